Source: an optimization exercise on an open RTL-to-GDS flow (aim: small area and a short achievable clock period). Production flows keep margins and buffers that such runs may drop.
At most, simulation tests tie the RTL to the original design; equivalence was not proved.
The runs stand in the order in which they began. Some may have run side by side, so a run need not build on the results above it, and the first need not be the original design.
Some runs may be left out. An edit can pass the tests and still lose a function that they never use.
Function not checked in runs 2 to 9: the RTL went through the layout flow alone.
The clock input has no modelled driver; a real chip could not lean on it and would need a root buffer or a full tree.
Power is estimated from default activity; no workload was simulated.

$ cat flow/design.v
`timescale 1ns / 1ps
module conv( input clk, input data_in, input [1:0]row_in, input [1:0]col_in,
input signed [7:0]data, output reg signed [7:0]out );
reg [71:0] x_flat;
localparam [35:0] KERNEL = {4'hF, 4'hE, 4'hF,    
                            4'h0, 4'h0, 4'h0,    
                            4'h1, 4'h2, 4'h1};   
integer m,n,sum;
reg signed [3:0] k;
reg [7:0] px;
always @(posedge clk) begin
if (data_in == 1) begin
  if (row_in <= 2 && col_in <= 2)
    x_flat[(row_in*3+col_in)*8 +: 8] <= data;
end
else begin
  sum = 0;
  for (m = 0 ; m <= 2 ; m = m + 1) begin
    for (n = 0 ; n <= 2 ; n = n + 1) begin
      k  = KERNEL[((2-m)*3+(2-n))*4 +: 4];
      px = x_flat[(m*3+n)*8 +: 8];
      sum = sum + $signed({1'b0, px}) * k;
    end
  end
  if (sum > 255)
    out <= 255;
  else if (sum < 0)
    out <= 0;
  else
    out <= sum[7:0];
end
end
endmodule
$ cat flow/run.sh
#!/bin/bash
# synth_recipe.tcl (not shown) runs the flow's synth.tcl, then flattens the netlist and writes it again
# the make line also repeats each setting of config.mk as NAME=value (left out here)
make -C /OpenROAD-flow-scripts/flow DESIGN_CONFIG=/design/flow/config.mk WORK_HOME=/design/flow/orfs CLKGATE_MAP_FILE= SYNTH_SCRIPT=/design/flow/synth_recipe.tcl finish
$ cat flow/config.mk
export PLATFORM = sky130hd
export DESIGN_NAME = conv
export DESIGN_NICKNAME = conv
export VERILOG_FILES = /design/flow/design.v
export SDC_FILE = /design/flow/constraint.sdc
export NUM_CORES = 4
export LEC_CHECK = 0
export CAP_MARGIN = 20
export CORE_MARGIN = 2
export CORE_UTILIZATION = 40
export SLEW_MARGIN = 20
$ cat flow/constraint.sdc
create_clock -name core_clock -period 6.0 [get_ports {clk}]
set_input_delay 1.2000 -clock core_clock [delete_from_list [all_inputs] [get_ports {clk}]]
set_output_delay 1.2000 -clock core_clock [all_outputs]
set_load 0.01 [all_outputs]
==> results of run 1 <==
[cells in the mapped netlist, types with 2 or more instances]
| cell type | instances |
|---|---|
| sky130_fd_sc_hd__a211oi_2 | 3 |
| sky130_fd_sc_hd__xor2_1 | 7 |
| sky130_fd_sc_hd__nor4_1 | 2 |
| sky130_fd_sc_hd__inv_1 | 87 |
| sky130_fd_sc_hd__o211ai_1 | 2 |
| sky130_fd_sc_hd__nand2_1 | 41 |
| sky130_fd_sc_hd__ha_1 | 38 |
| sky130_fd_sc_hd__a2111oi_4 | 2 |
| sky130_fd_sc_hd__a311o_1 | 2 |
| sky130_fd_sc_hd__o31ai_1 | 2 |
| sky130_fd_sc_hd__nand4_1 | 3 |
| sky130_fd_sc_hd__or3_1 | 2 |
| sky130_fd_sc_hd__fa_1 | 33 |
| sky130_fd_sc_hd__a21o_1 | 2 |
| sky130_fd_sc_hd__clkbuf_1 | 5 |
| sky130_fd_sc_hd__buf_2 | 2 |
| sky130_fd_sc_hd__a211o_1 | 2 |
| sky130_fd_sc_hd__o21ai_0 | 32 |
| sky130_fd_sc_hd__o21a_1 | 3 |
| sky130_fd_sc_hd__mux2_2 | 32 |
| sky130_fd_sc_hd__mux2_1 | 3 |
| sky130_fd_sc_hd__xnor2_1 | 9 |
| sky130_fd_sc_hd__a211oi_1 | 2 |
| sky130_fd_sc_hd__nor3_1 | 6 |
| sky130_fd_sc_hd__nor2_1 | 24 |
| sky130_fd_sc_hd__a21oi_2 | 4 |
| sky130_fd_sc_hd__a21oi_1 | 31 |
| sky130_fd_sc_hd__and3_1 | 2 |
| sky130_fd_sc_hd__nand3_1 | 3 |
| sky130_fd_sc_hd__and4_1 | 2 |
| sky130_fd_sc_hd__o21ai_1 | 4 |
| sky130_fd_sc_hd__nand2b_1 | 6 |
| sky130_fd_sc_hd__edfxtp_1 | 56 |
| sky130_fd_sc_hd__a41oi_1 | 2 |
| sky130_fd_sc_hd__buf_6 | 6 |
[cells by family after synthesis]
group	Yosys count	share of synthesized area, %
flops	56	33.5
mux	36	8.06
simple gates	101	9.91
buf+inv	101	8.58
compound gates	106	14.4
fa+ha+maj	71	22.7
xor+xnor	16	2.80
[sequential cells by signal, summed over array words and instances (netlist names)]
register and cells:
out 8, x_flat 48
[layout make-up]
class	instances	area, µm²
Clock buffer	5	125
Clock inverter	3	47.5
Fill cell	1154	6550
Inverter	87	327
Multi-Input combinational cell	330	2920
Sequential cell	56	1680
Tap cell	168	210
Timing Repair Buffer	26	248
[critical path, stage by stage (launching register included)]
cell,delay (ps)
sky130_fd_sc_hd__edfxtp_1,480
sky130_fd_sc_hd__nor2_1,280
sky130_fd_sc_hd__nand2_1,130
sky130_fd_sc_hd__nor2_1,160
sky130_fd_sc_hd__xnor2_1,150
sky130_fd_sc_hd__fa_1,440
sky130_fd_sc_hd__inv_1,80
sky130_fd_sc_hd__fa_1,440
sky130_fd_sc_hd__fa_1,550
sky130_fd_sc_hd__inv_1,40
sky130_fd_sc_hd__ha_1,360
sky130_fd_sc_hd__a21oi_1,300
sky130_fd_sc_hd__and2_1,210
sky130_fd_sc_hd__a21oi_2,100
sky130_fd_sc_hd__o21ai_0,250
sky130_fd_sc_hd__a21oi_1,130
sky130_fd_sc_hd__a2111oi_2,390
sky130_fd_sc_hd__and4_1,390
sky130_fd_sc_hd__a21oi_1,130
[worst paths after layout]
check	to	slack, ps	depth (start not counted)
worst max-delay path	out[6]	700	18
worst min-delay path	x_flat[16]	580	1
worst max register to register	out[6]	700	18
worst min register to register	x_flat[16]	580	1
[where the power goes]
| part | internal, mW | switching [mW] |
|---|---|---|
| sequential | 0.508 | 0.0213 |
| clock | 0.199 | 0.145 |
| combinational | 0.515 | 0.685 |
| total | 1.22 | 0.851 |
[layer usage]
metal,up-vias,GRT usage (%)
met3,9,2.82
met5,-,0
met1,1741,22.2
li1,1722,-
met4,0,4.29
met2,56,27.1
==> summary.md, run 1 <==
| Metric | Value |
|---|---|
| Max-slew violation count | `0` |
| DRC violation count after routing | `0` |
| Average size of a mapped cell | `10.3 µm²` |
| Fin. Hold Viols | `0` |
| Maximum level of the CTS H-tree | `2` |
| Clock root buffer | `sky130_fd_sc_hd__clkbuf_16` |
| Worst-path fanout max | `8` |
| Leading cell types by total area after synthesis | `sky130_fd_sc_hd__edfxtp_1, sky130_fd_sc_hd__fa_1, sky130_fd_sc_hd__ha_1, sky130_fd_sc_hd__mux2_2, sky130_fd_sc_hd__inv_1` |
| Number of inserted diodes | `0` |
| Vias in the first global route | `3532` |
| Area added between synthesis and finish | `10.9%` |
| Count of clock tree sinks | `56` |
| Worst setup path startpoint | `x_flat[8]` |
| #FFs+latches synth | `56` |
| Die outline width | `116 µm` |
| Share of synthesized area occupied by flip-flops and latches | `33.5%` |
| LEAKAGE | `around 2.3 nW` |
| Met3 wire length | `365 µm` |
| Fraction of layout instances using a drive strength above 1 | `12.8%` |
| Power Total | `2.07 mW` |
| Setup fix buffers added after clock tree synthesis | `0` |
| Global-route wire length before repair | `17100 µm` |
| Post-route non-filler standard cell count | `675` |
| Count of input and output buffers | `21` |
| Global route total overflow | `0` |
| Library cells used by synthesis | `60` |
| Status | `finished clean` |
| Pin count of the biggest net entering global routing | `49` |
| Worst slack, placed | `745 ps` |
| Worst-path clk slew | `70 ps` |
| Post-synthesis cell type with the largest combined area | `sky130_fd_sc_hd__edfxtp_1` |
| Die height | `116 µm` |
| Global-route usage over all layers | `16.3%` |
| Warnings from Yosys | `1` |
| Worst setup SP type | `flip-flop` |
| Async set or reset register ratio after synthesis | `0%` |
| Data arrival time at the worst-slack endpoint | `5330 ps` |
| Dominant register cell in the synthesized netlist | `sky130_fd_sc_hd__edfxtp_1` |
| Residual antenna-violating net count after detailed routing | `0` |
| Num ports | `22` |
| Hold slack final | `about 580 ps` |
| Nets@finish | `591` |
| Count of mapped cells out of synthesis | `487` |
| CTS hold repair buffers | `0` |
| Crit end category | `flip-flop` |
| Fin crit period | `5300 ps` |
| Per-cell routed wire length | `15.4 µm` |
| Total setup violations reported at the end of the flow | `0` |
| Number of standard-cell rows in the floorplan | `40` |
| Setup TNS after final layout | `0 ps` |
| Most frequent standard cell in the layout excluding fill and tap cells | `sky130_fd_sc_hd__inv_1` |
| Peak Freq | `189 MHz` |
| Detailed Routing Iterations Pass 1 | `4` |
| Dpl hpwl | `about 8100 µm` |
| Setup repair after global routing missed its margin | `no` |
| CORE AREA | `0.0121 mm²` |
| Routed vias | `3528` |
| Part of the cycle the worst path needs | `88.4%` |
| Starting Density | `41.4%` |
| Metal1 wirelength | `between 5000 and 6000 µm` |
| Area share of the largest cell type after synthesis | `33.5%` |
| Antenna violations before repair | `0` |
| Actual transition at the worst max-transition pin | `about 650 ps` |
| Total CTS buffers | `5` |
| Hold Path Class | `flip-flop to flip-flop` |
| Routability congestion estimate from global placement | `between 0.8 and 0.9` |
| Die ar. | `0.0134 mm²` |
| Uppermost layer routed | `met4` |
| Launch point of the worst hold path | `x_flat[16]` |
| Most frequent cells in the layout | `sky130_fd_sc_hd__inv_1, sky130_fd_sc_hd__edfxtp_1, sky130_fd_sc_hd__nand2_1, sky130_fd_sc_hd__ha_1, sky130_fd_sc_hd__fa_1` |
| Max IR drop VDD | `0.161 mV` |
| Clock tree from TritonCTS | `done` |
| Tightest slew margin relative to the limit | `a little under three fifths` |
| Placed insts | `667` |
| Clock network latency to the later pin of the worst-skew pair | `310 ps` |
| Critical path class | `flip-flop to flip-flop` |
| Final core utilization | `45.9%` |
| Routed vias/inst | `5.23` |
| Pwr Density | `between 300 and 400 mW/mm²` |
| Post-detailed-routing wire length | `10400 µm` |
| CTS resizes | `0` |
| Bufs on Longest Clock Path | `2` |
| Largest clock skew in the final design | `5.48 ps` |
| Non-Filler Cell Area, Final | `0.00556 mm²` |
| Total of max-cap violations | `0` |
| Met2 routed WL | `4910 µm` |
| Critical path required time | `6030 ps` |
| Post-synth EDFFs | `56` |
| Worst setup margin | `698 ps` |
| Critical register-to-register path startpoint | `x_flat[8]` |
| Post-placement cell area | `0.00539 mm²` |
| Post-synthesis instance area | `0.00501 mm²` |
| Iteration-0 DRC Markers | `172` |
==> inputs of run 2 (changes only) <==
==> flow/design.v (replaced) <==
`timescale 1ns / 1ps
module conv( input clk, input data_in, input [1:0]row_in, input [1:0]col_in,
input signed [7:0]data, output reg signed [7:0]out );
reg [7:0] x00, x01, x02, x20, x21, x22;
wire w0 = data_in & (row_in == 2'd0);
wire w2 = data_in & (row_in == 2'd2);
always @(posedge clk) begin
  if (w0 & (col_in == 2'd0)) x00 <= data;
  if (w0 & (col_in == 2'd1)) x01 <= data;
  if (w0 & (col_in == 2'd2)) x02 <= data;
  if (w2 & (col_in == 2'd0)) x20 <= data;
  if (w2 & (col_in == 2'd1)) x21 <= data;
  if (w2 & (col_in == 2'd2)) x22 <= data;
end
wire [9:0] p = x20 + {x21, 1'b0} + x22;
wire [9:0] n = x00 + {x01, 1'b0} + x02;
wire [10:0] s = {1'b0, p} - {1'b0, n};
always @(posedge clk)
  if (!data_in)
    out <= s[10] ? 8'd0 : (|s[9:8]) ? 8'd255 : s[7:0];
endmodule
==> run 2 against run 1 <==
  * Combinational power decreased by about 80%
  * Area after synthesis shrank 38%
  * Cell count shrank 48%
  * Maximum frequency is 35% higher
  * Routed wire length fell by 52%
  * Core utilization grew 0.71 points
  * First-iteration DRC count decreased by 69%
  * Largest cell class is now registers
  * Largest power group is now registers
==> summary.md, run 2 <==
| Metric | Value |
|---|---|
| Critical path required time | `6070 ps` |
| Average size of a mapped cell | `~14 µm²` |
| Dpl hpwl | `3810 µm` |
| Per-cell routed wire length | `14.0 µm` |
| Starting Density | `40.8%` |
| Status | `finished clean` |
| Most frequently used cell type in the post-synthesis netlist | `sky130_fd_sc_hd__inv_1` |
| Bufs on Longest Clock Path | `2` |
| List of most frequent post-synthesis cells | `sky130_fd_sc_hd__inv_1, sky130_fd_sc_hd__edfxtp_1, sky130_fd_sc_hd__fa_1, sky130_fd_sc_hd__ha_1` |
| Critical register-to-register path startpoint | `x02[2]` |
| Actual transition at the worst max-transition pin | `976 ps` |
| Area share of the largest cell type after synthesis | `53.9%` |
| Worst-path fanout max | `8` |
| Total of max-cap violations | `0` |
| Number of inserted diodes | `0` |
| Global-route wire length before repair | `8350 µm` |
| Vias in the first global route | `1743` |
| #FFs+latches synth | `56` |
| Worst setup SP type | `flip-flop` |
| DRC violation count after routing | `0` |
| Warnings from Yosys | `1` |
| Pwr Density | `256 mW/mm²` |
| Num ports | `22` |
| Library cells used by synthesis | `27` |
| Setup TNS after final layout | `0 ps` |
| Nets@finish | `~310` |
| Total CTS buffers | `5` |
| Routed vias/inst | `4.56` |
| LEAKAGE | `between 1 and 1.5 nW` |
| Power Total | `0.913 mW` |
| Fraction of layout instances using a drive strength above 1 | `under 10%` |
| Largest clock skew in the final design | `around 7.7 ps` |
| Most frequent standard cell in the layout excluding fill and tap cells | `sky130_fd_sc_hd__inv_1` |
| Dominant register cell in the synthesized netlist | `sky130_fd_sc_hd__edfxtp_1` |
| CTS resizes | `0` |
| Routability congestion estimate from global placement | `0.779` |
| Setup repair after global routing missed its margin | `no` |
| Die outline width | `92.3 µm` |
| Global route total overflow | `0` |
| Leading cell types by total area after synthesis | `sky130_fd_sc_hd__edfxtp_1, sky130_fd_sc_hd__fa_1, sky130_fd_sc_hd__inv_1, sky130_fd_sc_hd__ha_1, sky130_fd_sc_hd__o21a_1` |
| Count of input and output buffers | `21` |
| Die ar. | `0.00853 mm²` |
| Part of the cycle the worst path needs | `roughly 65%` |
| Clock root buffer | `sky130_fd_sc_hd__clkbuf_8` |
| Maximum level of the CTS H-tree | `2` |
| Setup fix buffers added after clock tree synthesis | `0` |
| Peak Freq | `255 MHz` |
| Iteration-0 DRC Markers | `53` |
| Hold Path Class | `flip-flop to flip-flop` |
| Fin crit period | `3920 ps` |
| Detailed Routing Iterations Pass 1 | `4` |
| Max IR drop VDD | `0.120 mV` |
| Critical path class | `flip-flop to flip-flop` |
| Total setup violations reported at the end of the flow | `0` |
| Routed vias | `1608` |
| Residual antenna-violating net count after detailed routing | `0` |
| Data arrival time at the worst-slack endpoint | `between 3000 and 4000 ps` |
| Worst setup path startpoint | `x02[2]` |
| Global-route usage over all layers | `12.8%` |
| Antenna violations before repair | `0` |
| Post-synthesis instance area | `0.00312 mm²` |
| Clock network latency to the later pin of the worst-skew pair | `310 ps` |
| Post-synthesis cell type with the largest combined area | `sky130_fd_sc_hd__edfxtp_1` |
| CORE AREA | `around 0.0076 mm²` |
| Async set or reset register ratio after synthesis | `0%` |
| Tightest slew margin relative to the limit | `approximately a third` |
| Post-detailed-routing wire length | `approximately 4900 µm` |
| Fin. Hold Viols | `0` |
| Launch point of the worst hold path | `x00[1]` |
| Number of standard-cell rows in the floorplan | `32` |
| Crit end category | `flip-flop` |
| Clock tree from TritonCTS | `done` |
| Post-synth EDFFs | `56` |
| Hold slack final | `835 ps` |
| Area added between synthesis and finish | `14.2%` |
| Worst-path clk slew | `100 ps` |
| Count of clock tree sinks | `56` |
| Share of synthesized area occupied by flip-flops and latches | `53.9%` |
| CTS hold repair buffers | `0` |
| Most frequent cells in the layout | `sky130_fd_sc_hd__inv_1, sky130_fd_sc_hd__edfxtp_1, sky130_fd_sc_hd__fa_1, sky130_fd_sc_hd__clkdlybuf4s50_1, sky130_fd_sc_hd__ha_1` |
| Die height | `92.3 µm` |
| Count of mapped cells out of synthesis | `between 200 and 250` |
| Max-slew violation count | `0` |
| Pin count of the biggest net entering global routing | `19` |
==> run 2: cells by family (layout without fill, tap and decap cells) <==
kind of cell / count (synthesis) / count (layout) / synth area share, %
buffers and inverters: 69 / 98 / 8.30
flip-flops: 56 / 56 / 53.9
AO/OA/AOI/OAI: 30 / 30 / 7.62
AND/OR/NAND/NOR: 19 / 19 / 4.13
adder cells (fa/ha/maj): 43 / 43 / 24.7
XOR/XNOR: 5 / 5 / 1.40
==> run 2: metrics by stage <==
step	cell area [µm²]	utilization [%]	setup WS [ps]	std cells
after floorplan	3120	-	2320	222
after global placement	3470	45.4	2100	345
after detailed placement	3470	45.4	2090	345
after CTS	3560	46.6	2060	353
after global routing	3560	46.6	1850	353
final	3560	46.6	2080	353
==> run 2: final cells by class <==
type	count	area [µm²]
repair buffers	21	210
inverters	69	259
clock inverters	3	21.3
clock buffers	5	68.8
flip-flops and latches	56	1680
well taps	102	128
fillers	691	4080
multi-input cells	97	1200
==> run 2: report_power, final <==
| part | leakage, nW | internal, mW | total, mW | switching (mW) |
|---|---|---|---|---|
| logic | 0.907 | 0.117 | 0.246 | 0.129 |
| clock network | 0.0445 | 0.0831 | 0.208 | 0.125 |
| registers | 0.515 | 0.454 | 0.458 | 0.00460 |
| total | 1.47 | 0.654 | 0.913 | 0.259 |
==> run 2: path summary, 6_finish.rpt <==
kind / slack, ps / cells past startpoint / endpoint
setup / recovery: 2080 / 12 / out[6]
hold / removal: 830 / 3 / out[0]
setup reg to reg: 2080 / 12 / out[6]
hold reg to reg: 830 / 3 / out[0]
==> run 2: layer usage <==
layer  vias up  global-route usage [%]  part of all wire (%)
li1        776                       -                     -
met5         -                       0                     0
met3         5                    2.69                   2.8
met4         0                    3.36                  0.91
met2        18                    22.1                    53
met1       809                    16.5                    43
==> run 2: worst max-delay path, stage by stage (launching register included) <==
cell	delay, ps
sky130_fd_sc_hd__edfxtp_1	380
sky130_fd_sc_hd__inv_1	80
sky130_fd_sc_hd__fa_1	430
sky130_fd_sc_hd__fa_1	540
sky130_fd_sc_hd__inv_1	50
sky130_fd_sc_hd__fa_1	620
sky130_fd_sc_hd__inv_1	60
sky130_fd_sc_hd__ha_1	320
sky130_fd_sc_hd__a211oi_2	310
sky130_fd_sc_hd__nor4b_2	120
sky130_fd_sc_hd__nor4_2	350
sky130_fd_sc_hd__o32ai_4	190
sky130_fd_sc_hd__o21a_1	220
==> inputs of run 3 (changes only) <==
--- a/flow/config.mk
+++ b/flow/config.mk
@@ -7,5 +7,6 @@
 export LEC_CHECK = 0
 export CAP_MARGIN = 20
 export CORE_MARGIN = 2
-export CORE_UTILIZATION = 40
+export CORE_UTILIZATION = 60
+export SETUP_SLACK_MARGIN = 3.8
 export SLEW_MARGIN = 20
==> run 3 against run 2 <==
  * Still clean
  * Combinational power grew 32%
  * Cell count shrank 5.1%
  * Flip-flop and latch count is the same
  * Global-route usage grew 8.3 points
  * Hold slack lost 0.51 ps
  * Routed wire length grew 8.6%
  * Sequential power is essentially flat
  * Critical path depth is the same
  * Non-clock buffer count grew 14
  * Largest cell class unchanged
  * Largest power group unchanged
==> summary.md, run 3 <==
| Metric | Value |
|---|---|
| Starting Density | `61.5%` |
| CTS hold repair buffers | `0` |
| Top Family by Delay on Critical Path | `adder cells` |
| Bufs on Longest Clock Path | `2` |
| Dominant register cell in the synthesized netlist | `sky130_fd_sc_hd__edfxtp_1` |
| Area added between synthesis and finish | `22.7%` |
| DRC violation count after routing | `0` |
| Max IR drop VDD | `0.196 mV` |
| CORE AREA | `just over 0.005 mm²` |
| Critical path, cell by cell | `fa_1 -> fa_1 -> inv_1 -> fa_2 -> inv_2 -> ha_4 -> a211oi_4 -> nor4b_4 -> buf_4 -> nor4_4 -> o32ai_4 -> o21a_1` |
| Max-slew violation count | `0` |
| Clock tree from TritonCTS | `done` |
| Largest stage delay on the critical path | `560 ps` |
| Dpl hpwl | `3910 µm` |
| Routed vias | `1739` |
| Die ar. | `0.00580 mm²` |
| Routability congestion estimate from global placement | `between 0.8 and 0.9` |
| Global-route wire length before repair | `9250 µm` |
| Library cells used by synthesis | `27` |
| Number of buffers and inverters on the critical path | `3` |
| Fraction of layout instances using a drive strength above 1 | `24.5%` |
| Area share of the largest cell type after synthesis | `53.9%` |
| Iteration-0 DRC Markers | `73` |
| Actual transition at the worst max-transition pin | `524 ps` |
| Antenna violations before repair | `0` |
| Critical path class | `flip-flop to flip-flop` |
| Die outline width | `76.1 µm` |
| Worst-path clk slew | `around 100 ps` |
| Clock network latency to the later pin of the worst-skew pair | `300 ps` |
| Pin count of the biggest net entering global routing | `18` |
| Most frequent cells in the layout | `sky130_fd_sc_hd__inv_1, sky130_fd_sc_hd__edfxtp_1, sky130_fd_sc_hd__fa_1, sky130_fd_sc_hd__inv_2, sky130_fd_sc_hd__buf_4` |
| #FFs+latches synth | `56` |
| Number of standard-cell rows in the floorplan | `26` |
| Global route total overflow | `0` |
| Fin. Hold Viols | `0` |
| Share of synthesized area occupied by flip-flops and latches | `a little over half` |
| Post-route non-filler standard cell count | `roughly 340` |
| LEAKAGE | `1.58 nW` |
| Power Total | `about 0.98 mW` |
| Hold Path Class | `flip-flop to flip-flop` |
| Count of input and output buffers | `21` |
| List of most frequent post-synthesis cells | `sky130_fd_sc_hd__inv_1, sky130_fd_sc_hd__edfxtp_1, sky130_fd_sc_hd__fa_1, sky130_fd_sc_hd__ha_1` |
| Final core utilization | `75.5%` |
| Warnings from Yosys | `1` |
| Data arrival time at the worst-slack endpoint | `3710 ps` |
| Hold slack final | `834 ps` |
| Maximum level of the CTS H-tree | `2` |
| Per-cell routed wire length | `16.0 µm` |
| Count of clock tree sinks | `56` |
| Crit end category | `flip-flop` |
| Fin crit period | `3650 ps` |
| Largest clock skew in the final design | `between 4 and 5 ps` |
| Average size of a mapped cell | `~14 µm²` |
| Pwr Density | `257 mW/mm²` |
| Leading cell types by total area after synthesis | `sky130_fd_sc_hd__edfxtp_1, sky130_fd_sc_hd__fa_1, sky130_fd_sc_hd__inv_1, sky130_fd_sc_hd__ha_1, sky130_fd_sc_hd__o21a_1` |
| Tightest slew margin relative to the limit | `64.9%` |
| Status | `finished clean` |
| Number of inserted diodes | `0` |
| Detailed Routing Iterations Pass 1 | `4` |
| Part of the cycle the worst path needs | `60.8%` |
| Setup repair after global routing missed its margin | `yes` |
| Vias in the first global route | `1916` |
| Slowest cell on the critical path | `sky130_fd_sc_hd__fa_2` |
| Async set or reset register ratio after synthesis | `0%` |
| Global-route usage over all layers | `about a fifth` |
| Peak Freq | `274 MHz` |
| Post-synthesis cell type with the largest combined area | `sky130_fd_sc_hd__edfxtp_1` |
| Residual antenna-violating net count after detailed routing | `0` |
| Post-synth EDFFs | `56` |
| Clock root buffer | `sky130_fd_sc_hd__clkbuf_8` |
| Worst-path fanout max | `8` |
| Dominant cell type by count on the critical path | `sky130_fd_sc_hd__fa_1` |
| Num ports | `22` |
| Total CTS buffers | `5` |
| Placed insts | `313` |
| Post-detailed-routing wire length | `between 5000 and 6000 µm` |
| Count of mapped cells out of synthesis | `between 200 and 250` |
| Routed vias/inst | `5.19` |
| Post-synthesis instance area | `0.00312 mm²` |
| Total setup violations reported at the end of the flow | `0` |
| Most frequently used cell type in the post-synthesis netlist | `sky130_fd_sc_hd__inv_1` |
| Critical path required time | `approximately 6000 ps` |
| Worst setup SP type | `flip-flop` |
| Die height | `around 76 µm` |
| Nets@finish | `321` |
| Total of max-cap violations | `0` |
| Setup TNS after final layout | `0 ps` |
[run 3: worst register-to-register path, stage by stage (launching register included)]
cell and delay, ps:
sky130_fd_sc_hd__edfxtp_1 420, sky130_fd_sc_hd__fa_1 520, sky130_fd_sc_hd__fa_1 500, sky130_fd_sc_hd__inv_1 50
sky130_fd_sc_hd__fa_2 560, sky130_fd_sc_hd__inv_2 50, sky130_fd_sc_hd__ha_4 220, sky130_fd_sc_hd__a211oi_4 260
sky130_fd_sc_hd__nor4b_4 90, sky130_fd_sc_hd__buf_4 150, sky130_fd_sc_hd__nor4_4 180, sky130_fd_sc_hd__o32ai_4 190
sky130_fd_sc_hd__o21a_1 220
[run 3: per-layer routing]
layer  up-vias  routed length [µm]  track usage, %
li1        805                   -               -
met3        12                 225            4.98
met2        43                2620            34.5
met4         0                  91            6.73
met5         -                   0               0
met1       879                2440            28.7
[run 3: worst paths after layout]
| check | startpoint | end | slack [ps] | depth (start not counted) |
|---|---|---|---|---|
| setup reg to reg | x20[2] | out[3] | 2350 | 12 |
| hold reg to reg | x00[1] | out[0] | 830 | 3 |
| setup / recovery | x20[2] | out[3] | 2350 | 12 |
| hold / removal | x00[1] | out[0] | 830 | 3 |
[run 3: what timing repair did]
action | 4_1_cts | 5_1_grt
buffers inserted | 10 | 4
resized for setup | 28 | 21
pin swaps | 8 | 14
setup endpoints to repair | 64 | 43
[run 3: layout make-up]
class,count,area (µm²)
Clock inverter,2,13.8
Sequential cell,56,1680
Fill cell,341,1240
Multi-Input combinational cell,97,1400
Inverter,69,263
Clock buffer,6,72.6
Timing Repair Buffer,35,315
Tap cell,70,87.6
[run 3: logic make-up after synthesis]
family / count (synthesis) / synth area share [%]
AO/OA/AOI/OAI: 30 / 7.62
XOR/XNOR: 5 / 1.40
adder cells (fa/ha/maj): 43 / 24.7
buffers and inverters: 69 / 8.30
flip-flops: 56 / 53.9
AND/OR/NAND/NOR: 19 / 4.13
[run 3: power breakdown]
group          total, mW  switching [mW]  internal [mW]  leakage (nW)
Sequential         0.459         0.00493          0.454         0.515
Clock              0.202           0.119         0.0835        0.0456
Combinational      0.324           0.166          0.157          1.02
[run 3: through the flow]
stage / setup WS (ps) / area, µm²
2_1_floorplan: 2560 / 3280
3_3_place_gp: 2440 / 3580
3_5_place_dp: 2320 / 3580
4_1_cts: 2360 / 3780
5_1_grt: 2210 / 3830
6_report: 2350 / 3830
==> inputs of run 4 (changes only) <==
--- a/flow/config.mk
+++ b/flow/config.mk
@@ -8,5 +8,5 @@
 export CAP_MARGIN = 20
 export CORE_MARGIN = 2
 export CORE_UTILIZATION = 60
-export SETUP_SLACK_MARGIN = 3.8
+export SETUP_SLACK_MARGIN = 3.0
 export SLEW_MARGIN = 20
==> run 4 against run 3 <==
  * Hold slack better by 50 ps
  * Sequential share of layout area up 1.0 points
  * Worst setup slack worse by 7.7 ps
  * Via count fell by 4.5%
  * Total power is 1.1% lower
  * Routed wire length is 1.2% lower
  * Sequential power hardly changed
  * Area after synthesis is the same
  * Die area did not move
  * Largest cell class unchanged
==> summary.md, run 4 <==
| Metric | Value |
|---|---|
| Area added between synthesis and finish | `19.9%` |
| Crit end category | `flip-flop` |
| Worst-path clk slew | `90 ps` |
| Net switching share of the total power | `28.4%` |
| Number of inserted diodes | `0` |
| Portion of total power attributed to sequential cells | `roughly 47%` |
| Critical path class | `flip-flop to flip-flop` |
| Clock tree from TritonCTS | `done` |
| Post-synthesis cell type with the largest combined area | `sky130_fd_sc_hd__edfxtp_1` |
| Reported clock group power | `0.189 mW` |
| Number of standard-cell rows in the floorplan | `26` |
| Non-Filler Cell Area, Final | `roughly 0.0037 mm²` |
| Library cells used by synthesis | `27` |
| Switching pwr | `0.276 mW` |
| Worst slack, placed | `between 2000 and 2500 ps` |
| Hold Path Class | `flip-flop to flip-flop` |
| Power consumed by sequential cells | `0.459 mW` |
| Post-synth EDFFs | `56` |
| Total CTS buffers | `5` |
| Routed vias | `1660` |
| List of most frequent post-synthesis cells | `sky130_fd_sc_hd__inv_1, sky130_fd_sc_hd__edfxtp_1, sky130_fd_sc_hd__fa_1, sky130_fd_sc_hd__ha_1` |
| Post-placement cell area | `0.00357 mm²` |
| Count of clock tree sinks | `56` |
| Worst-path fanout max | `8` |
| Vias in the first global route | `1824` |
| Reported combinational group power | `0.326 mW` |
| Max IR drop VDD | `0.177 mV` |
| Portion of total power attributed to the clock network | `19.4%` |
| Max-slew violation count | `0` |
| Per-cell routed wire length | `16.1 µm` |
| Final core utilization | `about three quarters` |
| Peak Freq | `274 MHz` |
| Clock network latency to the later pin of the worst-skew pair | `300 ps` |
| Part of the cycle the worst path needs | `60.9%` |
| Detailed Routing Iterations Pass 1 | `4` |
| Share of synthesized area occupied by flip-flops and latches | `53.9%` |
| Dpl hpwl | `between 3000 and 4000 µm` |
| #FFs+latches synth | `56` |
| Fin crit period | `3650 ps` |
| Post-route non-filler standard cell count | `329` |
| Most frequent standard cell in the layout excluding fill and tap cells | `sky130_fd_sc_hd__inv_1` |
| Average size of a mapped cell | `14.1 µm²` |
| Total of max-cap violations | `0` |
| Total setup violations reported at the end of the flow | `0` |
| Leading cell types by total area after synthesis | `sky130_fd_sc_hd__edfxtp_1, sky130_fd_sc_hd__fa_1, sky130_fd_sc_hd__inv_1, sky130_fd_sc_hd__ha_1, sky130_fd_sc_hd__o21a_1` |
| Post-synthesis instance area | `around 0.0031 mm²` |
| Biggest power consumer among the groups | `registers` |
| Die height | `76.1 µm` |
| Pwr Density | `260 mW/mm²` |
| Worst setup SP type | `flip-flop` |
| Largest clock skew in the final design | `around 8.2 ps` |
| Iteration-0 DRC Markers | `44` |
| Status | `finished clean` |
| Die ar. | `0.00580 mm²` |
| Global-route wire length before repair | `8780 µm` |
| Routed vias/inst | `5.05` |
| Starting Density | `approximately 62%` |
| Critical path required time | `6060 ps` |
| Power Total | `slightly below 1 mW` |
| Routability congestion estimate from global placement | `just over 0.8` |
| Antenna violations before repair | `0` |
| Bufs on Longest Clock Path | `2` |
| Warnings from Yosys | `1` |
| Global-route usage over all layers | `slightly above 20%` |
| Count of mapped cells out of synthesis | `222` |
| Async set or reset register ratio after synthesis | `0%` |
| Nets@finish | `about 320` |
| Actual transition at the worst max-transition pin | `1020 ps` |
| Internal power consumption | `roughly 0.7 mW` |
| Most frequently used cell type in the post-synthesis netlist | `sky130_fd_sc_hd__inv_1` |
| Dominant register cell in the synthesized netlist | `sky130_fd_sc_hd__edfxtp_1` |
| Num ports | `22` |
| Residual antenna-violating net count after detailed routing | `0` |
| Fraction of layout instances using a drive strength above 1 | `18.1%` |
| Pin count of the biggest net entering global routing | `17` |
| CTS hold repair buffers | `0` |
| Data arrival time at the worst-slack endpoint | `approximately 3700 ps` |
| Worst setup margin | `2350 ps` |
| Area share of the largest cell type after synthesis | `around 54%` |
| Combinational group share of total power | `33.4%` |
| Tightest slew margin relative to the limit | `31.8%` |
| Hold slack final | `884 ps` |
| Count of input and output buffers | `21` |
| Setup TNS after final layout | `0 ps` |
| Most frequent cells in the layout | `sky130_fd_sc_hd__inv_1, sky130_fd_sc_hd__edfxtp_1, sky130_fd_sc_hd__fa_1, sky130_fd_sc_hd__clkdlybuf4s50_1, sky130_fd_sc_hd__buf_4` |
| Post-detailed-routing wire length | `5310 µm` |
| Clock root buffer | `sky130_fd_sc_hd__clkbuf_8` |
| Setup repair after global routing missed its margin | `yes` |
| CORE AREA | `between 0.005 and 0.006 mm²` |
| LEAKAGE | `1.53 nW` |
| Maximum level of the CTS H-tree | `2` |
| Global route total overflow | `0` |
| Placed insts | `313` |
| Die outline width | `~76 µm` |
| Fin. Hold Viols | `0` |
| DRC violation count after routing | `0` |
==> run 4: cell types whose count changed in the layout (fill, tap and decap cells not counted), moves of 2 or more <==
cell	change
sky130_fd_sc_hd__clkdlybuf4s50_1	+13
sky130_fd_sc_hd__clkdlybuf4s15_1	-4
sky130_fd_sc_hd__buf_6	-2
sky130_fd_sc_hd__inv_2	-4
sky130_fd_sc_hd__dlygate4sd2_1	-6
sky130_fd_sc_hd__inv_1	+5
sky130_fd_sc_hd__nor3_4	-2
sky130_fd_sc_hd__buf_4	-3
==> run 4: path summary, 6_finish.rpt <==
| kind | startpoint | depth (start not counted) | slack, ps | endpoint |
|---|---|---|---|---|
| worst max-delay path | x00[0] | 14 | 2350 | out[2] |
| worst min-delay path | x00[1] | 3 | 880 | out[0] |
| worst max register to register | x00[0] | 14 | 2350 | out[2] |
| worst min register to register | x00[1] | 3 | 880 | out[0] |
==> run 4: cells by family (layout without fill, tap and decap cells) <==
| family | Yosys count | after routing | synth area share (%) |
|---|---|---|---|
| adders and majority gates | 43 | 43 | 24.7 |
| buffers and inverters | 69 | 106 | 8.30 |
| xor gates and xnor gates | 5 | 5 | 1.40 |
| and+or+nand+nor | 19 | 19 | 4.13 |
| AOI/OAI and AO/OA | 30 | 30 | 7.62 |
| DFF | 56 | 56 | 53.9 |
==> run 4: cell type report <==
class / count / area, µm²
clock inverters: 2 / 12.5
flip-flops and latches: 56 / 1680
fillers: 349 / 1330
inverters: 69 / 259
well taps: 70 / 87.6
repair buffers: 30 / 278
clock buffers: 5 / 68.8
multi-input cells: 97 / 1360
==> run 4: critical path, stage by stage, from the launching register on <==
cell	delay, ps
sky130_fd_sc_hd__edfxtp_1	400
sky130_fd_sc_hd__fa_1	550
sky130_fd_sc_hd__inv_1	50
sky130_fd_sc_hd__fa_2	330
sky130_fd_sc_hd__inv_2	60
sky130_fd_sc_hd__fa_1	420
sky130_fd_sc_hd__inv_2	80
sky130_fd_sc_hd__ha_4	130
sky130_fd_sc_hd__inv_2	40
sky130_fd_sc_hd__fa_2	380
sky130_fd_sc_hd__nand2b_4	160
sky130_fd_sc_hd__a21oi_4	190
sky130_fd_sc_hd__o2111a_1	270
sky130_fd_sc_hd__o32ai_4	150
sky130_fd_sc_hd__o21a_1	220
==> run 4: routing by layer <==
metal | vias to the layer above | wire (µm) | GRT usage (%)
met4 | 0 | 107 | 8.00
met5 | - | 0 | 0
met2 | 27 | 2850 | 36.6
met3 | 9 | 157 | 4.15
li1 | 794 | - | -
met1 | 830 | 2200 | 24.9
==> run 4: timing repair <==
action | CTS | global route
gates resized for setup | 6 | 3
pin swaps | 17 | 10
setup buffers | 4 | 5
endpoints found under the setup margin | 24 | 16
cloned | 0 | 0
==> inputs of run 5 (changes only) <==
==> flow/flow/run.sh (new file) <==
#!/bin/bash
# Standard ORFS flow with chosen overrides; full tool output goes to standard.log.
bash standard.sh BUFFER_PORTS_ARGS='-buffer_cell sky130_fd_sc_hd__buf_2' CORE_UTILIZATION=60 ABC_AREA=1 finish > standard.log 2>&1
==> flow/standard.sh (new file) <==
#!/bin/bash
# synth_recipe.tcl (not shown) runs the flow's synth.tcl, then flattens the netlist and writes it again
# the make line also repeats each setting of config.mk as NAME=value (left out here)
make -C /OpenROAD-flow-scripts/flow DESIGN_CONFIG=/design/flow/config.mk WORK_HOME=/design/flow/orfs CLKGATE_MAP_FILE= SYNTH_SCRIPT=/design/flow/synth_recipe.tcl "${@:-finish}"
--- a/flow/config.mk
+++ b/flow/config.mk
@@ -7,6 +7,5 @@
 export LEC_CHECK = 0
 export CAP_MARGIN = 20
 export CORE_MARGIN = 2
-export CORE_UTILIZATION = 60
-export SETUP_SLACK_MARGIN = 3.0
+export CORE_UTILIZATION = 40
 export SLEW_MARGIN = 20
removed: flow/run.sh
==> run 5 against run 4 <==
  * Still clean on timing, DRC and antenna
  * First-iteration DRC count rose by 120%
  * Sequential share of layout area rose by 3.6 points
  * Count of clock-buffer cells in the layout grew 1
  * Cell count rose by 7.3%
  * Worst setup slack better by 76 ps
  * Clock power hardly changed
  * Critical path type unchanged
  * Largest cell class unchanged
==> summary.md, run 5 <==
| Metric | Value |
|---|---|
| Switching pwr | `0.260 mW` |
| Clock tree from TritonCTS | `done` |
| Critical path required time | `6050 ps` |
| Async set or reset register ratio after synthesis | `0%` |
| Warnings from Yosys | `1` |
| Adder and majority cell fraction of the synthesized area | `~24%` |
| Area share of the largest cell type after synthesis | `53.2%` |
| List of most frequent post-synthesis cells | `sky130_fd_sc_hd__inv_1, sky130_fd_sc_hd__edfxtp_1, sky130_fd_sc_hd__fa_1, sky130_fd_sc_hd__nand2_1, sky130_fd_sc_hd__ha_1` |
| CTS hold repair buffers | `0` |
| Worst-path clk slew | `~90 ps` |
| Post-synthesis instance area | `0.00316 mm²` |
| CORE AREA | `0.00511 mm²` |
| Synth Area in Compound Gates | `2.73%` |
| Fin. Hold Viols | `0` |
| Total CTS buffers | `5` |
| Global-route usage over all layers | `18.7%` |
| Worst setup SP type | `flip-flop` |
| Post-detailed-routing wire length | `around 4700 µm` |
| Setup fix buffers added after clock tree synthesis | `0` |
| Antenna violations before repair | `0` |
| Hold slack final | `a little over 900 ps` |
| Dominant register cell in the synthesized netlist | `sky130_fd_sc_hd__edfxtp_1` |
| Setup TNS after final layout | `0 ps` |
| Share of the synthesized netlist area taken by xor and xnor gates | `0.831%` |
| Iteration-0 DRC Markers | `between 90 and 100` |
| Number of standard-cell rows in the floorplan | `26` |
| Routed vias | `around 1.7k` |
| Worst-path fanout max | `8` |
| Area added between synthesis and finish | `9.66%` |
| Data arrival time at the worst-slack endpoint | `3630 ps` |
| Routability congestion estimate from global placement | `between 0.8 and 0.9` |
| Worst slack, placed | `2430 ps` |
| Pwr Density | `255 mW/mm²` |
| Net switching share of the total power | `29.4%` |
| Hold Path Class | `flip-flop to flip-flop` |
| Largest stage delay on the critical path | `550 ps` |
| Critical path, cell by cell | `fa_1 -> inv_1 -> fa_1 -> inv_1 -> fa_1 -> inv_1 -> ha_1 -> inv_1 -> fa_1 -> inv_1 -> nand2_1 -> nand2_2 -> nand3_2 -> nand3_2 -> nand2_2 -> nor2_4 -> a21oi_1` |
| LEAKAGE | `1.57 nW` |
| Status | `finished clean` |
| Portion of total power attributed to the clock network | `a little over a fifth` |
| Nets@finish | `340` |
| Final core utilization | `roughly 68%` |
| Setup repair after global routing missed its margin | `no` |
| Average size of a mapped cell | `12.5 µm²` |
| CTS resizes | `0` |
| Crit end category | `flip-flop` |
| Max IR drop VDD | `0.134 mV` |
| Vias in the first global route | `between 1.5k and 2k` |
| Combinational group share of total power | `between 20% and 30%` |
| Total of max-cap violations | `0` |
| Post-synthesis cell type with the largest combined area | `sky130_fd_sc_hd__edfxtp_1` |
| Critical path class | `flip-flop to flip-flop` |
| Die ar. | `0.00587 mm²` |
| Most frequent standard cell in the layout excluding fill and tap cells | `sky130_fd_sc_hd__inv_1` |
| Most frequently used cell type in the post-synthesis netlist | `sky130_fd_sc_hd__inv_1` |
| Clock network latency to the later pin of the worst-skew pair | `~300 ps` |
| Dominant cell type by count on the critical path | `sky130_fd_sc_hd__inv_1` |
| Part of the cycle the worst path needs | `59.6%` |
| Actual transition at the worst max-transition pin | `977 ps` |
| Post-synth EDFFs | `56` |
| Max-slew violation count | `0` |
| Num ports | `22` |
| Fin crit period | `approximately 3600 ps` |
| Routed vias/inst | `just under 5` |
| Largest clock skew in the final design | `4.97 ps` |
| #FFs+latches synth | `between 50 and 60` |
| Tightest slew margin relative to the limit | `between 30 and 40%` |
| Slowest cell on the critical path | `sky130_fd_sc_hd__fa_1` |
| Number of inserted diodes | `0` |
| Count of input and output buffers | `21` |
| Portion of total power attributed to sequential cells | `51.7%` |
| Per-cell routed wire length | `between 10 and 15 µm` |
| Most frequent cells in the layout | `sky130_fd_sc_hd__inv_1, sky130_fd_sc_hd__edfxtp_1, sky130_fd_sc_hd__fa_1, sky130_fd_sc_hd__nand2_1, sky130_fd_sc_hd__buf_2` |
| Starting Density | `61.9%` |
| Proportion of synthesized area in mux cells | `0%` |
| Pin count of the biggest net entering global routing | `16` |
| DRC violation count after routing | `0` |
| Library cells used by synthesis | `19` |
| Residual antenna-violating net count after detailed routing | `0` |
| Share of synthesized area occupied by flip-flops and latches | `53.2%` |
| Global route total overflow | `0` |
| Fraction of layout instances using a drive strength above 1 | `17.3%` |
| Clock root buffer | `sky130_fd_sc_hd__clkbuf_8` |
| Maximum level of the CTS H-tree | `2` |
| Die height | `76.6 µm` |
| Worst setup margin | `2420 ps` |
| Global-route wire length before repair | `slightly above 8000 µm` |
| Count of mapped cells out of synthesis | `253` |
| Simple-gate area share of the yosys netlist | `about 9%` |
| Internal power consumption | `0.625 mW` |
| Dpl hpwl | `3600 µm` |
| Detailed Routing Iterations Pass 1 | `4` |
| Die outline width | `76.6 µm` |
| Leading cell types by total area after synthesis | `sky130_fd_sc_hd__edfxtp_1, sky130_fd_sc_hd__fa_1, sky130_fd_sc_hd__inv_1, sky130_fd_sc_hd__ha_1, sky130_fd_sc_hd__nand2_1` |
| Bufs on Longest Clock Path | `2` |
| Total setup violations reported at the end of the flow | `0` |
| Combinational family with the most area after synthesis | `adder cells` |
| Count of clock tree sinks | `between 50 and 60` |
| Peak Freq | `about 280 MHz` |
[run 5: layout make-up]
cell class	instances	area [µm²]
Sequential cell	56	1680
Multi-Input combinational cell	115	1190
Tap cell	70	87.6
Fill cell	411	1640
Clock buffer	6	72.6
Timing Repair Buffer	23	120
Clock inverter	1	5.00
Inverter	82	308
[run 5: metrics by stage]
stage	cell area, µm²	instances	power, mW
after floorplan	3160	253	0.649
after global placement	3390	346	0.700
after detailed placement	3390	346	0.704
after CTS	3470	353	0.891
after global routing	3470	353	0.944
final	3470	353	0.885
[run 5: cells by family after synthesis]
logic type	count (synthesis)
buffers and inverters	82
AOI/OAI and AO/OA	13
adders and majority gates	43
DFF	56
xor gates and xnor gates	3
and+or+nand+nor	56
[run 5: final timing paths]
check	startpoint	end	slack [ps]	cells after the start
setup / recovery	x00[0]	out[6]	2420	17
hold / removal	x00[1]	out[0]	910	4
setup reg to reg	x00[0]	out[6]	2420	17
hold reg to reg	x00[1]	out[0]	910	4
[run 5: power groups by stage]
| stage | combinational, mW | sequential [mW] | clock (mW) |
|---|---|---|---|
| floorplan | 0.175 | 0.473 | 0 |
| global placement | 0.234 | 0.466 | 0 |
| detailed placement | 0.238 | 0.467 | 0 |
| CTS | 0.239 | 0.458 | 0.194 |
| global route | 0.271 | 0.459 | 0.214 |
| finish | 0.238 | 0.457 | 0.189 |
[run 5: layer usage]
metal	share of wire [%]	vias to the layer above	track usage [%]
met4	1.2	0	6.55
met1	51	849	29.5
met5	0	-	0
met3	3.4	6	3.67
li1	-	840	-
met2	44	27	26.3
[run 5: critical path: cells and delay by family, from the launching register on]
| family | cells | cell delay [ps] |
|---|---|---|
| and+or+nand+nor | 6 | 550 |
| buffers and inverters | 5 | 340 |
| DFF | 1 | 400 |
| AOI/OAI and AO/OA | 1 | 100 |
| adders and majority gates | 5 | 1930 |
==> inputs of run 6 (changes only) <==
==> flow/design.v (replaced) <==
`timescale 1ns / 1ps
module conv( input clk, input data_in, input [1:0]row_in, input [1:0]col_in,
input signed [7:0]data, output reg signed [7:0]out );
reg [7:0] n00, n01, n02, x20, x21, x22;
wire w0 = data_in & (row_in == 2'd0);
wire w2 = data_in & (row_in == 2'd2);
always @(posedge clk) begin
  if (w0 & (col_in == 2'd0)) n00 <= ~data;
  if (w0 & (col_in == 2'd1)) n01 <= ~data;
  if (w0 & (col_in == 2'd2)) n02 <= ~data;
  if (w2 & (col_in == 2'd0)) x20 <= data;
  if (w2 & (col_in == 2'd1)) x21 <= data;
  if (w2 & (col_in == 2'd2)) x22 <= data;
end
wire [10:0] a = {3'b0, x20}, b = {3'b0, x22}, c = {3'b0, n00};
wire [10:0] d = {3'b0, n02}, e = {2'b0, x21, 1'b0}, f = {2'b0, n01, 1'b0};
wire [10:0] s1 = a ^ b ^ c, c1 = {(a & b | a & c | b & c), 1'b0};
wire [10:0] s2 = d ^ e ^ f, c2 = {(d & e | d & f | e & f), 1'b0};
wire [10:0] s3 = s1 ^ c1 ^ s2, c3 = {(s1 & c1 | s1 & s2 | c1 & s2), 1'b0};
wire [10:0] s4 = s3 ^ c3 ^ c2, c4 = {(s3 & c3 | s3 & c2 | c3 & c2), 1'b0};
wire [10:0] t = s4 + c4 + 11'd4;
always @(posedge clk)
  if (!data_in)
    out <= t[10] ? ((t[9] | t[8]) ? 8'd255 : t[7:0]) : 8'd0;
endmodule
==> run 6 against run 5 <==
  * Critical path depth rose by 2
  * Global-route usage rose by 0.051 points
  * Die area barely moved
  * Area after synthesis barely moved
  * Still clean on timing, DRC and antenna
  * Register-to-register slack got worse by 350 ps
  * Count of clock-buffer cells in the layout fell by 1
==> summary.md, run 6 <==
| Metric | Value |
|---|---|
| Clock network latency to the later pin of the worst-skew pair | `310 ps` |
| Average size of a mapped cell | `12.9 µm²` |
| Fill cell count | `398` |
| Critical path required time | `~6000 ps` |
| Net switching share of the total power | `roughly a third` |
| Die outline width | `76.6 µm` |
| Post-synthesis instance area | `0.00316 mm²` |
| Internal power consumption | `roughly 0.65 mW` |
| Residual antenna-violating net count after detailed routing | `0` |
| Portion of total power attributed to the clock network | `21.1%` |
| Dpl hpwl | `around 3500 µm` |
| Biggest power consumer among the groups | `registers` |
| Number of standard-cell rows in the floorplan | `26` |
| Hold-critical path endpoint | `out[0]` |
| Die height | `76.6 µm` |
| Total of max-cap violations | `0` |
| Count of clock tree sinks | `56` |
| Nets@finish | `338` |
| Launch point of the worst hold path | `n02[0]` |
| Die ar. | `0.00587 mm²` |
| Switching pwr | `0.298 mW` |
| Dominant register cell in the synthesized netlist | `sky130_fd_sc_hd__edfxtp_1` |
| Starting Density | `62.0%` |
| Setup repair after global routing missed its margin | `no` |
| CTS hold repair buffers | `0` |
| Critical path class | `flip-flop to flip-flop` |
| Global-route usage over all layers | `18.8%` |
| CORE AREA | `0.00511 mm²` |
| Actual transition at the worst max-transition pin | `915 ps` |
| DRC violation count after routing | `0` |
| Global-route wire length before repair | `8130 µm` |
| Part of the cycle the worst path needs | `65.4%` |
| Fin. Hold Viols | `0` |
| Hold Path Cell Cnt | `5` |
| Post-synthesis cell type with the largest combined area | `sky130_fd_sc_hd__edfxtp_1` |
| Crit end category | `flip-flop` |
| Flip-flop and latch area | `0.00168 mm²` |
| Combinational group share of total power | `30.1%` |
| Post-detailed-routing wire length | `4730 µm` |
| Maximum level of the CTS H-tree | `2` |
| Detailed Routing Iterations Pass 1 | `4` |
| Reported combinational group power | `between 0.2 and 0.3 mW` |
| Max IR drop VDD | `0.177 mV` |
| Status | `finished clean` |
| Hold Path Class | `flip-flop to flip-flop` |
| Number of inserted diodes | `0` |
| Pin count of the biggest net entering global routing | `18` |
| Cell depth of the worst flop-to-flop path | `19` |
| LEAKAGE | `~1.6 nW` |
| Post-placement cell area | `0.00339 mm²` |
| Power consumed by sequential cells | `between 0.4 and 0.5 mW` |
| Count of mapped cells out of synthesis | `246` |
| Most frequent standard cell in the layout excluding fill and tap cells | `sky130_fd_sc_hd__inv_1` |
| Post-synth EDFFs | `between 50 and 60` |
| Clock tree from TritonCTS | `done` |
| Worst-path fanout max | `8` |
| Num ports | `22` |
| Area added between synthesis and finish | `9.81%` |
| Iteration-0 DRC Markers | `64` |
| Leading cell types by total area after synthesis | `sky130_fd_sc_hd__edfxtp_1, sky130_fd_sc_hd__fa_1, sky130_fd_sc_hd__inv_1, sky130_fd_sc_hd__ha_1, sky130_fd_sc_hd__nand2_1` |
| Power Total | `0.947 mW` |
| Setup TNS after final layout | `0 ps` |
| Most frequently used cell type in the post-synthesis netlist | `sky130_fd_sc_hd__inv_1` |
| Pwr Density | `approximately 270 mW/mm²` |
| Fin crit period | `a little under 4000 ps` |
| Critical register-to-register path startpoint | `x20[3]` |
| Portion of total power attributed to sequential cells | `48.8%` |
| Bufs on Longest Clock Path | `2` |
| Most frequent cells in the layout | `sky130_fd_sc_hd__inv_1, sky130_fd_sc_hd__edfxtp_1, sky130_fd_sc_hd__fa_1, sky130_fd_sc_hd__nand2_1, sky130_fd_sc_hd__buf_2` |
| Worst-path clk slew | `90 ps` |
| Routed vias/inst | `~4.8` |
| Warnings from Yosys | `1` |
| Area share of the largest cell type after synthesis | `between 50% and 60%` |
| Non-Filler Cell Area, Final | `0.00347 mm²` |
| #FFs+latches synth | `56` |
| Reported clock group power | `0.200 mW` |
| Tightest slew margin relative to the limit | `38.6%` |
| Max-slew violation count | `0` |
| Global route total overflow | `0` |
| Total CTS buffers | `5` |
| Data arrival time at the worst-slack endpoint | `4000 ps` |
| Library cells used by synthesis | `19` |
| List of most frequent post-synthesis cells | `sky130_fd_sc_hd__inv_1, sky130_fd_sc_hd__edfxtp_1, sky130_fd_sc_hd__fa_1, sky130_fd_sc_hd__nand2_1, sky130_fd_sc_hd__ha_1` |
| Routability congestion estimate from global placement | `0.745` |
| CTS resizes | `0` |
| Clock root buffer | `sky130_fd_sc_hd__clkbuf_8` |
| Share of synthesized area occupied by flip-flops and latches | `between 50% and 60%` |
| Peak Freq | `255 MHz` |
| Fraction of layout instances using a drive strength above 1 | `15.3%` |
| Count of input and output buffers | `21` |
| Area of combinational cells with multiple inputs | `between 0.001 and 0.0015 mm²` |
| Worst setup SP type | `flip-flop` |
| Per-cell routed wire length | `13.7 µm` |
| Post-route non-filler standard cell count | `around 350` |
| Async set or reset register ratio after synthesis | `0%` |
| Routed vias | `1656` |
| Largest clock skew in the final design | `5.61 ps` |
| Vias in the first global route | `1714` |
| Placed insts | `approximately 340` |
| Setup fix buffers added after clock tree synthesis | `0` |
| Antenna violations before repair | `0` |
| Worst reg2reg endpoint | `out[3]` |
| Worst-case register-to-register setup slack | `2070 ps` |
| Total setup violations reported at the end of the flow | `0` |
## run 6: cell count changes after synthesis, sizes merged, moves of 2 or more
cell | before | now
nand4 | 2 | 0
inv | 82 | 74
a21oi | 12 | 3
nor2 | 7 | 5
ha | 12 | 18
xor2 | 3 | 1
nand3 | 4 | 14
## run 6: how the worst max path moves through the flow
stage | from | to | slack, ps | depth (start not counted)
after floorplan | x20[3] | out[0] | 2270 | 19
after global placement | x20[3] | out[2] | 2160 | 19
after detailed placement | x20[3] | out[1] | 2090 | 19
after CTS | x20[3] | out[1] | 2060 | 19
after global routing | x20[3] | out[1] | 1750 | 19
final | x20[3] | out[3] | 2070 | 19
## run 6: metrics by stage
step                      hold slack [ps]  setup WS [ps]  util, %
after global placement                741           2160     66.3
after global routing                  824           1750     68.0
final                                 765           2070     68.0
after detailed placement              738           2090     66.3
after floorplan                       695           2270        -
after CTS                             761           2060     68.0
## run 6: cell type report
type | instances | area share [%]
inverter | 75 | 8.10
tap | 70 | 2.52
sequential | 56 | 48.4
clock buffer | 5 | 1.98
clock inverter | 3 | 0.540
timing repair buffer | 21 | 3.02
multi-input combinational | 115 | 35.4
## run 6: routing by layer
layer,part of all wire [%],track usage (%),vias to the layer above
li1,-,-,822
met1,47,26.2,796
met2,48,30.0,31
met3,3.3,3.55,7
met4,2.0,6.55,0
met5,0,0,-
## run 6: cell families (layout without fill, tap and decap cells)
group	Yosys count	count (layout)	synth area share, %
buffers and inverters	75	104	8.90
DFF	56	56	53.1
xor gates and xnor gates	2	2	0.554
and+or+nand+nor	59	59	9.21
adders and majority gates	50	50	27.4
AOI/OAI and AO/OA	4	4	0.831
## run 6: critical path, cell delays in order, from the launching register on
cell and delay, ps:
sky130_fd_sc_hd__edfxtp_1 400, sky130_fd_sc_hd__fa_1 540, sky130_fd_sc_hd__inv_1 50, sky130_fd_sc_hd__fa_1 520
sky130_fd_sc_hd__inv_1 60, sky130_fd_sc_hd__fa_1 480, sky130_fd_sc_hd__ha_1 300, sky130_fd_sc_hd__ha_1 190
sky130_fd_sc_hd__inv_1 60, sky130_fd_sc_hd__fa_1 380, sky130_fd_sc_hd__inv_1 60, sky130_fd_sc_hd__nand2_1 60
sky130_fd_sc_hd__nand2_1 90, sky130_fd_sc_hd__nand3_2 80, sky130_fd_sc_hd__nand2_1 80, sky130_fd_sc_hd__nand2_2 60
sky130_fd_sc_hd__nand2_4 90, sky130_fd_sc_hd__nand3_1 80, sky130_fd_sc_hd__nand2_1 60, sky130_fd_sc_hd__inv_1 40
==> inputs of run 7 (changes only) <==
--- a/flow/design.v
+++ b/flow/design.v
@@ -14,12 +14,35 @@
 end
 wire [10:0] a = {3'b0, x20}, b = {3'b0, x22}, c = {3'b0, n00};
 wire [10:0] d = {3'b0, n02}, e = {2'b0, x21, 1'b0}, f = {2'b0, n01, 1'b0};
-wire [10:0] s1 = a ^ b ^ c, c1 = {(a & b | a & c | b & c), 1'b0};
-wire [10:0] s2 = d ^ e ^ f, c2 = {(d & e | d & f | e & f), 1'b0};
-wire [10:0] s3 = s1 ^ c1 ^ s2, c3 = {(s1 & c1 | s1 & s2 | c1 & s2), 1'b0};
-wire [10:0] s4 = s3 ^ c3 ^ c2, c4 = {(s3 & c3 | s3 & c2 | c3 & c2), 1'b0};
-wire [10:0] t = s4 + c4 + 11'd4;
+wire [10:0] s1 = a ^ b ^ c;
+wire [10:0] c1 = {(a & b | a & c | b & c), 1'b1};
+wire [10:0] s2 = d ^ e ^ f;
+wire [10:0] maj2 = d & e | d & f | e & f;    
+wire [10:0] c2 = {maj2[9:1], 1'b1, 1'b0};
+wire [10:0] s3 = s1 ^ c1 ^ s2;
+wire [10:0] c3 = {(s1 & c1 | s1 & s2 | c1 & s2), 1'b1};
+wire [10:0] s4 = s3 ^ c3 ^ c2;
+wire [10:0] c4 = {(s3 & c3 | s3 & c2 | c3 & c2), 1'b0};
+wire [9:0] g = s4[9:0] & c4[9:0];
+wire [9:0] p = s4[9:0] ^ c4[9:0];
+wire [7:0] g1, p1, g2, p2, g3;
+genvar i;
+generate for (i = 0; i < 8; i = i + 1) begin : ks
+  assign g1[i] = (i >= 1) ? g[i] | p[i] & g[i-1] : g[i];
+  assign p1[i] = (i >= 1) ? p[i] & p[i-1] : p[i];
+  assign g2[i] = (i >= 2) ? g1[i] | p1[i] & g1[i-2] : g1[i];
+  assign p2[i] = (i >= 2) ? p1[i] & p1[i-2] : p1[i];
+  assign g3[i] = (i >= 4) ? g2[i] | p2[i] & g2[i-4] : g2[i];
+end endgenerate
+wire [8:0] cy = {g3, 1'b0};           
+wire [7:0] lo = p[7:0] ^ cy[7:0];
+wire t8_0 = p[8],  t9_0 = p[9] ^ g[8],          t10_0 = c4[10] | g[9] | p[9] & g[8];
+wire t8_1 = ~p[8], t9_1 = p[9] ^ (g[8] | p[8]), t10_1 = c4[10] | g[9] | p[9] & (g[8] | p[8]);
+wire sat_0 = t10_0 & (t9_0 | t8_0), pass_0 = t10_0;
+wire sat_1 = t10_1 & (t9_1 | t8_1), pass_1 = t10_1;
+wire sat  = cy[8] ? sat_1 : sat_0;
+wire pass = cy[8] ? pass_1 : pass_0;
 always @(posedge clk)
   if (!data_in)
-    out <= t[10] ? ((t[9] | t[8]) ? 8'd255 : t[7:0]) : 8'd0;
+    out <= {8{sat}} | (lo & {8{pass}});
 endmodule
==> flow/flow/run.sh (replaced) <==
#!/bin/bash
# Standard ORFS flow with chosen overrides; full tool output goes to standard.log.
bash standard.sh SYNTH_ARGS=-noabc ABC_AREA=1 BUFFER_PORTS_ARGS='-buffer_cell sky130_fd_sc_hd__buf_2' CORE_UTILIZATION=60 finish > standard.log 2>&1
==> run 7 against run 6 <==
  * Combinational power down 15%
  * Final area down 4.4%
  * Die area down 5.2%
  * Sequential share of layout area up 2.2 points
  * Sequential power up 2%
  * Critical path type unchanged
  * Largest power group unchanged
  * Highest routed layer unchanged
==> summary.md, run 7 <==
| Metric | Value |
|---|---|
| Post-synthesis instance area | `0.00299 mm²` |
| Total setup violations reported at the end of the flow | `0` |
| Largest clock skew in the final design | `approximately 8.4 ps` |
| Area of combinational cells with multiple inputs | `0.00122 mm²` |
| #FFs+latches synth | `56` |
| Iteration-0 DRC Markers | `66` |
| Fin. Hold Viols | `0` |
| Total of max-cap violations | `0` |
| Count of mapped cells out of synthesis | `slightly above 200` |
| Clock network latency to the later pin of the worst-skew pair | `310 ps` |
| Global-route wire length before repair | `between 7000 and 8000 µm` |
| Async set or reset register ratio after synthesis | `0%` |
| Dominant register cell in the synthesized netlist | `sky130_fd_sc_hd__edfxtp_1` |
| Area share of the largest cell type after synthesis | `56.2%` |
| Clock root buffer | `sky130_fd_sc_hd__clkbuf_8` |
| Num ports | `22` |
| Critical path class | `flip-flop to flip-flop` |
| Combinational group share of total power | `about a quarter` |
| Data arrival time at the worst-slack endpoint | `3460 ps` |
| Setup TNS after final layout | `0 ps` |
| Per-cell routed wire length | `between 10 and 15 µm` |
| Die ar. | `0.00556 mm²` |
| Peak Freq | `294 MHz` |
| Count of clock tree sinks | `56` |
| Fill cell count | `347` |
| Cell depth of the worst flop-to-flop path | `11` |
| Residual antenna-violating net count after detailed routing | `0` |
| Setup fix buffers added after clock tree synthesis | `0` |
| Max IR drop VDD | `0.170 mV` |
| Count of input and output buffers | `21` |
| Crit end category | `flip-flop` |
| Pin count of the biggest net entering global routing | `18` |
| Post-synthesis cell type with the largest combined area | `sky130_fd_sc_hd__edfxtp_1` |
| Die height | `about 75 µm` |
| Worst-path fanout max | `8` |
| Most frequently used cell type in the post-synthesis netlist | `sky130_fd_sc_hd__edfxtp_1` |
| LEAKAGE | `1.36 nW` |
| Critical path required time | `6060 ps` |
| Global-route usage over all layers | `about 18%` |
| Leading cell types by total area after synthesis | `sky130_fd_sc_hd__edfxtp_1, sky130_fd_sc_hd__fa_1, sky130_fd_sc_hd__ha_1, sky130_fd_sc_hd__nand2_1, sky130_fd_sc_hd__inv_1` |
| Most frequent cells in the layout | `sky130_fd_sc_hd__edfxtp_1, sky130_fd_sc_hd__nand2_1, sky130_fd_sc_hd__fa_1, sky130_fd_sc_hd__inv_1, sky130_fd_sc_hd__buf_2` |
| Area added between synthesis and finish | `11.0%` |
| Die outline width | `74.6 µm` |
| Worst-path clk slew | `around 90 ps` |
| Bufs on Longest Clock Path | `2` |
| Global route total overflow | `0` |
| Worst slack, placed | `2590 ps` |
| Hold-critical path endpoint | `out[0]` |
| Worst reg2reg endpoint | `out[4]` |
| Max-slew violation count | `0` |
| Clock tree from TritonCTS | `done` |
| CORE AREA | `0.00475 mm²` |
| Internal power consumption | `0.689 mW` |
| Library cells used by synthesis | `21` |
| Number of inserted diodes | `0` |
| Launch point of the worst hold path | `n02[0]` |
| Status | `finished clean` |
| Fin crit period | `between 3000 and 4000 ps` |
| Hold Path Class | `flip-flop to flip-flop` |
| Actual transition at the worst max-transition pin | `about 940 ps` |
| Worst-case register-to-register setup slack | `2600 ps` |
| CTS hold repair buffers | `0` |
| Post-synth EDFFs | `56` |
| Flip-flop and latch area | `0.00168 mm²` |
| Pwr Density | `287 mW/mm²` |
| Routed vias | `1525` |
| Setup repair after global routing missed its margin | `no` |
| Worst setup margin | `roughly 2600 ps` |
| Starting Density | `62.9%` |
| Number of standard-cell rows in the floorplan | `25` |
| Portion of total power attributed to the clock network | `25.1%` |
| Warnings from Yosys | `1` |
| Average size of a mapped cell | `14.4 µm²` |
| Dpl hpwl | `3410 µm` |
| Worst setup SP type | `flip-flop` |
| Detailed Routing Iterations Pass 1 | `4` |
| Switching pwr | `0.264 mW` |
| Net switching share of the total power | `27.7%` |
| Fraction of layout instances using a drive strength above 1 | `19.9%` |
| Post-detailed-routing wire length | `between 4000 and 5000 µm` |
| Total CTS buffers | `5` |
| Tightest slew margin relative to the limit | `a little under two fifths` |
| DRC violation count after routing | `0` |
| Vias in the first global route | `1620` |
| Critical register-to-register path startpoint | `x20[7]` |
| Portion of total power attributed to sequential cells | `49.5%` |
| Routed vias/inst | `5.03` |
| Hold Path Cell Cnt | `4` |
| List of most frequent post-synthesis cells | `sky130_fd_sc_hd__edfxtp_1, sky130_fd_sc_hd__nand2_1, sky130_fd_sc_hd__fa_1, sky130_fd_sc_hd__inv_1, sky130_fd_sc_hd__ha_1` |
| Share of synthesized area occupied by flip-flops and latches | `~56%` |
| Most frequent standard cell in the layout excluding fill and tap cells | `sky130_fd_sc_hd__edfxtp_1` |
| Nets@finish | `296` |
| CTS resizes | `0` |
| Antenna violations before repair | `0` |
| Part of the cycle the worst path needs | `56.7%` |
| Maximum level of the CTS H-tree | `2` |
| Routability congestion estimate from global placement | `0.836` |
## run 7: changes by cell type in the layout (fill, tap and decap cells not counted), moves of 3 or more
cell                      change
sky130_fd_sc_hd__ha_1         -3
sky130_fd_sc_hd__inv_1       -45
sky130_fd_sc_hd__nand2_1     +11
sky130_fd_sc_hd__nand2_2      +3
sky130_fd_sc_hd__nand3_1      -8
## run 7: per-stage QoR
step           util, %  hold WS [ps]  instances  power [mW]  area, µm²
3_5_place_dp      67.5           761        295       0.726       3210
3_3_place_gp      67.5           755        295       0.719       3210
4_1_cts           69.8           784        303       0.962       3320
5_1_grt           69.8           827        303        1.01       3320
2_1_floorplan        -           716        207       0.663       2990
6_report          69.8           779        303       0.954       3320
## run 7: cell families after synthesis
kind of cell / Yosys count / share of synthesized area (%)
simple gates: 66 / 10.2
compound gates: 4 / 1.13
xor+xnor: 3 / 0.879
buf+inv: 31 / 3.89
fa+ha+maj: 47 / 27.7
flops: 56 / 56.2
## run 7: worst max-delay path, cell delays in order (launching register included)
cell	delay [ps]
sky130_fd_sc_hd__edfxtp_1	410
sky130_fd_sc_hd__fa_1	470
sky130_fd_sc_hd__fa_1	470
sky130_fd_sc_hd__fa_1	440
sky130_fd_sc_hd__fa_1	480
sky130_fd_sc_hd__ha_1	190
sky130_fd_sc_hd__or2_2	290
sky130_fd_sc_hd__o21a_1	110
sky130_fd_sc_hd__nand3_1	60
sky130_fd_sc_hd__nand2_1	70
sky130_fd_sc_hd__inv_2	110
sky130_fd_sc_hd__nand2_1	70
## run 7: power groups by stage
stage                     combinational [mW]  clock (mW)  sequential (mW)
after CTS                              0.246       0.243            0.472
final                                  0.242       0.240            0.472
after global routing                   0.280       0.258            0.475
after floorplan                        0.171           0            0.492
after detailed placement               0.245           0            0.481
after global placement                 0.238           0            0.481
## run 7: metal layers
metal  routed length [µm]  track usage, %  part of all wire, %  vias up
met5                    0               0                    0        -
met4                   77            8.33                  1.8        0
met3                  225            5.42                  5.2        5
met2                 2360            31.1                   54       35
met1                 1710            20.6                   39      750
li1                     -               -                    -      735
## run 7: cell type report
cell class,count,area share [%]
Clock buffer,6,2.19
Clock inverter,2,1.17
Inverter,31,3.50
Multi-Input combinational cell,120,36.8
Sequential cell,56,50.6
Tap cell,67,2.52
Timing Repair Buffer,21,3.17
## run 7: how the worst max path moves through the flow
stage | start | endpoint | slack (ps)
after floorplan | x20[7] | out[0] | 2760
after global placement | x20[7] | out[4] | 2700
after detailed placement | x20[7] | out[4] | 2590
after CTS | x20[7] | out[4] | 2590
after global routing | x20[7] | out[6] | 2440
final | x20[7] | out[4] | 2600
--- run 8: outline of the changes from run 7 ---
flow/design.v: 48 -> 51 lines; modules unchanged: 0
  conv: edited, 47 -> 50 lines, not shown
new, not shown: flow/flow/skew.tcl
==> flow/flow/run.sh (replaced) <==
#!/bin/bash
# Standard ORFS flow with chosen overrides, plus flow/skew.tcl after clock tree
# synthesis, which delays the clock of the out register (useful skew for the
# paths from the window registers into it). Full tool output goes to standard.log.
export SKEW_DLY_COUNT=1
export SKEW_DRV_CELL=sky130_fd_sc_hd__clkbuf_4
bash standard.sh SYNTH_ARGS=-noabc ABC_AREA=1 BUFFER_PORTS_ARGS='-buffer_cell sky130_fd_sc_hd__buf_2' CORE_UTILIZATION=60 HOLD_SLACK_MARGIN=0.1 POST_CTS_TCL=$PWD/flow/skew.tcl finish > standard.log 2>&1
==> run 8 against run 7 <==
  * Register-to-register slack improved by 930 ps
  * First-iteration DRC count increased by 30%
  * Critical path depth decreased by 10
  * Critical endpoint is now out[0]
  * Highest routed layer unchanged
==> summary.md, run 8 <==
| Metric | Value |
|---|---|
| Post-synthesis cell type with the largest combined area | `sky130_fd_sc_hd__dfxtp_1` |
| Num ports | `22` |
| Nets@finish | `404` |
| Dpl hpwl | `4030 µm` |
| Average size of a mapped cell | `9.57 µm²` |
| Dominant register cell in the synthesized netlist | `sky130_fd_sc_hd__dfxtp_1` |
| Most frequent cells in the layout | `sky130_fd_sc_hd__nand2_1, sky130_fd_sc_hd__dfxtp_1, sky130_fd_sc_hd__inv_1, sky130_fd_sc_hd__fa_1` |
| Total of max-cap violations | `0` |
| Number of buffers and inverters on the critical path | `1` |
| Residual antenna-violating net count after detailed routing | `0` |
| Global-route wire length before repair | `8850 µm` |
| Antenna violations before repair | `0` |
| Routed vias/inst | `4.91` |
| Levels on crit path | `1` |
| Count of clock tree sinks | `56` |
| Critical path, cell by cell | `buf_2` |
| Fraction of layout instances using a drive strength above 1 | `between 20% and 30%` |
| Part of the cycle the worst path needs | `43.4%` |
| Number of standard-cell rows in the floorplan | `26` |
| Most frequent standard cell in the layout excluding fill and tap cells | `sky130_fd_sc_hd__nand2_1` |
| Setup TNS after final layout | `0 ps` |
| Crit end category | `output pin` |
| Worst-path clk slew | `90 ps` |
| Die outline width | `75.8 µm` |
| Area share of the largest cell type after synthesis | `36.3%` |
| Vias in the first global route | `~2k` |
| Worst setup SP type | `flip-flop` |
| Worst reg2reg endpoint | `out[7]` |
| Worst-path fanout max | `2` |
| Top Family by Delay on Critical Path | `flip-flops` |
| Pin count of the biggest net entering global routing | `18` |
| Die height | `roughly 76 µm` |
| DRC violation count after routing | `0` |
| Status | `finished clean` |
| Warnings from Yosys | `1` |
| Routed vias | `2052` |
| Share of synthesized area occupied by flip-flops and latches | `36.3%` |
| Most frequently used cell type in the post-synthesis netlist | `sky130_fd_sc_hd__nand2_1` |
| Die ar. | `0.00574 mm²` |
| Starting Density | `approximately three fifths` |
| Setup repair after global routing missed its margin | `no` |
| Count of mapped cells out of synthesis | `323` |
| Number of inserted diodes | `0` |
| Clock network latency to the later pin of the worst-skew pair | `930 ps` |
| Slowest cell on the critical path | `sky130_fd_sc_hd__dfxtp_1` |
| List of most frequent post-synthesis cells | `sky130_fd_sc_hd__nand2_1, sky130_fd_sc_hd__dfxtp_1, sky130_fd_sc_hd__fa_1, sky130_fd_sc_hd__inv_1` |
| Fin. Hold Viols | `0` |
| Total setup violations reported at the end of the flow | `0` |
| Count of input and output buffers | `21` |
| Area added between synthesis and finish | `7.37%` |
| Per-cell routed wire length | `12.5 µm` |
| Data arrival time at the worst-slack endpoint | `1400 ps` |
| Fin crit period | `2600 ps` |
| CORE AREA | `0.00504 mm²` |
| Hold Path Class | `flip-flop to flip-flop` |
| Critical path capture point | `out[0]` |
| Largest clock skew in the final design | `about 650 ps` |
| Leading cell types by total area after synthesis | `sky130_fd_sc_hd__dfxtp_1, sky130_fd_sc_hd__fa_1, sky130_fd_sc_hd__nand2_1, sky130_fd_sc_hd__o21ai_2, sky130_fd_sc_hd__ha_1` |
| Worst-case register-to-register setup slack | `3530 ps` |
| Actual transition at the worst max-transition pin | `approximately 450 ps` |
| Iteration-0 DRC Markers | `86` |
| Tightest slew margin relative to the limit | `70.1%` |
| Post-detailed-routing wire length | `5240 µm` |
| Library cells used by synthesis | `24` |
| Cell depth of the worst flop-to-flop path | `11` |
| Critical register-to-register path startpoint | `x20[5]` |
| Max-slew violation count | `0` |
| Largest stage delay on the critical path | `about 340 ps` |
| Critical path class | `flip-flop to output pin` |
| Peak Freq | `384 MHz` |
| Async set or reset register ratio after synthesis | `0%` |
| Post-synth EDFFs | `0` |
| Global-route usage over all layers | `20.8%` |
| Critical path required time | `4800 ps` |
| Routability congestion estimate from global placement | `0.839` |
| Post-synthesis instance area | `~0.003 mm²` |
| Clock tree from TritonCTS | `done` |
| #FFs+latches synth | `56` |
| Detailed Routing Iterations Pass 1 | `4` |
| Worst setup path startpoint | `out[0]` |
| Global route total overflow | `0` |
run 8: logic make-up after synthesis:
logic type | after synthesis | synth area share (%)
buffers and inverters | 40 | 6.64
flip-flops | 56 | 36.3
AND/OR/NAND/NOR | 127 | 19.3
adder cells (fa/ha/maj) | 43 | 24.9
XOR/XNOR | 3 | 0.850
AO/OA/AOI/OAI | 54 | 12.0
run 8: layout make-up, without the clock buffers:
| class | count | area, µm² |
|---|---|---|
| flip-flops and latches | 56 | 1120 |
| repair buffers | 22 | 115 |
| inverters | 33 | 126 |
| multi-input cells | 227 | 1760 |
| clock inverters | 2 | 13.8 |
| well taps | 70 | 87.6 |
| fillers | 460 | 1720 |
run 8: routing by layer:
layer / global-route usage (%) / share of wire, %
met5: 0 / 0
met2: 36.3 / 50
met1: 26.0 / 47
met4: 6.04 / 1.1
met3: 4.37 / 1.7
run 8: worst register-to-register path, stage by stage (launching register included):
cell	delay [ps]
sky130_fd_sc_hd__dfxtp_1	340
sky130_fd_sc_hd__fa_1	520
sky130_fd_sc_hd__fa_1	570
sky130_fd_sc_hd__fa_1	420
sky130_fd_sc_hd__ha_1	370
sky130_fd_sc_hd__nand2_1	80
sky130_fd_sc_hd__nand2_1	100
sky130_fd_sc_hd__a21oi_4	190
sky130_fd_sc_hd__nand2_2	90
sky130_fd_sc_hd__nand2_2	60
sky130_fd_sc_hd__nand3_2	160
sky130_fd_sc_hd__nand3_1	130
run 8: worst min-delay path by stage:
stage	start	to	slack, ps	cells past startpoint
global route	x22[0]	out[0]	440	5
finish	x22[0]	out[0]	380	5
global placement	out[2]	out[2]	450	2
detailed placement	out[4]	out[4]	450	2
floorplan	n02[0]	n02[0]	430	2
run 8: through the flow:
stage / hold slack [ps] / worst slack, ps / std cells / instance area, µm² / utilization (%)
after floorplan: 434 / 3100 / 323 / 3090 / -
after global placement: 451 / 2950 / 407 / 3200 / 63.5
after detailed placement: 453 / 2920 / 407 / 3200 / 63.5
after global routing: 436 / 3330 / 418 / 3320 / 65.8
final: 376 / 3400 / 418 / 3320 / 65.8
Power of run 8 is not shown: default switching activity piles up to over one toggle a cycle in this logic, so the estimate is an artifact.
==> inputs of run 9 (changes only) <==
==> flow/flow/run.sh (replaced) <==
#!/bin/bash
# Standard ORFS flow with chosen overrides, plus flow/skew.tcl after clock tree
# synthesis, which delays the clock of the out register (useful skew for the
# paths from the window registers into it). Full tool output goes to standard.log.
export SKEW_DLY_COUNT=1
export SKEW_DRV_CELL=sky130_fd_sc_hd__clkbuf_4
bash standard.sh SYNTH_ARGS=-noabc ABC_AREA=1 BUFFER_PORTS_ARGS='-buffer_cell sky130_fd_sc_hd__buf_2' CORE_UTILIZATION=60 HOLD_SLACK_MARGIN=0.1 SETUP_SLACK_MARGIN=3.5 POST_CTS_TCL=$PWD/flow/skew.tcl finish > standard.log 2>&1
==> run 9 against run 8 <==
  * Still clean on timing, DRC and antenna
  * Worst setup slack improved by 27 ps
  * Via count rose by 3.7%
  * Routed wire length rose by 8.2%
  * Area after synthesis did not move
  * First-iteration DRC count fell by 9.3%
  * Final area rose by 5.0%
  * Synthesized cell count did not move
  * Maximum frequency rose by 1.1%
  * Die area did not move
  * Core utilization rose by 3.3 points
  * Sequential share of layout area fell by 1.2 points
  * Cell count rose by 0.24%
  * Largest cell class unchanged
==> summary.md, run 9 <==
| Metric | Value |
|---|---|
| Status | `finished clean` |
| Largest clock skew in the final design | `636 ps` |
| Global-route wire length before repair | `9310 µm` |
| Part of the cycle the worst path needs | `~43%` |
| Total of max-cap violations | `0` |
| Fin crit period | `2580 ps` |
| Clock network latency to the later pin of the worst-skew pair | `910 ps` |
| Die ar. | `0.00574 mm²` |
| Actual transition at the worst max-transition pin | `484 ps` |
| Slowest cell on the critical path | `sky130_fd_sc_hd__dfxtp_2` |
| Setup repair after global routing missed its margin | `yes` |
| Count of input and output buffers | `21` |
| Post-synthesis instance area | `0.00309 mm²` |
| Routability congestion estimate from global placement | `0.855` |
| Count of mapped cells out of synthesis | `323` |
| Dpl hpwl | `4130 µm` |
| Warnings from Yosys | `1` |
| Number of inserted diodes | `0` |
| Critical path required time | `about 4800 ps` |
| Per-cell routed wire length | `about 14 µm` |
| Global route total overflow | `0` |
| Post-synthesis cell type with the largest combined area | `sky130_fd_sc_hd__dfxtp_1` |
| Post-detailed-routing wire length | `5670 µm` |
| Async set or reset register ratio after synthesis | `0%` |
| Worst-path clk slew | `100 ps` |
| Average size of a mapped cell | `around 9.6 µm²` |
| Leading cell types by total area after synthesis | `sky130_fd_sc_hd__dfxtp_1, sky130_fd_sc_hd__fa_1, sky130_fd_sc_hd__nand2_1, sky130_fd_sc_hd__o21ai_2, sky130_fd_sc_hd__ha_1` |
| Num ports | `22` |
| Hold slack final | `89.6 ps` |
| Vias in the first global route | `~2.1k` |
| Number of buffers and inverters on the critical path | `1` |
| Nets@finish | `405` |
| Share of synthesized area occupied by flip-flops and latches | `36.3%` |
| List of most frequent post-synthesis cells | `sky130_fd_sc_hd__nand2_1, sky130_fd_sc_hd__dfxtp_1, sky130_fd_sc_hd__fa_1, sky130_fd_sc_hd__inv_1` |
| Die height | `75.8 µm` |
| Dominant register cell in the synthesized netlist | `sky130_fd_sc_hd__dfxtp_1` |
| Final core utilization | `69.1%` |
| Post-synth EDFFs | `0` |
| #FFs+latches synth | `56` |
| Crit end category | `output pin` |
| Iteration-0 DRC Markers | `78` |
| Antenna violations before repair | `0` |
| DRC violation count after routing | `0` |
| Critical path, cell by cell | `buf_6` |
| Data arrival time at the worst-slack endpoint | `1380 ps` |
| Most frequent cells in the layout | `sky130_fd_sc_hd__nand2_1, sky130_fd_sc_hd__dfxtp_1, sky130_fd_sc_hd__inv_1, sky130_fd_sc_hd__fa_1` |
| Fin. Hold Viols | `0` |
| Global-route usage over all layers | `22.0%` |
| Die outline width | `roughly 76 µm` |
| Residual antenna-violating net count after detailed routing | `0` |
| Pin count of the biggest net entering global routing | `18` |
| Worst setup SP type | `flip-flop` |
| Top Family by Delay on Critical Path | `flip-flops` |
| Fill cell count | `421` |
| Detailed Routing Iterations Pass 1 | `5` |
| Worst-path fanout max | `2` |
| Most frequently used cell type in the post-synthesis netlist | `sky130_fd_sc_hd__nand2_1` |
| Peak Freq | `388 MHz` |
| Total setup violations reported at the end of the flow | `0` |
| Tightest slew margin relative to the limit | `67.6%` |
| Area added between synthesis and finish | `12.7%` |
| Routed vias | `~2.1k` |
| Max-slew violation count | `0` |
| Critical path class | `flip-flop to output pin` |
| Hold Path Class | `flip-flop to flip-flop` |
| Most frequent standard cell in the layout excluding fill and tap cells | `sky130_fd_sc_hd__nand2_1` |
| Starting Density | `between 60% and 70%` |
| Setup TNS after final layout | `0 ps` |
| Clock tree from TritonCTS | `done` |
| Fraction of layout instances using a drive strength above 1 | `~28%` |
| Area share of the largest cell type after synthesis | `about 36%` |
| Count of clock tree sinks | `56` |
| Number of standard-cell rows in the floorplan | `26` |
| Largest stage delay on the critical path | `360 ps` |
| Library cells used by synthesis | `24` |
| CORE AREA | `0.00504 mm²` |
| Routed vias/inst | `5.08` |
==> run 9: cell type report, without the clock buffers <==
cell class | instances | area, µm² | area share (%)
Clock inverter | 2 | 13.8 | 0.395
Tap cell | 70 | 87.6 | 2.51
Inverter | 33 | 126 | 3.63
Multi-Input combinational cell | 227 | 1860 | 53.4
Sequential cell | 56 | 1140 | 32.6
Timing Repair Buffer | 23 | 170 | 4.89
==> run 9: worst paths after layout <==
kind / start / cells past startpoint / endpoint / slack, ps
worst max-delay path: out[1] / 1 / out[1] / 3420
worst min-delay path: n02[0] / 4 / out[0] / 90
worst max register to register: n00[5] / 12 / out[7] / 3650
worst min register to register: n02[0] / 4 / out[0] / 90
==> run 9: logic make-up after synthesis <==
| kind of cell | Yosys count | synth area share (%) |
|---|---|---|
| XOR/XNOR | 3 | 0.850 |
| flip-flops | 56 | 36.3 |
| buffers and inverters | 40 | 6.64 |
| adder cells (fa/ha/maj) | 43 | 24.9 |
| AO/OA/AOI/OAI | 54 | 12.0 |
| AND/OR/NAND/NOR | 127 | 19.3 |
==> run 9: metrics by stage <==
step / cells / worst slack, ps / area, µm²
3_3_place_gp: 407 / 3060 / 3270
6_report: 419 / 3420 / 3480
5_1_grt: 419 / 3380 / 3480
3_5_place_dp: 407 / 3010 / 3270
2_1_floorplan: 323 / 3190 / 3150
==> run 9: layer usage <==
layer	wire length (µm)	track usage, %	vias to the layer above
met1	2720	29.2	1003
met5	0	0	-
met3	154	4.23	8
met2	2700	36.8	29
met4	87	5.85	0
li1	-	-	1087
Power of run 9 is left out for the same reason.
==> inputs of run 10 (changes only) <==
--- a/flow/design.v
+++ b/flow/design.v
@@ -4,17 +4,13 @@
 reg [7:0] n00, n01, n02, x20, x21, x22;
 wire w0 = data_in & (row_in == 2'd0);
 wire w2 = data_in & (row_in == 2'd2);
-wire [5:0] we = {w2 & (col_in == 2'd2), w2 & (col_in == 2'd1), w2 & (col_in == 2'd0),
-                 w0 & (col_in == 2'd2), w0 & (col_in == 2'd1), w0 & (col_in == 2'd0)};
-wire [5:0] we_n = ~we;
-wire [7:0] dn = ~data;
 always @(posedge clk) begin
-  n00 <= {8{we[0]}} & dn   | {8{we_n[0]}} & n00;
-  n01 <= {8{we[1]}} & dn   | {8{we_n[1]}} & n01;
-  n02 <= {8{we[2]}} & dn   | {8{we_n[2]}} & n02;
-  x20 <= {8{we[3]}} & data | {8{we_n[3]}} & x20;
-  x21 <= {8{we[4]}} & data | {8{we_n[4]}} & x21;
-  x22 <= {8{we[5]}} & data | {8{we_n[5]}} & x22;
+  if (w0 & (col_in == 2'd0)) n00 <= ~data;
+  if (w0 & (col_in == 2'd1)) n01 <= ~data;
+  if (w0 & (col_in == 2'd2)) n02 <= ~data;
+  if (w2 & (col_in == 2'd0)) x20 <= data;
+  if (w2 & (col_in == 2'd1)) x21 <= data;
+  if (w2 & (col_in == 2'd2)) x22 <= data;
 end
 wire [10:0] a = {3'b0, x20}, b = {3'b0, x22}, c = {3'b0, n00};
 wire [10:0] d = {3'b0, n02}, e = {2'b0, x21, 1'b0}, f = {2'b0, n01, 1'b0};
==> flow/flow/run.sh (replaced) <==
#!/bin/bash
# Standard ORFS flow with chosen overrides, plus flow/skew.tcl after clock tree
# synthesis, which delays the clock of the out register (useful skew for the
# paths from the window registers into it). Full tool output goes to standard.log.
export SKEW_DLY_COUNT=1
export SKEW_DRV_CELL=sky130_fd_sc_hd__clkbuf_4
bash standard.sh SYNTH_ARGS=-noabc ABC_AREA=1 BUFFER_PORTS_ARGS='-buffer_cell sky130_fd_sc_hd__buf_2' CORE_UTILIZATION=60 HOLD_SLACK_MARGIN=0.1 POST_CTS_TCL=$PWD/flow/skew.tcl finish > standard.log 2>&1
==> run 10 against run 9 <==
  * Sequential share of layout area increased by 17 points
  * Via count decreased by 20%
  * First-iteration DRC count stayed put
  * Highest routed layer unchanged
  * Core utilization down 0.29 points
  * Critical path type is now input port to flip-flop
  * Routed wire length decreased by 12%
  * Clock skew rose by 18 ps
  * Register-to-register slack got worse by 210 ps
==> summary.md, run 10 <==
| Metric | Value |
|---|---|
| LEAKAGE | `1.32 nW` |
| Area of combinational cells with multiple inputs | `0.00123 mm²` |
| Global-route wire length before repair | `7900 µm` |
| Number of inserted diodes | `0` |
| Nets@finish | `305` |
| Clock tree from TritonCTS | `done` |
| Global route total overflow | `0` |
| Async set or reset register ratio after synthesis | `0%` |
| Post-detailed-routing wire length | `roughly 5000 µm` |
| Post-synthesis instance area | `about 0.0029 mm²` |
| Vias in the first global route | `1761` |
| Non-Filler Cell Area, Final | `0.00325 mm²` |
| Fin. Hold Viols | `0` |
| Flip-flop and latch area | `0.00160 mm²` |
| Setup TNS after final layout | `0 ps` |
| Fill cell count | `351` |
| Max IR drop VDD | `0.189 mV` |
| Clock network latency to the later pin of the worst-skew pair | `930 ps` |
| Starting Density | `about 62%` |
| Critical path required time | `5900 ps` |
| DRC violation count after routing | `0` |
| Post-route non-filler standard cell count | `approximately 320` |
| Total setup violations reported at the end of the flow | `0` |
| Most frequent cells in the layout | `sky130_fd_sc_hd__edfxtp_1, sky130_fd_sc_hd__nand2_1, sky130_fd_sc_hd__inv_1, sky130_fd_sc_hd__fa_1, sky130_fd_sc_hd__nand3_1` |
| Routed vias/inst | `5.37` |
| Number of standard-cell rows in the floorplan | `25` |
| Max-slew violation count | `0` |
| Post-placement cell area | `0.00314 mm²` |
| CORE AREA | `0.00472 mm²` |
| Share of synthesized area occupied by flip-flops and latches | `54.7%` |
| Actual transition at the worst max-transition pin | `973 ps` |
| Dominant register cell in the synthesized netlist | `sky130_fd_sc_hd__edfxtp_1` |
| Library cells used by synthesis | `22` |
| Critical register-to-register path startpoint | `x20[5]` |
| Power Total | `0.954 mW` |
| Worst-path fanout max | `10` |
| Worst-path clk slew | `90 ps` |
| Launch point of the worst hold path | `n02[0]` |
| Global-route usage over all layers | `20.7%` |
| Antenna violations before repair | `0` |
| Fin crit period | `about 2600 ps` |
| Tightest slew margin relative to the limit | `a little over a third` |
| Peak Freq | `approximately 380 MHz` |
| Average size of a mapped cell | `between 10 and 15 µm²` |
| Pwr Density | `between 200 and 300 mW/mm²` |
| Critical path class | `input port to flip-flop` |
| List of most frequent post-synthesis cells | `sky130_fd_sc_hd__edfxtp_1, sky130_fd_sc_hd__nand2_1, sky130_fd_sc_hd__fa_1, sky130_fd_sc_hd__inv_1, sky130_fd_sc_hd__nand3_1` |
| Dpl hpwl | `around 3800 µm` |
| Most frequent standard cell in the layout excluding fill and tap cells | `sky130_fd_sc_hd__edfxtp_1` |
| Detailed Routing Iterations Pass 1 | `4` |
| Warnings from Yosys | `1` |
| Die ar. | `~0.0055 mm²` |
| Part of the cycle the worst path needs | `43.8%` |
| Data arrival time at the worst-slack endpoint | `2530 ps` |
| Worst setup path startpoint | `data_in` |
| Post-synth EDFFs | `48` |
| Area share of the largest cell type after synthesis | `49.2%` |
| Leading cell types by total area after synthesis | `sky130_fd_sc_hd__edfxtp_1, sky130_fd_sc_hd__fa_1, sky130_fd_sc_hd__dfxtp_1, sky130_fd_sc_hd__ha_1, sky130_fd_sc_hd__nand2_1` |
| Die height | `around 74 µm` |
| Crit end category | `flip-flop` |
| Iteration-0 DRC Markers | `78` |
| Count of input and output buffers | `21` |
| Routability congestion estimate from global placement | `0.903` |
| Count of clock tree sinks | `56` |
| Count of mapped cells out of synthesis | `219` |
| Largest clock skew in the final design | `~650 ps` |
| Most frequently used cell type in the post-synthesis netlist | `sky130_fd_sc_hd__edfxtp_1` |
| Area added between synthesis and finish | `10.9%` |
| Routed vias | `1696` |
| Fraction of layout instances using a drive strength above 1 | `between 15 and 20%` |
| Num ports | `22` |
| Residual antenna-violating net count after detailed routing | `0` |
| Per-cell routed wire length | `15.7 µm` |
| #FFs+latches synth | `56` |
| Worst setup SP type | `input port` |
| Placed insts | `306` |
| Setup repair after global routing missed its margin | `no` |
| Status | `finished clean` |
| Pin count of the biggest net entering global routing | `18` |
| Die outline width | `73.9 µm` |
| Total of max-cap violations | `0` |
| Hold Path Class | `flip-flop to flip-flop` |
| Post-synthesis cell type with the largest combined area | `sky130_fd_sc_hd__edfxtp_1` |
==> run 10: cell count changes after synthesis, moves of 3 or more <==
cell	before	now
sky130_fd_sc_hd__nand2_2	9	4
sky130_fd_sc_hd__nor3_1	0	6
sky130_fd_sc_hd__o21ai_1	24	1
sky130_fd_sc_hd__edfxtp_1	0	48
sky130_fd_sc_hd__dfxtp_1	56	8
sky130_fd_sc_hd__buf_6	7	0
sky130_fd_sc_hd__o21ai_2	24	0
sky130_fd_sc_hd__nand3_2	5	2
sky130_fd_sc_hd__nand2_1	79	34
==> run 10: critical path, stage by stage <==
cell,delay [ps]
sky130_fd_sc_hd__buf_2,190
sky130_fd_sc_hd__inv_2,130
sky130_fd_sc_hd__nor2_1,120
sky130_fd_sc_hd__nand2_1,130
sky130_fd_sc_hd__nor3_2,760
==> run 10: stage by stage <==
step | util [%] | hold slack, ps | setup WS (ps)
finish | 68.8 | 79.6 | 3370
global route | 68.8 | 125 | 3280
detailed placement | 66.6 | 456 | 2830
global placement | 66.6 | 454 | 2910
floorplan | - | 500 | 3040
==> run 10: layout make-up, without the clock buffers <==
| type | instances | area share [%] |
|---|---|---|
| Multi-Input combinational cell | 129 | 37.9 |
| Inverter | 33 | 3.81 |
| Clock inverter | 3 | 0.578 |
| Sequential cell | 56 | 49.3 |
| Timing Repair Buffer | 21 | 3.23 |
| Tap cell | 67 | 2.58 |
==> run 10: cells by family (layout without fill, tap and decap cells) <==
logic type / Yosys count / count (layout) / share of synthesized area, %
AO/OA/AOI/OAI: 6 / 6 / 1.41
AND/OR/NAND/NOR: 77 / 77 / 12.3
buffers and inverters: 34 / 64 / 4.40
adder cells (fa/ha/maj): 43 / 43 / 26.3
flip-flops: 56 / 56 / 54.7
XOR/XNOR: 3 / 3 / 0.897
==> run 10: per-layer routing <==
layer | part of all wire, % | global-route usage, % | routed length, µm
met1 | 39 | 25.1 | 1930
met2 | 53 | 35.0 | 2650
met5 | 0 | 0 | 0
met4 | 3.4 | 9.70 | 167
met3 | 4.4 | 4.80 | 219
==> run 10: power breakdown <==
| group | total (mW) | leakage, nW | switching (mW) | internal (mW) |
|---|---|---|---|---|
| Sequential | 0.472 | 0.501 | 0.0159 | 0.456 |
| Combinational | 0.260 | 0.772 | 0.156 | 0.104 |
| Clock | 0.222 | 0.0463 | 0.122 | 0.0995 |
==> run 10: path summary, 6_finish.rpt <==
path             to  slack (ps)  cells past startpoint
min reg2reg  out[0]          80                      4
max          x20[0]        3370                      5
max reg2reg  out[3]        3440                     11
min          out[0]          80                      4
==> inputs of run 11 (changes only) <==
==> flow/flow/run.sh (replaced) <==
#!/bin/bash
# Standard ORFS flow with chosen overrides, plus flow/skew.tcl after clock tree
# synthesis, which delays the clock of the out register (useful skew for the
# paths from the window registers into it). Full tool output goes to standard.log.

export SKEW_DRV_CELL=sky130_fd_sc_hd__clkbuf_4
bash standard.sh SYNTH_ARGS=-noabc ABC_AREA=1 BUFFER_PORTS_ARGS='-buffer_cell sky130_fd_sc_hd__buf_2' CORE_UTILIZATION=60 HOLD_SLACK_MARGIN=0.1 POST_CTS_TCL=$PWD/flow/skew.tcl finish > standard.log 2>&1
==> flow/flow/skew.tcl (replaced) <==
# Useful skew for the paths from the window registers into the out register:
# after clock tree synthesis, delay the clock of the out flip-flops with a
# buffer (SKEW_DRV_CELL) and a chain of delay cells in front of it. Each cell
# of the chain is chosen from a list by the worst setup slack it gives, and the
# chain stops when no cell improves that slack.
proc skew_env {name default} {
  if {[info exists ::env($name)] && $::env($name) ne ""} { return $::env($name) }
  return $default
}
set drv_cell [skew_env SKEW_DRV_CELL sky130_fd_sc_hd__clkbuf_4]
set cands [skew_env SKEW_CANDS {sky130_fd_sc_hd__clkdlybuf4s50_1 sky130_fd_sc_hd__clkdlybuf4s25_1 sky130_fd_sc_hd__clkdlybuf4s18_1 sky130_fd_sc_hd__clkdlybuf4s15_1 sky130_fd_sc_hd__clkbuf_1}]
set max_cells [skew_env SKEW_MAX_CELLS 6]

proc skew_ws {} {
  estimate_parasitics -placement
  return [worst_slack -max]
}
proc skew_input_pin {inst} {
  return [get_pins -of_objects [get_cells $inst] -filter "direction == input"]
}

set pins {}
foreach pin [all_registers -clock_pins] {
  if {[string match {out\[*} [get_full_name $pin]]} { lappend pins $pin }
}
puts "skew: [llength $pins] out clock pins"
set ws0 [skew_ws]
puts "skew: worst setup slack without skew $ws0"
set head [insert_buffer -buffer_cell $drv_cell -load_pins $pins -load_pins_on_diff_nets -buffer_name skew_drv -net_name skew_net]
set ws [skew_ws]
puts "skew: driver $head ($drv_cell): worst setup slack $ws"
if {$ws <= $ws0} {
  remove_buffers $head
  estimate_parasitics -placement
  puts "skew: no gain, driver removed"
} else {
  for {set i 0} {$i < $max_cells} {incr i} {
    set x [insert_buffer -buffer_cell [lindex $cands 0] -load_pins [skew_input_pin $head] -buffer_name skew_dly$i -net_name skew_net]
    set best ""
    set best_ws $ws
    foreach c $cands {
      replace_cell $x $c
      set w [skew_ws]
      puts "skew:   $c: $w"
      if {$w > $best_ws + 0.002} { set best $c; set best_ws $w }
    }
    if {$best eq ""} {
      remove_buffers $x
      estimate_parasitics -placement
      puts "skew: no cell improves the slack; chain done"
      break
    }
    replace_cell $x $best
    set head $x
    set ws [skew_ws]
    puts "skew: added $x ($best): worst setup slack $ws"
  }
}
foreach n [[ord::get_db_block] getNets] {
  if {[string match skew_net* [$n getName]]} { $n setSigType CLOCK }
}
detailed_placement
check_placement -verbose
estimate_parasitics -placement
puts "skew: final worst setup slack [worst_slack -max]"
==> run 11 against run 10 <==
  * Via count down 0.71%
  * Sequential share of layout area unchanged
  * Core utilization stayed put
  * Worst setup slack lost 16 ps
  * Routed wire length grew 0.38%
  * Clock skew is 5.3 ps higher
  * Critical path type is now flip-flop to output pin
  * Largest cell class unchanged
==> summary.md, run 11 <==
| Metric | Value |
|---|---|
| Warnings from Yosys | `1` |
| Number of buffers and inverters on the critical path | `1` |
| Pin count of the biggest net entering global routing | `18` |
| Total of max-cap violations | `0` |
| Routed vias/inst | `5.33` |
| Average size of a mapped cell | `roughly 13 µm²` |
| Switching pwr | `0.296 mW` |
| Leading cell types by total area after synthesis | `sky130_fd_sc_hd__edfxtp_1, sky130_fd_sc_hd__fa_1, sky130_fd_sc_hd__dfxtp_1, sky130_fd_sc_hd__ha_1, sky130_fd_sc_hd__nand2_1` |
| Internal power consumption | `0.660 mW` |
| Post-synth EDFFs | `48` |
| Global-route usage over all layers | `20.7%` |
| Clock tree from TritonCTS | `done` |
| Setup repair after global routing missed its margin | `no` |
| Async set or reset register ratio after synthesis | `0%` |
| Antenna violations before repair | `0` |
| Global route total overflow | `0` |
| #FFs+latches synth | `56` |
| Area added between synthesis and finish | `10.9%` |
| Critical register-to-register path startpoint | `x20[5]` |
| DRC violation count after routing | `0` |
| Total setup violations reported at the end of the flow | `0` |
| Critical path, cell by cell | `buf_2` |
| Max IR drop VDD | `0.189 mV` |
| Worst setup SP type | `flip-flop` |
| Most frequent standard cell in the layout excluding fill and tap cells | `sky130_fd_sc_hd__edfxtp_1` |
| Post-synthesis instance area | `0.00293 mm²` |
| Routability congestion estimate from global placement | `0.903` |
| Number of inserted diodes | `0` |
| Starting Density | `62.0%` |
| Area share of the largest cell type after synthesis | `49.2%` |
| Die outline width | `73.9 µm` |
| Largest clock skew in the final design | `660 ps` |
| Data arrival time at the worst-slack endpoint | `1450 ps` |
| Most frequently used cell type in the post-synthesis netlist | `sky130_fd_sc_hd__edfxtp_1` |
| Num ports | `22` |
| Worst setup path startpoint | `out[5]` |
| Most frequent cells in the layout | `sky130_fd_sc_hd__edfxtp_1, sky130_fd_sc_hd__nand2_1, sky130_fd_sc_hd__inv_1, sky130_fd_sc_hd__fa_1, sky130_fd_sc_hd__nand3_1` |
| Critical path capture point | `out[5]` |
| Vias in the first global route | `roughly 1.8k` |
| Peak Freq | `378 MHz` |
| Per-cell routed wire length | `15.8 µm` |
| Clock network latency to the later pin of the worst-skew pair | `930 ps` |
| Hold slack final | `74.7 ps` |
| List of most frequent post-synthesis cells | `sky130_fd_sc_hd__edfxtp_1, sky130_fd_sc_hd__nand2_1, sky130_fd_sc_hd__fa_1, sky130_fd_sc_hd__inv_1, sky130_fd_sc_hd__nand3_1` |
| Max-slew violation count | `0` |
| Worst-case register-to-register setup slack | `3450 ps` |
| Global-route wire length before repair | `7900 µm` |
| Count of input and output buffers | `21` |
| Iteration-0 DRC Markers | `76` |
| Hold Path Cell Cnt | `4` |
| Worst-path clk slew | `90 ps` |
| Dpl hpwl | `approximately 3800 µm` |
| Setup TNS after final layout | `0 ps` |
| Die height | `between 70 and 80 µm` |
| Pwr Density | `294 mW/mm²` |
| Top Family by Delay on Critical Path | `flip-flops` |
| Largest stage delay on the critical path | `360 ps` |
| Count of clock tree sinks | `56` |
| Dominant register cell in the synthesized netlist | `sky130_fd_sc_hd__edfxtp_1` |
| Net switching share of the total power | `31.0%` |
| Levels on crit path | `1` |
| Portion of total power attributed to sequential cells | `49.5%` |
| Portion of total power attributed to the clock network | `roughly a quarter` |
| Fraction of layout instances using a drive strength above 1 | `18.5%` |
| Cell depth of the worst flop-to-flop path | `11` |
| Detailed Routing Iterations Pass 1 | `4` |
| Actual transition at the worst max-transition pin | `slightly below 1000 ps` |
| Slowest cell on the critical path | `sky130_fd_sc_hd__dfxtp_1` |
| Combinational group share of total power | `a little over a quarter` |
| Fin. Hold Viols | `0` |
| Share of synthesized area occupied by flip-flops and latches | `54.7%` |
| Part of the cycle the worst path needs | `44.1%` |
| Worst reg2reg endpoint | `out[3]` |
| Fin crit period | `2650 ps` |
| Critical path class | `flip-flop to output pin` |
| LEAKAGE | `1.32 nW` |
| Tightest slew margin relative to the limit | `approximately a third` |
| Die ar. | `0.00546 mm²` |
| Residual antenna-violating net count after detailed routing | `0` |
| CORE AREA | `~0.0047 mm²` |
| Number of standard-cell rows in the floorplan | `25` |
| Count of mapped cells out of synthesis | `219` |
| Post-synthesis cell type with the largest combined area | `sky130_fd_sc_hd__edfxtp_1` |
| Post-detailed-routing wire length | `4990 µm` |
| Status | `finished clean` |
| Library cells used by synthesis | `22` |
| Crit end category | `output pin` |
| Nets@finish | `305` |
| Fill cell count | `351` |
| Worst-path fanout max | `2` |
| Hold Path Class | `flip-flop to flip-flop` |
| Critical path required time | `4800 ps` |
| Routed vias | `between 1.5k and 2k` |
run 11: through the flow:
step	utilization (%)	cells	worst slack, ps	power (mW)	area (µm²)
after floorplan	-	219	3040	0.664	2930
after global placement	66.6	306	2910	0.730	3140
final	68.8	316	3350	0.956	3250
after detailed placement	66.6	306	2830	0.741	3140
after global routing	68.8	316	3280	1.01	3250
run 11: metal layers:
metal  global-route usage, %  vias to the layer above  part of all wire, %
met1                    25.1                      851                   40
met3                    4.80                       13                  3.0
met2                    35.0                       36                   53
met5                       0                        -                    0
li1                        -                      784                    -
met4                    9.70                        0                  3.3
run 11: power by group through the flow:
stage	combinational [mW]	clock, mW	sequential [mW]
global route	0.293	0.238	0.476
finish	0.260	0.222	0.473
detailed placement	0.260	0	0.481
global placement	0.251	0	0.479
floorplan	0.170	0	0.494
run 11: logic make-up after synthesis:
group	after synthesis	synth area share, %
buffers and inverters	34	4.40
and+or+nand+nor	77	12.3
AOI/OAI and AO/OA	6	1.41
xor gates and xnor gates	3	0.897
DFF	56	54.7
adders and majority gates	43	26.3
run 11: final cells by class, without the clock buffers:
type                            instances  area, µm²  share of cell area, %
Clock inverter                          3       18.8                  0.578
Inverter                               33        124                   3.81
Multi-Input combinational cell        129       1230                   37.9
Sequential cell                        56       1600                   49.3
Tap cell                               67       83.8                   2.58
Timing Repair Buffer                   21        105                   3.23
run 11: worst min path at each step:
stage          startpoint  endpoint  slack (ps)
6_report           n02[0]    out[0]          70
5_1_grt            n02[0]    out[0]         130
3_5_place_dp       out[4]    out[4]         460
3_3_place_gp       out[6]    out[6]         450
2_1_floorplan      out[6]    out[6]         500
==> inputs of run 12 (changes only) <==
==> flow/flow/run.sh (replaced) <==
#!/bin/bash
# The standard ORFS flow (standard.sh) with these changes:
#  - synthesis without Yosys's early ABC pass (SYNTH_ARGS=-noabc), ABC area script;
#  - extra don't-use cells: sky130_fd_sc_hd__ha_1 sky130_fd_sc_hd__ha_2 sky130_fd_sc_hd__ha_4
#  - port buffers of a chosen cell;
#  - flow/skew.tcl after clock tree synthesis, which delays the clock of the out
#    register (useful skew for the paths from the window registers into it).
# The full output of the tools goes to standard.log here (ORFS's own logs are under orfs/logs).
export SKEW_DRV_CELL=sky130_fd_sc_hd__clkbuf_4
export DONT_USE_CELLS="sky130_fd_sc_hd__ha_1 sky130_fd_sc_hd__ha_2 sky130_fd_sc_hd__ha_4"
bash standard.sh SYNTH_ARGS=-noabc ABC_AREA=1 BUFFER_PORTS_ARGS='-buffer_cell sky130_fd_sc_hd__buf_2' CORE_UTILIZATION=60 HOLD_SLACK_MARGIN=0.1  POST_CTS_TCL=$PWD/flow/skew.tcl finish > standard.log 2>&1
==> run 12 against run 11 <==
  * Via count did not move
  * Critical endpoint unchanged
  * Global-route usage is the same
  * Routed wire length unchanged
  * Largest power group unchanged
  * Sequential share of layout area is the same
  * Maximum frequency is the same
  * Register-to-register slack about the same
  * First-iteration DRC count is the same
==> summary.md, run 12 <==
| Metric | Value |
|---|---|
| Peak Freq | `378 MHz` |
| Iteration-0 DRC Markers | `76` |
| Max IR drop VDD | `0.189 mV` |
| Worst-path clk slew | `90 ps` |
| Worst setup SP type | `flip-flop` |
| Post-route non-filler standard cell count | `316` |
| Routed vias/inst | `between 5 and 6` |
| Total setup violations reported at the end of the flow | `0` |
| Most frequent standard cell in the layout excluding fill and tap cells | `sky130_fd_sc_hd__edfxtp_1` |
| Placed insts | `306` |
| Num ports | `22` |
| Clock tree from TritonCTS | `done` |
| Area added between synthesis and finish | `10.9%` |
| Most frequently used cell type in the post-synthesis netlist | `sky130_fd_sc_hd__edfxtp_1` |
| Post-synthesis instance area | `between 0.002 and 0.003 mm²` |
| Detailed Routing Iterations Pass 1 | `4` |
| DRC violation count after routing | `0` |
| Cell depth of the worst flop-to-flop path | `11` |
| Most frequent cells in the layout | `sky130_fd_sc_hd__edfxtp_1, sky130_fd_sc_hd__nand2_1, sky130_fd_sc_hd__inv_1, sky130_fd_sc_hd__fa_1, sky130_fd_sc_hd__nand3_1` |
| Hold-critical path endpoint | `out[0]` |
| Routability congestion estimate from global placement | `about 0.90` |
| Largest clock skew in the final design | `660 ps` |
| Critical register-to-register path startpoint | `x20[5]` |
| Actual transition at the worst max-transition pin | `991 ps` |
| Critical path required time | `4800 ps` |
| Starting Density | `62.0%` |
| Global route total overflow | `0` |
| Critical path, cell by cell | `buf_2` |
| Total of max-cap violations | `0` |
| Fin crit period | `~2600 ps` |
| CORE AREA | `0.00472 mm²` |
| Fin. Hold Viols | `0` |
| Routed vias | `1684` |
| Pwr Density | `294 mW/mm²` |
| Global-route usage over all layers | `between 20% and 30%` |
| Worst-case register-to-register setup slack | `3450 ps` |
| Worst reg2reg endpoint | `out[3]` |
| Clock network latency to the later pin of the worst-skew pair | `930 ps` |
| Number of inserted diodes | `0` |
| Pin count of the biggest net entering global routing | `18` |
| Number of buffers and inverters on the critical path | `1` |
| Number of standard-cell rows in the floorplan | `25` |
| Status | `finished clean` |
| Hold Path Cell Cnt | `4` |
| Nets@finish | `305` |
| Data arrival time at the worst-slack endpoint | `1450 ps` |
| Largest stage delay on the critical path | `360 ps` |
| Die outline width | `around 74 µm` |
| Count of mapped cells out of synthesis | `219` |
| Final core utilization | `between 60% and 70%` |
| Die height | `73.9 µm` |
| #FFs+latches synth | `56` |
| Global-route wire length before repair | `7900 µm` |
| Per-cell routed wire length | `15.8 µm` |
| Average size of a mapped cell | `13.4 µm²` |
| Non-Filler Cell Area, Final | `0.00325 mm²` |
| Fraction of layout instances using a drive strength above 1 | `18.5%` |
| Slowest cell on the critical path | `sky130_fd_sc_hd__dfxtp_1` |
| Share of synthesized area occupied by flip-flops and latches | `54.7%` |
| Hold Path Class | `flip-flop to flip-flop` |
| Antenna violations before repair | `0` |
| Max-slew violation count | `0` |
| List of most frequent post-synthesis cells | `sky130_fd_sc_hd__edfxtp_1, sky130_fd_sc_hd__nand2_1, sky130_fd_sc_hd__fa_1, sky130_fd_sc_hd__inv_1, sky130_fd_sc_hd__nand3_1` |
| Tightest slew margin relative to the limit | `33.6%` |
| Top Family by Delay on Critical Path | `flip-flops` |
| Count of clock tree sinks | `56` |
| Residual antenna-violating net count after detailed routing | `0` |
| Count of input and output buffers | `21` |
| Async set or reset register ratio after synthesis | `0%` |
| Dpl hpwl | `3770 µm` |
| Worst-path fanout max | `2` |
| Vias in the first global route | `roughly 1.8k` |
| Warnings from Yosys | `1` |
| Critical path class | `flip-flop to output pin` |
| Library cells used by synthesis | `22` |
| Setup repair after global routing missed its margin | `no` |
| Launch point of the worst hold path | `n02[0]` |
| Post-synth EDFFs | `48` |
| Crit end category | `output pin` |
| Hold slack final | `74.7 ps` |
| Post-synthesis cell type with the largest combined area | `sky130_fd_sc_hd__edfxtp_1` |
| Part of the cycle the worst path needs | `44.1%` |
| Dominant register cell in the synthesized netlist | `sky130_fd_sc_hd__edfxtp_1` |
| LEAKAGE | `about 1.3 nW` |
| Die ar. | `0.00546 mm²` |
| Post-detailed-routing wire length | `4990 µm` |
| Leading cell types by total area after synthesis | `sky130_fd_sc_hd__edfxtp_1, sky130_fd_sc_hd__fa_1, sky130_fd_sc_hd__dfxtp_1, sky130_fd_sc_hd__ha_1, sky130_fd_sc_hd__nand2_1` |
| Post-placement cell area | `0.00314 mm²` |
| Setup TNS after final layout | `0 ps` |
| Area share of the largest cell type after synthesis | `49.2%` |
## run 12: power by group
part	internal (mW)	switching [mW]	leakage, nW
clock network	0.0995	0.123	0.0463
logic	0.104	0.156	0.772
registers	0.456	0.0163	0.501
## run 12: per-stage QoR
step / power (mW) / setup WS [ps]
floorplan: 0.664 / 3040
global placement: 0.730 / 2910
detailed placement: 0.741 / 2830
global route: 1.01 / 3280
finish: 0.956 / 3350
## run 12: area by class of cell, without the clock buffers
| class | count | area [µm²] |
|---|---|---|
| timing repair buffer | 21 | 105 |
| clock inverter | 3 | 18.8 |
| fill | 351 | 1470 |
| inverter | 33 | 124 |
| multi-input combinational | 129 | 1230 |
| tap | 67 | 83.8 |
| sequential | 56 | 1600 |
## run 12: how the worst max path moves through the flow
| stage | cells past startpoint | end | slack (ps) | from |
|---|---|---|---|---|
| 2_1_floorplan | 12 | out[0] | 3040 | x20[5] |
| 3_3_place_gp | 11 | out[5] | 2910 | x20[5] |
| 3_5_place_dp | 11 | out[3] | 2830 | x20[5] |
| 5_1_grt | 11 | out[3] | 3280 | x20[5] |
| 6_report | 1 | out[5] | 3350 | out[5] |
## run 12: cell families after synthesis
family | after synthesis | share of synthesized area (%)
simple gates | 77 | 12.3
flops | 56 | 54.7
fa+ha+maj | 43 | 26.3
buf+inv | 34 | 4.40
compound gates | 6 | 1.41
xor+xnor | 3 | 0.897
## run 12: layer usage
layer | up-vias | routed length (µm) | GRT usage, %
met3 | 13 | 148 | 4.80
met5 | - | 0 | 0
li1 | 784 | - | -
met2 | 36 | 2650 | 35.0
met1 | 851 | 2020 | 25.1
met4 | 0 | 167 | 9.70
==> inputs of run 13 (changes only) <==
--- a/flow/flow/run.sh
+++ b/flow/flow/run.sh
@@ -8,4 +8,4 @@
 # The full output of the tools goes to standard.log here (ORFS's own logs are under orfs/logs).
 export SKEW_DRV_CELL=sky130_fd_sc_hd__clkbuf_4
 export DONT_USE_CELLS="sky130_fd_sc_hd__ha_1 sky130_fd_sc_hd__ha_2 sky130_fd_sc_hd__ha_4"
-bash standard.sh SYNTH_ARGS=-noabc ABC_AREA=1 BUFFER_PORTS_ARGS='-buffer_cell sky130_fd_sc_hd__buf_2' CORE_UTILIZATION=60 HOLD_SLACK_MARGIN=0.1  POST_CTS_TCL=$PWD/flow/skew.tcl finish > standard.log 2>&1
+bash standard.sh SYNTH_ARGS=-noabc ABC_AREA=1 BUFFER_PORTS_ARGS='-buffer_cell sky130_fd_sc_hd__buf_2' CORE_UTILIZATION=60 HOLD_SLACK_MARGIN=0.1 SETUP_SLACK_MARGIN=3.7 SETUP_MOVE_SEQUENCE=swap POST_CTS_TCL=$PWD/flow/skew.tcl finish > standard.log 2>&1
==> run 13 against run 12 <==
  * Total power rose by 2.6%
  * Clock power barely moved
  * Via count fell by 1.2%
  * Largest cell class unchanged
==> summary.md, run 13 <==
| Metric | Value |
|---|---|
| Status | `finished clean` |
| Clock tree from TritonCTS | `done` |
| Die ar. | `0.00546 mm²` |
| Metal1 wirelength | `1960 µm` |
| Number of standard-cell rows in the floorplan | `25` |
| Met3 wire length | `130 µm` |
| Residual antenna-violating net count after detailed routing | `0` |
| LEAKAGE | `approximately 1.3 nW` |
| Total setup violations reported at the end of the flow | `0` |
| Count of mapped cells out of synthesis | `219` |
| Largest clock skew in the final design | `651 ps` |
| Nets@finish | `305` |
| Post-synth EDFFs | `48` |
| Critical path required time | `4800 ps` |
| Pwr Density | `approximately 290 mW/mm²` |
| Area of combinational cells with multiple inputs | `0.00132 mm²` |
| Vias in the first global route | `1816` |
| Top Family by Delay on Critical Path | `flip-flops` |
| Max-slew violation count | `0` |
| DRC violation count after routing | `0` |
| Starting Density | `62.0%` |
| Worst-path clk slew | `90 ps` |
| Most frequent cells in the layout | `sky130_fd_sc_hd__edfxtp_1, sky130_fd_sc_hd__nand2_1, sky130_fd_sc_hd__inv_1, sky130_fd_sc_hd__fa_1, sky130_fd_sc_hd__nand3_1` |
| Peak Freq | `382 MHz` |
| Dpl hpwl | `~3700 µm` |
| Critical path class | `flip-flop to output pin` |
| Detailed Routing Iterations Pass 1 | `4` |
| Hold Path Class | `flip-flop to flip-flop` |
| Flip-flop and latch area | `0.00160 mm²` |
| Met2 routed WL | `about 2700 µm` |
| Leading cell types by total area after synthesis | `sky130_fd_sc_hd__edfxtp_1, sky130_fd_sc_hd__fa_1, sky130_fd_sc_hd__dfxtp_1, sky130_fd_sc_hd__ha_1, sky130_fd_sc_hd__nand2_1` |
| Area added between synthesis and finish | `14.0%` |
| Pin count of the biggest net entering global routing | `18` |
| Max IR drop VDD | `0.205 mV` |
| Per-cell routed wire length | `between 15 and 20 µm` |
| Die outline width | `73.9 µm` |
| Warnings from Yosys | `1` |
| Routed vias | `1663` |
| Total of max-cap violations | `0` |
| Setup TNS after final layout | `0 ps` |
| Area share of the largest cell type after synthesis | `about half` |
| Part of the cycle the worst path needs | `about 44%` |
| Fin crit period | `about 2600 ps` |
| Most frequent standard cell in the layout excluding fill and tap cells | `sky130_fd_sc_hd__edfxtp_1` |
| Post-synthesis instance area | `0.00293 mm²` |
| Global-route usage over all layers | `21.5%` |
| Largest stage delay on the critical path | `350 ps` |
| Global-route wire length before repair | `8280 µm` |
| Global route total overflow | `0` |
| Worst-path fanout max | `2` |
| Count of clock tree sinks | `56` |
| Worst setup SP type | `flip-flop` |
| Data arrival time at the worst-slack endpoint | `1420 ps` |
| Actual transition at the worst max-transition pin | `931 ps` |
| Iteration-0 DRC Markers | `106` |
| Fin. Hold Viols | `0` |
| List of most frequent post-synthesis cells | `sky130_fd_sc_hd__edfxtp_1, sky130_fd_sc_hd__nand2_1, sky130_fd_sc_hd__fa_1, sky130_fd_sc_hd__inv_1, sky130_fd_sc_hd__nand3_1` |
| Average size of a mapped cell | `13.4 µm²` |
| Post-detailed-routing wire length | `about 4900 µm` |
| Number of buffers and inverters on the critical path | `1` |
| Power Total | `0.981 mW` |
| CORE AREA | `0.00472 mm²` |
| Uppermost layer routed | `met4` |
| Fraction of layout instances using a drive strength above 1 | `21.7%` |
| Worst-case register-to-register setup slack | `3520 ps` |
| Num ports | `22` |
| Number of inserted diodes | `0` |
| Slowest cell on the critical path | `sky130_fd_sc_hd__dfxtp_1` |
| Antenna violations before repair | `0` |
| Clock network latency to the later pin of the worst-skew pair | `940 ps` |
| Routability congestion estimate from global placement | `about 0.96` |
| #FFs+latches synth | `56` |
| Tightest slew margin relative to the limit | `37.6%` |
| Routed vias/inst | `5.26` |
| Fill cell count | `between 300 and 400` |
| Setup repair after global routing missed its margin | `yes` |
| Library cells used by synthesis | `22` |
| Crit end category | `output pin` |
| Share of synthesized area occupied by flip-flops and latches | `54.7%` |
| Die height | `73.9 µm` |
| Critical path, cell by cell | `buf_2` |
| Async set or reset register ratio after synthesis | `0%` |
| Count of input and output buffers | `21` |
| Post-synthesis cell type with the largest combined area | `sky130_fd_sc_hd__edfxtp_1` |
| Most frequently used cell type in the post-synthesis netlist | `sky130_fd_sc_hd__edfxtp_1` |
| Dominant register cell in the synthesized netlist | `sky130_fd_sc_hd__edfxtp_1` |
-- run 13: cell counts after synthesis --
No cell type changed its count.
-- run 13: layer usage --
metal	vias up	global-route usage (%)
met1	847	25.7
met3	6	4.25
met2	22	39.3
met4	0	6.26
met5	-	0
li1	788	-
-- run 13: final timing paths --
kind                            startpoint     end  cells past startpoint
worst min-delay path                n02[0]  out[0]                      4
worst min register to register      n02[0]  out[0]                      4
worst max register to register      n00[2]  out[0]                     12
worst max-delay path                out[2]  out[2]                      1
-- run 13: where the power goes --
group	total, mW	internal (mW)	switching (mW)
clock network	0.225	0.102	0.123
logic	0.284	0.123	0.161
registers	0.472	0.456	0.0158
-- run 13: final cells by class, without the clock buffers --
type / count / share of cell area, %
inverters: 33 / 3.71
well taps: 67 / 2.51
repair buffers: 21 / 3.15
flip-flops and latches: 56 / 48.0
multi-input cells: 129 / 39.5
clock inverters: 2 / 0.487
-- run 13: cells by family (layout without fill, tap and decap cells) --
kind of cell	Yosys count	in the layout	synth area share, %
AO/OA/AOI/OAI	6	6	1.41
flip-flops	56	56	54.7
buffers and inverters	34	64	4.40
AND/OR/NAND/NOR	77	77	12.3
XOR/XNOR	3	3	0.897
adder cells (fa/ha/maj)	43	43	26.3
-- run 13: through the flow --
step                      utilization, %  area, µm²  worst slack [ps]  instances  hold slack [ps]
after floorplan                        -       3050              3120        219              499
after global placement              68.5       3230              2950        306              452
after detailed placement            68.5       3230              2900        306              450
after global routing                70.7       3340              3300        316              170
final                               70.7       3340              3380        316              155
==> inputs of run 14 (changes only) <==
==> flow/flow/run.sh (replaced) <==
#!/bin/bash
# The standard ORFS flow (standard.sh) with these changes:
#  - synthesis without Yosys's early ABC pass (SYNTH_ARGS=-noabc), ABC area script;
#  - extra don't-use cells: sky130_fd_sc_hd__ha_1 sky130_fd_sc_hd__ha_2 sky130_fd_sc_hd__ha_4
#  - port buffers of a chosen cell;
#  - flow/skew.tcl after clock tree synthesis, which delays the clock of the out
#    register (useful skew for the paths from the window registers into it).
# The full output of the tools goes to standard.log here (ORFS's own logs are under orfs/logs).
export SKEW_DRV_CELL=sky130_fd_sc_hd__clkbuf_4
# The platform's don't-use list, then the extra cells.
DU="sky130_fd_sc_hd__lpflow_bleeder_1 sky130_fd_sc_hd__lpflow_clkbufkapwr_1 sky130_fd_sc_hd__lpflow_clkbufkapwr_16 sky130_fd_sc_hd__lpflow_clkbufkapwr_2 sky130_fd_sc_hd__lpflow_clkbufkapwr_4 sky130_fd_sc_hd__lpflow_clkbufkapwr_8 sky130_fd_sc_hd__lpflow_clkinvkapwr_1 sky130_fd_sc_hd__lpflow_clkinvkapwr_16 sky130_fd_sc_hd__lpflow_clkinvkapwr_2 sky130_fd_sc_hd__lpflow_clkinvkapwr_4 sky130_fd_sc_hd__lpflow_clkinvkapwr_8 sky130_fd_sc_hd__lpflow_decapkapwr_12 sky130_fd_sc_hd__lpflow_decapkapwr_3 sky130_fd_sc_hd__lpflow_decapkapwr_4 sky130_fd_sc_hd__lpflow_decapkapwr_6 sky130_fd_sc_hd__lpflow_decapkapwr_8 sky130_fd_sc_hd__lpflow_inputiso0n_1 sky130_fd_sc_hd__lpflow_inputiso0p_1 sky130_fd_sc_hd__lpflow_inputiso1n_1 sky130_fd_sc_hd__lpflow_inputiso1p_1 sky130_fd_sc_hd__lpflow_inputisolatch_1 sky130_fd_sc_hd__lpflow_isobufsrc_1 sky130_fd_sc_hd__lpflow_isobufsrc_16 sky130_fd_sc_hd__lpflow_isobufsrc_2 sky130_fd_sc_hd__lpflow_isobufsrc_4 sky130_fd_sc_hd__lpflow_isobufsrc_8 sky130_fd_sc_hd__lpflow_isobufsrckapwr_16 sky130_fd_sc_hd__lpflow_lsbuf_lh_hl_isowell_tap_1 sky130_fd_sc_hd__lpflow_lsbuf_lh_hl_isowell_tap_2 sky130_fd_sc_hd__lpflow_lsbuf_lh_hl_isowell_tap_4 sky130_fd_sc_hd__lpflow_lsbuf_lh_isowell_4 sky130_fd_sc_hd__lpflow_lsbuf_lh_isowell_tap_1 sky130_fd_sc_hd__lpflow_lsbuf_lh_isowell_tap_2 sky130_fd_sc_hd__lpflow_lsbuf_lh_isowell_tap_4 sky130_fd_sc_hd__probe_p_8 sky130_fd_sc_hd__probec_p_8  sky130_fd_sc_hd__ha_1 sky130_fd_sc_hd__ha_2 sky130_fd_sc_hd__ha_4"
bash standard.sh DONT_USE_CELLS="$DU" SYNTH_ARGS=-noabc ABC_AREA=1 BUFFER_PORTS_ARGS='-buffer_cell sky130_fd_sc_hd__buf_2' CORE_UTILIZATION=60 HOLD_SLACK_MARGIN=0.1  POST_CTS_TCL=$PWD/flow/skew.tcl finish > standard.log 2>&1
==> run 14 against run 13 <==
  * Still clean on timing, DRC and antenna
  * Routed wire length down 2.5%
  * Area after synthesis down 1.0%
  * Sequential power down 2%
  * Critical endpoint is now x22[0]
  * Largest cell class unchanged
==> summary.md, run 14 <==
| Metric | Value |
|---|---|
| Status | `finished clean` |
| Area added between synthesis and finish | `10.5%` |
| Worst setup path startpoint | `data_in` |
| Critical path class | `input port to flip-flop` |
| Worst-path clk slew | `100 ps` |
| List of most frequent post-synthesis cells | `sky130_fd_sc_hd__edfxtp_1, sky130_fd_sc_hd__nand2_1, sky130_fd_sc_hd__fa_1, sky130_fd_sc_hd__inv_1, sky130_fd_sc_hd__nand3_1` |
| #FFs+latches synth | `56` |
| Max-slew violation count | `0` |
| Average size of a mapped cell | `12.6 µm²` |
| Cell depth of the worst flop-to-flop path | `10` |
| Total of max-cap violations | `0` |
| Worst-case register-to-register setup slack | `3530 ps` |
| Share of synthesized area occupied by flip-flops and latches | `approximately 55%` |
| Most frequent cells in the layout | `sky130_fd_sc_hd__edfxtp_1, sky130_fd_sc_hd__nand2_1, sky130_fd_sc_hd__fa_1, sky130_fd_sc_hd__inv_1, sky130_fd_sc_hd__nand3_1` |
| Tightest slew margin relative to the limit | `36.2%` |
| Switching pwr | `between 0.2 and 0.3 mW` |
| Worst reg2reg endpoint | `out[7]` |
| Pwr Density | `roughly 280 mW/mm²` |
| Global-route usage over all layers | `21.0%` |
| Peak Freq | `between 300 and 400 MHz` |
| Part of the cycle the worst path needs | `44.5%` |
| DRC violation count after routing | `0` |
| Max IR drop VDD | `0.175 mV` |
| Starting Density | `61.8%` |
| Fraction of layout instances using a drive strength above 1 | `21.8%` |
| Die ar. | `0.00541 mm²` |
| Final core utilization | `68.3%` |
| Warnings from Yosys | `1` |
| Post-synth EDFFs | `48` |
| Internal power consumption | `0.643 mW` |
| Area share of the largest cell type after synthesis | `49.7%` |
| Critical path capture point | `x22[0]` |
| Critical register-to-register path startpoint | `x20[2]` |
| Placed insts | `306` |
| Die height | `about 74 µm` |
| Non-Filler Cell Area, Final | `0.00320 mm²` |
| Number of standard-cell rows in the floorplan | `25` |
| Routed vias/inst | `5.25` |
| Per-cell routed wire length | `15.0 µm` |
| Global-route wire length before repair | `8170 µm` |
| Portion of total power attributed to sequential cells | `50.9%` |
| Setup TNS after final layout | `0 ps` |
| Total setup violations reported at the end of the flow | `0` |
| Largest clock skew in the final design | `653 ps` |
| Most frequent standard cell in the layout excluding fill and tap cells | `sky130_fd_sc_hd__edfxtp_1` |
| Dpl hpwl | `approximately 3600 µm` |
| Number of inserted diodes | `0` |
| Global route total overflow | `0` |
| Count of mapped cells out of synthesis | `231` |
| Die outline width | `73.5 µm` |
| CORE AREA | `0.00469 mm²` |
| LEAKAGE | `1.33 nW` |
| Hold Path Class | `flip-flop to flip-flop` |
| Library cells used by synthesis | `22` |
| Crit end category | `flip-flop` |
| Pin count of the biggest net entering global routing | `18` |
| Async set or reset register ratio after synthesis | `0%` |
| Antenna violations before repair | `0` |
| Worst setup SP type | `input port` |
| Data arrival time at the worst-slack endpoint | `2580 ps` |
| Worst-path fanout max | `10` |
| Iteration-0 DRC Markers | `slightly above 100` |
| Actual transition at the worst max-transition pin | `951 ps` |
| Count of clock tree sinks | `56` |
| Clock network latency to the later pin of the worst-skew pair | `930 ps` |
| Num ports | `22` |
| Post-detailed-routing wire length | `roughly 4800 µm` |
| Post-synthesis cell type with the largest combined area | `sky130_fd_sc_hd__edfxtp_1` |
| Post-placement cell area | `0.00310 mm²` |
| Portion of total power attributed to the clock network | `24.4%` |
| Setup repair after global routing missed its margin | `no` |
| Post-synthesis instance area | `0.00290 mm²` |
| Clock tree from TritonCTS | `done` |
| Leading cell types by total area after synthesis | `sky130_fd_sc_hd__edfxtp_1, sky130_fd_sc_hd__fa_1, sky130_fd_sc_hd__nand2_1, sky130_fd_sc_hd__dfxtp_1, sky130_fd_sc_hd__nand3_1` |
| Residual antenna-violating net count after detailed routing | `0` |
| Critical path required time | `5910 ps` |
| Dominant register cell in the synthesized netlist | `sky130_fd_sc_hd__edfxtp_1` |
| Nets@finish | `306` |
| Fin crit period | `2670 ps` |
| Detailed Routing Iterations Pass 1 | `4` |
| Post-route non-filler standard cell count | `316` |
| Fin. Hold Viols | `0` |
| Routed vias | `1658` |
| Net switching share of the total power | `29.5%` |
| Most frequently used cell type in the post-synthesis netlist | `sky130_fd_sc_hd__edfxtp_1` |
| Combinational group share of total power | `24.7%` |
| Count of input and output buffers | `21` |
| Vias in the first global route | `1767` |
| Routability congestion estimate from global placement | `around 0.84` |
-- run 14: changes by cell type after synthesis, moves of 3 or more --
cell,delta
sky130_fd_sc_hd__ha_1,-12
sky130_fd_sc_hd__inv_1,-4
sky130_fd_sc_hd__nand2_1,+13
sky130_fd_sc_hd__nand2_2,+4
sky130_fd_sc_hd__nor2_1,+4
sky130_fd_sc_hd__nor2_2,+3
-- run 14: area by class of cell, without the clock buffers --
type,instances,area [µm²]
multi-input combinational,144,1210
clock inverter,2,13.8
fill,361,1490
inverter,30,113
sequential,56,1600
timing repair buffer,22,113
tap,54,67.6
-- run 14: routing by layer --
layer	vias to the layer above	global-route usage, %	part of all wire, %
met3	11	4.80	2.6
met1	812	26.2	44
met2	24	35.0	51
met5	-	0	0
met4	0	9.29	2.7
li1	811	-	-
-- run 14: power groups by stage --
| stage | clock network (mW) | registers (mW) | logic [mW] |
|---|---|---|---|
| after floorplan | 0 | 0.482 | 0.155 |
| after global placement | 0 | 0.472 | 0.222 |
| after detailed placement | 0 | 0.472 | 0.228 |
| after global routing | 0.241 | 0.468 | 0.260 |
| final | 0.223 | 0.464 | 0.225 |
-- run 14: worst min path at each step --
stage | start | end | slack [ps] | cells after the start
6_report | n02[0] | out[0] | 130 | 4
5_1_grt | n02[0] | out[0] | 200 | 4
3_5_place_dp | out[0] | out[0] | 460 | 2
3_3_place_gp | out[0] | out[0] | 460 | 2
2_1_floorplan | out[1] | out[1] | 500 | 2
-- run 14: worst max-delay path, stage by stage --
cell and delay (ps):
sky130_fd_sc_hd__buf_2 180, sky130_fd_sc_hd__clkinv_1 290, sky130_fd_sc_hd__nor2_1 170, sky130_fd_sc_hd__nand2_1 130
sky130_fd_sc_hd__nor3_2 610
-- run 14: through the flow --
step	hold WS (ps)	worst slack, ps	total power [mW]
after detailed placement	457	2920	0.700
after floorplan	500	3070	0.637
after global placement	458	2710	0.694
after global routing	198	3150	0.968
final	129	3330	0.912
-- run 14: cells by family (layout without fill, tap and decap cells) --
kind of cell | count (synthesis) | in the layout | share of synthesized area [%]
xor gates and xnor gates | 3 | 3 | 0.906
and+or+nand+nor | 105 | 105 | 17.6
AOI/OAI and AO/OA | 5 | 5 | 0.863
DFF | 56 | 56 | 55.2
adders and majority gates | 31 | 31 | 21.4
buffers and inverters | 31 | 62 | 4.06
==> inputs of run 15 (changes only) <==
--- a/flow/flow/run.sh
+++ b/flow/flow/run.sh
@@ -9,4 +9,4 @@
 export SKEW_DRV_CELL=sky130_fd_sc_hd__clkbuf_4
 # The platform's don't-use list, then the extra cells.
 DU="sky130_fd_sc_hd__lpflow_bleeder_1 sky130_fd_sc_hd__lpflow_clkbufkapwr_1 sky130_fd_sc_hd__lpflow_clkbufkapwr_16 sky130_fd_sc_hd__lpflow_clkbufkapwr_2 sky130_fd_sc_hd__lpflow_clkbufkapwr_4 sky130_fd_sc_hd__lpflow_clkbufkapwr_8 sky130_fd_sc_hd__lpflow_clkinvkapwr_1 sky130_fd_sc_hd__lpflow_clkinvkapwr_16 sky130_fd_sc_hd__lpflow_clkinvkapwr_2 sky130_fd_sc_hd__lpflow_clkinvkapwr_4 sky130_fd_sc_hd__lpflow_clkinvkapwr_8 sky130_fd_sc_hd__lpflow_decapkapwr_12 sky130_fd_sc_hd__lpflow_decapkapwr_3 sky130_fd_sc_hd__lpflow_decapkapwr_4 sky130_fd_sc_hd__lpflow_decapkapwr_6 sky130_fd_sc_hd__lpflow_decapkapwr_8 sky130_fd_sc_hd__lpflow_inputiso0n_1 sky130_fd_sc_hd__lpflow_inputiso0p_1 sky130_fd_sc_hd__lpflow_inputiso1n_1 sky130_fd_sc_hd__lpflow_inputiso1p_1 sky130_fd_sc_hd__lpflow_inputisolatch_1 sky130_fd_sc_hd__lpflow_isobufsrc_1 sky130_fd_sc_hd__lpflow_isobufsrc_16 sky130_fd_sc_hd__lpflow_isobufsrc_2 sky130_fd_sc_hd__lpflow_isobufsrc_4 sky130_fd_sc_hd__lpflow_isobufsrc_8 sky130_fd_sc_hd__lpflow_isobufsrckapwr_16 sky130_fd_sc_hd__lpflow_lsbuf_lh_hl_isowell_tap_1 sky130_fd_sc_hd__lpflow_lsbuf_lh_hl_isowell_tap_2 sky130_fd_sc_hd__lpflow_lsbuf_lh_hl_isowell_tap_4 sky130_fd_sc_hd__lpflow_lsbuf_lh_isowell_4 sky130_fd_sc_hd__lpflow_lsbuf_lh_isowell_tap_1 sky130_fd_sc_hd__lpflow_lsbuf_lh_isowell_tap_2 sky130_fd_sc_hd__lpflow_lsbuf_lh_isowell_tap_4 sky130_fd_sc_hd__probe_p_8 sky130_fd_sc_hd__probec_p_8  sky130_fd_sc_hd__ha_1 sky130_fd_sc_hd__ha_2 sky130_fd_sc_hd__ha_4"
-bash standard.sh DONT_USE_CELLS="$DU" SYNTH_ARGS=-noabc ABC_AREA=1 BUFFER_PORTS_ARGS='-buffer_cell sky130_fd_sc_hd__buf_2' CORE_UTILIZATION=60 HOLD_SLACK_MARGIN=0.1  POST_CTS_TCL=$PWD/flow/skew.tcl finish > standard.log 2>&1
+bash standard.sh DONT_USE_CELLS="$DU" SYNTH_ARGS=-noabc ABC_AREA=1 BUFFER_PORTS_ARGS='-buffer_cell sky130_fd_sc_hd__buf_2' CORE_UTILIZATION=60 HOLD_SLACK_MARGIN=0.1 SLEW_MARGIN=60 POST_CTS_TCL=$PWD/flow/skew.tcl finish > standard.log 2>&1
==> run 15 against run 14 <==
  * Global-route usage rose by 0.37 points
  * Sequential share of layout area fell by 0.79 points
  * Still clean
  * Area after synthesis did not move
  * Clock skew rose by 2.1 ps
  * Highest routed layer unchanged
  * Final area rose by 1.6%
  * Clock power barely moved
  * Total power rose by 0.19%
==> summary.md, run 15 <==
| Metric | Value |
|---|---|
| Actual transition at the worst max-transition pin | `377 ps` |
| Part of the cycle the worst path needs | `between 40% and 50%` |
| Number of inserted diodes | `0` |
| #FFs+latches synth | `56` |
| Clock tree from TritonCTS | `done` |
| Fraction of layout instances using a drive strength above 1 | `23.2%` |
| Status | `finished clean` |
| Warnings from Yosys | `1` |
| Fin. Hold Viols | `0` |
| Dominant register cell in the synthesized netlist | `sky130_fd_sc_hd__edfxtp_1` |
| Die ar. | `0.00541 mm²` |
| Tightest slew margin relative to the limit | `74.7%` |
| Antenna violations before repair | `0` |
| Critical path required time | `4800 ps` |
| Largest clock skew in the final design | `between 600 and 700 ps` |
| Average size of a mapped cell | `12.6 µm²` |
| Global-route wire length before repair | `8340 µm` |
| Async set or reset register ratio after synthesis | `0%` |
| Routed vias | `1696` |
| Residual antenna-violating net count after detailed routing | `0` |
| Worst-case register-to-register setup slack | `approximately 3600 ps` |
| Iteration-0 DRC Markers | `133` |
| Most frequent standard cell in the layout excluding fill and tap cells | `sky130_fd_sc_hd__edfxtp_1` |
| Post-route non-filler standard cell count | `321` |
| Per-cell routed wire length | `14.8 µm` |
| Most frequent cells in the layout | `sky130_fd_sc_hd__edfxtp_1, sky130_fd_sc_hd__nand2_1, sky130_fd_sc_hd__fa_1, sky130_fd_sc_hd__inv_1` |
| Detailed Routing Iterations Pass 1 | `4` |
| Critical register-to-register path startpoint | `x20[2]` |
| Pin count of the biggest net entering global routing | `18` |
| Critical path class | `flip-flop to output pin` |
| Number of standard-cell rows in the floorplan | `25` |
| Nets@finish | `311` |
| DRC violation count after routing | `0` |
| Post-synth EDFFs | `48` |
| Share of synthesized area occupied by flip-flops and latches | `55.2%` |
| LEAKAGE | `1.36 nW` |
| Routability congestion estimate from global placement | `0.845` |
| Fin crit period | `2630 ps` |
| Post-synthesis cell type with the largest combined area | `sky130_fd_sc_hd__edfxtp_1` |
| Placed insts | `311` |
| Post-detailed-routing wire length | `4740 µm` |
| CORE AREA | `0.00469 mm²` |
| Die height | `around 74 µm` |
| Num ports | `22` |
| List of most frequent post-synthesis cells | `sky130_fd_sc_hd__edfxtp_1, sky130_fd_sc_hd__nand2_1, sky130_fd_sc_hd__fa_1, sky130_fd_sc_hd__inv_1, sky130_fd_sc_hd__nand3_1` |
| Number of buffers and inverters on the critical path | `1` |
| Clock network latency to the later pin of the worst-skew pair | `930 ps` |
| Most frequently used cell type in the post-synthesis netlist | `sky130_fd_sc_hd__edfxtp_1` |
| Peak Freq | `around 380 MHz` |
| Critical path, cell by cell | `buf_2` |
| Total of max-cap violations | `0` |
| Global-route usage over all layers | `21.3%` |
| Post-synthesis instance area | `0.00290 mm²` |
| Count of clock tree sinks | `56` |
| Max-slew violation count | `0` |
| Hold Path Class | `flip-flop to flip-flop` |
| Routed vias/inst | `5.28` |
| Count of input and output buffers | `21` |
| Die outline width | `73.5 µm` |
| Levels on crit path | `1` |
| Largest stage delay on the critical path | `360 ps` |
| Pwr Density | `281 mW/mm²` |
| Worst reg2reg endpoint | `out[7]` |
| Area share of the largest cell type after synthesis | `49.7%` |
| Max IR drop VDD | `0.195 mV` |
| Area added between synthesis and finish | `12.3%` |
| Setup repair after global routing missed its margin | `no` |
| Worst-path fanout max | `2` |
| Global route total overflow | `0` |
| Launch point of the worst hold path | `n02[0]` |
| Data arrival time at the worst-slack endpoint | `1430 ps` |
| Slowest cell on the critical path | `sky130_fd_sc_hd__dfxtp_1` |
| Leading cell types by total area after synthesis | `sky130_fd_sc_hd__edfxtp_1, sky130_fd_sc_hd__fa_1, sky130_fd_sc_hd__nand2_1, sky130_fd_sc_hd__dfxtp_1, sky130_fd_sc_hd__nand3_1` |
| Vias in the first global route | `1836` |
| Top Family by Delay on Critical Path | `flip-flops` |
| Total setup violations reported at the end of the flow | `0` |
| Critical path capture point | `out[7]` |
| Starting Density | `61.8%` |
| Count of mapped cells out of synthesis | `231` |
| Hold Path Cell Cnt | `5` |
| Worst-path clk slew | `100 ps` |
| Worst setup SP type | `flip-flop` |
| Library cells used by synthesis | `22` |
| Setup TNS after final layout | `0 ps` |
| Crit end category | `output pin` |
| Cell depth of the worst flop-to-flop path | `10` |
| Dpl hpwl | `slightly below 4000 µm` |
| Worst setup path startpoint | `out[7]` |
==> run 15: cell counts after synthesis <==
Identical to the previous run, type by type.
==> run 15: layer usage <==
layer	part of all wire (%)	wire [µm]	up-vias	GRT usage (%)
li1	-	-	827	-
met1	42	1980	842	26.2
met5	0	0	-	0
met2	54	2580	22	37.5
met3	2.8	132	5	4.25
met4	1.0	49	0	7.47
==> run 15: layout make-up, without the clock buffers <==
cell class,count,area [µm²]
Clock inverter,2,13.8
Fill cell,347,1440
Inverter,30,113
Multi-Input combinational cell,144,1220
Sequential cell,56,1600
Tap cell,54,67.6
Timing Repair Buffer,27,145
==> run 15: kinds of logic after synthesis <==
logic type      share of synthesized area, %
compound gates                         0.863
flops                                   55.2
buf+inv                                 4.06
xor+xnor                               0.906
fa+ha+maj                               21.4
simple gates                            17.6
==> run 15: worst min-delay path by stage <==
stage | to | slack [ps]
after floorplan | out[1] | 500
after global placement | out[0] | 460
final | out[0] | 110
after global routing | out[0] | 200
after detailed placement | out[0] | 460
==> run 15: where the power goes <==
part	total (mW)	switching [mW]	internal (mW)
Combinational	0.228	0.137	0.0908
Sequential	0.465	0.0149	0.450
Clock	0.221	0.119	0.102
==> run 15: stage by stage <==
| stage | util (%) | area (µm²) | power [mW] | worst slack, ps | hold WS (ps) |
|---|---|---|---|---|---|
| 2_1_floorplan | - | 2900 | 0.637 | 3070 | 500 |
| 3_3_place_gp | 65.9 | 3090 | 0.694 | 2710 | 458 |
| 3_5_place_dp | 67.2 | 3150 | 0.703 | 2940 | 457 |
| 5_1_grt | 69.4 | 3260 | 0.974 | 3250 | 200 |
| 6_report | 69.4 | 3260 | 0.914 | 3370 | 109 |
--- run 16: outline of the changes from run 15 ---
changed, not shown: flow/flow/run.sh
--- a/flow/flow/skew.tcl
+++ b/flow/flow/skew.tcl
@@ -56,6 +56,13 @@
     puts "skew: added $x ($best): worst setup slack $ws"
   }
 }
+# Optionally, size up cells on the worst paths once the skew is in place.
+set gain [skew_env SKEW_REPAIR_GAIN 0]
+if {$gain > 0} {
+  set ws [skew_ws]
+  repair_timing -setup -setup_margin [expr {$ws + $gain}] -sequence [skew_env SKEW_REPAIR_SEQ "sizeup,swap"] -verbose
+  puts "skew: after repair, worst setup slack [skew_ws]"
+}
 foreach n [[ord::get_db_block] getNets] {
   if {[string match skew_net* [$n getName]]} { $n setSigType CLOCK }
 }
==> run 16 against run 15 <==
  * Still clean
  * Core utilization unchanged
  * Critical path type unchanged
  * Final area unchanged
  * First-iteration DRC count unchanged
  * Hold slack unchanged
  * Clock power about the same
  * Register-to-register slack about the same
  * Flip-flop and latch count unchanged
  * Sequential share of layout area unchanged
  * Combinational power about the same
  * Total power unchanged
  * Critical endpoint unchanged
==> summary.md, run 16 <==
| Metric | Value |
|---|---|
| Status | `finished clean` |
| Worst-path fanout max | `2` |
| Non-Filler Cell Area, Final | `0.00326 mm²` |
| Most frequent cells in the layout | `sky130_fd_sc_hd__edfxtp_1, sky130_fd_sc_hd__nand2_1, sky130_fd_sc_hd__fa_1, sky130_fd_sc_hd__inv_1` |
| Total setup violations reported at the end of the flow | `0` |
| Library cells used by synthesis | `22` |
| Slowest cell on the critical path | `sky130_fd_sc_hd__dfxtp_1` |
| Number of inserted diodes | `0` |
| Post-route non-filler standard cell count | `321` |
| Post-synth EDFFs | `48` |
| Max IR drop VDD | `0.195 mV` |
| Vias in the first global route | `1836` |
| Die outline width | `between 70 and 80 µm` |
| Critical path required time | `4800 ps` |
| Global route total overflow | `0` |
| Num ports | `22` |
| Starting Density | `61.8%` |
| Dpl hpwl | `3960 µm` |
| Placed insts | `311` |
| DRC violation count after routing | `0` |
| #FFs+latches synth | `56` |
| Fin crit period | `roughly 2600 ps` |
| Post-synthesis cell type with the largest combined area | `sky130_fd_sc_hd__edfxtp_1` |
| Post-synthesis instance area | `0.00290 mm²` |
| Routability congestion estimate from global placement | `0.845` |
| Setup repair after global routing missed its margin | `no` |
| Nets@finish | `311` |
| Pin count of the biggest net entering global routing | `18` |
| Area share of the largest cell type after synthesis | `49.7%` |
| Area added between synthesis and finish | `12.3%` |
| LEAKAGE | `1.36 nW` |
| Critical path, cell by cell | `buf_2` |
| Fin. Hold Viols | `0` |
| Peak Freq | `381 MHz` |
| Routed vias/inst | `around 5.3` |
| Setup TNS after final layout | `0 ps` |
| Data arrival time at the worst-slack endpoint | `1430 ps` |
| Largest stage delay on the critical path | `between 300 and 400 ps` |
| Die height | `about 74 µm` |
| Fraction of layout instances using a drive strength above 1 | `between 20% and 30%` |
| Count of clock tree sinks | `56` |
| Leading cell types by total area after synthesis | `sky130_fd_sc_hd__edfxtp_1, sky130_fd_sc_hd__fa_1, sky130_fd_sc_hd__nand2_1, sky130_fd_sc_hd__dfxtp_1, sky130_fd_sc_hd__nand3_1` |
| Top Family by Delay on Critical Path | `flip-flops` |
| Count of input and output buffers | `21` |
| Max-slew violation count | `0` |
| Async set or reset register ratio after synthesis | `0%` |
| Iteration-0 DRC Markers | `between 100 and 150` |
| Clock tree from TritonCTS | `done` |
| Pwr Density | `281 mW/mm²` |
| Global-route usage over all layers | `21.3%` |
| Detailed Routing Iterations Pass 1 | `4` |
| Most frequent standard cell in the layout excluding fill and tap cells | `sky130_fd_sc_hd__edfxtp_1` |
| Per-cell routed wire length | `around 15 µm` |
| Dominant register cell in the synthesized netlist | `sky130_fd_sc_hd__edfxtp_1` |
| Warnings from Yosys | `1` |
| Worst-path clk slew | `100 ps` |
| Count of mapped cells out of synthesis | `approximately 230` |
| Largest clock skew in the final design | `655 ps` |
| Actual transition at the worst max-transition pin | `377 ps` |
| Number of standard-cell rows in the floorplan | `25` |
| Post-detailed-routing wire length | `around 4700 µm` |
| Average size of a mapped cell | `around 13 µm²` |
| Worst setup SP type | `flip-flop` |
| Crit end category | `output pin` |
| Hold Path Class | `flip-flop to flip-flop` |
| Power Total | `about 0.9 mW` |
| Clock network latency to the later pin of the worst-skew pair | `930 ps` |
| Part of the cycle the worst path needs | `43.8%` |
| Antenna violations before repair | `0` |
| Number of buffers and inverters on the critical path | `1` |
| Die ar. | `approximately 0.0054 mm²` |
| Most frequently used cell type in the post-synthesis netlist | `sky130_fd_sc_hd__edfxtp_1` |
| Total of max-cap violations | `0` |
| Tightest slew margin relative to the limit | `74.7%` |
| Routed vias | `1696` |
| Final core utilization | `between 60% and 70%` |
| Post-placement cell area | `between 0.003 and 0.004 mm²` |
| CORE AREA | `0.00469 mm²` |
| List of most frequent post-synthesis cells | `sky130_fd_sc_hd__edfxtp_1, sky130_fd_sc_hd__nand2_1, sky130_fd_sc_hd__fa_1, sky130_fd_sc_hd__inv_1, sky130_fd_sc_hd__nand3_1` |
| Global-route wire length before repair | `8340 µm` |
| Share of synthesized area occupied by flip-flops and latches | `55.2%` |
| Critical path class | `flip-flop to output pin` |
| Residual antenna-violating net count after detailed routing | `0` |
## run 16: area by class of cell, without the clock buffers
cell class,count,area (µm²)
flip-flops and latches,56,1600
fillers,347,1440
multi-input cells,144,1220
repair buffers,27,145
inverters,30,113
well taps,54,67.6
clock inverters,2,13.8
## run 16: routing by layer
| layer | vias up | share of wire (%) | track usage (%) | routed length (µm) |
|---|---|---|---|---|
| li1 | 827 | - | - | - |
| met5 | - | 0 | 0 | 0 |
| met4 | 0 | 1.0 | 7.47 | 49 |
| met2 | 22 | 54 | 37.5 | 2580 |
| met1 | 842 | 42 | 26.2 | 1980 |
| met3 | 5 | 2.8 | 4.25 | 132 |
## run 16: power by group
| part | switching (mW) | internal [mW] |
|---|---|---|
| clock | 0.119 | 0.102 |
| sequential | 0.0149 | 0.450 |
| combinational | 0.137 | 0.0908 |
| total | 0.270 | 0.643 |
## run 16: cells by family after synthesis
family          count (synthesis)  synth area share [%]
simple gates                  105                  17.6
xor+xnor                        3                 0.906
fa+ha+maj                      31                  21.4
compound gates                  5                 0.863
flops                          56                  55.2
buf+inv                        31                  4.06
## run 16: final timing paths
path	start	to	slack [ps]	cells past startpoint
worst max-delay path	out[7]	out[7]	3370	1
worst max register to register	x20[2]	out[7]	3570	10
worst min register to register	n02[0]	out[0]	110	5
worst min-delay path	n02[0]	out[0]	110	5
## run 16: per-stage QoR
stage                     hold slack, ps  worst slack (ps)
after floorplan                      500              3070
final                                109              3370
after global placement               458              2710
after global routing                 200              3250
after detailed placement             457              2940
--- run 17: outline of the changes from run 16 ---
changed, not shown: flow/flow/run.sh
==> run 17 against run 16 <==
  * Hold slack improved by 13 ps
  * Synthesized cell count unchanged
  * Routed wire length rose by 2.2%
  * Critical endpoint is now out[3]
  * Still clean
  * Total power is 3.6% higher
==> summary.md, run 17 <==
| Metric | Value |
|---|---|
| Setup repair after global routing missed its margin | `no` |
| Post-placement cell area | `0.00310 mm²` |
| Number of standard-cell rows in the floorplan | `25` |
| Fin crit period | `2580 ps` |
| Share of synthesized area occupied by flip-flops and latches | `55.2%` |
| Library cells used by synthesis | `22` |
| Dominant register cell in the synthesized netlist | `sky130_fd_sc_hd__edfxtp_1` |
| Most frequent cells in the layout | `sky130_fd_sc_hd__edfxtp_1, sky130_fd_sc_hd__nand2_1, sky130_fd_sc_hd__fa_1, sky130_fd_sc_hd__inv_1, sky130_fd_sc_hd__nand3_1` |
| Critical path class | `flip-flop to output pin` |
| Flip-flop and latch area | `0.00161 mm²` |
| Final core utilization | `69.8%` |
| LEAKAGE | `1.35 nW` |
| Area added between synthesis and finish | `13.0%` |
| Max-slew violation count | `0` |
| Status | `finished clean` |
| Total of max-cap violations | `0` |
| Routed vias/inst | `5.30` |
| Largest clock skew in the final design | `654 ps` |
| Fraction of layout instances using a drive strength above 1 | `24.8%` |
| Most frequently used cell type in the post-synthesis netlist | `sky130_fd_sc_hd__edfxtp_1` |
| Iteration-0 DRC Markers | `130` |
| Async set or reset register ratio after synthesis | `0%` |
| Antenna violations before repair | `0` |
| Worst setup path startpoint | `out[3]` |
| Pin count of the biggest net entering global routing | `18` |
| Critical register-to-register path startpoint | `x20[2]` |
| Worst-path fanout max | `2` |
| Global-route wire length before repair | `8260 µm` |
| #FFs+latches synth | `56` |
| Worst-path clk slew | `100 ps` |
| Worst slack, placed | `2920 ps` |
| Vias in the first global route | `1787` |
| Critical path, cell by cell | `buf_6` |
| Count of input and output buffers | `21` |
| Post-synthesis instance area | `between 0.002 and 0.003 mm²` |
| Worst setup SP type | `flip-flop` |
| Average size of a mapped cell | `12.6 µm²` |
| Launch point of the worst hold path | `n02[0]` |
| Post-synthesis cell type with the largest combined area | `sky130_fd_sc_hd__edfxtp_1` |
| Starting Density | `61.8%` |
| Top Family by Delay on Critical Path | `flip-flops` |
| List of most frequent post-synthesis cells | `sky130_fd_sc_hd__edfxtp_1, sky130_fd_sc_hd__nand2_1, sky130_fd_sc_hd__fa_1, sky130_fd_sc_hd__inv_1, sky130_fd_sc_hd__nand3_1` |
| Per-cell routed wire length | `15.3 µm` |
| Hold Path Class | `flip-flop to flip-flop` |
| Residual antenna-violating net count after detailed routing | `0` |
| Max IR drop VDD | `0.176 mV` |
| Post-detailed-routing wire length | `around 4800 µm` |
| Slowest cell on the critical path | `sky130_fd_sc_hd__dfxtp_2` |
| Most frequent standard cell in the layout excluding fill and tap cells | `sky130_fd_sc_hd__edfxtp_1` |
| Leading cell types by total area after synthesis | `sky130_fd_sc_hd__edfxtp_1, sky130_fd_sc_hd__fa_1, sky130_fd_sc_hd__nand2_1, sky130_fd_sc_hd__dfxtp_1, sky130_fd_sc_hd__nand3_1` |
| Worst setup margin | `between 3000 and 4000 ps` |
| Die height | `73.5 µm` |
| Num ports | `22` |
| Part of the cycle the worst path needs | `43.0%` |
| Post-synth EDFFs | `48` |
| Dpl hpwl | `3650 µm` |
| Non-Filler Cell Area, Final | `0.00328 mm²` |
| Routability congestion estimate from global placement | `0.845` |
| Count of clock tree sinks | `56` |
| Crit end category | `output pin` |
| Warnings from Yosys | `1` |
| Actual transition at the worst max-transition pin | `961 ps` |
| Total setup violations reported at the end of the flow | `0` |
| Routed vias | `1676` |
| Tightest slew margin relative to the limit | `~36%` |
| Data arrival time at the worst-slack endpoint | `1380 ps` |
| Largest stage delay on the critical path | `340 ps` |
| Clock network latency to the later pin of the worst-skew pair | `around 930 ps` |
| Area of combinational cells with multiple inputs | `0.00122 mm²` |
| Detailed Routing Iterations Pass 1 | `4` |
| Global route total overflow | `0` |
| DRC violation count after routing | `0` |
| Count of mapped cells out of synthesis | `231` |
| Global-route usage over all layers | `21.2%` |
| Die outline width | `73.5 µm` |
| Fin. Hold Viols | `0` |
| Fill cell count | `354` |
| Power Total | `0.946 mW` |
| Peak Freq | `387 MHz` |
| Pwr Density | `a little under 300 mW/mm²` |
| Setup TNS after final layout | `0 ps` |
| Die ar. | `around 0.0054 mm²` |
| Clock tree from TritonCTS | `done` |
| Area share of the largest cell type after synthesis | `49.7%` |
| Number of buffers and inverters on the critical path | `1` |
| CORE AREA | `approximately 0.0047 mm²` |
| Nets@finish | `306` |
| Number of inserted diodes | `0` |
| Critical path required time | `4800 ps` |
run 17: cell count changes in the layout (fill, tap and decap cells not counted):
cell / before / now
sky130_fd_sc_hd__buf_2: 23 / 13
sky130_fd_sc_hd__buf_4: 4 / 1
sky130_fd_sc_hd__buf_6: 0 / 8
sky130_fd_sc_hd__dfxtp_1: 8 / 0
sky130_fd_sc_hd__dfxtp_2: 0 / 8
sky130_fd_sc_hd__nor3_2: 2 / 3
sky130_fd_sc_hd__nor3_4: 3 / 2
run 17: kinds of logic after synthesis:
family	count (synthesis)	synth area share (%)
DFF	56	55.2
and+or+nand+nor	105	17.6
xor gates and xnor gates	3	0.906
buffers and inverters	31	4.06
AOI/OAI and AO/OA	5	0.863
adders and majority gates	31	21.4
run 17: worst paths after layout:
| kind | end | slack [ps] | depth (start not counted) |
|---|---|---|---|
| worst max-delay path | out[3] | 3420 | 1 |
| worst min-delay path | out[0] | 120 | 5 |
| worst max register to register | out[7] | 3530 | 10 |
| worst min register to register | out[0] | 120 | 5 |
run 17: metal layers:
metal | part of all wire [%] | track usage [%] | wire (µm)
met3 | 2.5 | 4.94 | 122
met2 | 51 | 35.4 | 2470
met5 | 0 | 0 | 0
met4 | 3.1 | 9.90 | 150
met1 | 43 | 26.2 | 2100
run 17: layout make-up, without the clock buffers:
| cell class | count | area share (%) |
|---|---|---|
| flip-flops and latches | 56 | 49.2 |
| inverters | 30 | 3.44 |
| clock inverters | 2 | 0.420 |
| multi-input cells | 144 | 37.2 |
| repair buffers | 22 | 4.96 |
| well taps | 54 | 2.06 |
run 17: metrics by stage:
step | instances | hold slack, ps
finish | 316 | 122
global placement | 306 | 458
floorplan | 231 | 500
global route | 316 | 194
detailed placement | 306 | 457
run 17: where the power goes:
| group | total (mW) | leakage [nW] | internal (mW) | switching (mW) |
|---|---|---|---|---|
| combinational | 0.249 | 0.790 | 0.114 | 0.136 |
| sequential | 0.474 | 0.502 | 0.455 | 0.0188 |
| clock | 0.223 | 0.0541 | 0.102 | 0.121 |
| total | 0.946 | 1.35 | 0.671 | 0.276 |
==> inputs of run 18 (changes only) <==
--- a/flow/design.v
+++ b/flow/design.v
@@ -35,7 +35,8 @@
   assign g3[i] = (i >= 4) ? g2[i] | p2[i] & g2[i-4] : g2[i];
 end endgenerate
 wire [8:0] cy = {g3, 1'b0};           
-wire [7:0] lo = p ^ cy[7:0];
+wire g1_copy = ~(~s4[1] | ~c4[1]);
+wire [7:0] lo = p ^ {cy[7:3], g1_copy, cy[1:0]};
 localparam [127:0] HTAB = 128'hfffffffffffffffbfffbb220b2200000;
 wire [4:0] hb = {c4[10], c4[9], s4[9], c4[8], s4[8]};
 wire [3:0] hf = HTAB[hb*4 +: 4];
==> run 18 against run 17 <==
  * Sequential power down 3%
  * Critical endpoint is now out[6]
  * Sequential share of layout area up 0.61 points
  * Routed wire length down 0.48%
  * Core utilization down 0.82 points
  * Hold slack better by 13 ps
  * Global-route usage down 0.92 points
  * Clock skew down 14 ps
  * First-iteration DRC count down 58%
  * Die area down 1.1%
  * Critical path depth unchanged
  * Still clean
  * Register-to-register slack better by 30 ps
==> summary.md, run 18 <==
| Metric | Value |
|---|---|
| Hold slack final | `135 ps` |
| Worst setup margin | `3400 ps` |
| Slowest cell on the critical path | `sky130_fd_sc_hd__dfxtp_1` |
| Share of synthesized area occupied by flip-flops and latches | `55.8%` |
| Fill cell count | `354` |
| Pwr Density | `293 mW/mm²` |
| Total setup violations reported at the end of the flow | `0` |
| Worst-path fanout max | `2` |
| Routed vias/inst | `5.27` |
| Iteration-0 DRC Markers | `54` |
| Worst slack, placed | `between 2000 and 3000 ps` |
| Global-route wire length before repair | `7780 µm` |
| Most frequent standard cell in the layout excluding fill and tap cells | `sky130_fd_sc_hd__nand2_1` |
| Max IR drop VDD | `0.173 mV` |
| Nets@finish | `310` |
| Critical path class | `flip-flop to output pin` |
| Peak Freq | `384 MHz` |
| List of most frequent post-synthesis cells | `sky130_fd_sc_hd__nand2_1, sky130_fd_sc_hd__edfxtp_1, sky130_fd_sc_hd__fa_1, sky130_fd_sc_hd__inv_1, sky130_fd_sc_hd__nand3_1` |
| Area share of the largest cell type after synthesis | `50.3%` |
| Post-synthesis cell type with the largest combined area | `sky130_fd_sc_hd__edfxtp_1` |
| Max-slew violation count | `0` |
| Post-placement cell area | `0.00307 mm²` |
| Dpl hpwl | `3550 µm` |
| Actual transition at the worst max-transition pin | `1010 ps` |
| Num ports | `22` |
| Post-synthesis instance area | `about 0.0029 mm²` |
| Setup TNS after final layout | `0 ps` |
| Async set or reset register ratio after synthesis | `0%` |
| Critical path required time | `about 4800 ps` |
| Power Total | `between 0.9 and 1 mW` |
| Clock tree from TritonCTS | `done` |
| Total of max-cap violations | `0` |
| Fraction of layout instances using a drive strength above 1 | `17.6%` |
| Dominant register cell in the synthesized netlist | `sky130_fd_sc_hd__edfxtp_1` |
| Area added between synthesis and finish | `12.2%` |
| Count of mapped cells out of synthesis | `233` |
| Residual antenna-violating net count after detailed routing | `0` |
| Average size of a mapped cell | `12.3 µm²` |
| Worst setup SP type | `flip-flop` |
| Crit end category | `output pin` |
| LEAKAGE | `between 1 and 1.5 nW` |
| Routability congestion estimate from global placement | `0.803` |
| Most frequent cells in the layout | `sky130_fd_sc_hd__nand2_1, sky130_fd_sc_hd__edfxtp_1, sky130_fd_sc_hd__fa_1, sky130_fd_sc_hd__inv_1, sky130_fd_sc_hd__nand3_1` |
| Worst-case register-to-register setup slack | `3560 ps` |
| Post-synth EDFFs | `48` |
| Vias in the first global route | `between 1.5k and 2k` |
| Number of standard-cell rows in the floorplan | `25` |
| Number of inserted diodes | `0` |
| Non-Filler Cell Area, Final | `0.00322 mm²` |
| Library cells used by synthesis | `21` |
| Part of the cycle the worst path needs | `43.4%` |
| Placed insts | `310` |
| Data arrival time at the worst-slack endpoint | `1400 ps` |
| Clock network latency to the later pin of the worst-skew pair | `910 ps` |
| Per-cell routed wire length | `15.0 µm` |
| Global route total overflow | `0` |
| Worst-path clk slew | `around 90 ps` |
| Final core utilization | `69.0%` |
| CORE AREA | `0.00466 mm²` |
| Die height | `about 73 µm` |
| Largest stage delay on the critical path | `between 300 and 400 ps` |
| Global-route usage over all layers | `20.3%` |
| Hold Path Class | `flip-flop to flip-flop` |
| Detailed Routing Iterations Pass 1 | `4` |
| Pin count of the biggest net entering global routing | `18` |
| Antenna violations before repair | `0` |
| Routed vias | `1691` |
| DRC violation count after routing | `0` |
| Tightest slew margin relative to the limit | `32.1%` |
| Number of buffers and inverters on the critical path | `1` |
| Post-detailed-routing wire length | `4820 µm` |
| Top Family by Delay on Critical Path | `flip-flops` |
| Post-route non-filler standard cell count | `roughly 320` |
| Count of input and output buffers | `21` |
| Die ar. | `approximately 0.0053 mm²` |
| #FFs+latches synth | `56` |
| Leading cell types by total area after synthesis | `sky130_fd_sc_hd__edfxtp_1, sky130_fd_sc_hd__fa_1, sky130_fd_sc_hd__nand2_1, sky130_fd_sc_hd__dfxtp_1, sky130_fd_sc_hd__nand3_1` |
| Die outline width | `73.1 µm` |
| Fin. Hold Viols | `0` |
| Count of clock tree sinks | `56` |
| Setup repair after global routing missed its margin | `no` |
| Starting Density | `61.5%` |
| Critical path, cell by cell | `buf_2` |
| Warnings from Yosys | `1` |
| Largest clock skew in the final design | `640 ps` |
| Fin crit period | `~2600 ps` |
| Most frequently used cell type in the post-synthesis netlist | `sky130_fd_sc_hd__nand2_1` |
| Status | `finished clean` |
## run 18: cell count changes after synthesis, sizes merged
cell,previous run,this run
clkinv,1,2
fa,31,30
or2,2,1
nand4,0,1
nand3,26,24
nand2b,0,1
xnor2,1,2
xor2,2,3
o21ai,2,4
a21oi,3,0
nand2,57,63
inv,29,25
## run 18: where the power goes
group / leakage [nW] / switching, mW / internal [mW] / total [mW]
clock: 0.0643 / 0.122 / 0.142 / 0.264
sequential: 0.501 / 0.0125 / 0.449 / 0.462
combinational: 0.762 / 0.132 / 0.0851 / 0.217
## run 18: routing by layer
metal / vias up / share of wire (%) / track usage [%]
met5: - / 0 / 0
met4: 0 / 1.2 / 6.17
met3: 7 / 4.0 / 4.83
met2: 28 / 50 / 34.0
met1: 828 / 44 / 26.4
li1: 828 / - / -
## run 18: path summary, 6_finish.rpt
check        startpoint  endpoint  depth (start not counted)
max              out[6]    out[6]                          1
min              n02[0]    out[1]                          5
max reg2reg      x20[6]    out[5]                         14
min reg2reg      n02[0]    out[1]                          5
## run 18: kinds of logic after synthesis
kind of cell    share of synthesized area [%]
compound gates                          0.698
xor+xnor                                 1.53
fa+ha+maj                                20.9
buf+inv                                  3.71
flops                                    55.8
simple gates                             17.3
## run 18: worst reg2reg max path: stages, from the launching register on
cell                       delay (ps)
sky130_fd_sc_hd__edfxtp_1         410
sky130_fd_sc_hd__fa_1             530
sky130_fd_sc_hd__fa_1             520
sky130_fd_sc_hd__fa_1             580
sky130_fd_sc_hd__inv_1             70
sky130_fd_sc_hd__nand2_1           70
sky130_fd_sc_hd__nand2_2           80
sky130_fd_sc_hd__nand2_2           90
sky130_fd_sc_hd__nor2_1            50
sky130_fd_sc_hd__nor2_2           100
sky130_fd_sc_hd__nand2_1           80
sky130_fd_sc_hd__nand2_1          100
sky130_fd_sc_hd__nand2_4           90
sky130_fd_sc_hd__nand3_1           90
sky130_fd_sc_hd__nand3_1           90
## run 18: layout make-up, without the clock buffers
type                            instances  area (µm²)  share of cell area (%)
Clock inverter                          3        42.5                    1.32
Multi-Input combinational cell        149        1180                    36.7
Timing Repair Buffer                   25         138                    4.28
Tap cell                               54        67.6                    2.10
Sequential cell                        56        1600                    49.8
Inverter                               27         101                    3.15
==> inputs of run 19 (changes only) <==
--- a/flow/flow/run.sh
+++ b/flow/flow/run.sh
@@ -7,7 +7,7 @@
 #    register (useful skew for the paths from the window registers into it).
 # The full output of the tools goes to standard.log here (ORFS's own logs are under orfs/logs).
 export SKEW_DRV_CELL=sky130_fd_sc_hd__clkbuf_4
-export SKEW_REPAIR_GAIN=0.15
+export SKEW_REPAIR_GAIN=0.3
 # The platform's don't-use list, then the extra cells.
 DU="sky130_fd_sc_hd__lpflow_bleeder_1 sky130_fd_sc_hd__lpflow_clkbufkapwr_1 sky130_fd_sc_hd__lpflow_clkbufkapwr_16 sky130_fd_sc_hd__lpflow_clkbufkapwr_2 sky130_fd_sc_hd__lpflow_clkbufkapwr_4 sky130_fd_sc_hd__lpflow_clkbufkapwr_8 sky130_fd_sc_hd__lpflow_clkinvkapwr_1 sky130_fd_sc_hd__lpflow_clkinvkapwr_16 sky130_fd_sc_hd__lpflow_clkinvkapwr_2 sky130_fd_sc_hd__lpflow_clkinvkapwr_4 sky130_fd_sc_hd__lpflow_clkinvkapwr_8 sky130_fd_sc_hd__lpflow_decapkapwr_12 sky130_fd_sc_hd__lpflow_decapkapwr_3 sky130_fd_sc_hd__lpflow_decapkapwr_4 sky130_fd_sc_hd__lpflow_decapkapwr_6 sky130_fd_sc_hd__lpflow_decapkapwr_8 sky130_fd_sc_hd__lpflow_inputiso0n_1 sky130_fd_sc_hd__lpflow_inputiso0p_1 sky130_fd_sc_hd__lpflow_inputiso1n_1 sky130_fd_sc_hd__lpflow_inputiso1p_1 sky130_fd_sc_hd__lpflow_inputisolatch_1 sky130_fd_sc_hd__lpflow_isobufsrc_1 sky130_fd_sc_hd__lpflow_isobufsrc_16 sky130_fd_sc_hd__lpflow_isobufsrc_2 sky130_fd_sc_hd__lpflow_isobufsrc_4 sky130_fd_sc_hd__lpflow_isobufsrc_8 sky130_fd_sc_hd__lpflow_isobufsrckapwr_16 sky130_fd_sc_hd__lpflow_lsbuf_lh_hl_isowell_tap_1 sky130_fd_sc_hd__lpflow_lsbuf_lh_hl_isowell_tap_2 sky130_fd_sc_hd__lpflow_lsbuf_lh_hl_isowell_tap_4 sky130_fd_sc_hd__lpflow_lsbuf_lh_isowell_4 sky130_fd_sc_hd__lpflow_lsbuf_lh_isowell_tap_1 sky130_fd_sc_hd__lpflow_lsbuf_lh_isowell_tap_2 sky130_fd_sc_hd__lpflow_lsbuf_lh_isowell_tap_4 sky130_fd_sc_hd__probe_p_8 sky130_fd_sc_hd__probec_p_8  sky130_fd_sc_hd__ha_1 sky130_fd_sc_hd__ha_2 sky130_fd_sc_hd__ha_4"
 bash standard.sh DONT_USE_CELLS="$DU" SYNTH_ARGS=-noabc ABC_AREA=1 BUFFER_PORTS_ARGS='-buffer_cell sky130_fd_sc_hd__buf_2' CORE_UTILIZATION=60 HOLD_SLACK_MARGIN=0.1  POST_CTS_TCL=$PWD/flow/skew.tcl finish > standard.log 2>&1
==> run 19 against run 18 <==
  * Clock power barely moved
  * Register-to-register slack barely moved
  * Worst setup slack improved by 31 ps
  * Synthesized cell count did not move
  * Still clean
  * Highest routed layer unchanged
  * Cell count did not move
==> summary.md, run 19 <==
| Metric | Value |
|---|---|
| Worst reg2reg endpoint | `out[5]` |
| Library cells used by synthesis | `21` |
| Clock network latency to the later pin of the worst-skew pair | `910 ps` |
| Num ports | `22` |
| Post-synthesis cell type with the largest combined area | `sky130_fd_sc_hd__edfxtp_1` |
| Pin count of the biggest net entering global routing | `18` |
| Most frequent cells in the layout | `sky130_fd_sc_hd__nand2_1, sky130_fd_sc_hd__edfxtp_1, sky130_fd_sc_hd__fa_1, sky130_fd_sc_hd__inv_1, sky130_fd_sc_hd__nand3_1` |
| CORE AREA | `0.00466 mm²` |
| LEAKAGE | `1.35 nW` |
| Starting Density | `approximately three fifths` |
| Top Family by Delay on Critical Path | `flip-flops` |
| Setup repair after global routing missed its margin | `no` |
| Number of inserted diodes | `0` |
| Routability congestion estimate from global placement | `0.803` |
| Part of the cycle the worst path needs | `between 40% and 50%` |
| Worst-path clk slew | `90 ps` |
| Count of input and output buffers | `21` |
| Worst-path fanout max | `2` |
| Critical path required time | `about 4800 ps` |
| Routed vias | `roughly 1.7k` |
| Area share of the largest cell type after synthesis | `about half` |
| Warnings from Yosys | `1` |
| Antenna violations before repair | `0` |
| Fin crit period | `between 2000 and 3000 ps` |
| Count of clock tree sinks | `56` |
| Peak Freq | `389 MHz` |
| Vias in the first global route | `1717` |
| Per-cell routed wire length | `15.1 µm` |
| Die outline width | `73.1 µm` |
| Cell depth of the worst flop-to-flop path | `14` |
| Power Total | `between 0.9 and 1 mW` |
| Leading cell types by total area after synthesis | `sky130_fd_sc_hd__edfxtp_1, sky130_fd_sc_hd__fa_1, sky130_fd_sc_hd__nand2_1, sky130_fd_sc_hd__dfxtp_1, sky130_fd_sc_hd__nand3_1` |
| Hold Path Class | `flip-flop to flip-flop` |
| Most frequent standard cell in the layout excluding fill and tap cells | `sky130_fd_sc_hd__nand2_1` |
| Hold Path Cell Cnt | `5` |
| Post-synth EDFFs | `48` |
| Global route total overflow | `0` |
| Clock tree from TritonCTS | `done` |
| Tightest slew margin relative to the limit | `34.8%` |
| Share of synthesized area occupied by flip-flops and latches | `55.8%` |
| Fraction of layout instances using a drive strength above 1 | `20.6%` |
| Pwr Density | `approximately 300 mW/mm²` |
| Nets@finish | `slightly above 300` |
| Launch point of the worst hold path | `n02[0]` |
| Largest clock skew in the final design | `~640 ps` |
| Average size of a mapped cell | `around 12 µm²` |
| Actual transition at the worst max-transition pin | `~970 ps` |
| Fill cell count | `345` |
| Slowest cell on the critical path | `sky130_fd_sc_hd__dfxtp_2` |
| Most frequently used cell type in the post-synthesis netlist | `sky130_fd_sc_hd__nand2_1` |
| Number of standard-cell rows in the floorplan | `25` |
| Hold-critical path endpoint | `out[1]` |
| Count of mapped cells out of synthesis | `about 230` |
| Data arrival time at the worst-slack endpoint | `about 1400 ps` |
| Max IR drop VDD | `around 0.17 mV` |
| Number of buffers and inverters on the critical path | `1` |
| Critical path, cell by cell | `buf_6` |
| Die ar. | `approximately 0.0053 mm²` |
| Crit end category | `output pin` |
| Residual antenna-violating net count after detailed routing | `0` |
| Dpl hpwl | `3550 µm` |
| Die height | `73.1 µm` |
| Fin. Hold Viols | `0` |
| Area added between synthesis and finish | `14.5%` |
| Post-detailed-routing wire length | `4850 µm` |
| Hold slack final | `130 ps` |
| Detailed Routing Iterations Pass 1 | `4` |
| Dominant register cell in the synthesized netlist | `sky130_fd_sc_hd__edfxtp_1` |
| Max-slew violation count | `0` |
| Critical path class | `flip-flop to output pin` |
| Global-route usage over all layers | `20.4%` |
| List of most frequent post-synthesis cells | `sky130_fd_sc_hd__nand2_1, sky130_fd_sc_hd__edfxtp_1, sky130_fd_sc_hd__fa_1, sky130_fd_sc_hd__inv_1, sky130_fd_sc_hd__nand3_1` |
| DRC violation count after routing | `0` |
| Routed vias/inst | `5.30` |
| Total of max-cap violations | `0` |
| Post-synthesis instance area | `0.00287 mm²` |
| Global-route wire length before repair | `7830 µm` |
| Critical register-to-register path startpoint | `x20[6]` |
| Status | `finished clean` |
| Worst setup SP type | `flip-flop` |
| Largest stage delay on the critical path | `about 340 ps` |
| Final core utilization | `between 70% and 80%` |
| Setup TNS after final layout | `0 ps` |
| Worst-case register-to-register setup slack | `3560 ps` |
| Total setup violations reported at the end of the flow | `0` |
| #FFs+latches synth | `56` |
| Iteration-0 DRC Markers | `61` |
| Async set or reset register ratio after synthesis | `0%` |
run 19: cells by family (layout without fill, tap and decap cells):
kind of cell	Yosys count	after routing	synth area share, %
xor gates and xnor gates	5	5	1.53
and+or+nand+nor	110	110	17.3
adders and majority gates	30	30	20.9
AOI/OAI and AO/OA	4	4	0.698
DFF	56	56	55.8
buffers and inverters	28	62	3.71
run 19: worst max path at each step:
stage                       start     end  slack, ps  cells past startpoint
after floorplan            x20[6]  out[1]       3200                     14
after global placement    data_in  x20[5]       2960                      6
after detailed placement  data_in  x20[4]       2900                      6
after global routing       x20[7]  out[5]       3350                     14
final                      out[4]  out[4]       3430                      1
run 19: where the power goes:
part	total [mW]	internal [mW]	switching, mW	leakage (nW)
Combinational	0.240	0.107	0.133	0.779
Sequential	0.471	0.453	0.0172	0.502
Clock	0.265	0.142	0.123	0.0643
Total	0.976	0.703	0.273	1.35
run 19: layout make-up, without the clock buffers:
class	instances	area (µm²)	share of cell area, %
timing repair buffer	25	188	5.72
inverter	27	101	3.09
sequential	56	1610	49.1
tap	54	67.6	2.06
multi-input combinational	149	1190	36.1
clock inverter	3	42.5	1.30
run 19: through the flow:
stage	setup slack [ps]	std cells	instance area, µm²
6_report	3430	321	3280
5_1_grt	3350	321	3280
3_5_place_dp	2900	310	3070
3_3_place_gp	2960	310	3070
2_1_floorplan	3200	233	2870
run 19: metal layers:
| layer | GRT usage, % | up-vias | wire length, µm |
|---|---|---|---|
| li1 | - | 832 | - |
| met1 | 27.3 | 842 | 2230 |
| met5 | 0 | - | 0 |
| met2 | 34.6 | 22 | 2470 |
| met4 | 5.14 | 0 | 40 |
| met3 | 3.87 | 5 | 107 |
--- run 20: outline of the changes from run 19 ---
changed, not shown: flow/flow/run.sh
==> run 20 against run 19 <==
  * Critical path depth is the same
  * Global-route usage down 0.35 points
  * Core utilization increased by 2.1 points
  * Largest cell class unchanged
  * Largest power group unchanged
  * Highest routed layer unchanged
==> summary.md, run 20 <==
| Metric | Value |
|---|---|
| Status | `finished clean` |
| Setup TNS after final layout | `0 ps` |
| Clock network latency to the later pin of the worst-skew pair | `1010 ps` |
| Part of the cycle the worst path needs | `between 40% and 50%` |
| Count of clock tree sinks | `56` |
| Routed vias | `1413` |
| Num ports | `22` |
| Launch point of the worst hold path | `x22[0]` |
| Critical register-to-register path startpoint | `x20[4]` |
| Critical path class | `flip-flop to output pin` |
| Max-slew violation count | `0` |
| Peak Freq | `around 370 MHz` |
| Largest clock skew in the final design | `726 ps` |
| Iteration-0 DRC Markers | `42` |
| Count of input and output buffers | `21` |
| Critical path, cell by cell | `buf_6` |
| Cell depth of the worst flop-to-flop path | `9` |
| Count of mapped cells out of synthesis | `164` |
| Most frequent cells in the layout | `sky130_fd_sc_hd__edfxtp_1, sky130_fd_sc_hd__fa_1, sky130_fd_sc_hd__buf_2` |
| Nets@finish | `between 200 and 250` |
| Dpl hpwl | `3350 µm` |
| Tightest slew margin relative to the limit | `between 30% and 40%` |
| Post-synthesis instance area | `0.00274 mm²` |
| Area of combinational cells with multiple inputs | `roughly 0.0011 mm²` |
| Post-synth EDFFs | `48` |
| Dominant register cell in the synthesized netlist | `sky130_fd_sc_hd__edfxtp_1` |
| Most frequent standard cell in the layout excluding fill and tap cells | `sky130_fd_sc_hd__edfxtp_1` |
| Most frequently used cell type in the post-synthesis netlist | `sky130_fd_sc_hd__edfxtp_1` |
| Fraction of layout instances using a drive strength above 1 | `~28%` |
| Number of inserted diodes | `0` |
| Average size of a mapped cell | `roughly 17 µm²` |
| Warnings from Yosys | `1` |
| Global route total overflow | `0` |
| Global-route usage over all layers | `20.0%` |
| Fin crit period | `approximately 2700 ps` |
| #FFs+latches synth | `56` |
| Die outline width | `71.5 µm` |
| Post-synthesis cell type with the largest combined area | `sky130_fd_sc_hd__edfxtp_1` |
| Worst-path fanout max | `2` |
| Crit end category | `output pin` |
| Library cells used by synthesis | `35` |
| Levels on crit path | `1` |
| Post-detailed-routing wire length | `between 4000 and 5000 µm` |
| Hold slack final | `129 ps` |
| LEAKAGE | `1.12 nW` |
| Critical path capture point | `out[2]` |
| Detailed Routing Iterations Pass 1 | `4` |
| Routability congestion estimate from global placement | `0.821` |
| Slowest cell on the critical path | `sky130_fd_sc_hd__dfxtp_2` |
| Pin count of the biggest net entering global routing | `18` |
| Setup repair after global routing missed its margin | `no` |
| Worst reg2reg endpoint | `out[1]` |
| Die height | `approximately 72 µm` |
| CORE AREA | `between 0.004 and 0.005 mm²` |
| Largest stage delay on the critical path | `360 ps` |
| Vias in the first global route | `~1.6k` |
| Total of max-cap violations | `0` |
| DRC violation count after routing | `0` |
| Area added between synthesis and finish | `16.3%` |
| Final core utilization | `between 70% and 80%` |
| Share of synthesized area occupied by flip-flops and latches | `58.6%` |
| Die ar. | `0.00511 mm²` |
| List of most frequent post-synthesis cells | `sky130_fd_sc_hd__edfxtp_1, sky130_fd_sc_hd__fa_1, sky130_fd_sc_hd__nor2_1` |
| Fin. Hold Viols | `0` |
| Data arrival time at the worst-slack endpoint | `around 1500 ps` |
| Area share of the largest cell type after synthesis | `52.7%` |
| Antenna violations before repair | `0` |
| Residual antenna-violating net count after detailed routing | `0` |
| Worst-path clk slew | `~90 ps` |
| Number of standard-cell rows in the floorplan | `24` |
| Number of buffers and inverters on the critical path | `1` |
| Leading cell types by total area after synthesis | `sky130_fd_sc_hd__edfxtp_1, sky130_fd_sc_hd__fa_1, sky130_fd_sc_hd__dfxtp_1, sky130_fd_sc_hd__xnor2_1, sky130_fd_sc_hd__nor2b_1` |
| Pwr Density | `300 mW/mm²` |
| Actual transition at the worst max-transition pin | `slightly above 900 ps` |
| Routed vias/inst | `5.61` |
| Per-cell routed wire length | `about 18 µm` |
| Global-route wire length before repair | `7450 µm` |
| Clock tree from TritonCTS | `done` |
| Async set or reset register ratio after synthesis | `0%` |
| Top Family by Delay on Critical Path | `flip-flops` |
| Worst setup path startpoint | `out[2]` |
| Starting Density | `62.4%` |
| Worst setup SP type | `flip-flop` |
| Critical path required time | `around 4800 ps` |
| Total setup violations reported at the end of the flow | `0` |
| Flip-flop and latch area | `0.00161 mm²` |
| Max IR drop VDD | `~0.17 mV` |
| Fill cell count | `about 290` |
| Hold Path Class | `flip-flop to flip-flop` |
| Worst-case register-to-register setup slack | `3440 ps` |
==> run 20: how the worst min path moves through the flow <==
stage / cells past startpoint / to
6_report: 3 / out[0]
5_1_grt: 3 / out[0]
3_5_place_dp: 2 / out[3]
3_3_place_gp: 2 / out[3]
2_1_floorplan: 2 / out[0]
==> run 20: cell type report, without the clock buffers <==
type                       count  share of cell area, %
sequential                    56                   50.7
multi-input combinational     99                   36.0
tap                           52                   2.05
clock inverter                 3                   1.34
inverter                       8                  0.944
timing repair buffer          26                   6.22
==> run 20: worst reg2reg max path: cells and delay by family, from the launching register on <==
| family | cells | cell delay, ps |
|---|---|---|
| AOI/OAI and AO/OA | 4 | 760 |
| and+or+nand+nor | 2 | 380 |
| DFF | 1 | 410 |
| adders and majority gates | 3 | 1580 |
==> run 20: kinds of logic (layout without fill, tap and decap cells) <==
kind of cell	after synthesis	count (layout)	share of synthesized area, %
AO/OA/AOI/OAI	21	21	5.86
XOR/XNOR	12	12	4.39
adder cells (fa/ha/maj)	31	31	22.3
buffers and inverters	9	45	1.24
flip-flops	56	56	58.6
AND/OR/NAND/NOR	35	35	7.64
==> run 20: metal layers <==
layer / share of wire [%] / track usage [%] / vias to the layer above
met5: 0 / 0 / -
met4: 1.9 / 8.18 / 0
met3: 1.9 / 3.09 / 7
met2: 55 / 34.9 / 18
met1: 42 / 25.4 / 726
li1: - / - / 662
==> run 20: stage by stage <==
step	std cells	worst slack, ps	total power, mW	instance area, µm²
final	252	3330	0.955	3180
after detailed placement	239	2600	0.664	2940
after global placement	239	2710	0.656	2940
after floorplan	164	2830	0.609	2740
after global routing	252	3220	1.00	3180
==> run 20: report_power, final <==
group | total (mW) | switching [mW] | leakage, nW | internal (mW)
Combinational | 0.222 | 0.112 | 0.550 | 0.111
Sequential | 0.464 | 0.0151 | 0.500 | 0.449
Clock | 0.269 | 0.124 | 0.0655 | 0.145
==> inputs of run 21 (changes only) <==
==> flow/flow/run.sh (replaced) <==
#!/bin/bash
# The standard ORFS flow (standard.sh) with these changes:
#  - synthesis without Yosys's early ABC pass (SYNTH_ARGS=-noabc), ABC area script;
#  - extra don't-use cells: 
#  - port buffers of a chosen cell;
#  - flow/skew.tcl after clock tree synthesis, which delays the clock of the out
#    register (useful skew for the paths from the window registers into it).
# The full output of the tools goes to standard.log here (ORFS's own logs are under orfs/logs).
export SKEW_DRV_CELL=sky130_fd_sc_hd__clkbuf_4
export SKEW_REPAIR_GAIN=0.3
# The platform's don't-use list, then the extra cells.
DU="sky130_fd_sc_hd__lpflow_bleeder_1 sky130_fd_sc_hd__lpflow_clkbufkapwr_1 sky130_fd_sc_hd__lpflow_clkbufkapwr_16 sky130_fd_sc_hd__lpflow_clkbufkapwr_2 sky130_fd_sc_hd__lpflow_clkbufkapwr_4 sky130_fd_sc_hd__lpflow_clkbufkapwr_8 sky130_fd_sc_hd__lpflow_clkinvkapwr_1 sky130_fd_sc_hd__lpflow_clkinvkapwr_16 sky130_fd_sc_hd__lpflow_clkinvkapwr_2 sky130_fd_sc_hd__lpflow_clkinvkapwr_4 sky130_fd_sc_hd__lpflow_clkinvkapwr_8 sky130_fd_sc_hd__lpflow_decapkapwr_12 sky130_fd_sc_hd__lpflow_decapkapwr_3 sky130_fd_sc_hd__lpflow_decapkapwr_4 sky130_fd_sc_hd__lpflow_decapkapwr_6 sky130_fd_sc_hd__lpflow_decapkapwr_8 sky130_fd_sc_hd__lpflow_inputiso0n_1 sky130_fd_sc_hd__lpflow_inputiso0p_1 sky130_fd_sc_hd__lpflow_inputiso1n_1 sky130_fd_sc_hd__lpflow_inputiso1p_1 sky130_fd_sc_hd__lpflow_inputisolatch_1 sky130_fd_sc_hd__lpflow_isobufsrc_1 sky130_fd_sc_hd__lpflow_isobufsrc_16 sky130_fd_sc_hd__lpflow_isobufsrc_2 sky130_fd_sc_hd__lpflow_isobufsrc_4 sky130_fd_sc_hd__lpflow_isobufsrc_8 sky130_fd_sc_hd__lpflow_isobufsrckapwr_16 sky130_fd_sc_hd__lpflow_lsbuf_lh_hl_isowell_tap_1 sky130_fd_sc_hd__lpflow_lsbuf_lh_hl_isowell_tap_2 sky130_fd_sc_hd__lpflow_lsbuf_lh_hl_isowell_tap_4 sky130_fd_sc_hd__lpflow_lsbuf_lh_isowell_4 sky130_fd_sc_hd__lpflow_lsbuf_lh_isowell_tap_1 sky130_fd_sc_hd__lpflow_lsbuf_lh_isowell_tap_2 sky130_fd_sc_hd__lpflow_lsbuf_lh_isowell_tap_4 sky130_fd_sc_hd__probe_p_8 sky130_fd_sc_hd__probec_p_8  "
bash standard.sh DONT_USE_CELLS="$DU" SYNTH_ARGS=-noabc ABC_AREA=1 BUFFER_PORTS_ARGS='-buffer_cell sky130_fd_sc_hd__buf_2' CORE_UTILIZATION=60 HOLD_SLACK_MARGIN=0.1 ADDER_MAP_FILE= POST_CTS_TCL=$PWD/flow/skew.tcl finish > standard.log 2>&1
==> run 21 against run 20 <==
  * Still clean on timing, DRC and antenna
  * Synthesized cell count increased to 3.4 times the previous value
  * Clock skew decreased by 710 ps
  * Sequential share of layout area decreased by 12 points
  * Combinational power decreased by 26%
  * Clock power decreased by about 20%
  * Final area increased by 31%
==> summary.md, run 21 <==
| Metric | Value |
|---|---|
| Per-cell routed wire length | `12.3 µm` |
| Antenna violations before repair | `0` |
| Number of inserted diodes | `0` |
| Clock network latency to the later pin of the worst-skew pair | `320 ps` |
| Crit end category | `flip-flop` |
| CORE AREA | `0.00624 mm²` |
| Hold Path Class | `flip-flop to flip-flop` |
| Fin crit period | `2540 ps` |
| Dominant register cell in the synthesized netlist | `sky130_fd_sc_hd__edfxtp_1` |
| Status | `finished clean` |
| Post-synthesis cell type with the largest combined area | `sky130_fd_sc_hd__edfxtp_1` |
| Max-slew violation count | `0` |
| Routability congestion estimate from global placement | `0.816` |
| Setup TNS after final layout | `0 ps` |
| Residual antenna-violating net count after detailed routing | `0` |
| DRC violation count after routing | `0` |
| #FFs+latches synth | `56` |
| Most frequent cells in the layout | `sky130_fd_sc_hd__nand2_1, sky130_fd_sc_hd__nand3_1, sky130_fd_sc_hd__inv_1, sky130_fd_sc_hd__edfxtp_1, sky130_fd_sc_hd__buf_2` |
| Worst setup SP type | `input port` |
| Fill cell count | `about 540` |
| Total setup violations reported at the end of the flow | `0` |
| Nets@finish | `600` |
| Async set or reset register ratio after synthesis | `0%` |
| Number of standard-cell rows in the floorplan | `29` |
| Die ar. | `0.00703 mm²` |
| Total of max-cap violations | `0` |
| Fraction of layout instances using a drive strength above 1 | `between 10% and 20%` |
| Detailed Routing Iterations Pass 1 | `5` |
| Average size of a mapped cell | `6.89 µm²` |
| Die outline width | `83.9 µm` |
| Pin count of the biggest net entering global routing | `20` |
| Actual transition at the worst max-transition pin | `494 ps` |
| Area added between synthesis and finish | `9.16%` |
| Num ports | `22` |
| Clock tree from TritonCTS | `done` |
| Die height | `83.9 µm` |
| Part of the cycle the worst path needs | `42.3%` |
| Library cells used by synthesis | `28` |
| Global-route wire length before repair | `approximately 14000 µm` |
| Iteration-0 DRC Markers | `roughly 170` |
| Routed vias/inst | `between 5 and 6` |
| Power Total | `0.834 mW` |
| Worst-path clk slew | `~110 ps` |
| Global-route usage over all layers | `between 20 and 25%` |
| Max IR drop VDD | `0.156 mV` |
| Worst-path fanout max | `11` |
| Global route total overflow | `0` |
| Starting Density | `61.3%` |
| Count of clock tree sinks | `56` |
| Count of mapped cells out of synthesis | `approximately 560` |
| Warnings from Yosys | `1` |
| LEAKAGE | `2.23 nW` |
| Post-detailed-routing wire length | `8170 µm` |
| Leading cell types by total area after synthesis | `sky130_fd_sc_hd__edfxtp_1, sky130_fd_sc_hd__nand2_1, sky130_fd_sc_hd__nand3_1, sky130_fd_sc_hd__inv_1, sky130_fd_sc_hd__dfxtp_1` |
| Peak Freq | `394 MHz` |
| Share of synthesized area occupied by flip-flops and latches | `41.9%` |
| Dpl hpwl | `between 6000 and 7000 µm` |
| Fin. Hold Viols | `0` |
| Critical path required time | `6040 ps` |
| Setup repair after global routing missed its margin | `no` |
| Area share of the largest cell type after synthesis | `a little under two fifths` |
| Most frequently used cell type in the post-synthesis netlist | `sky130_fd_sc_hd__nand2_1` |
| Tightest slew margin relative to the limit | `67.0%` |
| Largest clock skew in the final design | `11.3 ps` |
| Count of input and output buffers | `21` |
| Most frequent standard cell in the layout excluding fill and tap cells | `sky130_fd_sc_hd__nand2_1` |
| Pwr Density | `200 mW/mm²` |
| Critical path class | `input port to flip-flop` |
| Vias in the first global route | `around 3.2k` |
| List of most frequent post-synthesis cells | `sky130_fd_sc_hd__nand2_1, sky130_fd_sc_hd__nand3_1, sky130_fd_sc_hd__inv_1, sky130_fd_sc_hd__edfxtp_1, sky130_fd_sc_hd__nor2_1` |
| Routed vias | `3486` |
| Data arrival time at the worst-slack endpoint | `~2600 ps` |
| Post-synthesis instance area | `0.00383 mm²` |
| Post-synth EDFFs | `48` |
[run 21: worst paths after layout]
| path | startpoint | slack [ps] | end | depth (start not counted) |
|---|---|---|---|---|
| worst max-delay path | data_in | 3460 | x20[7] | 6 |
| worst min-delay path | out[2] | 580 | out[2] | 3 |
| worst max register to register | x20[2] | 3600 | out[2] | 18 |
| worst min register to register | out[2] | 580 | out[2] | 3 |
[run 21: layout make-up, without the clock buffers]
| cell class | instances | area, µm² | share of cell area [%] |
|---|---|---|---|
| Clock inverter | 3 | 26.3 | 0.629 |
| Inverter | 82 | 308 | 7.37 |
| Multi-Input combinational cell | 416 | 1940 | 46.5 |
| Sequential cell | 56 | 1600 | 38.3 |
| Tap cell | 77 | 96.3 | 2.31 |
| Timing Repair Buffer | 25 | 135 | 3.24 |
[run 21: per-layer routing]
layer	GRT usage [%]	wire length, µm
met1	31.6	3730
met2	44.7	4110
met3	3.46	249
met5	0	0
met4	6.01	80
[run 21: critical path: stages]
cell and delay [ps]:
sky130_fd_sc_hd__buf_2 190, sky130_fd_sc_hd__clkinv_1 250, sky130_fd_sc_hd__nor2_1 140, sky130_fd_sc_hd__nand2_1 170, sky130_fd_sc_hd__nor3_2 380, sky130_fd_sc_hd__buf_4 240
[run 21: cells by family (layout without fill, tap and decap cells)]
group	count (synthesis)	count (layout)	synth area share (%)
XOR/XNOR	7	7	1.60
AND/OR/NAND/NOR	383	383	43.8
AO/OA/AOI/OAI	26	26	4.64
buffers and inverters	83	115	8.14
flip-flops	56	56	41.9
[run 21: power by group]
group	total (mW)	leakage [nW]	internal, mW	switching (mW)
logic	0.165	1.69	0.0593	0.106
registers	0.453	0.500	0.441	0.0113
clock network	0.216	0.0423	0.0852	0.131
total	0.834	2.23	0.586	0.248
[run 21: metrics by stage]
stage / utilization (%) / hold slack, ps / cells / worst slack, ps / area, µm²
3_3_place_gp: 65.0 / 545 / 656 / 2710 / 4050
6_report: 66.9 / 579 / 664 / 3460 / 4180
5_1_grt: 66.9 / 607 / 664 / 3160 / 4180
3_5_place_dp: 65.1 / 558 / 656 / 2950 / 4060
2_1_floorplan: - / 587 / 555 / 3440 / 3830
--- run 22: outline of the changes from run 21 ---
changed, not shown: flow/flow/run.sh
changed, not shown: flow/flow/skew.tcl
==> run 22 against run 21 <==
  * The flow now stops in 4_1_cts
  * Area after synthesis is 25% lower
  * Synthesized cell count is 58% lower
==> summary.md, run 22 <==
| Metric | Value |
|---|---|
| Leading cell types by total area after synthesis | `sky130_fd_sc_hd__edfxtp_1, sky130_fd_sc_hd__fa_1, sky130_fd_sc_hd__nand2_1, sky130_fd_sc_hd__dfxtp_1, sky130_fd_sc_hd__nand3_1` |
| Most frequently used cell type in the post-synthesis netlist | `sky130_fd_sc_hd__nand2_1` |
| Die outline width | `73.1 µm` |
| Error message | `Error: cts.tcl, 90 can't read "::skew_out_regs": no such variable` |
| Status | `did not finish` |
| Die height | `~73 µm` |
| List of most frequent post-synthesis cells | `sky130_fd_sc_hd__nand2_1, sky130_fd_sc_hd__edfxtp_1, sky130_fd_sc_hd__fa_1, sky130_fd_sc_hd__inv_1, sky130_fd_sc_hd__nand3_1` |
| Warnings from Yosys | `1` |
| Count of clock tree sinks | `56` |
| Post-synthesis cell type with the largest combined area | `sky130_fd_sc_hd__edfxtp_1` |
| Post-synthesis instance area | `~0.0029 mm²` |
| Stage where the flow stopped | `4_1_cts` |
| Starting Density | `between 60 and 70%` |
| Number of standard-cell rows in the floorplan | `25` |
| Post-synth EDFFs | `48` |
| Routability congestion estimate from global placement | `0.803` |
| Async set or reset register ratio after synthesis | `0%` |
| Count of mapped cells out of synthesis | `233` |
| Dpl hpwl | `between 3000 and 4000 µm` |
| Count of input and output buffers | `21` |
| Worst slack, placed | `2900 ps` |
| Dominant register cell in the synthesized netlist | `sky130_fd_sc_hd__edfxtp_1` |
| Share of synthesized area occupied by flip-flops and latches | `55.8%` |
| Average size of a mapped cell | `12.3 µm²` |
| #FFs+latches synth | `56` |
| Num ports | `22` |
| Library cells used by synthesis | `21` |
| Area share of the largest cell type after synthesis | `between 50% and 60%` |
[run 22: stage by stage]
step / utilization (%) / hold WS (ps) / instances / instance area [µm²]
after floorplan: - / 500 / 233 / 2870
after global placement: 65.9 / 451 / 310 / 3070
after detailed placement: 65.9 / 454 / 310 / 3070
[run 22: how the worst min path moves through the flow]
stage / slack, ps / from / endpoint / depth (start not counted)
after detailed placement: 450 / out[0] / out[0] / 2
after global placement: 450 / out[1] / out[1] / 2
after floorplan: 500 / out[1] / out[1] / 2
[run 22: kinds of logic after synthesis]
| group | count (synthesis) | synth area share, % |
|---|---|---|
| flops | 56 | 55.8 |
| buf+inv | 28 | 3.71 |
| xor+xnor | 5 | 1.53 |
| simple gates | 110 | 17.3 |
| fa+ha+maj | 30 | 20.9 |
| compound gates | 4 | 0.698 |
==> inputs of run 23 (changes only) <==
--- a/flow/flow/run.sh
+++ b/flow/flow/run.sh
@@ -8,7 +8,7 @@
 # The full output of the tools goes to standard.log here (ORFS's own logs are under orfs/logs).
 export SKEW_DRV_CELL=sky130_fd_sc_hd__clkbuf_4
 export SKEW_REPAIR_GAIN=0.15
-export SKEW_OUT_MARGIN=0
+export SKEW_OUT_MARGIN=0.06
 # The platform's don't-use list, then the extra cells.
 DU="sky130_fd_sc_hd__lpflow_bleeder_1 sky130_fd_sc_hd__lpflow_clkbufkapwr_1 sky130_fd_sc_hd__lpflow_clkbufkapwr_16 sky130_fd_sc_hd__lpflow_clkbufkapwr_2 sky130_fd_sc_hd__lpflow_clkbufkapwr_4 sky130_fd_sc_hd__lpflow_clkbufkapwr_8 sky130_fd_sc_hd__lpflow_clkinvkapwr_1 sky130_fd_sc_hd__lpflow_clkinvkapwr_16 sky130_fd_sc_hd__lpflow_clkinvkapwr_2 sky130_fd_sc_hd__lpflow_clkinvkapwr_4 sky130_fd_sc_hd__lpflow_clkinvkapwr_8 sky130_fd_sc_hd__lpflow_decapkapwr_12 sky130_fd_sc_hd__lpflow_decapkapwr_3 sky130_fd_sc_hd__lpflow_decapkapwr_4 sky130_fd_sc_hd__lpflow_decapkapwr_6 sky130_fd_sc_hd__lpflow_decapkapwr_8 sky130_fd_sc_hd__lpflow_inputiso0n_1 sky130_fd_sc_hd__lpflow_inputiso0p_1 sky130_fd_sc_hd__lpflow_inputiso1n_1 sky130_fd_sc_hd__lpflow_inputiso1p_1 sky130_fd_sc_hd__lpflow_inputisolatch_1 sky130_fd_sc_hd__lpflow_isobufsrc_1 sky130_fd_sc_hd__lpflow_isobufsrc_16 sky130_fd_sc_hd__lpflow_isobufsrc_2 sky130_fd_sc_hd__lpflow_isobufsrc_4 sky130_fd_sc_hd__lpflow_isobufsrc_8 sky130_fd_sc_hd__lpflow_isobufsrckapwr_16 sky130_fd_sc_hd__lpflow_lsbuf_lh_hl_isowell_tap_1 sky130_fd_sc_hd__lpflow_lsbuf_lh_hl_isowell_tap_2 sky130_fd_sc_hd__lpflow_lsbuf_lh_hl_isowell_tap_4 sky130_fd_sc_hd__lpflow_lsbuf_lh_isowell_4 sky130_fd_sc_hd__lpflow_lsbuf_lh_isowell_tap_1 sky130_fd_sc_hd__lpflow_lsbuf_lh_isowell_tap_2 sky130_fd_sc_hd__lpflow_lsbuf_lh_isowell_tap_4 sky130_fd_sc_hd__probe_p_8 sky130_fd_sc_hd__probec_p_8  sky130_fd_sc_hd__ha_1 sky130_fd_sc_hd__ha_2 sky130_fd_sc_hd__ha_4"
 bash standard.sh DONT_USE_CELLS="$DU" SYNTH_ARGS=-noabc ABC_AREA=1 BUFFER_PORTS_ARGS='-buffer_cell sky130_fd_sc_hd__buf_2' CORE_UTILIZATION=60 HOLD_SLACK_MARGIN=0.1  POST_CTS_TCL=$PWD/flow/skew.tcl finish > standard.log 2>&1
==> run 23 against run 22 <==
  * The run again fails in 4_1_cts
  * Area after synthesis is the same
  * Synthesized cell count did not move
==> summary.md, run 23 <==
| Metric | Value |
|---|---|
| Area share of the largest cell type after synthesis | `50.3%` |
| Starting Density | `61.5%` |
| Post-synth EDFFs | `48` |
| Stage where the flow stopped | `4_1_cts` |
| Routability congestion estimate from global placement | `0.803` |
| Dpl hpwl | `~3500 µm` |
| #FFs+latches synth | `56` |
| Synth Area in Compound Gates | `0.698%` |
| Count of mapped cells out of synthesis | `233` |
| Share of synthesized area occupied by flip-flops and latches | `roughly 56%` |
| Post-synthesis instance area | `0.00287 mm²` |
| Warnings from Yosys | `1` |
| Library cells used by synthesis | `21` |
| Combinational family with the most area after synthesis | `adder cells` |
| Count of input and output buffers | `21` |
| Post-placement cell area | `about 0.003 mm²` |
| Dominant register cell in the synthesized netlist | `sky130_fd_sc_hd__edfxtp_1` |
| Leading cell types by total area after synthesis | `sky130_fd_sc_hd__edfxtp_1, sky130_fd_sc_hd__fa_1, sky130_fd_sc_hd__nand2_1, sky130_fd_sc_hd__dfxtp_1, sky130_fd_sc_hd__nand3_1` |
| Status | `did not finish` |
| Most frequently used cell type in the post-synthesis netlist | `sky130_fd_sc_hd__nand2_1` |
| Worst slack, placed | `roughly 2900 ps` |
| Async set or reset register ratio after synthesis | `0%` |
| Num ports | `22` |
| List of most frequent post-synthesis cells | `sky130_fd_sc_hd__nand2_1, sky130_fd_sc_hd__edfxtp_1, sky130_fd_sc_hd__fa_1, sky130_fd_sc_hd__inv_1, sky130_fd_sc_hd__nand3_1` |
| Post-synthesis cell type with the largest combined area | `sky130_fd_sc_hd__edfxtp_1` |
| Number of standard-cell rows in the floorplan | `25` |
| Count of clock tree sinks | `56` |
| Error message | `Error: cts.tcl, 90 can't read "::skew_out_regs": no such variable` |
| Simple-gate area share of the yosys netlist | `17.3%` |
| Proportion of synthesized area in mux cells | `0%` |
| Die outline width | `~73 µm` |
| Average size of a mapped cell | `12.3 µm²` |
| Adder and majority cell fraction of the synthesized area | `around a fifth` |
| Share of the synthesized netlist area taken by xor and xnor gates | `1.53%` |
| Die height | `73.1 µm` |
## run 23: worst max path at each step
stage	depth (start not counted)	slack, ps	endpoint	startpoint
global placement	6	2960	x20[5]	data_in
floorplan	14	3200	out[1]	x20[6]
detailed placement	6	2900	x20[4]	data_in
## run 23: metrics by stage
stage               hold slack (ps)  std cells
global placement                451        310
detailed placement              454        310
floorplan                       500        233
## run 23: cell families after synthesis
logic type | count (synthesis)
adders and majority gates | 30
buffers and inverters | 28
AOI/OAI and AO/OA | 4
and+or+nand+nor | 110
xor gates and xnor gates | 5
DFF | 56
==> inputs of run 24 (changes only) <==
--- a/flow/flow/skew.tcl
+++ b/flow/flow/skew.tcl
@@ -10,7 +10,7 @@
 set drv_cell [skew_env SKEW_DRV_CELL sky130_fd_sc_hd__clkbuf_4]
 set cands [skew_env SKEW_CANDS {sky130_fd_sc_hd__clkdlybuf4s50_1 sky130_fd_sc_hd__clkdlybuf4s25_1 sky130_fd_sc_hd__clkdlybuf4s18_1 sky130_fd_sc_hd__clkdlybuf4s15_1 sky130_fd_sc_hd__clkbuf_1}]
 set max_cells [skew_env SKEW_MAX_CELLS 6]
-set skew_out_margin [skew_env SKEW_OUT_MARGIN 0]
+set ::skew_out_margin [skew_env SKEW_OUT_MARGIN 0]
 
 # The slack the skew trades: the worst of the paths into the out flip-flops
 # and the paths from them to the output ports.
@@ -30,7 +30,7 @@
   if {[string match {out\[*} [get_full_name $pin]]} { lappend pins $pin }
 }
 puts "skew: [llength $pins] out clock pins"
-set skew_out_regs [get_cells -of_objects $pins]
+set ::skew_out_regs [get_cells -of_objects $pins]
 set ws0 [skew_ws]
 puts "skew: worst setup slack without skew $ws0"
 set head [insert_buffer -buffer_cell $drv_cell -load_pins $pins -load_pins_on_diff_nets -buffer_name skew_drv -net_name skew_net]
==> run 24 against run 23 <==
  * Now clean on timing, DRC and antenna
  * Area after synthesis did not move
  * Synthesized cell count did not move
==> summary.md, run 24 <==
| Metric | Value |
|---|---|
| Routed vias/inst | `around 5.2` |
| Pwr Density | `around 290 mW/mm²` |
| Simple-gate area share of the yosys netlist | `17.3%` |
| Global-route usage over all layers | `20.3%` |
| Hold Path Cell Cnt | `4` |
| Max-slew violation count | `0` |
| #FFs+latches synth | `56` |
| CORE AREA | `0.00466 mm²` |
| Crit end category | `flip-flop` |
| Dpl hpwl | `3550 µm` |
| Count of input and output buffers | `21` |
| Internal power consumption | `0.677 mW` |
| Clock tree from TritonCTS | `done` |
| Fill cell count | `355` |
| Data arrival time at the worst-slack endpoint | `3250 ps` |
| Leading cell types by total area after synthesis | `sky130_fd_sc_hd__edfxtp_1, sky130_fd_sc_hd__fa_1, sky130_fd_sc_hd__nand2_1, sky130_fd_sc_hd__dfxtp_1, sky130_fd_sc_hd__nand3_1` |
| Slowest cell on the critical path | `sky130_fd_sc_hd__fa_1` |
| Most frequent standard cell in the layout excluding fill and tap cells | `sky130_fd_sc_hd__nand2_1` |
| Tightest slew margin relative to the limit | `33.9%` |
| Proportion of synthesized area in mux cells | `0%` |
| Nets@finish | `a little over 300` |
| Hold Path Class | `flip-flop to flip-flop` |
| Post-synthesis instance area | `0.00287 mm²` |
| Antenna violations before repair | `0` |
| Most frequently used cell type in the post-synthesis netlist | `sky130_fd_sc_hd__nand2_1` |
| Post-route non-filler standard cell count | `about 320` |
| DRC violation count after routing | `0` |
| Status | `finished clean` |
| Post-detailed-routing wire length | `4830 µm` |
| Residual antenna-violating net count after detailed routing | `0` |
| Library cells used by synthesis | `21` |
| Part of the cycle the worst path needs | `between 40% and 50%` |
| Total setup violations reported at the end of the flow | `0` |
| Critical path, cell by cell | `fa_1 -> fa_1 -> fa_1 -> inv_1 -> nand2_1 -> nand2_2 -> nand2_2 -> nor2_1 -> nor2_2 -> nand2_1 -> nand2_1 -> nand2_4 -> nand3_1 -> nand3_1` |
| Critical path class | `flip-flop to flip-flop` |
| Detailed Routing Iterations Pass 1 | `4` |
| Placed insts | `310` |
| Fin. Hold Viols | `0` |
| Average size of a mapped cell | `12.3 µm²` |
| Routed vias | `1682` |
| List of most frequent post-synthesis cells | `sky130_fd_sc_hd__nand2_1, sky130_fd_sc_hd__edfxtp_1, sky130_fd_sc_hd__fa_1, sky130_fd_sc_hd__inv_1, sky130_fd_sc_hd__nand3_1` |
| Count of clock tree sinks | `56` |
| Synth Area in Compound Gates | `0.698%` |
| Vias in the first global route | `1728` |
| Most frequent cells in the layout | `sky130_fd_sc_hd__nand2_1, sky130_fd_sc_hd__edfxtp_1, sky130_fd_sc_hd__fa_1, sky130_fd_sc_hd__inv_1, sky130_fd_sc_hd__nand3_1` |
| Async set or reset register ratio after synthesis | `0%` |
| Worst-path clk slew | `about 90 ps` |
| Share of synthesized area occupied by flip-flops and latches | `55.8%` |
| Dominant register cell in the synthesized netlist | `sky130_fd_sc_hd__edfxtp_1` |
| Pin count of the biggest net entering global routing | `18` |
| Share of the synthesized netlist area taken by xor and xnor gates | `1.53%` |
| Critical path required time | `6660 ps` |
| Cell depth of the worst flop-to-flop path | `14` |
| Portion of total power attributed to the clock network | `28.2%` |
| Worst-path fanout max | `8` |
| Routability congestion estimate from global placement | `0.803` |
| Max IR drop VDD | `0.173 mV` |
| Die outline width | `around 73 µm` |
| Per-cell routed wire length | `15.1 µm` |
| Die ar. | `0.00535 mm²` |
| Power Total | `0.945 mW` |
| Combinational group share of total power | `23.0%` |
| Number of inserted diodes | `0` |
| Fraction of layout instances using a drive strength above 1 | `between 10% and 20%` |
| Count of mapped cells out of synthesis | `between 200 and 250` |
| Setup TNS after final layout | `0 ps` |
| LEAKAGE | `1.32 nW` |
| Post-synth EDFFs | `48` |
| Fin crit period | `2590 ps` |
| Area added between synthesis and finish | `12.0%` |
| Actual transition at the worst max-transition pin | `985 ps` |
| Largest stage delay on the critical path | `580 ps` |
| Iteration-0 DRC Markers | `57` |
| Worst setup margin | `3410 ps` |
| Global-route wire length before repair | `7780 µm` |
| Num ports | `22` |
| Combinational family with the most area after synthesis | `adder cells` |
| Total of max-cap violations | `0` |
| Setup repair after global routing missed its margin | `no` |
| Peak Freq | `386 MHz` |
| Post-synthesis cell type with the largest combined area | `sky130_fd_sc_hd__edfxtp_1` |
| Switching pwr | `0.268 mW` |
| Worst slack, placed | `2900 ps` |
| Largest clock skew in the final design | `between 400 and 500 ps` |
| Area share of the largest cell type after synthesis | `50.3%` |
| Global route total overflow | `0` |
| Adder and majority cell fraction of the synthesized area | `20.9%` |
| Starting Density | `61.5%` |
| Net switching share of the total power | `roughly 28%` |
| Number of standard-cell rows in the floorplan | `25` |
| Worst setup SP type | `flip-flop` |
| Portion of total power attributed to sequential cells | `48.8%` |
| Clock network latency to the later pin of the worst-skew pair | `770 ps` |
| Die height | `73.1 µm` |
| Warnings from Yosys | `1` |
-- run 24: cell counts after synthesis --
No cell type changed its count.
-- run 24: worst max-delay path, delay by kind of cell (launching register included) --
kind          cells  cell delay [ps]
buf+inv           1               70
simple gates     10              840
flops             1              410
fa+ha+maj         3             1630
-- run 24: through the flow --
step           hold WS [ps]  utilization [%]  area (µm²)
2_1_floorplan           500                -        2870
3_3_place_gp            451             65.9        3070
3_5_place_dp            454             65.9        3070
5_1_grt                 214             68.9        3210
6_report                190             68.9        3210
-- run 24: cell families (layout without fill, tap and decap cells) --
family,after synthesis,after routing
simple gates,110,110
flops,56,56
compound gates,4,4
buf+inv,28,62
fa+ha+maj,30,30
xor+xnor,5,5
-- run 24: power groups by stage --
stage	clock network [mW]	logic [mW]	registers [mW]
floorplan	0	0.149	0.480
global placement	0	0.213	0.470
detailed placement	0	0.217	0.470
global route	0.285	0.249	0.464
finish	0.267	0.217	0.462
-- run 24: path summary, 6_finish.rpt --
path	from	end	slack, ps
worst max-delay path	x20[6]	out[5]	3410
worst min register to register	n02[0]	out[0]	190
worst min-delay path	n02[0]	out[0]	190
worst max register to register	x20[6]	out[5]	3410
-- run 24: area by class of cell, without the clock buffers --
cell class | count | area [µm²] | share of cell area [%]
clock inverter | 3 | 42.5 | 1.33
inverter | 27 | 101 | 3.16
multi-input combinational | 149 | 1180 | 36.7
sequential | 56 | 1600 | 49.9
tap | 54 | 67.6 | 2.10
timing repair buffer | 24 | 128 | 3.98
-- run 24: layer usage --
metal | GRT usage (%) | share of wire, %
met3 | 4.83 | 3.0
met5 | 0 | 0
met1 | 26.4 | 46
met2 | 34.0 | 50
met4 | 6.17 | 1.4
==> inputs of run 25 (changes only) <==
--- a/flow/flow/run.sh
+++ b/flow/flow/run.sh
@@ -8,7 +8,7 @@
 # The full output of the tools goes to standard.log here (ORFS's own logs are under orfs/logs).
 export SKEW_DRV_CELL=sky130_fd_sc_hd__clkbuf_4
 export SKEW_REPAIR_GAIN=0.15
-export SKEW_OUT_MARGIN=0.06
+export SKEW_OUT_MARGIN=0
 # The platform's don't-use list, then the extra cells.
 DU="sky130_fd_sc_hd__lpflow_bleeder_1 sky130_fd_sc_hd__lpflow_clkbufkapwr_1 sky130_fd_sc_hd__lpflow_clkbufkapwr_16 sky130_fd_sc_hd__lpflow_clkbufkapwr_2 sky130_fd_sc_hd__lpflow_clkbufkapwr_4 sky130_fd_sc_hd__lpflow_clkbufkapwr_8 sky130_fd_sc_hd__lpflow_clkinvkapwr_1 sky130_fd_sc_hd__lpflow_clkinvkapwr_16 sky130_fd_sc_hd__lpflow_clkinvkapwr_2 sky130_fd_sc_hd__lpflow_clkinvkapwr_4 sky130_fd_sc_hd__lpflow_clkinvkapwr_8 sky130_fd_sc_hd__lpflow_decapkapwr_12 sky130_fd_sc_hd__lpflow_decapkapwr_3 sky130_fd_sc_hd__lpflow_decapkapwr_4 sky130_fd_sc_hd__lpflow_decapkapwr_6 sky130_fd_sc_hd__lpflow_decapkapwr_8 sky130_fd_sc_hd__lpflow_inputiso0n_1 sky130_fd_sc_hd__lpflow_inputiso0p_1 sky130_fd_sc_hd__lpflow_inputiso1n_1 sky130_fd_sc_hd__lpflow_inputiso1p_1 sky130_fd_sc_hd__lpflow_inputisolatch_1 sky130_fd_sc_hd__lpflow_isobufsrc_1 sky130_fd_sc_hd__lpflow_isobufsrc_16 sky130_fd_sc_hd__lpflow_isobufsrc_2 sky130_fd_sc_hd__lpflow_isobufsrc_4 sky130_fd_sc_hd__lpflow_isobufsrc_8 sky130_fd_sc_hd__lpflow_isobufsrckapwr_16 sky130_fd_sc_hd__lpflow_lsbuf_lh_hl_isowell_tap_1 sky130_fd_sc_hd__lpflow_lsbuf_lh_hl_isowell_tap_2 sky130_fd_sc_hd__lpflow_lsbuf_lh_hl_isowell_tap_4 sky130_fd_sc_hd__lpflow_lsbuf_lh_isowell_4 sky130_fd_sc_hd__lpflow_lsbuf_lh_isowell_tap_1 sky130_fd_sc_hd__lpflow_lsbuf_lh_isowell_tap_2 sky130_fd_sc_hd__lpflow_lsbuf_lh_isowell_tap_4 sky130_fd_sc_hd__probe_p_8 sky130_fd_sc_hd__probec_p_8  sky130_fd_sc_hd__ha_1 sky130_fd_sc_hd__ha_2 sky130_fd_sc_hd__ha_4"
 bash standard.sh DONT_USE_CELLS="$DU" SYNTH_ARGS=-noabc ABC_AREA=1 BUFFER_PORTS_ARGS='-buffer_cell sky130_fd_sc_hd__buf_2' CORE_UTILIZATION=60 HOLD_SLACK_MARGIN=0.1  POST_CTS_TCL=$PWD/flow/skew.tcl finish > standard.log 2>&1
==> run 25 against run 24 <==
  * Still clean
  * Sequential power is essentially flat
  * Flip-flop and latch count is the same
  * First-iteration DRC count shrank 5.3%
  * Worst setup slack lost 11 ps
  * Total power shrank 0.25%
==> summary.md, run 25 <==
| Metric | Value |
|---|---|
| Status | `finished clean` |
| Launch point of the worst hold path | `n02[0]` |
| Area of combinational cells with multiple inputs | `0.00118 mm²` |
| Post-synthesis instance area | `0.00287 mm²` |
| Power Total | `between 0.9 and 1 mW` |
| Dpl hpwl | `roughly 3500 µm` |
| Library cells used by synthesis | `21` |
| Most frequent standard cell in the layout excluding fill and tap cells | `sky130_fd_sc_hd__nand2_1` |
| Vias in the first global route | `1725` |
| Routed vias | `1691` |
| Fraction of met2 tracks used by global routing | `34.0%` |
| Most frequent cells in the layout | `sky130_fd_sc_hd__nand2_1, sky130_fd_sc_hd__edfxtp_1, sky130_fd_sc_hd__fa_1, sky130_fd_sc_hd__inv_1, sky130_fd_sc_hd__nand3_1` |
| Fin crit period | `2600 ps` |
| Count of clock tree sinks | `56` |
| Area share of the largest cell type after synthesis | `50.3%` |
| Met1 demand-to-capacity share in global routing | `26.4%` |
| Routed vias/inst | `5.27` |
| Worst slack, placed | `2900 ps` |
| Global route total overflow | `0` |
| Post-detailed-routing wire length | `4820 µm` |
| List of most frequent post-synthesis cells | `sky130_fd_sc_hd__nand2_1, sky130_fd_sc_hd__edfxtp_1, sky130_fd_sc_hd__fa_1, sky130_fd_sc_hd__inv_1, sky130_fd_sc_hd__nand3_1` |
| Antenna violations before repair | `0` |
| Total setup violations reported at the end of the flow | `0` |
| Per-cell routed wire length | `15.0 µm` |
| Detailed Routing Iterations Pass 1 | `4` |
| Worst setup path startpoint | `out[6]` |
| Routability congestion estimate from global placement | `around 0.8` |
| Data arrival time at the worst-slack endpoint | `1400 ps` |
| Nets@finish | `310` |
| Largest stage delay on the critical path | `around 350 ps` |
| Worst setup SP type | `flip-flop` |
| Area added between synthesis and finish | `12.2%` |
| Clock tree from TritonCTS | `done` |
| Post-route non-filler standard cell count | `321` |
| Total of max-cap violations | `0` |
| Tightest slew margin relative to the limit | `32.1%` |
| Share of synthesized area occupied by flip-flops and latches | `around 56%` |
| Global-route layer with the greatest usage | `met2` |
| Top Family by Delay on Critical Path | `flip-flops` |
| Actual transition at the worst max-transition pin | `about 1000 ps` |
| Max-slew violation count | `0` |
| Slowest cell on the critical path | `sky130_fd_sc_hd__dfxtp_1` |
| Fill cell count | `354` |
| Peak Freq | `~380 MHz` |
| Count of mapped cells out of synthesis | `233` |
| Leading cell types by total area after synthesis | `sky130_fd_sc_hd__edfxtp_1, sky130_fd_sc_hd__fa_1, sky130_fd_sc_hd__nand2_1, sky130_fd_sc_hd__dfxtp_1, sky130_fd_sc_hd__nand3_1` |
| Die ar. | `roughly 0.0053 mm²` |
| Worst-path fanout max | `2` |
| Clock network latency to the later pin of the worst-skew pair | `910 ps` |
| Critical register-to-register path startpoint | `x20[6]` |
| Fraction of layout instances using a drive strength above 1 | `17.6%` |
| Global-route wire length before repair | `between 7000 and 8000 µm` |
| Hold Path Class | `flip-flop to flip-flop` |
| Critical path, cell by cell | `buf_2` |
| Pwr Density | `between 200 and 300 mW/mm²` |
| Critical path required time | `4800 ps` |
| Iteration-0 DRC Markers | `54` |
| Fin. Hold Viols | `0` |
| Most frequently used cell type in the post-synthesis netlist | `sky130_fd_sc_hd__nand2_1` |
| LEAKAGE | `between 1 and 1.5 nW` |
| Met3 routing resource usage after global routing | `4.83%` |
| Die outline width | `73.1 µm` |
| Max IR drop VDD | `~0.17 mV` |
| Number of inserted diodes | `0` |
| Dominant register cell in the synthesized netlist | `sky130_fd_sc_hd__edfxtp_1` |
| Number of buffers and inverters on the critical path | `1` |
| Warnings from Yosys | `1` |
| Placed insts | `310` |
| Count of input and output buffers | `21` |
| Post-synthesis cell type with the largest combined area | `sky130_fd_sc_hd__edfxtp_1` |
| Setup repair after global routing missed its margin | `no` |
| Number of standard-cell rows in the floorplan | `25` |
| CORE AREA | `0.00466 mm²` |
| Post-synth EDFFs | `between 40 and 50` |
| Setup TNS after final layout | `0 ps` |
| DRC violation count after routing | `0` |
| Average size of a mapped cell | `12.3 µm²` |
| Starting Density | `61.5%` |
| Crit end category | `output pin` |
| Global-route usage over all layers | `20.3%` |
| Die height | `between 70 and 80 µm` |
| Worst setup margin | `roughly 3400 ps` |
| Pin count of the biggest net entering global routing | `18` |
| Flip-flop and latch area | `0.00160 mm²` |
| Largest clock skew in the final design | `640 ps` |
| Residual antenna-violating net count after detailed routing | `0` |
| Final core utilization | `69.0%` |
| Num ports | `22` |
| Worst-path clk slew | `90 ps` |
| Async set or reset register ratio after synthesis | `0%` |
| Critical path class | `flip-flop to output pin` |
| Part of the cycle the worst path needs | `between 40% and 50%` |
| #FFs+latches synth | `56` |
[run 25: kinds of logic (layout without fill, tap and decap cells)]
| group | count (synthesis) | after routing | share of synthesized area [%] |
|---|---|---|---|
| and+or+nand+nor | 110 | 110 | 17.3 |
| DFF | 56 | 56 | 55.8 |
| adders and majority gates | 30 | 30 | 20.9 |
| buffers and inverters | 28 | 62 | 3.71 |
| xor gates and xnor gates | 5 | 5 | 1.53 |
| AOI/OAI and AO/OA | 4 | 4 | 0.698 |
[run 25: final timing paths]
| path | to | slack, ps | cells after the start |
|---|---|---|---|
| max | out[6] | 3400 | 1 |
| min | out[1] | 140 | 5 |
| max reg2reg | out[5] | 3560 | 14 |
| min reg2reg | out[1] | 140 | 5 |
[run 25: worst reg2reg max path, delay by kind of cell (launching register included)]
| kind | cells | cell delay [ps] |
|---|---|---|
| simple gates | 10 | 840 |
| buf+inv | 1 | 70 |
| fa+ha+maj | 3 | 1630 |
| flops | 1 | 410 |
[run 25: through the flow]
step / instance area, µm² / hold WS (ps)
after floorplan: 2870 / 500
after global placement: 3070 / 451
after detailed placement: 3070 / 454
after global routing: 3220 / 154
final: 3220 / 135
[run 25: cell type report, without the clock buffers]
cell class                 count  share of cell area, %
multi-input combinational    149                   36.7
timing repair buffer          25                   4.28
inverter                      27                   3.15
sequential                    56                   49.8
clock inverter                 3                   1.32
tap                           54                   2.10
[run 25: where the power goes]
group / total (mW) / leakage (nW) / switching [mW] / internal (mW)
Clock: 0.264 / 0.0643 / 0.122 / 0.142
Combinational: 0.217 / 0.762 / 0.132 / 0.0851
Sequential: 0.462 / 0.501 / 0.0125 / 0.449
Total: 0.943 / 1.33 / 0.266 / 0.677
[run 25: layer usage]
layer	part of all wire [%]	routed length [µm]
met1	44	2140
met5	0	0
met4	1.2	60
met2	50	2430
met3	4.0	192
--- run 26: outline of the changes from run 25 ---
changed, not shown: flow/flow/run.sh
new, not shown: flow/flow/tree.tcl
--- a/flow/flow/skew.tcl
+++ b/flow/flow/skew.tcl
@@ -25,6 +25,11 @@
   return [get_pins -of_objects [get_cells $inst] -filter "direction == input"]
 }
 
+# Optionally replace the clock tree first (flow/tree.tcl).
+if {[skew_env TREE_N 0] > 0} {
+  source [file join [file dirname [info script]] tree.tcl]
+  estimate_parasitics -placement
+}
 set pins {}
 foreach pin [all_registers -clock_pins] {
   if {[string match {out\[*} [get_full_name $pin]]} { lappend pins $pin }
==> run 26 against run 25 <==
  * Total power decreased by 9.9%
  * Critical path depth increased by 5
  * Combinational power is essentially flat
  * Still clean on timing, DRC and antenna
  * Hold slack worse by 96 ps
  * Sequential power is essentially flat
  * Core utilization fell by 1.4 points
==> summary.md, run 26 <==
| Metric | Value |
|---|---|
| Status | `finished clean` |
| Global-route usage over all layers | `20.2%` |
| Post-synthesis instance area | `0.00287 mm²` |
| Area share of the largest cell type after synthesis | `between 50% and 60%` |
| Async set or reset register ratio after synthesis | `0%` |
| Critical register-to-register path startpoint | `x20[6]` |
| Total setup violations reported at the end of the flow | `0` |
| Fill cell count | `360` |
| Worst-path fanout max | `10` |
| LEAKAGE | `1.30 nW` |
| DRC violation count after routing | `0` |
| Peak Freq | `about 370 MHz` |
| Routed vias/inst | `5.33` |
| Nets@finish | `308` |
| Residual antenna-violating net count after detailed routing | `0` |
| Starting Density | `61.5%` |
| Die height | `about 73 µm` |
| Launch point of the worst hold path | `n02[0]` |
| Crit end category | `flip-flop` |
| Worst setup margin | `roughly 3300 ps` |
| Antenna violations before repair | `0` |
| List of most frequent post-synthesis cells | `sky130_fd_sc_hd__nand2_1, sky130_fd_sc_hd__edfxtp_1, sky130_fd_sc_hd__fa_1, sky130_fd_sc_hd__inv_1, sky130_fd_sc_hd__nand3_1` |
| Most frequently used cell type in the post-synthesis netlist | `sky130_fd_sc_hd__nand2_1` |
| Hold-critical path endpoint | `out[0]` |
| Worst-path clk slew | `90 ps` |
| Num ports | `22` |
| Actual transition at the worst max-transition pin | `943 ps` |
| Slowest cell on the critical path | `sky130_fd_sc_hd__nor3_2` |
| Area added between synthesis and finish | `9.86%` |
| Setup TNS after final layout | `0 ps` |
| Critical path, cell by cell | `buf_2 -> clkinv_1 -> nor2_1 -> nand2_1 -> nor3_2 -> buf_4` |
| Worst reg2reg endpoint | `out[5]` |
| Fin crit period | `2690 ps` |
| Count of input and output buffers | `21` |
| Most frequent cells in the layout | `sky130_fd_sc_hd__nand2_1, sky130_fd_sc_hd__edfxtp_1, sky130_fd_sc_hd__fa_1, sky130_fd_sc_hd__inv_1, sky130_fd_sc_hd__nand3_1` |
| Number of inserted diodes | `0` |
| Pin count of the biggest net entering global routing | `15` |
| Die outline width | `roughly 73 µm` |
| Largest stage delay on the critical path | `310 ps` |
| Flip-flop and latch area | `0.00160 mm²` |
| Worst setup path startpoint | `data_in` |
| Most frequent standard cell in the layout excluding fill and tap cells | `sky130_fd_sc_hd__nand2_1` |
| Top Family by Delay on Critical Path | `buffers and inverters` |
| Post-synth EDFFs | `48` |
| Average size of a mapped cell | `12.3 µm²` |
| Total of max-cap violations | `0` |
| Clock network latency to the later pin of the worst-skew pair | `just under 800 ps` |
| Critical path class | `input port to flip-flop` |
| Routability congestion estimate from global placement | `0.803` |
| Critical path required time | `5830 ps` |
| Count of mapped cells out of synthesis | `233` |
| Worst setup SP type | `input port` |
| Die ar. | `0.00535 mm²` |
| Leading cell types by total area after synthesis | `sky130_fd_sc_hd__edfxtp_1, sky130_fd_sc_hd__fa_1, sky130_fd_sc_hd__nand2_1, sky130_fd_sc_hd__dfxtp_1, sky130_fd_sc_hd__nand3_1` |
| Hold Path Cell Cnt | `4` |
| Number of standard-cell rows in the floorplan | `25` |
| Vias in the first global route | `1669` |
| Area of combinational cells with multiple inputs | `around 0.0012 mm²` |
| Routed vias | `about 1.7k` |
| Share of synthesized area occupied by flip-flops and latches | `55.8%` |
| Fraction of layout instances using a drive strength above 1 | `between 10% and 20%` |
| Post-synthesis cell type with the largest combined area | `sky130_fd_sc_hd__edfxtp_1` |
| Dominant register cell in the synthesized netlist | `sky130_fd_sc_hd__edfxtp_1` |
| Warnings from Yosys | `1` |
| Levels on crit path | `6` |
| Largest clock skew in the final design | `644 ps` |
| Global route total overflow | `0` |
| Data arrival time at the worst-slack endpoint | `2530 ps` |
| #FFs+latches synth | `56` |
| Iteration-0 DRC Markers | `67` |
| CORE AREA | `0.00466 mm²` |
| Worst-case register-to-register setup slack | `3570 ps` |
| Max-slew violation count | `0` |
| Dpl hpwl | `3550 µm` |
| Per-cell routed wire length | `14.9 µm` |
| Detailed Routing Iterations Pass 1 | `4` |
| Global-route wire length before repair | `7660 µm` |
| Part of the cycle the worst path needs | `between 40% and 50%` |
| Pwr Density | `270 mW/mm²` |
| Setup repair after global routing missed its margin | `no` |
| Post-detailed-routing wire length | `around 4700 µm` |
| Fin. Hold Viols | `0` |
| Power Total | `0.850 mW` |
| Library cells used by synthesis | `21` |
| Worst slack, placed | `2900 ps` |
| Max IR drop VDD | `0.186 mV` |
| Hold Path Class | `flip-flop to flip-flop` |
| Count of clock tree sinks | `56` |
| Tightest slew margin relative to the limit | `a little under two fifths` |
| Number of buffers and inverters on the critical path | `3` |
| Cell depth of the worst flop-to-flop path | `14` |
[run 26: cell counts after synthesis]
No cell type changed its count.
[run 26: per-layer routing]
| metal | GRT usage [%] | share of wire, % | vias to the layer above |
|---|---|---|---|
| met5 | 0 | 0 | - |
| met4 | 6.79 | 1.4 | 0 |
| met3 | 3.31 | 2.3 | 5 |
| met2 | 33.9 | 50 | 28 |
| met1 | 26.9 | 46 | 830 |
| li1 | - | - | 820 |
[run 26: cell families after synthesis]
group / Yosys count / synth area share (%)
AOI/OAI and AO/OA: 4 / 0.698
adders and majority gates: 30 / 20.9
buffers and inverters: 28 / 3.71
and+or+nand+nor: 110 / 17.3
DFF: 56 / 55.8
xor gates and xnor gates: 5 / 1.53
[run 26: final cells by class, without the clock buffers]
class | instances | share of cell area, %
multi-input combinational | 149 | 37.5
sequential | 56 | 50.8
inverter | 27 | 3.22
tap | 54 | 2.14
buffer | 4 | 1.75
timing repair buffer | 24 | 4.05
[run 26: stage by stage]
step / std cells / utilization, % / cell area (µm²) / hold slack [ps]
2_1_floorplan: 233 / - / 2870 / 500
3_3_place_gp: 310 / 65.9 / 3070 / 451
3_5_place_dp: 310 / 65.9 / 3070 / 454
5_1_grt: 316 / 67.6 / 3150 / 108
6_report: 316 / 67.6 / 3150 / 39.8
[run 26: how the worst max path moves through the flow]
stage                         to  slack, ps
after floorplan           out[1]       3200
after global placement    x20[5]       2960
after detailed placement  x20[4]       2900
after global routing      x20[3]       3160
final                     x20[3]       3310
[run 26: where the power goes]
part	internal (mW)	switching, mW	total (mW)
logic	0.0849	0.132	0.217
clock network	0.0798	0.0917	0.172
registers	0.449	0.0124	0.461
[run 26: tightest hold or removal path, delay by kind of cell (launching register included)]
family / cells / cell delay, ps
buf+inv: 1 / 50
flops: 1 / 390
xor+xnor: 1 / 90
simple gates: 2 / 130
--- run 27: outline of the changes from run 26 ---
changed, not shown: flow/flow/run.sh
--- a/flow/flow/skew.tcl
+++ b/flow/flow/skew.tcl
@@ -68,6 +68,22 @@
     puts "skew: added $x ($best): worst setup slack $ws"
   }
 }
+# Optionally, repair the paths from the input ports alone (the skew does not
+# change them) up to the slack the skew reached, plus SKEW_INPUT_EXTRA.
+set in_extra [skew_env SKEW_INPUT_EXTRA ""]
+if {$in_extra ne ""} {
+  set target [expr {[skew_ws] + $in_extra}]
+  set d [get_pins -of_objects $::skew_out_regs -filter "direction == input"]
+  set_false_path -setup -to $d
+  set_false_path -setup -to [all_outputs]
+  estimate_parasitics -placement
+  puts "skew: input paths: worst slack [worst_slack -max], target $target"
+  repair_timing -setup -setup_margin $target -verbose
+  unset_path_exceptions -setup -to $d
+  unset_path_exceptions -setup -to [all_outputs]
+  estimate_parasitics -placement
+  puts "skew: after input repair, worst setup slack [worst_slack -max]"
+}
 # Optionally, size up cells on the worst paths once the skew is in place.
 set gain [skew_env SKEW_REPAIR_GAIN 0]
 if {$gain > 0} {
==> run 27 against run 26 <==
  * Still clean
  * First-iteration DRC count down 30%
  * Area after synthesis unchanged
  * Clock power about the same
  * Maximum frequency up 4.5%
  * Register-to-register slack better by 30 ps
  * Clock skew up 0.53 ps
  * Hold slack about the same
  * Critical path depth down 3
  * Worst setup slack better by 120 ps
==> summary.md, run 27 <==
| Metric | Value |
|---|---|
| Share of synthesized area occupied by flip-flops and latches | `~56%` |
| Pwr Density | `268 mW/mm²` |
| Routed vias/inst | `5.27` |
| Count of clock tree sinks | `56` |
| Combinational group share of total power | `about a quarter` |
| List of most frequent post-synthesis cells | `sky130_fd_sc_hd__nand2_1, sky130_fd_sc_hd__edfxtp_1, sky130_fd_sc_hd__fa_1, sky130_fd_sc_hd__inv_1, sky130_fd_sc_hd__nand3_1` |
| Leading cell types by total area after synthesis | `sky130_fd_sc_hd__edfxtp_1, sky130_fd_sc_hd__fa_1, sky130_fd_sc_hd__nand2_1, sky130_fd_sc_hd__dfxtp_1, sky130_fd_sc_hd__nand3_1` |
| Die height | `73.1 µm` |
| Portion of total power attributed to sequential cells | `54.2%` |
| Peak Freq | `388 MHz` |
| Area share of the largest cell type after synthesis | `50.3%` |
| Dominant register cell in the synthesized netlist | `sky130_fd_sc_hd__edfxtp_1` |
| Routability congestion estimate from global placement | `around 0.8` |
| Worst-path fanout max | `10` |
| Internal power consumption | `0.615 mW` |
| Fill cell count | `357` |
| Average size of a mapped cell | `12.3 µm²` |
| Nets@finish | `310` |
| Worst slack, placed | `approximately 2900 ps` |
| Count of input and output buffers | `21` |
| Hold Path Cell Cnt | `4` |
| Fin crit period | `2580 ps` |
| Async set or reset register ratio after synthesis | `0%` |
| Setup repair after global routing missed its margin | `no` |
| Post-synth EDFFs | `48` |
| Status | `finished clean` |
| Post-route non-filler standard cell count | `318` |
| Residual antenna-violating net count after detailed routing | `0` |
| LEAKAGE | `roughly 1.3 nW` |
| Portion of total power attributed to the clock network | `20.2%` |
| Flip-flop and latch area | `roughly 0.0016 mm²` |
| Crit end category | `flip-flop` |
| Power Total | `0.851 mW` |
| Total setup violations reported at the end of the flow | `0` |
| Antenna violations before repair | `0` |
| Largest clock skew in the final design | `645 ps` |
| Most frequent cells in the layout | `sky130_fd_sc_hd__nand2_1, sky130_fd_sc_hd__edfxtp_1, sky130_fd_sc_hd__fa_1, sky130_fd_sc_hd__inv_1, sky130_fd_sc_hd__nand3_1` |
| Switching pwr | `0.236 mW` |
| Area of combinational cells with multiple inputs | `0.00119 mm²` |
| Fin. Hold Viols | `0` |
| Per-cell routed wire length | `14.9 µm` |
| Global-route wire length before repair | `7690 µm` |
| Hold Path Class | `flip-flop to flip-flop` |
| Critical path class | `input port to flip-flop` |
| Part of the cycle the worst path needs | `43.0%` |
| Starting Density | `61.5%` |
| Post-synthesis cell type with the largest combined area | `sky130_fd_sc_hd__edfxtp_1` |
| Detailed Routing Iterations Pass 1 | `4` |
| #FFs+latches synth | `56` |
| CORE AREA | `approximately 0.0047 mm²` |
| Total of max-cap violations | `0` |
| Cell depth of the worst flop-to-flop path | `14` |
| Number of standard-cell rows in the floorplan | `25` |
| Fraction of layout instances using a drive strength above 1 | `17.8%` |
| Post-detailed-routing wire length | `4740 µm` |
| Worst-path clk slew | `about 90 ps` |
| Pin count of the biggest net entering global routing | `15` |
| Actual transition at the worst max-transition pin | `962 ps` |
| Setup TNS after final layout | `0 ps` |
| Post-synthesis instance area | `between 0.002 and 0.003 mm²` |
| Data arrival time at the worst-slack endpoint | `2330 ps` |
| Worst setup SP type | `input port` |
| Die ar. | `roughly 0.0053 mm²` |
| Max IR drop VDD | `0.187 mV` |
| Tightest slew margin relative to the limit | `35.5%` |
| Iteration-0 DRC Markers | `47` |
| Max-slew violation count | `0` |
| Placed insts | `310` |
| Library cells used by synthesis | `21` |
| Critical path required time | `5750 ps` |
| Dpl hpwl | `3550 µm` |
| Global route total overflow | `0` |
| Area added between synthesis and finish | `10.7%` |
| Die outline width | `~73 µm` |
| Warnings from Yosys | `1` |
| Vias in the first global route | `1684` |
| Count of mapped cells out of synthesis | `roughly 230` |
| Most frequently used cell type in the post-synthesis netlist | `sky130_fd_sc_hd__nand2_1` |
| Number of inserted diodes | `0` |
| Net switching share of the total power | `~28%` |
| Routed vias | `1675` |
| Num ports | `22` |
| Worst setup margin | `3420 ps` |
| Clock network latency to the later pin of the worst-skew pair | `770 ps` |
| DRC violation count after routing | `0` |
| Most frequent standard cell in the layout excluding fill and tap cells | `sky130_fd_sc_hd__nand2_1` |
| Global-route usage over all layers | `20.3%` |
==> run 27: cell count changes in the layout (fill, tap and decap cells not counted), sizes merged <==
cell / previous run / this run
buf: 24 / 26
clkinv: 2 / 1
clkinvlp: 0 / 1
==> run 27: worst paths after layout <==
| kind | start | to | slack (ps) |
|---|---|---|---|
| worst max-delay path | data_in | n00[0] | 3420 |
| worst min-delay path | n02[0] | out[0] | 40 |
| worst max register to register | x20[6] | out[5] | 3600 |
| worst min register to register | n02[0] | out[0] | 40 |
==> run 27: routing by layer <==
layer	GRT usage [%]	up-vias	share of wire [%]
li1	-	822	-
met3	3.31	5	1.8
met5	0	-	0
met2	34.3	19	50
met1	26.8	829	47
met4	6.79	0	1.4
==> run 27: final cells by class, without the clock buffers <==
type,count,share of cell area [%]
repair buffers,26,4.49
plain buffers,4,1.73
multi-input cells,149,37.4
flip-flops and latches,56,50.4
well taps,54,2.13
inverters,27,3.31
==> run 27: worst max-delay path, cell delays in order <==
cell and delay [ps]:
sky130_fd_sc_hd__buf_2 210, sky130_fd_sc_hd__nand2_1 160, sky130_fd_sc_hd__nor3_2 750
==> run 27: power groups by stage <==
stage / Combinational, mW / Clock (mW) / Sequential, mW
detailed placement: 0.217 / 0 / 0.470
global placement: 0.213 / 0 / 0.470
finish: 0.218 / 0.172 / 0.461
global route: 0.251 / 0.187 / 0.464
floorplan: 0.149 / 0 / 0.480
==> run 27: cells by family (layout without fill, tap and decap cells) <==
logic type,count (synthesis),count (layout),synth area share [%]
adders and majority gates,30,30,20.9
buffers and inverters,28,59,3.71
AOI/OAI and AO/OA,4,4,0.698
and+or+nand+nor,110,110,17.3
DFF,56,56,55.8
xor gates and xnor gates,5,5,1.53
==> run 27: metrics by stage <==
step           hold slack [ps]  util (%)  cell area (µm²)
2_1_floorplan              500         -             2870
3_3_place_gp               451      65.9             3070
3_5_place_dp               454      65.9             3070
5_1_grt                    108      68.1             3180
6_report                  40.2      68.1             3180
==> inputs of run 28 (changes only) <==
--- a/flow/flow/run.sh
+++ b/flow/flow/run.sh
@@ -8,7 +8,7 @@
 #    register (useful skew for the paths from the window registers into it).
 # The full output of the tools goes to standard.log here (ORFS's own logs are under orfs/logs).
 export SKEW_DRV_CELL=sky130_fd_sc_hd__clkbuf_4
-export SKEW_REPAIR_GAIN=0
+export SKEW_REPAIR_GAIN=0.1
 export SKEW_OUT_MARGIN=0
 export TREE_N=4
 export SKEW_INPUT_EXTRA=0.05
==> run 28 against run 27 <==
  * Sequential share of layout area unchanged
  * Clock power about the same
  * Die area unchanged
  * Hold slack unchanged
  * Core utilization unchanged
  * Flip-flop and latch count unchanged
  * Final area unchanged
  * Synthesized cell count unchanged
  * Critical path type unchanged
  * Critical endpoint unchanged
==> summary.md, run 28 <==
| Metric | Value |
|---|---|
| Part of the cycle the worst path needs | `43.0%` |
| Global route total overflow | `0` |
| DRC violation count after routing | `0` |
| Post-synth EDFFs | `48` |
| List of most frequent post-synthesis cells | `sky130_fd_sc_hd__nand2_1, sky130_fd_sc_hd__edfxtp_1, sky130_fd_sc_hd__fa_1, sky130_fd_sc_hd__inv_1, sky130_fd_sc_hd__nand3_1` |
| CORE AREA | `0.00466 mm²` |
| Crit end category | `flip-flop` |
| Data arrival time at the worst-slack endpoint | `~2300 ps` |
| Fin. Hold Viols | `0` |
| Hold Path Class | `flip-flop to flip-flop` |
| Post-synthesis instance area | `0.00287 mm²` |
| Post-synthesis cell type with the largest combined area | `sky130_fd_sc_hd__edfxtp_1` |
| Peak Freq | `388 MHz` |
| Total setup violations reported at the end of the flow | `0` |
| Number of standard-cell rows in the floorplan | `25` |
| Worst-path clk slew | `90 ps` |
| Tightest slew margin relative to the limit | `35.5%` |
| Count of clock tree sinks | `56` |
| Routed vias | `1675` |
| Antenna violations before repair | `0` |
| Per-cell routed wire length | `14.9 µm` |
| Num ports | `22` |
| Routed vias/inst | `roughly 5.3` |
| Library cells used by synthesis | `21` |
| LEAKAGE | `about 1.3 nW` |
| Async set or reset register ratio after synthesis | `0%` |
| Share of synthesized area occupied by flip-flops and latches | `between 50 and 60%` |
| Setup repair after global routing missed its margin | `no` |
| Actual transition at the worst max-transition pin | `962 ps` |
| Post-detailed-routing wire length | `4740 µm` |
| Pin count of the biggest net entering global routing | `15` |
| Max-slew violation count | `0` |
| Routability congestion estimate from global placement | `0.803` |
| Status | `finished clean` |
| #FFs+latches synth | `56` |
| Critical path, cell by cell | `buf_2 -> nand2_1 -> nor3_2` |
| Die outline width | `73.1 µm` |
| Worst slack, placed | `between 2000 and 3000 ps` |
| Total of max-cap violations | `0` |
| Vias in the first global route | `1684` |
| Number of inserted diodes | `0` |
| Most frequent standard cell in the layout excluding fill and tap cells | `sky130_fd_sc_hd__nand2_1` |
| Count of input and output buffers | `21` |
| Count of mapped cells out of synthesis | `roughly 230` |
| Most frequent cells in the layout | `sky130_fd_sc_hd__nand2_1, sky130_fd_sc_hd__edfxtp_1, sky130_fd_sc_hd__fa_1, sky130_fd_sc_hd__inv_1, sky130_fd_sc_hd__nand3_1` |
| Global-route usage over all layers | `a little over 20%` |
| Most frequently used cell type in the post-synthesis netlist | `sky130_fd_sc_hd__nand2_1` |
| Critical path class | `input port to flip-flop` |
| Largest clock skew in the final design | `645 ps` |
| Max IR drop VDD | `0.187 mV` |
| Hold slack final | `40.2 ps` |
| Slowest cell on the critical path | `sky130_fd_sc_hd__nor3_2` |
| Iteration-0 DRC Markers | `47` |
| Die ar. | `about 0.0053 mm²` |
| Clock network latency to the later pin of the worst-skew pair | `about 770 ps` |
| Die height | `73.1 µm` |
| Fraction of layout instances using a drive strength above 1 | `17.8%` |
| Global-route wire length before repair | `7690 µm` |
| Worst setup SP type | `input port` |
| Dominant register cell in the synthesized netlist | `sky130_fd_sc_hd__edfxtp_1` |
| Largest stage delay on the critical path | `750 ps` |
| Critical path required time | `~5800 ps` |
| Dpl hpwl | `3550 µm` |
| Detailed Routing Iterations Pass 1 | `4` |
| Leading cell types by total area after synthesis | `sky130_fd_sc_hd__edfxtp_1, sky130_fd_sc_hd__fa_1, sky130_fd_sc_hd__nand2_1, sky130_fd_sc_hd__dfxtp_1, sky130_fd_sc_hd__nand3_1` |
| Area added between synthesis and finish | `10.7%` |
| Fin crit period | `2580 ps` |
| Area share of the largest cell type after synthesis | `50.3%` |
| Worst setup margin | `between 3000 and 4000 ps` |
| Worst-path fanout max | `10` |
| Average size of a mapped cell | `12.3 µm²` |
| Warnings from Yosys | `1` |
| Setup TNS after final layout | `0 ps` |
| Nets@finish | `310` |
| Starting Density | `61.5%` |
| Residual antenna-violating net count after detailed routing | `0` |
| Fill cell count | `357` |
| Pwr Density | `268 mW/mm²` |
run 28: kinds of logic after synthesis:
| kind of cell | count (synthesis) | share of synthesized area (%) |
|---|---|---|
| xor+xnor | 5 | 1.53 |
| simple gates | 110 | 17.3 |
| buf+inv | 28 | 3.71 |
| compound gates | 4 | 0.698 |
| fa+ha+maj | 30 | 20.9 |
| flops | 56 | 55.8 |
run 28: cell type report, without the clock buffers:
cell class              instances  area (µm²)  share of cell area [%]
well taps                      54        67.6                    2.13
repair buffers                 26         143                    4.49
multi-input cells             149        1190                    37.4
flip-flops and latches         56        1600                    50.4
plain buffers                   4        55.1                    1.73
inverters                      27         105                    3.31
run 28: worst max-delay path: cells and delay by family:
family	cells	cell delay, ps
buffers and inverters	1	210
and+or+nand+nor	2	910
run 28: report_power, final:
part / leakage (nW) / internal [mW] / total, mW / switching, mW
clock: 0.0373 / 0.0798 / 0.172 / 0.0919
sequential: 0.501 / 0.449 / 0.461 / 0.0122
combinational: 0.770 / 0.0856 / 0.218 / 0.132
total: 1.31 / 0.615 / 0.851 / 0.236
run 28: path summary, 6_finish.rpt:
| path | start | end | slack, ps | depth (start not counted) |
|---|---|---|---|---|
| max | data_in | n00[0] | 3420 | 3 |
| min | n02[0] | out[0] | 40 | 4 |
| max reg2reg | x20[6] | out[5] | 3600 | 14 |
| min reg2reg | n02[0] | out[0] | 40 | 4 |
run 28: per-stage QoR:
stage / cells / instance area [µm²] / util (%) / total power, mW
after global placement: 310 / 3070 / 65.9 / 0.683
final: 318 / 3180 / 68.1 / 0.851
after floorplan: 233 / 2870 / - / 0.629
after detailed placement: 310 / 3070 / 65.9 / 0.687
after global routing: 318 / 3180 / 68.1 / 0.901
run 28: routing by layer:
metal	part of all wire, %	GRT usage [%]
met5	0	0
met4	1.4	6.79
met3	1.8	3.31
met2	50	34.3
met1	47	26.8
--- run 29: outline of the changes from run 28 ---
changed, not shown: flow/flow/run.sh
--- a/flow/flow/skew.tcl
+++ b/flow/flow/skew.tcl
@@ -68,6 +68,31 @@
     puts "skew: added $x ($best): worst setup slack $ws"
   }
 }
+# Optionally, give the nets that drive the flip-flops' enable pins
+# (SKEW_DE_FANOUT or more of them) a stronger driver: the same cell at drive
+# strength 4 when the library has it.
+set de_fanout [skew_env SKEW_DE_FANOUT 0]
+if {$de_fanout > 0} {
+  set lib_cells {}
+  foreach n [[ord::get_db_block] getNets] {
+    set de 0
+    set drv ""
+    foreach it [$n getITerms] {
+      if {[$it getMTerm] ne "" && [[$it getMTerm] getName] eq "DE"} { incr de }
+      if {[$it isOutputSignal]} { set drv [$it getInst] }
+    }
+    if {$de >= $de_fanout && $drv ne ""} {
+      set m [[$drv getMaster] getName]
+      regsub {_[0-9]+$} $m {_4} m4
+      if {$m4 ne $m && [[ord::get_db] findMaster $m4] ne "NULL"} {
+        puts "skew: [$drv getName] $m -> $m4 (drives $de enable pins)"
+        replace_cell [$drv getName] $m4
+      }
+    }
+  }
+  estimate_parasitics -placement
+  puts "skew: after enable drivers, worst setup slack [worst_slack -max]"
+}
 # Optionally, repair the paths from the input ports alone (the skew does not
 # change them) up to the slack the skew reached, plus SKEW_INPUT_EXTRA.
 set in_extra [skew_env SKEW_INPUT_EXTRA ""]
==> run 29 against run 28 <==
  * Still clean on timing, DRC and antenna
  * Worst setup slack worse by 320 ps
  * Final area is 0.35% lower
  * Hold slack improved by 6.0 ps
  * Largest cell class unchanged
==> summary.md, run 29 <==
| Metric | Value |
|---|---|
| Setup TNS after final layout | `0 ps` |
| Hold Path Cell Cnt | `4` |
| Total of max-cap violations | `0` |
| Leading cell types by total area after synthesis | `sky130_fd_sc_hd__edfxtp_1, sky130_fd_sc_hd__fa_1, sky130_fd_sc_hd__nand2_1, sky130_fd_sc_hd__dfxtp_1, sky130_fd_sc_hd__nand3_1` |
| Setup repair after global routing missed its margin | `no` |
| Slowest cell on the critical path | `sky130_fd_sc_hd__nor3_1` |
| Critical path required time | `between 5000 and 6000 ps` |
| Library cells used by synthesis | `21` |
| Routed vias | `approximately 1.7k` |
| Actual transition at the worst max-transition pin | `617 ps` |
| Number of standard-cell rows in the floorplan | `25` |
| Area share of the largest cell type after synthesis | `50.3%` |
| Status | `finished clean` |
| List of most frequent post-synthesis cells | `sky130_fd_sc_hd__nand2_1, sky130_fd_sc_hd__edfxtp_1, sky130_fd_sc_hd__fa_1, sky130_fd_sc_hd__inv_1, sky130_fd_sc_hd__nand3_1` |
| CORE AREA | `0.00466 mm²` |
| Internal power consumption | `0.614 mW` |
| Area added between synthesis and finish | `10.3%` |
| Number of inserted diodes | `0` |
| Clock network latency to the later pin of the worst-skew pair | `770 ps` |
| Total setup violations reported at the end of the flow | `0` |
| Worst reg2reg endpoint | `out[5]` |
| Post-synth EDFFs | `48` |
| Pwr Density | `around 270 mW/mm²` |
| Global route total overflow | `0` |
| Count of clock tree sinks | `56` |
| Hold Path Class | `flip-flop to flip-flop` |
| Worst-path fanout max | `10` |
| Final core utilization | `67.9%` |
| Combinational group share of total power | `between 20% and 30%` |
| Residual antenna-violating net count after detailed routing | `0` |
| Global-route wire length before repair | `7660 µm` |
| Part of the cycle the worst path needs | `about half` |
| Fin. Hold Viols | `0` |
| Starting Density | `61.5%` |
| Dpl hpwl | `3550 µm` |
| Met3 routing resource usage after global routing | `3.31%` |
| Cell depth of the worst flop-to-flop path | `14` |
| LEAKAGE | `approximately 1.3 nW` |
| Worst setup SP type | `input port` |
| Most frequent standard cell in the layout excluding fill and tap cells | `sky130_fd_sc_hd__nand2_1` |
| Num ports | `22` |
| Critical register-to-register path startpoint | `x20[6]` |
| #FFs+latches synth | `56` |
| Crit end category | `flip-flop` |
| Net switching share of the total power | `approximately 28%` |
| Average size of a mapped cell | `roughly 12 µm²` |
| Top Family by Delay on Critical Path | `buffers and inverters` |
| Die ar. | `around 0.0053 mm²` |
| Pin count of the biggest net entering global routing | `15` |
| Number of buffers and inverters on the critical path | `3` |
| Most frequently used cell type in the post-synthesis netlist | `sky130_fd_sc_hd__nand2_1` |
| Warnings from Yosys | `1` |
| Power Total | `between 0.8 and 0.9 mW` |
| Launch point of the worst hold path | `n02[0]` |
| Worst-path clk slew | `about 90 ps` |
| Met1 demand-to-capacity share in global routing | `26.9%` |
| Post-detailed-routing wire length | `4700 µm` |
| Die outline width | `about 73 µm` |
| Die height | `73.1 µm` |
| Largest stage delay on the critical path | `480 ps` |
| Antenna violations before repair | `0` |
| Per-cell routed wire length | `14.9 µm` |
| Largest clock skew in the final design | `641 ps` |
| Global-route layer with the greatest usage | `met2` |
| Fraction of layout instances using a drive strength above 1 | `16.4%` |
| DRC violation count after routing | `0` |
| Post-synthesis cell type with the largest combined area | `sky130_fd_sc_hd__edfxtp_1` |
| Tightest slew margin relative to the limit | `58.7%` |
| Dominant register cell in the synthesized netlist | `sky130_fd_sc_hd__edfxtp_1` |
| Critical path class | `input port to flip-flop` |
| Levels on crit path | `6` |
| Count of input and output buffers | `21` |
| Async set or reset register ratio after synthesis | `0%` |
| Worst setup path startpoint | `data_in` |
| Fraction of met2 tracks used by global routing | `33.4%` |
| Hold-critical path endpoint | `out[0]` |
| Detailed Routing Iterations Pass 1 | `4` |
| Share of synthesized area occupied by flip-flops and latches | `55.8%` |
| Most frequent cells in the layout | `sky130_fd_sc_hd__nand2_1, sky130_fd_sc_hd__edfxtp_1, sky130_fd_sc_hd__fa_1, sky130_fd_sc_hd__inv_1, sky130_fd_sc_hd__nand3_1` |
| Nets@finish | `between 300 and 400` |
| Data arrival time at the worst-slack endpoint | `2730 ps` |
| Portion of total power attributed to the clock network | `between 20% and 30%` |
| Iteration-0 DRC Markers | `65` |
| Routability congestion estimate from global placement | `0.803` |
| Global-route usage over all layers | `between 20% and 30%` |
| Count of mapped cells out of synthesis | `233` |
| Switching pwr | `0.236 mW` |
| Fin crit period | `2890 ps` |
| Routed vias/inst | `approximately 5.3` |
| Worst-case register-to-register setup slack | `3590 ps` |
| Post-synthesis instance area | `about 0.0029 mm²` |
| Portion of total power attributed to sequential cells | `54.3%` |
| Peak Freq | `between 300 and 400 MHz` |
| Vias in the first global route | `1672` |
| Max-slew violation count | `0` |
| Max IR drop VDD | `between 0.15 and 0.2 mV` |
| Critical path, cell by cell | `buf_2 -> clkinv_1 -> nor2_1 -> nand2_1 -> nor3_1 -> buf_4` |
-- run 29: cell types whose count changed in the layout (fill, tap and decap cells not counted), sizes merged --
cell	delta
clkinv	+1
buf	-2
clkinvlp	-1
-- run 29: cell families (layout without fill, tap and decap cells) --
family,after synthesis,after routing,synth area share [%]
AND/OR/NAND/NOR,110,110,17.3
flip-flops,56,56,55.8
adder cells (fa/ha/maj),30,30,20.9
buffers and inverters,28,57,3.71
AO/OA/AOI/OAI,4,4,0.698
XOR/XNOR,5,5,1.53
-- run 29: worst max-delay path by stage --
| stage | end | slack, ps |
|---|---|---|
| floorplan | out[1] | 3200 |
| global placement | x20[5] | 2960 |
| detailed placement | x20[4] | 2900 |
| global route | x20[3] | 2930 |
| finish | x20[3] | 3110 |
-- run 29: layer usage --
metal / wire length (µm) / vias to the layer above / share of wire (%)
li1: - / 822 / -
met1: 2080 / 813 / 44
met2: 2330 / 25 / 50
met3: 173 / 7 / 3.7
met4: 104 / 0 / 2.2
met5: 0 / - / 0
-- run 29: through the flow --
step	hold slack [ps]	setup slack [ps]	cell area [µm²]	std cells
floorplan	500	3200	2870	233
global placement	451	2960	3070	310
global route	109	2930	3160	316
finish	46.2	3110	3160	316
detailed placement	454	2900	3070	310
-- run 29: area by class of cell, without the clock buffers --
cell class	count	area (µm²)
fillers	355	1500
well taps	54	67.6
repair buffers	24	128
plain buffers	4	55.1
inverters	27	101
flip-flops and latches	56	1600
multi-input cells	149	1190
-- run 29: tightest hold or removal path, cell delays in order (launching register included) --
cell	delay (ps)
sky130_fd_sc_hd__edfxtp_1	390
sky130_fd_sc_hd__xnor2_1	90
sky130_fd_sc_hd__inv_1	50
sky130_fd_sc_hd__nand3_1	70
sky130_fd_sc_hd__nand3_1	60
-- run 29: power groups by stage --
stage / Sequential (mW) / Combinational [mW] / Clock, mW
floorplan: 0.480 / 0.149 / 0
detailed placement: 0.470 / 0.217 / 0
global placement: 0.470 / 0.213 / 0
finish: 0.461 / 0.217 / 0.172
global route: 0.464 / 0.250 / 0.187
==> inputs of run 30 (changes only) <==
--- a/flow/flow/run.sh
+++ b/flow/flow/run.sh
@@ -11,7 +11,7 @@
 export SKEW_REPAIR_GAIN=0
 export SKEW_OUT_MARGIN=0
 export TREE_N=4
-export SKEW_INPUT_EXTRA=
+export SKEW_INPUT_EXTRA=0.1
 export SKEW_DE_FANOUT=4
 export TREE_CELL=sky130_fd_sc_hd__clkbuf_8
 # The platform's don't-use list, then the extra cells.
==> run 30 against run 29 <==
  * Via count is 4.4% higher
  * Cell count is 1.6% higher
  * Clock skew is 6.9 ps higher
  * Global-route usage is 0.69 points higher
  * Clock power hardly changed
  * Register-to-register slack hardly changed
  * Core utilization is 1.9 points higher
  * Synthesized cell count stayed put
  * Routed wire length is 5.9% higher
  * Area after synthesis stayed put
  * Largest cell class unchanged
==> summary.md, run 30 <==
| Metric | Value |
|---|---|
| Power Total | `0.857 mW` |
| Area share of the largest cell type after synthesis | `50.3%` |
| Share of synthesized area occupied by flip-flops and latches | `55.8%` |
| Peak Freq | `407 MHz` |
| Leading cell types by total area after synthesis | `sky130_fd_sc_hd__edfxtp_1, sky130_fd_sc_hd__fa_1, sky130_fd_sc_hd__nand2_1, sky130_fd_sc_hd__dfxtp_1, sky130_fd_sc_hd__nand3_1` |
| Total setup violations reported at the end of the flow | `0` |
| Fraction of layout instances using a drive strength above 1 | `a little under a fifth` |
| Count of input and output buffers | `21` |
| Proportion of synthesized area in mux cells | `0%` |
| Hold Path Cell Cnt | `4` |
| Async set or reset register ratio after synthesis | `0%` |
| Most frequent cells in the layout | `sky130_fd_sc_hd__nand2_1, sky130_fd_sc_hd__edfxtp_1, sky130_fd_sc_hd__fa_1, sky130_fd_sc_hd__inv_1, sky130_fd_sc_hd__nand3_1` |
| Crit end category | `flip-flop` |
| Clock network latency to the later pin of the worst-skew pair | `between 700 and 800 ps` |
| Total of max-cap violations | `0` |
| Critical register-to-register path startpoint | `x20[6]` |
| Max IR drop VDD | `0.185 mV` |
| List of most frequent post-synthesis cells | `sky130_fd_sc_hd__nand2_1, sky130_fd_sc_hd__edfxtp_1, sky130_fd_sc_hd__fa_1, sky130_fd_sc_hd__inv_1, sky130_fd_sc_hd__nand3_1` |
| Simple-gate area share of the yosys netlist | `between 10% and 20%` |
| Max-slew violation count | `0` |
| Fill cell count | `around 340` |
| Critical path required time | `between 5000 and 6000 ps` |
| Worst-case register-to-register setup slack | `3580 ps` |
| Num ports | `22` |
| DRC violation count after routing | `0` |
| Actual transition at the worst max-transition pin | `314 ps` |
| Number of inserted diodes | `0` |
| Synth Area in Compound Gates | `less than 1%` |
| Worst reg2reg endpoint | `out[2]` |
| Pwr Density | `263 mW/mm²` |
| Pin count of the biggest net entering global routing | `15` |
| Worst-path fanout max | `10` |
| Non-Filler Cell Area, Final | `0.00325 mm²` |
| Post-synthesis instance area | `0.00287 mm²` |
| Cell depth of the worst flop-to-flop path | `14` |
| Setup TNS after final layout | `0 ps` |
| Die ar. | `about 0.0053 mm²` |
| Routed vias | `1741` |
| Routability congestion estimate from global placement | `approximately 0.80` |
| Die height | `73.1 µm` |
| Average size of a mapped cell | `12.3 µm²` |
| Launch point of the worst hold path | `n02[0]` |
| Critical path capture point | `x22[0]` |
| Hold slack final | `between 30 and 40 ps` |
| Count of clock tree sinks | `56` |
| CORE AREA | `0.00466 mm²` |
| Hold Path Class | `flip-flop to flip-flop` |
| Die outline width | `73.1 µm` |
| Post-detailed-routing wire length | `4970 µm` |
| Antenna violations before repair | `0` |
| Status | `finished clean` |
| Post-placement cell area | `0.00307 mm²` |
| Global-route usage over all layers | `20.9%` |
| Global-route wire length before repair | `between 7000 and 8000 µm` |
| Most frequently used cell type in the post-synthesis netlist | `sky130_fd_sc_hd__nand2_1` |
| Library cells used by synthesis | `21` |
| Dpl hpwl | `3550 µm` |
| Area added between synthesis and finish | `13.5%` |
| Per-cell routed wire length | `15.5 µm` |
| Combinational family with the most area after synthesis | `adder cells` |
| Worst-path clk slew | `90 ps` |
| Global route total overflow | `0` |
| Starting Density | `around three fifths` |
| Number of standard-cell rows in the floorplan | `25` |
| Worst setup path startpoint | `data_in` |
| Routed vias/inst | `5.42` |
| Count of mapped cells out of synthesis | `233` |
| Critical path class | `input port to flip-flop` |
| Residual antenna-violating net count after detailed routing | `0` |
| Tightest slew margin relative to the limit | `78.9%` |
| Post-synthesis cell type with the largest combined area | `sky130_fd_sc_hd__edfxtp_1` |
| Share of the synthesized netlist area taken by xor and xnor gates | `1.53%` |
| Adder and majority cell fraction of the synthesized area | `20.9%` |
| Detailed Routing Iterations Pass 1 | `4` |
| Fin crit period | `2460 ps` |
| LEAKAGE | `1.34 nW` |
| Vias in the first global route | `approximately 1.8k` |
| Nets@finish | `~310` |
| Iteration-0 DRC Markers | `71` |
| #FFs+latches synth | `56` |
| Worst setup SP type | `input port` |
| Fin. Hold Viols | `0` |
| Warnings from Yosys | `1` |
| Part of the cycle the worst path needs | `40.9%` |
| Largest clock skew in the final design | `roughly 650 ps` |
| Setup repair after global routing missed its margin | `no` |
| Data arrival time at the worst-slack endpoint | `2290 ps` |
| Dominant register cell in the synthesized netlist | `sky130_fd_sc_hd__edfxtp_1` |
| Post-synth EDFFs | `48` |
| Most frequent standard cell in the layout excluding fill and tap cells | `sky130_fd_sc_hd__nand2_1` |
## run 30: cell types whose count changed in the layout (fill, tap and decap cells not counted)
cell                         delta
sky130_fd_sc_hd__clkinvlp_4     +1
sky130_fd_sc_hd__buf_12         +3
sky130_fd_sc_hd__clkinv_1       -1
sky130_fd_sc_hd__buf_4          +2
sky130_fd_sc_hd__nor3_4         +1
sky130_fd_sc_hd__nor3_1         -1
## run 30: metal layers
layer,track usage (%),vias to the layer above,share of wire [%]
met4,8.64,0,2.7
li1,-,827,-
met5,0,-,0
met3,3.31,13,3.9
met1,27.2,851,42
met2,35.1,50,51
## run 30: area by class of cell, without the clock buffers
cell class,count,area (µm²),area share [%]
buffer,4,55.1,1.69
inverter,27,105,3.23
multi-input combinational,149,1200,37.0
sequential,56,1600,49.2
tap,54,67.6,2.08
timing repair buffer,29,203,6.23
## run 30: critical path: stages
cell and delay, ps:
sky130_fd_sc_hd__buf_2 220, sky130_fd_sc_hd__clkinvlp_4 150, sky130_fd_sc_hd__nor2_1 120, sky130_fd_sc_hd__nand2_1 130, sky130_fd_sc_hd__nor3_1 210, sky130_fd_sc_hd__buf_4 250
## run 30: worst min path at each step
stage | slack [ps] | to
after detailed placement | 450 | out[0]
after global routing | 110 | out[0]
after global placement | 450 | out[1]
final | 40 | out[0]
after floorplan | 500 | out[1]
## run 30: cell families after synthesis
kind of cell,count (synthesis)
xor+xnor,5
flops,56
simple gates,110
fa+ha+maj,30
compound gates,4
buf+inv,28
## run 30: per-stage QoR
stage | std cells | setup WS [ps] | utilization, %
2_1_floorplan | 233 | 3200 | -
3_3_place_gp | 310 | 2960 | 65.9
3_5_place_dp | 310 | 2900 | 65.9
5_1_grt | 321 | 3340 | 69.8
6_report | 321 | 3540 | 69.8
## run 30: power breakdown
group          internal (mW)  switching (mW)
registers              0.449          0.0127
clock network         0.0799          0.0924
logic                 0.0871           0.136
total                  0.616           0.241
--- run 31: outline of the changes from run 30 ---
changed, not shown: flow/flow/run.sh
--- a/flow/flow/skew.tcl
+++ b/flow/flow/skew.tcl
@@ -81,7 +81,10 @@
       if {[$it getMTerm] ne "" && [[$it getMTerm] getName] eq "DE"} { incr de }
       if {[$it isOutputSignal]} { set drv [$it getInst] }
     }
-    if {$de >= $de_fanout && $drv ne ""} {
+    if {$de >= $de_fanout && $drv ne "" && [skew_env SKEW_DE_BUF ""] ne ""} {
+      set b [insert_buffer -buffer_cell [skew_env SKEW_DE_BUF ""] -net [$n getName]]
+      puts "skew: buffered [$n getName] ($de enable pins) with [skew_env SKEW_DE_BUF ""]"
+    } elseif {$de >= $de_fanout && $drv ne ""} {
       set m [[$drv getMaster] getName]
       regsub {_[0-9]+$} $m {_4} m4
       if {$m4 ne $m && [[ord::get_db] findMaster $m4] ne "NULL"} {
==> run 31 against run 30 <==
  * Combinational power hardly changed
  * Critical path depth down 5
  * Clock power barely moved
  * Maximum frequency is 0.27% higher
  * Highest routed layer unchanged
==> summary.md, run 31 <==
| Metric | Value |
|---|---|
| CORE AREA | `about 0.0047 mm²` |
| List of most frequent post-synthesis cells | `sky130_fd_sc_hd__nand2_1, sky130_fd_sc_hd__edfxtp_1, sky130_fd_sc_hd__fa_1, sky130_fd_sc_hd__inv_1, sky130_fd_sc_hd__nand3_1` |
| Max IR drop VDD | `between 0.15 and 0.2 mV` |
| Critical path class | `flip-flop to output pin` |
| Cell depth of the worst flop-to-flop path | `14` |
| Warnings from Yosys | `1` |
| Async set or reset register ratio after synthesis | `0%` |
| Most frequent cells in the layout | `sky130_fd_sc_hd__nand2_1, sky130_fd_sc_hd__edfxtp_1, sky130_fd_sc_hd__fa_1, sky130_fd_sc_hd__inv_1, sky130_fd_sc_hd__nand3_1` |
| Iteration-0 DRC Markers | `53` |
| Launch point of the worst hold path | `n02[0]` |
| Switching pwr | `between 0.2 and 0.25 mW` |
| Portion of total power attributed to the clock network | `about 20%` |
| Levels on crit path | `1` |
| Setup repair after global routing missed its margin | `no` |
| Global route total overflow | `0` |
| Most frequently used cell type in the post-synthesis netlist | `sky130_fd_sc_hd__nand2_1` |
| Worst-path clk slew | `90 ps` |
| Global-route wire length before repair | `7950 µm` |
| Worst setup SP type | `flip-flop` |
| Worst reg2reg endpoint | `out[5]` |
| Post-synthesis cell type with the largest combined area | `sky130_fd_sc_hd__edfxtp_1` |
| Routed vias | `1719` |
| Clock network latency to the later pin of the worst-skew pair | `between 700 and 800 ps` |
| Crit end category | `output pin` |
| Die ar. | `0.00535 mm²` |
| Num ports | `22` |
| Dpl hpwl | `3550 µm` |
| Count of clock tree sinks | `56` |
| Worst-case register-to-register setup slack | `3600 ps` |
| Fill cell count | `354` |
| Routability congestion estimate from global placement | `0.803` |
| Post-synth EDFFs | `48` |
| Fraction of layout instances using a drive strength above 1 | `20.0%` |
| Critical path capture point | `out[6]` |
| Number of inserted diodes | `0` |
| Routed vias/inst | `5.31` |
| Area share of the largest cell type after synthesis | `50.3%` |
| Number of standard-cell rows in the floorplan | `25` |
| Detailed Routing Iterations Pass 1 | `4` |
| Starting Density | `61.5%` |
| Share of synthesized area occupied by flip-flops and latches | `55.8%` |
| Global-route usage over all layers | `20.9%` |
| Antenna violations before repair | `0` |
| Die height | `73.1 µm` |
| DRC violation count after routing | `0` |
| Worst-path fanout max | `2` |
| Average size of a mapped cell | `around 12 µm²` |
| #FFs+latches synth | `56` |
| Flip-flop and latch area | `0.00160 mm²` |
| Hold slack final | `between 30 and 40 ps` |
| Pin count of the biggest net entering global routing | `15` |
| Actual transition at the worst max-transition pin | `about 320 ps` |
| Worst setup path startpoint | `out[6]` |
| Critical path required time | `4800 ps` |
| Number of buffers and inverters on the critical path | `1` |
| Max-slew violation count | `0` |
| Library cells used by synthesis | `21` |
| Hold Path Class | `flip-flop to flip-flop` |
| Fin. Hold Viols | `0` |
| Status | `finished clean` |
| Portion of total power attributed to sequential cells | `between 50% and 60%` |
| Internal power consumption | `0.616 mW` |
| Critical register-to-register path startpoint | `x20[6]` |
| Data arrival time at the worst-slack endpoint | `1250 ps` |
| Area added between synthesis and finish | `12.5%` |
| Combinational group share of total power | `25.8%` |
| Count of input and output buffers | `21` |
| Part of the cycle the worst path needs | `40.8%` |
| Post-detailed-routing wire length | `4890 µm` |
| Per-cell routed wire length | `15.1 µm` |
| Die outline width | `73.1 µm` |
| Peak Freq | `408 MHz` |
| LEAKAGE | `1.34 nW` |
| Total of max-cap violations | `0` |
| Slowest cell on the critical path | `sky130_fd_sc_hd__dfxtp_1` |
| Nets@finish | `316` |
| Total setup violations reported at the end of the flow | `0` |
| Most frequent standard cell in the layout excluding fill and tap cells | `sky130_fd_sc_hd__nand2_1` |
| Largest stage delay on the critical path | `350 ps` |
| Dominant register cell in the synthesized netlist | `sky130_fd_sc_hd__edfxtp_1` |
| Fin crit period | `2450 ps` |
| Leading cell types by total area after synthesis | `sky130_fd_sc_hd__edfxtp_1, sky130_fd_sc_hd__fa_1, sky130_fd_sc_hd__nand2_1, sky130_fd_sc_hd__dfxtp_1, sky130_fd_sc_hd__nand3_1` |
| Residual antenna-violating net count after detailed routing | `0` |
| Pwr Density | `264 mW/mm²` |
| Area of combinational cells with multiple inputs | `0.00119 mm²` |
| Vias in the first global route | `1736` |
| Tightest slew margin relative to the limit | `78.7%` |
| Post-synthesis instance area | `~0.0029 mm²` |
| Largest clock skew in the final design | `647 ps` |
| Top Family by Delay on Critical Path | `flip-flops` |
| Count of mapped cells out of synthesis | `233` |
| Net switching share of the total power | `around 28%` |
| Setup TNS after final layout | `0 ps` |
| Critical path, cell by cell | `buf_2` |
-- run 31: area by class of cell, without the clock buffers --
cell class / count / share of cell area, %
buffer: 4 / 1.71
inverter: 27 / 3.26
multi-input combinational: 149 / 36.9
sequential: 56 / 49.7
tap: 54 / 2.09
timing repair buffer: 32 / 5.90
-- run 31: routing by layer --
| layer | up-vias | track usage (%) | routed length [µm] |
|---|---|---|---|
| met4 | 0 | 8.64 | 121 |
| met1 | 845 | 27.5 | 2190 |
| met5 | - | 0 | 0 |
| met2 | 29 | 34.5 | 2440 |
| li1 | 836 | - | - |
| met3 | 9 | 4.01 | 137 |
-- run 31: per-stage QoR --
stage	setup WS [ps]	util, %	cells	total power [mW]	cell area [µm²]
detailed placement	2900	65.9	310	0.687	3070
finish	3550	69.2	324	0.853	3230
floorplan	3200	-	233	0.629	2870
global route	3350	69.2	324	0.904	3230
global placement	2960	65.9	310	0.683	3070
-- run 31: how the worst min path moves through the flow --
stage	slack, ps	endpoint	depth (start not counted)
after floorplan	500	out[1]	2
after global placement	450	out[1]	2
after detailed placement	450	out[0]	2
after global routing	110	out[0]	4
final	40	out[0]	4
-- run 31: cells by family after synthesis --
group,synth area share [%]
and+or+nand+nor,17.3
AOI/OAI and AO/OA,0.698
buffers and inverters,3.71
xor gates and xnor gates,1.53
adders and majority gates,20.9
DFF,55.8
-- run 31: power by group through the flow --
stage / combinational (mW) / clock, mW / sequential (mW)
floorplan: 0.149 / 0 / 0.480
global placement: 0.213 / 0 / 0.470
detailed placement: 0.217 / 0 / 0.470
global route: 0.252 / 0.187 / 0.464
finish: 0.220 / 0.171 / 0.461
==> inputs of run 32 (changes only) <==
--- a/flow/flow/run.sh
+++ b/flow/flow/run.sh
@@ -17,4 +17,4 @@
 export TREE_CELL=sky130_fd_sc_hd__clkbuf_8
 # The platform's don't-use list, then the extra cells.
 DU="sky130_fd_sc_hd__lpflow_bleeder_1 sky130_fd_sc_hd__lpflow_clkbufkapwr_1 sky130_fd_sc_hd__lpflow_clkbufkapwr_16 sky130_fd_sc_hd__lpflow_clkbufkapwr_2 sky130_fd_sc_hd__lpflow_clkbufkapwr_4 sky130_fd_sc_hd__lpflow_clkbufkapwr_8 sky130_fd_sc_hd__lpflow_clkinvkapwr_1 sky130_fd_sc_hd__lpflow_clkinvkapwr_16 sky130_fd_sc_hd__lpflow_clkinvkapwr_2 sky130_fd_sc_hd__lpflow_clkinvkapwr_4 sky130_fd_sc_hd__lpflow_clkinvkapwr_8 sky130_fd_sc_hd__lpflow_decapkapwr_12 sky130_fd_sc_hd__lpflow_decapkapwr_3 sky130_fd_sc_hd__lpflow_decapkapwr_4 sky130_fd_sc_hd__lpflow_decapkapwr_6 sky130_fd_sc_hd__lpflow_decapkapwr_8 sky130_fd_sc_hd__lpflow_inputiso0n_1 sky130_fd_sc_hd__lpflow_inputiso0p_1 sky130_fd_sc_hd__lpflow_inputiso1n_1 sky130_fd_sc_hd__lpflow_inputiso1p_1 sky130_fd_sc_hd__lpflow_inputisolatch_1 sky130_fd_sc_hd__lpflow_isobufsrc_1 sky130_fd_sc_hd__lpflow_isobufsrc_16 sky130_fd_sc_hd__lpflow_isobufsrc_2 sky130_fd_sc_hd__lpflow_isobufsrc_4 sky130_fd_sc_hd__lpflow_isobufsrc_8 sky130_fd_sc_hd__lpflow_isobufsrckapwr_16 sky130_fd_sc_hd__lpflow_lsbuf_lh_hl_isowell_tap_1 sky130_fd_sc_hd__lpflow_lsbuf_lh_hl_isowell_tap_2 sky130_fd_sc_hd__lpflow_lsbuf_lh_hl_isowell_tap_4 sky130_fd_sc_hd__lpflow_lsbuf_lh_isowell_4 sky130_fd_sc_hd__lpflow_lsbuf_lh_isowell_tap_1 sky130_fd_sc_hd__lpflow_lsbuf_lh_isowell_tap_2 sky130_fd_sc_hd__lpflow_lsbuf_lh_isowell_tap_4 sky130_fd_sc_hd__probe_p_8 sky130_fd_sc_hd__probec_p_8  sky130_fd_sc_hd__ha_1 sky130_fd_sc_hd__ha_2 sky130_fd_sc_hd__ha_4"
-bash standard.sh DONT_USE_CELLS="$DU" SYNTH_ARGS=-noabc ABC_AREA=1 BUFFER_PORTS_ARGS='-buffer_cell sky130_fd_sc_hd__buf_2' CORE_UTILIZATION=60 HOLD_SLACK_MARGIN=0.1  POST_CTS_TCL=$PWD/flow/skew.tcl finish > standard.log 2>&1
+bash standard.sh DONT_USE_CELLS="$DU" SYNTH_ARGS=-noabc ABC_AREA=1 BUFFER_PORTS_ARGS='-buffer_cell sky130_fd_sc_hd__buf_1' CORE_UTILIZATION=60 HOLD_SLACK_MARGIN=0.1 HOLD_SLACK_MARGIN=0.2 POST_CTS_TCL=$PWD/flow/skew.tcl finish > standard.log 2>&1
==> run 32 against run 31 <==
  * Combinational power decreased by 2%
  * Clock power hardly changed
  * Core utilization increased by 0.54 points
  * Global-route usage is 0.40 points higher
  * Critical path type unchanged
  * Highest routed layer unchanged
==> summary.md, run 32 <==
| Metric | Value |
|---|---|
| Status | `finished clean` |
| DRC violation count after routing | `0` |
| Setup TNS after final layout | `0 ps` |
| Critical path required time | `4800 ps` |
| Async set or reset register ratio after synthesis | `0%` |
| Post-route non-filler standard cell count | `327` |
| Routed vias/inst | `5.25` |
| Worst slack, placed | `between 2000 and 3000 ps` |
| Routed vias | `roughly 1.7k` |
| Fill cell count | `334` |
| LEAKAGE | `1.31 nW` |
| Die ar. | `about 0.0053 mm²` |
| Critical path class | `flip-flop to output pin` |
| Critical path, cell by cell | `buf_1` |
| Tightest slew margin relative to the limit | `a little over two thirds` |
| Warnings from Yosys | `1` |
| Area added between synthesis and finish | `13.4%` |
| Count of clock tree sinks | `56` |
| Share of synthesized area occupied by flip-flops and latches | `55.8%` |
| Slowest cell on the critical path | `sky130_fd_sc_hd__dfxtp_1` |
| Die height | `73.1 µm` |
| Vias in the first global route | `1787` |
| Number of inserted diodes | `0` |
| Post-synthesis instance area | `between 0.002 and 0.003 mm²` |
| Most frequent cells in the layout | `sky130_fd_sc_hd__nand2_1, sky130_fd_sc_hd__edfxtp_1, sky130_fd_sc_hd__fa_1, sky130_fd_sc_hd__inv_1, sky130_fd_sc_hd__nand3_1` |
| CORE AREA | `0.00466 mm²` |
| Setup repair after global routing missed its margin | `no` |
| Most frequent standard cell in the layout excluding fill and tap cells | `sky130_fd_sc_hd__nand2_1` |
| Most frequently used cell type in the post-synthesis netlist | `sky130_fd_sc_hd__nand2_1` |
| Post-synthesis cell type with the largest combined area | `sky130_fd_sc_hd__edfxtp_1` |
| Worst-path fanout max | `2` |
| Top Family by Delay on Critical Path | `flip-flops` |
| Pin count of the biggest net entering global routing | `15` |
| Fin crit period | `approximately 2500 ps` |
| Total setup violations reported at the end of the flow | `0` |
| Residual antenna-violating net count after detailed routing | `0` |
| Starting Density | `61.5%` |
| Peak Freq | `402 MHz` |
| Largest stage delay on the critical path | `approximately 360 ps` |
| Post-detailed-routing wire length | `4970 µm` |
| Num ports | `22` |
| Worst-case register-to-register setup slack | `around 3600 ps` |
| Number of buffers and inverters on the critical path | `1` |
| Nets@finish | `319` |
| Average size of a mapped cell | `12.3 µm²` |
| Global-route usage over all layers | `about a fifth` |
| Per-cell routed wire length | `15.2 µm` |
| Iteration-0 DRC Markers | `103` |
| Worst setup SP type | `flip-flop` |
| Actual transition at the worst max-transition pin | `454 ps` |
| Pwr Density | `262 mW/mm²` |
| Total of max-cap violations | `0` |
| Global-route wire length before repair | `8140 µm` |
| #FFs+latches synth | `56` |
| Count of input and output buffers | `21` |
| Dpl hpwl | `3730 µm` |
| List of most frequent post-synthesis cells | `sky130_fd_sc_hd__nand2_1, sky130_fd_sc_hd__edfxtp_1, sky130_fd_sc_hd__fa_1, sky130_fd_sc_hd__inv_1, sky130_fd_sc_hd__nand3_1` |
| Part of the cycle the worst path needs | `between 40 and 50%` |
| Routability congestion estimate from global placement | `0.798` |
| Dominant register cell in the synthesized netlist | `sky130_fd_sc_hd__edfxtp_1` |
| Count of mapped cells out of synthesis | `233` |
| Non-Filler Cell Area, Final | `0.00325 mm²` |
| Max IR drop VDD | `0.196 mV` |
| Leading cell types by total area after synthesis | `sky130_fd_sc_hd__edfxtp_1, sky130_fd_sc_hd__fa_1, sky130_fd_sc_hd__nand2_1, sky130_fd_sc_hd__dfxtp_1, sky130_fd_sc_hd__nand3_1` |
| Number of standard-cell rows in the floorplan | `25` |
| Global route total overflow | `0` |
| Placed insts | `310` |
| Largest clock skew in the final design | `653 ps` |
| Area share of the largest cell type after synthesis | `50.3%` |
| Final core utilization | `69.7%` |
| Post-synth EDFFs | `48` |
| Worst setup margin | `3510 ps` |
| Hold Path Class | `flip-flop to flip-flop` |
| Crit end category | `output pin` |
| Hold slack final | `206 ps` |
| Antenna violations before repair | `0` |
| Max-slew violation count | `0` |
| Detailed Routing Iterations Pass 1 | `4` |
| Die outline width | `~73 µm` |
| Data arrival time at the worst-slack endpoint | `between 1000 and 1500 ps` |
| Worst-path clk slew | `90 ps` |
| Library cells used by synthesis | `21` |
| Post-placement cell area | `0.00305 mm²` |
| Fraction of layout instances using a drive strength above 1 | `13.9%` |
| Power Total | `0.851 mW` |
| Fin. Hold Viols | `0` |
| Clock network latency to the later pin of the worst-skew pair | `780 ps` |
## run 32: metal layers
metal	vias to the layer above	wire, µm	GRT usage, %
met2	20	2590	35.2
met3	7	105	3.31
met1	850	2180	28.4
met5	-	0	0
li1	841	-	-
met4	0	93	8.85
## run 32: power by group
group / total [mW] / leakage, nW / switching, mW / internal, mW
Clock: 0.173 / 0.0373 / 0.0926 / 0.0799
Combinational: 0.215 / 0.776 / 0.134 / 0.0815
Sequential: 0.463 / 0.501 / 0.0138 / 0.449
## run 32: cell families (layout without fill, tap and decap cells)
logic type / count (synthesis) / after routing / share of synthesized area [%]
simple gates: 110 / 110 / 17.3
flops: 56 / 56 / 55.8
compound gates: 4 / 4 / 0.698
buf+inv: 28 / 68 / 3.71
xor+xnor: 5 / 5 / 1.53
fa+ha+maj: 30 / 30 / 20.9
## run 32: worst paths after layout
check | startpoint | end | depth (start not counted)
setup / recovery | out[4] | out[4] | 1
hold / removal | n00[0] | out[0] | 5
setup reg to reg | x20[5] | out[6] | 14
hold reg to reg | n00[0] | out[0] | 5
## run 32: final cells by class, without the clock buffers
class | instances | area [µm²] | area share (%)
sequential | 56 | 1600 | 49.3
multi-input combinational | 149 | 1210 | 37.3
timing repair buffer | 35 | 194 | 5.97
inverter | 27 | 104 | 3.19
tap | 54 | 67.6 | 2.08
buffer | 4 | 55.1 | 1.69
==> inputs of run 33 (changes only) <==
--- a/flow/flow/run.sh
+++ b/flow/flow/run.sh
@@ -17,4 +17,4 @@
 export TREE_CELL=sky130_fd_sc_hd__clkbuf_8
 # The platform's don't-use list, then the extra cells.
 DU="sky130_fd_sc_hd__lpflow_bleeder_1 sky130_fd_sc_hd__lpflow_clkbufkapwr_1 sky130_fd_sc_hd__lpflow_clkbufkapwr_16 sky130_fd_sc_hd__lpflow_clkbufkapwr_2 sky130_fd_sc_hd__lpflow_clkbufkapwr_4 sky130_fd_sc_hd__lpflow_clkbufkapwr_8 sky130_fd_sc_hd__lpflow_clkinvkapwr_1 sky130_fd_sc_hd__lpflow_clkinvkapwr_16 sky130_fd_sc_hd__lpflow_clkinvkapwr_2 sky130_fd_sc_hd__lpflow_clkinvkapwr_4 sky130_fd_sc_hd__lpflow_clkinvkapwr_8 sky130_fd_sc_hd__lpflow_decapkapwr_12 sky130_fd_sc_hd__lpflow_decapkapwr_3 sky130_fd_sc_hd__lpflow_decapkapwr_4 sky130_fd_sc_hd__lpflow_decapkapwr_6 sky130_fd_sc_hd__lpflow_decapkapwr_8 sky130_fd_sc_hd__lpflow_inputiso0n_1 sky130_fd_sc_hd__lpflow_inputiso0p_1 sky130_fd_sc_hd__lpflow_inputiso1n_1 sky130_fd_sc_hd__lpflow_inputiso1p_1 sky130_fd_sc_hd__lpflow_inputisolatch_1 sky130_fd_sc_hd__lpflow_isobufsrc_1 sky130_fd_sc_hd__lpflow_isobufsrc_16 sky130_fd_sc_hd__lpflow_isobufsrc_2 sky130_fd_sc_hd__lpflow_isobufsrc_4 sky130_fd_sc_hd__lpflow_isobufsrc_8 sky130_fd_sc_hd__lpflow_isobufsrckapwr_16 sky130_fd_sc_hd__lpflow_lsbuf_lh_hl_isowell_tap_1 sky130_fd_sc_hd__lpflow_lsbuf_lh_hl_isowell_tap_2 sky130_fd_sc_hd__lpflow_lsbuf_lh_hl_isowell_tap_4 sky130_fd_sc_hd__lpflow_lsbuf_lh_isowell_4 sky130_fd_sc_hd__lpflow_lsbuf_lh_isowell_tap_1 sky130_fd_sc_hd__lpflow_lsbuf_lh_isowell_tap_2 sky130_fd_sc_hd__lpflow_lsbuf_lh_isowell_tap_4 sky130_fd_sc_hd__probe_p_8 sky130_fd_sc_hd__probec_p_8  sky130_fd_sc_hd__ha_1 sky130_fd_sc_hd__ha_2 sky130_fd_sc_hd__ha_4"
-bash standard.sh DONT_USE_CELLS="$DU" SYNTH_ARGS=-noabc ABC_AREA=1 BUFFER_PORTS_ARGS='-buffer_cell sky130_fd_sc_hd__buf_1' CORE_UTILIZATION=60 HOLD_SLACK_MARGIN=0.1 HOLD_SLACK_MARGIN=0.2 POST_CTS_TCL=$PWD/flow/skew.tcl finish > standard.log 2>&1
+bash standard.sh DONT_USE_CELLS="$DU" SYNTH_ARGS=-noabc ABC_AREA=1 BUFFER_PORTS_ARGS='-buffer_cell sky130_fd_sc_hd__buf_2' CORE_UTILIZATION=60 HOLD_SLACK_MARGIN=0.1 HOLD_SLACK_MARGIN=0.2 POST_CTS_TCL=$PWD/flow/skew.tcl finish > standard.log 2>&1
==> run 33 against run 32 <==
  * Critical path type unchanged
  * Via count is 0.58% higher
  * Total power is 0.36% higher
  * Final area is 0.15% lower
  * Maximum frequency is 1.7% higher
  * Still clean on timing, DRC and antenna
==> summary.md, run 33 <==
| Metric | Value |
|---|---|
| Status | `finished clean` |
| Largest stage delay on the critical path | `340 ps` |
| Post-synth EDFFs | `48` |
| Total setup violations reported at the end of the flow | `0` |
| Max IR drop VDD | `0.185 mV` |
| Most frequent standard cell in the layout excluding fill and tap cells | `sky130_fd_sc_hd__nand2_1` |
| Die height | `73.1 µm` |
| Crit end category | `output pin` |
| Library cells used by synthesis | `21` |
| Post-placement cell area | `0.00307 mm²` |
| DRC violation count after routing | `0` |
| Clock network latency to the later pin of the worst-skew pair | `about 770 ps` |
| Pwr Density | `between 200 and 300 mW/mm²` |
| Tightest slew margin relative to the limit | `78.8%` |
| Area added between synthesis and finish | `13.2%` |
| Global-route usage over all layers | `a little over a fifth` |
| Most frequently used cell type in the post-synthesis netlist | `sky130_fd_sc_hd__nand2_1` |
| Most frequent cells in the layout | `sky130_fd_sc_hd__nand2_1, sky130_fd_sc_hd__edfxtp_1, sky130_fd_sc_hd__fa_1, sky130_fd_sc_hd__inv_1, sky130_fd_sc_hd__nand3_1` |
| Worst-path fanout max | `2` |
| Residual antenna-violating net count after detailed routing | `0` |
| Critical path class | `flip-flop to output pin` |
| Per-cell routed wire length | `between 15 and 20 µm` |
| Vias in the first global route | `1736` |
| Die ar. | `0.00535 mm²` |
| Peak Freq | `409 MHz` |
| Fin. Hold Viols | `0` |
| Dominant register cell in the synthesized netlist | `sky130_fd_sc_hd__edfxtp_1` |
| Post-synthesis instance area | `0.00287 mm²` |
| Antenna violations before repair | `0` |
| Actual transition at the worst max-transition pin | `about 310 ps` |
| Max-slew violation count | `0` |
| Routed vias/inst | `5.30` |
| Setup TNS after final layout | `0 ps` |
| CORE AREA | `0.00466 mm²` |
| Final core utilization | `69.6%` |
| Count of input and output buffers | `21` |
| Count of mapped cells out of synthesis | `233` |
| Cell depth of the worst flop-to-flop path | `14` |
| Num ports | `22` |
| Worst-path clk slew | `90 ps` |
| Count of clock tree sinks | `56` |
| Detailed Routing Iterations Pass 1 | `4` |
| Levels on crit path | `1` |
| Async set or reset register ratio after synthesis | `0%` |
| Leading cell types by total area after synthesis | `sky130_fd_sc_hd__edfxtp_1, sky130_fd_sc_hd__fa_1, sky130_fd_sc_hd__nand2_1, sky130_fd_sc_hd__dfxtp_1, sky130_fd_sc_hd__nand3_1` |
| Hold Path Cell Cnt | `4` |
| Starting Density | `between 60% and 70%` |
| Worst setup margin | `3550 ps` |
| Warnings from Yosys | `1` |
| Top Family by Delay on Critical Path | `flip-flops` |
| Worst slack, placed | `2900 ps` |
| Fin crit period | `2450 ps` |
| Data arrival time at the worst-slack endpoint | `1250 ps` |
| Area share of the largest cell type after synthesis | `50.3%` |
| Number of standard-cell rows in the floorplan | `25` |
| Setup repair after global routing missed its margin | `no` |
| Iteration-0 DRC Markers | `55` |
| Worst-case register-to-register setup slack | `around 3600 ps` |
| Post-synthesis cell type with the largest combined area | `sky130_fd_sc_hd__edfxtp_1` |
| Post-detailed-routing wire length | `between 4000 and 5000 µm` |
| Number of inserted diodes | `0` |
| Critical path, cell by cell | `buf_2` |
| #FFs+latches synth | `56` |
| Worst setup SP type | `flip-flop` |
| Part of the cycle the worst path needs | `40.8%` |
| Global-route wire length before repair | `7950 µm` |
| Die outline width | `73.1 µm` |
| Routability congestion estimate from global placement | `roughly 0.8` |
| Slowest cell on the critical path | `sky130_fd_sc_hd__dfxtp_1` |
| List of most frequent post-synthesis cells | `sky130_fd_sc_hd__nand2_1, sky130_fd_sc_hd__edfxtp_1, sky130_fd_sc_hd__fa_1, sky130_fd_sc_hd__inv_1, sky130_fd_sc_hd__nand3_1` |
| Power Total | `0.854 mW` |
| Number of buffers and inverters on the critical path | `1` |
| Largest clock skew in the final design | `646 ps` |
| Fraction of layout instances using a drive strength above 1 | `between 15 and 20%` |
| Nets@finish | `318` |
| Hold Path Class | `flip-flop to flip-flop` |
| LEAKAGE | `1.35 nW` |
| Dpl hpwl | `roughly 3500 µm` |
| Total of max-cap violations | `0` |
| Average size of a mapped cell | `12.3 µm²` |
| Global route total overflow | `0` |
| Non-Filler Cell Area, Final | `0.00325 mm²` |
| Share of synthesized area occupied by flip-flops and latches | `55.8%` |
| Pin count of the biggest net entering global routing | `15` |
| Critical path required time | `4800 ps` |
| Routed vias | `around 1.7k` |
[run 33: power by group]
group	switching (mW)	internal, mW
registers	0.0123	0.449
clock network	0.0921	0.0799
logic	0.133	0.0870
[run 33: area by class of cell, without the clock buffers]
cell class	instances	area, µm²
Sequential cell	56	1600
Fill cell	348	1420
Multi-Input combinational cell	149	1190
Timing Repair Buffer	34	210
Inverter	27	105
Tap cell	54	67.6
Buffer	4	55.1
[run 33: per-layer routing]
layer  vias up  track usage [%]  wire, µm
li1        838                -         -
met1       842             27.5      2130
met2        39             34.5      2450
met3         9             4.01       212
met4         0             8.64       121
met5         -                0         0
[run 33: final timing paths]
path,from,end
setup reg to reg,x20[6],out[5]
hold / removal,n02[0],out[2]
setup / recovery,out[6],out[6]
hold reg to reg,n02[0],out[2]
[run 33: logic make-up (layout without fill, tap and decap cells)]
group | Yosys count | count (layout) | share of synthesized area [%]
DFF | 56 | 56 | 55.8
xor gates and xnor gates | 5 | 5 | 1.53
and+or+nand+nor | 110 | 110 | 17.3
buffers and inverters | 28 | 67 | 3.71
adders and majority gates | 30 | 30 | 20.9
AOI/OAI and AO/OA | 4 | 4 | 0.698
[run 33: through the flow]
step | instances | hold WS, ps
floorplan | 233 | 500
global placement | 310 | 451
detailed placement | 310 | 454
global route | 326 | 205
finish | 326 | 147
==> inputs of run 34 (changes only) <==
--- a/flow/flow/run.sh
+++ b/flow/flow/run.sh
@@ -17,4 +17,4 @@
 export TREE_CELL=sky130_fd_sc_hd__clkbuf_8
 # The platform's don't-use list, then the extra cells.
 DU="sky130_fd_sc_hd__lpflow_bleeder_1 sky130_fd_sc_hd__lpflow_clkbufkapwr_1 sky130_fd_sc_hd__lpflow_clkbufkapwr_16 sky130_fd_sc_hd__lpflow_clkbufkapwr_2 sky130_fd_sc_hd__lpflow_clkbufkapwr_4 sky130_fd_sc_hd__lpflow_clkbufkapwr_8 sky130_fd_sc_hd__lpflow_clkinvkapwr_1 sky130_fd_sc_hd__lpflow_clkinvkapwr_16 sky130_fd_sc_hd__lpflow_clkinvkapwr_2 sky130_fd_sc_hd__lpflow_clkinvkapwr_4 sky130_fd_sc_hd__lpflow_clkinvkapwr_8 sky130_fd_sc_hd__lpflow_decapkapwr_12 sky130_fd_sc_hd__lpflow_decapkapwr_3 sky130_fd_sc_hd__lpflow_decapkapwr_4 sky130_fd_sc_hd__lpflow_decapkapwr_6 sky130_fd_sc_hd__lpflow_decapkapwr_8 sky130_fd_sc_hd__lpflow_inputiso0n_1 sky130_fd_sc_hd__lpflow_inputiso0p_1 sky130_fd_sc_hd__lpflow_inputiso1n_1 sky130_fd_sc_hd__lpflow_inputiso1p_1 sky130_fd_sc_hd__lpflow_inputisolatch_1 sky130_fd_sc_hd__lpflow_isobufsrc_1 sky130_fd_sc_hd__lpflow_isobufsrc_16 sky130_fd_sc_hd__lpflow_isobufsrc_2 sky130_fd_sc_hd__lpflow_isobufsrc_4 sky130_fd_sc_hd__lpflow_isobufsrc_8 sky130_fd_sc_hd__lpflow_isobufsrckapwr_16 sky130_fd_sc_hd__lpflow_lsbuf_lh_hl_isowell_tap_1 sky130_fd_sc_hd__lpflow_lsbuf_lh_hl_isowell_tap_2 sky130_fd_sc_hd__lpflow_lsbuf_lh_hl_isowell_tap_4 sky130_fd_sc_hd__lpflow_lsbuf_lh_isowell_4 sky130_fd_sc_hd__lpflow_lsbuf_lh_isowell_tap_1 sky130_fd_sc_hd__lpflow_lsbuf_lh_isowell_tap_2 sky130_fd_sc_hd__lpflow_lsbuf_lh_isowell_tap_4 sky130_fd_sc_hd__probe_p_8 sky130_fd_sc_hd__probec_p_8  sky130_fd_sc_hd__ha_1 sky130_fd_sc_hd__ha_2 sky130_fd_sc_hd__ha_4"
-bash standard.sh DONT_USE_CELLS="$DU" SYNTH_ARGS=-noabc ABC_AREA=1 BUFFER_PORTS_ARGS='-buffer_cell sky130_fd_sc_hd__buf_2' CORE_UTILIZATION=60 HOLD_SLACK_MARGIN=0.1 HOLD_SLACK_MARGIN=0.2 POST_CTS_TCL=$PWD/flow/skew.tcl finish > standard.log 2>&1
+bash standard.sh DONT_USE_CELLS="$DU" SYNTH_ARGS=-noabc ABC_AREA=1 BUFFER_PORTS_ARGS='-buffer_cell sky130_fd_sc_hd__buf_2' CORE_UTILIZATION=60 HOLD_SLACK_MARGIN=0.1 HOLD_SLACK_MARGIN=0.2 CORE_UTILIZATION=75 POST_CTS_TCL=$PWD/flow/skew.tcl finish > standard.log 2>&1
==> run 34 against run 33 <==
  * Still clean on timing, DRC and antenna
  * Die area shrank 19%
  * Clock skew shrank 8.7 ps
  * Sequential power is essentially flat
==> summary.md, run 34 <==
| Metric | Value |
|---|---|
| Area of combinational cells with multiple inputs | `roughly 0.0012 mm²` |
| Library cells used by synthesis | `21` |
| Share of synthesized area occupied by flip-flops and latches | `55.8%` |
| Num ports | `22` |
| LEAKAGE | `1.37 nW` |
| Internal power consumption | `~0.62 mW` |
| Combinational group share of total power | `28.4%` |
| Peak Freq | `about 390 MHz` |
| DRC violation count after routing | `0` |
| Vias in the first global route | `around 2.1k` |
| Hold Path Class | `flip-flop to flip-flop` |
| List of most frequent post-synthesis cells | `sky130_fd_sc_hd__nand2_1, sky130_fd_sc_hd__edfxtp_1, sky130_fd_sc_hd__fa_1, sky130_fd_sc_hd__inv_1, sky130_fd_sc_hd__nand3_1` |
| Most frequent cells in the layout | `sky130_fd_sc_hd__nand2_1, sky130_fd_sc_hd__edfxtp_1, sky130_fd_sc_hd__fa_1, sky130_fd_sc_hd__inv_1, sky130_fd_sc_hd__nand3_1` |
| Post-synth EDFFs | `48` |
| Placed insts | `between 300 and 400` |
| Worst-path fanout max | `8` |
| Leading cell types by total area after synthesis | `sky130_fd_sc_hd__edfxtp_1, sky130_fd_sc_hd__fa_1, sky130_fd_sc_hd__nand2_1, sky130_fd_sc_hd__dfxtp_1, sky130_fd_sc_hd__nand3_1` |
| Die outline width | `65.8 µm` |
| Portion of total power attributed to the clock network | `19.6%` |
| Average size of a mapped cell | `12.3 µm²` |
| Critical path class | `flip-flop to flip-flop` |
| Fin. Hold Viols | `0` |
| Pwr Density | `between 200 and 300 mW/mm²` |
| Crit end category | `flip-flop` |
| Hold-critical path endpoint | `out[2]` |
| Part of the cycle the worst path needs | `42.8%` |
| Fin crit period | `around 2600 ps` |
| Dominant cell type by count on the critical path | `sky130_fd_sc_hd__nand2_1` |
| Post-route non-filler standard cell count | `about 320` |
| Launch point of the worst hold path | `n02[0]` |
| Area share of the largest cell type after synthesis | `50.3%` |
| Post-detailed-routing wire length | `~6500 µm` |
| Largest clock skew in the final design | `637 ps` |
| Count of input and output buffers | `21` |
| Warnings from Yosys | `1` |
| Worst reg2reg endpoint | `out[3]` |
| Worst-case register-to-register setup slack | `3430 ps` |
| #FFs+latches synth | `56` |
| Data arrival time at the worst-slack endpoint | `3200 ps` |
| Cell depth of the worst flop-to-flop path | `14` |
| Global-route wire length before repair | `10200 µm` |
| Routed vias | `slightly below 2k` |
| Net switching share of the total power | `30.3%` |
| Iteration-0 DRC Markers | `209` |
| Die height | `65.8 µm` |
| Tightest slew margin relative to the limit | `67.9%` |
| Post-synthesis cell type with the largest combined area | `sky130_fd_sc_hd__edfxtp_1` |
| Antenna violations before repair | `0` |
| Dominant register cell in the synthesized netlist | `sky130_fd_sc_hd__edfxtp_1` |
| Worst setup margin | `3430 ps` |
| Setup repair after global routing missed its margin | `no` |
| Global route total overflow | `0` |
| Portion of total power attributed to sequential cells | `52.1%` |
| Detailed Routing Iterations Pass 1 | `5` |
| Number of inserted diodes | `0` |
| Most frequent standard cell in the layout excluding fill and tap cells | `sky130_fd_sc_hd__nand2_1` |
| Worst setup SP type | `flip-flop` |
| Global-route usage over all layers | `34.7%` |
| Post-synthesis instance area | `~0.0029 mm²` |
| Flip-flop and latch area | `roughly 0.0016 mm²` |
| Fill cell count | `146` |
| Max IR drop VDD | `0.200 mV` |
| Count of clock tree sinks | `56` |
| Setup TNS after final layout | `0 ps` |
| Max-slew violation count | `0` |
| Pin count of the biggest net entering global routing | `15` |
| Number of standard-cell rows in the floorplan | `22` |
| Actual transition at the worst max-transition pin | `476 ps` |
| Switching pwr | `around 0.27 mW` |
| Largest stage delay on the critical path | `610 ps` |
| Clock network latency to the later pin of the worst-skew pair | `760 ps` |
| Hold Path Cell Cnt | `4` |
| Total of max-cap violations | `0` |
| Total setup violations reported at the end of the flow | `0` |
| Die ar. | `between 0.004 and 0.005 mm²` |
| Worst slack, placed | `2870 ps` |
| Area added between synthesis and finish | `13.9%` |
| Most frequently used cell type in the post-synthesis netlist | `sky130_fd_sc_hd__nand2_1` |
| Routability congestion estimate from global placement | `0.813` |
| Worst-path clk slew | `90 ps` |
| Routed vias/inst | `roughly 6.1` |
| Slowest cell on the critical path | `sky130_fd_sc_hd__fa_1` |
| Power Total | `between 0.8 and 0.9 mW` |
| Status | `finished clean` |
| Starting Density | `approximately four fifths` |
| Async set or reset register ratio after synthesis | `0%` |
| Count of mapped cells out of synthesis | `between 200 and 250` |
| CORE AREA | `0.00366 mm²` |
| Per-cell routed wire length | `20.2 µm` |
| Residual antenna-violating net count after detailed routing | `0` |
| Nets@finish | `319` |
| Critical path required time | `6630 ps` |
| Dpl hpwl | `4080 µm` |
| Final core utilization | `89.2%` |
| Fraction of layout instances using a drive strength above 1 | `21.2%` |
| Critical path, cell by cell | `fa_1 -> fa_1 -> fa_1 -> inv_1 -> nand2_1 -> nand2_2 -> nand2_2 -> nor2_1 -> nor2_2 -> nand2_1 -> nand2_1 -> nand2_1 -> nand2_2 -> nand3_1` |
| Critical register-to-register path startpoint | `x20[6]` |
run 34: cells by family (layout without fill, tap and decap cells):
family / count (synthesis) / in the layout / synth area share, %
simple gates: 110 / 110 / 17.3
buf+inv: 28 / 68 / 3.71
fa+ha+maj: 30 / 30 / 20.9
compound gates: 4 / 4 / 0.698
xor+xnor: 5 / 5 / 1.53
flops: 56 / 56 / 55.8
run 34: worst max path at each step:
stage          endpoint  startpoint  cells after the start  slack (ps)
5_1_grt          out[3]      x20[4]                     13        3240
6_report         out[3]      x20[6]                     14        3430
2_1_floorplan    out[1]      x20[6]                     14        3200
3_5_place_dp     x21[2]     data_in                      6        2870
3_3_place_gp     x21[4]     data_in                      6        2910
run 34: metrics by stage:
| step | instance area, µm² | hold slack [ps] |
|---|---|---|
| floorplan | 2870 | 500 |
| global placement | 3070 | 450 |
| detailed placement | 3070 | 455 |
| global route | 3270 | 236 |
| finish | 3270 | 204 |
run 34: per-layer routing:
layer  global-route usage, %  up-vias  wire length, µm
li1                        -      845                -
met1                    39.1      922             2080
met2                    57.6      140             3400
met3                    9.54       46              548
met4                    23.4        0              467
met5                       0        -                0
run 34: layout make-up, without the clock buffers:
class,instances,area share [%]
timing repair buffer,35,6.59
multi-input combinational,149,37.1
tap,48,1.84
inverter,27,3.22
buffer,4,1.69
sequential,56,49.0
run 34: critical path: cells and delay by family (launching register included):
family,cells,cell delay (ps)
adder cells (fa/ha/maj),3,1650
flip-flops,1,410
AND/OR/NAND/NOR,10,890
buffers and inverters,1,110
run 34: power groups by stage:
stage	clock, mW	combinational (mW)	sequential (mW)
floorplan	0	0.149	0.480
global placement	0	0.211	0.469
detailed placement	0	0.224	0.470
global route	0.187	0.275	0.464
finish	0.173	0.252	0.461
==> inputs of run 35 (changes only) <==
--- a/flow/flow/run.sh
+++ b/flow/flow/run.sh
@@ -17,4 +17,4 @@
 export TREE_CELL=sky130_fd_sc_hd__clkbuf_8
 # The platform's don't-use list, then the extra cells.
 DU="sky130_fd_sc_hd__lpflow_bleeder_1 sky130_fd_sc_hd__lpflow_clkbufkapwr_1 sky130_fd_sc_hd__lpflow_clkbufkapwr_16 sky130_fd_sc_hd__lpflow_clkbufkapwr_2 sky130_fd_sc_hd__lpflow_clkbufkapwr_4 sky130_fd_sc_hd__lpflow_clkbufkapwr_8 sky130_fd_sc_hd__lpflow_clkinvkapwr_1 sky130_fd_sc_hd__lpflow_clkinvkapwr_16 sky130_fd_sc_hd__lpflow_clkinvkapwr_2 sky130_fd_sc_hd__lpflow_clkinvkapwr_4 sky130_fd_sc_hd__lpflow_clkinvkapwr_8 sky130_fd_sc_hd__lpflow_decapkapwr_12 sky130_fd_sc_hd__lpflow_decapkapwr_3 sky130_fd_sc_hd__lpflow_decapkapwr_4 sky130_fd_sc_hd__lpflow_decapkapwr_6 sky130_fd_sc_hd__lpflow_decapkapwr_8 sky130_fd_sc_hd__lpflow_inputiso0n_1 sky130_fd_sc_hd__lpflow_inputiso0p_1 sky130_fd_sc_hd__lpflow_inputiso1n_1 sky130_fd_sc_hd__lpflow_inputiso1p_1 sky130_fd_sc_hd__lpflow_inputisolatch_1 sky130_fd_sc_hd__lpflow_isobufsrc_1 sky130_fd_sc_hd__lpflow_isobufsrc_16 sky130_fd_sc_hd__lpflow_isobufsrc_2 sky130_fd_sc_hd__lpflow_isobufsrc_4 sky130_fd_sc_hd__lpflow_isobufsrc_8 sky130_fd_sc_hd__lpflow_isobufsrckapwr_16 sky130_fd_sc_hd__lpflow_lsbuf_lh_hl_isowell_tap_1 sky130_fd_sc_hd__lpflow_lsbuf_lh_hl_isowell_tap_2 sky130_fd_sc_hd__lpflow_lsbuf_lh_hl_isowell_tap_4 sky130_fd_sc_hd__lpflow_lsbuf_lh_isowell_4 sky130_fd_sc_hd__lpflow_lsbuf_lh_isowell_tap_1 sky130_fd_sc_hd__lpflow_lsbuf_lh_isowell_tap_2 sky130_fd_sc_hd__lpflow_lsbuf_lh_isowell_tap_4 sky130_fd_sc_hd__probe_p_8 sky130_fd_sc_hd__probec_p_8  sky130_fd_sc_hd__ha_1 sky130_fd_sc_hd__ha_2 sky130_fd_sc_hd__ha_4"
-bash standard.sh DONT_USE_CELLS="$DU" SYNTH_ARGS=-noabc ABC_AREA=1 BUFFER_PORTS_ARGS='-buffer_cell sky130_fd_sc_hd__buf_2' CORE_UTILIZATION=60 HOLD_SLACK_MARGIN=0.1 HOLD_SLACK_MARGIN=0.2 CORE_UTILIZATION=75 POST_CTS_TCL=$PWD/flow/skew.tcl finish > standard.log 2>&1
+bash standard.sh DONT_USE_CELLS="$DU" SYNTH_ARGS=-noabc ABC_AREA=1 BUFFER_PORTS_ARGS='-buffer_cell sky130_fd_sc_hd__buf_2' CORE_UTILIZATION=60 HOLD_SLACK_MARGIN=0.1 HOLD_SLACK_MARGIN=0.2 ABC_AREA=0 POST_CTS_TCL=$PWD/flow/skew.tcl finish > standard.log 2>&1
==> run 35 against run 34 <==
  * Via count shrank 27%
  * Worst setup slack lost 670 ps
  * Critical path depth shrank 3
  * Critical endpoint is now out[5]
  * Largest cell class unchanged
==> summary.md, run 35 <==
| Metric | Value |
|---|---|
| Status | `finished clean` |
| Met3 routing resource usage after global routing | `3.23%` |
| Total setup violations reported at the end of the flow | `0` |
| Launch point of the worst hold path | `n00[0]` |
| Tightest slew margin relative to the limit | `71.3%` |
| Area share of the largest cell type after synthesis | `between 50% and 60%` |
| Dpl hpwl | `3350 µm` |
| Part of the cycle the worst path needs | `between 50% and 60%` |
| Routed vias/inst | `about 5.5` |
| Iteration-0 DRC Markers | `33` |
| Max-slew violation count | `0` |
| Count of mapped cells out of synthesis | `164` |
| Setup repair after global routing missed its margin | `no` |
| Warnings from Yosys | `1` |
| Cell depth of the worst flop-to-flop path | `11` |
| Detailed Routing Iterations Pass 1 | `4` |
| Fin crit period | `3240 ps` |
| Library cells used by synthesis | `35` |
| Clock network latency to the later pin of the worst-skew pair | `960 ps` |
| Die outline width | `71.5 µm` |
| Fraction of met2 tracks used by global routing | `between 30% and 40%` |
| Worst setup SP type | `flip-flop` |
| Power Total | `~0.84 mW` |
| Post-detailed-routing wire length | `4510 µm` |
| Routed vias | `1429` |
| LEAKAGE | `~1.1 nW` |
| Count of input and output buffers | `21` |
| Hold Path Cell Cnt | `4` |
| Largest clock skew in the final design | `834 ps` |
| Leading cell types by total area after synthesis | `sky130_fd_sc_hd__edfxtp_1, sky130_fd_sc_hd__fa_1, sky130_fd_sc_hd__dfxtp_1, sky130_fd_sc_hd__xnor2_1, sky130_fd_sc_hd__nor2b_1` |
| Worst reg2reg endpoint | `out[5]` |
| Hold Path Class | `flip-flop to flip-flop` |
| Average size of a mapped cell | `16.7 µm²` |
| Global-route usage over all layers | `about a fifth` |
| Global-route layer with the greatest usage | `met2` |
| Crit end category | `flip-flop` |
| Nets@finish | `~250` |
| Setup TNS after final layout | `0 ps` |
| Die height | `71.5 µm` |
| Count of clock tree sinks | `56` |
| Max IR drop VDD | `0.194 mV` |
| Global route total overflow | `0` |
| Post-synthesis cell type with the largest combined area | `sky130_fd_sc_hd__edfxtp_1` |
| Residual antenna-violating net count after detailed routing | `0` |
| CORE AREA | `0.00438 mm²` |
| Number of standard-cell rows in the floorplan | `24` |
| Num ports | `22` |
| Share of synthesized area occupied by flip-flops and latches | `between 50% and 60%` |
| Data arrival time at the worst-slack endpoint | `between 4000 and 5000 ps` |
| Pin count of the biggest net entering global routing | `15` |
| Non-Filler Cell Area, Final | `between 0.003 and 0.004 mm²` |
| Fraction of layout instances using a drive strength above 1 | `23.7%` |
| Most frequently used cell type in the post-synthesis netlist | `sky130_fd_sc_hd__edfxtp_1` |
| Post-placement cell area | `about 0.003 mm²` |
| #FFs+latches synth | `56` |
| Area added between synthesis and finish | `15.0%` |
| Critical register-to-register path startpoint | `n01[0]` |
| Global-route wire length before repair | `7440 µm` |
| Critical path required time | `6840 ps` |
| Peak Freq | `309 MHz` |
| Async set or reset register ratio after synthesis | `0%` |
| Most frequent cells in the layout | `sky130_fd_sc_hd__edfxtp_1, sky130_fd_sc_hd__fa_1, sky130_fd_sc_hd__buf_2, sky130_fd_sc_hd__buf_4, sky130_fd_sc_hd__nor2_1` |
| Met1 demand-to-capacity share in global routing | `25.0%` |
| Post-synth EDFFs | `48` |
| List of most frequent post-synthesis cells | `sky130_fd_sc_hd__edfxtp_1, sky130_fd_sc_hd__fa_1, sky130_fd_sc_hd__nor2_1` |
| Hold-critical path endpoint | `out[2]` |
| Starting Density | `between 60 and 70%` |
| Die ar. | `0.00511 mm²` |
| Most frequent standard cell in the layout excluding fill and tap cells | `sky130_fd_sc_hd__edfxtp_1` |
| Number of inserted diodes | `0` |
| Worst-case register-to-register setup slack | `2760 ps` |
| Worst-path fanout max | `8` |
| Post-synthesis instance area | `between 0.002 and 0.003 mm²` |
| Total of max-cap violations | `0` |
| Worst-path clk slew | `90 ps` |
| Routability congestion estimate from global placement | `0.821` |
| Pwr Density | `267 mW/mm²` |
| DRC violation count after routing | `0` |
| Fin. Hold Viols | `0` |
| Vias in the first global route | `1598` |
| Critical path class | `flip-flop to flip-flop` |
| Dominant register cell in the synthesized netlist | `sky130_fd_sc_hd__edfxtp_1` |
| Per-cell routed wire length | `17.4 µm` |
| Antenna violations before repair | `0` |
| Actual transition at the worst max-transition pin | `between 400 and 500 ps` |
-- run 35: cell types whose count changed after synthesis, sizes merged, moves of 2 or more --
cell    before  now
nand2       63    5
nor2b        0    8
a21oi        0    3
nor3         6    3
nor2        14   11
nand3       24    1
xnor2        2    8
a31oi        0    2
inv         25    8
clkinv       2    0
o22ai        0    8
-- run 35: metal layers --
| metal | wire (µm) | up-vias |
|---|---|---|
| met5 | 0 | - |
| met4 | 98 | 0 |
| met3 | 100 | 9 |
| met2 | 2440 | 20 |
| met1 | 1870 | 726 |
| li1 | - | 674 |
-- run 35: where the power goes --
part           switching (mW)  total [mW]  internal [mW]
clock                  0.0936       0.181         0.0877
sequential             0.0107       0.456          0.445
combinational           0.110       0.202         0.0920
-- run 35: through the flow --
step | std cells | setup slack [ps] | util, % | hold slack [ps]
after floorplan | 164 | 2830 | - | 549
after global placement | 239 | 2710 | 67.1 | 495
after detailed placement | 239 | 2600 | 67.1 | 503
after global routing | 259 | 2620 | 71.7 | 204
final | 259 | 2760 | 71.7 | 200
-- run 35: critical path: stages, from the launching register on --
cell                            delay (ps)
sky130_fd_sc_hd__edfxtp_1              350
sky130_fd_sc_hd__dlygate4sd3_1         570
sky130_fd_sc_hd__fa_1                  430
sky130_fd_sc_hd__dlygate4sd3_1         580
sky130_fd_sc_hd__fa_1                  380
sky130_fd_sc_hd__fa_1                  480
sky130_fd_sc_hd__a31oi_2               320
sky130_fd_sc_hd__o21ai_4               130
sky130_fd_sc_hd__nand3_2               100
sky130_fd_sc_hd__a22oi_1               110
sky130_fd_sc_hd__nor3_4                350
sky130_fd_sc_hd__o22ai_1               150
-- run 35: kinds of logic (layout without fill, tap and decap cells) --
family                     Yosys count  count (layout)  share of synthesized area [%]
DFF                                 56              56                           58.6
and+or+nand+nor                     35              35                           7.64
adders and majority gates           31              31                           22.3
AOI/OAI and AO/OA                   21              21                           5.86
xor gates and xnor gates            12              12                           4.39
buffers and inverters                9              52                           1.24
-- run 35: final cells by class, without the clock buffers --
cell class	count	area (µm²)
Buffer	4	55.1
Timing Repair Buffer	37	240
Multi-Input combinational cell	99	1120
Sequential cell	56	1600
Inverter	8	30.0
Fill cell	301	1240
Tap cell	52	65.1
-- run 35: worst max path at each step --
stage / from / end / slack, ps / depth (start not counted)
after floorplan: x20[7] / out[0] / 2830 / 9
after global placement: x20[7] / out[7] / 2710 / 9
after detailed placement: x20[7] / out[2] / 2600 / 9
after global routing: n01[0] / out[6] / 2620 / 11
final: n01[0] / out[5] / 2760 / 11
--- run 36: outline of the changes from run 35 ---
changed, not shown: flow/flow/run.sh
==> run 36 against run 35 <==
  * Core utilization shrank 1.3 points
  * Maximum frequency grew 28%
  * Area after synthesis grew 7.8%
  * Combinational power grew 29%
  * Clock skew shrank 110 ps
  * Flip-flop and latch count is the same
  * Critical path depth shrank 10
  * First-iteration DRC count grew to 3.0 times the previous value
  * Register-to-register slack gained 760 ps
  * Synthesized cell count grew 39%
  * Largest power group unchanged
  * Largest cell class unchanged
  * Total power grew 8.3%
  * Final area grew 5.8%
==> summary.md, run 36 <==
| Metric | Value |
|---|---|
| Status | `finished clean` |
| Fin crit period | `2530 ps` |
| Critical path, cell by cell | `buf_2` |
| Number of inserted diodes | `0` |
| Detailed Routing Iterations Pass 1 | `4` |
| Count of clock tree sinks | `56` |
| Post-placement cell area | `0.00317 mm²` |
| Num ports | `22` |
| Power Total | `just over 0.9 mW` |
| Cell depth of the worst flop-to-flop path | `11` |
| Dominant register cell in the synthesized netlist | `sky130_fd_sc_hd__edfxtp_1` |
| Fill cell count | `340` |
| Top Family by Delay on Critical Path | `flip-flops` |
| Worst setup SP type | `flip-flop` |
| Warnings from Yosys | `1` |
| List of most frequent post-synthesis cells | `sky130_fd_sc_hd__edfxtp_1, sky130_fd_sc_hd__nand2_1, sky130_fd_sc_hd__inv_1, sky130_fd_sc_hd__fa_1, sky130_fd_sc_hd__nand3_1` |
| Routed vias/inst | `5.14` |
| Iteration-0 DRC Markers | `100` |
| Max-slew violation count | `0` |
| Residual antenna-violating net count after detailed routing | `0` |
| Largest clock skew in the final design | `725 ps` |
| Most frequent cells in the layout | `sky130_fd_sc_hd__edfxtp_1, sky130_fd_sc_hd__nand2_1, sky130_fd_sc_hd__inv_1, sky130_fd_sc_hd__fa_1, sky130_fd_sc_hd__nand3_1` |
| Post-detailed-routing wire length | `between 4000 and 5000 µm` |
| Part of the cycle the worst path needs | `42.2%` |
| Setup repair after global routing missed its margin | `no` |
| Slowest cell on the critical path | `sky130_fd_sc_hd__dfxtp_1` |
| Global route total overflow | `0` |
| Count of mapped cells out of synthesis | `~230` |
| Critical path class | `flip-flop to output pin` |
| Fin. Hold Viols | `0` |
| Pin count of the biggest net entering global routing | `15` |
| Pwr Density | `273 mW/mm²` |
| Average size of a mapped cell | `12.9 µm²` |
| Tightest slew margin relative to the limit | `a little under nine tenths` |
| Global-route usage over all layers | `21.8%` |
| Fraction of layout instances using a drive strength above 1 | `18.8%` |
| Hold Path Cell Cnt | `5` |
| Worst setup path startpoint | `out[4]` |
| Most frequent standard cell in the layout excluding fill and tap cells | `sky130_fd_sc_hd__edfxtp_1` |
| Global-route wire length before repair | `8490 µm` |
| Nets@finish | `around 330` |
| #FFs+latches synth | `56` |
| Critical path required time | `4800 ps` |
| Die height | `74.1 µm` |
| Share of synthesized area occupied by flip-flops and latches | `54.3%` |
| Peak Freq | `between 300 and 400 MHz` |
| Post-synthesis instance area | `0.00295 mm²` |
| Levels on crit path | `1` |
| Area share of the largest cell type after synthesis | `48.9%` |
| Worst-path clk slew | `around 90 ps` |
| Clock network latency to the later pin of the worst-skew pair | `850 ps` |
| Routed vias | `1712` |
| Dpl hpwl | `3780 µm` |
| Post-synth EDFFs | `48` |
| Antenna violations before repair | `0` |
| Area added between synthesis and finish | `12.8%` |
| Vias in the first global route | `1802` |
| Launch point of the worst hold path | `n00[0]` |
| Most frequently used cell type in the post-synthesis netlist | `sky130_fd_sc_hd__edfxtp_1` |
| Leading cell types by total area after synthesis | `sky130_fd_sc_hd__edfxtp_1, sky130_fd_sc_hd__fa_1, sky130_fd_sc_hd__ha_1, sky130_fd_sc_hd__dfxtp_1, sky130_fd_sc_hd__nand2_1` |
| Setup TNS after final layout | `0 ps` |
| Hold Path Class | `flip-flop to flip-flop` |
| Number of standard-cell rows in the floorplan | `25` |
| LEAKAGE | `1.40 nW` |
| Number of buffers and inverters on the critical path | `1` |
| Worst-case register-to-register setup slack | `between 3000 and 4000 ps` |
| Worst reg2reg endpoint | `out[5]` |
| Actual transition at the worst max-transition pin | `221 ps` |
| Worst-path fanout max | `2` |
| CORE AREA | `roughly 0.0047 mm²` |
| Critical path capture point | `out[4]` |
| Starting Density | `62.4%` |
| Async set or reset register ratio after synthesis | `0%` |
| Routability congestion estimate from global placement | `0.935` |
| Non-Filler Cell Area, Final | `0.00333 mm²` |
| Post-synthesis cell type with the largest combined area | `sky130_fd_sc_hd__edfxtp_1` |
| Data arrival time at the worst-slack endpoint | `1330 ps` |
| Count of input and output buffers | `21` |
| Die outline width | `74.1 µm` |
| Die ar. | `0.00549 mm²` |
| Critical register-to-register path startpoint | `x20[5]` |
| Largest stage delay on the critical path | `350 ps` |
| Library cells used by synthesis | `19` |
| Max IR drop VDD | `about 0.24 mV` |
| Total of max-cap violations | `0` |
| Per-cell routed wire length | `15.0 µm` |
| Crit end category | `output pin` |
| DRC violation count after routing | `0` |
| Total setup violations reported at the end of the flow | `0` |
run 36: changes by cell type after synthesis, sizes merged, moves of 2 or more:
cell   change
o22ai      -8
inv       +26
nor2       -4
ha        +13
nand4      +2
nor3       +3
a31oi      -2
nand2     +40
nor2b      -8
xnor2      -8
nand3     +24
run 36: logic make-up (layout without fill, tap and decap cells):
logic type	Yosys count	count (layout)	share of synthesized area, %
buf+inv	36	74	4.71
flops	56	56	54.3
xor+xnor	3	3	0.891
simple gates	85	85	13.2
compound gates	5	5	0.976
fa+ha+maj	43	43	25.9
run 36: worst min-delay path by stage:
stage	endpoint	slack, ps
finish	out[0]	300
global route	out[0]	380
detailed placement	out[7]	450
global placement	out[5]	450
floorplan	out[6]	500
run 36: stage by stage:
step	util [%]	hold slack (ps)	instances	setup slack [ps]
2_1_floorplan	-	499	228	3020
3_3_place_gp	66.9	453	317	2710
3_5_place_dp	67.0	453	317	2810
5_1_grt	70.4	377	333	3310
6_report	70.4	301	333	3470
run 36: layout make-up, without the clock buffers:
cell class	count	area [µm²]	share of cell area, %
Sequential cell	56	1600	48.1
Multi-Input combinational cell	136	1240	37.3
Timing Repair Buffer	32	190	5.72
Inverter	35	135	4.06
Tap cell	67	83.8	2.52
Buffer	4	55.1	1.65
run 36: where the power goes:
group / internal, mW / switching [mW] / total (mW)
registers: 0.456 / 0.0162 / 0.472
clock network: 0.0826 / 0.0944 / 0.177
logic: 0.104 / 0.156 / 0.260
run 36: layer usage:
layer	routed length, µm	global-route usage (%)	part of all wire (%)	vias to the layer above
met4	74	6.26	1.5	0
met1	2140	28.7	43	849
li1	-	-	-	826
met3	188	5.83	3.8	6
met5	0	0	0	-
met2	2580	36.1	52	31
--- run 37: outline of the changes from run 36 ---
changed, not shown: flow/flow/run.sh
==> run 37 against run 36 <==
  * Sequential power fell by 2%
  * First-iteration DRC count rose by 4.0%
  * Hold slack got worse by 140 ps
  * Die area rose by 16%
  * Critical endpoint is now out[2]
  * Largest power group unchanged
==> summary.md, run 37 <==
| Metric | Value |
|---|---|
| Status | `finished clean` |
| Area of combinational cells with multiple inputs | `0.00120 mm²` |
| Setup repair after global routing missed its margin | `no` |
| Count of mapped cells out of synthesis | `approximately 230` |
| Pin count of the biggest net entering global routing | `15` |
| Worst-path clk slew | `90 ps` |
| Part of the cycle the worst path needs | `41.2%` |
| Warnings from Yosys | `1` |
| Most frequent cells in the layout | `sky130_fd_sc_hd__nand2_1, sky130_fd_sc_hd__edfxtp_1, sky130_fd_sc_hd__fa_1, sky130_fd_sc_hd__inv_1, sky130_fd_sc_hd__nand3_1` |
| Flip-flop and latch area | `0.00160 mm²` |
| Die height | `79.7 µm` |
| Average size of a mapped cell | `12.3 µm²` |
| Detailed Routing Iterations Pass 1 | `4` |
| Library cells used by synthesis | `21` |
| Fraction of met2 tracks used by global routing | `31.8%` |
| Critical path required time | `4800 ps` |
| Synth Area in Compound Gates | `0.698%` |
| Peak Freq | `405 MHz` |
| Worst-path fanout max | `2` |
| Hold Path Class | `flip-flop to flip-flop` |
| Critical path class | `flip-flop to output pin` |
| Share of the synthesized netlist area taken by xor and xnor gates | `1.53%` |
| Routed vias/inst | `4.98` |
| Post-synth EDFFs | `48` |
| Number of inserted diodes | `0` |
| Met1 demand-to-capacity share in global routing | `between 20% and 30%` |
| Per-cell routed wire length | `15.1 µm` |
| Max IR drop VDD | `0.196 mV` |
| Routed vias | `approximately 1.7k` |
| Area added between synthesis and finish | `13.4%` |
| Tightest slew margin relative to the limit | `80.9%` |
| Residual antenna-violating net count after detailed routing | `0` |
| Most frequent standard cell in the layout excluding fill and tap cells | `sky130_fd_sc_hd__nand2_1` |
| Nets@finish | `315` |
| Async set or reset register ratio after synthesis | `0%` |
| Fill cell count | `461` |
| Fraction of layout instances using a drive strength above 1 | `roughly a fifth` |
| Largest stage delay on the critical path | `350 ps` |
| Actual transition at the worst max-transition pin | `between 200 and 300 ps` |
| Combinational family with the most area after synthesis | `adder cells` |
| Leading cell types by total area after synthesis | `sky130_fd_sc_hd__edfxtp_1, sky130_fd_sc_hd__fa_1, sky130_fd_sc_hd__nand2_1, sky130_fd_sc_hd__dfxtp_1, sky130_fd_sc_hd__nand3_1` |
| Top Family by Delay on Critical Path | `flip-flops` |
| Met3 routing resource usage after global routing | `2.83%` |
| Num ports | `22` |
| Area share of the largest cell type after synthesis | `50.3%` |
| Starting Density | `52.1%` |
| LEAKAGE | `about 1.3 nW` |
| Count of input and output buffers | `21` |
| Number of standard-cell rows in the floorplan | `27` |
| Post-synthesis cell type with the largest combined area | `sky130_fd_sc_hd__edfxtp_1` |
| Simple-gate area share of the yosys netlist | `17.3%` |
| Slowest cell on the critical path | `sky130_fd_sc_hd__dfxtp_1` |
| Share of synthesized area occupied by flip-flops and latches | `55.8%` |
| Global-route usage over all layers | `18.5%` |
| Most frequently used cell type in the post-synthesis netlist | `sky130_fd_sc_hd__nand2_1` |
| Count of clock tree sinks | `56` |
| Number of buffers and inverters on the critical path | `1` |
| Dpl hpwl | `3810 µm` |
| #FFs+latches synth | `56` |
| Post-synthesis instance area | `0.00287 mm²` |
| Critical path, cell by cell | `buf_2` |
| Clock network latency to the later pin of the worst-skew pair | `a little under 800 ps` |
| Proportion of synthesized area in mux cells | `0%` |
| Max-slew violation count | `0` |
| Global-route layer with the greatest usage | `met2` |
| Total of max-cap violations | `0` |
| Data arrival time at the worst-slack endpoint | `1270 ps` |
| Die outline width | `between 70 and 80 µm` |
| CORE AREA | `0.00551 mm²` |
| DRC violation count after routing | `0` |
| Worst slack, placed | `2970 ps` |
| Setup TNS after final layout | `0 ps` |
| Largest clock skew in the final design | `649 ps` |
| Fin crit period | `between 2000 and 2500 ps` |
| Iteration-0 DRC Markers | `about 100` |
| Crit end category | `output pin` |
| Adder and majority cell fraction of the synthesized area | `20.9%` |
| Worst setup SP type | `flip-flop` |
| Die ar. | `about 0.0064 mm²` |
| Pwr Density | `265 mW/mm²` |
| Vias in the first global route | `1853` |
| Routability congestion estimate from global placement | `0.774` |
| Worst setup margin | `3530 ps` |
| Fin. Hold Viols | `0` |
| Global-route wire length before repair | `8550 µm` |
| Post-detailed-routing wire length | `5140 µm` |
| List of most frequent post-synthesis cells | `sky130_fd_sc_hd__nand2_1, sky130_fd_sc_hd__edfxtp_1, sky130_fd_sc_hd__fa_1, sky130_fd_sc_hd__inv_1, sky130_fd_sc_hd__nand3_1` |
| Antenna violations before repair | `0` |
| Dominant register cell in the synthesized netlist | `sky130_fd_sc_hd__edfxtp_1` |
| Total setup violations reported at the end of the flow | `0` |
| Global route total overflow | `0` |
-- run 37: changes by cell type after synthesis, sizes merged --
cell,delta
or2,+1
a21oi,-2
nand3,-1
nand4,-1
o21ai,+1
ha,-13
nand2b,+1
nand2,+18
inv,-9
xnor2,+2
nor2,+7
clkinv,+1
-- run 37: logic make-up (layout without fill, tap and decap cells) --
family                     Yosys count  after routing
xor gates and xnor gates             5              5
buffers and inverters               28             64
AOI/OAI and AO/OA                    4              4
and+or+nand+nor                    110            110
adders and majority gates           30             30
DFF                                 56             56
-- run 37: routing by layer --
| metal | routed length (µm) | vias up |
|---|---|---|
| met4 | 54 | 0 |
| met2 | 2720 | 17 |
| met1 | 2220 | 842 |
| li1 | - | 835 |
| met5 | 0 | - |
| met3 | 144 | 4 |
-- run 37: layout make-up, without the clock buffers --
type                            instances  share of cell area, %
Sequential cell                        56                   49.2
Multi-Input combinational cell        149                   36.8
Timing Repair Buffer                   31                   5.69
Inverter                               27                   3.23
Tap cell                               72                   2.77
Buffer                                  4                   1.69
-- run 37: final timing paths --
path	startpoint	to	slack [ps]	cells after the start
min reg2reg	n02[0]	out[1]	160	5
max reg2reg	x20[6]	out[6]	3640	14
max	out[2]	out[2]	3530	1
min	n02[0]	out[1]	160	5
-- run 37: report_power, final --
group          total, mW  switching, mW  internal (mW)
registers          0.462         0.0130          0.449
clock network      0.176         0.0960         0.0800
logic              0.224          0.137         0.0871
total              0.862          0.246          0.616
-- run 37: metrics by stage --
step	power, mW	area, µm²	hold WS (ps)	utilization, %	cells
floorplan	0.629	2870	500	-	233
global placement	0.690	3100	454	56.2	328
detailed placement	0.693	3100	458	56.2	328
global route	0.915	3250	204	59.1	341
finish	0.862	3250	159	59.1	341
--- run 38: outline of the changes from run 37 ---
changed, not shown: flow/flow/run.sh
--- a/flow/flow/skew.tcl
+++ b/flow/flow/skew.tcl
@@ -81,7 +81,9 @@
       if {[$it getMTerm] ne "" && [[$it getMTerm] getName] eq "DE"} { incr de }
       if {[$it isOutputSignal]} { set drv [$it getInst] }
     }
-    if {$de >= $de_fanout && $drv ne "" && [skew_env SKEW_DE_BUF ""] ne ""} {
+    if {$de >= $de_fanout && $drv ne "" && [string match {sky130_fd_sc_hd__buf_*} [[$drv getMaster] getName]]} {
+      puts "skew: [$n getName] ($de enable pins) is already driven by a buffer"
+    } elseif {$de >= $de_fanout && $drv ne "" && [skew_env SKEW_DE_BUF ""] ne ""} {
       set b [insert_buffer -buffer_cell [skew_env SKEW_DE_BUF ""] -net [$n getName]]
       puts "skew: buffered [$n getName] ($de enable pins) with [skew_env SKEW_DE_BUF ""]"
     } elseif {$de >= $de_fanout && $drv ne ""} {
==> run 38 against run 37 <==
  * Still clean on timing, DRC and antenna
  * Core utilization rose by 10 points
  * Global-route usage rose by 1.9 points
  * Via count rose by 1.4%
  * Area after synthesis did not move
  * Hold slack got worse by 14 ps
  * Die area fell by 16%
  * Routed wire length fell by 5.4%
  * Largest power group unchanged
  * Highest routed layer unchanged
==> summary.md, run 38 <==
| Metric | Value |
|---|---|
| Worst-case register-to-register setup slack | `between 3000 and 4000 ps` |
| CORE AREA | `0.00466 mm²` |
| Average size of a mapped cell | `12.3 µm²` |
| Power Total | `roughly 0.85 mW` |
| Vias in the first global route | `1706` |
| LEAKAGE | `approximately 1.3 nW` |
| Antenna violations before repair | `0` |
| Residual antenna-violating net count after detailed routing | `0` |
| Top Family by Delay on Critical Path | `flip-flops` |
| Peak Freq | `409 MHz` |
| Actual transition at the worst max-transition pin | `314 ps` |
| Die ar. | `roughly 0.0053 mm²` |
| Async set or reset register ratio after synthesis | `0%` |
| Global route total overflow | `0` |
| Global-route usage over all layers | `20.4%` |
| Count of mapped cells out of synthesis | `roughly 230` |
| Largest stage delay on the critical path | `roughly 340 ps` |
| Number of buffers and inverters on the critical path | `1` |
| Iteration-0 DRC Markers | `81` |
| Largest clock skew in the final design | `between 600 and 700 ps` |
| Area added between synthesis and finish | `12.2%` |
| Hold Path Class | `flip-flop to flip-flop` |
| Most frequently used cell type in the post-synthesis netlist | `sky130_fd_sc_hd__nand2_1` |
| Worst setup margin | `around 3600 ps` |
| Warnings from Yosys | `1` |
| Crit end category | `output pin` |
| Starting Density | `61.5%` |
| Post-detailed-routing wire length | `roughly 5000 µm` |
| Die height | `73.1 µm` |
| Area share of the largest cell type after synthesis | `50.3%` |
| Fin. Hold Viols | `0` |
| Dominant register cell in the synthesized netlist | `sky130_fd_sc_hd__edfxtp_1` |
| Count of input and output buffers | `21` |
| Part of the cycle the worst path needs | `40.7%` |
| Data arrival time at the worst-slack endpoint | `around 1200 ps` |
| Total setup violations reported at the end of the flow | `0` |
| Post-synth EDFFs | `between 40 and 50` |
| List of most frequent post-synthesis cells | `sky130_fd_sc_hd__nand2_1, sky130_fd_sc_hd__edfxtp_1, sky130_fd_sc_hd__fa_1, sky130_fd_sc_hd__inv_1, sky130_fd_sc_hd__nand3_1` |
| Total of max-cap violations | `0` |
| Clock network latency to the later pin of the worst-skew pair | `roughly 770 ps` |
| DRC violation count after routing | `0` |
| #FFs+latches synth | `56` |
| Max-slew violation count | `0` |
| Critical path required time | `roughly 4800 ps` |
| Hold slack final | `144 ps` |
| Global-route wire length before repair | `slightly below 8000 µm` |
| Number of inserted diodes | `0` |
| Detailed Routing Iterations Pass 1 | `4` |
| Routability congestion estimate from global placement | `0.803` |
| Leading cell types by total area after synthesis | `sky130_fd_sc_hd__edfxtp_1, sky130_fd_sc_hd__fa_1, sky130_fd_sc_hd__nand2_1, sky130_fd_sc_hd__dfxtp_1, sky130_fd_sc_hd__nand3_1` |
| Post-synthesis instance area | `approximately 0.0029 mm²` |
| Status | `finished clean` |
| Number of standard-cell rows in the floorplan | `25` |
| Worst-path clk slew | `approximately 90 ps` |
| Dpl hpwl | `3550 µm` |
| Routed vias/inst | `5.33` |
| Pwr Density | `265 mW/mm²` |
| Fraction of layout instances using a drive strength above 1 | `roughly 19%` |
| Most frequent cells in the layout | `sky130_fd_sc_hd__nand2_1, sky130_fd_sc_hd__edfxtp_1, sky130_fd_sc_hd__fa_1, sky130_fd_sc_hd__inv_1, sky130_fd_sc_hd__nand3_1` |
| Most frequent standard cell in the layout excluding fill and tap cells | `sky130_fd_sc_hd__nand2_1` |
| Fin crit period | `2440 ps` |
| Setup repair after global routing missed its margin | `no` |
| Worst slack, placed | `2900 ps` |
| Worst setup SP type | `flip-flop` |
| Routed vias | `around 1.7k` |
| Pin count of the biggest net entering global routing | `15` |
| Per-cell routed wire length | `15.0 µm` |
| Post-synthesis cell type with the largest combined area | `sky130_fd_sc_hd__edfxtp_1` |
| Num ports | `22` |
| Slowest cell on the critical path | `sky130_fd_sc_hd__dfxtp_1` |
| Fill cell count | `357` |
| Share of synthesized area occupied by flip-flops and latches | `55.8%` |
| Nets@finish | `315` |
| Setup TNS after final layout | `0 ps` |
| Tightest slew margin relative to the limit | `78.8%` |
| Worst-path fanout max | `2` |
| Die outline width | `73.1 µm` |
| Critical path class | `flip-flop to output pin` |
| Library cells used by synthesis | `21` |
| Count of clock tree sinks | `56` |
| Critical path, cell by cell | `buf_2` |
| Max IR drop VDD | `0.187 mV` |
run 38: cells by family after synthesis:
family	Yosys count	share of synthesized area, %
XOR/XNOR	5	1.53
adder cells (fa/ha/maj)	30	20.9
buffers and inverters	28	3.71
flip-flops	56	55.8
AND/OR/NAND/NOR	110	17.3
AO/OA/AOI/OAI	4	0.698
run 38: worst paths after layout:
path	from	end	depth (start not counted)
worst max-delay path	out[6]	out[6]	1
worst min-delay path	n02[0]	out[2]	4
worst max register to register	x20[6]	out[5]	14
worst min register to register	n02[0]	out[2]	4
run 38: power breakdown:
group | internal (mW) | switching [mW] | total [mW]
clock network | 0.0799 | 0.0921 | 0.172
registers | 0.449 | 0.0123 | 0.461
logic | 0.0863 | 0.133 | 0.219
total | 0.615 | 0.237 | 0.852
run 38: cell type report, without the clock buffers:
| type | instances | area [µm²] | area share [%] |
|---|---|---|---|
| plain buffers | 4 | 55.1 | 1.71 |
| multi-input cells | 149 | 1190 | 36.9 |
| repair buffers | 31 | 185 | 5.75 |
| well taps | 54 | 67.6 | 2.10 |
| flip-flops and latches | 56 | 1600 | 49.8 |
| inverters | 27 | 105 | 3.27 |
run 38: routing by layer:
| metal | share of wire (%) | GRT usage (%) | vias up |
|---|---|---|---|
| met3 | 4.4 | 3.31 | 7 |
| met1 | 43 | 26.9 | 844 |
| met2 | 50 | 34.1 | 36 |
| li1 | - | - | 834 |
| met4 | 2.1 | 7.82 | 0 |
| met5 | 0 | 0 | - |
run 38: per-stage QoR:
step	cell area (µm²)	util [%]	cells
after floorplan	2870	-	233
after global routing	3220	69.0	323
after detailed placement	3070	65.9	310
after global placement	3070	65.9	310
final	3220	69.0	323
--- run 39: outline of the changes from run 38 ---
changed, not shown: flow/flow/run.sh
--- a/flow/flow/skew.tcl
+++ b/flow/flow/skew.tcl
@@ -1,8 +1,10 @@
-# Useful skew for the paths from the window registers into the out register:
-# after clock tree synthesis, delay the clock of the out flip-flops with a
-# buffer (SKEW_DRV_CELL) and a chain of delay cells in front of it. Each cell
-# of the chain is chosen from a list by the worst setup slack it gives, and the
-# chain stops when no cell improves that slack.
+# Run after clock tree synthesis (POST_CTS_TCL). Optionally replaces the clock
+# tree (tree.tcl). Then useful skew for the paths from the window registers
+# into the out register: the clock of the out flip-flops gets a buffer
+# (SKEW_DRV_CELL) and a chain of delay cells in front of it. Each cell of the
+# chain is chosen from a list by the worst slack it gives to the paths into and
+# out of the out flip-flops, and the chain stops when no cell improves that
+# slack. Then optional repairs of the enable nets and of the input paths.
 proc skew_env {name default} {
   if {[info exists ::env($name)] && $::env($name) ne ""} { return $::env($name) }
   return $default
==> run 39 against run 38 <==
  * Clock power is essentially flat
  * Routed wire length is the same
  * Flip-flop and latch count unchanged
  * Sequential power hardly changed
  * Combinational power about the same
  * Total power stayed put
  * Die area is the same
  * Area after synthesis unchanged
  * Clock skew stayed put
  * First-iteration DRC count unchanged
  * Critical path type unchanged
  * Largest power group unchanged
  * Highest routed layer unchanged
==> summary.md, run 39 <==
| Metric | Value |
|---|---|
| Status | `finished clean` |
| Num ports | `22` |
| Count of input and output buffers | `21` |
| Part of the cycle the worst path needs | `40.7%` |
| Proportion of synthesized area in mux cells | `0%` |
| Residual antenna-violating net count after detailed routing | `0` |
| Post-route non-filler standard cell count | `323` |
| Simple-gate area share of the yosys netlist | `17.3%` |
| Adder and majority cell fraction of the synthesized area | `around a fifth` |
| Most frequent cells in the layout | `sky130_fd_sc_hd__nand2_1, sky130_fd_sc_hd__edfxtp_1, sky130_fd_sc_hd__fa_1, sky130_fd_sc_hd__inv_1, sky130_fd_sc_hd__nand3_1` |
| Share of synthesized area occupied by flip-flops and latches | `55.8%` |
| Library cells used by synthesis | `21` |
| Peak Freq | `409 MHz` |
| Most frequently used cell type in the post-synthesis netlist | `sky130_fd_sc_hd__nand2_1` |
| Total setup violations reported at the end of the flow | `0` |
| Clock network latency to the later pin of the worst-skew pair | `770 ps` |
| Actual transition at the worst max-transition pin | `between 300 and 400 ps` |
| Worst setup margin | `3560 ps` |
| Global-route usage over all layers | `20.4%` |
| Critical path, cell by cell | `buf_2` |
| Worst-case register-to-register setup slack | `around 3600 ps` |
| Post-synth EDFFs | `48` |
| Data arrival time at the worst-slack endpoint | `1240 ps` |
| Crit end category | `output pin` |
| Global route total overflow | `0` |
| Worst slack, placed | `2900 ps` |
| Fin crit period | `2440 ps` |
| Max IR drop VDD | `0.187 mV` |
| Tightest slew margin relative to the limit | `78.8%` |
| Setup TNS after final layout | `0 ps` |
| Met2 routed WL | `2430 µm` |
| Combinational family with the most area after synthesis | `adder cells` |
| Worst-path fanout max | `2` |
| Levels on crit path | `1` |
| Nets@finish | `315` |
| Routability congestion estimate from global placement | `0.803` |
| Area added between synthesis and finish | `12.2%` |
| DRC violation count after routing | `0` |
| Area of combinational cells with multiple inputs | `0.00119 mm²` |
| Routed vias/inst | `5.33` |
| Hold-critical path endpoint | `out[2]` |
| Average size of a mapped cell | `between 10 and 15 µm²` |
| Count of clock tree sinks | `56` |
| Uppermost layer routed | `met4` |
| Largest clock skew in the final design | `644 ps` |
| Count of mapped cells out of synthesis | `~230` |
| Number of standard-cell rows in the floorplan | `25` |
| Die ar. | `0.00535 mm²` |
| Starting Density | `61.5%` |
| Dominant register cell in the synthesized netlist | `sky130_fd_sc_hd__edfxtp_1` |
| Per-cell routed wire length | `15.0 µm` |
| Die height | `73.1 µm` |
| Post-synthesis instance area | `0.00287 mm²` |
| Vias in the first global route | `1706` |
| LEAKAGE | `around 1.3 nW` |
| List of most frequent post-synthesis cells | `sky130_fd_sc_hd__nand2_1, sky130_fd_sc_hd__edfxtp_1, sky130_fd_sc_hd__fa_1, sky130_fd_sc_hd__inv_1, sky130_fd_sc_hd__nand3_1` |
| Hold Path Class | `flip-flop to flip-flop` |
| Number of inserted diodes | `0` |
| Async set or reset register ratio after synthesis | `0%` |
| Global-route wire length before repair | `7770 µm` |
| Critical path class | `flip-flop to output pin` |
| Share of the synthesized netlist area taken by xor and xnor gates | `between 1.5 and 2%` |
| Metal1 wirelength | `2110 µm` |
| Detailed Routing Iterations Pass 1 | `4` |
| CORE AREA | `between 0.004 and 0.005 mm²` |
| Cell depth of the worst flop-to-flop path | `14` |
| Warnings from Yosys | `1` |
| Dpl hpwl | `3550 µm` |
| Most frequent standard cell in the layout excluding fill and tap cells | `sky130_fd_sc_hd__nand2_1` |
| Worst-path clk slew | `approximately 90 ps` |
| Number of buffers and inverters on the critical path | `1` |
| Pin count of the biggest net entering global routing | `15` |
| Total of max-cap violations | `0` |
| Post-synthesis cell type with the largest combined area | `sky130_fd_sc_hd__edfxtp_1` |
| Critical register-to-register path startpoint | `x20[6]` |
| Placed insts | `310` |
| Power Total | `0.852 mW` |
| Antenna violations before repair | `0` |
| Post-detailed-routing wire length | `between 4000 and 5000 µm` |
| Flip-flop and latch area | `0.00160 mm²` |
| Fraction of layout instances using a drive strength above 1 | `between 10% and 20%` |
| Met3 wire length | `roughly 210 µm` |
| Slowest cell on the critical path | `sky130_fd_sc_hd__dfxtp_1` |
| Synth Area in Compound Gates | `0.698%` |
| Largest stage delay on the critical path | `340 ps` |
| Leading cell types by total area after synthesis | `sky130_fd_sc_hd__edfxtp_1, sky130_fd_sc_hd__fa_1, sky130_fd_sc_hd__nand2_1, sky130_fd_sc_hd__dfxtp_1, sky130_fd_sc_hd__nand3_1` |
| Routed vias | `around 1.7k` |
| Worst reg2reg endpoint | `out[5]` |
| Die outline width | `73.1 µm` |
| Fin. Hold Viols | `0` |
| Worst setup SP type | `flip-flop` |
| Fill cell count | `357` |
| Pwr Density | `265 mW/mm²` |
| Setup repair after global routing missed its margin | `no` |
| Area share of the largest cell type after synthesis | `between 50 and 60%` |
| Iteration-0 DRC Markers | `~80` |
| Max-slew violation count | `0` |
| Critical path required time | `about 4800 ps` |
| Hold slack final | `144 ps` |
| #FFs+latches synth | `56` |
| Top Family by Delay on Critical Path | `flip-flops` |
| Launch point of the worst hold path | `n02[0]` |
| Hold Path Cell Cnt | `4` |
==> run 39: cell counts in the layout (fill, tap and decap cells not counted) <==
Identical to the previous run, type by type.
==> run 39: worst max path at each step <==
stage | to | start | slack [ps]
6_report | out[6] | out[6] | 3560
5_1_grt | out[5] | x20[7] | 3350
3_5_place_dp | x20[4] | data_in | 2900
3_3_place_gp | x20[5] | data_in | 2960
2_1_floorplan | out[1] | x20[6] | 3200
==> run 39: final cells by class, without the clock buffers <==
class,instances,share of cell area (%)
Inverter,27,3.27
Tap cell,54,2.10
Multi-Input combinational cell,149,36.9
Buffer,4,1.71
Timing Repair Buffer,31,5.75
Sequential cell,56,49.8
==> run 39: logic make-up after synthesis <==
kind of cell | Yosys count
buffers and inverters | 28
xor gates and xnor gates | 5
DFF | 56
AOI/OAI and AO/OA | 4
adders and majority gates | 30
and+or+nand+nor | 110
==> run 39: routing by layer <==
layer,up-vias,GRT usage (%)
li1,834,-
met2,36,34.1
met5,-,0
met1,844,26.9
met4,0,7.82
met3,7,3.31
==> run 39: power breakdown <==
group          total, mW  internal, mW  leakage (nW)  switching, mW
logic              0.219        0.0863         0.795          0.133
registers          0.461         0.449         0.501         0.0123
clock network      0.172        0.0799        0.0373         0.0921
==> run 39: per-stage QoR <==
stage | cell area, µm² | utilization (%)
2_1_floorplan | 2870 | -
3_3_place_gp | 3070 | 65.9
3_5_place_dp | 3070 | 65.9
5_1_grt | 3220 | 69.0
6_report | 3220 | 69.0
==> run 39: worst min-delay path: stages (launching register included) <==
cell                       delay, ps
sky130_fd_sc_hd__edfxtp_1        410
sky130_fd_sc_hd__nand3_2         120
sky130_fd_sc_hd__xor2_1           70
sky130_fd_sc_hd__nand3_1          80
sky130_fd_sc_hd__nand3_1          60
==> inputs of run 40 (changes only) <==
--- a/flow/flow/run.sh
+++ b/flow/flow/run.sh
@@ -24,4 +24,4 @@
 export SKEW_INPUT_EXTRA=0.1
 # The platform's don't-use list, then the half-adder cells.
 DU="sky130_fd_sc_hd__lpflow_bleeder_1 sky130_fd_sc_hd__lpflow_clkbufkapwr_1 sky130_fd_sc_hd__lpflow_clkbufkapwr_16 sky130_fd_sc_hd__lpflow_clkbufkapwr_2 sky130_fd_sc_hd__lpflow_clkbufkapwr_4 sky130_fd_sc_hd__lpflow_clkbufkapwr_8 sky130_fd_sc_hd__lpflow_clkinvkapwr_1 sky130_fd_sc_hd__lpflow_clkinvkapwr_16 sky130_fd_sc_hd__lpflow_clkinvkapwr_2 sky130_fd_sc_hd__lpflow_clkinvkapwr_4 sky130_fd_sc_hd__lpflow_clkinvkapwr_8 sky130_fd_sc_hd__lpflow_decapkapwr_12 sky130_fd_sc_hd__lpflow_decapkapwr_3 sky130_fd_sc_hd__lpflow_decapkapwr_4 sky130_fd_sc_hd__lpflow_decapkapwr_6 sky130_fd_sc_hd__lpflow_decapkapwr_8 sky130_fd_sc_hd__lpflow_inputiso0n_1 sky130_fd_sc_hd__lpflow_inputiso0p_1 sky130_fd_sc_hd__lpflow_inputiso1n_1 sky130_fd_sc_hd__lpflow_inputiso1p_1 sky130_fd_sc_hd__lpflow_inputisolatch_1 sky130_fd_sc_hd__lpflow_isobufsrc_1 sky130_fd_sc_hd__lpflow_isobufsrc_16 sky130_fd_sc_hd__lpflow_isobufsrc_2 sky130_fd_sc_hd__lpflow_isobufsrc_4 sky130_fd_sc_hd__lpflow_isobufsrc_8 sky130_fd_sc_hd__lpflow_isobufsrckapwr_16 sky130_fd_sc_hd__lpflow_lsbuf_lh_hl_isowell_tap_1 sky130_fd_sc_hd__lpflow_lsbuf_lh_hl_isowell_tap_2 sky130_fd_sc_hd__lpflow_lsbuf_lh_hl_isowell_tap_4 sky130_fd_sc_hd__lpflow_lsbuf_lh_isowell_4 sky130_fd_sc_hd__lpflow_lsbuf_lh_isowell_tap_1 sky130_fd_sc_hd__lpflow_lsbuf_lh_isowell_tap_2 sky130_fd_sc_hd__lpflow_lsbuf_lh_isowell_tap_4 sky130_fd_sc_hd__probe_p_8 sky130_fd_sc_hd__probec_p_8  sky130_fd_sc_hd__ha_1 sky130_fd_sc_hd__ha_2 sky130_fd_sc_hd__ha_4"
-bash standard.sh DONT_USE_CELLS="$DU" SYNTH_ARGS=-noabc ABC_AREA=1 BUFFER_PORTS_ARGS='-buffer_cell sky130_fd_sc_hd__buf_2' CORE_UTILIZATION=60 HOLD_SLACK_MARGIN=0.2 POST_CTS_TCL=$PWD/flow/skew.tcl finish > standard.log 2>&1
+bash standard.sh DONT_USE_CELLS="$DU" SYNTH_ARGS=-noabc ABC_AREA=1 BUFFER_PORTS_ARGS='-buffer_cell sky130_fd_sc_hd__buf_2' CORE_UTILIZATION=60 HOLD_SLACK_MARGIN=0.2 PLACE_DENSITY=0.80 POST_CTS_TCL=$PWD/flow/skew.tcl finish > standard.log 2>&1
==> run 40 against run 39 <==
  * Clock skew up 32 ps
  * Area after synthesis unchanged
  * First-iteration DRC count up 51%
  * Register-to-register slack worse by 70 ps
  * Core utilization up 0.46 points
  * Worst setup slack worse by 36 ps
  * Sequential power about the same
  * Largest cell class unchanged
  * Cell count up 0.31%
  * Synthesized cell count unchanged
  * Routed wire length up 12%
  * Total power up 1.7%
  * Via count up 4.4%
  * Still clean
==> summary.md, run 40 <==
| Metric | Value |
|---|---|
| Residual antenna-violating net count after detailed routing | `0` |
| Met3 routing resource usage after global routing | `about 4.6%` |
| Setup repair after global routing missed its margin | `no` |
| Peak Freq | `403 MHz` |
| Pin count of the biggest net entering global routing | `15` |
| Non-Filler Cell Area, Final | `between 0.003 and 0.004 mm²` |
| Average size of a mapped cell | `12.3 µm²` |
| Critical path class | `flip-flop to flip-flop` |
| Post-placement cell area | `~0.003 mm²` |
| Worst-path clk slew | `90 ps` |
| Routed vias/inst | `5.54` |
| Post-synthesis cell type with the largest combined area | `sky130_fd_sc_hd__edfxtp_1` |
| Status | `finished clean` |
| Pwr Density | `268 mW/mm²` |
| Warnings from Yosys | `1` |
| Number of standard-cell rows in the floorplan | `25` |
| Max IR drop VDD | `0.155 mV` |
| List of most frequent post-synthesis cells | `sky130_fd_sc_hd__nand2_1, sky130_fd_sc_hd__edfxtp_1, sky130_fd_sc_hd__fa_1, sky130_fd_sc_hd__inv_1, sky130_fd_sc_hd__nand3_1` |
| Met1 demand-to-capacity share in global routing | `between 20% and 30%` |
| Nets@finish | `around 320` |
| Die ar. | `0.00535 mm²` |
| Dominant register cell in the synthesized netlist | `sky130_fd_sc_hd__edfxtp_1` |
| Fraction of met2 tracks used by global routing | `40.8%` |
| Fin crit period | `roughly 2500 ps` |
| Die outline width | `73.1 µm` |
| Most frequent cells in the layout | `sky130_fd_sc_hd__nand2_1, sky130_fd_sc_hd__edfxtp_1, sky130_fd_sc_hd__fa_1, sky130_fd_sc_hd__inv_1, sky130_fd_sc_hd__nand3_1` |
| Per-cell routed wire length | `16.8 µm` |
| Vias in the first global route | `around 1.9k` |
| Area share of the largest cell type after synthesis | `approximately half` |
| Total setup violations reported at the end of the flow | `0` |
| Post-synthesis instance area | `0.00287 mm²` |
| Num ports | `22` |
| Critical path required time | `6690 ps` |
| Portion of total power attributed to sequential cells | `53.2%` |
| Die height | `73.1 µm` |
| Post-synth EDFFs | `48` |
| Global-route usage over all layers | `a little under a quarter` |
| Global route total overflow | `0` |
| Antenna violations before repair | `0` |
| Async set or reset register ratio after synthesis | `0%` |
| Library cells used by synthesis | `21` |
| Area added between synthesis and finish | `13.0%` |
| Detailed Routing Iterations Pass 1 | `4` |
| Fin. Hold Viols | `0` |
| Worst setup SP type | `flip-flop` |
| CORE AREA | `around 0.0047 mm²` |
| Crit end category | `flip-flop` |
| Critical path, cell by cell | `fa_1 -> fa_1 -> fa_1 -> nand2_1 -> nand2_1 -> nand2_1 -> inv_1 -> nor2_1 -> nand2_1 -> nand3_1 -> nand2_1 -> nand3_1 -> nand3_1` |
| Switching pwr | `0.250 mW` |
| Count of clock tree sinks | `56` |
| Final core utilization | `69.5%` |
| Worst setup path startpoint | `x22[3]` |
| #FFs+latches synth | `56` |
| Global-route wire length before repair | `between 8000 and 9000 µm` |
| Tightest slew margin relative to the limit | `77.7%` |
| Dpl hpwl | `3930 µm` |
| Count of input and output buffers | `21` |
| Routability congestion estimate from global placement | `between 0.8 and 0.9` |
| Clock network latency to the later pin of the worst-skew pair | `800 ps` |
| Actual transition at the worst max-transition pin | `331 ps` |
| Portion of total power attributed to the clock network | `between 20 and 25%` |
| Hold Path Class | `flip-flop to flip-flop` |
| Number of inserted diodes | `0` |
| Starting Density | `61.5%` |
| Setup TNS after final layout | `0 ps` |
| Post-detailed-routing wire length | `5430 µm` |
| Launch point of the worst hold path | `n00[0]` |
| Dominant cell type by count on the critical path | `sky130_fd_sc_hd__nand2_1` |
| Internal power consumption | `0.617 mW` |
| Fraction of layout instances using a drive strength above 1 | `20.0%` |
| Part of the cycle the worst path needs | `between 40% and 50%` |
| Data arrival time at the worst-slack endpoint | `3170 ps` |
| Critical register-to-register path startpoint | `x22[3]` |
| Worst-case register-to-register setup slack | `3520 ps` |
| Largest clock skew in the final design | `676 ps` |
| Net switching share of the total power | `28.8%` |
| Most frequently used cell type in the post-synthesis netlist | `sky130_fd_sc_hd__nand2_1` |
| Iteration-0 DRC Markers | `122` |
| LEAKAGE | `1.35 nW` |
| Combinational group share of total power | `a little over a quarter` |
| Slowest cell on the critical path | `sky130_fd_sc_hd__fa_1` |
| Worst-path fanout max | `4` |
| Share of synthesized area occupied by flip-flops and latches | `55.8%` |
| Largest stage delay on the critical path | `~600 ps` |
| Total of max-cap violations | `0` |
| Global-route layer with the greatest usage | `met2` |
| Leading cell types by total area after synthesis | `sky130_fd_sc_hd__edfxtp_1, sky130_fd_sc_hd__fa_1, sky130_fd_sc_hd__nand2_1, sky130_fd_sc_hd__dfxtp_1, sky130_fd_sc_hd__nand3_1` |
| DRC violation count after routing | `0` |
| Most frequent standard cell in the layout excluding fill and tap cells | `sky130_fd_sc_hd__nand2_1` |
| Max-slew violation count | `0` |
| Routed vias | `between 1.5k and 2k` |
| Count of mapped cells out of synthesis | `233` |
run 40: cell counts after synthesis:
No cell type changed its count.
run 40: final timing paths:
| check | end | depth (start not counted) |
|---|---|---|
| setup / recovery | out[7] | 13 |
| hold / removal | out[0] | 5 |
| setup reg to reg | out[7] | 13 |
| hold reg to reg | out[0] | 5 |
run 40: layout make-up, without the clock buffers:
| cell class | instances | area, µm² |
|---|---|---|
| plain buffers | 4 | 55.1 |
| fillers | 326 | 1420 |
| inverters | 27 | 105 |
| multi-input cells | 149 | 1200 |
| flip-flops and latches | 56 | 1600 |
| well taps | 54 | 67.6 |
| repair buffers | 32 | 193 |
run 40: cell families (layout without fill, tap and decap cells):
family                     Yosys count  after routing  share of synthesized area [%]
buffers and inverters               28             65                           3.71
AOI/OAI and AO/OA                    4              4                          0.698
DFF                                 56             56                           55.8
and+or+nand+nor                    110            110                           17.3
xor gates and xnor gates             5              5                           1.53
adders and majority gates           30             30                           20.9
run 40: critical path: cells and delay by family (launching register included):
kind / cells / cell delay [ps]
fa+ha+maj: 3 / 1590
flops: 1 / 430
buf+inv: 1 / 90
simple gates: 9 / 900
run 40: power groups by stage:
stage          sequential (mW)  clock, mW  combinational, mW
2_1_floorplan            0.480          0              0.149
3_3_place_gp             0.470          0              0.211
3_5_place_dp             0.471          0              0.220
5_1_grt                  0.465      0.187              0.262
6_report                 0.461      0.176              0.230
run 40: layer usage:
metal / up-vias / wire length, µm
met5: - / 0
met4: 0 / 227
met3: 21 / 228
met2: 61 / 2850
met1: 877 / 2130
li1: 837 / -
run 40: through the flow:
stage	hold slack (ps)	setup WS (ps)	total power, mW	instances
floorplan	500	3200	0.629	233
global placement	456	2890	0.682	310
detailed placement	453	2790	0.691	310
global route	265	3400	0.914	324
finish	217	3520	0.867	324
==> inputs of run 41 (changes only) <==
--- a/flow/flow/run.sh
+++ b/flow/flow/run.sh
@@ -24,4 +24,4 @@
 export SKEW_INPUT_EXTRA=0.1
 # The platform's don't-use list, then the half-adder cells.
 DU="sky130_fd_sc_hd__lpflow_bleeder_1 sky130_fd_sc_hd__lpflow_clkbufkapwr_1 sky130_fd_sc_hd__lpflow_clkbufkapwr_16 sky130_fd_sc_hd__lpflow_clkbufkapwr_2 sky130_fd_sc_hd__lpflow_clkbufkapwr_4 sky130_fd_sc_hd__lpflow_clkbufkapwr_8 sky130_fd_sc_hd__lpflow_clkinvkapwr_1 sky130_fd_sc_hd__lpflow_clkinvkapwr_16 sky130_fd_sc_hd__lpflow_clkinvkapwr_2 sky130_fd_sc_hd__lpflow_clkinvkapwr_4 sky130_fd_sc_hd__lpflow_clkinvkapwr_8 sky130_fd_sc_hd__lpflow_decapkapwr_12 sky130_fd_sc_hd__lpflow_decapkapwr_3 sky130_fd_sc_hd__lpflow_decapkapwr_4 sky130_fd_sc_hd__lpflow_decapkapwr_6 sky130_fd_sc_hd__lpflow_decapkapwr_8 sky130_fd_sc_hd__lpflow_inputiso0n_1 sky130_fd_sc_hd__lpflow_inputiso0p_1 sky130_fd_sc_hd__lpflow_inputiso1n_1 sky130_fd_sc_hd__lpflow_inputiso1p_1 sky130_fd_sc_hd__lpflow_inputisolatch_1 sky130_fd_sc_hd__lpflow_isobufsrc_1 sky130_fd_sc_hd__lpflow_isobufsrc_16 sky130_fd_sc_hd__lpflow_isobufsrc_2 sky130_fd_sc_hd__lpflow_isobufsrc_4 sky130_fd_sc_hd__lpflow_isobufsrc_8 sky130_fd_sc_hd__lpflow_isobufsrckapwr_16 sky130_fd_sc_hd__lpflow_lsbuf_lh_hl_isowell_tap_1 sky130_fd_sc_hd__lpflow_lsbuf_lh_hl_isowell_tap_2 sky130_fd_sc_hd__lpflow_lsbuf_lh_hl_isowell_tap_4 sky130_fd_sc_hd__lpflow_lsbuf_lh_isowell_4 sky130_fd_sc_hd__lpflow_lsbuf_lh_isowell_tap_1 sky130_fd_sc_hd__lpflow_lsbuf_lh_isowell_tap_2 sky130_fd_sc_hd__lpflow_lsbuf_lh_isowell_tap_4 sky130_fd_sc_hd__probe_p_8 sky130_fd_sc_hd__probec_p_8  sky130_fd_sc_hd__ha_1 sky130_fd_sc_hd__ha_2 sky130_fd_sc_hd__ha_4"
-bash standard.sh DONT_USE_CELLS="$DU" SYNTH_ARGS=-noabc ABC_AREA=1 BUFFER_PORTS_ARGS='-buffer_cell sky130_fd_sc_hd__buf_2' CORE_UTILIZATION=60 HOLD_SLACK_MARGIN=0.2 PLACE_DENSITY=0.80 POST_CTS_TCL=$PWD/flow/skew.tcl finish > standard.log 2>&1
+bash standard.sh DONT_USE_CELLS="$DU" SYNTH_ARGS=-noabc ABC_AREA=1 BUFFER_PORTS_ARGS='-buffer_cell sky130_fd_sc_hd__buf_2' CORE_UTILIZATION=60 HOLD_SLACK_MARGIN=0.2 PLACE_DENSITY=0.45 POST_CTS_TCL=$PWD/flow/skew.tcl finish > standard.log 2>&1
==> run 41 against run 40 <==
  * Clock skew down 32 ps
  * Largest power group unchanged
  * Sequential share of layout area rose by 0.33 points
  * Area after synthesis is the same
  * Still clean
  * Combinational power shrank 5%
==> summary.md, run 41 <==
| Metric | Value |
|---|---|
| Worst slack, placed | `around 2900 ps` |
| Share of the synthesized netlist area taken by xor and xnor gates | `1.53%` |
| Pin count of the biggest net entering global routing | `15` |
| Crit end category | `output pin` |
| Dominant register cell in the synthesized netlist | `sky130_fd_sc_hd__edfxtp_1` |
| Total setup violations reported at the end of the flow | `0` |
| Most frequent standard cell in the layout excluding fill and tap cells | `sky130_fd_sc_hd__nand2_1` |
| Pwr Density | `265 mW/mm²` |
| Synth Area in Compound Gates | `0.698%` |
| Num ports | `22` |
| Routed vias/inst | `5.33` |
| Status | `finished clean` |
| Adder and majority cell fraction of the synthesized area | `a little over a fifth` |
| Area added between synthesis and finish | `12.2%` |
| Setup TNS after final layout | `0 ps` |
| Per-cell routed wire length | `15.0 µm` |
| Top Family by Delay on Critical Path | `flip-flops` |
| Clock network latency to the later pin of the worst-skew pair | `roughly 770 ps` |
| Count of input and output buffers | `21` |
| Post-detailed-routing wire length | `approximately 4900 µm` |
| Critical path required time | `4800 ps` |
| Worst setup margin | `3560 ps` |
| Actual transition at the worst max-transition pin | `314 ps` |
| Share of synthesized area occupied by flip-flops and latches | `55.8%` |
| Routed vias | `1721` |
| Placed insts | `310` |
| Async set or reset register ratio after synthesis | `0%` |
| Hold slack final | `144 ps` |
| Leading cell types by total area after synthesis | `sky130_fd_sc_hd__edfxtp_1, sky130_fd_sc_hd__fa_1, sky130_fd_sc_hd__nand2_1, sky130_fd_sc_hd__dfxtp_1, sky130_fd_sc_hd__nand3_1` |
| Routability congestion estimate from global placement | `between 0.8 and 0.9` |
| Die ar. | `0.00535 mm²` |
| Total of max-cap violations | `0` |
| Final core utilization | `69.0%` |
| DRC violation count after routing | `0` |
| Hold Path Class | `flip-flop to flip-flop` |
| Slowest cell on the critical path | `sky130_fd_sc_hd__dfxtp_1` |
| Area of combinational cells with multiple inputs | `0.00119 mm²` |
| Number of standard-cell rows in the floorplan | `25` |
| Fill cell count | `357` |
| Part of the cycle the worst path needs | `approximately two fifths` |
| Count of clock tree sinks | `56` |
| Setup repair after global routing missed its margin | `no` |
| Antenna violations before repair | `0` |
| Global route total overflow | `0` |
| #FFs+latches synth | `56` |
| Library cells used by synthesis | `21` |
| Critical path class | `flip-flop to output pin` |
| Vias in the first global route | `around 1.7k` |
| CORE AREA | `0.00466 mm²` |
| Die height | `~73 µm` |
| Number of buffers and inverters on the critical path | `1` |
| Warnings from Yosys | `1` |
| Area share of the largest cell type after synthesis | `between 50% and 60%` |
| Largest stage delay on the critical path | `340 ps` |
| Simple-gate area share of the yosys netlist | `17.3%` |
| Critical path, cell by cell | `buf_2` |
| Post-synth EDFFs | `48` |
| LEAKAGE | `between 1 and 1.5 nW` |
| Most frequently used cell type in the post-synthesis netlist | `sky130_fd_sc_hd__nand2_1` |
| Max IR drop VDD | `around 0.19 mV` |
| Tightest slew margin relative to the limit | `78.8%` |
| Average size of a mapped cell | `between 10 and 15 µm²` |
| Number of inserted diodes | `0` |
| Combinational family with the most area after synthesis | `adder cells` |
| Non-Filler Cell Area, Final | `0.00322 mm²` |
| Largest clock skew in the final design | `roughly 640 ps` |
| Worst setup SP type | `flip-flop` |
| Detailed Routing Iterations Pass 1 | `4` |
| Global-route wire length before repair | `7770 µm` |
| Residual antenna-violating net count after detailed routing | `0` |
| Flip-flop and latch area | `0.00160 mm²` |
| Worst-path fanout max | `2` |
| Power Total | `between 0.8 and 0.9 mW` |
| Nets@finish | `315` |
| Fraction of layout instances using a drive strength above 1 | `between 10% and 20%` |
| Max-slew violation count | `0` |
| List of most frequent post-synthesis cells | `sky130_fd_sc_hd__nand2_1, sky130_fd_sc_hd__edfxtp_1, sky130_fd_sc_hd__fa_1, sky130_fd_sc_hd__inv_1, sky130_fd_sc_hd__nand3_1` |
| Post-synthesis instance area | `0.00287 mm²` |
| Post-synthesis cell type with the largest combined area | `sky130_fd_sc_hd__edfxtp_1` |
| Worst-path clk slew | `around 90 ps` |
| Global-route usage over all layers | `between 20% and 30%` |
| Post-placement cell area | `0.00307 mm²` |
| Post-route non-filler standard cell count | `323` |
| Fin. Hold Viols | `0` |
| Proportion of synthesized area in mux cells | `0%` |
| Starting Density | `just over 60%` |
| Peak Freq | `409 MHz` |
| Dpl hpwl | `3550 µm` |
| Fin crit period | `between 2000 and 2500 ps` |
| Iteration-0 DRC Markers | `81` |
| Count of mapped cells out of synthesis | `~230` |
| Data arrival time at the worst-slack endpoint | `~1200 ps` |
| Die outline width | `73.1 µm` |
| Most frequent cells in the layout | `sky130_fd_sc_hd__nand2_1, sky130_fd_sc_hd__edfxtp_1, sky130_fd_sc_hd__fa_1, sky130_fd_sc_hd__inv_1, sky130_fd_sc_hd__nand3_1` |
## run 41: cell counts after synthesis
Identical to the previous run, type by type.
## run 41: power breakdown
| group | leakage, nW | switching (mW) | total [mW] | internal [mW] |
|---|---|---|---|---|
| sequential | 0.501 | 0.0123 | 0.461 | 0.449 |
| combinational | 0.795 | 0.133 | 0.219 | 0.0863 |
| clock | 0.0373 | 0.0921 | 0.172 | 0.0799 |
## run 41: path summary, 6_finish.rpt
path,from,end,slack (ps),depth (start not counted)
max,out[6],out[6],3560,1
min,n02[0],out[2],140,4
max reg2reg,x20[6],out[5],3590,14
min reg2reg,n02[0],out[2],140,4
## run 41: final cells by class, without the clock buffers
cell class                 count  area share (%)
tap                           54            2.10
buffer                         4            1.71
inverter                      27            3.27
sequential                    56            49.8
timing repair buffer          31            5.75
multi-input combinational    149            36.9
## run 41: cell families (layout without fill, tap and decap cells)
logic type,count (synthesis),count (layout)
and+or+nand+nor,110,110
DFF,56,56
AOI/OAI and AO/OA,4,4
buffers and inverters,28,64
adders and majority gates,30,30
xor gates and xnor gates,5,5
## run 41: metal layers
layer,wire (µm),track usage [%],up-vias
li1,-,-,834
met1,2110,26.9,844
met2,2430,34.1,36
met3,213,3.31,7
met4,102,7.82,0
met5,0,0,-
--- run 42: outline of the changes from run 41 ---
changed, not shown: flow/flow/run.sh
==> run 42 against run 41 <==
  * Still clean
  * Routed wire length unchanged
  * Flip-flop and latch count did not move
  * Critical path depth unchanged
  * Area after synthesis unchanged
  * Clock skew unchanged
  * Via count unchanged
  * Hold slack unchanged
  * Global-route usage is the same
  * Sequential power about the same
  * Largest cell class unchanged
==> summary.md, run 42 <==
| Metric | Value |
|---|---|
| Critical path, cell by cell | `buf_2` |
| Total setup violations reported at the end of the flow | `0` |
| Count of clock tree sinks | `56` |
| Library cells used by synthesis | `21` |
| Non-Filler Cell Area, Final | `around 0.0032 mm²` |
| Post-synthesis cell type with the largest combined area | `sky130_fd_sc_hd__edfxtp_1` |
| Detailed Routing Iterations Pass 1 | `4` |
| Worst-case register-to-register setup slack | `around 3600 ps` |
| Actual transition at the worst max-transition pin | `314 ps` |
| Die outline width | `73.1 µm` |
| Number of inserted diodes | `0` |
| Fin. Hold Viols | `0` |
| Vias in the first global route | `about 1.7k` |
| Count of mapped cells out of synthesis | `233` |
| Most frequently used cell type in the post-synthesis netlist | `sky130_fd_sc_hd__nand2_1` |
| Post-placement cell area | `0.00307 mm²` |
| Starting Density | `61.5%` |
| Count of input and output buffers | `21` |
| Total of max-cap violations | `0` |
| Critical path required time | `4800 ps` |
| Hold-critical path endpoint | `out[2]` |
| DRC violation count after routing | `0` |
| List of most frequent post-synthesis cells | `sky130_fd_sc_hd__nand2_1, sky130_fd_sc_hd__edfxtp_1, sky130_fd_sc_hd__fa_1, sky130_fd_sc_hd__inv_1, sky130_fd_sc_hd__nand3_1` |
| Critical register-to-register path startpoint | `x20[6]` |
| Worst slack, placed | `2900 ps` |
| Nets@finish | `~320` |
| Most frequent cells in the layout | `sky130_fd_sc_hd__nand2_1, sky130_fd_sc_hd__edfxtp_1, sky130_fd_sc_hd__fa_1, sky130_fd_sc_hd__inv_1, sky130_fd_sc_hd__nand3_1` |
| Routed vias | `1721` |
| Antenna violations before repair | `0` |
| Top Family by Delay on Critical Path | `flip-flops` |
| Max-slew violation count | `0` |
| Pin count of the biggest net entering global routing | `15` |
| Worst setup SP type | `flip-flop` |
| Hold Path Cell Cnt | `4` |
| Fin crit period | `2440 ps` |
| Leading cell types by total area after synthesis | `sky130_fd_sc_hd__edfxtp_1, sky130_fd_sc_hd__fa_1, sky130_fd_sc_hd__nand2_1, sky130_fd_sc_hd__dfxtp_1, sky130_fd_sc_hd__nand3_1` |
| Die height | `approximately 73 µm` |
| Part of the cycle the worst path needs | `40.7%` |
| Pwr Density | `265 mW/mm²` |
| Post-detailed-routing wire length | `approximately 4900 µm` |
| Async set or reset register ratio after synthesis | `0%` |
| Data arrival time at the worst-slack endpoint | `1240 ps` |
| Routability congestion estimate from global placement | `0.803` |
| Number of standard-cell rows in the floorplan | `25` |
| Setup TNS after final layout | `0 ps` |
| Uppermost layer routed | `met4` |
| Launch point of the worst hold path | `n02[0]` |
| Dominant register cell in the synthesized netlist | `sky130_fd_sc_hd__edfxtp_1` |
| Setup repair after global routing missed its margin | `no` |
| Worst-path fanout max | `2` |
| Area added between synthesis and finish | `12.2%` |
| Global-route usage over all layers | `20.4%` |
| CORE AREA | `0.00466 mm²` |
| Die ar. | `0.00535 mm²` |
| Share of synthesized area occupied by flip-flops and latches | `55.8%` |
| Cell depth of the worst flop-to-flop path | `14` |
| Slowest cell on the critical path | `sky130_fd_sc_hd__dfxtp_1` |
| Global route total overflow | `0` |
| Max IR drop VDD | `around 0.19 mV` |
| Hold Path Class | `flip-flop to flip-flop` |
| Number of buffers and inverters on the critical path | `1` |
| Warnings from Yosys | `1` |
| Area share of the largest cell type after synthesis | `50.3%` |
| Crit end category | `output pin` |
| Num ports | `22` |
| Global-route wire length before repair | `7770 µm` |
| Peak Freq | `409 MHz` |
| Worst setup margin | `roughly 3600 ps` |
| Critical path class | `flip-flop to output pin` |
| Residual antenna-violating net count after detailed routing | `0` |
| Metal1 wirelength | `2110 µm` |
| Fraction of layout instances using a drive strength above 1 | `around 19%` |
| Clock network latency to the later pin of the worst-skew pair | `770 ps` |
| Per-cell routed wire length | `15.0 µm` |
| LEAKAGE | `~1.3 nW` |
| Largest stage delay on the critical path | `340 ps` |
| Met2 routed WL | `2430 µm` |
| Worst-path clk slew | `90 ps` |
| Routed vias/inst | `5.33` |
| Iteration-0 DRC Markers | `81` |
| Post-synthesis instance area | `0.00287 mm²` |
| Average size of a mapped cell | `12.3 µm²` |
| Status | `finished clean` |
| Met3 wire length | `approximately 210 µm` |
| Largest clock skew in the final design | `644 ps` |
| Worst reg2reg endpoint | `out[5]` |
| Tightest slew margin relative to the limit | `approximately 79%` |
| Dpl hpwl | `3550 µm` |
| #FFs+latches synth | `56` |
| Post-synth EDFFs | `48` |
| Worst setup path startpoint | `out[6]` |
| Levels on crit path | `1` |
| Most frequent standard cell in the layout excluding fill and tap cells | `sky130_fd_sc_hd__nand2_1` |
[run 42: area by class of cell, without the clock buffers]
cell class / count / area, µm²
Sequential cell: 56 / 1600
Fill cell: 357 / 1440
Multi-Input combinational cell: 149 / 1190
Timing Repair Buffer: 31 / 185
Inverter: 27 / 105
Tap cell: 54 / 67.6
Buffer: 4 / 55.1
[run 42: kinds of logic after synthesis]
family	after synthesis	synth area share, %
AO/OA/AOI/OAI	4	0.698
XOR/XNOR	5	1.53
adder cells (fa/ha/maj)	30	20.9
buffers and inverters	28	3.71
flip-flops	56	55.8
AND/OR/NAND/NOR	110	17.3
[run 42: layer usage]
| layer | global-route usage, % | vias to the layer above |
|---|---|---|
| li1 | - | 834 |
| met1 | 26.9 | 844 |
| met2 | 34.1 | 36 |
| met3 | 3.31 | 7 |
| met4 | 7.82 | 0 |
| met5 | 0 | - |
[run 42: per-stage QoR]
step / instances / hold WS [ps] / total power [mW] / util, %
after detailed placement: 310 / 454 / 0.687 / 65.9
after floorplan: 233 / 500 / 0.629 / -
final: 323 / 144 / 0.852 / 69.0
after global placement: 310 / 451 / 0.683 / 65.9
after global routing: 323 / 214 / 0.902 / 69.0
[run 42: where the power goes]
group	total, mW	leakage, nW	internal [mW]	switching, mW
clock network	0.172	0.0373	0.0799	0.0921
logic	0.219	0.795	0.0863	0.133
registers	0.461	0.501	0.449	0.0123
total	0.852	1.33	0.615	0.237
[run 42: how the worst max path moves through the flow]
| stage | endpoint | slack, ps |
|---|---|---|
| global route | out[5] | 3350 |
| floorplan | out[1] | 3200 |
| global placement | x20[5] | 2960 |
| detailed placement | x20[4] | 2900 |
| finish | out[6] | 3560 |
[run 42: worst min-delay path: stages, from the launching register on]
cell                       delay (ps)
sky130_fd_sc_hd__edfxtp_1         410
sky130_fd_sc_hd__nand3_2          120
sky130_fd_sc_hd__xor2_1            70
sky130_fd_sc_hd__nand3_1           80
sky130_fd_sc_hd__nand3_1           60
==> inputs of run 43 (changes only) <==
--- a/flow/flow/run.sh
+++ b/flow/flow/run.sh
@@ -20,8 +20,8 @@
 export SKEW_REPAIR_GAIN=0
 export SKEW_OUT_MARGIN=0
 export SKEW_DE_FANOUT=4
-export SKEW_DE_BUF=sky130_fd_sc_hd__buf_4
-export SKEW_INPUT_EXTRA=0.05
+export SKEW_DE_BUF=sky130_fd_sc_hd__buf_2
+export SKEW_INPUT_EXTRA=0.1
 # The platform's don't-use list, then the half-adder cells.
 DU="sky130_fd_sc_hd__lpflow_bleeder_1 sky130_fd_sc_hd__lpflow_clkbufkapwr_1 sky130_fd_sc_hd__lpflow_clkbufkapwr_16 sky130_fd_sc_hd__lpflow_clkbufkapwr_2 sky130_fd_sc_hd__lpflow_clkbufkapwr_4 sky130_fd_sc_hd__lpflow_clkbufkapwr_8 sky130_fd_sc_hd__lpflow_clkinvkapwr_1 sky130_fd_sc_hd__lpflow_clkinvkapwr_16 sky130_fd_sc_hd__lpflow_clkinvkapwr_2 sky130_fd_sc_hd__lpflow_clkinvkapwr_4 sky130_fd_sc_hd__lpflow_clkinvkapwr_8 sky130_fd_sc_hd__lpflow_decapkapwr_12 sky130_fd_sc_hd__lpflow_decapkapwr_3 sky130_fd_sc_hd__lpflow_decapkapwr_4 sky130_fd_sc_hd__lpflow_decapkapwr_6 sky130_fd_sc_hd__lpflow_decapkapwr_8 sky130_fd_sc_hd__lpflow_inputiso0n_1 sky130_fd_sc_hd__lpflow_inputiso0p_1 sky130_fd_sc_hd__lpflow_inputiso1n_1 sky130_fd_sc_hd__lpflow_inputiso1p_1 sky130_fd_sc_hd__lpflow_inputisolatch_1 sky130_fd_sc_hd__lpflow_isobufsrc_1 sky130_fd_sc_hd__lpflow_isobufsrc_16 sky130_fd_sc_hd__lpflow_isobufsrc_2 sky130_fd_sc_hd__lpflow_isobufsrc_4 sky130_fd_sc_hd__lpflow_isobufsrc_8 sky130_fd_sc_hd__lpflow_isobufsrckapwr_16 sky130_fd_sc_hd__lpflow_lsbuf_lh_hl_isowell_tap_1 sky130_fd_sc_hd__lpflow_lsbuf_lh_hl_isowell_tap_2 sky130_fd_sc_hd__lpflow_lsbuf_lh_hl_isowell_tap_4 sky130_fd_sc_hd__lpflow_lsbuf_lh_isowell_4 sky130_fd_sc_hd__lpflow_lsbuf_lh_isowell_tap_1 sky130_fd_sc_hd__lpflow_lsbuf_lh_isowell_tap_2 sky130_fd_sc_hd__lpflow_lsbuf_lh_isowell_tap_4 sky130_fd_sc_hd__probe_p_8 sky130_fd_sc_hd__probec_p_8  sky130_fd_sc_hd__ha_1 sky130_fd_sc_hd__ha_2 sky130_fd_sc_hd__ha_4"
 bash standard.sh DONT_USE_CELLS="$DU" SYNTH_ARGS=-noabc ABC_AREA=1 BUFFER_PORTS_ARGS='-buffer_cell sky130_fd_sc_hd__buf_2' CORE_UTILIZATION=60 HOLD_SLACK_MARGIN=0.2 POST_CTS_TCL=$PWD/flow/skew.tcl finish > standard.log 2>&1
==> run 43 against run 42 <==
  * Hold slack gained 1.9 ps
  * Sequential power is essentially flat
  * Critical endpoint unchanged
  * Core utilization shrank 0.16 points
  * First-iteration DRC count decreased by 33%
  * Final area shrank 0.23%
  * Largest power group unchanged
  * Clock skew rose by 1.5 ps
  * Area after synthesis stayed put
  * Via count fell by 0.64%
  * Global-route usage is essentially flat
==> summary.md, run 43 <==
| Metric | Value |
|---|---|
| Leading cell types by total area after synthesis | `sky130_fd_sc_hd__edfxtp_1, sky130_fd_sc_hd__fa_1, sky130_fd_sc_hd__nand2_1, sky130_fd_sc_hd__dfxtp_1, sky130_fd_sc_hd__nand3_1` |
| Placed insts | `310` |
| Count of input and output buffers | `21` |
| Antenna violations before repair | `0` |
| Crit end category | `output pin` |
| Top Family by Delay on Critical Path | `flip-flops` |
| Critical path class | `flip-flop to output pin` |
| Starting Density | `roughly three fifths` |
| Setup TNS after final layout | `0 ps` |
| Total setup violations reported at the end of the flow | `0` |
| Fin crit period | `about 2400 ps` |
| Max IR drop VDD | `0.187 mV` |
| Worst setup margin | `between 3000 and 4000 ps` |
| Max-slew violation count | `0` |
| Flip-flop and latch area | `between 0.0015 and 0.002 mm²` |
| Cell depth of the worst flop-to-flop path | `14` |
| Hold-critical path endpoint | `out[2]` |
| Global-route wire length before repair | `7750 µm` |
| Vias in the first global route | `1703` |
| Die height | `73.1 µm` |
| Switching pwr | `0.236 mW` |
| Worst-path fanout max | `2` |
| DRC violation count after routing | `0` |
| Peak Freq | `between 400 and 500 MHz` |
| Global route total overflow | `0` |
| Post-route non-filler standard cell count | `323` |
| Num ports | `22` |
| Met2 routed WL | `2400 µm` |
| Routed vias/inst | `around 5.3` |
| Post-synthesis instance area | `about 0.0029 mm²` |
| Routability congestion estimate from global placement | `0.803` |
| Total of max-cap violations | `0` |
| Fin. Hold Viols | `0` |
| Nets@finish | `315` |
| Metal1 wirelength | `2050 µm` |
| Per-cell routed wire length | `roughly 15 µm` |
| Share of synthesized area occupied by flip-flops and latches | `55.8%` |
| CORE AREA | `0.00466 mm²` |
| Slowest cell on the critical path | `sky130_fd_sc_hd__dfxtp_1` |
| Part of the cycle the worst path needs | `40.8%` |
| Average size of a mapped cell | `12.3 µm²` |
| Portion of total power attributed to sequential cells | `54.2%` |
| Fraction of layout instances using a drive strength above 1 | `18.6%` |
| LEAKAGE | `1.33 nW` |
| Count of mapped cells out of synthesis | `233` |
| Number of inserted diodes | `0` |
| Data arrival time at the worst-slack endpoint | `1250 ps` |
| Post-synth EDFFs | `48` |
| Dominant register cell in the synthesized netlist | `sky130_fd_sc_hd__edfxtp_1` |
| Library cells used by synthesis | `21` |
| Setup repair after global routing missed its margin | `no` |
| Area of combinational cells with multiple inputs | `~0.0012 mm²` |
| Die ar. | `0.00535 mm²` |
| Pwr Density | `between 200 and 300 mW/mm²` |
| Most frequent cells in the layout | `sky130_fd_sc_hd__nand2_1, sky130_fd_sc_hd__edfxtp_1, sky130_fd_sc_hd__fa_1, sky130_fd_sc_hd__inv_1, sky130_fd_sc_hd__buf_2` |
| Pin count of the biggest net entering global routing | `15` |
| Actual transition at the worst max-transition pin | `314 ps` |
| Worst-path clk slew | `approximately 90 ps` |
| Portion of total power attributed to the clock network | `about a fifth` |
| Worst setup SP type | `flip-flop` |
| Hold Path Cell Cnt | `4` |
| Largest stage delay on the critical path | `340 ps` |
| Warnings from Yosys | `1` |
| Count of clock tree sinks | `56` |
| Async set or reset register ratio after synthesis | `0%` |
| Largest clock skew in the final design | `about 650 ps` |
| Hold Path Class | `flip-flop to flip-flop` |
| Routed vias | `approximately 1.7k` |
| Uppermost layer routed | `met4` |
| Critical path required time | `4800 ps` |
| Post-synthesis cell type with the largest combined area | `sky130_fd_sc_hd__edfxtp_1` |
| Most frequently used cell type in the post-synthesis netlist | `sky130_fd_sc_hd__nand2_1` |
| Status | `finished clean` |
| Number of buffers and inverters on the critical path | `1` |
| Die outline width | `73.1 µm` |
| Area share of the largest cell type after synthesis | `between 50% and 60%` |
| Launch point of the worst hold path | `n02[0]` |
| Worst slack, placed | `2900 ps` |
| List of most frequent post-synthesis cells | `sky130_fd_sc_hd__nand2_1, sky130_fd_sc_hd__edfxtp_1, sky130_fd_sc_hd__fa_1, sky130_fd_sc_hd__inv_1, sky130_fd_sc_hd__nand3_1` |
| Number of standard-cell rows in the floorplan | `25` |
| Combinational group share of total power | `25.6%` |
| Post-detailed-routing wire length | `4800 µm` |
| Most frequent standard cell in the layout excluding fill and tap cells | `sky130_fd_sc_hd__nand2_1` |
| Residual antenna-violating net count after detailed routing | `0` |
| Iteration-0 DRC Markers | `54` |
| Clock network latency to the later pin of the worst-skew pair | `~770 ps` |
| Worst-case register-to-register setup slack | `3600 ps` |
| Internal power consumption | `about 0.6 mW` |
| Dpl hpwl | `3550 µm` |
| Met3 wire length | `around 230 µm` |
| Detailed Routing Iterations Pass 1 | `4` |
| Fill cell count | `357` |
| Critical register-to-register path startpoint | `x20[6]` |
| Critical path, cell by cell | `buf_2` |
| Tightest slew margin relative to the limit | `between 70% and 80%` |
| Global-route usage over all layers | `20.4%` |
| #FFs+latches synth | `between 50 and 60` |
| Worst reg2reg endpoint | `out[5]` |
| Net switching share of the total power | `27.8%` |
| Area added between synthesis and finish | `12.0%` |
[run 43: cell count changes in the layout (fill, tap and decap cells not counted)]
cell	previous run	this run
sky130_fd_sc_hd__buf_2	21	24
sky130_fd_sc_hd__buf_4	8	5
[run 43: per-stage QoR]
| stage | utilization (%) | instance area, µm² | hold WS [ps] | total power [mW] |
|---|---|---|---|---|
| floorplan | - | 2870 | 500 | 0.629 |
| global placement | 65.9 | 3070 | 451 | 0.683 |
| detailed placement | 65.9 | 3070 | 454 | 0.687 |
| global route | 68.9 | 3210 | 214 | 0.902 |
| finish | 68.9 | 3210 | 146 | 0.851 |
[run 43: layout make-up, without the clock buffers]
cell class                 instances  share of cell area (%)
buffer                             4                    1.71
inverter                          27                    3.27
multi-input combinational        149                    36.9
sequential                        56                    49.9
tap                               54                    2.10
timing repair buffer              31                    5.53
[run 43: metal layers]
metal / GRT usage [%] / up-vias
met5: 0 / -
met4: 8.64 / 0
met3: 4.01 / 8
met2: 33.6 / 31
met1: 26.4 / 837
li1: - / 834
[run 43: power groups by stage]
stage	clock (mW)	sequential (mW)	combinational, mW
after floorplan	0	0.480	0.149
after global placement	0	0.470	0.213
after detailed placement	0	0.470	0.217
after global routing	0.187	0.464	0.251
final	0.172	0.461	0.218
[run 43: cells by family (layout without fill, tap and decap cells)]
family                     Yosys count  count (layout)  share of synthesized area, %
DFF                                 56              56                          55.8
and+or+nand+nor                    110             110                          17.3
AOI/OAI and AO/OA                    4               4                         0.698
buffers and inverters               28              64                          3.71
adders and majority gates           30              30                          20.9
xor gates and xnor gates             5               5                          1.53
[run 43: how the worst max path moves through the flow]
stage / from / to / depth (start not counted)
finish: out[6] / out[6] / 1
global route: x20[7] / out[5] / 14
detailed placement: data_in / x20[4] / 6
global placement: data_in / x20[5] / 6
floorplan: x20[6] / out[1] / 14
==> inputs of run 44 (changes only) <==
--- a/flow/flow/run.sh
+++ b/flow/flow/run.sh
@@ -14,8 +14,8 @@
 #      4. the paths from the input ports are repaired up to the slack the skew reached.
 # make's output (all tools) goes to standard.log here; ORFS's per-step logs are
 # under orfs/logs.
-export TREE_N=4
-export TREE_CELL=sky130_fd_sc_hd__clkbuf_8
+export TREE_N=2
+export TREE_CELL=sky130_fd_sc_hd__clkbuf_16
 export SKEW_DRV_CELL=sky130_fd_sc_hd__clkbuf_4
 export SKEW_REPAIR_GAIN=0
 export SKEW_OUT_MARGIN=0
==> run 44 against run 43 <==
  * Maximum frequency decreased by 1.8%
  * Area after synthesis unchanged
  * Clock power about the same
  * Total power about the same
  * Synthesized cell count unchanged
  * Routed wire length decreased by 0.98%
  * Worst setup slack got worse by 44 ps
  * Final area decreased by 0.39%
  * Flip-flop and latch count unchanged
  * Sequential power about the same
==> summary.md, run 44 <==
| Metric | Value |
|---|---|
| Status | `finished clean` |
| Count of clock tree sinks | `56` |
| Average size of a mapped cell | `around 12 µm²` |
| Residual antenna-violating net count after detailed routing | `0` |
| Setup TNS after final layout | `0 ps` |
| Clock network latency to the later pin of the worst-skew pair | `800 ps` |
| Final core utilization | `68.6%` |
| Vias in the first global route | `around 1.7k` |
| Post-detailed-routing wire length | `4750 µm` |
| Leading cell types by total area after synthesis | `sky130_fd_sc_hd__edfxtp_1, sky130_fd_sc_hd__fa_1, sky130_fd_sc_hd__nand2_1, sky130_fd_sc_hd__dfxtp_1, sky130_fd_sc_hd__nand3_1` |
| Total of max-cap violations | `0` |
| Area share of the largest cell type after synthesis | `about half` |
| Async set or reset register ratio after synthesis | `0%` |
| Launch point of the worst hold path | `n00[0]` |
| #FFs+latches synth | `56` |
| Data arrival time at the worst-slack endpoint | `1290 ps` |
| Pwr Density | `266 mW/mm²` |
| Critical path, cell by cell | `buf_2` |
| Area added between synthesis and finish | `11.5%` |
| Starting Density | `61.5%` |
| Die ar. | `approximately 0.0053 mm²` |
| Per-cell routed wire length | `between 10 and 15 µm` |
| Critical path required time | `4800 ps` |
| Nets@finish | `312` |
| Hold Path Class | `flip-flop to flip-flop` |
| LEAKAGE | `1.32 nW` |
| Number of standard-cell rows in the floorplan | `25` |
| Critical path class | `flip-flop to output pin` |
| Fin. Hold Viols | `0` |
| Die outline width | `73.1 µm` |
| Dominant register cell in the synthesized netlist | `sky130_fd_sc_hd__edfxtp_1` |
| Worst setup margin | `3510 ps` |
| Largest stage delay on the critical path | `350 ps` |
| Combinational family with the most area after synthesis | `adder cells` |
| Part of the cycle the worst path needs | `41.5%` |
| Largest clock skew in the final design | `654 ps` |
| Worst-path fanout max | `2` |
| Worst-path clk slew | `around 90 ps` |
| Fin crit period | `2490 ps` |
| Post-synthesis cell type with the largest combined area | `sky130_fd_sc_hd__edfxtp_1` |
| Number of buffers and inverters on the critical path | `1` |
| Most frequent cells in the layout | `sky130_fd_sc_hd__nand2_1, sky130_fd_sc_hd__edfxtp_1, sky130_fd_sc_hd__fa_1, sky130_fd_sc_hd__inv_1, sky130_fd_sc_hd__buf_2` |
| Detailed Routing Iterations Pass 1 | `4` |
| Total setup violations reported at the end of the flow | `0` |
| Worst setup path startpoint | `out[6]` |
| Max IR drop VDD | `between 0.2 and 0.25 mV` |
| Fill cell count | `360` |
| Post-synthesis instance area | `0.00287 mm²` |
| DRC violation count after routing | `0` |
| Global-route usage over all layers | `19.6%` |
| Adder and majority cell fraction of the synthesized area | `20.9%` |
| Global route total overflow | `0` |
| Most frequent standard cell in the layout excluding fill and tap cells | `sky130_fd_sc_hd__nand2_1` |
| CORE AREA | `0.00466 mm²` |
| Simple-gate area share of the yosys netlist | `between 10% and 20%` |
| Most frequently used cell type in the post-synthesis netlist | `sky130_fd_sc_hd__nand2_1` |
| Count of input and output buffers | `21` |
| Library cells used by synthesis | `21` |
| Synth Area in Compound Gates | `less than 1%` |
| List of most frequent post-synthesis cells | `sky130_fd_sc_hd__nand2_1, sky130_fd_sc_hd__edfxtp_1, sky130_fd_sc_hd__fa_1, sky130_fd_sc_hd__inv_1, sky130_fd_sc_hd__nand3_1` |
| Dpl hpwl | `3550 µm` |
| Peak Freq | `~400 MHz` |
| Num ports | `22` |
| Iteration-0 DRC Markers | `45` |
| Pin count of the biggest net entering global routing | `29` |
| Die height | `~73 µm` |
| Routed vias | `approximately 1.7k` |
| Worst slack, placed | `2900 ps` |
| Share of the synthesized netlist area taken by xor and xnor gates | `1.53%` |
| Warnings from Yosys | `1` |
| Number of inserted diodes | `0` |
| Actual transition at the worst max-transition pin | `317 ps` |
| Count of mapped cells out of synthesis | `233` |
| Worst setup SP type | `flip-flop` |
| Max-slew violation count | `0` |
| Crit end category | `output pin` |
| Antenna violations before repair | `0` |
| Critical register-to-register path startpoint | `x20[6]` |
| Setup repair after global routing missed its margin | `no` |
| Routed vias/inst | `5.31` |
| Global-route wire length before repair | `~7700 µm` |
| Tightest slew margin relative to the limit | `78.7%` |
| Fraction of layout instances using a drive strength above 1 | `between 10% and 20%` |
| Hold slack final | `between 200 and 250 ps` |
| Post-synth EDFFs | `48` |
| Proportion of synthesized area in mux cells | `0%` |
| Top Family by Delay on Critical Path | `flip-flops` |
| Routability congestion estimate from global placement | `between 0.8 and 0.9` |
| Share of synthesized area occupied by flip-flops and latches | `around 56%` |
| Slowest cell on the critical path | `sky130_fd_sc_hd__dfxtp_1` |
-- run 44: worst paths after layout --
path / endpoint / slack, ps / cells after the start
min reg2reg: out[0] / 230 / 5
max reg2reg: out[5] / 3600 / 14
max: out[6] / 3510 / 1
min: out[0] / 230 / 5
-- run 44: power by group --
part | switching, mW | total (mW) | internal (mW) | leakage [nW]
clock | 0.0924 | 0.172 | 0.0799 | 0.0332
combinational | 0.132 | 0.218 | 0.0860 | 0.789
sequential | 0.0125 | 0.461 | 0.449 | 0.501
-- run 44: cell families after synthesis --
| group | Yosys count |
|---|---|
| adder cells (fa/ha/maj) | 30 |
| buffers and inverters | 28 |
| AND/OR/NAND/NOR | 110 |
| XOR/XNOR | 5 |
| AO/OA/AOI/OAI | 4 |
| flip-flops | 56 |
-- run 44: area by class of cell, without the clock buffers --
| type | instances | area [µm²] | share of cell area, % |
|---|---|---|---|
| well taps | 54 | 67.6 | 2.11 |
| plain buffers | 2 | 50.0 | 1.56 |
| inverters | 27 | 105 | 3.29 |
| flip-flops and latches | 56 | 1600 | 50.1 |
| repair buffers | 30 | 170 | 5.32 |
| multi-input cells | 149 | 1190 | 37.1 |
-- run 44: through the flow --
stage          instances  power [mW]  cell area, µm²
6_report             320       0.852            3200
2_1_floorplan        233       0.629            2870
3_5_place_dp         310       0.687            3070
5_1_grt              320       0.902            3200
3_3_place_gp         310       0.683            3070
-- run 44: layer usage --
metal | vias up | global-route usage, % | wire length [µm]
li1 | 829 | - | -
met5 | - | 0 | 0
met1 | 837 | 26.6 | 2110
met2 | 29 | 33.8 | 2410
met3 | 5 | 2.90 | 165
met4 | 0 | 4.32 | 63
--- run 45: outline of the changes from run 44 ---
changed, not shown: flow/flow/run.sh
==> flow/flow/abc_nobuf.script (new file) <==
strash
dch
map -B 0.9
topo
stime -c
==> flow/flow/synth_wrap.tcl (new file) <==
# The standard flow's synthesis script (synth_recipe.tcl in the folder above), with one change:
# ABC maps with flow/abc_nobuf.script, ORFS's area script without its final
# buffering and sizing steps (the layout flow sizes the cells itself).
set ::flow_abc_script [file join [file dirname [file normalize [info script]]] abc_nobuf.script]
proc flow_abc_script_swap {name1 name2 op} {
  upvar #0 abc_args a
  set i [lsearch -exact $a -script]
  if {$i >= 0} { lset a [expr {$i + 1}] $::flow_abc_script }
}
trace add variable ::abc_args write flow_abc_script_swap
source [file join [file dirname [file dirname [file normalize [info script]]]] synth_recipe.tcl]
==> run 45 against run 44 <==
  * Die area decreased by 1.3%
  * Area after synthesis down 1.4%
  * Routed wire length shrank 0.82%
  * Via count up 0.35%
  * Core utilization is 3.5 points higher
  * Final area up 0.16%
  * Clock skew decreased by 6.5 ps
  * Critical endpoint is now out[0]
==> summary.md, run 45 <==
| Metric | Value |
|---|---|
| Status | `finished clean` |
| Total of max-cap violations | `0` |
| Count of clock tree sinks | `56` |
| Post-synthesis instance area | `0.00283 mm²` |
| Routability congestion estimate from global placement | `0.806` |
| Global-route wire length before repair | `7820 µm` |
| Fin. Hold Viols | `0` |
| Count of mapped cells out of synthesis | `232` |
| Number of standard-cell rows in the floorplan | `24` |
| Data arrival time at the worst-slack endpoint | `3160 ps` |
| Worst-path clk slew | `90 ps` |
| Worst setup margin | `3510 ps` |
| Vias in the first global route | `1727` |
| Count of input and output buffers | `21` |
| Share of synthesized area occupied by flip-flops and latches | `between 50% and 60%` |
| Max-slew violation count | `0` |
| Library cells used by synthesis | `14` |
| Dominant register cell in the synthesized netlist | `sky130_fd_sc_hd__edfxtp_1` |
| Average size of a mapped cell | `12.2 µm²` |
| Leading cell types by total area after synthesis | `sky130_fd_sc_hd__edfxtp_1, sky130_fd_sc_hd__fa_1, sky130_fd_sc_hd__nand2_1, sky130_fd_sc_hd__dfxtp_1, sky130_fd_sc_hd__nand3_1` |
| Residual antenna-violating net count after detailed routing | `0` |
| Total setup violations reported at the end of the flow | `0` |
| Worst slack, placed | `~2900 ps` |
| Post-detailed-routing wire length | `4710 µm` |
| Area share of the largest cell type after synthesis | `51.0%` |
| Internal power consumption | `between 0.6 and 0.7 mW` |
| Tightest slew margin relative to the limit | `79.9%` |
| Hold Path Class | `flip-flop to flip-flop` |
| Critical path class | `flip-flop to flip-flop` |
| Portion of total power attributed to the clock network | `about a fifth` |
| Most frequent standard cell in the layout excluding fill and tap cells | `sky130_fd_sc_hd__nand2_1` |
| Cell depth of the worst flop-to-flop path | `14` |
| #FFs+latches synth | `56` |
| Warnings from Yosys | `1` |
| Most frequent cells in the layout | `sky130_fd_sc_hd__nand2_1, sky130_fd_sc_hd__edfxtp_1, sky130_fd_sc_hd__fa_1, sky130_fd_sc_hd__clkinv_1` |
| Pwr Density | `264 mW/mm²` |
| Area added between synthesis and finish | `13.3%` |
| Routed vias/inst | `roughly 5.3` |
| Detailed Routing Iterations Pass 1 | `4` |
| Async set or reset register ratio after synthesis | `0%` |
| Largest clock skew in the final design | `647 ps` |
| Portion of total power attributed to sequential cells | `54.6%` |
| Starting Density | `63.6%` |
| DRC violation count after routing | `0` |
| Critical path required time | `roughly 6700 ps` |
| Fraction of layout instances using a drive strength above 1 | `17.0%` |
| Global-route usage over all layers | `between 20% and 30%` |
| Number of inserted diodes | `0` |
| Per-cell routed wire length | `~15 µm` |
| Clock network latency to the later pin of the worst-skew pair | `roughly 780 ps` |
| Worst setup path startpoint | `x20[6]` |
| List of most frequent post-synthesis cells | `sky130_fd_sc_hd__nand2_1, sky130_fd_sc_hd__edfxtp_1, sky130_fd_sc_hd__fa_1, sky130_fd_sc_hd__clkinv_1, sky130_fd_sc_hd__nand3_1` |
| Nets@finish | `316` |
| Hold slack final | `123 ps` |
| Switching pwr | `0.232 mW` |
| Iteration-0 DRC Markers | `~100` |
| Critical path capture point | `out[0]` |
| Worst-path fanout max | `8` |
| Post-synthesis cell type with the largest combined area | `sky130_fd_sc_hd__edfxtp_1` |
| Net switching share of the total power | `27.5%` |
| Critical register-to-register path startpoint | `x20[6]` |
| Dpl hpwl | `3560 µm` |
| Setup repair after global routing missed its margin | `no` |
| Routed vias | `1706` |
| Die outline width | `72.7 µm` |
| Peak Freq | `401 MHz` |
| Fin crit period | `2490 ps` |
| Post-synth EDFFs | `between 40 and 50` |
| LEAKAGE | `1.25 nW` |
| Worst setup SP type | `flip-flop` |
| Num ports | `22` |
| Part of the cycle the worst path needs | `about two fifths` |
| Crit end category | `flip-flop` |
| Global route total overflow | `0` |
| Pin count of the biggest net entering global routing | `15` |
| Combinational group share of total power | `25.1%` |
| Die ar. | `0.00528 mm²` |
| Most frequently used cell type in the post-synthesis netlist | `sky130_fd_sc_hd__nand2_1` |
| Non-Filler Cell Area, Final | `0.00320 mm²` |
| Antenna violations before repair | `0` |
| Actual transition at the worst max-transition pin | `between 200 and 300 ps` |
| Setup TNS after final layout | `0 ps` |
| CORE AREA | `0.00444 mm²` |
| Max IR drop VDD | `0.185 mV` |
| Worst reg2reg endpoint | `out[0]` |
| Post-placement cell area | `0.00304 mm²` |
| Die height | `72.7 µm` |
| Worst-case register-to-register setup slack | `3510 ps` |
run 45: cells by family after synthesis:
family / synth area share [%]
and+or+nand+nor: 16.3
AOI/OAI and AO/OA: 0.708
DFF: 56.6
buffers and inverters: 3.58
xor gates and xnor gates: 1.55
adders and majority gates: 21.2
run 45: cell type report, without the clock buffers:
cell class              instances  area [µm²]
multi-input cells             149        1180
repair buffers                 32         183
inverters                      27         105
flip-flops and latches         56        1600
fillers                       319        1240
well taps                      52        65.1
plain buffers                   4        55.1
run 45: worst min-delay path by stage:
stage          startpoint     end  slack (ps)  depth (start not counted)
2_1_floorplan      out[1]  out[1]         500                          2
3_3_place_gp       out[7]  out[7]         450                          2
3_5_place_dp       out[7]  out[7]         460                          2
5_1_grt            n02[0]  out[1]         200                          5
6_report           n02[0]  out[1]         120                          5
run 45: layer usage:
| layer | track usage, % | share of wire (%) | wire [µm] |
|---|---|---|---|
| met1 | 27.3 | 42 | 1980 |
| met2 | 34.7 | 52 | 2430 |
| met3 | 4.14 | 4.8 | 227 |
| met4 | 6.38 | 1.6 | 73 |
| met5 | 0 | 0 | 0 |
run 45: power by group through the flow:
stage	combinational (mW)	sequential (mW)	clock [mW]
3_5_place_dp	0.208	0.470	0
6_report	0.212	0.461	0.172
2_1_floorplan	0.140	0.480	0
3_3_place_gp	0.205	0.469	0
5_1_grt	0.244	0.464	0.187
run 45: through the flow:
stage	cells	total power, mW	util (%)
floorplan	232	0.620	-
global placement	308	0.674	68.3
detailed placement	308	0.678	68.3
global route	322	0.896	72.1
finish	322	0.844	72.1
run 45: worst max-delay path, stage by stage (launching register included):
cell                       delay [ps]
sky130_fd_sc_hd__edfxtp_1         410
sky130_fd_sc_hd__fa_1             530
sky130_fd_sc_hd__fa_1             510
sky130_fd_sc_hd__fa_1             580
sky130_fd_sc_hd__clkinv_1         100
sky130_fd_sc_hd__nand2_1           60
sky130_fd_sc_hd__nand2_1           80
sky130_fd_sc_hd__nand2_1           90
sky130_fd_sc_hd__nor2_1            40
sky130_fd_sc_hd__nor2_1           120
sky130_fd_sc_hd__nand2_1           90
sky130_fd_sc_hd__nand2_1           70
sky130_fd_sc_hd__nand2_1          160
sky130_fd_sc_hd__nand3_1          130
sky130_fd_sc_hd__nand3_1           70
--- run 46: outline of the changes from run 45 ---
changed, not shown: flow/flow/run.sh
removed: flow/flow/abc_nobuf.script
removed: flow/flow/synth_wrap.tcl
==> flow/flow/adder_map.v (new file) <==
// Full adders as two xor2 cells and a majority cell instead of the fa_1 cell:
// the sum takes two xor2 delays, faster than the fa_1 cell's sum output.
(* techmap_celltype = "$fa" *)
module _tech_fa (A, B, C, X, Y);
  parameter WIDTH = 1;
  (* force_downto *)
  input [WIDTH-1 : 0] A, B, C;
  (* force_downto *)
  output [WIDTH-1 : 0] X, Y;
  genvar i;
  generate for (i = 0; i < WIDTH; i = i + 1) begin
    wire t;
    sky130_fd_sc_hd__xor2_1 x1 (.A(A[i]), .B(B[i]), .X(t));
    sky130_fd_sc_hd__xor2_1 x2 (.A(t), .B(C[i]), .X(Y[i]));
    sky130_fd_sc_hd__maj3_1 m (.A(A[i]), .B(B[i]), .C(C[i]), .X(X[i]));
  end endgenerate
endmodule
==> run 46 against run 45 <==
  * Still clean on timing, DRC and antenna
  * Hold slack better by 91 ps
  * Core utilization down 3.2 points
  * Total power up 11%
  * Largest cell class is now multi-input combinational cells
==> summary.md, run 46 <==
| Metric | Value |
|---|---|
| Max IR drop VDD | `0.217 mV` |
| Routability congestion estimate from global placement | `0.778` |
| Portion of total power attributed to sequential cells | `49.2%` |
| Critical path required time | `4800 ps` |
| Internal power consumption | `0.650 mW` |
| Status | `finished clean` |
| Average size of a mapped cell | `about 11 µm²` |
| Pin count of the biggest net entering global routing | `15` |
| Post-synth EDFFs | `48` |
| Top Family by Delay on Critical Path | `flip-flops` |
| Die height | `78.4 µm` |
| Dpl hpwl | `3920 µm` |
| Die outline width | `78.4 µm` |
| Routed vias | `2144` |
| Largest clock skew in the final design | `739 ps` |
| Setup TNS after final layout | `0 ps` |
| Worst-path fanout max | `2` |
| Critical path class | `flip-flop to output pin` |
| Slowest cell on the critical path | `sky130_fd_sc_hd__dfxtp_1` |
| Async set or reset register ratio after synthesis | `0%` |
| Post-synthesis cell type with the largest combined area | `sky130_fd_sc_hd__edfxtp_1` |
| Most frequent cells in the layout | `sky130_fd_sc_hd__xor2_1, sky130_fd_sc_hd__edfxtp_1, sky130_fd_sc_hd__maj3_1, sky130_fd_sc_hd__nand2_1, sky130_fd_sc_hd__inv_1` |
| #FFs+latches synth | `56` |
| Starting Density | `just over 60%` |
| Fin. Hold Viols | `0` |
| CORE AREA | `0.00544 mm²` |
| Leading cell types by total area after synthesis | `sky130_fd_sc_hd__edfxtp_1, sky130_fd_sc_hd__xor2_1, sky130_fd_sc_hd__maj3_1, sky130_fd_sc_hd__dfxtp_1, sky130_fd_sc_hd__nand2_1` |
| Most frequent standard cell in the layout excluding fill and tap cells | `sky130_fd_sc_hd__xor2_1` |
| Critical path, cell by cell | `buf_2` |
| Dominant register cell in the synthesized netlist | `sky130_fd_sc_hd__edfxtp_1` |
| Clock network latency to the later pin of the worst-skew pair | `870 ps` |
| Peak Freq | `394 MHz` |
| Max-slew violation count | `0` |
| Total of max-cap violations | `0` |
| Warnings from Yosys | `1` |
| Largest stage delay on the critical path | `340 ps` |
| Global-route wire length before repair | `a little under 9000 µm` |
| Power Total | `0.939 mW` |
| Global-route usage over all layers | `18.7%` |
| Number of buffers and inverters on the critical path | `1` |
| Routed vias/inst | `4.89` |
| Iteration-0 DRC Markers | `114` |
| Vias in the first global route | `2041` |
| Post-synthesis instance area | `0.00332 mm²` |
| Data arrival time at the worst-slack endpoint | `about 1300 ps` |
| Met3 routing resource usage after global routing | `3.79%` |
| Switching pwr | `0.289 mW` |
| Library cells used by synthesis | `20` |
| Combinational group share of total power | `31.7%` |
| Worst-path clk slew | `80 ps` |
| Most frequently used cell type in the post-synthesis netlist | `sky130_fd_sc_hd__xor2_1` |
| Pwr Density | `approximately 250 mW/mm²` |
| Count of clock tree sinks | `56` |
| Per-cell routed wire length | `approximately 12 µm` |
| Total setup violations reported at the end of the flow | `0` |
| Die ar. | `a little over 0.006 mm²` |
| DRC violation count after routing | `0` |
| Worst setup SP type | `flip-flop` |
| Met1 demand-to-capacity share in global routing | `between 20% and 30%` |
| Area added between synthesis and finish | `12.7%` |
| Antenna violations before repair | `0` |
| Share of synthesized area occupied by flip-flops and latches | `48.2%` |
| Net switching share of the total power | `30.8%` |
| Residual antenna-violating net count after detailed routing | `0` |
| Global-route layer with the greatest usage | `met2` |
| LEAKAGE | `1.57 nW` |
| Crit end category | `output pin` |
| Detailed Routing Iterations Pass 1 | `4` |
| Fin crit period | `around 2500 ps` |
| Count of mapped cells out of synthesis | `309` |
| Area share of the largest cell type after synthesis | `43.4%` |
| Portion of total power attributed to the clock network | `19.1%` |
| Fraction of met2 tracks used by global routing | `34.1%` |
| Num ports | `22` |
| Number of standard-cell rows in the floorplan | `27` |
| Post-detailed-routing wire length | `5280 µm` |
| Part of the cycle the worst path needs | `approximately 42%` |
| Count of input and output buffers | `21` |
| Fraction of layout instances using a drive strength above 1 | `12.6%` |
| List of most frequent post-synthesis cells | `sky130_fd_sc_hd__xor2_1, sky130_fd_sc_hd__edfxtp_1, sky130_fd_sc_hd__maj3_1, sky130_fd_sc_hd__nand2_1, sky130_fd_sc_hd__inv_1` |
| Setup repair after global routing missed its margin | `no` |
| Hold Path Class | `flip-flop to flip-flop` |
| Global route total overflow | `0` |
| Nets@finish | `approximately 380` |
| Number of inserted diodes | `0` |
## run 46: cell types whose count changed in the layout (fill, tap and decap cells not counted), moves of 8 or more
cell,change
sky130_fd_sc_hd__xor2_1,+80
sky130_fd_sc_hd__maj3_1,+43
sky130_fd_sc_hd__inv_1,+34
sky130_fd_sc_hd__fa_1,-30
sky130_fd_sc_hd__clkinv_1,-26
sky130_fd_sc_hd__conb_1,+23
sky130_fd_sc_hd__nand2_1,-22
sky130_fd_sc_hd__nor2_1,-8
## run 46: metal layers
layer / up-vias / wire, µm / share of wire, %
li1: 1118 / - / -
met1: 992 / 2380 / 45
met2: 29 / 2700 / 51
met3: 5 / 145 / 2.7
met4: 0 / 55 / 1.0
met5: - / 0 / 0
## run 46: per-stage QoR
step	cell area [µm²]	utilization (%)	setup slack, ps	hold WS, ps	cells
floorplan	3410	-	3160	499	331
global placement	3630	66.8	2910	449	426
detailed placement	3630	66.8	2850	452	426
global route	3740	68.8	3260	293	438
finish	3740	68.8	3460	214	438
## run 46: area by class of cell, without the clock buffers
type	instances	area [µm²]
inverter	35	135
tap	72	90.1
timing repair buffer	29	160
buffer	4	55.1
fill	440	1700
multi-input combinational	239	1680
sequential	56	1600
## run 46: power by group through the flow
stage,logic (mW),registers (mW),clock network (mW)
5_1_grt,0.342,0.466,0.196
6_report,0.298,0.463,0.179
2_1_floorplan,0.224,0.482,0
3_3_place_gp,0.291,0.470,0
3_5_place_dp,0.297,0.472,0
## run 46: final timing paths
kind	startpoint	endpoint	slack, ps	cells past startpoint
worst min register to register	n00[0]	out[0]	210	6
worst max-delay path	out[3]	out[3]	3460	1
worst min-delay path	n00[0]	out[0]	210	6
worst max register to register	x20[3]	out[2]	3610	15
## run 46: cell families (layout without fill, tap and decap cells)
kind of cell	Yosys count	after routing	share of synthesized area, %
AOI/OAI and AO/OA	5	5	0.866
and+or+nand+nor	85	85	11.8
xor gates and xnor gates	83	83	21.9
DFF	56	56	48.2
buffers and inverters	36	71	4.18
adders and majority gates	43	43	13.0
other	1	23	0.113
--- run 47: outline of the changes from run 46 ---
changed, not shown: flow/flow/run.sh
removed: flow/flow/adder_map.v
--- a/flow/flow/skew.tcl
+++ b/flow/flow/skew.tcl
@@ -125,6 +125,16 @@
   estimate_parasitics -placement
   puts "skew: after repair, worst setup slack [worst_slack -max]"
 }
+# Optionally, repair hold here, where the setup slack the skew reached can be
+# protected (SKEW_HOLD_MARGIN; the setup margin is that slack less 0.05 ns).
+set hold_margin [skew_env SKEW_HOLD_MARGIN ""]
+if {$hold_margin ne ""} {
+  estimate_parasitics -placement
+  set ws [worst_slack -max]
+  repair_timing -hold -hold_margin $hold_margin -setup_margin [expr {$ws - 0.05}] -verbose
+  estimate_parasitics -placement
+  puts "skew: after hold repair, worst setup slack [worst_slack -max], worst hold slack [worst_slack -min]"
+}
 foreach n [[ord::get_db_block] getNets] {
   if {[string match skew_net* [$n getName]]} { $n setSigType CLOCK }
 }
==> run 47 against run 46 <==
  * Flip-flop and latch count unchanged
  * Sequential power decreased by 2%
  * Combinational power shrank 33%
  * Worst setup slack worse by 100 ps
  * Still clean on timing, DRC and antenna
  * Global-route usage up 1.2 points
  * Area after synthesis is 18% lower
  * Total power fell by 11%
  * Synthesized cell count decreased by 47%
  * Largest power group unchanged
==> summary.md, run 47 <==
| Metric | Value |
|---|---|
| Slowest cell on the critical path | `sky130_fd_sc_hd__dfxtp_1` |
| Post-synthesis instance area | `0.00274 mm²` |
| Die ar. | `roughly 0.0051 mm²` |
| Worst-case register-to-register setup slack | `3390 ps` |
| Count of clock tree sinks | `56` |
| Detailed Routing Iterations Pass 1 | `4` |
| Share of synthesized area occupied by flip-flops and latches | `58.6%` |
| Dpl hpwl | `3350 µm` |
| CORE AREA | `about 0.0044 mm²` |
| List of most frequent post-synthesis cells | `sky130_fd_sc_hd__edfxtp_1, sky130_fd_sc_hd__fa_1, sky130_fd_sc_hd__nor2_1` |
| Post-synthesis cell type with the largest combined area | `sky130_fd_sc_hd__edfxtp_1` |
| Fin. Hold Viols | `0` |
| Critical path class | `flip-flop to output pin` |
| Post-route non-filler standard cell count | `approximately 260` |
| Post-synth EDFFs | `48` |
| Count of mapped cells out of synthesis | `164` |
| Pwr Density | `between 200 and 300 mW/mm²` |
| Die outline width | `71.5 µm` |
| Most frequently used cell type in the post-synthesis netlist | `sky130_fd_sc_hd__edfxtp_1` |
| Tightest slew margin relative to the limit | `60.7%` |
| Total of max-cap violations | `0` |
| Residual antenna-violating net count after detailed routing | `0` |
| Vias in the first global route | `roughly 1.6k` |
| Leading cell types by total area after synthesis | `sky130_fd_sc_hd__edfxtp_1, sky130_fd_sc_hd__fa_1, sky130_fd_sc_hd__dfxtp_1, sky130_fd_sc_hd__xnor2_1, sky130_fd_sc_hd__nor2b_1` |
| Dominant register cell in the synthesized netlist | `sky130_fd_sc_hd__edfxtp_1` |
| Largest stage delay on the critical path | `350 ps` |
| Worst-path fanout max | `2` |
| Critical path capture point | `out[2]` |
| Clock network latency to the later pin of the worst-skew pair | `950 ps` |
| Pin count of the biggest net entering global routing | `15` |
| Worst-path clk slew | `approximately 90 ps` |
| Die height | `71.5 µm` |
| Worst setup SP type | `flip-flop` |
| Routed vias | `1427` |
| LEAKAGE | `1.11 nW` |
| Routed vias/inst | `5.57` |
| Max-slew violation count | `0` |
| Count of input and output buffers | `21` |
| Global-route wire length before repair | `7420 µm` |
| Worst setup path startpoint | `out[2]` |
| Crit end category | `output pin` |
| Data arrival time at the worst-slack endpoint | `1440 ps` |
| Per-cell routed wire length | `between 15 and 20 µm` |
| Total setup violations reported at the end of the flow | `0` |
| Part of the cycle the worst path needs | `44.0%` |
| Average size of a mapped cell | `16.7 µm²` |
| Iteration-0 DRC Markers | `45` |
| Fraction of layout instances using a drive strength above 1 | `22.5%` |
| Levels on crit path | `1` |
| Number of standard-cell rows in the floorplan | `24` |
| Library cells used by synthesis | `35` |
| Max IR drop VDD | `0.187 mV` |
| Hold Path Class | `flip-flop to flip-flop` |
| Hold Path Cell Cnt | `5` |
| Peak Freq | `379 MHz` |
| Critical path, cell by cell | `buf_2` |
| #FFs+latches synth | `56` |
| Warnings from Yosys | `1` |
| Number of buffers and inverters on the critical path | `1` |
| Area added between synthesis and finish | `13.4%` |
| Largest clock skew in the final design | `831 ps` |
| Number of inserted diodes | `0` |
| Global-route usage over all layers | `19.8%` |
| Nets@finish | `250` |
| Async set or reset register ratio after synthesis | `0%` |
| Most frequent standard cell in the layout excluding fill and tap cells | `sky130_fd_sc_hd__edfxtp_1` |
| Setup repair after global routing missed its margin | `no` |
| Starting Density | `62.4%` |
| Fin crit period | `between 2000 and 3000 ps` |
| Placed insts | `239` |
| Routability congestion estimate from global placement | `0.821` |
| Post-detailed-routing wire length | `4450 µm` |
| DRC violation count after routing | `0` |
| Worst reg2reg endpoint | `out[7]` |
| Critical path required time | `approximately 4800 ps` |
| Critical register-to-register path startpoint | `x20[7]` |
| Top Family by Delay on Critical Path | `flip-flops` |
| Cell depth of the worst flop-to-flop path | `9` |
| Setup TNS after final layout | `0 ps` |
| Actual transition at the worst max-transition pin | `587 ps` |
| Most frequent cells in the layout | `sky130_fd_sc_hd__edfxtp_1, sky130_fd_sc_hd__fa_1, sky130_fd_sc_hd__buf_2, sky130_fd_sc_hd__nor2_1` |
| Global route total overflow | `0` |
| Num ports | `22` |
| Status | `finished clean` |
| Antenna violations before repair | `0` |
| Area share of the largest cell type after synthesis | `52.7%` |
## run 47: cell count changes in the layout (fill, tap and decap cells not counted), moves of 5 or more
cell	delta
sky130_fd_sc_hd__dlygate4sd3_1	+5
sky130_fd_sc_hd__nand2_1	-35
sky130_fd_sc_hd__inv_1	-26
sky130_fd_sc_hd__nor2b_1	+8
sky130_fd_sc_hd__nand3_1	-23
sky130_fd_sc_hd__xor2_1	-79
sky130_fd_sc_hd__xnor2_1	+6
sky130_fd_sc_hd__fa_1	+30
sky130_fd_sc_hd__conb_1	-23
sky130_fd_sc_hd__maj3_1	-42
sky130_fd_sc_hd__o22ai_1	+8
## run 47: worst min-delay path by stage
| stage | from | to | slack [ps] |
|---|---|---|---|
| global placement | out[3] | out[3] | 500 |
| global route | n01[0] | out[2] | 260 |
| finish | n01[0] | out[2] | 250 |
| detailed placement | out[3] | out[3] | 500 |
| floorplan | out[0] | out[0] | 550 |
## run 47: cells by family (layout without fill, tap and decap cells)
kind of cell	Yosys count	in the layout	share of synthesized area [%]
AOI/OAI and AO/OA	21	21	5.86
xor gates and xnor gates	12	12	4.39
adders and majority gates	31	31	22.3
buffers and inverters	9	49	1.24
DFF	56	56	58.6
and+or+nand+nor	35	35	7.64
## run 47: layout make-up, without the clock buffers
| type | count | area (µm²) |
|---|---|---|
| plain buffers | 4 | 55.1 |
| fillers | 303 | 1280 |
| flip-flops and latches | 56 | 1600 |
| multi-input cells | 99 | 1120 |
| inverters | 8 | 30.0 |
| well taps | 52 | 65.1 |
| repair buffers | 34 | 208 |
## run 47: per-stage QoR
stage | area [µm²] | hold WS, ps | total power, mW | util, % | setup WS [ps]
global placement | 2940 | 495 | 0.656 | 67.1 | 2710
floorplan | 2740 | 549 | 0.609 | - | 2830
finish | 3100 | 250 | 0.837 | 70.8 | 3360
global route | 3100 | 257 | 0.883 | 70.8 | 3260
detailed placement | 2940 | 503 | 0.664 | 67.1 | 2600
## run 47: per-layer routing
metal  wire length (µm)  GRT usage, %
met1               1880          24.6
met5                  0             0
met2               2370          35.0
met3                103          3.52
met4                102          7.55
## run 47: power breakdown
group	leakage, nW	total [mW]	internal [mW]	switching, mW
sequential	0.501	0.456	0.445	0.0109
combinational	0.569	0.201	0.0912	0.109
clock	0.0418	0.180	0.0877	0.0926
total	1.11	0.837	0.624	0.213
==> inputs of run 48 (changes only) <==
--- a/flow/flow/run.sh
+++ b/flow/flow/run.sh
@@ -25,4 +25,4 @@
 export SKEW_HOLD_MARGIN=0.25
 # The platform's don't-use list, then the half-adder cells.
 DU="sky130_fd_sc_hd__lpflow_bleeder_1 sky130_fd_sc_hd__lpflow_clkbufkapwr_1 sky130_fd_sc_hd__lpflow_clkbufkapwr_16 sky130_fd_sc_hd__lpflow_clkbufkapwr_2 sky130_fd_sc_hd__lpflow_clkbufkapwr_4 sky130_fd_sc_hd__lpflow_clkbufkapwr_8 sky130_fd_sc_hd__lpflow_clkinvkapwr_1 sky130_fd_sc_hd__lpflow_clkinvkapwr_16 sky130_fd_sc_hd__lpflow_clkinvkapwr_2 sky130_fd_sc_hd__lpflow_clkinvkapwr_4 sky130_fd_sc_hd__lpflow_clkinvkapwr_8 sky130_fd_sc_hd__lpflow_decapkapwr_12 sky130_fd_sc_hd__lpflow_decapkapwr_3 sky130_fd_sc_hd__lpflow_decapkapwr_4 sky130_fd_sc_hd__lpflow_decapkapwr_6 sky130_fd_sc_hd__lpflow_decapkapwr_8 sky130_fd_sc_hd__lpflow_inputiso0n_1 sky130_fd_sc_hd__lpflow_inputiso0p_1 sky130_fd_sc_hd__lpflow_inputiso1n_1 sky130_fd_sc_hd__lpflow_inputiso1p_1 sky130_fd_sc_hd__lpflow_inputisolatch_1 sky130_fd_sc_hd__lpflow_isobufsrc_1 sky130_fd_sc_hd__lpflow_isobufsrc_16 sky130_fd_sc_hd__lpflow_isobufsrc_2 sky130_fd_sc_hd__lpflow_isobufsrc_4 sky130_fd_sc_hd__lpflow_isobufsrc_8 sky130_fd_sc_hd__lpflow_isobufsrckapwr_16 sky130_fd_sc_hd__lpflow_lsbuf_lh_hl_isowell_tap_1 sky130_fd_sc_hd__lpflow_lsbuf_lh_hl_isowell_tap_2 sky130_fd_sc_hd__lpflow_lsbuf_lh_hl_isowell_tap_4 sky130_fd_sc_hd__lpflow_lsbuf_lh_isowell_4 sky130_fd_sc_hd__lpflow_lsbuf_lh_isowell_tap_1 sky130_fd_sc_hd__lpflow_lsbuf_lh_isowell_tap_2 sky130_fd_sc_hd__lpflow_lsbuf_lh_isowell_tap_4 sky130_fd_sc_hd__probe_p_8 sky130_fd_sc_hd__probec_p_8  sky130_fd_sc_hd__ha_1 sky130_fd_sc_hd__ha_2 sky130_fd_sc_hd__ha_4"
-bash standard.sh DONT_USE_CELLS="$DU" SYNTH_ARGS=-noabc ABC_AREA=0 BUFFER_PORTS_ARGS='-buffer_cell sky130_fd_sc_hd__buf_2' CORE_UTILIZATION=60 HOLD_SLACK_MARGIN=0.2 POST_CTS_TCL=$PWD/flow/skew.tcl finish > standard.log 2>&1
+bash standard.sh DONT_USE_CELLS="$DU" SYNTH_ARGS=-noabc ABC_AREA=1 BUFFER_PORTS_ARGS='-buffer_cell sky130_fd_sc_hd__buf_2' CORE_UTILIZATION=60 HOLD_SLACK_MARGIN=0.2 POST_CTS_TCL=$PWD/flow/skew.tcl finish > standard.log 2>&1
==> run 48 against run 47 <==
  * Sequential power is 1% higher
  * Register-to-register slack better by 200 ps
  * Largest cell class unchanged
  * Synthesized cell count is 42% higher
  * Die area is 4.6% higher
  * Critical endpoint is now out[6]
  * Area after synthesis is 4.8% higher
  * Clock skew is 190 ps lower
  * Maximum frequency is 8.1% higher
  * Still clean on timing, DRC and antenna
  * Cell count is 26% higher
==> summary.md, run 48 <==
| Metric | Value |
|---|---|
| Status | `finished clean` |
| Residual antenna-violating net count after detailed routing | `0` |
| Post-detailed-routing wire length | `4780 µm` |
| Largest stage delay on the critical path | `340 ps` |
| Number of inserted diodes | `0` |
| Library cells used by synthesis | `21` |
| Largest clock skew in the final design | `between 600 and 700 ps` |
| Crit end category | `output pin` |
| #FFs+latches synth | `56` |
| Routability congestion estimate from global placement | `0.803` |
| Global-route wire length before repair | `just under 8000 µm` |
| Fill cell count | `356` |
| Part of the cycle the worst path needs | `about two fifths` |
| Non-Filler Cell Area, Final | `0.00321 mm²` |
| Power Total | `0.851 mW` |
| Total of max-cap violations | `0` |
| Nets@finish | `315` |
| Pwr Density | `between 200 and 300 mW/mm²` |
| Critical path required time | `~4800 ps` |
| Area share of the largest cell type after synthesis | `50.3%` |
| Setup TNS after final layout | `0 ps` |
| Warnings from Yosys | `1` |
| Critical register-to-register path startpoint | `x20[6]` |
| Iteration-0 DRC Markers | `51` |
| Top Family by Delay on Critical Path | `flip-flops` |
| CORE AREA | `roughly 0.0047 mm²` |
| Async set or reset register ratio after synthesis | `0%` |
| Slowest cell on the critical path | `sky130_fd_sc_hd__dfxtp_1` |
| Count of clock tree sinks | `56` |
| Hold Path Class | `flip-flop to flip-flop` |
| Most frequently used cell type in the post-synthesis netlist | `sky130_fd_sc_hd__nand2_1` |
| Most frequent standard cell in the layout excluding fill and tap cells | `sky130_fd_sc_hd__nand2_1` |
| Max-slew violation count | `0` |
| Area added between synthesis and finish | `12.0%` |
| Post-synthesis instance area | `0.00287 mm²` |
| Routed vias | `1714` |
| Number of buffers and inverters on the critical path | `1` |
| Peak Freq | `409 MHz` |
| Vias in the first global route | `1713` |
| Cell depth of the worst flop-to-flop path | `14` |
| Post-synth EDFFs | `48` |
| Die outline width | `73.1 µm` |
| Die ar. | `0.00535 mm²` |
| Worst-case register-to-register setup slack | `between 3000 and 4000 ps` |
| Total setup violations reported at the end of the flow | `0` |
| Setup repair after global routing missed its margin | `no` |
| Critical path capture point | `out[6]` |
| Share of synthesized area occupied by flip-flops and latches | `between 50% and 60%` |
| Worst-path fanout max | `2` |
| Pin count of the biggest net entering global routing | `15` |
| Critical path, cell by cell | `buf_2` |
| Critical path class | `flip-flop to output pin` |
| Number of standard-cell rows in the floorplan | `25` |
| Worst setup SP type | `flip-flop` |
| Dominant register cell in the synthesized netlist | `sky130_fd_sc_hd__edfxtp_1` |
| Actual transition at the worst max-transition pin | `314 ps` |
| Fin. Hold Viols | `0` |
| Count of mapped cells out of synthesis | `233` |
| Post-placement cell area | `between 0.003 and 0.004 mm²` |
| Dpl hpwl | `3550 µm` |
| Levels on crit path | `1` |
| Average size of a mapped cell | `between 10 and 15 µm²` |
| Area of combinational cells with multiple inputs | `roughly 0.0012 mm²` |
| Fraction of layout instances using a drive strength above 1 | `18.6%` |
| Per-cell routed wire length | `between 10 and 15 µm` |
| LEAKAGE | `roughly 1.3 nW` |
| Clock network latency to the later pin of the worst-skew pair | `770 ps` |
| Fin crit period | `2440 ps` |
| Antenna violations before repair | `0` |
| Num ports | `22` |
| Worst-path clk slew | `90 ps` |
| Tightest slew margin relative to the limit | `78.9%` |
| Count of input and output buffers | `21` |
| Global-route usage over all layers | `20.4%` |
| Flip-flop and latch area | `0.00160 mm²` |
| Max IR drop VDD | `0.187 mV` |
| Worst reg2reg endpoint | `out[5]` |
| List of most frequent post-synthesis cells | `sky130_fd_sc_hd__nand2_1, sky130_fd_sc_hd__edfxtp_1, sky130_fd_sc_hd__fa_1, sky130_fd_sc_hd__inv_1, sky130_fd_sc_hd__nand3_1` |
| Starting Density | `61.5%` |
| Global route total overflow | `0` |
| DRC violation count after routing | `0` |
| Worst setup path startpoint | `out[6]` |
| Routed vias/inst | `approximately 5.3` |
| Most frequent cells in the layout | `sky130_fd_sc_hd__nand2_1, sky130_fd_sc_hd__edfxtp_1, sky130_fd_sc_hd__fa_1, sky130_fd_sc_hd__inv_1, sky130_fd_sc_hd__buf_2` |
| Leading cell types by total area after synthesis | `sky130_fd_sc_hd__edfxtp_1, sky130_fd_sc_hd__fa_1, sky130_fd_sc_hd__nand2_1, sky130_fd_sc_hd__dfxtp_1, sky130_fd_sc_hd__nand3_1` |
| Detailed Routing Iterations Pass 1 | `4` |
| Data arrival time at the worst-slack endpoint | `1240 ps` |
| Post-synthesis cell type with the largest combined area | `sky130_fd_sc_hd__edfxtp_1` |
| Die height | `roughly 73 µm` |
run 48: metrics by stage:
step	setup slack [ps]	utilization, %	std cells	hold WS, ps
after floorplan	3200	-	233	500
after global placement	2960	65.9	310	451
after detailed placement	2900	65.9	310	454
after global routing	3350	68.9	323	442
final	3560	68.9	323	375
run 48: cells by family (layout without fill, tap and decap cells):
kind of cell    after synthesis  in the layout  synth area share (%)
simple gates                110            110                  17.3
flops                        56             56                  55.8
fa+ha+maj                    30             30                  20.9
buf+inv                      28             64                  3.71
xor+xnor                      5              5                  1.53
compound gates                4              4                 0.698
run 48: worst min path at each step:
stage / startpoint / slack, ps / depth (start not counted) / end
3_3_place_gp: out[1] / 450 / 2 / out[1]
6_report: n00[0] / 370 / 6 / out[1]
2_1_floorplan: out[1] / 500 / 2 / out[1]
5_1_grt: n00[0] / 440 / 6 / out[1]
3_5_place_dp: out[0] / 450 / 2 / out[0]
run 48: metal layers:
| layer | up-vias | GRT usage (%) | routed length [µm] |
|---|---|---|---|
| li1 | 835 | - | - |
| met1 | 839 | 26.4 | 2080 |
| met2 | 32 | 33.9 | 2370 |
| met3 | 8 | 4.01 | 205 |
| met4 | 0 | 8.64 | 122 |
| met5 | - | 0 | 0 |
run 48: layout make-up, without the clock buffers:
class	instances	area share [%]
buffer	4	1.71
timing repair buffer	31	5.53
multi-input combinational	149	36.9
inverter	27	3.27
sequential	56	49.9
tap	54	2.10
run 48: where the power goes:
group	switching (mW)	internal, mW
Clock	0.0913	0.0798
Combinational	0.132	0.0866
Sequential	0.0121	0.449
==> inputs of run 49 (changes only) <==
--- a/flow/flow/run.sh
+++ b/flow/flow/run.sh
@@ -17,7 +17,7 @@
 export TREE_N=4
 export TREE_CELL=sky130_fd_sc_hd__clkbuf_8
 export SKEW_DRV_CELL=sky130_fd_sc_hd__clkbuf_4
-export SKEW_REPAIR_GAIN=0
+export SKEW_REPAIR_GAIN=0.1
 export SKEW_OUT_MARGIN=0
 export SKEW_DE_FANOUT=4
 export SKEW_DE_BUF=sky130_fd_sc_hd__buf_2
==> run 49 against run 48 <==
  * Core utilization up 1.5 points
  * Synthesized cell count unchanged
  * Critical endpoint is now out[4]
  * Largest power group unchanged
  * Still clean on timing, DRC and antenna
  * Largest cell class unchanged
  * Register-to-register slack better by 80 ps
==> summary.md, run 49 <==
| Metric | Value |
|---|---|
| Average size of a mapped cell | `12.3 µm²` |
| Pwr Density | `~270 mW/mm²` |
| Vias in the first global route | `1726` |
| Routed vias/inst | `approximately 5.3` |
| Most frequently used cell type in the post-synthesis netlist | `sky130_fd_sc_hd__nand2_1` |
| Leading cell types by total area after synthesis | `sky130_fd_sc_hd__edfxtp_1, sky130_fd_sc_hd__fa_1, sky130_fd_sc_hd__nand2_1, sky130_fd_sc_hd__dfxtp_1, sky130_fd_sc_hd__nand3_1` |
| CORE AREA | `0.00466 mm²` |
| Routability congestion estimate from global placement | `0.803` |
| Per-cell routed wire length | `between 15 and 20 µm` |
| Fill cell count | `around 340` |
| Dpl hpwl | `3550 µm` |
| Global-route usage over all layers | `20.6%` |
| #FFs+latches synth | `between 50 and 60` |
| Warnings from Yosys | `1` |
| Non-Filler Cell Area, Final | `between 0.003 and 0.004 mm²` |
| Actual transition at the worst max-transition pin | `317 ps` |
| Max IR drop VDD | `just under 0.2 mV` |
| Number of inserted diodes | `0` |
| Slowest cell on the critical path | `sky130_fd_sc_hd__dfxtp_2` |
| Post-placement cell area | `0.00307 mm²` |
| Clock network latency to the later pin of the worst-skew pair | `a little under 800 ps` |
| Async set or reset register ratio after synthesis | `0%` |
| Routed vias | `1728` |
| Count of input and output buffers | `21` |
| Die outline width | `73.1 µm` |
| Crit end category | `output pin` |
| Residual antenna-violating net count after detailed routing | `0` |
| Peak Freq | `409 MHz` |
| Die ar. | `about 0.0053 mm²` |
| Area share of the largest cell type after synthesis | `50.3%` |
| Critical path, cell by cell | `buf_6` |
| Count of clock tree sinks | `56` |
| LEAKAGE | `roughly 1.4 nW` |
| Number of standard-cell rows in the floorplan | `25` |
| Fraction of layout instances using a drive strength above 1 | `22.3%` |
| Worst setup SP type | `flip-flop` |
| Setup TNS after final layout | `0 ps` |
| Starting Density | `61.5%` |
| Area added between synthesis and finish | `14.4%` |
| Number of buffers and inverters on the critical path | `1` |
| Count of mapped cells out of synthesis | `233` |
| Top Family by Delay on Critical Path | `flip-flops` |
| Fin crit period | `2440 ps` |
| Met2 routed WL | `2450 µm` |
| Total of max-cap violations | `0` |
| Num ports | `22` |
| Setup repair after global routing missed its margin | `no` |
| Global route total overflow | `0` |
| Die height | `between 70 and 80 µm` |
| Largest clock skew in the final design | `664 ps` |
| Library cells used by synthesis | `21` |
| Most frequent cells in the layout | `sky130_fd_sc_hd__nand2_1, sky130_fd_sc_hd__edfxtp_1, sky130_fd_sc_hd__fa_1, sky130_fd_sc_hd__inv_1, sky130_fd_sc_hd__nand3_1` |
| Metal1 wirelength | `2100 µm` |
| Worst-path fanout max | `2` |
| Critical path class | `flip-flop to output pin` |
| DRC violation count after routing | `0` |
| Iteration-0 DRC Markers | `39` |
| Post-synth EDFFs | `48` |
| Global-route wire length before repair | `between 7000 and 8000 µm` |
| Uppermost layer routed | `met4` |
| Max-slew violation count | `0` |
| Pin count of the biggest net entering global routing | `15` |
| Part of the cycle the worst path needs | `40.7%` |
| Hold Path Class | `flip-flop to flip-flop` |
| Total setup violations reported at the end of the flow | `0` |
| Most frequent standard cell in the layout excluding fill and tap cells | `sky130_fd_sc_hd__nand2_1` |
| Detailed Routing Iterations Pass 1 | `4` |
| Post-synthesis instance area | `0.00287 mm²` |
| Status | `finished clean` |
| Critical path required time | `4800 ps` |
| Met3 wire length | `166 µm` |
| Tightest slew margin relative to the limit | `78.6%` |
| Antenna violations before repair | `0` |
| Nets@finish | `roughly 320` |
| Worst-path clk slew | `around 90 ps` |
| Post-detailed-routing wire length | `~4800 µm` |
| Fin. Hold Viols | `0` |
| Share of synthesized area occupied by flip-flops and latches | `55.8%` |
| Post-synthesis cell type with the largest combined area | `sky130_fd_sc_hd__edfxtp_1` |
| Dominant register cell in the synthesized netlist | `sky130_fd_sc_hd__edfxtp_1` |
| Data arrival time at the worst-slack endpoint | `roughly 1200 ps` |
| List of most frequent post-synthesis cells | `sky130_fd_sc_hd__nand2_1, sky130_fd_sc_hd__edfxtp_1, sky130_fd_sc_hd__fa_1, sky130_fd_sc_hd__inv_1, sky130_fd_sc_hd__nand3_1` |
| Largest stage delay on the critical path | `about 340 ps` |
==> run 49: cell counts after synthesis <==
No cell type changed its count.
==> run 49: worst min-delay path, stage by stage (launching register included) <==
cell and delay [ps]:
sky130_fd_sc_hd__edfxtp_1 340, sky130_fd_sc_hd__fa_1 240, sky130_fd_sc_hd__nand2_1 80, sky130_fd_sc_hd__xor2_1 130, sky130_fd_sc_hd__inv_1 50, sky130_fd_sc_hd__nand3_1 80, sky130_fd_sc_hd__nand3_1 60
==> run 49: report_power, final <==
group / switching [mW] / internal [mW] / leakage, nW / total (mW)
Combinational: 0.135 / 0.109 / 0.816 / 0.244
Sequential: 0.0170 / 0.453 / 0.502 / 0.471
Clock: 0.0930 / 0.0799 / 0.0373 / 0.173
==> run 49: stage by stage <==
step | worst slack, ps | instances | hold slack [ps] | util, % | power, mW
global placement | 2960 | 310 | 451 | 65.9 | 0.683
floorplan | 3200 | 233 | 500 | - | 0.629
finish | 3560 | 323 | 351 | 70.4 | 0.887
detailed placement | 2900 | 310 | 454 | 65.9 | 0.687
global route | 3450 | 323 | 421 | 70.4 | 0.938
==> run 49: cells by family after synthesis <==
group,count (synthesis),share of synthesized area (%)
buffers and inverters,28,3.71
AND/OR/NAND/NOR,110,17.3
flip-flops,56,55.8
XOR/XNOR,5,1.53
AO/OA/AOI/OAI,4,0.698
adder cells (fa/ha/maj),30,20.9
==> run 49: final cells by class, without the clock buffers <==
cell class                      count  area, µm²  area share [%]
Multi-Input combinational cell    149       1200            36.5
Tap cell                           54       67.6            2.06
Buffer                              4       55.1            1.68
Sequential cell                    56       1610            49.1
Timing Repair Buffer               31        228            6.94
Inverter                           27        105            3.20
==> run 49: per-layer routing <==
metal	vias up	track usage, %
met1	856	26.4
met3	8	4.01
met5	-	0
met2	28	34.2
li1	836	-
met4	0	9.05
==> run 49: path summary, 6_finish.rpt <==
| kind | startpoint | endpoint | slack (ps) | depth (start not counted) |
|---|---|---|---|---|
| setup reg to reg | n02[6] | out[5] | 3670 | 14 |
| hold / removal | n00[0] | out[1] | 350 | 6 |
| setup / recovery | out[4] | out[4] | 3560 | 1 |
| hold reg to reg | n00[0] | out[1] | 350 | 6 |

[re-timing with driven ports]
The results above use ideal ports. As a check the final layouts listed here were re-extracted and re-timed, cells and wires unchanged.
Step 1, drivers: a clkbuf_16 drives clk and a buf_2 each remaining input, both assumed.
Step 2, shift: input delay + t, output delay - t, t = (earliest + latest rising clock arrival at the registers) / 2. This alone moves slack from input paths to output paths.
a / b / c = ideal ports / drivers / drivers and shift; a / b = the first two.
run	t, ns	setup slack, ns	clock arrival spread, ns	worst slew at a driven data input, ns
run 1	0.341	0.698 / 0.698 / 0.698	0.009 / 0.008	0.03
run 2	0.336	2.083 / 2.083 / 2.083	0.008 / 0.008	0.04
run 3	0.328	2.354 / 2.354 / 2.354	0.006 / 0.006	0.04
run 4	0.323	2.347 / 2.347 / 2.347	0.011 / 0.010	0.04
run 5	0.327	2.423 / 2.423 / 2.423	0.004 / 0.005	0.04
run 6	0.332	2.075 / 2.075 / 2.075	0.009 / 0.009	0.03
run 7	0.328	2.598 / 2.598 / 2.598	0.013 / 0.013	0.04
run 8	0.633	3.397 / 3.367 / 3.353	0.651 / 0.651	0.03
run 9	0.620	3.424 / 3.398 / 3.302	0.636 / 0.636	0.03
run 10	0.632	3.369 / 3.349 / 2.747	0.655 / 0.655	0.03
run 11	0.635	3.353 / 3.323 / 2.741	0.660 / 0.660	0.03
run 12	0.635	3.353 / 3.323 / 2.741	0.660 / 0.660	0.03
run 13	0.640	3.380 / 3.352 / 3.002	0.651 / 0.651	0.03
run 14	0.627	3.330 / 3.336 / 2.708	0.653 / 0.653	0.03
run 15	0.624	3.373 / 3.347 / 2.835	0.655 / 0.655	0.03
run 16	0.624	3.373 / 3.347 / 2.835	0.655 / 0.655	0.03
run 17	0.628	3.419 / 3.391 / 2.851	0.654 / 0.654	0.05
run 18	0.618	3.399 / 3.371 / 2.826	0.640 / 0.640	0.03
run 19	0.621	3.430 / 3.403 / 2.908	0.642 / 0.642	0.03
run 20	0.674	3.332 / 3.305 / 2.813	0.726 / 0.726	0.03
run 21	0.340	3.463 / 3.466 / 3.126	0.012 / 0.012	0.03
run 24	0.546	3.410 / 3.410 / 2.876	0.496 / 0.497	0.03
run 25	0.618	3.399 / 3.371 / 2.826	0.640 / 0.640	0.03
run 26	0.501	3.306 / 3.339 / 2.838	0.644 / 0.644	0.03
run 27	0.501	3.423 / 3.456 / 2.954	0.645 / 0.645	0.03
run 28	0.501	3.423 / 3.456 / 2.954	0.645 / 0.645	0.03
run 29	0.500	3.107 / 3.141 / 2.640	0.641 / 0.641	0.03
run 30	0.502	3.543 / 3.493 / 3.071	0.648 / 0.648	0.03
run 31	0.500	3.550 / 3.495 / 3.133	0.647 / 0.647	0.03
run 32	0.508	3.511 / 3.452 / 3.148	0.654 / 0.653	0.03
run 33	0.500	3.553 / 3.498 / 3.135	0.646 / 0.645	0.03
run 34	0.497	3.430 / 3.430 / 3.090	0.637 / 0.637	0.04
run 35	0.599	2.761 / 2.761 / 2.761	0.834 / 0.834	0.03
run 36	0.542	3.467 / 3.411 / 3.044	0.726 / 0.725	0.03
run 37	0.517	3.531 / 3.470 / 3.140	0.649 / 0.649	0.03
run 38	0.500	3.556 / 3.501 / 3.164	0.643 / 0.644	0.03
run 39	0.500	3.556 / 3.501 / 3.164	0.643 / 0.644	0.03
run 40	0.522	3.520 / 3.466 / 3.102	0.676 / 0.676	0.04
run 41	0.500	3.556 / 3.501 / 3.164	0.643 / 0.644	0.03
run 42	0.500	3.556 / 3.501 / 3.164	0.643 / 0.644	0.03
run 43	0.500	3.553 / 3.498 / 3.161	0.646 / 0.645	0.03
run 44	0.518	3.509 / 3.462 / 3.117	0.654 / 0.654	0.03
run 45	0.513	3.507 / 3.491 / 3.154	0.648 / 0.648	0.03
run 46	0.557	3.459 / 3.401 / 3.211	0.739 / 0.739	0.03
run 47	0.594	3.358 / 3.302 / 2.922	0.831 / 0.830	0.03
run 48	0.499	3.555 / 3.501 / 3.174	0.645 / 0.645	0.03
run 49	0.509	3.557 / 3.503 / 3.133	0.664 / 0.664	0.03
Clock arrivals are far apart in 39 of these runs, so t is only a midpoint there and step 2 fits no single register.
